Context: an optimization exercise on an open-source flow, tuned for small area and a short achievable clock period. The choices shown serve that exercise and are no tape-out recipe.
RTL that was checked went through simulation tests only; none was proved equivalent to the original.
Order is by start time. A run may have started before the one above it ended, and the first run may already hold edits.
Some runs may be left out. An edit can pass the tests and still lose a function that they never use.
No functional check of the RTL was part of runs 2 to 5, 10, 15, 16, 23, 24, 27, 28, 32, 34 and 40.
Power figures rest on the tool's default switching activity, not on a simulated workload.

`design/flow/run.sh`:
```
#!/bin/bash
# synth_recipe.tcl (not shown) runs the flow's synth.tcl, then flattens the netlist and writes it again
# the make line also repeats each setting of config.mk as NAME=value (left out here)
make -C /OpenROAD-flow-scripts/flow DESIGN_CONFIG=/design/flow/config.mk WORK_HOME=/design/flow/orfs CLKGATE_MAP_FILE= SYNTH_SCRIPT=/design/flow/synth_recipe.tcl finish
```
`design/flow/config.mk`:
```
export PLATFORM = sky130hd
export DESIGN_NAME = running_average
export DESIGN_NICKNAME = running_average
export VERILOG_FILES = /design/flow/design.v
export SDC_FILE = /design/flow/constraint.sdc
export NUM_CORES = 4
export LEC_CHECK = 0
export CAP_MARGIN = 20
export CORE_MARGIN = 2
export CORE_UTILIZATION = 40
export SLEW_MARGIN = 20
```
`design/flow/constraint.sdc`:
```
create_clock -name core_clock -period 7.0 [get_ports {clk}]
set_input_delay 1.4000 -clock core_clock [delete_from_list [all_inputs] [get_ports {clk}]]
set_output_delay 1.4000 -clock core_clock [all_outputs]
set_load 0.01 [all_outputs]
```
`design/flow/design.v`:
```
module running_average #(
  parameter N = 4,
  parameter DATAWIDTH = 32
)(
  input   wire        clk,
  input   wire        reset,
  input   wire [DATAWIDTH -1 : 0] data_i,
  output  wire [DATAWIDTH -1 : 0] average_o 
);
localparam M = $clog2(N) ;
reg [DATAWIDTH -1 : 0] last_N_inputs [0: N-1];
reg [DATAWIDTH -1 : 0] sum_old;  
wire [DATAWIDTH-1 : 0] sum_new;
int i;
always_ff @(posedge clk or posedge reset) begin
    if (reset) begin
        sum_old <= '0;
        for (i = 0; i< N; i++) begin
            last_N_inputs[i] <= '0;
        end
    end
    else begin 
        for (i = N -1; i> 0; i-- ) begin
            last_N_inputs[i] <= last_N_inputs[i-1];
    end
        last_N_inputs[0] <= data_i;
        sum_old <= sum_new;
    end
end
assign sum_new = (reset) ? '0 : (sum_old - last_N_inputs[N-1] + data_i);
assign average_o = (reset) ? '0 : (sum_new >> M);
endmodule
```
==> key figures, run 1 <==
Status
  • Status: no timing/DRC/antenna violations

STA
  • TNS Setup: 0 ps
  • Clock skew: roughly 10 ps
  • Post-layout min period: ~6400 ps
  • Final setup violation count: 0
  • Relative slew slack: a little under half
  • Slew Viols, Final: 0
  • Final Hold Viols: 0
  • Final critical-path share of the clock period: 91.4%
  • FMAX: roughly 160 MHz
  • RSZ-0062 raised after global routing: no
  • Worst hold margin: roughly 340 ps
  • Measured slew at the worst slew-check pin: ~800 ps

Layout
  • Filler instances: 1632
  • Antenna Cells: 0
  • Multi-input gate area: ~2600 µm²
  • Final core area utilization: between 40% and 50%
  • Register Area: about 4000 µm²
  • Share of cells above drive strength 1: under 10%
  • Final nets: slightly below 800
  • Finished Layout Cells: approximately 940
  • Area Overhead vs Synth: 16.0%

Floorplanning
  • Die area: about 20000 µm²
  • Rows: just under 50
  • Die Y-Extent: 140 µm
  • Starting Density: around 41%
  • Io pins: 66
  • Total core area: 18100 µm²
  • Die width: 140 µm

Worst setup path
  • CP max FO: 5
  • Critical path launch point type: input port
  • Reg-to-Reg End: sum_old[24]
  • Reg2reg start: sum_old[1]
  • Worst R2R Setup Slack: just under 4000 ps
  • Worst setup path end: average_o[24]
  • Crit end category: output port
  • Crit path kind: input port to output port
  • Beginning of the critical path: data_i[3]
  • Required time of the critical path: around 5600 ps
  • Reg2reg path depth: 10
  • Critical Path AT: ~5000 ps

Yosys
  • Post-synthesis async set-or-reset flop share: 100%
  • Syn Area/Cell: ~11 µm²
  • Yosys warns: 2
  • Number of synthesized flops with an enable pin: 0
  • Post-Syn Instances: 660
  • Unique cell type count in the Yosys netlist: between 50 and 60
  • Area leader, netlist: dfrtp_1
  • #FFs+latches synth: 160
  • Post-synthesis sequential area ratio: approximately 54%
  • Area contributors post-synth: dfrtp_1 (54%), fa_1 (8.3%), inv_1 (6.6%), ha_1 (5.4%), buf_4 (3.5%)
  • Yosys top cell area share: roughly 54%
  • Mapped Area: 7440 µm²
  • Synth Flop Type: dfrtp_1

Power
  • Comb power frac: about half
  • Sw Share: between 30% and 40%
  • Cell Pwr Density: approximately 460 nW/µm²
  • Peak supply drop: ~0.21 mV
  • Clock power share: about a quarter
  • Leakage: between 4 and 5 nW
  • Internal power: 2.47 mW
  • Seq pwr share: a little over a quarter
  • P_sw: 1.49 mW

CTS
  • Max Root-Sink Buffers: 2
  • Clock Sinks: 160
  • CTS resizes: 0
  • Skew-Pair Late Insertion Delay: roughly 430 ps
  • TritonCTS buffer count: 17
  • Clock Tree Root: clkbuf_16
  • CTS tree: yes
  • Cts hold-fix bufs: 0
  • CTS H-Tree Depth: 4
  • Setup Buffers After CTS: 0
  • CTS clock-pin slew for the worst setup and hold paths: about 60 ps

Global routing
  • Initial antenna violation count: 0
  • Vias in the first global route: 4717
  • Largest net degree at the start of global routing: between 60 and 70
  • All-Layer GR Usage: about 15%
  • Global-route wire length before repair: approximately 23000 µm
  • GR Overflow Total: 0

Placed design
  • Placer Congestion: 0.854
  • Placed Instances: roughly 900
  • Port bufs: 63
  • Dpl hpwl: roughly 9700 µm

Detailed routing
  • DR iter-0 viols: ~240
  • Remaining antenna violation count: 0
  • Drt drc: 0
  • Post-DR vias/cell: between 4 and 5
  • Routed len/inst: 14.2 µm
  • Drt total wl: between 10000 and 15000 µm
  • Drt first pass iters: 4
  • Vias: 4373

Min path
  • Worst Hold Class: flip-flop to flip-flop

Run
  • Maxcap violations: 0
## synthesized netlist by cell type (all sizes together), types with 2 or more instances
| cell type | instances |
|---|---|
| dfrtp | 160 |
| inv | 130 |
| nor2 | 46 |
| buf | 44 |
| a21oi | 35 |
| ha | 32 |
| fa | 31 |
| nand2 | 25 |
| a21o | 18 |
| o21ai | 18 |
| nand4 | 14 |
| xnor2 | 14 |
| xor2 | 12 |
| a31oi | 9 |
| clkbuf | 7 |
| o211ai | 5 |
| nand3 | 4 |
| nor2b | 4 |
| nor3 | 4 |
| o21bai | 4 |
| o31ai | 4 |
| a211oi | 3 |
| a31o | 3 |
| and2 | 3 |
| mux2 | 3 |
| nand2b | 3 |
| o21a | 3 |
| and3 | 2 |
| and4 | 2 |
| nand3b | 2 |
| or2 | 2 |
| or3 | 2 |
## critical path: stages
cell	delay, ps
clkdlybuf4s50_1	480
inv_1	70
fa_1	520
inv_1	40
ha_1	350
o211ai_1	210
a21oi_1	80
o21ai_0	180
nand3_1	200
a21bo_2	270
a31oi_1	310
mux2_1	390
clkdlybuf4s50_1	490
## placed cells by master (no fill, tap or decap), drive strengths merged, types with 5 or more instances in the layout
master / n
a21o: 18
a21oi: 35
a31oi: 9
clkbuf: 17
clkdlybuf4s50: 63
clkinv: 6
dfrtp: 160
fa: 31
ha: 32
inv: 131
nand2: 25
nand4: 14
nor2: 46
o211ai: 5
o21ai: 18
xnor2: 14
xor2: 12
## metal layers
metal | wire, µm | vias up | global-route usage [%]
met5 | 0 | - | 0
met4 | 228 | 0 | 6.22
met3 | 510 | 15 | 3.83
met2 | 5920 | 94 | 22.7
met1 | 6620 | 2153 | 20.7
li1 | - | 2111 | -
## stage by stage
| stage | area, µm² | setup WS, ps | total power [mW] |
|---|---|---|---|
| final | 8630 | 600 | 3.96 |
| after global routing | 8630 | 365 | 4.26 |
| after CTS | 8630 | 601 | 4.00 |
| after detailed placement | 8020 | 610 | 3.01 |
| after global placement | 8020 | 635 | 2.98 |
| after floorplan | 7450 | 682 | 2.62 |
## final cells by class
class                           instances  share of cell area [%]
Sequential cell                       160                    46.4
Multi-Input combinational cell        318                    29.8
Timing Repair Buffer                   67                    7.65
Inverter                              130                    5.70
Clock buffer                           17                    4.93
Tap cell                              229                    3.32
Clock inverter                         14                    2.20
## worst min path at each step
| stage | startpoint | to | slack [ps] | cells after the start |
|---|---|---|---|---|
| final | last_N_inputs[0][14] | last_N_inputs[1][14] | 340 | 0 |
| after global routing | last_N_inputs[2][28] | last_N_inputs[3][28] | 350 | 0 |
| after detailed placement | last_N_inputs[0][14] | last_N_inputs[1][14] | 330 | 0 |
| after CTS | last_N_inputs[0][14] | last_N_inputs[1][14] | 350 | 0 |
| after floorplan | last_N_inputs[0][0] | last_N_inputs[1][0] | 330 | 0 |
| after global placement | last_N_inputs[0][12] | last_N_inputs[1][12] | 330 | 0 |
## cell families after synthesis
group,synth area share [%]
multiplexers,0.588
flip-flops,53.8
adder cells (fa/ha/maj),13.7
other,0.0504
XOR/XNOR,3.06
AO/OA/AOI/OAI,10.0
AND/OR/NAND/NOR,7.08
buffers and inverters,11.7
## power by group through the flow
stage                     Combinational, mW  Clock, mW  Sequential [mW]
after global routing                   2.16       1.03             1.08
after floorplan                        1.54          0             1.08
after detailed placement               1.92          0             1.09
after global placement                 1.90          0             1.08
final                                  1.93      0.961             1.07
after CTS                              1.94      0.989             1.07
## registers in the layout, summed over array words and instances, names as in the netlist
signal and flops:
last_N_inputs 128, sum_old 32
==> run 2, diff against run 1 <==
==> design/flow/design.v (replaced) <==
module running_average #(
  parameter N = 4,
  parameter DATAWIDTH = 32
)(
  input   wire        clk,
  input   wire        reset,
  input   wire [DATAWIDTH -1 : 0] data_i,
  output  wire [DATAWIDTH -1 : 0] average_o
);
reg  [DATAWIDTH-1:0] s1, s2, s3;
wire [DATAWIDTH-1:0] d = reset ? '0 : data_i;
wire [DATAWIDTH-1:0] sum = d + s3;
always_ff @(posedge clk or posedge reset) begin
  if (reset) begin
    s1 <= '0;
    s2 <= '0;
    s3 <= '0;
  end else begin
    s1 <= data_i;
    s2 <= data_i + s1;
    s3 <= data_i + s2;
  end
end
assign average_o = sum >> 2;
endmodule
==> run 2 against run 1 <==
Still clean on timing, DRC and antenna. Global-route usage increased by 1.8 points. Combinational power decreased by 18%. First-iteration DRC count increased by 7.4%. Hold slack improved by 150 ps. Die area decreased by 2.3%. Final area decreased by 2.4%. Critical path type unchanged. Critical endpoint is now average_o[29].
==> key figures, run 2 <==
Global routing
  • Vias in the first global route: ~5400
  • Initial antenna violation count: 0
  • Global-route wire length before repair: 26700 µm
  • All-Layer GR Usage: 16.8%
  • Largest net degree at the start of global routing: 72
  • GR Overflow Total: 0

Detailed routing
  • Routed len/inst: about 15 µm
  • Drt total wl: 15900 µm
  • Met2 routed WL: slightly above 6000 µm
  • Drt drc: 0
  • Post-DR vias/cell: 5.24
  • Metal1 wirelength: ~9000 µm
  • Remaining antenna violation count: 0
  • Drt first pass iters: 5
  • Wire length on met3: between 500 and 600 µm
  • DR iter-0 viols: 260
  • Highest metal used: met4
  • Vias: ~5600

CTS
  • TritonCTS buffer count: 9
  • CTS resizes: 0
  • CTS H-Tree Depth: 3
  • CTS clock-pin slew for the worst setup and hold paths: approximately 70 ps
  • Clock Tree Root: clkbuf_16
  • Skew-Pair Late Insertion Delay: between 300 and 400 ps
  • CTS tree: yes
  • Setup Buffers After CTS: 0
  • Max Root-Sink Buffers: 2
  • Clock Sinks: 96
  • Cts hold-fix bufs: 0

Yosys
  • Syn Area/Cell: 9.36 µm²
  • Unique cell type count in the Yosys netlist: 62
  • Synth Flop Type: dfrtp_1
  • Yosys warns: 1
  • Area contributors post-synth: dfrtp_1 (33%), ha_1 (16%), xnor2_1 (6.6%), a21oi_1 (5.4%), a21o_1 (5.2%)
  • Post-Syn Instances: 776
  • Post-synth top cells: dfrtp_1 (96), ha_1 (92), a21oi_1 (79), xnor2_1 (55), a21o_1 (50)
  • #FFs+latches synth: 96
  • Number of synthesized flops with an enable pin: 0
  • Post-synthesis async set-or-reset flop share: between 90% and 100%
  • Yosys top cell area share: roughly a third
  • Area leader, netlist: dfrtp_1
  • Post-synthesis sequential area ratio: between 30% and 40%
  • Top-count cell post-synth: dfrtp_1
  • Mapped Area: approximately 7300 µm²

Status
  • Status: no timing/DRC/antenna violations

Floorplanning
  • Io pins: 66
  • Starting Density: approximately two fifths
  • Die width: 139 µm
  • Die area: 19300 µm²
  • Total core area: approximately 18000 µm²
  • Die Y-Extent: between 100 and 150 µm
  • Rows: 49

Run
  • Maxcap violations: 0

STA
  • Slew Viols, Final: 0
  • Final WS setup: slightly above 600 ps
  • Final setup violation count: 0
  • Final critical-path share of the clock period: around 91%
  • Measured slew at the worst slew-check pin: around 860 ps
  • TNS Setup: 0 ps
  • Relative slew slack: 42.5%
  • Post-layout min period: 6390 ps
  • RSZ-0062 raised after global routing: no
  • Final Hold Viols: 0
  • Clock skew: a little over 8 ps
  • FMAX: ~160 MHz

Placed design
  • Placer Congestion: between 0.8 and 0.9
  • Post-place instance area: between 8000 and 9000 µm²
  • Dpl hpwl: between 10000 and 15000 µm
  • Port bufs: between 60 and 70
  • Worst slack, placed: roughly 550 ps

Min path
  • Worst Hold Class: flip-flop to flip-flop
  • Hold path start: s2[0]
  • Hold Path Sink: s3[0]
  • WHS Path Cells: 1

Layout
  • Antenna Cells: 0
  • Post-route cell area: about 8400 µm²
  • Commonest cells after routing, fill and taps aside: dfrtp_1 (96), ha_1 (92), a21oi_1 (79)
  • Leading registers by flop count: s1 x32, s2 x32, s3 x32
  • Most common cell after layout, fill and taps aside: dfrtp_1
  • Share of cells above drive strength 1: ~4.6%
  • Filler instances: approximately 1800
  • Final nets: 964
  • Area Overhead vs Synth: 15.9%

Worst setup path
  • Crit path kind: input port to output port
  • Critical path launch point type: input port
  • Crit-path most repeated cell: clkdlybuf4s50_1
  • Delay-heaviest family, CP: buffers and inverters
  • Crit path largest cell delay: 760 ps
  • Reg2reg start: s1[0]
  • CP max FO: 16
  • Critical Path AT: between 4000 and 5000 ps
  • Required time of the critical path: roughly 5600 ps
  • Crit end category: output port
  • Reg-to-Reg End: s2[30]
  • Buf/Inv on CP: 2
  • Reg2reg path depth: 10
  • Critical path's slowest cell: clkdlybuf4s50_1
  • Critical Path, Cell by Cell: clkdlybuf4s50_1 -> nor2b_1 -> ha_1 -> and4b_1 -> o221ai_2 -> o211ai_2 -> nand4_1 -> a2111oi_2 -> o2111ai_1 -> nand3b_1 -> xnor2_1 -> clkdlybuf4s50_1
  • Worst R2R Setup Slack: 3770 ps

Power
  • Peak supply drop: 0.220 mV
  • Leakage: roughly 3.8 nW
  • Cell Pwr Density: about 330 nW/µm²
run 2: how the worst max path moves through the flow:
stage / to / cells past startpoint / slack (ps) / from
floorplan: average_o[29] / 11 / 1900 / reset
finish: average_o[29] / 12 / 610 / reset
global placement: average_o[29] / 12 / 600 / reset
detailed placement: average_o[29] / 12 / 550 / reset
CTS: average_o[29] / 12 / 550 / reset
global route: average_o[29] / 12 / 240 / reset
run 2: logic make-up (layout without fill, tap and decap cells):
logic type / after synthesis / after routing / synth area share (%)
multiplexers: 2 / 2 / 0.276
buffers and inverters: 34 / 98 / 1.89
AO/OA/AOI/OAI: 253 / 253 / 23.3
flip-flops: 96 / 96 / 33.1
AND/OR/NAND/NOR: 217 / 217 / 15.5
other: 1 / 2 / 0.0516
XOR/XNOR: 79 / 79 / 9.52
adder cells (fa/ha/maj): 94 / 94 / 16.4
run 2: layer usage:
metal  vias up  track usage, %
met4         0            4.15
li1       2962               -
met3        14            2.28
met2       114            23.2
met1      2518            27.4
met5         -               0
run 2: power breakdown:
group          switching (mW)  internal (mW)  total (mW)
Combinational           0.798          0.793        1.59
Clock                   0.229          0.248       0.477
Sequential             0.0489          0.692       0.741
run 2: area by class of cell:
class	count	area, µm²	share of cell area, %
multi-input combinational	647	4730	56.1
sequential	96	2400	28.5
timing repair buffer	66	653	7.76
tap	229	287	3.40
clock buffer	9	225	2.67
clock inverter	7	63.8	0.758
inverter	16	62.6	0.743
run 2: metrics by stage:
stage,hold WS (ps),power (mW),utilization (%),cells
global placement,452,2.33,45.4,1054
detailed placement,472,2.34,45.4,1054
global route,494,3.03,47.0,1070
finish,490,2.81,47.0,1070
CTS,491,2.83,47.0,1070
floorplan,443,1.79,-,777
==> run 3, diff against run 2 <==
--- a/design/flow/config.mk
+++ b/design/flow/config.mk
@@ -10,2 +10,3 @@
 export CORE_UTILIZATION = 40
+export SETUP_SLACK_MARGIN = 3.0
 export SLEW_MARGIN = 20
==> run 3 against run 2 <==
Highest routed layer unchanged. Clock skew decreased by 1.0 ps. Register-to-register slack improved by 300 ps. Core utilization increased by 4.3 points. Final cell count increased by 4.1%. Wire length increased by 11%. Synthesized cell count unchanged. Hold slack got worse by 1.6 ps. Maximum frequency increased by 22%. Flip-flop and latch count unchanged. Sequential power increased by 1%. Die area unchanged.
==> key figures, run 3 <==
Detailed routing
  • Routed len/inst: about 16 µm
  • Drt first pass iters: 4
  • Post-DR vias/cell: ~5.3
  • Drt drc: 0
  • Vias: between 5000 and 6000
  • DR iter-0 viols: 255
  • Drt total wl: between 15000 and 20000 µm
  • Remaining antenna violation count: 0

Yosys
  • Adder-cell share of the synthesized area: 16.4%
  • Yosys top cell area share: between 30% and 40%
  • Post-Syn Instances: 776
  • Mapped Area: around 7300 µm²
  • Xor-xnor portion of the synthesized cell area: 9.52%
  • Syn Area/Cell: around 9.4 µm²
  • Synth Flop Type: dfrtp_1
  • Largest family of logic cells by synthesized area: compound AO/OA/AOI/OAI gates
  • Simple-Gate Fraction of Synth Area: around 16%
  • Number of synthesized flops with an enable pin: 0
  • Post-synthesis sequential area ratio: roughly a third
  • #FFs+latches synth: 96
  • Top-count cell post-synth: dfrtp_1
  • Post-synth top cells: dfrtp_1 (96), ha_1 (92), a21oi_1 (79), xnor2_1 (55), a21o_1 (50)
  • Post-synthesis mux area share: less than 1%
  • Synth Area in Compound Gates: a little under a quarter
  • Unique cell type count in the Yosys netlist: 62
  • Post-synthesis async set-or-reset flop share: 100%
  • Area leader, netlist: dfrtp_1
  • Yosys warns: 1
  • Area contributors post-synth: dfrtp_1 (33%), ha_1 (16%), xnor2_1 (6.6%), a21oi_1 (5.4%), a21o_1 (5.2%)

Placed design
  • Dpl hpwl: ~13000 µm
  • Port bufs: 63
  • Placer Congestion: 0.878

CTS
  • Cts hold-fix bufs: 0
  • CTS tree: yes
  • Max Root-Sink Buffers: 2
  • Clock Sinks: 96
  • CTS clock-pin slew for the worst setup and hold paths: 70 ps
  • TritonCTS buffer count: 9
  • Clock Tree Root: clkbuf_16
  • Skew-Pair Late Insertion Delay: between 300 and 400 ps
  • CTS H-Tree Depth: 3

STA
  • RSZ-0062 raised after global routing: yes
  • Slew Viols, Final: 0
  • Clock skew: a little over 7 ps
  • Measured slew at the worst slew-check pin: just over 900 ps
  • Final critical-path share of the clock period: approximately 75%
  • Post-layout min period: ~5200 ps
  • Relative slew slack: roughly two fifths
  • TNS Setup: 0 ps
  • FMAX: between 150 and 200 MHz
  • Final setup violation count: 0
  • Final Hold Viols: 0

Layout
  • Commonest cells after routing, fill and taps aside: dfrtp_1 (96), ha_1 (86), a21oi_1 (69)
  • Final nets: roughly 1000
  • Antenna Cells: 0
  • Leading registers by flop count: s1 x32, s2 x32, s3 x32
  • Share of cells above drive strength 1: a little over a fifth
  • Most common cell after layout, fill and taps aside: dfrtp_1
  • Area Overhead vs Synth: 26.5%

Worst setup path
  • Reg2reg path depth: 10
  • Crit end category: output port
  • Critical path launch point type: input port
  • CP max FO: 4
  • Required time of the critical path: about 5600 ps
  • Critical Path AT: between 3000 and 4000 ps
  • Crit path kind: input port to output port

Power
  • Peak supply drop: between 0.15 and 0.2 mV
  • Cell Pwr Density: 335 nW/µm²
  • Leakage: around 4.3 nW
  • Tot Pwr: 3.07 mW

Global routing
  • GR Overflow Total: 0
  • Largest net degree at the start of global routing: 75
  • Initial antenna violation count: 0
  • All-Layer GR Usage: 18.3%
  • Vias in the first global route: 5649
  • Global-route wire length before repair: 28800 µm

Floorplanning
  • Die width: 139 µm
  • Die Y-Extent: between 100 and 150 µm
  • Rows: 49
  • Io pins: 66
  • Total core area: 17900 µm²
  • Die area: 19300 µm²
  • Starting Density: around two fifths

Min path
  • Worst Hold Class: flip-flop to flip-flop
  • WHS Path Cells: 1

Run
  • Maxcap violations: 0

Status
  • Status: no timing/DRC/antenna violations
run 3: metal layers:
metal	track usage (%)	share of wire, %
met1	28.5	54
met2	26.8	42
met3	2.38	2.8
met4	5.00	1.4
met5	0	0
run 3: timing repair:
item	CTS	global route
resized for setup	260	51
cloned	2	0
buffers inserted	34	9
pin swaps	47	29
setup endpoints to repair	40	37
run 3: kinds of logic after synthesis:
kind of cell             count (synthesis)
AO/OA/AOI/OAI                          253
XOR/XNOR                                79
adder cells (fa/ha/maj)                 94
buffers and inverters                   34
flip-flops                              96
multiplexers                             2
other                                    1
AND/OR/NAND/NOR                        217
run 3: final timing paths:
check | from | end | slack, ps
hold reg to reg | s1[0] | s2[0] | 490
hold / removal | s1[0] | s2[0] | 490
setup reg to reg | s2[0] | s3[30] | 4070
max in group asynchronous | reset | s1[8] | 4250
setup / recovery | data_i[15] | average_o[25] | 1760
min in group asynchronous | reset | s3[4] | 1480
run 3: cell type report:
| type | count | area, µm² |
|---|---|---|
| clock buffers | 9 | 225 |
| multi-input cells | 647 | 5200 |
| inverters | 16 | 63.8 |
| clock inverters | 7 | 86.3 |
| flip-flops and latches | 96 | 2400 |
| repair buffers | 110 | 917 |
| well taps | 229 | 287 |
| fillers | 1663 | 8720 |
run 3: critical path, cell delays in order:
cell	delay (ps)
clkdlybuf4s15_2	250
nor2b_1	160
ha_1	340
a21o_1	180
a21o_1	170
a21oi_1	270
o21ai_1	150
a21oi_4	240
nor2b_4	90
a211o_1	290
xor2_2	150
buf_2	140
run 3: power by group:
| part | total [mW] | switching [mW] | internal (mW) |
|---|---|---|---|
| logic | 1.81 | 0.946 | 0.862 |
| registers | 0.751 | 0.0586 | 0.693 |
| clock network | 0.516 | 0.231 | 0.284 |
| total | 3.07 | 1.24 | 1.84 |
run 3: stage by stage:
stage / setup slack [ps] / hold WS (ps) / utilization [%] / std cells / instance area (µm²)
2_1_floorplan: 2110 / 443 / - / 777 / 7420
3_3_place_gp: 555 / 446 / 46.0 / 1053 / 8240
3_5_place_dp: 485 / 456 / 46.0 / 1053 / 8240
4_1_cts: 1740 / 478 / 49.8 / 1105 / 8920
5_1_grt: 1660 / 512 / 51.3 / 1114 / 9190
6_report: 1760 / 488 / 51.3 / 1114 / 9190
==> run 4, diff against run 3 <==
==> design/flow/design.v (replaced) <==
module running_average #(
  parameter N = 4,
  parameter DATAWIDTH = 32
)(
  input   wire        clk,
  input   wire        reset,
  input   wire [DATAWIDTH -1 : 0] data_i,
  output  wire [DATAWIDTH -1 : 0] average_o
);
reg  [31:0] s1, s2, s3;
wire [31:0] s2_n, s3_n;
wire [29:0] avg;
ra_add_out u_out (.a(data_i), .b(s3), .r(reset), .y(avg));
ra_add_nxt u_n2  (.a(data_i), .b(s1), .y(s2_n));
ra_add_nxt u_n3  (.a(data_i), .b(s2), .y(s3_n));
always_ff @(posedge clk or posedge reset) begin
  if (reset) begin
    s1 <= '0;
    s2 <= '0;
    s3 <= '0;
  end else begin
    s1 <= data_i;
    s2 <= s2_n;
    s3 <= s3_n;
  end
end
assign average_o = {2'b00, avg};
endmodule
module ra_add_out (input wire [31:0] a, input wire [31:0] b, input wire r, output wire [29:0] y);
  wire n1;
  wire n2;
  wire n3;
  wire n4;
  wire n5;
  wire n6;
  wire n7;
  wire n8;
  wire n9;
  wire n10;
  wire n11;
  wire n12;
  wire n13;
  wire n14;
  wire n15;
  wire n16;
  wire n17;
  wire n18;
  wire n19;
  wire n20;
  wire n21;
  wire n22;
  wire n23;
  wire n24;
  wire n25;
  wire n26;
  wire n27;
  wire n28;
  wire n29;
  wire n30;
  wire n31;
  wire n32;
  wire n33;
  wire n34;
  wire n35;
  wire n36;
  wire n37;
  wire n38;
  wire n39;
  wire n40;
  wire n41;
  wire n42;
  wire n43;
  wire n44;
  wire n45;
  wire n46;
  wire n47;
  wire n48;
  wire n49;
  wire n50;
  wire n51;
  wire n52;
  wire n53;
  wire n54;
  wire n55;
  wire n56;
  wire n57;
  wire n58;
  wire n59;
  wire n60;
  wire n61;
  wire n62;
  wire n63;
  wire n64;
  wire n65;
  wire n66;
  wire n67;
  wire n68;
  wire n69;
  wire n70;
  wire n71;
  wire n72;
  wire n73;
  wire n74;
  wire n75;
  wire n76;
  wire n77;
  wire n78;
  wire n79;
  wire n80;
  wire n81;
  wire n82;
  wire n83;
  wire n84;
  wire n85;
  wire n86;
  wire n87;
  wire n88;
  wire n89;
  wire n90;
  wire n91;
  wire n92;
  wire n93;
  wire n94;
  wire n95;
  wire n96;
  wire n97;
  wire n98;
  wire n99;
  wire n100;
  wire n101;
  wire n102;
  wire n103;
  wire n104;
  wire n105;
  wire n106;
  wire n107;
  wire n108;
  wire n109;
  wire n110;
  wire n111;
  wire n112;
  wire n113;
  wire n114;
  wire n115;
  wire n116;
  wire n117;
  wire n118;
  wire n119;
  wire n120;
  wire n121;
  wire n122;
  wire n123;
  wire n124;
  wire n125;
  wire n126;
  wire n127;
  wire n128;
  wire n129;
  wire n130;
  wire n131;
  wire n132;
  wire n133;
  wire n134;
  wire n135;
  wire n136;
  wire n137;
  wire n138;
  wire n139;
  wire n140;
  wire n141;
  wire n142;
  wire n143;
  wire n144;
  wire n145;
  wire n146;
  wire n147;
  wire n148;
  wire n150;
  wire n151;
  wire n153;
  wire n154;
  wire n156;
  wire n157;
  wire n159;
  wire n160;
  wire n162;
  wire n163;
  wire n165;
  wire n166;
  wire n168;
  wire n169;
  wire n171;
  wire n172;
  wire n174;
  wire n175;
  wire n177;
  wire n178;
  wire n180;
  wire n181;
  wire n183;
  wire n184;
  wire n186;
  wire n187;
  wire n189;
  wire n190;
  wire n192;
  wire n193;
  wire n195;
  wire n196;
  wire n198;
  wire n199;
  wire n201;
  wire n202;
  wire n204;
  wire n205;
  wire n207;
  wire n208;
  wire n210;
  wire n211;
  wire n213;
  wire n214;
  wire n216;
  wire n217;
  wire n219;
  wire n220;
  wire n222;
  wire n223;
  wire n225;
  wire n226;
  wire n228;
  wire n229;
  wire n231;
  wire n232;
  wire n234;
  wire n235;
  ra_nand2 g1 (.a(a[0]), .b(b[0]), .y(n1));
  ra_nor2 g2 (.a(a[0]), .b(b[0]), .y(n2));
  ra_nand2 g3 (.a(a[1]), .b(b[1]), .y(n3));
  ra_nor2 g4 (.a(a[1]), .b(b[1]), .y(n4));
  ra_nand2 g5 (.a(a[2]), .b(b[2]), .y(n5));
  ra_nor2 g6 (.a(a[2]), .b(b[2]), .y(n6));
  ra_nand2 g7 (.a(a[3]), .b(b[3]), .y(n7));
  ra_nor2 g8 (.a(a[3]), .b(b[3]), .y(n8));
  ra_nand2 g9 (.a(a[4]), .b(b[4]), .y(n9));
  ra_nor2 g10 (.a(a[4]), .b(b[4]), .y(n10));
  ra_nand2 g11 (.a(a[5]), .b(b[5]), .y(n11));
  ra_nor2 g12 (.a(a[5]), .b(b[5]), .y(n12));
  ra_nand2 g13 (.a(a[6]), .b(b[6]), .y(n13));
  ra_nor2 g14 (.a(a[6]), .b(b[6]), .y(n14));
  ra_nand2 g15 (.a(a[7]), .b(b[7]), .y(n15));
  ra_nor2 g16 (.a(a[7]), .b(b[7]), .y(n16));
  ra_nand2 g17 (.a(a[8]), .b(b[8]), .y(n17));
  ra_nor2 g18 (.a(a[8]), .b(b[8]), .y(n18));
  ra_nand2 g19 (.a(a[9]), .b(b[9]), .y(n19));
  ra_nor2 g20 (.a(a[9]), .b(b[9]), .y(n20));
  ra_nand2 g21 (.a(a[10]), .b(b[10]), .y(n21));
  ra_nor2 g22 (.a(a[10]), .b(b[10]), .y(n22));
  ra_nand2 g23 (.a(a[11]), .b(b[11]), .y(n23));
  ra_nor2 g24 (.a(a[11]), .b(b[11]), .y(n24));
  ra_nand2 g25 (.a(a[12]), .b(b[12]), .y(n25));
  ra_nor2 g26 (.a(a[12]), .b(b[12]), .y(n26));
  ra_nand2 g27 (.a(a[13]), .b(b[13]), .y(n27));
  ra_nor2 g28 (.a(a[13]), .b(b[13]), .y(n28));
  ra_nand2 g29 (.a(a[14]), .b(b[14]), .y(n29));
  ra_nor2 g30 (.a(a[14]), .b(b[14]), .y(n30));
  ra_nand2 g31 (.a(a[15]), .b(b[15]), .y(n31));
  ra_nor2 g32 (.a(a[15]), .b(b[15]), .y(n32));
  ra_nand2 g33 (.a(a[16]), .b(b[16]), .y(n33));
  ra_nor2 g34 (.a(a[16]), .b(b[16]), .y(n34));
  ra_nand2 g35 (.a(a[17]), .b(b[17]), .y(n35));
  ra_nor2 g36 (.a(a[17]), .b(b[17]), .y(n36));
  ra_nand2 g37 (.a(a[18]), .b(b[18]), .y(n37));
  ra_nor2 g38 (.a(a[18]), .b(b[18]), .y(n38));
  ra_nand2 g39 (.a(a[19]), .b(b[19]), .y(n39));
  ra_nor2 g40 (.a(a[19]), .b(b[19]), .y(n40));
  ra_nand2 g41 (.a(a[20]), .b(b[20]), .y(n41));
  ra_nor2 g42 (.a(a[20]), .b(b[20]), .y(n42));
  ra_nand2 g43 (.a(a[21]), .b(b[21]), .y(n43));
  ra_nor2 g44 (.a(a[21]), .b(b[21]), .y(n44));
  ra_nand2 g45 (.a(a[22]), .b(b[22]), .y(n45));
  ra_nor2 g46 (.a(a[22]), .b(b[22]), .y(n46));
  ra_nand2 g47 (.a(a[23]), .b(b[23]), .y(n47));
  ra_nor2 g48 (.a(a[23]), .b(b[23]), .y(n48));
  ra_nand2 g49 (.a(a[24]), .b(b[24]), .y(n49));
  ra_nor2 g50 (.a(a[24]), .b(b[24]), .y(n50));
  ra_nand2 g51 (.a(a[25]), .b(b[25]), .y(n51));
  ra_nor2 g52 (.a(a[25]), .b(b[25]), .y(n52));
  ra_nand2 g53 (.a(a[26]), .b(b[26]), .y(n53));
  ra_nor2 g54 (.a(a[26]), .b(b[26]), .y(n54));
  ra_nand2 g55 (.a(a[27]), .b(b[27]), .y(n55));
  ra_nor2 g56 (.a(a[27]), .b(b[27]), .y(n56));
  ra_nand2 g57 (.a(a[28]), .b(b[28]), .y(n57));
  ra_nor2 g58 (.a(a[28]), .b(b[28]), .y(n58));
  ra_nand2 g59 (.a(a[29]), .b(b[29]), .y(n59));
  ra_nor2 g60 (.a(a[29]), .b(b[29]), .y(n60));
  ra_nand2 g61 (.a(a[30]), .b(b[30]), .y(n61));
  ra_nor2 g62 (.a(a[30]), .b(b[30]), .y(n62));
  ra_oai21 g63 (.a1(n4), .a2(n1), .b1(n3), .y(n63));
  ra_oai21 g64 (.a1(n8), .a2(n5), .b1(n7), .y(n64));
  ra_nor2 g65 (.a(n8), .b(n6), .y(n65));
  ra_oai21 g66 (.a1(n12), .a2(n9), .b1(n11), .y(n66));
  ra_nor2 g67 (.a(n12), .b(n10), .y(n67));
  ra_oai21 g68 (.a1(n16), .a2(n13), .b1(n15), .y(n68));
  ra_nor2 g69 (.a(n16), .b(n14), .y(n69));
  ra_oai21 g70 (.a1(n20), .a2(n17), .b1(n19), .y(n70));
  ra_nor2 g71 (.a(n20), .b(n18), .y(n71));
  ra_oai21 g72 (.a1(n24), .a2(n21), .b1(n23), .y(n72));
  ra_nor2 g73 (.a(n24), .b(n22), .y(n73));
  ra_oai21 g74 (.a1(n28), .a2(n25), .b1(n27), .y(n74));
  ra_nor2 g75 (.a(n28), .b(n26), .y(n75));
  ra_oai21 g76 (.a1(n32), .a2(n29), .b1(n31), .y(n76));
  ra_nor2 g77 (.a(n32), .b(n30), .y(n77));
  ra_oai21 g78 (.a1(n36), .a2(n33), .b1(n35), .y(n78));
  ra_nor2 g79 (.a(n36), .b(n34), .y(n79));
  ra_oai21 g80 (.a1(n40), .a2(n37), .b1(n39), .y(n80));
  ra_nor2 g81 (.a(n40), .b(n38), .y(n81));
  ra_oai21 g82 (.a1(n44), .a2(n41), .b1(n43), .y(n82));
  ra_nor2 g83 (.a(n44), .b(n42), .y(n83));
  ra_oai21 g84 (.a1(n48), .a2(n45), .b1(n47), .y(n84));
  ra_nor2 g85 (.a(n48), .b(n46), .y(n85));
  ra_oai21 g86 (.a1(n52), .a2(n49), .b1(n51), .y(n86));
  ra_nor2 g87 (.a(n52), .b(n50), .y(n87));
  ra_oai21 g88 (.a1(n56), .a2(n53), .b1(n55), .y(n88));
  ra_nor2 g89 (.a(n56), .b(n54), .y(n89));
  ra_oai21 g90 (.a1(n60), .a2(n57), .b1(n59), .y(n90));
  ra_nor2 g91 (.a(n60), .b(n58), .y(n91));
  ra_aoi21 g92 (.a1(n65), .a2(n63), .b1(n64), .y(n92));
  ra_aoi21 g93 (.a1(n69), .a2(n66), .b1(n68), .y(n93));
  ra_nand2 g94 (.a(n69), .b(n67), .y(n94));
  ra_aoi21 g95 (.a1(n73), .a2(n70), .b1(n72), .y(n95));
  ra_nand2 g96 (.a(n73), .b(n71), .y(n96));
  ra_aoi21 g97 (.a1(n77), .a2(n74), .b1(n76), .y(n97));
  ra_nand2 g98 (.a(n77), .b(n75), .y(n98));
  ra_aoi21 g99 (.a1(n81), .a2(n78), .b1(n80), .y(n99));
  ra_nand2 g100 (.a(n81), .b(n79), .y(n100));
  ra_aoi21 g101 (.a1(n85), .a2(n82), .b1(n84), .y(n101));
  ra_nand2 g102 (.a(n85), .b(n83), .y(n102));
  ra_aoi21 g103 (.a1(n89), .a2(n86), .b1(n88), .y(n103));
  ra_nand2 g104 (.a(n89), .b(n87), .y(n104));
  ra_oai21 g105 (.a1(n94), .a2(n92), .b1(n93), .y(n105));
  ra_oai21 g106 (.a1(n98), .a2(n95), .b1(n97), .y(n106));
  ra_nor2 g107 (.a(n98), .b(n96), .y(n107));
  ra_oai21 g108 (.a1(n102), .a2(n99), .b1(n101), .y(n108));
  ra_nor2 g109 (.a(n102), .b(n100), .y(n109));
  ra_aoi21 g110 (.a1(n107), .a2(n105), .b1(n106), .y(n110));
  ra_inv g111 (.a(n110), .y(n111));
  ra_aoi21 g112 (.a1(n109), .a2(n111), .b1(n108), .y(n112));
  ra_inv g113 (.a(n105), .y(n113));
  ra_oai21 g114 (.a1(n96), .a2(n113), .b1(n95), .y(n114));
  ra_oai21 g115 (.a1(n100), .a2(n110), .b1(n99), .y(n115));
  ra_oai21 g116 (.a1(n104), .a2(n112), .b1(n103), .y(n116));
  ra_inv g117 (.a(n92), .y(n117));
  ra_aoi21 g118 (.a1(n67), .a2(n117), .b1(n66), .y(n118));
  ra_aoi21 g119 (.a1(n71), .a2(n105), .b1(n70), .y(n119));
  ra_aoi21 g120 (.a1(n75), .a2(n114), .b1(n74), .y(n120));
  ra_inv g121 (.a(n110), .y(n121));
  ra_aoi21 g122 (.a1(n79), .a2(n121), .b1(n78), .y(n122));
  ra_aoi21 g123 (.a1(n83), .a2(n115), .b1(n82), .y(n123));
  ra_inv g124 (.a(n112), .y(n124));
  ra_aoi21 g125 (.a1(n87), .a2(n124), .b1(n86), .y(n125));
  ra_aoi21 g126 (.a1(n91), .a2(n116), .b1(n90), .y(n126));
  ra_inv g127 (.a(n63), .y(n127));
  ra_oai21 g128 (.a1(n6), .a2(n127), .b1(n5), .y(n128));
  ra_oai21 g129 (.a1(n10), .a2(n92), .b1(n9), .y(n129));
  ra_oai21 g130 (.a1(n14), .a2(n118), .b1(n13), .y(n130));
  ra_inv g131 (.a(n105), .y(n131));
  ra_oai21 g132 (.a1(n18), .a2(n131), .b1(n17), .y(n132));
  ra_oai21 g133 (.a1(n22), .a2(n119), .b1(n21), .y(n133));
  ra_inv g134 (.a(n114), .y(n134));
  ra_oai21 g135 (.a1(n26), .a2(n134), .b1(n25), .y(n135));
  ra_oai21 g136 (.a1(n30), .a2(n120), .b1(n29), .y(n136));
  ra_oai21 g137 (.a1(n34), .a2(n110), .b1(n33), .y(n137));
  ra_oai21 g138 (.a1(n38), .a2(n122), .b1(n37), .y(n138));
  ra_inv g139 (.a(n115), .y(n139));
  ra_oai21 g140 (.a1(n42), .a2(n139), .b1(n41), .y(n140));
  ra_oai21 g141 (.a1(n46), .a2(n123), .b1(n45), .y(n141));
  ra_oai21 g142 (.a1(n50), .a2(n112), .b1(n49), .y(n142));
  ra_oai21 g143 (.a1(n54), .a2(n125), .b1(n53), .y(n143));
  ra_inv g144 (.a(n116), .y(n144));
  ra_oai21 g145 (.a1(n58), .a2(n144), .b1(n57), .y(n145));
  ra_oai21 g146 (.a1(n62), .a2(n126), .b1(n61), .y(n146));
  ra_xnor2 g147 (.a(a[2]), .b(b[2]), .y(n147));
  ra_nor2 g148 (.a(n147), .b(r), .y(n148));
  ra_xor2 g149 (.a(n148), .b(n63), .y(y[0]));
  ra_xnor2 g150 (.a(a[3]), .b(b[3]), .y(n150));
  ra_nor2 g151 (.a(n150), .b(r), .y(n151));
  ra_xor2 g152 (.a(n151), .b(n128), .y(y[1]));
  ra_xnor2 g153 (.a(a[4]), .b(b[4]), .y(n153));
  ra_nor2 g154 (.a(n153), .b(r), .y(n154));
  ra_xnor2 g155 (.a(n154), .b(n92), .y(y[2]));
  ra_xnor2 g156 (.a(a[5]), .b(b[5]), .y(n156));
  ra_nor2 g157 (.a(n156), .b(r), .y(n157));
  ra_xor2 g158 (.a(n157), .b(n129), .y(y[3]));
  ra_xnor2 g159 (.a(a[6]), .b(b[6]), .y(n159));
  ra_nor2 g160 (.a(n159), .b(r), .y(n160));
  ra_xnor2 g161 (.a(n160), .b(n118), .y(y[4]));
  ra_xnor2 g162 (.a(a[7]), .b(b[7]), .y(n162));
  ra_nor2 g163 (.a(n162), .b(r), .y(n163));
  ra_xor2 g164 (.a(n163), .b(n130), .y(y[5]));
  ra_xnor2 g165 (.a(a[8]), .b(b[8]), .y(n165));
  ra_nor2 g166 (.a(n165), .b(r), .y(n166));
  ra_xor2 g167 (.a(n166), .b(n105), .y(y[6]));
  ra_xnor2 g168 (.a(a[9]), .b(b[9]), .y(n168));
  ra_nor2 g169 (.a(n168), .b(r), .y(n169));
  ra_xor2 g170 (.a(n169), .b(n132), .y(y[7]));
  ra_xnor2 g171 (.a(a[10]), .b(b[10]), .y(n171));
  ra_nor2 g172 (.a(n171), .b(r), .y(n172));
  ra_xnor2 g173 (.a(n172), .b(n119), .y(y[8]));
  ra_xnor2 g174 (.a(a[11]), .b(b[11]), .y(n174));
  ra_nor2 g175 (.a(n174), .b(r), .y(n175));
  ra_xor2 g176 (.a(n175), .b(n133), .y(y[9]));
  ra_xnor2 g177 (.a(a[12]), .b(b[12]), .y(n177));
  ra_nor2 g178 (.a(n177), .b(r), .y(n178));
  ra_xor2 g179 (.a(n178), .b(n114), .y(y[10]));
  ra_xnor2 g180 (.a(a[13]), .b(b[13]), .y(n180));
  ra_nor2 g181 (.a(n180), .b(r), .y(n181));
  ra_xor2 g182 (.a(n181), .b(n135), .y(y[11]));
  ra_xnor2 g183 (.a(a[14]), .b(b[14]), .y(n183));
  ra_nor2 g184 (.a(n183), .b(r), .y(n184));
  ra_xnor2 g185 (.a(n184), .b(n120), .y(y[12]));
  ra_xnor2 g186 (.a(a[15]), .b(b[15]), .y(n186));
  ra_nor2 g187 (.a(n186), .b(r), .y(n187));
  ra_xor2 g188 (.a(n187), .b(n136), .y(y[13]));
  ra_xnor2 g189 (.a(a[16]), .b(b[16]), .y(n189));
  ra_nor2 g190 (.a(n189), .b(r), .y(n190));
  ra_xnor2 g191 (.a(n190), .b(n110), .y(y[14]));
  ra_xnor2 g192 (.a(a[17]), .b(b[17]), .y(n192));
  ra_nor2 g193 (.a(n192), .b(r), .y(n193));
  ra_xor2 g194 (.a(n193), .b(n137), .y(y[15]));
  ra_xnor2 g195 (.a(a[18]), .b(b[18]), .y(n195));
  ra_nor2 g196 (.a(n195), .b(r), .y(n196));
  ra_xnor2 g197 (.a(n196), .b(n122), .y(y[16]));
  ra_xnor2 g198 (.a(a[19]), .b(b[19]), .y(n198));
  ra_nor2 g199 (.a(n198), .b(r), .y(n199));
  ra_xor2 g200 (.a(n199), .b(n138), .y(y[17]));
  ra_xnor2 g201 (.a(a[20]), .b(b[20]), .y(n201));
  ra_nor2 g202 (.a(n201), .b(r), .y(n202));
  ra_xor2 g203 (.a(n202), .b(n115), .y(y[18]));
  ra_xnor2 g204 (.a(a[21]), .b(b[21]), .y(n204));
  ra_nor2 g205 (.a(n204), .b(r), .y(n205));
  ra_xor2 g206 (.a(n205), .b(n140), .y(y[19]));
  ra_xnor2 g207 (.a(a[22]), .b(b[22]), .y(n207));
  ra_nor2 g208 (.a(n207), .b(r), .y(n208));
  ra_xnor2 g209 (.a(n208), .b(n123), .y(y[20]));
  ra_xnor2 g210 (.a(a[23]), .b(b[23]), .y(n210));
  ra_nor2 g211 (.a(n210), .b(r), .y(n211));
  ra_xor2 g212 (.a(n211), .b(n141), .y(y[21]));
  ra_xnor2 g213 (.a(a[24]), .b(b[24]), .y(n213));
  ra_nor2 g214 (.a(n213), .b(r), .y(n214));
  ra_xnor2 g215 (.a(n214), .b(n112), .y(y[22]));
  ra_xnor2 g216 (.a(a[25]), .b(b[25]), .y(n216));
  ra_nor2 g217 (.a(n216), .b(r), .y(n217));
  ra_xor2 g218 (.a(n217), .b(n142), .y(y[23]));
  ra_xnor2 g219 (.a(a[26]), .b(b[26]), .y(n219));
  ra_nor2 g220 (.a(n219), .b(r), .y(n220));
  ra_xnor2 g221 (.a(n220), .b(n125), .y(y[24]));
  ra_xnor2 g222 (.a(a[27]), .b(b[27]), .y(n222));
  ra_nor2 g223 (.a(n222), .b(r), .y(n223));
  ra_xor2 g224 (.a(n223), .b(n143), .y(y[25]));
  ra_xnor2 g225 (.a(a[28]), .b(b[28]), .y(n225));
  ra_nor2 g226 (.a(n225), .b(r), .y(n226));
  ra_xor2 g227 (.a(n226), .b(n116), .y(y[26]));
  ra_xnor2 g228 (.a(a[29]), .b(b[29]), .y(n228));
  ra_nor2 g229 (.a(n228), .b(r), .y(n229));
  ra_xor2 g230 (.a(n229), .b(n145), .y(y[27]));
  ra_xnor2 g231 (.a(a[30]), .b(b[30]), .y(n231));
  ra_nor2 g232 (.a(n231), .b(r), .y(n232));
  ra_xnor2 g233 (.a(n232), .b(n126), .y(y[28]));
  ra_xnor2 g234 (.a(a[31]), .b(b[31]), .y(n234));
  ra_nor2 g235 (.a(n234), .b(r), .y(n235));
  ra_xor2 g236 (.a(n235), .b(n146), .y(y[29]));
endmodule
module ra_add_nxt (input wire [31:0] a, input wire [31:0] b, output wire [31:0] y);
  wire n1;
  wire n2;
  wire n3;
  wire n4;
  wire n5;
  wire n6;
  wire n7;
  wire n8;
  wire n9;
  wire n10;
  wire n11;
  wire n12;
  wire n13;
  wire n14;
  wire n15;
  wire n16;
  wire n17;
  wire n18;
  wire n19;
  wire n20;
  wire n21;
  wire n22;
  wire n23;
  wire n24;
  wire n25;
  wire n26;
  wire n27;
  wire n28;
  wire n29;
  wire n30;
  wire n31;
  wire n32;
  wire n33;
  wire n34;
  wire n35;
  wire n36;
  wire n37;
  wire n38;
  wire n39;
  wire n40;
  wire n41;
  wire n42;
  wire n43;
  wire n44;
  wire n45;
  wire n46;
  wire n47;
  wire n48;
  wire n49;
  wire n50;
  wire n51;
  wire n52;
  wire n53;
  wire n54;
  wire n55;
  wire n56;
  wire n57;
  wire n58;
  wire n59;
  wire n60;
  wire n61;
  wire n62;
  wire n63;
  wire n64;
  wire n65;
  wire n66;
  wire n67;
  wire n68;
  wire n69;
  wire n70;
  wire n71;
  wire n72;
  wire n73;
  wire n74;
  wire n75;
  wire n76;
  wire n77;
  wire n78;
  wire n79;
  wire n80;
  wire n81;
  wire n82;
  wire n83;
  wire n84;
  wire n85;
  wire n86;
  wire n87;
  wire n88;
  wire n89;
  wire n90;
  wire n91;
  wire n92;
  wire n93;
  wire n94;
  wire n95;
  wire n96;
  wire n97;
  wire n98;
  wire n99;
  wire n100;
  wire n101;
  wire n102;
  wire n103;
  wire n104;
  wire n105;
  wire n106;
  wire n107;
  wire n108;
  wire n109;
  wire n110;
  wire n111;
  wire n112;
  wire n113;
  wire n114;
  wire n115;
  wire n116;
  wire n117;
  wire n118;
  wire n119;
  wire n120;
  wire n121;
  wire n122;
  wire n123;
  wire n124;
  wire n125;
  wire n126;
  wire n127;
  wire n128;
  wire n129;
  wire n130;
  wire n131;
  wire n132;
  wire n133;
  wire n134;
  wire n135;
  wire n136;
  wire n137;
  wire n138;
  wire n139;
  wire n140;
  wire n141;
  wire n142;
  wire n143;
  wire n144;
  wire n145;
  wire n146;
  wire n148;
  wire n150;
  wire n152;
  wire n154;
  wire n156;
  wire n158;
  wire n160;
  wire n162;
  wire n164;
  wire n166;
  wire n168;
  wire n170;
  wire n172;
  wire n174;
  wire n176;
  wire n178;
  wire n180;
  wire n182;
  wire n184;
  wire n186;
  wire n188;
  wire n190;
  wire n192;
  wire n194;
  wire n196;
  wire n198;
  wire n200;
  wire n202;
  wire n204;
  wire n206;
  wire n208;
  ra_nand2 g1 (.a(a[0]), .b(b[0]), .y(n1));
  ra_nor2 g2 (.a(a[0]), .b(b[0]), .y(n2));
  ra_nand2 g3 (.a(a[1]), .b(b[1]), .y(n3));
  ra_nor2 g4 (.a(a[1]), .b(b[1]), .y(n4));
  ra_nand2 g5 (.a(a[2]), .b(b[2]), .y(n5));
  ra_nor2 g6 (.a(a[2]), .b(b[2]), .y(n6));
  ra_nand2 g7 (.a(a[3]), .b(b[3]), .y(n7));
  ra_nor2 g8 (.a(a[3]), .b(b[3]), .y(n8));
  ra_nand2 g9 (.a(a[4]), .b(b[4]), .y(n9));
  ra_nor2 g10 (.a(a[4]), .b(b[4]), .y(n10));
  ra_nand2 g11 (.a(a[5]), .b(b[5]), .y(n11));
  ra_nor2 g12 (.a(a[5]), .b(b[5]), .y(n12));
  ra_nand2 g13 (.a(a[6]), .b(b[6]), .y(n13));
  ra_nor2 g14 (.a(a[6]), .b(b[6]), .y(n14));
  ra_nand2 g15 (.a(a[7]), .b(b[7]), .y(n15));
  ra_nor2 g16 (.a(a[7]), .b(b[7]), .y(n16));
  ra_nand2 g17 (.a(a[8]), .b(b[8]), .y(n17));
  ra_nor2 g18 (.a(a[8]), .b(b[8]), .y(n18));
  ra_nand2 g19 (.a(a[9]), .b(b[9]), .y(n19));
  ra_nor2 g20 (.a(a[9]), .b(b[9]), .y(n20));
  ra_nand2 g21 (.a(a[10]), .b(b[10]), .y(n21));
  ra_nor2 g22 (.a(a[10]), .b(b[10]), .y(n22));
  ra_nand2 g23 (.a(a[11]), .b(b[11]), .y(n23));
  ra_nor2 g24 (.a(a[11]), .b(b[11]), .y(n24));
  ra_nand2 g25 (.a(a[12]), .b(b[12]), .y(n25));
  ra_nor2 g26 (.a(a[12]), .b(b[12]), .y(n26));
  ra_nand2 g27 (.a(a[13]), .b(b[13]), .y(n27));
  ra_nor2 g28 (.a(a[13]), .b(b[13]), .y(n28));
  ra_nand2 g29 (.a(a[14]), .b(b[14]), .y(n29));
  ra_nor2 g30 (.a(a[14]), .b(b[14]), .y(n30));
  ra_nand2 g31 (.a(a[15]), .b(b[15]), .y(n31));
  ra_nor2 g32 (.a(a[15]), .b(b[15]), .y(n32));
  ra_nand2 g33 (.a(a[16]), .b(b[16]), .y(n33));
  ra_nor2 g34 (.a(a[16]), .b(b[16]), .y(n34));
  ra_nand2 g35 (.a(a[17]), .b(b[17]), .y(n35));
  ra_nor2 g36 (.a(a[17]), .b(b[17]), .y(n36));
  ra_nand2 g37 (.a(a[18]), .b(b[18]), .y(n37));
  ra_nor2 g38 (.a(a[18]), .b(b[18]), .y(n38));
  ra_nand2 g39 (.a(a[19]), .b(b[19]), .y(n39));
  ra_nor2 g40 (.a(a[19]), .b(b[19]), .y(n40));
  ra_nand2 g41 (.a(a[20]), .b(b[20]), .y(n41));
  ra_nor2 g42 (.a(a[20]), .b(b[20]), .y(n42));
  ra_nand2 g43 (.a(a[21]), .b(b[21]), .y(n43));
  ra_nor2 g44 (.a(a[21]), .b(b[21]), .y(n44));
  ra_nand2 g45 (.a(a[22]), .b(b[22]), .y(n45));
  ra_nor2 g46 (.a(a[22]), .b(b[22]), .y(n46));
  ra_nand2 g47 (.a(a[23]), .b(b[23]), .y(n47));
  ra_nor2 g48 (.a(a[23]), .b(b[23]), .y(n48));
  ra_nand2 g49 (.a(a[24]), .b(b[24]), .y(n49));
  ra_nor2 g50 (.a(a[24]), .b(b[24]), .y(n50));
  ra_nand2 g51 (.a(a[25]), .b(b[25]), .y(n51));
  ra_nor2 g52 (.a(a[25]), .b(b[25]), .y(n52));
  ra_nand2 g53 (.a(a[26]), .b(b[26]), .y(n53));
  ra_nor2 g54 (.a(a[26]), .b(b[26]), .y(n54));
  ra_nand2 g55 (.a(a[27]), .b(b[27]), .y(n55));
  ra_nor2 g56 (.a(a[27]), .b(b[27]), .y(n56));
  ra_nand2 g57 (.a(a[28]), .b(b[28]), .y(n57));
  ra_nor2 g58 (.a(a[28]), .b(b[28]), .y(n58));
  ra_nand2 g59 (.a(a[29]), .b(b[29]), .y(n59));
  ra_nor2 g60 (.a(a[29]), .b(b[29]), .y(n60));
  ra_nand2 g61 (.a(a[30]), .b(b[30]), .y(n61));
  ra_nor2 g62 (.a(a[30]), .b(b[30]), .y(n62));
  ra_oai21 g63 (.a1(n4), .a2(n1), .b1(n3), .y(n63));
  ra_oai21 g64 (.a1(n8), .a2(n5), .b1(n7), .y(n64));
  ra_nor2 g65 (.a(n8), .b(n6), .y(n65));
  ra_oai21 g66 (.a1(n12), .a2(n9), .b1(n11), .y(n66));
  ra_nor2 g67 (.a(n12), .b(n10), .y(n67));
  ra_oai21 g68 (.a1(n16), .a2(n13), .b1(n15), .y(n68));
  ra_nor2 g69 (.a(n16), .b(n14), .y(n69));
  ra_oai21 g70 (.a1(n20), .a2(n17), .b1(n19), .y(n70));
  ra_nor2 g71 (.a(n20), .b(n18), .y(n71));
  ra_oai21 g72 (.a1(n24), .a2(n21), .b1(n23), .y(n72));
  ra_nor2 g73 (.a(n24), .b(n22), .y(n73));
  ra_oai21 g74 (.a1(n28), .a2(n25), .b1(n27), .y(n74));
  ra_nor2 g75 (.a(n28), .b(n26), .y(n75));
  ra_oai21 g76 (.a1(n32), .a2(n29), .b1(n31), .y(n76));
  ra_nor2 g77 (.a(n32), .b(n30), .y(n77));
  ra_oai21 g78 (.a1(n36), .a2(n33), .b1(n35), .y(n78));
  ra_nor2 g79 (.a(n36), .b(n34), .y(n79));
  ra_oai21 g80 (.a1(n40), .a2(n37), .b1(n39), .y(n80));
  ra_nor2 g81 (.a(n40), .b(n38), .y(n81));
  ra_oai21 g82 (.a1(n44), .a2(n41), .b1(n43), .y(n82));
  ra_nor2 g83 (.a(n44), .b(n42), .y(n83));
  ra_oai21 g84 (.a1(n48), .a2(n45), .b1(n47), .y(n84));
  ra_nor2 g85 (.a(n48), .b(n46), .y(n85));
  ra_oai21 g86 (.a1(n52), .a2(n49), .b1(n51), .y(n86));
  ra_nor2 g87 (.a(n52), .b(n50), .y(n87));
  ra_oai21 g88 (.a1(n56), .a2(n53), .b1(n55), .y(n88));
  ra_nor2 g89 (.a(n56), .b(n54), .y(n89));
  ra_oai21 g90 (.a1(n60), .a2(n57), .b1(n59), .y(n90));
  ra_nor2 g91 (.a(n60), .b(n58), .y(n91));
  ra_aoi21 g92 (.a1(n65), .a2(n63), .b1(n64), .y(n92));
  ra_aoi21 g93 (.a1(n69), .a2(n66), .b1(n68), .y(n93));
  ra_nand2 g94 (.a(n69), .b(n67), .y(n94));
  ra_aoi21 g95 (.a1(n73), .a2(n70), .b1(n72), .y(n95));
  ra_nand2 g96 (.a(n73), .b(n71), .y(n96));
  ra_aoi21 g97 (.a1(n77), .a2(n74), .b1(n76), .y(n97));
  ra_nand2 g98 (.a(n77), .b(n75), .y(n98));
  ra_aoi21 g99 (.a1(n81), .a2(n78), .b1(n80), .y(n99));
  ra_nand2 g100 (.a(n81), .b(n79), .y(n100));
  ra_aoi21 g101 (.a1(n85), .a2(n82), .b1(n84), .y(n101));
  ra_nand2 g102 (.a(n85), .b(n83), .y(n102));
  ra_aoi21 g103 (.a1(n89), .a2(n86), .b1(n88), .y(n103));
  ra_nand2 g104 (.a(n89), .b(n87), .y(n104));
  ra_oai21 g105 (.a1(n94), .a2(n92), .b1(n93), .y(n105));
  ra_oai21 g106 (.a1(n98), .a2(n95), .b1(n97), .y(n106));
  ra_nor2 g107 (.a(n98), .b(n96), .y(n107));
  ra_oai21 g108 (.a1(n102), .a2(n99), .b1(n101), .y(n108));
  ra_nor2 g109 (.a(n102), .b(n100), .y(n109));
  ra_aoi21 g110 (.a1(n107), .a2(n105), .b1(n106), .y(n110));
  ra_inv g111 (.a(n110), .y(n111));
  ra_aoi21 g112 (.a1(n109), .a2(n111), .b1(n108), .y(n112));
  ra_inv g113 (.a(n105), .y(n113));
  ra_oai21 g114 (.a1(n96), .a2(n113), .b1(n95), .y(n114));
  ra_oai21 g115 (.a1(n100), .a2(n110), .b1(n99), .y(n115));
  ra_oai21 g116 (.a1(n104), .a2(n112), .b1(n103), .y(n116));
  ra_inv g117 (.a(n92), .y(n117));
  ra_aoi21 g118 (.a1(n67), .a2(n117), .b1(n66), .y(n118));
  ra_aoi21 g119 (.a1(n71), .a2(n105), .b1(n70), .y(n119));
  ra_aoi21 g120 (.a1(n75), .a2(n114), .b1(n74), .y(n120));
  ra_inv g121 (.a(n110), .y(n121));
  ra_aoi21 g122 (.a1(n79), .a2(n121), .b1(n78), .y(n122));
  ra_aoi21 g123 (.a1(n83), .a2(n115), .b1(n82), .y(n123));
  ra_inv g124 (.a(n112), .y(n124));
  ra_aoi21 g125 (.a1(n87), .a2(n124), .b1(n86), .y(n125));
  ra_aoi21 g126 (.a1(n91), .a2(n116), .b1(n90), .y(n126));
  ra_inv g127 (.a(n63), .y(n127));
  ra_oai21 g128 (.a1(n6), .a2(n127), .b1(n5), .y(n128));
  ra_oai21 g129 (.a1(n10), .a2(n92), .b1(n9), .y(n129));
  ra_oai21 g130 (.a1(n14), .a2(n118), .b1(n13), .y(n130));
  ra_inv g131 (.a(n105), .y(n131));
  ra_oai21 g132 (.a1(n18), .a2(n131), .b1(n17), .y(n132));
  ra_oai21 g133 (.a1(n22), .a2(n119), .b1(n21), .y(n133));
  ra_inv g134 (.a(n114), .y(n134));
  ra_oai21 g135 (.a1(n26), .a2(n134), .b1(n25), .y(n135));
  ra_oai21 g136 (.a1(n30), .a2(n120), .b1(n29), .y(n136));
  ra_oai21 g137 (.a1(n34), .a2(n110), .b1(n33), .y(n137));
  ra_oai21 g138 (.a1(n38), .a2(n122), .b1(n37), .y(n138));
  ra_inv g139 (.a(n115), .y(n139));
  ra_oai21 g140 (.a1(n42), .a2(n139), .b1(n41), .y(n140));
  ra_oai21 g141 (.a1(n46), .a2(n123), .b1(n45), .y(n141));
  ra_oai21 g142 (.a1(n50), .a2(n112), .b1(n49), .y(n142));
  ra_oai21 g143 (.a1(n54), .a2(n125), .b1(n53), .y(n143));
  ra_inv g144 (.a(n116), .y(n144));
  ra_oai21 g145 (.a1(n58), .a2(n144), .b1(n57), .y(n145));
  ra_oai21 g146 (.a1(n62), .a2(n126), .b1(n61), .y(n146));
  ra_xor2 g147 (.a(a[0]), .b(b[0]), .y(y[0]));
  ra_xor2 g148 (.a(a[1]), .b(b[1]), .y(n148));
  ra_xnor2 g149 (.a(n148), .b(n1), .y(y[1]));
  ra_xor2 g150 (.a(a[2]), .b(b[2]), .y(n150));
  ra_xor2 g151 (.a(n150), .b(n63), .y(y[2]));
  ra_xor2 g152 (.a(a[3]), .b(b[3]), .y(n152));
  ra_xor2 g153 (.a(n152), .b(n128), .y(y[3]));
  ra_xor2 g154 (.a(a[4]), .b(b[4]), .y(n154));
  ra_xnor2 g155 (.a(n154), .b(n92), .y(y[4]));
  ra_xor2 g156 (.a(a[5]), .b(b[5]), .y(n156));
  ra_xor2 g157 (.a(n156), .b(n129), .y(y[5]));
  ra_xor2 g158 (.a(a[6]), .b(b[6]), .y(n158));
  ra_xnor2 g159 (.a(n158), .b(n118), .y(y[6]));
  ra_xor2 g160 (.a(a[7]), .b(b[7]), .y(n160));
  ra_xor2 g161 (.a(n160), .b(n130), .y(y[7]));
  ra_xor2 g162 (.a(a[8]), .b(b[8]), .y(n162));
  ra_xor2 g163 (.a(n162), .b(n105), .y(y[8]));
  ra_xor2 g164 (.a(a[9]), .b(b[9]), .y(n164));
  ra_xor2 g165 (.a(n164), .b(n132), .y(y[9]));
  ra_xor2 g166 (.a(a[10]), .b(b[10]), .y(n166));
  ra_xnor2 g167 (.a(n166), .b(n119), .y(y[10]));
  ra_xor2 g168 (.a(a[11]), .b(b[11]), .y(n168));
  ra_xor2 g169 (.a(n168), .b(n133), .y(y[11]));
  ra_xor2 g170 (.a(a[12]), .b(b[12]), .y(n170));
  ra_xor2 g171 (.a(n170), .b(n114), .y(y[12]));
  ra_xor2 g172 (.a(a[13]), .b(b[13]), .y(n172));
  ra_xor2 g173 (.a(n172), .b(n135), .y(y[13]));
  ra_xor2 g174 (.a(a[14]), .b(b[14]), .y(n174));
  ra_xnor2 g175 (.a(n174), .b(n120), .y(y[14]));
  ra_xor2 g176 (.a(a[15]), .b(b[15]), .y(n176));
  ra_xor2 g177 (.a(n176), .b(n136), .y(y[15]));
  ra_xor2 g178 (.a(a[16]), .b(b[16]), .y(n178));
  ra_xnor2 g179 (.a(n178), .b(n110), .y(y[16]));
  ra_xor2 g180 (.a(a[17]), .b(b[17]), .y(n180));
  ra_xor2 g181 (.a(n180), .b(n137), .y(y[17]));
  ra_xor2 g182 (.a(a[18]), .b(b[18]), .y(n182));
  ra_xnor2 g183 (.a(n182), .b(n122), .y(y[18]));
  ra_xor2 g184 (.a(a[19]), .b(b[19]), .y(n184));
  ra_xor2 g185 (.a(n184), .b(n138), .y(y[19]));
  ra_xor2 g186 (.a(a[20]), .b(b[20]), .y(n186));
  ra_xor2 g187 (.a(n186), .b(n115), .y(y[20]));
  ra_xor2 g188 (.a(a[21]), .b(b[21]), .y(n188));
  ra_xor2 g189 (.a(n188), .b(n140), .y(y[21]));
  ra_xor2 g190 (.a(a[22]), .b(b[22]), .y(n190));
  ra_xnor2 g191 (.a(n190), .b(n123), .y(y[22]));
  ra_xor2 g192 (.a(a[23]), .b(b[23]), .y(n192));
  ra_xor2 g193 (.a(n192), .b(n141), .y(y[23]));
  ra_xor2 g194 (.a(a[24]), .b(b[24]), .y(n194));
  ra_xnor2 g195 (.a(n194), .b(n112), .y(y[24]));
  ra_xor2 g196 (.a(a[25]), .b(b[25]), .y(n196));
  ra_xor2 g197 (.a(n196), .b(n142), .y(y[25]));
  ra_xor2 g198 (.a(a[26]), .b(b[26]), .y(n198));
  ra_xnor2 g199 (.a(n198), .b(n125), .y(y[26]));
  ra_xor2 g200 (.a(a[27]), .b(b[27]), .y(n200));
  ra_xor2 g201 (.a(n200), .b(n143), .y(y[27]));
  ra_xor2 g202 (.a(a[28]), .b(b[28]), .y(n202));
  ra_xor2 g203 (.a(n202), .b(n116), .y(y[28]));
  ra_xor2 g204 (.a(a[29]), .b(b[29]), .y(n204));
  ra_xor2 g205 (.a(n204), .b(n145), .y(y[29]));
  ra_xor2 g206 (.a(a[30]), .b(b[30]), .y(n206));
  ra_xnor2 g207 (.a(n206), .b(n126), .y(y[30]));
  ra_xor2 g208 (.a(a[31]), .b(b[31]), .y(n208));
  ra_xor2 g209 (.a(n208), .b(n146), .y(y[31]));
endmodule
module ra_aoi21 (input wire a1, input wire a2, input wire b1, output wire y);
  assign y = ~((a1 & a2) | b1);
endmodule
module ra_inv (input wire a, output wire y);
  assign y = ~a;
endmodule
module ra_nand2 (input wire a, input wire b, output wire y);
  assign y = ~(a & b);
endmodule
module ra_nor2 (input wire a, input wire b, output wire y);
  assign y = ~(a | b);
endmodule
module ra_oai21 (input wire a1, input wire a2, input wire b1, output wire y);
  assign y = ~((a1 | a2) & b1);
endmodule
module ra_xnor2 (input wire a, input wire b, output wire y);
  assign y = ~(a ^ b);
endmodule
module ra_xor2 (input wire a, input wire b, output wire y);
  assign y = a ^ b;
endmodule
--- a/design/flow/config.mk
+++ b/design/flow/config.mk
@@ -10,3 +10,3 @@
 export CORE_UTILIZATION = 40
-export SETUP_SLACK_MARGIN = 3.0
 export SLEW_MARGIN = 20
+export SYNTH_HIERARCHICAL = 1
==> run 4 against run 3 <==
Still clean. Clock-buffer cell count grew 4. Final area decreased by 20%. Hold slack got worse by 28 ps. Sequential power grew 8.9%. Combinational power is 22% lower. Global-route usage decreased by 2.7 points. Core utilization decreased by 2.8 points. Non-clock buffer count fell by 44. Die area decreased by 15%. Synthesized cell count shrank 3.2%. Synthesized area shrank 15%. Critical path depth up 2. Critical path type unchanged. Critical endpoint is now average_o[29].
==> key figures, run 4 <==
Detailed routing
  • Remaining antenna violation count: 0
  • Post-DR vias/cell: about 4.8
  • Drt first pass iters: 4
  • Vias: a little under 5000
  • Drt total wl: approximately 12000 µm
  • DR iter-0 viols: 140
  • Drt drc: 0
  • Routed len/inst: approximately 12 µm

Worst setup path
  • CP max FO: 10
  • Required time of the critical path: approximately 5600 ps
  • Crit path kind: input port to output port
  • Crit end category: output port
  • Reg2reg path depth: 11
  • Critical Path AT: roughly 4600 ps
  • Critical path launch point type: input port

Global routing
  • Vias in the first global route: 4723
  • Largest net degree at the start of global routing: 57
  • GR Overflow Total: 0
  • All-Layer GR Usage: 15.6%
  • Global-route wire length before repair: roughly 21000 µm
  • Initial antenna violation count: 0

Layout
  • Final nets: around 860
  • Area Overhead vs Synth: 18.9%
  • Share of cells above drive strength 1: approximately 8.2%
  • Most common cell after layout, fill and taps aside: nor2_1
  • Leading registers by flop count: s1 x32, s2 x32, s3 x32
  • Filler instances: between 1000 and 1500
  • Commonest cells after routing, fill and taps aside: nor2_1 (168), xor2_1 (124), nand2_1 (111)
  • Final core area utilization: roughly 48%
  • Antenna Cells: 0

Placed design
  • Dpl hpwl: 9010 µm
  • Port bufs: 63
  • Placer Congestion: 0.753

Power
  • Leakage: about 3.1 nW
  • Peak supply drop: 0.142 mV
  • Cell Pwr Density: ~370 nW/µm²

Yosys
  • Yosys warns: 7
  • Yosys top cell area share: between 30% and 40%
  • Area leader, netlist: dfrtp_1
  • Unique cell type count in the Yosys netlist: 10
  • Number of synthesized flops with an enable pin: 0
  • Mapped Area: roughly 6200 µm²
  • Post-Syn Instances: ~750
  • Post-synth top cells: nor2_1 (168), xor2_1 (124), nand2_1 (111), o21ai_1 (108), dfrtp_1 (96)
  • Post-synthesis sequential area ratio: 38.9%
  • Syn Area/Cell: 8.22 µm²
  • Synth Flop Type: dfrtp_1
  • Area contributors post-synth: dfrtp_1 (39%), xor2_1 (18%), nor2_1 (10%), xnor2_1 (8.8%), o21ai_1 (8.8%)
  • Post-synthesis async set-or-reset flop share: 100%
  • #FFs+latches synth: between 90 and 100
  • Top-count cell post-synth: nor2_1

Status
  • Status: no timing/DRC/antenna violations

STA
  • Final critical-path share of the clock period: 85.9%
  • TNS Setup: 0 ps
  • RSZ-0062 raised after global routing: no
  • FMAX: ~170 MHz
  • Relative slew slack: between 50% and 60%
  • Clock skew: 8.06 ps
  • Measured slew at the worst slew-check pin: about 730 ps
  • Post-layout min period: between 6000 and 7000 ps
  • Final setup violation count: 0
  • Slew Viols, Final: 0
  • Final Hold Viols: 0

Min path
  • Worst Hold Class: flip-flop to flip-flop
  • WHS Path Cells: 1

Floorplanning
  • Die width: 128 µm
  • Rows: 45
  • Io pins: 66
  • Die Y-Extent: about 130 µm
  • Starting Density: approximately two fifths
  • Die area: ~16000 µm²
  • Total core area: 15100 µm²

Run
  • Maxcap violations: 0

CTS
  • CTS clock-pin slew for the worst setup and hold paths: 70 ps
  • Setup Buffers After CTS: 0
  • Max Root-Sink Buffers: 2
  • Clock Sinks: 96
  • CTS H-Tree Depth: 3
  • Skew-Pair Late Insertion Delay: between 300 and 400 ps
  • Clock Tree Root: clkbuf_16
  • TritonCTS buffer count: 9
  • CTS resizes: 0
  • Cts hold-fix bufs: 0
  • CTS tree: yes
==> run 4: changes by cell type in the layout (fill, tap and decap cells not counted), sizes merged, moves of 13 or more <==
cell	change
a21o	-50
ha	-92
a21oi	-33
o21ai	+68
nand2	+67
inv	+13
buf	-87
nor2	+122
nor2b	-48
o21a	-13
clkdlybuf4s50	+55
nand3	-18
xor2	+100
==> run 4: metal layers <==
layer  track usage [%]  vias to the layer above  wire (µm)
met5                 0                        -          0
met4              6.85                        0        254
met3              2.46                       17        349
met2              26.7                       57       5500
met1              19.5                     2214       5700
li1                  -                     2573          -
==> run 4: report_power, final <==
| group | switching (mW) | internal, mW | total (mW) | leakage, nW |
|---|---|---|---|---|
| registers | 0.120 | 0.698 | 0.818 | 1.12 |
| logic | 0.709 | 0.703 | 1.41 | 1.88 |
| clock network | 0.211 | 0.277 | 0.488 | 0.144 |
==> run 4: final cells by class <==
class,count,area (µm²),share of cell area (%)
Inverter,31,119,1.62
Tap cell,188,235,3.20
Clock inverter,2,12.5,0.170
Clock buffer,13,280,3.82
Timing Repair Buffer,66,648,8.83
Multi-Input combinational cell,623,3640,49.6
Sequential cell,96,2400,32.7
==> run 4: logic make-up (layout without fill, tap and decap cells) <==
| logic type | after synthesis | in the layout | share of synthesized area, % |
|---|---|---|---|
| flops | 96 | 96 | 38.9 |
| other cells | 1 | 2 | 0.0607 |
| buf+inv | 33 | 112 | 2.13 |
| xor+xnor | 186 | 186 | 26.4 |
| compound gates | 156 | 156 | 15.6 |
| simple gates | 279 | 279 | 17.0 |
==> run 4: path summary, 6_finish.rpt <==
path                       startpoint       endpoint  slack, ps
max in group asynchronous       reset         s1[15]       4490
max                         data_i[2]  average_o[29]        990
min in group asynchronous       reset          s3[0]       1380
min reg2reg                     s2[0]          s3[0]        460
max reg2reg                     s1[0]         s2[31]       4270
min                             s2[0]          s3[0]        460
==> run 4: metrics by stage <==
stage / total power [mW] / cell area, µm² / cells / worst slack (ps) / hold WS, ps
after floorplan: 1.71 / 6180 / 752 / 2430 / 441
after global routing: 2.93 / 7340 / 1019 / 685 / 488
after detailed placement: 2.25 / 7050 / 1004 / 986 / 455
after CTS: 2.75 / 7340 / 1019 / 981 / 465
final: 2.72 / 7340 / 1019 / 990 / 460
after global placement: 2.24 / 7050 / 1004 / 1050 / 445
==> run 4: per-module statistics from Yosys (local to each module, per instance), a selection <==
module	times used	cells	flip-flops and latches
running_average	1	100	96
ra_aoi21	48	1	0
ra_xnor2	62	1	0
ra_xor2	124	1	0
ra_oai21	108	1	0
ra_inv	30	1	0
ra_nand2	111	1	0
ra_nor2	168	1	0
==> run 4: worst max-delay path: stages <==
cell             delay, ps
clkdlybuf4s50_1        590
nor2_1                 210
nor2_1                  80
a21oi_2                250
o21ai_1                110
buf_4                  160
a21oi_2                260
inv_1                   90
a21oi_2                240
o21ai_1                200
a21oi_2                220
o21ai_1                100
xor2_1                 140
clkdlybuf4s50_1        540
## Run 5: large edit since run 4, in outline
design/flow/design.v: 881 -> 1143 lines; modules unchanged: 8
  ra_add_out: edited, 444 -> 572 lines, shown in part
  ra_add_nxt: edited, 388 -> 516 lines, not shown
  ra_a21boi: new, 3 lines
  ra_nor2b: new, 3 lines
==> module ra_add_out, changes in run 5, first 127 of 490 lines <==
@@ -149,60 +149,124 @@
   wire n148;
+  wire n149;
   wire n150;
   wire n151;
+  wire n152;
   wire n153;
   wire n154;
+  wire n155;
   wire n156;
   wire n157;
+  wire n158;
   wire n159;
   wire n160;
+  wire n161;
   wire n162;
   wire n163;
+  wire n164;
   wire n165;
   wire n166;
+  wire n167;
   wire n168;
   wire n169;
+  wire n170;
   wire n171;
   wire n172;
+  wire n173;
   wire n174;
   wire n175;
+  wire n176;
   wire n177;
   wire n178;
+  wire n179;
   wire n180;
   wire n181;
+  wire n182;
   wire n183;
   wire n184;
+  wire n185;
   wire n186;
   wire n187;
+  wire n188;
   wire n189;
   wire n190;
+  wire n191;
   wire n192;
   wire n193;
+  wire n194;
   wire n195;
   wire n196;
+  wire n197;
   wire n198;
   wire n199;
+  wire n200;
   wire n201;
   wire n202;
+  wire n203;
   wire n204;
   wire n205;
+  wire n206;
   wire n207;
   wire n208;
+  wire n209;
   wire n210;
   wire n211;
-  wire n213;
+  wire n212;
   wire n214;
-  wire n216;
+  wire n215;
   wire n217;
-  wire n219;
+  wire n218;
   wire n220;
-  wire n222;
+  wire n221;
   wire n223;
-  wire n225;
+  wire n224;
   wire n226;
-  wire n228;
+  wire n227;
   wire n229;
-  wire n231;
+  wire n230;
   wire n232;
-  wire n234;
+  wire n233;
   wire n235;
+  wire n236;
+  wire n238;
+  wire n239;
+  wire n241;
+  wire n242;
+  wire n244;
+  wire n245;
+  wire n247;
+  wire n248;
+  wire n250;
+  wire n251;
+  wire n253;
+  wire n254;
+  wire n256;
+  wire n257;
+  wire n259;
+  wire n260;
+  wire n262;
+  wire n263;
+  wire n265;
+  wire n266;
+  wire n268;
+  wire n269;
+  wire n271;
+  wire n272;
+  wire n274;
+  wire n275;
+  wire n277;
+  wire n278;
+  wire n280;
+  wire n281;
+  wire n283;
+  wire n284;
+  wire n286;
+  wire n287;
+  wire n289;
+  wire n290;
+  wire n292;
==> module ra_a21boi as of run 5 <==
module ra_a21boi (input wire a1, input wire a2, input wire b1n, output wire y);
  assign y = ~((a1 & a2) | ~b1n);
endmodule
==> module ra_nor2b as of run 5 <==
module ra_nor2b (input wire a, input wire bn, output wire y);
  assign y = ~(a | ~bn);
endmodule
==> run 5 against run 4 <==
Maximum frequency increased by 2.7%. Sequential power barely moved. Largest power group unchanged. Still clean. Synthesized cell count increased by 26%. Register-to-register slack better by 170 ps.
==> key figures, run 5 <==
Layout
  • Register Area: between 2000 and 2500 µm²
  • Multi-input gate area: approximately 4900 µm²
  • Area Overhead vs Synth: 17.0%
  • Final nets: roughly 1100
  • Commonest cells after routing, fill and taps aside: nor2_1 (177), nand2_1 (126), o21ai_1 (123)
  • Post-route cell area: 8980 µm²
  • Most common cell after layout, fill and taps aside: nor2_1
  • Antenna Cells: 0
  • Finished Layout Cells: roughly 1300
  • Share of cells above drive strength 1: 16.7%
  • Filler instances: 1848
  • Leading registers by flop count: s1 x32, s2 x32, s3 x32

Global routing
  • GR Overflow Total: 0
  • All-Layer GR Usage: between 10% and 20%
  • Vias in the first global route: 5584
  • Global-route wire length before repair: between 20000 and 30000 µm
  • Initial antenna violation count: 0
  • Largest net degree at the start of global routing: between 60 and 70

Yosys
  • Post-synthesis sequential area ratio: between 30% and 40%
  • Top-count cell post-synth: nor2_1
  • Largest family of logic cells by synthesized area: simple AND/OR/NAND/NOR gates
  • Post-synthesis mux area share: 0%
  • Post-synth top cells: nor2_1 (177), nand2_1 (126), o21ai_1 (123), xor2_1 (103), dfrtp_1 (96)
  • Mapped Area: ~7700 µm²
  • Xor-xnor portion of the synthesized cell area: a little over a fifth
  • Yosys top cell area share: 31.3%
  • Simple-Gate Fraction of Synth Area: between 20% and 30%
  • Synth Area in Compound Gates: between 20 and 25%
  • Adder-cell share of the synthesized area: 0%
  • Post-Syn Instances: 943
  • Area contributors post-synth: dfrtp_1 (31%), xor2_1 (12%), a21oi_2 (9.6%), xnor2_1 (9.5%), nor2_1 (8.7%)
  • #FFs+latches synth: 96
  • Post-synthesis async set-or-reset flop share: 100%
  • Unique cell type count in the Yosys netlist: 12
  • Area leader, netlist: dfrtp_1
  • Number of synthesized flops with an enable pin: 0
  • Yosys warns: 7
  • Syn Area/Cell: just over 8 µm²
  • Synth Flop Type: dfrtp_1

Floorplanning
  • Total core area: around 19000 µm²
  • Io pins: 66
  • Die Y-Extent: ~140 µm
  • Rows: 50
  • Die width: 143 µm
  • Die area: roughly 20000 µm²
  • Starting Density: 40.9%

STA
  • Post-layout min period: between 5000 and 6000 ps
  • Final critical-path share of the clock period: a little over four fifths
  • Final setup violation count: 0
  • RSZ-0062 raised after global routing: no
  • TNS Setup: 0 ps
  • Final Hold Viols: 0
  • Clock skew: around 11 ps
  • FMAX: 171 MHz
  • Measured slew at the worst slew-check pin: roughly 1000 ps
  • Slew Viols, Final: 0
  • Relative slew slack: approximately 30%

Min path
  • Worst Hold Class: flip-flop to flip-flop

Worst setup path
  • Critical path launch point type: input port
  • Crit path kind: input port to output port
  • Delay-heaviest family, CP: simple AND/OR/NAND/NOR gates
  • Required time of the critical path: between 5000 and 6000 ps
  • Critical path's slowest cell: clkdlybuf4s50_1
  • Critical Path AT: about 4500 ps
  • Crit-path most repeated cell: nor2_1
  • Crit end category: output port
  • Buf/Inv on CP: 2
  • Critical Path, Cell by Cell: clkdlybuf4s50_1 -> nor2_1 -> nor2_1 -> nand2_1 -> nor2_1 -> nor2b_4 -> a21oi_2 -> xnor2_1 -> clkdlybuf4s50_1
  • CP max FO: 10
  • Crit path largest cell delay: roughly 690 ps

Detailed routing
  • Vias: 6008
  • DR iter-0 viols: 270
  • Remaining antenna violation count: 0
  • Routed len/inst: 12.3 µm
  • Drt total wl: roughly 16000 µm
  • Drt drc: 0
  • Post-DR vias/cell: around 4.8
  • Drt first pass iters: 4

Power
  • Tot Pwr: 3.27 mW
  • Cell Pwr Density: about 360 nW/µm²
  • Leakage: 3.86 nW
  • Peak supply drop: between 0.1 and 0.15 mV

Placed design
  • Dpl hpwl: ~12000 µm
  • Port bufs: 63
  • Placer Congestion: between 0.7 and 0.8
  • Post-place instance area: 8660 µm²
  • Placed Instances: ~1200

CTS
  • Clock Sinks: between 90 and 100
  • Setup Buffers After CTS: 0
  • CTS resizes: 0
  • Cts hold-fix bufs: 0
  • Skew-Pair Late Insertion Delay: ~350 ps
  • CTS clock-pin slew for the worst setup and hold paths: about 60 ps
  • CTS H-Tree Depth: 3
  • CTS tree: yes
  • TritonCTS buffer count: 9
  • Max Root-Sink Buffers: 2
  • Clock Tree Root: clkbuf_16

Run
  • Maxcap violations: 0

Status
  • Status: no timing/DRC/antenna violations
-- run 5: routing by layer --
layer | routed length [µm] | global-route usage (%)
met1 | 7710 | 22.1
met2 | 7220 | 27.0
met3 | 451 | 2.69
met4 | 177 | 3.75
met5 | 0 | 0
-- run 5: cell type report --
| class | count | share of cell area (%) |
|---|---|---|
| inverter | 85 | 3.58 |
| sequential | 96 | 26.7 |
| clock buffer | 11 | 2.70 |
| timing repair buffer | 72 | 7.77 |
| tap | 234 | 3.26 |
| multi-input combinational | 761 | 55.1 |
| clock inverter | 5 | 0.877 |
-- run 5: report_power, final --
part	total (mW)	internal (mW)	switching (mW)
clock network	0.544	0.323	0.220
registers	0.821	0.699	0.123
logic	1.90	0.938	0.967
total	3.27	1.96	1.31
-- run 5: Yosys stat by module (local to each module, per instance), excerpt --
module	copies in the design	cell area, µm²
ra_oai21	123	5.00
ra_nor2	177	3.75
ra_a21boi	18	11.3
ra_nand2	126	3.75
ra_xor2	103	8.76
ra_xnor2	83	8.76
ra_inv	84	3.75
running_average	1	2420
ra_aoi21	84	8.76
ra_nor2b	45	13.8
-- run 5: per-stage QoR --
step	setup slack [ps]	utilization, %	hold WS, ps
4_1_cts	1090	47.9	467
6_report	1150	47.9	467
3_5_place_dp	1080	46.2	457
2_1_floorplan	2470	-	441
5_1_grt	847	47.9	492
3_3_place_gp	1140	46.2	447
-- run 5: worst paths after layout --
path | start | cells after the start | slack (ps) | endpoint
worst max-delay path | data_i[18] | 9 | 1150 | average_o[23]
worst min-delay path | s2[0] | 1 | 470 | s3[0]
worst max register to register | s2[1] | 8 | 4440 | s3[31]
worst min register to register | s2[0] | 1 | 470 | s3[0]
max in group asynchronous | reset | 3 | 3610 | s3[21]
min in group asynchronous | reset | 2 | 2210 | s3[24]
-- run 5: cell families after synthesis --
| kind of cell | Yosys count |
|---|---|
| compound gates | 225 |
| xor+xnor | 186 |
| buf+inv | 87 |
| flops | 96 |
| other cells | 1 |
| simple gates | 348 |
-- run 5: worst reg2reg max path, stage by stage (launching register included) --
cell	delay, ps
dfrtp_1	400
nor2_1	110
o21ai_1	120
a21oi_2	290
o21ai_1	120
buf_4	200
a21oi_2	740
o21ai_1	250
xor2_1	210
## Run 6: large edit since run 5, in outline
design/flow/design.v: 1143 -> 1045 lines; modules unchanged: 10
  running_average: edited, 28 -> 27 lines
  ra_add_nxt: edited, 516 -> 415 lines, shown in part
  ra_fa: new, 4 lines
==> module running_average as of run 6 <==
module running_average #(
  parameter N = 4,
  parameter DATAWIDTH = 32
)(
  input   wire        clk,
  input   wire        reset,
  input   wire [DATAWIDTH -1 : 0] data_i,
  output  wire [DATAWIDTH -1 : 0] average_o
);
reg  [31:0] s1, s2, s3;
wire [31:0] s3_n;
wire [29:0] avg;
ra_add_out u_out (.a(data_i), .b(s3), .r(reset), .y(avg));
ra_add_nxt u_nxt (.a(s1), .b(s2), .c(data_i), .y(s3_n));
always_ff @(posedge clk or posedge reset) begin
  if (reset) begin
    s1 <= '0;
    s2 <= '0;
    s3 <= '0;
  end else begin
    s1 <= data_i;
    s2 <= s1;
    s3 <= s3_n;
  end
end
assign average_o = {2'b00, avg};
endmodule
==> module ra_add_nxt as of run 6, first 96 of 415 lines <==
module ra_add_nxt (input wire [31:0] a, input wire [31:0] b, input wire [31:0] c, output wire [31:0] y);
  wire [31:0] fs;
  wire [32:0] fc;
  wire n1;
  wire n2;
  wire n3;
  wire n4;
  wire n5;
  wire n6;
  wire n7;
  wire n8;
  wire n9;
  wire n10;
  wire n11;
  wire n12;
  wire n13;
  wire n14;
  wire n15;
  wire n16;
  wire n17;
  wire n18;
  wire n19;
  wire n20;
  wire n21;
  wire n22;
  wire n23;
  wire n24;
  wire n25;
  wire n26;
  wire n27;
  wire n28;
  wire n29;
  wire n30;
  wire n31;
  wire n32;
  wire n33;
  wire n34;
  wire n35;
  wire n36;
  wire n37;
  wire n38;
  wire n39;
  wire n40;
  wire n41;
  wire n42;
  wire n43;
  wire n44;
  wire n45;
  wire n46;
  wire n47;
  wire n48;
  wire n49;
  wire n50;
  wire n51;
  wire n52;
  wire n53;
  wire n54;
  wire n55;
  wire n56;
  wire n57;
  wire n58;
  wire n59;
  wire n60;
  wire n61;
  wire n62;
  wire n63;
  wire n64;
  wire n65;
  wire n66;
  wire n67;
  wire n68;
  wire n69;
  wire n70;
  wire n71;
  wire n72;
  wire n73;
  wire n74;
  wire n75;
  wire n76;
  wire n77;
  wire n78;
  wire n79;
  wire n80;
  wire n81;
  wire n82;
  wire n83;
  wire n84;
  wire n85;
  wire n86;
  wire n87;
  wire n88;
  wire n89;
  wire n90;
  wire n91;
  wire n92;
  wire n93;
==> module ra_fa as of run 6 <==
module ra_fa (input wire a, input wire b, input wire ci, output wire s, output wire co);
  assign s = a ^ b ^ ci;
  assign co = (a & b) | (ci & (a ^ b));
endmodule
--- a/design/flow/config.mk
+++ b/design/flow/config.mk
@@ -10,2 +10,3 @@
 export CORE_UTILIZATION = 40
+export SETUP_SLACK_MARGIN = 5.0
 export SLEW_MARGIN = 20
==> run 6 against run 5 <==
Die area is 19% lower. Clock-buffer cell count is 1 lower. Still clean on timing, DRC and antenna. Wire length is 1.7% higher. Clock power is 7.0% higher. Core utilization is 14 points higher. Combinational power is 15% higher. Critical path type unchanged. Largest power group unchanged. Final area is 4.7% higher. Critical endpoint is now average_o[21]. Synthesized area is 19% lower. Clock skew is 3.7 ps lower. Via count is 18% lower. Non-clock buffer count is 93 higher.
==> key figures, run 6 <==
STA
  • Final critical-path share of the clock period: between 60% and 70%
  • Clock skew: a little over 7 ps
  • RSZ-0062 raised after global routing: yes
  • Final WS setup: roughly 2700 ps
  • TNS Setup: 0 ps
  • Final Hold Viols: 0
  • FMAX: roughly 230 MHz
  • Final setup violation count: 0
  • Worst hold margin: between 400 and 500 ps
  • Slew Viols, Final: 0
  • Post-layout min period: roughly 4300 ps

Yosys
  • Yosys warns: 7
  • Xor-xnor portion of the synthesized cell area: between 10% and 20%
  • Post-synth top cells: nor2_1 (124), dfrtp_1 (96), nand2_1 (78), o21ai_1 (76), xnor2_1 (58)
  • Mapped Area: around 6200 µm²
  • Top-count cell post-synth: nor2_1
  • Simple-Gate Fraction of Synth Area: a little over a fifth
  • Largest family of logic cells by synthesized area: simple AND/OR/NAND/NOR gates
  • Post-Syn Instances: 635
  • Area leader, netlist: dfrtp_1
  • Unique cell type count in the Yosys netlist: 13
  • Post-synthesis sequential area ratio: between 30% and 40%
  • Syn Area/Cell: between 9 and 10 µm²
  • Post-synthesis mux area share: 0%
  • #FFs+latches synth: 96
  • Synth Area in Compound Gates: between 10% and 20%
  • Yosys top cell area share: 38.6%
  • Synth Flop Type: dfrtp_1
  • Number of synthesized flops with an enable pin: 0
  • Area contributors post-synth: dfrtp_1 (39%), fa_1 (10%), nor2b_4 (9.7%), xnor2_1 (8.2%), nor2_1 (7.5%)
  • Post-synthesis async set-or-reset flop share: between 90% and 100%
  • Adder-cell share of the synthesized area: between 10 and 15%

CTS
  • CTS clock-pin slew for the worst setup and hold paths: about 70 ps
  • CTS tree: yes
  • TritonCTS buffer count: 9
  • Max Root-Sink Buffers: 2
  • Cts hold-fix bufs: 0
  • Clock Tree Root: clkbuf_16
  • CTS H-Tree Depth: 3
  • Clock Sinks: between 90 and 100
  • Skew-Pair Late Insertion Delay: roughly 360 ps

Power
  • Clock power share: between 15 and 20%
  • Sw Share: 41.2%
  • P_sw: 1.46 mW
  • Leakage: 4.10 nW
  • Comb power frac: 61.7%
  • Internal power: roughly 2.1 mW
  • Cell Pwr Density: between 300 and 400 nW/µm²
  • Seq pwr share: a little over a fifth
  • Peak supply drop: 0.182 mV

Worst setup path
  • Critical Path, Cell by Cell: buf_8 -> nor2_4 -> o21ai_4 -> a21oi_4 -> o21ai_4 -> a21oi_4 -> buf_12 -> inv_4 -> a21boi_2 -> xnor2_1 -> buf_2
  • CP max FO: 8
  • Reg2reg path depth: 12
  • Crit end category: output port
  • Worst setup path end: average_o[21]
  • Crit path kind: input port to output port
  • Beginning of the critical path: data_i[9]
  • Reg2reg start: s1[10]
  • Required time of the critical path: about 5600 ps
  • Critical Path AT: 2940 ps
  • Crit path largest cell delay: 220 ps
  • Reg-to-Reg End: s3[28]
  • Worst R2R Setup Slack: ~4400 ps
  • Critical path launch point type: input port
  • Critical path's slowest cell: a21oi_4

Placed design
  • Worst slack, placed: 1370 ps
  • Dpl hpwl: a little over 9000 µm
  • Placer Congestion: 0.779
  • Port bufs: 63

Layout
  • Leading registers by flop count: s1 x32, s2 x32, s3 x32
  • Commonest cells after routing, fill and taps aside: dfrtp_1 (96), nor2_1 (61), buf_4 (61)
  • Area Overhead vs Synth: 51.3%
  • Filler instances: between 1000 and 1500
  • Most common cell after layout, fill and taps aside: dfrtp_1
  • Antenna Cells: 0
  • Final nets: slightly below 900
  • Share of cells above drive strength 1: roughly 55%

Floorplanning
  • Die area: approximately 17000 µm²
  • Starting Density: about two fifths
  • Die Y-Extent: 129 µm
  • Rows: 45
  • Die width: between 100 and 150 µm
  • Total core area: between 15000 and 20000 µm²
  • Io pins: between 60 and 70

Global routing
  • GR Overflow Total: 0
  • GR met3 Demand/Resource: around 4.3%
  • M2 GR Usage: around 34%
  • Largest net degree at the start of global routing: 60
  • GR peak layer: met2
  • All-Layer GR Usage: about a fifth
  • Initial antenna violation count: 0
  • Vias in the first global route: roughly 5200
  • Met1 GRT Util: 23.9%
  • Global-route wire length before repair: 24900 µm

Detailed routing
  • Vias: just under 5000
  • Post-DR vias/cell: 4.89
  • Drt first pass iters: 4
  • Remaining antenna violation count: 0
  • DR iter-0 viols: a little over 200
  • Drt total wl: between 15000 and 20000 µm
  • Routed len/inst: between 15 and 20 µm
  • Drt drc: 0

Status
  • Status: no timing/DRC/antenna violations

Min path
  • WHS Path Cells: 0
  • Worst Hold Class: flip-flop to flip-flop

Run
  • Maxcap violations: 0
run 6: repair_timing:
item | 4_1_cts | 5_1_grt
gates cloned | 3 | 0
setup endpoints to repair | 158 | 156
setup buffers | 66 | 30
resized for setup | 485 | 102
pin swaps | 107 | 76
run 6: kinds of logic (layout without fill, tap and decap cells):
family,after synthesis,after routing
fa+ha+maj,32,32
buf+inv,42,220
other cells,1,2
flops,96,96
compound gates,126,126
simple gates,246,246
xor+xnor,92,92
run 6: how the worst min path moves through the flow:
| stage | startpoint | endpoint | slack, ps |
|---|---|---|---|
| global route | s1[27] | s2[27] | 420 |
| CTS | s1[29] | s2[29] | 410 |
| detailed placement | s1[14] | s2[14] | 400 |
| finish | s1[20] | s2[20] | 410 |
| global placement | s1[18] | s2[18] | 390 |
| floorplan | s1[0] | s2[0] | 390 |
run 6: per-module statistics from Yosys, one instance, submodules excluded, a selection:
module / cells inside / cell area, µm²
ra_nor2: 1 / 3.75
ra_xor2: 1 / 8.76
ra_xnor2: 1 / 8.76
running_average: 100 / 2420
ra_oai21: 1 / 5.00
ra_nor2b: 1 / 13.8
ra_a21boi: 1 / 11.3
ra_nand2: 1 / 3.75
ra_fa: 1 / 20.0
ra_add_nxt: 1 / 7.51
ra_aoi21: 1 / 8.76
run 6: power by group through the flow:
stage | clock network, mW | registers, mW | logic [mW]
detailed placement | 0 | 0.751 | 1.57
global placement | 0 | 0.746 | 1.55
CTS | 0.596 | 0.765 | 1.95
global route | 0.616 | 0.789 | 2.35
finish | 0.582 | 0.776 | 2.19
floorplan | 0 | 0.736 | 1.07
run 6: layout make-up:
type	instances	area [µm²]	share of cell area [%]
clock buffer	10	229	2.43
clock inverter	6	108	1.14
inverter	39	168	1.78
multi-input combinational	498	4750	50.5
sequential	96	2400	25.5
tap	188	235	2.50
timing repair buffer	165	1510	16.1
run 6: per-layer routing:
layer	routed length (µm)	part of all wire, %
met1	6790	43
met2	8230	52
met3	586	3.7
met4	213	1.3
met5	0	0
run 6: worst max-delay path, delay by kind of cell:
kind	cells	cell delay, ps
AOI/OAI and AO/OA	5	750
buffers and inverters	4	500
and+or+nand+nor	1	150
xor gates and xnor gates	1	140
run 6: stage by stage:
| step | power, mW | cells | util, % | area [µm²] |
|---|---|---|---|---|
| after global routing | 3.75 | 1002 | 61.9 | 9410 |
| after floorplan | 1.81 | 636 | - | 6410 |
| final | 3.55 | 1002 | 61.9 | 9410 |
| after global placement | 2.30 | 887 | 47.9 | 7280 |
| after CTS | 3.31 | 972 | 58.1 | 8840 |
| after detailed placement | 2.32 | 887 | 47.9 | 7280 |
==> run 7, diff against run 6 <==
--- a/design/flow/config.mk
+++ b/design/flow/config.mk
@@ -10,3 +10,3 @@
 export CORE_UTILIZATION = 40
-export SETUP_SLACK_MARGIN = 5.0
+export SETUP_SLACK_MARGIN = 3.0
 export SLEW_MARGIN = 20
==> run 7 against run 6 <==
Still clean on timing, DRC and antenna. First-iteration DRC count down 26%. Die area is the same. Synthesized cell count unchanged. Critical path type unchanged. Highest routed layer unchanged.
==> key figures, run 7 <==
Yosys
  • Area contributors post-synth: dfrtp_1 (39%), fa_1 (10%), nor2b_4 (9.7%), xnor2_1 (8.2%), nor2_1 (7.5%)
  • Post-synthesis sequential area ratio: between 30% and 40%
  • Yosys warns: 7
  • Top-count cell post-synth: nor2_1
  • #FFs+latches synth: 96
  • Syn Area/Cell: just under 10 µm²
  • Number of synthesized flops with an enable pin: 0
  • Post-synthesis async set-or-reset flop share: 100%
  • Yosys top cell area share: 38.6%
  • Post-synth top cells: nor2_1 (124), dfrtp_1 (96), nand2_1 (78), o21ai_1 (76), xnor2_1 (58)
  • Post-Syn Instances: 635
  • Synth Flop Type: dfrtp_1
  • Mapped Area: 6220 µm²
  • Area leader, netlist: dfrtp_1
  • Unique cell type count in the Yosys netlist: 13

Global routing
  • Largest net degree at the start of global routing: 67
  • Global-route wire length before repair: about 23000 µm
  • Vias in the first global route: between 4000 and 5000
  • Initial antenna violation count: 0
  • All-Layer GR Usage: around 18%
  • GR Overflow Total: 0

STA
  • Measured slew at the worst slew-check pin: 848 ps
  • Clock skew: ~6.7 ps
  • Final Hold Viols: 0
  • Final critical-path share of the clock period: a little over three fifths
  • Slew Viols, Final: 0
  • Post-layout min period: 4390 ps
  • RSZ-0062 raised after global routing: yes
  • TNS Setup: 0 ps
  • FMAX: 228 MHz
  • Relative slew slack: between 40% and 50%
  • Worst hold margin: a little over 400 ps
  • Final setup violation count: 0

Worst setup path
  • Critical path's slowest cell: a21oi_4
  • Required time of the critical path: roughly 5600 ps
  • Crit path largest cell delay: around 170 ps
  • Critical Path AT: between 2000 and 3000 ps
  • Crit end category: output port
  • Crit path kind: input port to output port
  • Crit-path most repeated cell: buf_6
  • Delay-heaviest family, CP: buffers and inverters
  • CP max FO: 8
  • Critical Path, Cell by Cell: buf_6 -> nor2_4 -> nor2_4 -> a21oi_2 -> o21ai_4 -> buf_6 -> a21oi_4 -> buf_6 -> buf_12 -> inv_2 -> a21oi_2 -> xnor2_1 -> buf_2
  • Buf/Inv on CP: 6
  • Critical path launch point type: input port

Placed design
  • Dpl hpwl: 8870 µm
  • Post-place instance area: about 7200 µm²
  • Placer Congestion: ~0.8
  • Placed Instances: around 890
  • Port bufs: 63

Layout
  • Share of cells above drive strength 1: 39.4%
  • Final nets: roughly 810
  • Filler instances: ~1300
  • Leading registers by flop count: s1 x32, s2 x32, s3 x32
  • Antenna Cells: 0
  • Finished Layout Cells: ~940
  • Post-route cell area: 8300 µm²
  • Most common cell after layout, fill and taps aside: dfrtp_1
  • Area Overhead vs Synth: 33.4%
  • Commonest cells after routing, fill and taps aside: dfrtp_1 (96), nor2_1 (84), nand2_1 (65)

CTS
  • CTS clock-pin slew for the worst setup and hold paths: 60 ps
  • TritonCTS buffer count: 9
  • Skew-Pair Late Insertion Delay: between 300 and 400 ps
  • Clock Tree Root: clkbuf_16
  • CTS tree: yes
  • Clock Sinks: 96
  • CTS H-Tree Depth: 3
  • Max Root-Sink Buffers: 2

Floorplanning
  • Die Y-Extent: ~130 µm
  • Io pins: 66
  • Rows: between 40 and 50
  • Die area: about 17000 µm²
  • Starting Density: between 40% and 50%
  • Die width: approximately 130 µm
  • Total core area: approximately 15000 µm²

Power
  • Peak supply drop: ~0.19 mV
  • Cell Pwr Density: roughly 380 nW/µm²
  • Leakage: 3.66 nW

Detailed routing
  • Drt drc: 0
  • DR iter-0 viols: 150
  • Routed len/inst: around 14 µm
  • Drt first pass iters: 4
  • Remaining antenna violation count: 0
  • Drt total wl: between 10000 and 15000 µm
  • Post-DR vias/cell: roughly 4.9
  • Vias: 4611

Status
  • Status: no timing/DRC/antenna violations

Min path
  • Worst Hold Class: flip-flop to flip-flop

Run
  • Maxcap violations: 0
run 7: worst reg2reg max path, stage by stage, from the launching register on:
cell,delay [ps]
dfrtp_1,400
fa_1,490
nor2_1,230
o21ai_1,160
a21oi_2,330
o21ai_4,160
a21oi_4,230
inv_1,80
a21oi_2,250
o21ai_1,200
inv_1,90
o21ai_1,80
xor2_1,170
run 7: final timing paths:
path | startpoint | endpoint | slack (ps) | depth (start not counted)
worst max-delay path | data_i[7] | average_o[26] | 2610 | 13
worst min-delay path | s1[10] | s2[10] | 400 | 0
worst max register to register | s1[2] | s3[30] | 4020 | 12
worst min register to register | s1[10] | s2[10] | 400 | 0
max in group asynchronous | reset | s2[0] | 4290 | 4
min in group asynchronous | reset | s2[17] | 1530 | 3
run 7: Yosys stat by module, one instance, submodules excluded, a selection:
module | cells inside | flops+latches
ra_xor2 | 1 | 0
ra_nand2 | 1 | 0
ra_xnor2 | 1 | 0
ra_aoi21 | 1 | 0
ra_inv | 1 | 0
ra_fa | 1 | 0
ra_oai21 | 1 | 0
run 7: report_power, final:
group,internal (mW),leakage [nW],switching [mW]
Clock,0.395,0.176,0.211
Sequential,0.653,1.12,0.119
Combinational,0.872,2.36,0.942
run 7: through the flow:
stage               total power, mW  worst slack (ps)  util, %
floorplan                      1.77              2950        -
global placement               2.26              1470     47.2
detailed placement             2.28              1410     47.2
CTS                            3.09              2630     53.3
global route                   3.41              2530     54.6
finish                         3.19              2610     54.6
run 7: logic make-up after synthesis:
| group | after synthesis | share of synthesized area, % |
|---|---|---|
| xor+xnor | 92 | 13.0 |
| flops | 96 | 38.6 |
| simple gates | 246 | 21.9 |
| fa+ha+maj | 32 | 10.3 |
| other cells | 1 | 0.0603 |
| compound gates | 126 | 13.4 |
| buf+inv | 42 | 2.72 |
run 7: layout make-up:
cell class,instances,area (µm²),share of cell area (%)
clock buffer,11,243,2.93
clock inverter,5,128,1.54
inverter,39,151,1.83
multi-input combinational,498,4230,51.0
sequential,96,2400,29.0
tap,188,235,2.84
timing repair buffer,104,908,11.0
run 7: repair_timing:
| action | 4_1_cts | 5_1_grt |
|---|---|---|
| cloned | 2 | 0 |
| setup buffers | 28 | 9 |
| endpoints found under the setup margin | 45 | 30 |
| pin swaps | 48 | 31 |
| gates resized for setup | 349 | 39 |
| hold buffers | 0 | 0 |
run 7: per-layer routing:
metal / GRT usage, % / up-vias / routed length, µm
met4: 4.99 / 0 / 176
met5: 0 / - / 0
met3: 4.28 / 13 / 414
li1: - / 2259 / -
met1: 22.3 / 2278 / 6040
met2: 30.0 / 61 / 6960
==> run 8, diff against run 7 <==
==> design/flow/flow/run.sh (new file) <==
#!/bin/bash
# Standard layout, logs kept in this folder.
cp standard.sh flow/standard.sh.copy 2>/dev/null
bash standard.sh > standard.log 2>&1
==> design/flow/flow/standard.sh.copy (new file) <==
#!/bin/bash
# The standard flow's own layout of this design, on the ORFS make targets given (by default finish). After
# finish it leaves the final layout's DEF at /design/flow/out/final.def.
set -euo pipefail
make -C /OpenROAD-flow-scripts/flow DESIGN_CONFIG=/design/flow/config.mk WORK_HOME=/design/flow/orfs CLKGATE_MAP_FILE= SYNTH_SCRIPT=/design/flow/synth_recipe.tcl CAP_MARGIN=20 CORE_MARGIN=2 CORE_UTILIZATION=40 SETUP_SLACK_MARGIN=3.0 SLEW_MARGIN=20 SYNTH_HIERARCHICAL=1 "${@:-finish}"
if [[ -f /design/flow/orfs/results/sky130hd/running_average/base/6_final.odb ]]; then
  : # left out here: write the final layout as DEF
fi
==> design/flow/standard.sh (new file) <==
#!/bin/bash
# synth_recipe.tcl (not shown) runs the flow's synth.tcl, then flattens the netlist and writes it again
# the make line also repeats each setting of config.mk as NAME=value (left out here)
make -C /OpenROAD-flow-scripts/flow DESIGN_CONFIG=/design/flow/config.mk WORK_HOME=/design/flow/orfs CLKGATE_MAP_FILE= SYNTH_SCRIPT=/design/flow/synth_recipe.tcl "${@:-finish}"
removed: design/flow/run.sh
==> run 8 against run 7 <==
Still clean on timing, DRC and antenna. Critical path depth did not move. First-iteration DRC count did not move. Register-to-register slack barely moved. Final area did not move. Non-clock buffer count did not move. Final cell count did not move. Power did not move.
==> key figures, run 8 <==
Yosys
  • Post-synthesis sequential area ratio: 38.6%
  • Synth Flop Type: dfrtp_1
  • Unique cell type count in the Yosys netlist: 13
  • Area leader, netlist: dfrtp_1
  • Post-synthesis async set-or-reset flop share: 100%
  • Yosys warns: 7
  • Top-count cell post-synth: nor2_1
  • Area contributors post-synth: dfrtp_1 (39%), fa_1 (10%), nor2b_4 (9.7%), xnor2_1 (8.2%), nor2_1 (7.5%)
  • Post-Syn Instances: 635
  • #FFs+latches synth: 96
  • Post-synth top cells: nor2_1 (124), dfrtp_1 (96), nand2_1 (78), o21ai_1 (76), xnor2_1 (58)
  • Number of synthesized flops with an enable pin: 0
  • Mapped Area: around 6200 µm²
  • Yosys top cell area share: about 39%
  • Syn Area/Cell: 9.79 µm²

Worst setup path
  • Reg2reg path depth: 12
  • Critical Path AT: roughly 3000 ps
  • Critical path launch point type: input port
  • Crit path kind: input port to output port
  • CP max FO: 8
  • Crit end category: output port
  • Required time of the critical path: around 5600 ps

Detailed routing
  • Routed len/inst: between 10 and 15 µm
  • Drt drc: 0
  • Drt first pass iters: 4
  • DR iter-0 viols: 150
  • Remaining antenna violation count: 0
  • Drt total wl: between 10000 and 15000 µm
  • Vias: roughly 4600
  • Post-DR vias/cell: just under 5

STA
  • Final setup violation count: 0
  • Final critical-path share of the clock period: 62.7%
  • TNS Setup: 0 ps
  • Final WS setup: 2610 ps
  • Clock skew: between 6 and 7 ps
  • Post-layout min period: about 4400 ps
  • Worst hold margin: ~400 ps
  • RSZ-0062 raised after global routing: yes
  • Measured slew at the worst slew-check pin: about 850 ps
  • Slew Viols, Final: 0
  • Final Hold Viols: 0
  • FMAX: approximately 230 MHz
  • Relative slew slack: 43.5%

Layout
  • Commonest cells after routing, fill and taps aside: dfrtp_1 (96), nor2_1 (84), nand2_1 (65)
  • Final nets: between 800 and 900
  • Share of cells above drive strength 1: around 39%
  • Antenna Cells: 0
  • Most common cell after layout, fill and taps aside: dfrtp_1
  • Leading registers by flop count: s1 x32, s2 x32, s3 x32
  • Filler instances: about 1300
  • Final core area utilization: 54.6%
  • Area Overhead vs Synth: 33.4%

Placed design
  • Dpl hpwl: 8870 µm
  • Port bufs: 63
  • Placer Congestion: around 0.79
  • Worst slack, placed: around 1400 ps

CTS
  • Skew-Pair Late Insertion Delay: between 300 and 400 ps
  • TritonCTS buffer count: 9
  • CTS H-Tree Depth: 3
  • CTS tree: yes
  • Cts hold-fix bufs: 0
  • CTS clock-pin slew for the worst setup and hold paths: about 60 ps
  • Clock Tree Root: clkbuf_16
  • Clock Sinks: 96
  • Max Root-Sink Buffers: 2

Min path
  • Worst Hold Class: flip-flop to flip-flop
  • WHS Path Cells: 0

Power
  • Leakage: 3.66 nW
  • Peak supply drop: 0.190 mV
  • Cell Pwr Density: 385 nW/µm²

Status
  • Status: no timing/DRC/antenna violations

Global routing
  • Vias in the first global route: between 4000 and 5000
  • GR Overflow Total: 0
  • Global-route wire length before repair: 22800 µm
  • All-Layer GR Usage: ~18%
  • Initial antenna violation count: 0
  • Largest net degree at the start of global routing: 67

Floorplanning
  • Starting Density: about two fifths
  • Io pins: 66
  • Die width: approximately 130 µm
  • Die Y-Extent: approximately 130 µm
  • Rows: 45
  • Total core area: roughly 15000 µm²
  • Die area: 16600 µm²

Run
  • Maxcap violations: 0
[run 8: cells by family (layout without fill, tap and decap cells)]
| kind of cell | Yosys count | in the layout | share of synthesized area [%] |
|---|---|---|---|
| AOI/OAI and AO/OA | 126 | 126 | 13.4 |
| xor gates and xnor gates | 92 | 92 | 13.0 |
| adders and majority gates | 32 | 32 | 10.3 |
| buffers and inverters | 42 | 159 | 2.72 |
| DFF | 96 | 96 | 38.6 |
| other | 1 | 2 | 0.0603 |
| and+or+nand+nor | 246 | 246 | 21.9 |
[run 8: report_power, final]
| part | leakage [nW] | internal [mW] | switching [mW] |
|---|---|---|---|
| Sequential | 1.12 | 0.653 | 0.119 |
| Clock | 0.176 | 0.395 | 0.211 |
| Combinational | 2.36 | 0.872 | 0.942 |
| Total | 3.66 | 1.92 | 1.27 |
[run 8: repair_timing]
action / 4_1_cts / 5_1_grt
pin swaps: 48 / 31
cloned: 2 / 0
setup buffers: 28 / 9
gates resized for setup: 349 / 39
hold endpoints to repair: 0 / 0
setup endpoints to repair: 45 / 30
[run 8: final cells by class]
cell class              instances  area [µm²]  area share, %
multi-input cells             498        4230           51.0
repair buffers                104         908           11.0
well taps                     188         235           2.84
clock inverters                 5         128           1.54
flip-flops and latches         96        2400           29.0
inverters                      39         151           1.83
clock buffers                  11         243           2.93
[run 8: path summary, 6_finish.rpt]
| check | slack [ps] | start | endpoint |
|---|---|---|---|
| worst max-delay path | 2610 | data_i[7] | average_o[26] |
| worst min-delay path | 400 | s1[10] | s2[10] |
| worst max register to register | 4020 | s1[2] | s3[30] |
| worst min register to register | 400 | s1[10] | s2[10] |
| max in group asynchronous | 4290 | reset | s2[0] |
| min in group asynchronous | 1530 | reset | s2[17] |
[run 8: layer usage]
metal,share of wire [%],GRT usage [%],up-vias,wire [µm]
met5,0,0,-,0
met4,1.3,4.99,0,176
met3,3.0,4.28,13,414
met2,51,30.0,61,6960
met1,44,22.3,2278,6040
li1,-,-,2259,-
[run 8: metrics by stage]
step	power (mW)	cell area (µm²)	cells
2_1_floorplan	1.77	6320	636
6_report	3.19	8300	941
3_3_place_gp	2.26	7180	886
5_1_grt	3.41	8300	941
4_1_cts	3.09	8100	932
3_5_place_dp	2.28	7180	886
[run 8: worst max-delay path, stage by stage]
cell	delay, ps
buf_6	120
nor2_4	150
nor2_4	50
a21oi_2	160
o21ai_4	90
buf_6	130
a21oi_4	170
buf_6	130
buf_12	130
inv_2	40
a21oi_2	140
xnor2_1	130
buf_2	150
[run 8: modules after synthesis, one instance, submodules excluded, a selection]
module,times used,flip-flops and latches
ra_nor2,124,0
ra_inv,38,0
ra_fa,32,0
ra_xnor2,58,0
ra_add_nxt,1,0
ra_a21boi,6,0
ra_nor2b,44,0
ra_aoi21,44,0
ra_xor2,34,0
running_average,1,96
ra_nand2,78,0
ra_oai21,76,0
==> run 9, diff against run 8 <==
==> design/flow/flow/run.sh (replaced) <==
#!/bin/bash
set -euo pipefail
here=$(pwd)
DU_DEFAULT=$(cat flow/default_dont_use.txt)
DU_BIG=$(cat flow/big_cells.txt)
bash standard.sh DONT_USE_CELLS="$DU_DEFAULT $DU_BIG" synth > "$here/synth.log" 2>&1
args=()
if [[ -f flow/pnr_args.txt ]]; then
  while IFS= read -r line; do
    [[ -n "$line" && "$line" != \#* ]] && args+=("$line")
  done < flow/pnr_args.txt
fi
bash standard.sh "${args[@]}" finish > "$here/pnr.log" 2>&1
==> design/flow/flow/big_cells.txt (new file) <==
sky130_fd_sc_hd__a2111o_2 sky130_fd_sc_hd__a2111o_4 sky130_fd_sc_hd__a2111oi_2 sky130_fd_sc_hd__a2111oi_4 sky130_fd_sc_hd__a211o_2 sky130_fd_sc_hd__a211o_4 sky130_fd_sc_hd__a211oi_2 sky130_fd_sc_hd__a211oi_4 sky130_fd_sc_hd__a21bo_2 sky130_fd_sc_hd__a21bo_4 sky130_fd_sc_hd__a21boi_2 sky130_fd_sc_hd__a21boi_4 sky130_fd_sc_hd__a21o_2 sky130_fd_sc_hd__a21o_4 sky130_fd_sc_hd__a21oi_2 sky130_fd_sc_hd__a21oi_4 sky130_fd_sc_hd__a221o_2 sky130_fd_sc_hd__a221o_4 sky130_fd_sc_hd__a221oi_2 sky130_fd_sc_hd__a221oi_4 sky130_fd_sc_hd__a22o_2 sky130_fd_sc_hd__a22o_4 sky130_fd_sc_hd__a22oi_2 sky130_fd_sc_hd__a22oi_4 sky130_fd_sc_hd__a2bb2o_2 sky130_fd_sc_hd__a2bb2o_4 sky130_fd_sc_hd__a2bb2oi_2 sky130_fd_sc_hd__a2bb2oi_4 sky130_fd_sc_hd__a311o_2 sky130_fd_sc_hd__a311o_4 sky130_fd_sc_hd__a311oi_2 sky130_fd_sc_hd__a311oi_4 sky130_fd_sc_hd__a31o_2 sky130_fd_sc_hd__a31o_4 sky130_fd_sc_hd__a31oi_2 sky130_fd_sc_hd__a31oi_4 sky130_fd_sc_hd__a32o_2 sky130_fd_sc_hd__a32o_4 sky130_fd_sc_hd__a32oi_2 sky130_fd_sc_hd__a32oi_4 sky130_fd_sc_hd__a41o_2 sky130_fd_sc_hd__a41o_4 sky130_fd_sc_hd__a41oi_2 sky130_fd_sc_hd__a41oi_4 sky130_fd_sc_hd__and2_2 sky130_fd_sc_hd__and2_4 sky130_fd_sc_hd__and2b_2 sky130_fd_sc_hd__and2b_4 sky130_fd_sc_hd__and3_2 sky130_fd_sc_hd__and3_4 sky130_fd_sc_hd__and3b_2 sky130_fd_sc_hd__and3b_4 sky130_fd_sc_hd__and4_2 sky130_fd_sc_hd__and4_4 sky130_fd_sc_hd__and4b_2 sky130_fd_sc_hd__and4b_4 sky130_fd_sc_hd__and4bb_2 sky130_fd_sc_hd__and4bb_4 sky130_fd_sc_hd__fa_2 sky130_fd_sc_hd__fa_4 sky130_fd_sc_hd__ha_2 sky130_fd_sc_hd__ha_4 sky130_fd_sc_hd__inv_12 sky130_fd_sc_hd__inv_16 sky130_fd_sc_hd__inv_2 sky130_fd_sc_hd__inv_4 sky130_fd_sc_hd__inv_6 sky130_fd_sc_hd__inv_8 sky130_fd_sc_hd__maj3_2 sky130_fd_sc_hd__maj3_4 sky130_fd_sc_hd__mux2_2 sky130_fd_sc_hd__mux2_4 sky130_fd_sc_hd__mux2_8 sky130_fd_sc_hd__mux2i_2 sky130_fd_sc_hd__mux2i_4 sky130_fd_sc_hd__mux4_2 sky130_fd_sc_hd__mux4_4 sky130_fd_sc_hd__nand2_2 sky130_fd_sc_hd__nand2_4 sky130_fd_sc_hd__nand2_8 sky130_fd_sc_hd__nand2b_2 sky130_fd_sc_hd__nand2b_4 sky130_fd_sc_hd__nand3_2 sky130_fd_sc_hd__nand3_4 sky130_fd_sc_hd__nand3b_2 sky130_fd_sc_hd__nand3b_4 sky130_fd_sc_hd__nand4_2 sky130_fd_sc_hd__nand4_4 sky130_fd_sc_hd__nand4b_2 sky130_fd_sc_hd__nand4b_4 sky130_fd_sc_hd__nand4bb_2 sky130_fd_sc_hd__nand4bb_4 sky130_fd_sc_hd__nor2_2 sky130_fd_sc_hd__nor2_4 sky130_fd_sc_hd__nor2_8 sky130_fd_sc_hd__nor2b_2 sky130_fd_sc_hd__nor2b_4 sky130_fd_sc_hd__nor3_2 sky130_fd_sc_hd__nor3_4 sky130_fd_sc_hd__nor3b_2 sky130_fd_sc_hd__nor3b_4 sky130_fd_sc_hd__nor4_2 sky130_fd_sc_hd__nor4_4 sky130_fd_sc_hd__nor4b_2 sky130_fd_sc_hd__nor4b_4 sky130_fd_sc_hd__nor4bb_2 sky130_fd_sc_hd__nor4bb_4 sky130_fd_sc_hd__o2111a_2 sky130_fd_sc_hd__o2111a_4 sky130_fd_sc_hd__o2111ai_2 sky130_fd_sc_hd__o2111ai_4 sky130_fd_sc_hd__o211a_2 sky130_fd_sc_hd__o211a_4 sky130_fd_sc_hd__o211ai_2 sky130_fd_sc_hd__o211ai_4 sky130_fd_sc_hd__o21a_2 sky130_fd_sc_hd__o21a_4 sky130_fd_sc_hd__o21ai_2 sky130_fd_sc_hd__o21ai_4 sky130_fd_sc_hd__o21ba_2 sky130_fd_sc_hd__o21ba_4 sky130_fd_sc_hd__o21bai_2 sky130_fd_sc_hd__o21bai_4 sky130_fd_sc_hd__o221a_2 sky130_fd_sc_hd__o221a_4 sky130_fd_sc_hd__o221ai_2 sky130_fd_sc_hd__o221ai_4 sky130_fd_sc_hd__o22a_2 sky130_fd_sc_hd__o22a_4 sky130_fd_sc_hd__o22ai_2 sky130_fd_sc_hd__o22ai_4 sky130_fd_sc_hd__o2bb2a_2 sky130_fd_sc_hd__o2bb2a_4 sky130_fd_sc_hd__o2bb2ai_2 sky130_fd_sc_hd__o2bb2ai_4 sky130_fd_sc_hd__o311a_2 sky130_fd_sc_hd__o311a_4 sky130_fd_sc_hd__o311ai_2 sky130_fd_sc_hd__o311ai_4 sky130_fd_sc_hd__o31a_2 sky130_fd_sc_hd__o31a_4 sky130_fd_sc_hd__o31ai_2 sky130_fd_sc_hd__o31ai_4 sky130_fd_sc_hd__o32a_2 sky130_fd_sc_hd__o32a_4 sky130_fd_sc_hd__o32ai_2 sky130_fd_sc_hd__o32ai_4 sky130_fd_sc_hd__o41a_2 sky130_fd_sc_hd__o41a_4 sky130_fd_sc_hd__o41ai_2 sky130_fd_sc_hd__o41ai_4 sky130_fd_sc_hd__or2_2 sky130_fd_sc_hd__or2_4 sky130_fd_sc_hd__or2b_2 sky130_fd_sc_hd__or2b_4 sky130_fd_sc_hd__or3_2 sky130_fd_sc_hd__or3_4 sky130_fd_sc_hd__or3b_2 sky130_fd_sc_hd__or3b_4 sky130_fd_sc_hd__or4_2 sky130_fd_sc_hd__or4_4 sky130_fd_sc_hd__or4b_2 sky130_fd_sc_hd__or4b_4 sky130_fd_sc_hd__or4bb_2 sky130_fd_sc_hd__or4bb_4 sky130_fd_sc_hd__xnor2_2 sky130_fd_sc_hd__xnor2_4 sky130_fd_sc_hd__xnor3_2 sky130_fd_sc_hd__xnor3_4 sky130_fd_sc_hd__xor2_2 sky130_fd_sc_hd__xor2_4 sky130_fd_sc_hd__xor3_2 sky130_fd_sc_hd__xor3_4
==> design/flow/flow/default_dont_use.txt (new file) <==
sky130_fd_sc_hd__probe_p_8 sky130_fd_sc_hd__probec_p_8 sky130_fd_sc_hd__lpflow_bleeder_1 sky130_fd_sc_hd__lpflow_clkbufkapwr_1 sky130_fd_sc_hd__lpflow_clkbufkapwr_16 sky130_fd_sc_hd__lpflow_clkbufkapwr_2 sky130_fd_sc_hd__lpflow_clkbufkapwr_4 sky130_fd_sc_hd__lpflow_clkbufkapwr_8 sky130_fd_sc_hd__lpflow_clkinvkapwr_1 sky130_fd_sc_hd__lpflow_clkinvkapwr_16 sky130_fd_sc_hd__lpflow_clkinvkapwr_2 sky130_fd_sc_hd__lpflow_clkinvkapwr_4 sky130_fd_sc_hd__lpflow_clkinvkapwr_8 sky130_fd_sc_hd__lpflow_decapkapwr_12 sky130_fd_sc_hd__lpflow_decapkapwr_3 sky130_fd_sc_hd__lpflow_decapkapwr_4 sky130_fd_sc_hd__lpflow_decapkapwr_6 sky130_fd_sc_hd__lpflow_decapkapwr_8 sky130_fd_sc_hd__lpflow_inputiso0n_1 sky130_fd_sc_hd__lpflow_inputiso0p_1 sky130_fd_sc_hd__lpflow_inputiso1n_1 sky130_fd_sc_hd__lpflow_inputiso1p_1 sky130_fd_sc_hd__lpflow_inputisolatch_1 sky130_fd_sc_hd__lpflow_isobufsrc_1 sky130_fd_sc_hd__lpflow_isobufsrc_16 sky130_fd_sc_hd__lpflow_isobufsrc_2 sky130_fd_sc_hd__lpflow_isobufsrc_4 sky130_fd_sc_hd__lpflow_isobufsrc_8 sky130_fd_sc_hd__lpflow_isobufsrckapwr_16 sky130_fd_sc_hd__lpflow_lsbuf_lh_hl_isowell_tap_1 sky130_fd_sc_hd__lpflow_lsbuf_lh_hl_isowell_tap_2 sky130_fd_sc_hd__lpflow_lsbuf_lh_hl_isowell_tap_4 sky130_fd_sc_hd__lpflow_lsbuf_lh_isowell_4 sky130_fd_sc_hd__lpflow_lsbuf_lh_isowell_tap_1 sky130_fd_sc_hd__lpflow_lsbuf_lh_isowell_tap_2 sky130_fd_sc_hd__lpflow_lsbuf_lh_isowell_tap_4 
==> design/flow/flow/pnr_args.txt (new file) <==
removed: design/flow/flow/standard.sh.copy
==> run 9 against run 8 <==
Critical path depth shrank 1. Synthesized cell count stayed put. First-iteration DRC count is 58% higher. Final area fell by 6.8%. Hold slack improved by 1.8 ps. Core utilization grew 1.1 points. Power is 7.5% lower. Clock power shrank 11%. Critical path type unchanged.
==> key figures, run 9 <==
Status
  • Status: no timing/DRC/antenna violations

STA
  • Post-layout min period: roughly 4400 ps
  • Final critical-path share of the clock period: 62.6%
  • Final Hold Viols: 0
  • RSZ-0062 raised after global routing: yes
  • TNS Setup: 0 ps
  • Measured slew at the worst slew-check pin: around 800 ps
  • Slew Viols, Final: 0
  • FMAX: 228 MHz
  • Clock skew: 4.55 ps
  • Relative slew slack: between 40 and 50%
  • Final setup violation count: 0

Yosys
  • Post-synth top cells: nor2_1 (124), dfrtp_1 (96), nand2_1 (78), o21ai_1 (76), xnor2_1 (58)
  • Top-count cell post-synth: nor2_1
  • Xor-xnor portion of the synthesized cell area: 14.1%
  • Post-synthesis mux area share: 0%
  • Mapped Area: between 5000 and 6000 µm²
  • Synth Flop Type: dfrtp_1
  • Synth Area in Compound Gates: around 11%
  • Yosys warns: 7
  • #FFs+latches synth: 96
  • Area contributors post-synth: dfrtp_1 (42%), fa_1 (11%), xnor2_1 (8.9%), nor2_1 (8.2%), o21ai_1 (6.7%)
  • Area leader, netlist: dfrtp_1
  • Post-Syn Instances: between 600 and 700
  • Simple-Gate Fraction of Synth Area: approximately 18%
  • Syn Area/Cell: between 8 and 9 µm²
  • Yosys top cell area share: a little over two fifths
  • Largest family of logic cells by synthesized area: simple AND/OR/NAND/NOR gates
  • Adder-cell share of the synthesized area: between 10% and 20%
  • Number of synthesized flops with an enable pin: 0
  • Post-synthesis sequential area ratio: 42.1%
  • Unique cell type count in the Yosys netlist: 13
  • Post-synthesis async set-or-reset flop share: 100%

Layout
  • Leading registers by flop count: s1 x32, s2 x32, s3 x32
  • Final core area utilization: 55.7%
  • Most common cell after layout, fill and taps aside: dfrtp_1
  • Final nets: ~820
  • Finished Layout Cells: between 900 and 1000
  • Share of cells above drive strength 1: about 29%
  • Commonest cells after routing, fill and taps aside: dfrtp_1 (96), nor2_1 (90), nand2_1 (66)
  • Area Overhead vs Synth: 35.6%

Worst setup path
  • Buf/Inv on CP: 6
  • Crit end category: output port
  • Critical Path, Cell by Cell: buf_12 -> nor2_4 -> o21ai_4 -> a21oi_2 -> o21ai_4 -> buf_6 -> a21oi_4 -> buf_12 -> buf_16 -> buf_6 -> xnor2_2 -> buf_2
  • Critical Path AT: between 2000 and 3000 ps
  • Critical path's slowest cell: a21oi_4
  • Beginning of the critical path: data_i[5]
  • Delay-heaviest family, CP: buffers and inverters
  • Required time of the critical path: approximately 5600 ps
  • CP max FO: 8
  • Crit path kind: input port to output port
  • Critical path launch point type: input port
  • Reg2reg start: s1[1]
  • Crit path largest cell delay: ~210 ps

Min path
  • Worst Hold Class: flip-flop to flip-flop
  • Hold path start: s1[22]

Global routing
  • Global-route wire length before repair: 21200 µm
  • Met1 GRT Util: about a quarter
  • Vias in the first global route: 4521
  • Initial antenna violation count: 1
  • GR Overflow Total: 0
  • M2 GR Usage: 30.3%
  • All-Layer GR Usage: between 15 and 20%
  • GR peak layer: met2
  • GR met3 Demand/Resource: about 3.4%
  • Largest net degree at the start of global routing: 64

Placed design
  • Placed Instances: 878
  • Placer Congestion: 0.801
  • Dpl hpwl: 8570 µm
  • Port bufs: 63

Detailed routing
  • Drt total wl: approximately 13000 µm
  • Vias: 4570
  • Drt drc: 0
  • Remaining antenna violation count: 0
  • Drt first pass iters: 4
  • DR iter-0 viols: between 200 and 250
  • Post-DR vias/cell: 4.88
  • Routed len/inst: ~14 µm

CTS
  • Clock Sinks: between 90 and 100
  • Clock Tree Root: clkbuf_16
  • TritonCTS buffer count: 9
  • CTS H-Tree Depth: 3
  • Max Root-Sink Buffers: 2
  • CTS tree: yes
  • CTS clock-pin slew for the worst setup and hold paths: about 60 ps
  • Skew-Pair Late Insertion Delay: about 350 ps
  • Cts hold-fix bufs: 0

Floorplanning
  • Die area: approximately 15000 µm²
  • Starting Density: just over 40%
  • Rows: 43
  • Total core area: between 10000 and 15000 µm²
  • Die width: about 120 µm
  • Io pins: between 60 and 70
  • Die Y-Extent: 123 µm

Power
  • Leakage: ~3.3 nW
  • Cell Pwr Density: about 380 nW/µm²
  • Tot Pwr: approximately 3 mW
  • Peak supply drop: roughly 0.17 mV

Run
  • Maxcap violations: 0
[run 9: cell type report]
type / instances / area, µm²
clock buffer: 10 / 239
clock inverter: 6 / 92.6
inverter: 39 / 148
tap: 180 / 225
multi-input combinational: 498 / 3740
fill: 1262 / 6150
sequential: 96 / 2400
timing repair buffer: 107 / 882
antenna: 1 / 2.50
[run 9: Yosys stat by module (local to each module, per instance), excerpt]
module           area [µm²]  copies in the design
ra_a21boi              7.51                     6
ra_add_nxt             7.51                     1
ra_aoi21               5.00                    44
ra_fa                  20.0                    32
ra_inv                 3.75                    38
ra_nand2               3.75                    78
ra_nor2                3.75                   124
ra_nor2b               6.26                    44
ra_oai21               5.00                    76
ra_xnor2               8.76                    58
ra_xor2                8.76                    34
running_average        2420                     1
[run 9: logic make-up after synthesis]
logic type	count (synthesis)
buffers and inverters	42
AOI/OAI and AO/OA	126
other	1
DFF	96
xor gates and xnor gates	92
and+or+nand+nor	246
adders and majority gates	32
[run 9: stage by stage]
| step | setup WS (ps) | hold slack [ps] | cell area, µm² |
|---|---|---|---|
| 2_1_floorplan | 2970 | 386 | 5810 |
| 3_3_place_gp | 1550 | 391 | 6660 |
| 3_5_place_dp | 1480 | 394 | 6660 |
| 4_1_cts | 2670 | 409 | 7600 |
| 5_1_grt | 2540 | 417 | 7730 |
| 6_report | 2620 | 406 | 7730 |
[run 9: per-layer routing]
layer | wire length (µm) | vias to the layer above
met5 | 0 | -
met4 | 297 | 0
met3 | 522 | 19
met2 | 6650 | 71
met1 | 5820 | 2228
li1 | - | 2252
[run 9: path summary, 6_finish.rpt]
check	end	slack, ps	depth (start not counted)
worst max-delay path	average_o[14]	2620	12
worst min-delay path	s2[22]	410	0
worst max register to register	s3[30]	4020	12
worst min register to register	s2[22]	410	0
max in group asynchronous	s2[21]	4220	4
min in group asynchronous	s2[4]	1590	3
[run 9: report_power, final]
part           total [mW]  internal (mW)  switching, mW  leakage, nW
sequential          0.767          0.653          0.114         1.12
clock               0.540          0.324          0.216        0.155
combinational        1.65          0.786          0.862         2.03
[run 9: timing repair]
item                       CTS  global route
setup buffers               35             5
setup endpoints to repair   47            30
gates cloned                 2             0
gates resized for setup    360            33
pin swaps                   68            27
==> run 10, diff against run 9 <==
--- a/design/flow/design.v
+++ b/design/flow/design.v
@@ -239,61 +239,32 @@
   wire n211;
-  wire n212;
-  wire n214;
+  wire n213;
   wire n215;
   wire n217;
-  wire n218;
-  wire n220;
+  wire n219;
   wire n221;
   wire n223;
-  wire n224;
-  wire n226;
+  wire n225;
   wire n227;
   wire n229;
-  wire n230;
-  wire n232;
+  wire n231;
   wire n233;
   wire n235;
-  wire n236;
-  wire n238;
+  wire n237;
   wire n239;
   wire n241;
-  wire n242;
-  wire n244;
+  wire n243;
   wire n245;
   wire n247;
-  wire n248;
-  wire n250;
+  wire n249;
   wire n251;
   wire n253;
-  wire n254;
-  wire n256;
+  wire n255;
   wire n257;
   wire n259;
-  wire n260;
-  wire n262;
+  wire n261;
   wire n263;
   wire n265;
-  wire n266;
-  wire n268;
+  wire n267;
   wire n269;
-  wire n271;
-  wire n272;
-  wire n274;
-  wire n275;
-  wire n277;
-  wire n278;
-  wire n280;
-  wire n281;
-  wire n283;
-  wire n284;
-  wire n286;
-  wire n287;
-  wire n289;
-  wire n290;
-  wire n292;
-  wire n293;
-  wire n295;
-  wire n296;
-  wire n298;
-  wire n299;
+  wire n270;
   ra_nand2 g1 (.a(a[0]), .b(b[0]), .y(n1));
@@ -508,92 +479,63 @@
   ra_oai21 g210 (.a1(n187), .a2(n171), .b1(n186), .y(n210));
-  ra_xnor2 g211 (.a(a[2]), .b(b[2]), .y(n211));
-  ra_nor2 g212 (.a(n211), .b(r), .y(n212));
-  ra_xor2 g213 (.a(n212), .b(n63), .y(y[0]));
-  ra_xnor2 g214 (.a(a[3]), .b(b[3]), .y(n214));
-  ra_nor2 g215 (.a(n214), .b(r), .y(n215));
-  ra_xor2 g216 (.a(n215), .b(n93), .y(y[1]));
-  ra_xnor2 g217 (.a(a[4]), .b(b[4]), .y(n217));
-  ra_nor2 g218 (.a(n217), .b(r), .y(n218));
-  ra_xnor2 g219 (.a(n218), .b(n94), .y(y[2]));
-  ra_xnor2 g220 (.a(a[5]), .b(b[5]), .y(n220));
-  ra_nor2 g221 (.a(n220), .b(r), .y(n221));
-  ra_xor2 g222 (.a(n221), .b(n128), .y(y[3]));
-  ra_xnor2 g223 (.a(a[6]), .b(b[6]), .y(n223));
-  ra_nor2 g224 (.a(n223), .b(r), .y(n224));
-  ra_xnor2 g225 (.a(n224), .b(n130), .y(y[4]));
-  ra_xnor2 g226 (.a(a[7]), .b(b[7]), .y(n226));
-  ra_nor2 g227 (.a(n226), .b(r), .y(n227));
-  ra_xnor2 g228 (.a(n227), .b(n132), .y(y[5]));
-  ra_xnor2 g229 (.a(a[8]), .b(b[8]), .y(n229));
-  ra_nor2 g230 (.a(n229), .b(r), .y(n230));
-  ra_xor2 g231 (.a(n230), .b(n133), .y(y[6]));
-  ra_xnor2 g232 (.a(a[9]), .b(b[9]), .y(n232));
-  ra_nor2 g233 (.a(n232), .b(r), .y(n233));
-  ra_xor2 g234 (.a(n233), .b(n163), .y(y[7]));
-  ra_xnor2 g235 (.a(a[10]), .b(b[10]), .y(n235));
-  ra_nor2 g236 (.a(n235), .b(r), .y(n236));
-  ra_xnor2 g237 (.a(n236), .b(n164), .y(y[8]));
-  ra_xnor2 g238 (.a(a[11]), .b(b[11]), .y(n238));
-  ra_nor2 g239 (.a(n238), .b(r), .y(n239));
-  ra_xnor2 g240 (.a(n239), .b(n165), .y(y[9]));
-  ra_xnor2 g241 (.a(a[12]), .b(b[12]), .y(n241));
-  ra_nor2 g242 (.a(n241), .b(r), .y(n242));
-  ra_xor2 g243 (.a(n242), .b(n167), .y(y[10]));
-  ra_xnor2 g244 (.a(a[13]), .b(b[13]), .y(n244));
-  ra_nor2 g245 (.a(n244), .b(r), .y(n245));
-  ra_xnor2 g246 (.a(n245), .b(n168), .y(y[11]));
-  ra_xnor2 g247 (.a(a[14]), .b(b[14]), .y(n247));
-  ra_nor2 g248 (.a(n247), .b(r), .y(n248));
-  ra_xnor2 g249 (.a(n248), .b(n169), .y(y[12]));
-  ra_xnor2 g250 (.a(a[15]), .b(b[15]), .y(n250));
-  ra_nor2 g251 (.a(n250), .b(r), .y(n251));
-  ra_xnor2 g252 (.a(n251), .b(n170), .y(y[13]));
-  ra_xnor2 g253 (.a(a[16]), .b(b[16]), .y(n253));
-  ra_nor2 g254 (.a(n253), .b(r), .y(n254));
-  ra_xnor2 g255 (.a(n254), .b(n171), .y(y[14]));
-  ra_xnor2 g256 (.a(a[17]), .b(b[17]), .y(n256));
-  ra_nor2 g257 (.a(n256), .b(r), .y(n257));
-  ra_xor2 g258 (.a(n257), .b(n188), .y(y[15]));
-  ra_xnor2 g259 (.a(a[18]), .b(b[18]), .y(n259));
-  ra_nor2 g260 (.a(n259), .b(r), .y(n260));
-  ra_xnor2 g261 (.a(n260), .b(n190), .y(y[16]));
-  ra_xnor2 g262 (.a(a[19]), .b(b[19]), .y(n262));
-  ra_nor2 g263 (.a(n262), .b(r), .y(n263));
-  ra_xnor2 g264 (.a(n263), .b(n192), .y(y[17]));
-  ra_xnor2 g265 (.a(a[20]), .b(b[20]), .y(n265));
-  ra_nor2 g266 (.a(n265), .b(r), .y(n266));
-  ra_xor2 g267 (.a(n266), .b(n193), .y(y[18]));
-  ra_xnor2 g268 (.a(a[21]), .b(b[21]), .y(n268));
-  ra_nor2 g269 (.a(n268), .b(r), .y(n269));
-  ra_xnor2 g270 (.a(n269), .b(n195), .y(y[19]));
-  ra_xnor2 g271 (.a(a[22]), .b(b[22]), .y(n271));
-  ra_nor2 g272 (.a(n271), .b(r), .y(n272));
-  ra_xnor2 g273 (.a(n272), .b(n197), .y(y[20]));
-  ra_xnor2 g274 (.a(a[23]), .b(b[23]), .y(n274));
-  ra_nor2 g275 (.a(n274), .b(r), .y(n275));
-  ra_xnor2 g276 (.a(n275), .b(n199), .y(y[21]));
-  ra_xnor2 g277 (.a(a[24]), .b(b[24]), .y(n277));
-  ra_nor2 g278 (.a(n277), .b(r), .y(n278));
-  ra_xnor2 g279 (.a(n278), .b(n201), .y(y[22]));
-  ra_xnor2 g280 (.a(a[25]), .b(b[25]), .y(n280));
-  ra_nor2 g281 (.a(n280), .b(r), .y(n281));
-  ra_xnor2 g282 (.a(n281), .b(n203), .y(y[23]));
-  ra_xnor2 g283 (.a(a[26]), .b(b[26]), .y(n283));
-  ra_nor2 g284 (.a(n283), .b(r), .y(n284));
-  ra_xor2 g285 (.a(n284), .b(n204), .y(y[24]));
-  ra_xnor2 g286 (.a(a[27]), .b(b[27]), .y(n286));
-  ra_nor2 g287 (.a(n286), .b(r), .y(n287));
-  ra_xor2 g288 (.a(n287), .b(n205), .y(y[25]));
-  ra_xnor2 g289 (.a(a[28]), .b(b[28]), .y(n289));
-  ra_nor2 g290 (.a(n289), .b(r), .y(n290));
-  ra_xnor2 g291 (.a(n290), .b(n207), .y(y[26]));
-  ra_xnor2 g292 (.a(a[29]), .b(b[29]), .y(n292));
-  ra_nor2 g293 (.a(n292), .b(r), .y(n293));
-  ra_xor2 g294 (.a(n293), .b(n208), .y(y[27]));
-  ra_xnor2 g295 (.a(a[30]), .b(b[30]), .y(n295));
-  ra_nor2 g296 (.a(n295), .b(r), .y(n296));
-  ra_xor2 g297 (.a(n296), .b(n209), .y(y[28]));
-  ra_xnor2 g298 (.a(a[31]), .b(b[31]), .y(n298));
-  ra_nor2 g299 (.a(n298), .b(r), .y(n299));
-  ra_xor2 g300 (.a(n299), .b(n210), .y(y[29]));
+  ra_nor3b g211 (.a(n6), .b(r), .cn(n5), .y(n211));
+  ra_xor2 g212 (.a(n211), .b(n63), .y(y[0]));
+  ra_nor3b g213 (.a(n8), .b(r), .cn(n7), .y(n213));
+  ra_xor2 g214 (.a(n213), .b(n93), .y(y[1]));
+  ra_nor3b g215 (.a(n10), .b(r), .cn(n9), .y(n215));
+  ra_xnor2 g216 (.a(n215), .b(n94), .y(y[2]));
+  ra_nor3b g217 (.a(n12), .b(r), .cn(n11), .y(n217));
+  ra_xor2 g218 (.a(n217), .b(n128), .y(y[3]));
+  ra_nor3b g219 (.a(n14), .b(r), .cn(n13), .y(n219));
+  ra_xnor2 g220 (.a(n219), .b(n130), .y(y[4]));
+  ra_nor3b g221 (.a(n16), .b(r), .cn(n15), .y(n221));
+  ra_xnor2 g222 (.a(n221), .b(n132), .y(y[5]));
+  ra_nor3b g223 (.a(n18), .b(r), .cn(n17), .y(n223));
+  ra_xor2 g224 (.a(n223), .b(n133), .y(y[6]));
+  ra_nor3b g225 (.a(n20), .b(r), .cn(n19), .y(n225));
+  ra_xor2 g226 (.a(n225), .b(n163), .y(y[7]));
+  ra_nor3b g227 (.a(n22), .b(r), .cn(n21), .y(n227));
+  ra_xnor2 g228 (.a(n227), .b(n164), .y(y[8]));
+  ra_nor3b g229 (.a(n24), .b(r), .cn(n23), .y(n229));
+  ra_xnor2 g230 (.a(n229), .b(n165), .y(y[9]));
+  ra_nor3b g231 (.a(n26), .b(r), .cn(n25), .y(n231));
+  ra_xor2 g232 (.a(n231), .b(n167), .y(y[10]));
+  ra_nor3b g233 (.a(n28), .b(r), .cn(n27), .y(n233));
+  ra_xnor2 g234 (.a(n233), .b(n168), .y(y[11]));
+  ra_nor3b g235 (.a(n30), .b(r), .cn(n29), .y(n235));
+  ra_xnor2 g236 (.a(n235), .b(n169), .y(y[12]));
+  ra_nor3b g237 (.a(n32), .b(r), .cn(n31), .y(n237));
+  ra_xnor2 g238 (.a(n237), .b(n170), .y(y[13]));
+  ra_nor3b g239 (.a(n34), .b(r), .cn(n33), .y(n239));
+  ra_xnor2 g240 (.a(n239), .b(n171), .y(y[14]));
+  ra_nor3b g241 (.a(n36), .b(r), .cn(n35), .y(n241));
+  ra_xor2 g242 (.a(n241), .b(n188), .y(y[15]));
+  ra_nor3b g243 (.a(n38), .b(r), .cn(n37), .y(n243));
+  ra_xnor2 g244 (.a(n243), .b(n190), .y(y[16]));
+  ra_nor3b g245 (.a(n40), .b(r), .cn(n39), .y(n245));
+  ra_xnor2 g246 (.a(n245), .b(n192), .y(y[17]));
+  ra_nor3b g247 (.a(n42), .b(r), .cn(n41), .y(n247));
+  ra_xor2 g248 (.a(n247), .b(n193), .y(y[18]));
+  ra_nor3b g249 (.a(n44), .b(r), .cn(n43), .y(n249));
+  ra_xnor2 g250 (.a(n249), .b(n195), .y(y[19]));
+  ra_nor3b g251 (.a(n46), .b(r), .cn(n45), .y(n251));
+  ra_xnor2 g252 (.a(n251), .b(n197), .y(y[20]));
+  ra_nor3b g253 (.a(n48), .b(r), .cn(n47), .y(n253));
+  ra_xnor2 g254 (.a(n253), .b(n199), .y(y[21]));
+  ra_nor3b g255 (.a(n50), .b(r), .cn(n49), .y(n255));
+  ra_xnor2 g256 (.a(n255), .b(n201), .y(y[22]));
+  ra_nor3b g257 (.a(n52), .b(r), .cn(n51), .y(n257));
+  ra_xnor2 g258 (.a(n257), .b(n203), .y(y[23]));
+  ra_nor3b g259 (.a(n54), .b(r), .cn(n53), .y(n259));
+  ra_xor2 g260 (.a(n259), .b(n204), .y(y[24]));
+  ra_nor3b g261 (.a(n56), .b(r), .cn(n55), .y(n261));
+  ra_xor2 g262 (.a(n261), .b(n205), .y(y[25]));
+  ra_nor3b g263 (.a(n58), .b(r), .cn(n57), .y(n263));
+  ra_xnor2 g264 (.a(n263), .b(n207), .y(y[26]));
+  ra_nor3b g265 (.a(n60), .b(r), .cn(n59), .y(n265));
+  ra_xor2 g266 (.a(n265), .b(n208), .y(y[27]));
+  ra_nor3b g267 (.a(n62), .b(r), .cn(n61), .y(n267));
+  ra_xor2 g268 (.a(n267), .b(n209), .y(y[28]));
+  ra_xnor2 g269 (.a(a[31]), .b(b[31]), .y(n269));
+  ra_nor2 g270 (.a(n269), .b(r), .y(n270));
+  ra_xor2 g271 (.a(n270), .b(n210), .y(y[29]));
 endmodule
@@ -1036,2 +978,5 @@
 endmodule
+module ra_nor3b (input wire a, input wire b, input wire cn, output wire y);
+  assign y = ~(a | b | ~cn);
+endmodule
 module ra_oai21 (input wire a1, input wire a2, input wire b1, output wire y);
==> run 10 against run 9 <==
Sequential power down 4.0%. Register-to-register slack better by 60 ps. Global-route usage up 0.34 points. Flip-flop and latch count unchanged. Clock-buffer cell count up 2. Wire length up 2.5%. Sequential share of layout area down 1.1 points. Hold slack worse by 1.4 ps. Die area down 2.5%. Worst setup slack worse by 44 ps. Via count up 0.63%. Critical path type unchanged. Highest routed layer unchanged.
==> key figures, run 10 <==
Placed design
  • Dpl hpwl: 8560 µm
  • Placer Congestion: 0.772
  • Port bufs: between 60 and 70

Min path
  • WHS Path Cells: 0
  • Worst Hold Class: flip-flop to flip-flop

Layout
  • Share of cells above drive strength 1: 36.5%
  • Leading registers by flop count: s1 x32, s2 x32, s3 x32
  • Filler instances: 1153
  • Final core area utilization: around three fifths
  • Commonest cells after routing, fill and taps aside: dfrtp_1 (96), nand2_1 (61), nor2_1 (54)
  • Antenna Cells: 0
  • Area Overhead vs Synth: 44.3%
  • Final nets: just over 800
  • Most common cell after layout, fill and taps aside: dfrtp_1

Detailed routing
  • Drt first pass iters: 4
  • Drt total wl: between 10000 and 15000 µm
  • DR iter-0 viols: between 150 and 200
  • Drt drc: 0
  • Routed len/inst: roughly 15 µm
  • Vias: roughly 4600
  • Remaining antenna violation count: 0
  • Post-DR vias/cell: between 4 and 5

Worst setup path
  • Reg2reg path depth: 11
  • Required time of the critical path: 5600 ps
  • Critical Path, Cell by Cell: buf_12 -> nor2_4 -> o21ai_2 -> a21oi_2 -> o21ai_4 -> buf_12 -> a21oi_4 -> buf_12 -> inv_4 -> a21boi_4 -> xnor2_2 -> buf_2
  • Crit path largest cell delay: approximately 200 ps
  • Crit end category: output port
  • Crit path kind: input port to output port
  • Critical Path AT: between 3000 and 4000 ps
  • Buf/Inv on CP: 5
  • Critical path's slowest cell: a21oi_2
  • Critical path depth: 12
  • CP max FO: 8
  • Critical path launch point type: input port
  • Crit-path most repeated cell: buf_12
  • Delay-heaviest family, CP: compound AO/OA/AOI/OAI gates

STA
  • Relative slew slack: ~64%
  • Measured slew at the worst slew-check pin: approximately 540 ps
  • Clock skew: roughly 6.2 ps
  • Slew Viols, Final: 0
  • TNS Setup: 0 ps
  • Final Hold Viols: 0
  • Post-layout min period: approximately 4400 ps
  • Final critical-path share of the clock period: ~63%
  • FMAX: 226 MHz
  • Final setup violation count: 0
  • RSZ-0062 raised after global routing: yes

Yosys
  • Mapped Area: about 5600 µm²
  • Post-synthesis async set-or-reset flop share: 100%
  • Area leader, netlist: dfrtp_1
  • Post-Syn Instances: 606
  • Syn Area/Cell: around 9.2 µm²
  • Unique cell type count in the Yosys netlist: 14
  • Post-synth top cells: dfrtp_1 (96), nor2_1 (95), nand2_1 (78), o21ai_1 (76)
  • Post-synthesis sequential area ratio: between 40 and 50%
  • Yosys top cell area share: between 40% and 50%
  • Synth Flop Type: dfrtp_1
  • #FFs+latches synth: 96
  • Yosys warns: 7
  • Area contributors post-synth: dfrtp_1 (43%), fa_1 (12%), o21ai_1 (6.8%), nor2_1 (6.4%), xor2_1 (5.4%)
  • Number of synthesized flops with an enable pin: 0
  • Top-count cell post-synth: dfrtp_1

Floorplanning
  • Rows: 43
  • Die Y-Extent: around 120 µm
  • Die area: 14800 µm²
  • Io pins: 66
  • Starting Density: between 40 and 50%
  • Total core area: approximately 14000 µm²
  • Die width: 122 µm

CTS
  • Skew-Pair Late Insertion Delay: 350 ps
  • CTS H-Tree Depth: 3
  • Clock Sinks: 96
  • CTS clock-pin slew for the worst setup and hold paths: 60 ps
  • Cts hold-fix bufs: 0
  • Max Root-Sink Buffers: 2
  • TritonCTS buffer count: 9
  • CTS tree: yes
  • Clock Tree Root: clkbuf_16

Status
  • Status: no timing/DRC/antenna violations

Run
  • Maxcap violations: 0

Global routing
  • Largest net degree at the start of global routing: 44
  • All-Layer GR Usage: ~19%
  • Global-route wire length before repair: around 21000 µm
  • Initial antenna violation count: 0
  • GR Overflow Total: 0
  • Vias in the first global route: about 4600

Power
  • Leakage: approximately 3.4 nW
  • Cell Pwr Density: about 380 nW/µm²
  • Peak supply drop: ~0.19 mV
run 10: final cells by class:
| class | instances | area, µm² | share of cell area [%] |
|---|---|---|---|
| clock buffer | 12 | 256 | 3.20 |
| multi-input combinational | 470 | 3800 | 47.4 |
| inverter | 39 | 168 | 2.09 |
| timing repair buffer | 123 | 1100 | 13.8 |
| clock inverter | 3 | 65.1 | 0.811 |
| tap | 180 | 225 | 2.81 |
| sequential | 96 | 2400 | 30.0 |
run 10: what timing repair did:
action	CTS	global route
setup buffers	39	17
resized for setup	376	73
pin swaps	69	48
endpoints found under the setup margin	47	33
cloned	2	0
run 10: worst paths after layout:
kind / slack (ps) / start / to
max: 2580 / data_i[5] / average_o[21]
min: 400 / s1[2] / s2[2]
max reg2reg: 4080 / s1[1] / s3[24]
min reg2reg: 400 / s1[2] / s2[2]
max in group asynchronous: 4610 / reset / s3[19]
min in group asynchronous: 1510 / reset / s3[14]
run 10: cells by family (layout without fill, tap and decap cells):
group / Yosys count / after routing / share of synthesized area (%)
AO/OA/AOI/OAI: 126 / 127 / 11.6
flip-flops: 96 / 96 / 43.2
adder cells (fa/ha/maj): 32 / 32 / 11.5
XOR/XNOR: 63 / 63 / 9.93
buffers and inverters: 42 / 177 / 3.04
other: 1 / 2 / 0.0675
AND/OR/NAND/NOR: 246 / 246 / 20.6
run 10: metrics by stage:
stage	setup WS [ps]	area, µm²	std cells	power (mW)	hold slack (ps)
finish	2580	8020	923	3.04	405
global route	2510	8020	923	3.23	414
CTS	2610	7600	906	2.82	409
detailed placement	1510	6530	850	1.99	395
global placement	1560	6530	850	1.97	390
floorplan	2970	5670	607	1.51	386
run 10: per-layer routing:
layer / track usage, % / wire length [µm]
met1: 23.8 / 5820
met2: 31.4 / 6960
met3: 3.56 / 637
met4: 7.04 / 196
met5: 0 / 0
run 10: modules after synthesis (local to each module, per instance), a selection:
module           cells inside  times used  flip-flops and latches  area [µm²]
ra_xnor2                    1          29                       0        8.76
ra_nor2                     1          95                       0        3.75
ra_oai21                    1          76                       0        5.00
ra_aoi21                    1          44                       0        5.00
ra_fa                       1          32                       0        20.0
running_average           100           1                      96        2420
ra_inv                      1          38                       0        3.75
ra_a21boi                   1           6                       0        7.51
ra_nand2                    1          78                       0        3.75
run 10: report_power, final:
part | total (mW) | switching, mW | internal [mW] | leakage (nW)
Sequential | 0.736 | 0.0822 | 0.654 | 1.12
Clock | 0.532 | 0.202 | 0.330 | 0.159
Combinational | 1.78 | 0.938 | 0.837 | 2.13
==> run 11, diff against run 10 <==
==> design/flow/design.v: back to that of run 6 <==
--- a/design/flow/config.mk
+++ b/design/flow/config.mk
@@ -10,3 +10,3 @@
 export CORE_UTILIZATION = 40
-export SETUP_SLACK_MARGIN = 3.0
+export SETUP_SLACK_MARGIN = 2.5
 export SLEW_MARGIN = 20
==> run 11 against run 10 <==
First-iteration DRC count increased by 18%. Maximum frequency decreased by 0.75%. Die area increased by 2.5%. Largest cell class unchanged.
==> key figures, run 11 <==
Detailed routing
  • Drt total wl: 12500 µm
  • Drt first pass iters: 5
  • Post-DR vias/cell: just under 5
  • Remaining antenna violation count: 0
  • Routed len/inst: between 10 and 15 µm
  • DR iter-0 viols: around 220
  • Vias: 4493
  • Drt drc: 0

Worst setup path
  • Delay-heaviest family, CP: compound AO/OA/AOI/OAI gates
  • Critical path depth: 10
  • Critical path launch point type: input port
  • Required time of the critical path: approximately 5600 ps
  • Reg-to-Reg End: s3[28]
  • Buf/Inv on CP: 3
  • CP max FO: 5
  • Reg2reg start: s1[2]
  • Crit path largest cell delay: between 300 and 400 ps
  • Crit end category: output port
  • Critical path's slowest cell: dlygate4sd2_1
  • Critical Path, Cell by Cell: dlygate4sd2_1 -> nand2_2 -> o21ai_2 -> a21oi_2 -> inv_1 -> a21oi_1 -> a21boi_1 -> o21ai_1 -> xor2_1 -> clkdlybuf4s15_2
  • Worst R2R Setup Slack: about 3700 ps
  • Critical Path AT: 3060 ps
  • Crit path kind: input port to output port
  • Reg2reg path depth: 12

CTS
  • TritonCTS buffer count: 9
  • Clock Tree Root: clkbuf_16
  • CTS tree: yes
  • Clock Sinks: 96
  • CTS clock-pin slew for the worst setup and hold paths: roughly 70 ps
  • Skew-Pair Late Insertion Delay: approximately 340 ps
  • Max Root-Sink Buffers: 2
  • CTS H-Tree Depth: 3

STA
  • Final Hold Viols: 0
  • Final setup violation count: 0
  • TNS Setup: 0 ps
  • RSZ-0062 raised after global routing: yes
  • Post-layout min period: roughly 4500 ps
  • FMAX: roughly 220 MHz
  • Clock skew: between 6 and 7 ps
  • Relative slew slack: 59.5%
  • Measured slew at the worst slew-check pin: approximately 600 ps
  • Final critical-path share of the clock period: between 60% and 70%
  • Slew Viols, Final: 0

Layout
  • Leading registers by flop count: s1 x32, s2 x32, s3 x32
  • Commonest cells after routing, fill and taps aside: nor2_1 (97), dfrtp_1 (96), nand2_1 (70)
  • Antenna Cells: 0
  • Share of cells above drive strength 1: approximately a fifth
  • Post-route cell area: a little over 7000 µm²
  • Area Overhead vs Synth: 24.2%
  • Most common cell after layout, fill and taps aside: nor2_1
  • Final nets: 794

Yosys
  • Area contributors post-synth: dfrtp_1 (42%), fa_1 (11%), xnor2_1 (8.9%), nor2_1 (8.2%), o21ai_1 (6.7%)
  • Yosys top cell area share: between 40% and 50%
  • Synth Flop Type: dfrtp_1
  • #FFs+latches synth: 96
  • Post-synthesis async set-or-reset flop share: 100%
  • Mapped Area: ~5700 µm²
  • Number of synthesized flops with an enable pin: 0
  • Post-synth top cells: nor2_1 (124), dfrtp_1 (96), nand2_1 (78), o21ai_1 (76), xnor2_1 (58)
  • Area leader, netlist: dfrtp_1
  • Post-synthesis sequential area ratio: around 42%
  • Post-Syn Instances: 635
  • Syn Area/Cell: between 8 and 9 µm²
  • Yosys warns: 7
  • Unique cell type count in the Yosys netlist: 13
  • Top-count cell post-synth: nor2_1

Floorplanning
  • Io pins: 66
  • Total core area: between 10000 and 15000 µm²
  • Die area: between 15000 and 20000 µm²
  • Die Y-Extent: around 120 µm
  • Die width: roughly 120 µm
  • Rows: 43
  • Starting Density: ~41%

Min path
  • WHS Path Cells: 0
  • Worst Hold Class: flip-flop to flip-flop
  • Hold path start: s1[26]
  • Hold Path Sink: s2[26]

Power
  • Peak supply drop: roughly 0.19 mV
  • Cell Pwr Density: about 370 nW/µm²
  • Leakage: about 3 nW

Placed design
  • Port bufs: 63
  • Dpl hpwl: ~9000 µm
  • Post-place instance area: around 6600 µm²
  • Placer Congestion: 0.806

Global routing
  • Initial antenna violation count: 0
  • Vias in the first global route: around 4500
  • Global-route wire length before repair: between 20000 and 25000 µm
  • All-Layer GR Usage: between 10% and 20%
  • Largest net degree at the start of global routing: 40
  • GR Overflow Total: 0

Status
  • Status: no timing/DRC/antenna violations

Run
  • Maxcap violations: 0
-- run 11: changes by cell type after synthesis, sizes merged --
cell / delta
xnor2: +29
nor2: +29
nor3b: -29
-- run 11: logic make-up after synthesis --
kind of cell | count (synthesis) | share of synthesized area [%]
fa+ha+maj | 32 | 11.2
compound gates | 126 | 11.3
simple gates | 246 | 18.1
other cells | 1 | 0.0658
buf+inv | 42 | 2.96
xor+xnor | 92 | 14.1
flops | 96 | 42.1
-- run 11: Yosys stat by module, one instance, submodules excluded, a selection --
module	cell area, µm²	cells inside
ra_aoi21	5.00	1
ra_xnor2	8.76	1
ra_oai21	5.00	1
ra_inv	3.75	1
running_average	2420	100
ra_nand2	3.75	1
ra_xor2	8.76	1
ra_nor2b	6.26	1
ra_a21boi	7.51	1
ra_add_nxt	7.51	1
ra_fa	20.0	1
ra_nor2	3.75	1
-- run 11: per-layer routing --
metal	up-vias	track usage [%]	share of wire [%]
li1	2205	-	-
met3	12	3.04	4.3
met5	-	0	0
met2	99	30.0	49
met4	0	6.18	1.3
met1	2177	22.5	45
-- run 11: report_power, final --
part	internal [mW]	leakage [nW]	switching (mW)
combinational	0.632	1.78	0.743
sequential	0.653	1.12	0.106
clock	0.296	0.150	0.208
-- run 11: final cells by class --
class / count / area (µm²)
fillers: 1291 / 6800
multi-input cells: 498 / 3390
flip-flops and latches: 96 / 2400
repair buffers: 84 / 616
clock buffers: 13 / 260
well taps: 180 / 225
inverters: 39 / 148
clock inverters: 3 / 40.0
-- run 11: timing repair --
item,in CTS,in global routing
gates cloned,1,0
setup endpoints to repair,34,28
pin swaps,19,24
hold buffers,0,0
buffers inserted,12,3
gates resized for setup,187,88
-- run 11: how the worst max path moves through the flow --
stage | start | end | slack [ps]
after floorplan | data_i[1] | average_o[22] | 2570
final | data_i[24] | average_o[28] | 2540
after detailed placement | data_i[2] | average_o[23] | 1340
after global routing | data_i[24] | average_o[28] | 2460
after global placement | data_i[2] | average_o[16] | 1400
after CTS | data_i[21] | average_o[26] | 2500
-- run 11: through the flow --
| step | setup slack, ps | instances | util, % | power [mW] | hold slack [ps] |
|---|---|---|---|---|---|
| after floorplan | 2570 | 636 | - | 1.55 | 386 |
| after global placement | 1400 | 881 | 47.4 | 2.05 | 388 |
| after detailed placement | 1340 | 881 | 47.4 | 2.07 | 394 |
| after CTS | 2500 | 910 | 50.5 | 2.60 | 408 |
| after global routing | 2460 | 913 | 51.0 | 2.84 | 413 |
| final | 2540 | 913 | 51.0 | 2.64 | 405 |
==> run 12, diff against run 11 <==
--- a/design/flow/config.mk
+++ b/design/flow/config.mk
@@ -10,4 +10,5 @@
 export CORE_UTILIZATION = 40
-export SETUP_SLACK_MARGIN = 2.5
+export SETUP_SLACK_MARGIN = 3.0
 export SLEW_MARGIN = 20
 export SYNTH_HIERARCHICAL = 1
+export TNS_END_PERCENT = 10
==> run 12 against run 11 <==
Sequential power grew 1%. Core utilization up 2.8 points. Critical path type unchanged. Clock skew is 1.2 ps lower. Still clean. Synthesized area unchanged. Final area grew 5.5%. Global-route usage increased by 0.73 points. Highest routed layer unchanged. Non-clock buffer count grew 13.
==> key figures, run 12 <==
Status
  • Status: no timing/DRC/antenna violations

STA
  • RSZ-0062 raised after global routing: yes
  • Final setup violation count: 0
  • Measured slew at the worst slew-check pin: 803 ps
  • Clock skew: 5.24 ps
  • Final Hold Viols: 0
  • Post-layout min period: 4410 ps
  • Relative slew slack: about 46%
  • FMAX: ~230 MHz
  • Final critical-path share of the clock period: ~63%
  • TNS Setup: 0 ps
  • Slew Viols, Final: 0

Yosys
  • Post-synthesis async set-or-reset flop share: 100%
  • Yosys top cell area share: between 40% and 50%
  • Area leader, netlist: dfrtp_1
  • Post-Syn Instances: roughly 640
  • Number of synthesized flops with an enable pin: 0
  • Unique cell type count in the Yosys netlist: 13
  • Top-count cell post-synth: nor2_1
  • Area contributors post-synth: dfrtp_1 (42%), fa_1 (11%), xnor2_1 (8.9%), nor2_1 (8.2%), o21ai_1 (6.7%)
  • Mapped Area: between 5000 and 6000 µm²
  • Post-synthesis sequential area ratio: 42.1%
  • Synth Flop Type: dfrtp_1
  • #FFs+latches synth: 96
  • Syn Area/Cell: 8.98 µm²
  • Post-synth top cells: nor2_1 (124), dfrtp_1 (96), nand2_1 (78), o21ai_1 (76), xnor2_1 (58)
  • Yosys warns: 7

Detailed routing
  • Remaining antenna violation count: 0
  • DR iter-0 viols: 220
  • Drt total wl: 12900 µm
  • Routed len/inst: between 10 and 15 µm
  • Drt first pass iters: 4
  • Vias: between 4000 and 5000
  • Post-DR vias/cell: around 4.9
  • Drt drc: 0

Placed design
  • Placed Instances: approximately 900
  • Port bufs: between 60 and 70
  • Placer Congestion: roughly 0.8
  • Dpl hpwl: 8610 µm

Power
  • Leakage: roughly 3.2 nW
  • Peak supply drop: between 0.15 and 0.2 mV
  • Cell Pwr Density: roughly 380 nW/µm²

Floorplanning
  • Io pins: 66
  • Die Y-Extent: roughly 120 µm
  • Rows: 43
  • Die width: around 120 µm
  • Total core area: roughly 14000 µm²
  • Die area: roughly 15000 µm²
  • Starting Density: 41.1%

Worst setup path
  • Reg2reg path depth: 12
  • Reg2reg start: s1[3]
  • Beginning of the critical path: data_i[1]
  • Crit path kind: input port to output port
  • CP max FO: 8
  • Critical Path AT: 3010 ps
  • Worst R2R Setup Slack: ~3600 ps
  • Critical path launch point type: input port
  • Required time of the critical path: roughly 5600 ps
  • Crit end category: output port

Min path
  • Hold path start: s1[25]
  • Worst Hold Class: flip-flop to flip-flop
  • WHS Path Cells: 0

CTS
  • Skew-Pair Late Insertion Delay: ~350 ps
  • CTS clock-pin slew for the worst setup and hold paths: 60 ps
  • Clock Tree Root: clkbuf_16
  • Max Root-Sink Buffers: 2
  • CTS tree: yes
  • TritonCTS buffer count: 9
  • CTS H-Tree Depth: 3
  • Clock Sinks: 96

Layout
  • Final core area utilization: between 50 and 60%
  • Most common cell after layout, fill and taps aside: dfrtp_1
  • Commonest cells after routing, fill and taps aside: dfrtp_1 (96), nor2_1 (88), nand2_1 (64)
  • Antenna Cells: 0
  • Filler instances: about 1300
  • Multi-input gate area: between 3000 and 4000 µm²
  • Leading registers by flop count: s1 x32, s2 x32, s3 x32
  • Register Area: 2400 µm²
  • Final nets: between 800 and 900
  • Finished Layout Cells: 926
  • Share of cells above drive strength 1: 25.1%
  • Area Overhead vs Synth: 30.9%

Global routing
  • Vias in the first global route: 4614
  • Largest net degree at the start of global routing: 53
  • Global-route wire length before repair: around 21000 µm
  • GR Overflow Total: 0
  • Initial antenna violation count: 0
  • All-Layer GR Usage: about 18%

Run
  • Maxcap violations: 0
==> run 12: timing repair <==
action	4_1_cts	5_1_grt
buffers inserted	26	5
endpoints found under the setup margin	46	41
pin swaps	39	19
gates cloned	1	0
gates resized for setup	274	43
hold buffers	0	0
==> run 12: final timing paths <==
kind                                  to
max                        average_o[29]
max in group asynchronous          s3[8]
min in group asynchronous         s3[21]
max reg2reg                       s3[28]
min reg2reg                       s2[25]
min                               s2[25]
==> run 12: cell families after synthesis <==
group / synth area share [%]
other cells: 0.0658
buf+inv: 2.96
compound gates: 11.3
simple gates: 18.1
xor+xnor: 14.1
fa+ha+maj: 11.2
flops: 42.1
==> run 12: stage by stage <==
step                instance area [µm²]  hold WS (ps)  setup slack, ps  power [mW]
global placement                   6660           391             1560        2.07
detailed placement                 6660           395             1530        2.10
floorplan                          5810           386             2970        1.60
finish                             7460           409             2590        2.86
CTS                                7360           409             2620        2.81
global route                       7460           415             2490        3.07
==> run 12: routing by layer <==
metal | routed length [µm] | vias to the layer above | part of all wire (%) | global-route usage, %
met1 | 5660 | 2207 | 44 | 22.6
li1 | - | 2237 | - | -
met4 | 209 | 0 | 1.6 | 6.39
met5 | 0 | - | 0 | 0
met2 | 6620 | 79 | 51 | 31.9
met3 | 446 | 16 | 3.4 | 3.69
==> run 12: critical path: stages <==
cell and delay, ps:
buf_8 110, nor2_4 110, o21ai_4 80, a21oi_4 210
o21ai_4 90, buf_6 130, a21oi_4 200, buf_12 140
buf_16 140, o21ai_2 60, xor2_1 180, buf_2 160
==> run 12: Yosys stat by module (local to each module, per instance), excerpt <==
module / times used / cells inside
ra_inv: 38 / 1
ra_aoi21: 44 / 1
ra_add_nxt: 1 / 1
ra_nand2: 78 / 1
ra_xor2: 34 / 1
ra_a21boi: 6 / 1
ra_fa: 32 / 1
ra_nor2b: 44 / 1
ra_xnor2: 58 / 1
running_average: 1 / 100
==> run 12: power by group <==
group	switching, mW	internal (mW)
clock network	0.215	0.322
registers	0.115	0.653
logic	0.815	0.741
total	1.15	1.72
==> run 12: layout make-up <==
type / count / area share, %
sequential: 96 / 32.2
inverter: 39 / 1.98
clock inverter: 5 / 1.07
multi-input combinational: 498 / 48.3
timing repair buffer: 97 / 10.2
tap: 180 / 3.02
clock buffer: 11 / 3.25
==> run 13, diff against run 12 <==
==> design/flow/flow/pnr_args.txt (replaced) <==
BUFFER_PORTS_ARGS=-buffer_cell sky130_fd_sc_hd__buf_2
--- a/design/flow/config.mk
+++ b/design/flow/config.mk
@@ -10,5 +10,5 @@
 export CORE_UTILIZATION = 40
-export SETUP_SLACK_MARGIN = 3.0
+export CTS_BUF_LIST = sky130_fd_sc_hd__clkbuf_4 sky130_fd_sc_hd__clkbuf_8
+export SETUP_SLACK_MARGIN = 2.5
 export SLEW_MARGIN = 20
 export SYNTH_HIERARCHICAL = 1
-export TNS_END_PERCENT = 10
==> run 13 against run 12 <==
Still clean. Via count shrank 3.7%. Final area is 11% lower. Synthesized area stayed put. Hold slack improved by 0.98 ps. Largest power group unchanged. Highest routed layer unchanged.
==> key figures, run 13 <==
CTS
  • CTS H-Tree Depth: 3
  • Skew-Pair Late Insertion Delay: 370 ps
  • Clock Tree Root: clkbuf_8
  • Cts hold-fix bufs: 0
  • Max Root-Sink Buffers: 2
  • TritonCTS buffer count: 9
  • Clock Sinks: 96
  • CTS clock-pin slew for the worst setup and hold paths: ~90 ps
  • CTS tree: yes

Global routing
  • All-Layer GR Usage: roughly 17%
  • Largest net degree at the start of global routing: around 60
  • Vias in the first global route: 4200
  • Global-route wire length before repair: about 20000 µm
  • GR Overflow Total: 0
  • Initial antenna violation count: 0

Floorplanning
  • Rows: 43
  • Starting Density: approximately two fifths
  • Total core area: 13900 µm²
  • Die area: around 15000 µm²
  • Die Y-Extent: 123 µm
  • Die width: 123 µm
  • Io pins: 66

Layout
  • Share of cells above drive strength 1: 15.5%
  • Multi-input gate area: between 3000 and 4000 µm²
  • Leading registers by flop count: s1 x32, s2 x32, s3 x32
  • Commonest cells after routing, fill and taps aside: nor2_1 (117), dfrtp_1 (96), nand2_1 (77)
  • Post-route cell area: around 6700 µm²
  • Filler instances: ~1300
  • Area Overhead vs Synth: 16.8%
  • Finished Layout Cells: roughly 900
  • Most common cell after layout, fill and taps aside: nor2_1
  • Antenna Cells: 0
  • Register Area: between 2000 and 2500 µm²
  • Final nets: just under 800

Detailed routing
  • Drt drc: 0
  • Drt total wl: about 12000 µm
  • Remaining antenna violation count: 0
  • Drt first pass iters: 4
  • Routed len/inst: between 10 and 15 µm
  • DR iter-0 viols: 255
  • Post-DR vias/cell: 4.84
  • Vias: between 4000 and 5000

Worst setup path
  • Crit end category: output port
  • Delay-heaviest family, CP: buffers and inverters
  • Reg2reg start: s1[3]
  • Crit path kind: input port to output port
  • Beginning of the critical path: data_i[6]
  • Critical path's slowest cell: o21ai_4
  • CP max FO: 5
  • Critical path launch point type: input port
  • Critical Path, Cell by Cell: buf_2 -> nor2_2 -> nor2_1 -> nand2_1 -> o21ai_4 -> buf_4 -> inv_1 -> o21ai_1 -> xor2_1 -> buf_2
  • Crit-path most repeated cell: buf_2
  • Crit path largest cell delay: 240 ps
  • Required time of the critical path: around 5600 ps
  • Critical Path AT: approximately 3000 ps
  • Buf/Inv on CP: 4

Yosys
  • #FFs+latches synth: 96
  • Yosys top cell area share: between 40% and 50%
  • Post-synth top cells: nor2_1 (124), dfrtp_1 (96), nand2_1 (78), o21ai_1 (76), xnor2_1 (58)
  • Area contributors post-synth: dfrtp_1 (42%), fa_1 (11%), xnor2_1 (8.9%), nor2_1 (8.2%), o21ai_1 (6.7%)
  • Top-count cell post-synth: nor2_1
  • Unique cell type count in the Yosys netlist: 13
  • Number of synthesized flops with an enable pin: 0
  • Mapped Area: between 5000 and 6000 µm²
  • Synth Flop Type: dfrtp_1
  • Yosys warns: 7
  • Area leader, netlist: dfrtp_1
  • Post-synthesis sequential area ratio: 42.1%
  • Post-Syn Instances: about 640
  • Post-synthesis async set-or-reset flop share: between 90% and 100%
  • Syn Area/Cell: between 8 and 9 µm²

Power
  • Peak supply drop: roughly 0.20 mV
  • Cell Pwr Density: 362 nW/µm²
  • Tot Pwr: approximately 2.4 mW
  • Leakage: around 2.9 nW

STA
  • Final Hold Viols: 0
  • Measured slew at the worst slew-check pin: 756 ps
  • Clock skew: approximately 4.4 ps
  • Final setup violation count: 0
  • Post-layout min period: 4400 ps
  • Worst hold margin: ~410 ps
  • Slew Viols, Final: 0
  • RSZ-0062 raised after global routing: yes
  • FMAX: about 230 MHz
  • Final critical-path share of the clock period: between 60% and 70%
  • Relative slew slack: 49.6%
  • TNS Setup: 0 ps

Placed design
  • Placer Congestion: 0.784
  • Post-place instance area: 6230 µm²
  • Port bufs: 63
  • Dpl hpwl: ~8700 µm
  • Placed Instances: between 800 and 900

Status
  • Status: no timing/DRC/antenna violations

Run
  • Maxcap violations: 0

Min path
  • Hold path start: s1[16]
  • Worst Hold Class: flip-flop to flip-flop
[run 13: cell types whose count changed in the layout (fill, tap and decap cells not counted), sizes merged]
cell           change
clkbuf             -4
dlymetal6s2s       -1
buf                +1
clkinv             +1
dlygate4sd2        -7
clkdlybuf4s50      -8
clkdlybuf4s15      -5
[run 13: worst paths after layout]
path	slack, ps	cells after the start	to
worst max-delay path	2600	10	average_o[10]
max in group asynchronous	4370	3	s3[6]
worst min register to register	410	0	s2[16]
min in group asynchronous	1460	2	s3[23]
worst max register to register	3610	12	s3[28]
worst min-delay path	410	0	s2[16]
[run 13: worst register-to-register path, stage by stage, from the launching register on]
cell	delay (ps)
dfrtp_1	410
fa_1	510
nor2_1	200
nor2_1	80
a21oi_1	350
o21ai_1	320
a21oi_2	380
inv_1	80
a21oi_1	360
inv_1	80
a21oi_1	230
o21ai_1	120
xor2_1	170
[run 13: modules after synthesis, one instance, submodules excluded, a selection]
module / cell area, µm² / cells inside / times used
ra_a21boi: 7.51 / 1 / 6
ra_aoi21: 5.00 / 1 / 44
ra_inv: 3.75 / 1 / 38
ra_nand2: 3.75 / 1 / 78
ra_nor2: 3.75 / 1 / 124
ra_nor2b: 6.26 / 1 / 44
ra_oai21: 5.00 / 1 / 76
ra_xnor2: 8.76 / 1 / 58
ra_xor2: 8.76 / 1 / 34
running_average: 2420 / 100 / 1
[run 13: cells by family after synthesis]
family / share of synthesized area [%]
and+or+nand+nor: 18.1
adders and majority gates: 11.2
AOI/OAI and AO/OA: 11.3
xor gates and xnor gates: 14.1
buffers and inverters: 2.96
DFF: 42.1
other: 0.0658
[run 13: cell type report]
type	instances	area share, %
multi-input combinational	498	48.7
sequential	96	36.1
timing repair buffer	74	6.16
tap	180	3.38
inverter	39	2.22
clock buffer	10	2.07
clock inverter	6	1.39
[run 13: metal layers]
metal  part of all wire, %  GRT usage (%)
met1                    45           21.5
met2                    50           28.0
met3                   4.2           4.01
met4                  0.46           5.04
met5                     0              0
[run 13: metrics by stage]
step,utilization [%],setup WS (ps)
4_1_cts,47.1,2510
3_5_place_dp,44.9,1550
5_1_grt,48.0,2450
2_1_floorplan,-,2570
6_report,48.0,2600
3_3_place_gp,44.9,1610
[run 13: timing repair]
item / in CTS / in global routing
endpoints found under the setup margin: 23 / 19
pin swaps: 2 / 3
setup buffers: 3 / 7
resized for setup: 9 / 17
[run 13: report_power, final]
group          internal, mW  leakage, nW  total, mW  switching (mW)
Combinational         0.550         1.68       1.25           0.700
Clock                 0.212        0.109      0.415           0.203
Sequential            0.652         1.12      0.743          0.0905
==> run 14, diff against run 13 <==
==> design/flow/flow/pnr_args.txt (replaced) <==
--- a/design/flow/config.mk
+++ b/design/flow/config.mk
@@ -10,4 +10,3 @@
 export CORE_UTILIZATION = 40
-export CTS_BUF_LIST = sky130_fd_sc_hd__clkbuf_4 sky130_fd_sc_hd__clkbuf_8
-export SETUP_SLACK_MARGIN = 2.5
+export SETUP_SLACK_MARGIN = 2.0
 export SLEW_MARGIN = 20
==> run 14 against run 13 <==
Combinational power rose by 9%. Largest cell class unchanged. Synthesized area did not move. Sequential power barely moved. Non-clock buffer count did not move. Maximum frequency fell by 11%. Clock power rose by 34%. Clock skew rose by 0.79 ps. Power rose by 10%. First-iteration DRC count fell by 18%. Highest routed layer is now met5. Critical path type unchanged. Still clean on timing, DRC and antenna. Global-route usage rose by 0.15 points.
==> key figures, run 14 <==
Status
  • Status: no timing/DRC/antenna violations

Global routing
  • Largest net degree at the start of global routing: 64
  • GR met3 Demand/Resource: roughly 4.6%
  • Met1 GRT Util: roughly 22%
  • M2 GR Usage: between 20 and 30%
  • Global-route wire length before repair: between 15000 and 20000 µm
  • Vias in the first global route: 4201
  • GR peak layer: met2
  • Initial antenna violation count: 1
  • All-Layer GR Usage: 16.9%
  • GR Overflow Total: 0

STA
  • Relative slew slack: approximately half
  • Worst hold margin: between 400 and 500 ps
  • Final critical-path share of the clock period: between 70 and 80%
  • Slew Viols, Final: 0
  • Clock skew: 5.23 ps
  • Post-layout min period: around 5000 ps
  • Measured slew at the worst slew-check pin: 769 ps
  • Final Hold Viols: 0
  • Final setup violation count: 0
  • RSZ-0062 raised after global routing: yes
  • FMAX: about 200 MHz
  • Final WS setup: a little over 2000 ps
  • TNS Setup: 0 ps

Yosys
  • Synth Flop Type: dfrtp_1
  • Post-synthesis async set-or-reset flop share: between 90% and 100%
  • Post-Syn Instances: between 600 and 700
  • Unique cell type count in the Yosys netlist: 13
  • Top-count cell post-synth: nor2_1
  • Number of synthesized flops with an enable pin: 0
  • Area contributors post-synth: dfrtp_1 (42%), fa_1 (11%), xnor2_1 (8.9%), nor2_1 (8.2%), o21ai_1 (6.7%)
  • Syn Area/Cell: between 8 and 9 µm²
  • Post-synthesis sequential area ratio: between 40 and 50%
  • Mapped Area: 5700 µm²
  • Yosys top cell area share: a little over two fifths
  • #FFs+latches synth: 96
  • Post-synth top cells: nor2_1 (124), dfrtp_1 (96), nand2_1 (78), o21ai_1 (76), xnor2_1 (58)
  • Area leader, netlist: dfrtp_1
  • Yosys warns: 7

Worst setup path
  • CP max FO: 5
  • Buf/Inv on CP: 3
  • Critical path's slowest cell: clkdlybuf4s50_1
  • Crit path largest cell delay: 550 ps
  • Worst R2R Setup Slack: ~3500 ps
  • Reg2reg start: s1[1]
  • Required time of the critical path: between 5000 and 6000 ps
  • Beginning of the critical path: data_i[19]
  • Delay-heaviest family, CP: buffers and inverters
  • Critical path depth: 9
  • Crit path kind: input port to output port
  • Crit end category: output port
  • Reg-to-Reg End: s3[28]
  • Critical Path, Cell by Cell: clkdlybuf4s50_1 -> nor2_1 -> o21ai_1 -> a21oi_4 -> inv_1 -> a21oi_1 -> a21boi_1 -> xnor2_1 -> clkdlybuf4s50_1
  • Critical path launch point type: input port
  • Crit-path most repeated cell: clkdlybuf4s50_1
  • Reg2reg path depth: 12
  • Critical Path AT: 3550 ps

CTS
  • CTS H-Tree Depth: 3
  • TritonCTS buffer count: 9
  • Cts hold-fix bufs: 0
  • Skew-Pair Late Insertion Delay: approximately 350 ps
  • CTS tree: yes
  • Clock Tree Root: clkbuf_16
  • Max Root-Sink Buffers: 2
  • CTS clock-pin slew for the worst setup and hold paths: roughly 60 ps
  • Clock Sinks: between 90 and 100

Layout
  • Final core area utilization: 51.0%
  • Most common cell after layout, fill and taps aside: nor2_1
  • Final nets: about 780
  • Leading registers by flop count: s1 x32, s2 x32, s3 x32
  • Filler instances: approximately 1300
  • Area Overhead vs Synth: 24.1%
  • Commonest cells after routing, fill and taps aside: nor2_1 (108), dfrtp_1 (96), nand2_1 (76)
  • Register Area: around 2400 µm²
  • Multi-input gate area: 3290 µm²
  • Post-route cell area: between 7000 and 8000 µm²
  • Share of cells above drive strength 1: approximately 8.6%

Floorplanning
  • Starting Density: roughly two fifths
  • Die width: 123 µm
  • Rows: 43
  • Die area: between 15000 and 20000 µm²
  • Die Y-Extent: approximately 120 µm
  • Total core area: about 14000 µm²
  • Io pins: between 60 and 70

Detailed routing
  • Routed len/inst: ~13 µm
  • Drt first pass iters: 4
  • DR iter-0 viols: 210
  • Remaining antenna violation count: 0
  • Drt drc: 0
  • Vias: 4363
  • Drt total wl: between 10000 and 15000 µm
  • Post-DR vias/cell: 4.83

Placed design
  • Port bufs: 63
  • Placer Congestion: 0.812
  • Post-place instance area: approximately 6600 µm²
  • Worst slack, placed: 1050 ps
  • Dpl hpwl: between 8000 and 9000 µm

Min path
  • WHS Path Cells: 0
  • Worst Hold Class: flip-flop to flip-flop
  • Hold Path Sink: s2[14]
  • Hold path start: s1[14]

Run
  • Maxcap violations: 0

Power
  • Peak supply drop: 0.220 mV
  • Leakage: about 3.0 nW
  • Cell Pwr Density: 376 nW/µm²
run 14: where the power goes:
part / switching [mW] / internal (mW) / total [mW] / leakage, nW
Sequential: 0.0892 / 0.653 / 0.743 / 1.12
Clock: 0.210 / 0.348 / 0.558 / 0.162
Combinational: 0.716 / 0.641 / 1.36 / 1.76
Total: 1.02 / 1.64 / 2.66 / 3.04
run 14: final cells by class:
| type | instances | share of cell area, % |
|---|---|---|
| sequential | 96 | 34.0 |
| clock buffer | 10 | 3.24 |
| tap | 180 | 3.18 |
| timing repair buffer | 74 | 9.48 |
| clock inverter | 6 | 1.52 |
| inverter | 39 | 2.09 |
| multi-input combinational | 498 | 46.5 |
| antenna | 1 | 0.0354 |
run 14: worst max path at each step:
stage / to / slack (ps)
5_1_grt: average_o[20] / 1930
2_1_floorplan: average_o[15] / 2330
3_5_place_dp: average_o[29] / 1050
3_3_place_gp: average_o[29] / 1150
6_report: average_o[20] / 2050
4_1_cts: average_o[29] / 1880
run 14: routing by layer:
layer | share of wire (%) | vias to the layer above
met5 | 0.11 | -
met4 | 1.0 | 2
met3 | 5.6 | 11
met2 | 48 | 103
met1 | 45 | 2063
li1 | - | 2184
run 14: through the flow:
step	cells	total power, mW
3_5_place_dp	879	2.05
6_report	904	2.66
3_3_place_gp	879	2.03
4_1_cts	901	2.66
2_1_floorplan	636	1.55
5_1_grt	903	2.86
run 14: Yosys stat by module (local to each module, per instance), a selection:
module | flip-flops and latches | copies in the design
ra_xor2 | 0 | 34
ra_fa | 0 | 32
ra_nand2 | 0 | 78
ra_a21boi | 0 | 6
ra_xnor2 | 0 | 58
ra_nor2b | 0 | 44
running_average | 96 | 1
ra_add_nxt | 0 | 1
ra_nor2 | 0 | 124
ra_aoi21 | 0 | 44
run 14: logic make-up after synthesis:
| kind of cell | after synthesis | share of synthesized area (%) |
|---|---|---|
| compound gates | 126 | 11.3 |
| xor+xnor | 92 | 14.1 |
| fa+ha+maj | 32 | 11.2 |
| buf+inv | 42 | 2.96 |
| flops | 96 | 42.1 |
| other cells | 1 | 0.0658 |
| simple gates | 246 | 18.1 |
run 14: timing repair:
action | in CTS | in global routing
cloned | 1 | 0
resized for setup | 68 | 20
pin swaps | 6 | 1
endpoints found under the setup margin | 24 | 17
setup buffers | 5 | 2
run 14: worst register-to-register path, stage by stage (launching register included):
cell and delay [ps]:
dfrtp_1 400, fa_1 510, nand2_1 130, o21ai_1 130, a21oi_1 370, o21ai_1 300, a21oi_1 490, inv_1 80
a21oi_1 360, inv_1 80, a21oi_1 230, o21ai_1 130, xor2_1 170
--- run 15: outline of the changes from run 14 ---
design/flow/design.v: 1045 -> 1147 lines; modules unchanged: 11
  ra_add_out: edited, 572 -> 674 lines, shown in part
  ra_nor3b: new, 3 lines
  removed: ra_a21boi
==> module ra_add_out, changes in run 15, first 115 of 643 lines <==
@@ -213,60 +213,111 @@
   wire n212;
+  wire n213;
   wire n214;
   wire n215;
+  wire n216;
   wire n217;
   wire n218;
+  wire n219;
   wire n220;
   wire n221;
+  wire n222;
   wire n223;
   wire n224;
+  wire n225;
   wire n226;
   wire n227;
+  wire n228;
   wire n229;
   wire n230;
+  wire n231;
   wire n232;
   wire n233;
+  wire n234;
   wire n235;
   wire n236;
+  wire n237;
   wire n238;
   wire n239;
+  wire n240;
   wire n241;
   wire n242;
+  wire n243;
   wire n244;
   wire n245;
+  wire n246;
   wire n247;
   wire n248;
+  wire n249;
   wire n250;
   wire n251;
+  wire n252;
   wire n253;
   wire n254;
+  wire n255;
   wire n256;
   wire n257;
+  wire n258;
   wire n259;
   wire n260;
+  wire n261;
   wire n262;
   wire n263;
+  wire n264;
   wire n265;
   wire n266;
+  wire n267;
   wire n268;
   wire n269;
+  wire n270;
   wire n271;
   wire n272;
+  wire n273;
   wire n274;
   wire n275;
+  wire n276;
   wire n277;
   wire n278;
+  wire n279;
   wire n280;
   wire n281;
+  wire n282;
   wire n283;
   wire n284;
+  wire n285;
   wire n286;
   wire n287;
+  wire n288;
   wire n289;
   wire n290;
-  wire n292;
+  wire n291;
   wire n293;
   wire n295;
-  wire n296;
-  wire n298;
+  wire n297;
   wire n299;
+  wire n301;
+  wire n303;
+  wire n305;
+  wire n307;
+  wire n309;
+  wire n311;
+  wire n313;
+  wire n315;
+  wire n317;
+  wire n319;
+  wire n321;
+  wire n323;
+  wire n325;
+  wire n327;
+  wire n329;
+  wire n331;
+  wire n333;
+  wire n335;
+  wire n337;
+  wire n339;
+  wire n341;
+  wire n343;
+  wire n345;
+  wire n347;
+  wire n349;
+  wire n350;
   ra_nand2 g1 (.a(a[0]), .b(b[0]), .y(n1));
==> module ra_nor3b as of run 15 <==
module ra_nor3b (input wire a, input wire b, input wire cn, output wire y);
  assign y = ~(a | b | ~cn);
endmodule
==> design/flow/flow/pnr_args.txt (replaced) <==
BUFFER_PORTS_ARGS=-buffer_cell sky130_fd_sc_hd__buf_2
--- a/design/flow/config.mk
+++ b/design/flow/config.mk
@@ -10,3 +10,4 @@
 export CORE_UTILIZATION = 40
-export SETUP_SLACK_MARGIN = 2.0
+export CTS_BUF_LIST = sky130_fd_sc_hd__clkbuf_4 sky130_fd_sc_hd__clkbuf_8
+export SETUP_SLACK_MARGIN = 2.5
 export SLEW_MARGIN = 20
==> run 15 against run 14 <==
Still clean. Power fell by 8.3%. Final cell count rose by 5.4%. Die area rose by 2.8%. Register-to-register slack improved by 120 ps. Clock power is 32% lower. Critical path depth stayed put. Synthesized cell count grew 8.0%. Largest cell class unchanged.
==> key figures, run 15 <==
Yosys
  • Post-synthesis sequential area ratio: about two fifths
  • Mapped Area: 5860 µm²
  • Yosys top cell area share: 41.0%
  • Yosys warns: 7
  • Top-count cell post-synth: nor2_1
  • Post-synthesis async set-or-reset flop share: between 90% and 100%
  • #FFs+latches synth: 96
  • Area contributors post-synth: dfrtp_1 (41%), fa_1 (11%), o21ai_1 (9.1%), nor2_1 (8.2%), nand2_1 (7.0%)
  • Area leader, netlist: dfrtp_1
  • Syn Area/Cell: roughly 8.5 µm²
  • Synth Flop Type: dfrtp_1
  • Number of synthesized flops with an enable pin: 0
  • Post-synth top cells: nor2_1 (128), nand2_1 (109), o21ai_1 (107), dfrtp_1 (96), a21oi_1 (68)
  • Unique cell type count in the Yosys netlist: 13
  • Post-Syn Instances: approximately 700

Worst setup path
  • Critical Path AT: approximately 3000 ps
  • Reg2reg path depth: 12
  • Crit path kind: input port to output port
  • Crit end category: output port
  • CP max FO: 4
  • Critical path launch point type: input port
  • Worst R2R Setup Slack: between 3000 and 4000 ps
  • Required time of the critical path: between 5000 and 6000 ps

Layout
  • Final nets: 831
  • Filler instances: roughly 1500
  • Antenna Cells: 0
  • Share of cells above drive strength 1: 15.0%
  • Commonest cells after routing, fill and taps aside: nor2_1 (115), nand2_1 (109), o21ai_1 (102)
  • Post-route cell area: approximately 6800 µm²
  • Most common cell after layout, fill and taps aside: nor2_1
  • Leading registers by flop count: s1 x32, s2 x32, s3 x32
  • Area Overhead vs Synth: 15.1%

Global routing
  • GR Overflow Total: 0
  • Largest net degree at the start of global routing: 56
  • Vias in the first global route: about 4900
  • All-Layer GR Usage: about a fifth
  • Initial antenna violation count: 0
  • Global-route wire length before repair: 24300 µm

Floorplanning
  • Die width: between 100 and 150 µm
  • Io pins: 66
  • Rows: 44
  • Total core area: between 10000 and 15000 µm²
  • Die Y-Extent: about 130 µm
  • Starting Density: about 40%
  • Die area: approximately 16000 µm²

Power
  • Tot Pwr: 2.44 mW
  • Leakage: 2.89 nW
  • P_sw: between 1 and 1.5 mW
  • Sw Share: 45.3%
  • Comb power frac: 55.5%
  • Cell Pwr Density: between 300 and 400 nW/µm²
  • Peak supply drop: about 0.17 mV
  • Clock power share: 15.5%
  • Seq pwr share: about 29%
  • Internal power: 1.33 mW

Detailed routing
  • DR iter-0 viols: about 260
  • Post-DR vias/cell: ~5.1
  • Drt first pass iters: 4
  • Drt drc: 0
  • Drt total wl: 14300 µm
  • Remaining antenna violation count: 0
  • Routed len/inst: roughly 15 µm
  • Vias: a little under 5000

STA
  • TNS Setup: 0 ps
  • Final Hold Viols: 0
  • FMAX: ~230 MHz
  • Measured slew at the worst slew-check pin: ~700 ps
  • Slew Viols, Final: 0
  • Final setup violation count: 0
  • Relative slew slack: a little over half
  • Final critical-path share of the clock period: a little over three fifths
  • Clock skew: roughly 13 ps
  • RSZ-0062 raised after global routing: yes
  • Post-layout min period: about 4400 ps

CTS
  • CTS tree: yes
  • Clock Sinks: 96
  • CTS H-Tree Depth: 3
  • TritonCTS buffer count: 9
  • Skew-Pair Late Insertion Delay: approximately 380 ps
  • Clock Tree Root: clkbuf_8
  • Max Root-Sink Buffers: 2
  • Cts hold-fix bufs: 0
  • CTS clock-pin slew for the worst setup and hold paths: roughly 100 ps

Placed design
  • Post-place instance area: 6400 µm²
  • Dpl hpwl: between 10000 and 15000 µm
  • Placer Congestion: about 0.82
  • Port bufs: 63

Min path
  • WHS Path Cells: 0
  • Worst Hold Class: flip-flop to flip-flop

Run
  • Maxcap violations: 0

Status
  • Status: no timing/DRC/antenna violations
-- run 15: cell count changes after synthesis, sizes merged --
cell	previous run	this run
xor2	34	41
nor2	124	128
nor2b	44	29
a21oi	44	68
nand2	78	109
xnor2	58	22
inv	39	21
o21ai	76	107
a21boi	6	0
nor3b	0	29
-- run 15: layout make-up --
type	instances	area, µm²	share of cell area (%)
Multi-Input combinational cell	567	3460	51.3
Sequential cell	96	2400	35.6
Timing Repair Buffer	70	368	5.45
Tap cell	184	230	3.41
Clock buffer	11	151	2.24
Inverter	21	81.3	1.20
Clock inverter	4	52.6	0.778
-- run 15: worst paths after layout --
kind	to	from
worst max-delay path	average_o[28]	data_i[3]
worst min-delay path	s2[27]	s1[27]
worst max register to register	s3[28]	s1[1]
worst min register to register	s2[27]	s1[27]
max in group asynchronous	s2[9]	reset
min in group asynchronous	s3[17]	reset
-- run 15: power groups by stage --
stage	sequential, mW	combinational (mW)	clock (mW)
after floorplan	0.703	0.876	0
after global placement	0.711	1.29	0
after detailed placement	0.713	1.30	0
after CTS	0.704	1.32	0.394
after global routing	0.721	1.52	0.420
final	0.708	1.35	0.377
-- run 15: metrics by stage --
stage	hold WS, ps	instances	util [%]	setup WS (ps)
after floorplan	386	687	-	2960
after global placement	390	932	44.4	2240
after detailed placement	395	932	44.4	2220
after CTS	411	948	46.1	2470
after global routing	424	953	46.8	2470
final	408	953	46.8	2600
-- run 15: per-module statistics from Yosys (local to each module, per instance), a selection --
module           cell area (µm²)  cells inside
running_average             2420           100
ra_fa                       20.0             1
ra_xnor2                    8.76             1
ra_xor2                     8.76             1
ra_add_nxt                  7.51             1
ra_nor3b                    7.51             1
ra_nor2b                    6.26             1
ra_aoi21                    5.00             1
ra_oai21                    5.00             1
ra_inv                      3.75             1
ra_nand2                    3.75             1
ra_nor2                     3.75             1
-- run 15: repair_timing --
action | CTS | global route
setup endpoints to repair | 9 | 17
setup buffers | 1 | 5
resized for setup | 8 | 22
pin swaps | 1 | 3
hold endpoints to repair | 0 | 0
-- run 15: metal layers --
layer	vias up	share of wire, %	global-route usage (%)
li1	2435	-	-
met5	-	0	0
met2	74	47	31.4
met4	0	1.3	5.23
met1	2347	49	27.4
met3	13	3.1	4.28
-- run 15: cells by family after synthesis --
| kind of cell | count (synthesis) | synth area share, % |
|---|---|---|
| xor gates and xnor gates | 63 | 9.41 |
| AOI/OAI and AO/OA | 175 | 14.9 |
| DFF | 96 | 41.0 |
| adders and majority gates | 32 | 10.9 |
| buffers and inverters | 24 | 1.73 |
| other | 1 | 0.0639 |
| and+or+nand+nor | 295 | 22.0 |
-- run 15: critical path, stage by stage --
cell     delay [ps]
buf_2           130
nor2_1          210
o21ai_1         150
a21oi_1         240
o21ai_2         140
a21oi_2         240
o21ai_1         140
xor2_1          200
buf_2           160
## Run 16: large edit since run 15, in outline
design/flow/design.v: 1147 -> 961 lines; modules unchanged: 12
  ra_add_out: edited, 674 -> 488 lines, shown in part
==> module ra_add_out as of run 16, first 140 of 488 lines <==
module ra_add_out (input wire [31:0] a, input wire [31:0] b, input wire r, output wire [29:0] y);
  wire n1;
  wire n2;
  wire n3;
  wire n4;
  wire n5;
  wire n6;
  wire n7;
  wire n8;
  wire n9;
  wire n10;
  wire n11;
  wire n12;
  wire n13;
  wire n14;
  wire n15;
  wire n16;
  wire n17;
  wire n18;
  wire n19;
  wire n20;
  wire n21;
  wire n22;
  wire n23;
  wire n24;
  wire n25;
  wire n26;
  wire n27;
  wire n28;
  wire n29;
  wire n30;
  wire n31;
  wire n32;
  wire n33;
  wire n34;
  wire n35;
  wire n36;
  wire n37;
  wire n38;
  wire n39;
  wire n40;
  wire n41;
  wire n42;
  wire n43;
  wire n44;
  wire n45;
  wire n46;
  wire n47;
  wire n48;
  wire n49;
  wire n50;
  wire n51;
  wire n52;
  wire n53;
  wire n54;
  wire n55;
  wire n56;
  wire n57;
  wire n58;
  wire n59;
  wire n60;
  wire n61;
  wire n62;
  wire n63;
  wire n64;
  wire n65;
  wire n66;
  wire n67;
  wire n68;
  wire n69;
  wire n70;
  wire n71;
  wire n72;
  wire n73;
  wire n74;
  wire n75;
  wire n76;
  wire n77;
  wire n78;
  wire n79;
  wire n80;
  wire n81;
  wire n82;
  wire n83;
  wire n84;
  wire n85;
  wire n86;
  wire n87;
  wire n88;
  wire n89;
  wire n90;
  wire n91;
  wire n92;
  wire n93;
  wire n94;
  wire n95;
  wire n96;
  wire n97;
  wire n98;
  wire n99;
  wire n100;
  wire n101;
  wire n102;
  wire n103;
  wire n104;
  wire n105;
  wire n106;
  wire n107;
  wire n108;
  wire n109;
  wire n110;
  wire n111;
  wire n112;
  wire n113;
  wire n114;
  wire n115;
  wire n116;
  wire n117;
  wire n118;
  wire n119;
  wire n120;
  wire n121;
  wire n122;
  wire n123;
  wire n124;
  wire n125;
  wire n126;
  wire n127;
  wire n128;
  wire n129;
  wire n130;
  wire n131;
  wire n132;
  wire n133;
  wire n134;
  wire n135;
  wire n136;
  wire n137;
  wire n138;
  wire n139;
==> run 16 against run 15 <==
Still clean on timing, DRC and antenna. First-iteration DRC count down 40%. Hold slack got worse by 0.93 ps. Combinational power down 11%. Synthesized area fell by 7.0%. Via count fell by 12%. Power fell by 4.6%. Wire length fell by 17%. Sequential share of layout area up 1.3 points. Largest power group unchanged.
==> key figures, run 16 <==
Min path
  • WHS Path Cells: 0
  • Hold path start: s1[16]
  • Worst Hold Class: flip-flop to flip-flop
  • Hold Path Sink: s2[16]

STA
  • Worst hold margin: 407 ps
  • Final critical-path share of the clock period: between 60% and 70%
  • Slew Viols, Final: 0
  • Final setup violation count: 0
  • Final Hold Viols: 0
  • Post-layout min period: around 4500 ps
  • Measured slew at the worst slew-check pin: a little over 800 ps
  • TNS Setup: 0 ps
  • Clock skew: 18.8 ps
  • Relative slew slack: roughly 45%
  • RSZ-0062 raised after global routing: yes
  • FMAX: about 220 MHz

Layout
  • Leading registers by flop count: s1 x32, s2 x32, s3 x32
  • Most common cell after layout, fill and taps aside: dfrtp_1
  • Share of cells above drive strength 1: a little over a fifth
  • Final nets: about 740
  • Antenna Cells: 0
  • Commonest cells after routing, fill and taps aside: dfrtp_1 (96), nand2_1 (84), nor2_1 (78)
  • Filler instances: around 1200
  • Area Overhead vs Synth: 19.5%
  • Finished Layout Cells: roughly 850

Placed design
  • Placed Instances: 831
  • Port bufs: 63
  • Dpl hpwl: 8960 µm
  • Placer Congestion: between 0.9 and 1

Worst setup path
  • Reg2reg path depth: 12
  • Critical Path AT: roughly 3100 ps
  • Critical path launch point type: input port
  • Crit path kind: input port to output port
  • Required time of the critical path: approximately 5600 ps
  • Reg2reg start: s1[1]
  • CP max FO: 4
  • Reg-to-Reg End: s3[30]
  • Worst R2R Setup Slack: approximately 3600 ps
  • Crit end category: output port

Yosys
  • #FFs+latches synth: 96
  • Area leader, netlist: dfrtp_1
  • Yosys top cell area share: between 40% and 50%
  • Top-count cell post-synth: nor2_1
  • Syn Area/Cell: 9.20 µm²
  • Post-synthesis sequential area ratio: 44.0%
  • Yosys warns: 7
  • Mapped Area: 5450 µm²
  • Area contributors post-synth: dfrtp_1 (44%), fa_1 (12%), o21ai_1 (7.8%), xor2_1 (7.4%), nor2_1 (7.0%)
  • Post-synth top cells: nor2_1 (101), dfrtp_1 (96), nand2_1 (87), o21ai_1 (85), xor2_1 (46)
  • Synth Flop Type: dfrtp_1
  • Unique cell type count in the Yosys netlist: 13
  • Post-Syn Instances: around 590
  • Post-synthesis async set-or-reset flop share: 100%
  • Number of synthesized flops with an enable pin: 0

Floorplanning
  • Total core area: ~13000 µm²
  • Die area: around 15000 µm²
  • Die width: 121 µm
  • Io pins: 66
  • Rows: 42
  • Starting Density: between 40% and 50%
  • Die Y-Extent: 121 µm

CTS
  • Clock Sinks: 96
  • Cts hold-fix bufs: 0
  • TritonCTS buffer count: 9
  • Max Root-Sink Buffers: 2
  • Clock Tree Root: clkbuf_8
  • CTS tree: yes
  • CTS clock-pin slew for the worst setup and hold paths: roughly 100 ps
  • Skew-Pair Late Insertion Delay: roughly 380 ps
  • CTS H-Tree Depth: 3

Global routing
  • Vias in the first global route: about 4200
  • M2 GR Usage: a little over a quarter
  • GR Overflow Total: 0
  • All-Layer GR Usage: between 10% and 20%
  • GR peak layer: met2
  • Initial antenna violation count: 0
  • GR met3 Demand/Resource: 4.53%
  • Met1 GRT Util: 22.9%
  • Largest net degree at the start of global routing: a little over 50
  • Global-route wire length before repair: about 19000 µm

Detailed routing
  • Drt first pass iters: 4
  • Vias: ~4300
  • Remaining antenna violation count: 0
  • DR iter-0 viols: between 150 and 200
  • Drt total wl: 11800 µm
  • Routed len/inst: about 14 µm
  • Post-DR vias/cell: around 5.0
  • Drt drc: 0

Power
  • Cell Pwr Density: between 300 and 400 nW/µm²
  • Peak supply drop: around 0.19 mV
  • Leakage: about 2.8 nW

Status
  • Status: no timing/DRC/antenna violations

Run
  • Maxcap violations: 0
-- run 16: cell count changes after synthesis --
cell     previous run  this run
nor2_1            128       101
o21ai_1           107        85
a21oi_1            68        41
xnor2_1            22        17
xor2_1             41        46
inv_1              21        26
nand2_1           109        87
-- run 16: critical path, cell delays in order --
cell and delay [ps]:
buf_2 130, nor2_1 80, nor2_1 240, nand2_1 160, nor2_1 210, nand2_1 100
o21ai_2 200, inv_1 70, o21ai_1 180, xor2_1 210, buf_2 160
-- run 16: worst max-delay path by stage --
stage	start	end	slack (ps)	cells after the start
finish	data_i[20]	average_o[27]	2470	11
global route	data_i[21]	average_o[27]	2390	11
CTS	data_i[18]	average_o[19]	2440	11
detailed placement	data_i[0]	average_o[23]	2060	11
global placement	data_i[0]	average_o[23]	2150	11
floorplan	data_i[0]	average_o[23]	2700	9
-- run 16: through the flow --
stage	setup WS (ps)	area (µm²)	utilization (%)	power, mW
after floorplan	2700	5460	-	1.42
after global placement	2150	5980	45.0	1.75
after detailed placement	2060	5980	45.0	1.76
after CTS	2440	6260	47.1	2.21
after global routing	2390	6520	49.0	2.50
final	2470	6520	49.0	2.33
-- run 16: kinds of logic (layout without fill, tap and decap cells) --
family / after synthesis / count (layout) / synth area share, %
AO/OA/AOI/OAI: 126 / 126 / 11.6
XOR/XNOR: 63 / 63 / 10.1
adder cells (fa/ha/maj): 32 / 32 / 11.7
buffers and inverters: 29 / 112 / 2.20
flip-flops: 96 / 96 / 44.0
other: 1 / 2 / 0.0688
AND/OR/NAND/NOR: 246 / 246 / 20.3
-- run 16: layout make-up --
class	instances	area, µm²	area share (%)
clock buffer	12	159	2.44
clock inverter	4	76.3	1.17
inverter	26	98.8	1.52
multi-input combinational	469	3190	48.9
sequential	96	2400	36.9
tap	176	220	3.38
timing repair buffer	70	370	5.68
-- run 16: power breakdown --
| part | total (mW) | switching (mW) | internal (mW) |
|---|---|---|---|
| Sequential | 0.705 | 0.0534 | 0.652 |
| Combinational | 1.20 | 0.736 | 0.463 |
| Clock | 0.421 | 0.196 | 0.225 |
| Total | 2.33 | 0.985 | 1.34 |
-- run 16: per-layer routing --
| metal | share of wire, % | up-vias |
|---|---|---|
| li1 | - | 2098 |
| met1 | 46 | 2049 |
| met2 | 46 | 90 |
| met3 | 4.9 | 25 |
| met4 | 2.5 | 0 |
| met5 | 0 | - |
-- run 16: what timing repair did --
action                     4_1_cts  5_1_grt
setup endpoints to repair       17       16
setup buffers                    0        6
pin swaps                        2       20
gates resized for setup         11       59
-- run 16: Yosys stat by module, one instance, submodules excluded, a selection --
module / copies in the design / flip-flops and latches / area, µm²
ra_add_nxt: 1 / 0 / 7.51
ra_aoi21: 41 / 0 / 5.00
ra_inv: 25 / 0 / 3.75
ra_nor2: 101 / 0 / 3.75
ra_nor2b: 29 / 0 / 6.26
ra_nor3b: 29 / 0 / 7.51
ra_oai21: 85 / 0 / 5.00
ra_xnor2: 17 / 0 / 8.76
ra_xor2: 46 / 0 / 8.76
running_average: 1 / 96 / 2420
==> run 17, diff against run 16 <==
==> design/flow/design.v: back to that of run 6 <==
--- a/design/flow/config.mk
+++ b/design/flow/config.mk
@@ -11,3 +11,3 @@
 export CTS_BUF_LIST = sky130_fd_sc_hd__clkbuf_4 sky130_fd_sc_hd__clkbuf_8
-export SETUP_SLACK_MARGIN = 2.5
+export SETUP_SLACK_MARGIN = 2.7
 export SLEW_MARGIN = 20
==> run 17 against run 16 <==
Still clean on timing, DRC and antenna. Final area grew 11%. Final cell count grew 6.8%. Synthesized area grew 4.5%. Critical path type unchanged. Largest power group unchanged.
==> key figures, run 17 <==
Layout
  • Finished Layout Cells: slightly above 900
  • Commonest cells after routing, fill and taps aside: dfrtp_1 (96), nor2_1 (86), nand2_1 (65)
  • Leading registers by flop count: s1 x32, s2 x32, s3 x32
  • Post-route cell area: between 7000 and 8000 µm²
  • Final nets: ~800
  • Share of cells above drive strength 1: between 20% and 30%
  • Final core area utilization: roughly half
  • Most common cell after layout, fill and taps aside: dfrtp_1
  • Filler instances: 1278
  • Antenna Cells: 0
  • Area Overhead vs Synth: 26.5%

Yosys
  • Largest family of logic cells by synthesized area: simple AND/OR/NAND/NOR gates
  • Post-synthesis async set-or-reset flop share: 100%
  • Post-synthesis mux area share: 0%
  • Mapped Area: between 5000 and 6000 µm²
  • #FFs+latches synth: 96
  • Unique cell type count in the Yosys netlist: 13
  • Simple-Gate Fraction of Synth Area: between 10% and 20%
  • Syn Area/Cell: approximately 9 µm²
  • Yosys top cell area share: a little over two fifths
  • Synth Flop Type: dfrtp_1
  • Area contributors post-synth: dfrtp_1 (42%), fa_1 (11%), xnor2_1 (8.9%), nor2_1 (8.2%), o21ai_1 (6.7%)
  • Synth Area in Compound Gates: 11.3%
  • Post-Syn Instances: ~640
  • Post-synth top cells: nor2_1 (124), dfrtp_1 (96), nand2_1 (78), o21ai_1 (76), xnor2_1 (58)
  • Xor-xnor portion of the synthesized cell area: ~14%
  • Area leader, netlist: dfrtp_1
  • Number of synthesized flops with an enable pin: 0
  • Adder-cell share of the synthesized area: between 10 and 15%
  • Top-count cell post-synth: nor2_1
  • Yosys warns: 7
  • Post-synthesis sequential area ratio: 42.1%

Detailed routing
  • Drt first pass iters: 4
  • Drt total wl: between 10000 and 15000 µm
  • Routed len/inst: roughly 14 µm
  • Vias: 4511
  • Drt drc: 0
  • Remaining antenna violation count: 0
  • DR iter-0 viols: roughly 260
  • Post-DR vias/cell: between 4 and 5

Power
  • Cell Pwr Density: about 360 nW/µm²
  • Peak supply drop: between 0.15 and 0.2 mV
  • Tot Pwr: approximately 2.6 mW
  • Leakage: roughly 3.1 nW

STA
  • TNS Setup: 0 ps
  • Worst hold margin: between 400 and 500 ps
  • Clock skew: ~10 ps
  • Final WS setup: 2720 ps
  • Final Hold Viols: 0
  • RSZ-0062 raised after global routing: yes
  • Measured slew at the worst slew-check pin: about 820 ps
  • Post-layout min period: between 4000 and 5000 ps
  • Slew Viols, Final: 0
  • Relative slew slack: between 40% and 50%
  • FMAX: between 200 and 250 MHz
  • Final critical-path share of the clock period: ~61%
  • Final setup violation count: 0

Floorplanning
  • Total core area: 13900 µm²
  • Io pins: between 60 and 70
  • Starting Density: 41.1%
  • Die Y-Extent: approximately 120 µm
  • Rows: 43
  • Die area: about 15000 µm²
  • Die width: between 100 and 150 µm

Global routing
  • Largest net degree at the start of global routing: 67
  • GR Overflow Total: 0
  • All-Layer GR Usage: 17.1%
  • Initial antenna violation count: 0
  • Vias in the first global route: 4444
  • Global-route wire length before repair: 20200 µm

Status
  • Status: no timing/DRC/antenna violations

CTS
  • CTS H-Tree Depth: 3
  • Skew-Pair Late Insertion Delay: ~380 ps
  • CTS tree: yes
  • Clock Tree Root: clkbuf_8
  • Max Root-Sink Buffers: 2
  • Cts hold-fix bufs: 0
  • Clock Sinks: 96
  • TritonCTS buffer count: 9
  • CTS clock-pin slew for the worst setup and hold paths: 90 ps

Worst setup path
  • Critical path's slowest cell: a21oi_4
  • Critical path launch point type: input port
  • Reg2reg path depth: 12
  • Crit path kind: input port to output port
  • Critical path depth: 11
  • Required time of the critical path: 5600 ps
  • Delay-heaviest family, CP: compound AO/OA/AOI/OAI gates
  • Buf/Inv on CP: 4
  • Crit end category: output port
  • Crit path largest cell delay: roughly 210 ps
  • CP max FO: 8
  • Critical Path, Cell by Cell: buf_2 -> nor2_4 -> nor2_4 -> a21oi_4 -> o21ai_4 -> a21oi_4 -> buf_6 -> inv_1 -> a21oi_2 -> xnor2_1 -> buf_2
  • Critical Path AT: approximately 2900 ps

Placed design
  • Worst slack, placed: a little over 2000 ps
  • Dpl hpwl: approximately 8500 µm
  • Placer Congestion: 0.827
  • Port bufs: between 60 and 70
  • Post-place instance area: 6250 µm²
  • Placed Instances: 877

Min path
  • WHS Path Cells: 0
  • Worst Hold Class: flip-flop to flip-flop

Run
  • Maxcap violations: 0
-- run 17: cell count changes after synthesis, sizes merged, moves of 12 or more --
| cell | before | now |
|---|---|---|
| inv | 26 | 39 |
| nor2 | 101 | 124 |
| nor2b | 29 | 44 |
| nor3b | 29 | 0 |
| xnor2 | 17 | 58 |
| xor2 | 46 | 34 |
-- run 17: power by group --
part | switching, mW | total, mW | internal, mW
clock network | 0.194 | 0.419 | 0.225
registers | 0.109 | 0.761 | 0.652
logic | 0.804 | 1.45 | 0.647
-- run 17: repair_timing --
action | 4_1_cts | 5_1_grt
pin swaps | 8 | 42
setup endpoints to repair | 24 | 23
buffers inserted | 9 | 9
resized for setup | 31 | 138
-- run 17: worst register-to-register path: cells and delay by family, from the launching register on --
kind / cells / cell delay (ps)
AO/OA/AOI/OAI: 7 / 1760
buffers and inverters: 2 / 150
flip-flops: 1 / 410
AND/OR/NAND/NOR: 1 / 160
XOR/XNOR: 1 / 170
adder cells (fa/ha/maj): 1 / 500
-- run 17: area by class of cell --
class | instances | area, µm² | area share [%]
tap | 180 | 225 | 3.12
inverter | 39 | 148 | 2.05
clock buffer | 12 | 159 | 2.20
timing repair buffer | 82 | 569 | 7.90
sequential | 96 | 2400 | 33.3
clock inverter | 4 | 76.3 | 1.06
multi-input combinational | 498 | 3630 | 50.4
-- run 17: metal layers --
layer | vias to the layer above | track usage (%) | wire (µm) | part of all wire (%)
li1 | 2203 | - | - | -
met1 | 2225 | 21.4 | 5490 | 44
met2 | 74 | 29.1 | 6330 | 51
met3 | 9 | 4.15 | 547 | 4.4
met4 | 0 | 5.47 | 128 | 1.0
met5 | - | 0 | 0 | 0
-- run 17: cells by family after synthesis --
group / count (synthesis)
adders and majority gates: 32
xor gates and xnor gates: 92
AOI/OAI and AO/OA: 126
other: 1
buffers and inverters: 42
and+or+nand+nor: 246
DFF: 96
-- run 17: worst paths after layout --
path,from,endpoint,slack (ps)
max,data_i[11],average_o[17],2720
min,s1[11],s2[11],410
max reg2reg,s1[2],s3[28],3730
min reg2reg,s1[11],s2[11],410
max in group asynchronous,reset,s1[11],4400
min in group asynchronous,reset,s2[5],1400
-- run 17: modules after synthesis (local to each module, per instance), a selection --
module / copies in the design / cells inside / flops+latches / area, µm²
ra_nand2: 78 / 1 / 0 / 3.75
ra_xnor2: 58 / 1 / 0 / 8.76
ra_inv: 38 / 1 / 0 / 3.75
ra_aoi21: 44 / 1 / 0 / 5.00
ra_oai21: 76 / 1 / 0 / 5.00
ra_nor2: 124 / 1 / 0 / 3.75
ra_xor2: 34 / 1 / 0 / 8.76
ra_fa: 32 / 1 / 0 / 20.0
ra_a21boi: 6 / 1 / 0 / 7.51
ra_add_nxt: 1 / 1 / 0 / 7.51
running_average: 1 / 100 / 96 / 2420
ra_nor2b: 44 / 1 / 0 / 6.26
==> run 18, diff against run 17 <==
--- a/design/flow/config.mk
+++ b/design/flow/config.mk
@@ -11,3 +11,3 @@
 export CTS_BUF_LIST = sky130_fd_sc_hd__clkbuf_4 sky130_fd_sc_hd__clkbuf_8
-export SETUP_SLACK_MARGIN = 2.7
+export SETUP_SLACK_MARGIN = 2.9
 export SLEW_MARGIN = 20
==> run 18 against run 17 <==
Final cell count is 0.55% higher. Final area is 2.9% higher. Maximum frequency is 1.1% lower. Sequential power hardly changed. Clock power is 4% lower. Critical endpoint is now average_o[20]. Register-to-register slack better by 210 ps.
==> key figures, run 18 <==
Worst setup path
  • Crit path kind: input port to output port
  • Crit end category: output port
  • Worst R2R Setup Slack: 3940 ps
  • Critical path's slowest cell: a21oi_4
  • CP max FO: 8
  • Reg2reg path depth: 11
  • Required time of the critical path: 5600 ps
  • Critical path launch point type: input port
  • Reg-to-Reg End: s3[31]
  • Critical Path, Cell by Cell: buf_4 -> nor2_4 -> o21ai_2 -> a21oi_2 -> o21ai_4 -> a21oi_4 -> buf_12 -> inv_1 -> a21boi_2 -> xnor2_1 -> buf_2
  • Delay-heaviest family, CP: compound AO/OA/AOI/OAI gates
  • Crit path largest cell delay: 190 ps
  • Buf/Inv on CP: 4
  • Critical Path AT: slightly below 3000 ps
  • Reg2reg start: s1[1]

Min path
  • WHS Path Cells: 0
  • Worst Hold Class: flip-flop to flip-flop
  • Hold path start: s1[30]
  • Hold Path Sink: s2[30]

Floorplanning
  • Die width: 123 µm
  • Total core area: between 10000 and 15000 µm²
  • Starting Density: about two fifths
  • Io pins: 66
  • Rows: between 40 and 50
  • Die Y-Extent: between 100 and 150 µm
  • Die area: 15200 µm²

CTS
  • TritonCTS buffer count: 9
  • Skew-Pair Late Insertion Delay: between 300 and 400 ps
  • CTS tree: yes
  • CTS H-Tree Depth: 3
  • Max Root-Sink Buffers: 2
  • Clock Sinks: 96
  • Clock Tree Root: clkbuf_8
  • CTS clock-pin slew for the worst setup and hold paths: 80 ps

Placed design
  • Post-place instance area: ~6300 µm²
  • Placer Congestion: approximately 0.80
  • Port bufs: 63
  • Placed Instances: 877
  • Dpl hpwl: 8450 µm

Layout
  • Leading registers by flop count: s1 x32, s2 x32, s3 x32
  • Most common cell after layout, fill and taps aside: dfrtp_1
  • Filler instances: 1186
  • Share of cells above drive strength 1: between 20 and 30%
  • Final core area utilization: a little over half
  • Finished Layout Cells: approximately 920
  • Area Overhead vs Synth: 30.1%
  • Commonest cells after routing, fill and taps aside: dfrtp_1 (96), nor2_1 (93), nand2_1 (68)
  • Final nets: 797
  • Post-route cell area: 7420 µm²
  • Antenna Cells: 0

Yosys
  • Synth Area in Compound Gates: between 10% and 20%
  • Post-Syn Instances: 635
  • Top-count cell post-synth: nor2_1
  • Yosys warns: 7
  • Simple-Gate Fraction of Synth Area: between 10% and 20%
  • #FFs+latches synth: 96
  • Yosys top cell area share: a little over two fifths
  • Adder-cell share of the synthesized area: 11.2%
  • Unique cell type count in the Yosys netlist: 13
  • Number of synthesized flops with an enable pin: 0
  • Post-synthesis sequential area ratio: 42.1%
  • Post-synth top cells: nor2_1 (124), dfrtp_1 (96), nand2_1 (78), o21ai_1 (76), xnor2_1 (58)
  • Post-synthesis mux area share: 0%
  • Mapped Area: about 5700 µm²
  • Largest family of logic cells by synthesized area: simple AND/OR/NAND/NOR gates
  • Post-synthesis async set-or-reset flop share: 100%
  • Syn Area/Cell: between 8 and 9 µm²
  • Area leader, netlist: dfrtp_1
  • Synth Flop Type: dfrtp_1
  • Xor-xnor portion of the synthesized cell area: between 10% and 20%
  • Area contributors post-synth: dfrtp_1 (42%), fa_1 (11%), xnor2_1 (8.9%), nor2_1 (8.2%), o21ai_1 (6.7%)

Power
  • Clock power share: around 15%
  • Sw Share: around 42%
  • Internal power: 1.58 mW
  • Peak supply drop: 0.191 mV
  • Seq pwr share: approximately 28%
  • Cell Pwr Density: around 370 nW/µm²
  • P_sw: around 1.2 mW
  • Comb power frac: ~58%
  • Leakage: approximately 3.1 nW

Global routing
  • Global-route wire length before repair: 20000 µm
  • All-Layer GR Usage: ~17%
  • Initial antenna violation count: 0
  • Largest net degree at the start of global routing: between 60 and 70
  • GR Overflow Total: 0
  • Vias in the first global route: about 4400

Detailed routing
  • Post-DR vias/cell: 4.88
  • Drt first pass iters: 6
  • Drt drc: 0
  • Vias: between 4000 and 5000
  • Remaining antenna violation count: 0
  • DR iter-0 viols: 181
  • Routed len/inst: approximately 14 µm
  • Drt total wl: about 12000 µm

STA
  • Post-layout min period: approximately 4300 ps
  • FMAX: between 200 and 250 MHz
  • RSZ-0062 raised after global routing: yes
  • Measured slew at the worst slew-check pin: between 700 and 800 ps
  • TNS Setup: 0 ps
  • Clock skew: 9.01 ps
  • Final critical-path share of the clock period: approximately 62%
  • Slew Viols, Final: 0
  • Final setup violation count: 0
  • Worst hold margin: 410 ps
  • Relative slew slack: 48.2%
  • Final Hold Viols: 0

Status
  • Status: no timing/DRC/antenna violations

Run
  • Maxcap violations: 0
-- run 18: changes by cell type in the layout (fill, tap and decap cells not counted), sizes merged --
cell / before / now
buf: 76 / 85
clkbuf: 18 / 12
clkinv: 2 / 4
-- run 18: area by class of cell --
class                      count  area, µm²  area share, %
tap                          180        225           3.04
clock inverter                 6       82.6           1.11
clock buffer                  10        138           1.86
timing repair buffer          87        701           9.45
inverter                      39        155           2.09
multi-input combinational    498       3710           50.1
sequential                    96       2400           32.4
-- run 18: what timing repair did --
| item | 4_1_cts | 5_1_grt |
|---|---|---|
| setup buffers | 15 | 7 |
| gates cloned | 1 | 0 |
| hold buffers | 0 | 0 |
| endpoints found under the setup margin | 26 | 28 |
| pin swaps | 37 | 39 |
| gates resized for setup | 106 | 80 |
-- run 18: Yosys stat by module (local to each module, per instance), excerpt --
| module | flops+latches | cell area [µm²] | times used | cells |
|---|---|---|---|---|
| ra_inv | 0 | 3.75 | 38 | 1 |
| ra_oai21 | 0 | 5.00 | 76 | 1 |
| ra_nand2 | 0 | 3.75 | 78 | 1 |
| ra_nor2 | 0 | 3.75 | 124 | 1 |
| running_average | 96 | 2420 | 1 | 100 |
| ra_add_nxt | 0 | 7.51 | 1 | 1 |
| ra_a21boi | 0 | 7.51 | 6 | 1 |
| ra_xor2 | 0 | 8.76 | 34 | 1 |
| ra_fa | 0 | 20.0 | 32 | 1 |
| ra_aoi21 | 0 | 5.00 | 44 | 1 |
| ra_nor2b | 0 | 6.26 | 44 | 1 |
| ra_xnor2 | 0 | 8.76 | 58 | 1 |
-- run 18: power by group through the flow --
stage,sequential (mW),clock (mW),combinational (mW)
final,0.758,0.403,1.58
after global routing,0.773,0.445,1.72
after CTS,0.747,0.422,1.42
after detailed placement,0.745,0,1.17
after global placement,0.742,0,1.15
after floorplan,0.731,0,0.848
-- run 18: per-layer routing --
| layer | track usage, % | part of all wire [%] | up-vias |
|---|---|---|---|
| met5 | 0 | 0 | - |
| met4 | 4.90 | 2.0 | 0 |
| met3 | 5.17 | 4.6 | 20 |
| met2 | 29.2 | 51 | 83 |
| met1 | 21.2 | 43 | 2162 |
| li1 | - | - | 2207 |
-- run 18: cells by family after synthesis --
| group | count (synthesis) |
|---|---|
| flops | 96 |
| other cells | 1 |
| xor+xnor | 92 |
| buf+inv | 42 |
| fa+ha+maj | 32 |
| simple gates | 246 |
| compound gates | 126 |
-- run 18: stage by stage --
step,worst slack (ps),total power [mW]
after floorplan,2930,1.58
after global routing,2600,2.94
after CTS,2720,2.58
after global placement,2350,1.89
final,2670,2.74
after detailed placement,2310,1.91
-- run 18: worst reg2reg max path, cell delays in order (launching register included) --
cell and delay, ps:
dfrtp_1 410, fa_1 500, nand2_1 130, o21ai_1 130, a21oi_1 360, o21ai_2 230
a21oi_4 270, inv_1 60, a21oi_1 310, o21ai_1 220, a21oi_1 230, xnor2_1 140
-- run 18: how the worst max path moves through the flow --
stage | from | to | cells after the start
floorplan | data_i[16] | average_o[26] | 8
CTS | data_i[5] | average_o[25] | 11
global placement | data_i[17] | average_o[23] | 10
finish | data_i[15] | average_o[20] | 11
global route | data_i[15] | average_o[22] | 11
detailed placement | data_i[16] | average_o[23] | 10
==> run 19, diff against run 18 <==
--- a/design/flow/config.mk
+++ b/design/flow/config.mk
@@ -11,3 +11,3 @@
 export CTS_BUF_LIST = sky130_fd_sc_hd__clkbuf_4 sky130_fd_sc_hd__clkbuf_8
-export SETUP_SLACK_MARGIN = 2.9
+export SETUP_SLACK_MARGIN = 0
 export SLEW_MARGIN = 20
==> run 19 against run 18 <==
Final area shrank 13%. Flip-flop and latch count is the same. Via count shrank 4.5%. Combinational power shrank 28%. Clock power grew 6.5%. Synthesized area is the same. Critical path type unchanged.
==> key figures, run 19 <==
Yosys
  • Yosys top cell area share: 42.1%
  • Post-synth top cells: nor2_1 (124), dfrtp_1 (96), nand2_1 (78), o21ai_1 (76), xnor2_1 (58)
  • Area contributors post-synth: dfrtp_1 (42%), fa_1 (11%), xnor2_1 (8.9%), nor2_1 (8.2%), o21ai_1 (6.7%)
  • Post-Syn Instances: about 640
  • Top-count cell post-synth: nor2_1
  • Unique cell type count in the Yosys netlist: 13
  • Area leader, netlist: dfrtp_1
  • Synth Flop Type: dfrtp_1
  • Post-synthesis async set-or-reset flop share: between 90% and 100%
  • Post-synthesis sequential area ratio: between 40 and 50%
  • Mapped Area: ~5700 µm²
  • Yosys warns: 7
  • Number of synthesized flops with an enable pin: 0
  • Syn Area/Cell: between 8 and 9 µm²
  • #FFs+latches synth: 96

Floorplanning
  • Die width: between 100 and 150 µm
  • Die Y-Extent: 123 µm
  • Io pins: 66
  • Total core area: 13900 µm²
  • Rows: between 40 and 50
  • Die area: between 15000 and 20000 µm²
  • Starting Density: 41.1%

STA
  • Final critical-path share of the clock period: around 80%
  • Measured slew at the worst slew-check pin: just over 800 ps
  • Post-layout min period: between 5000 and 6000 ps
  • Final setup violation count: 0
  • Slew Viols, Final: 0
  • RSZ-0062 raised after global routing: no
  • Relative slew slack: a little under half
  • Clock skew: slightly below 10 ps
  • Final Hold Viols: 0
  • FMAX: roughly 180 MHz
  • TNS Setup: 0 ps

Power
  • Peak supply drop: about 0.21 mV
  • Cell Pwr Density: ~360 nW/µm²
  • Tot Pwr: around 2.3 mW
  • Leakage: between 2 and 3 nW

Min path
  • Worst Hold Class: flip-flop to flip-flop

Worst setup path
  • CP max FO: 9
  • Crit end category: output port
  • Reg2reg start: s1[1]
  • Reg-to-Reg End: s3[28]
  • Beginning of the critical path: data_i[2]
  • Critical Path AT: 4090 ps
  • Reg2reg path depth: 12
  • Crit path kind: input port to output port
  • Worst R2R Setup Slack: 3570 ps
  • Required time of the critical path: roughly 5600 ps
  • Critical path launch point type: input port
  • Worst setup path end: average_o[23]

Placed design
  • Port bufs: 63
  • Dpl hpwl: ~9000 µm
  • Placer Congestion: 0.847

Layout
  • Final nets: slightly below 800
  • Register Area: around 2400 µm²
  • Most common cell after layout, fill and taps aside: nor2_1
  • Filler instances: approximately 1400
  • Share of cells above drive strength 1: 11.5%
  • Multi-input gate area: between 3000 and 4000 µm²
  • Area Overhead vs Synth: 13.6%
  • Leading registers by flop count: s1 x32, s2 x32, s3 x32
  • Commonest cells after routing, fill and taps aside: nor2_1 (124), dfrtp_1 (96), nand2_1 (78)

Global routing
  • All-Layer GR Usage: about 16%
  • Largest net degree at the start of global routing: between 60 and 70
  • GR Overflow Total: 0
  • Initial antenna violation count: 2
  • Global-route wire length before repair: about 19000 µm
  • Vias in the first global route: about 4200

Status
  • Status: no timing/DRC/antenna violations

Run
  • Maxcap violations: 0

CTS
  • CTS tree: yes
  • Clock Sinks: 96
  • Setup Buffers After CTS: 0
  • TritonCTS buffer count: 9
  • Max Root-Sink Buffers: 2
  • Cts hold-fix bufs: 0
  • Skew-Pair Late Insertion Delay: 370 ps
  • CTS clock-pin slew for the worst setup and hold paths: around 90 ps
  • CTS H-Tree Depth: 3
  • Clock Tree Root: clkbuf_8
  • CTS resizes: 0

Detailed routing
  • Drt drc: 0
  • Post-DR vias/cell: ~4.8
  • Drt total wl: around 12000 µm
  • Routed len/inst: between 10 and 15 µm
  • Drt first pass iters: 4
  • DR iter-0 viols: about 280
  • Remaining antenna violation count: 0
  • Vias: roughly 4300
[run 19: cell counts after synthesis]
No cell type changed its count.
[run 19: worst max-delay path, stage by stage]
cell     delay, ps
buf_2          140
nor2_1         140
nor2_1          60
a21oi_1        390
o21ai_1        380
a21oi_1        750
buf_4          300
inv_1           50
a21oi_1        160
xnor2_1        150
buf_2          160
[run 19: final cells by class]
cell class / instances / share of cell area [%]
clock inverters: 7 / 1.70
well taps: 180 / 3.48
inverters: 39 / 2.28
flip-flops and latches: 96 / 37.1
clock buffers: 9 / 1.91
multi-input cells: 498 / 48.4
repair buffers: 65 / 5.10
diodes: 1 / 0.0386
[run 19: logic make-up after synthesis]
| family | synth area share, % |
|---|---|
| AOI/OAI and AO/OA | 11.3 |
| xor gates and xnor gates | 14.1 |
| and+or+nand+nor | 18.1 |
| buffers and inverters | 2.96 |
| DFF | 42.1 |
| adders and majority gates | 11.2 |
| other | 0.0658 |
[run 19: metal layers]
layer	GRT usage (%)	share of wire [%]	up-vias	wire length [µm]
met5	0	0.095	-	11
met4	5.97	1.4	2	157
met3	3.37	4.2	14	484
met2	27.1	47	77	5470
met1	21.5	47	2015	5400
li1	-	-	2161	-
[run 19: through the flow]
stage	hold WS, ps	setup WS (ps)	area, µm²	utilization, %	cells
finish	405	1510	6470	46.6	895
global route	432	1190	6470	46.6	895
CTS	416	1550	6470	46.6	894
detailed placement	394	1530	6240	44.9	878
global placement	390	1680	6240	44.9	878
floorplan	386	2330	5700	-	636
[run 19: where the power goes]
group | total (mW) | switching, mW | internal, mW
Sequential | 0.738 | 0.0852 | 0.652
Combinational | 1.14 | 0.653 | 0.490
Clock | 0.429 | 0.194 | 0.235
[run 19: how the worst min path moves through the flow]
stage / slack, ps / endpoint / from / cells past startpoint
2_1_floorplan: 390 / s2[0] / s1[0] / 0
3_3_place_gp: 390 / s2[28] / s1[28] / 0
3_5_place_dp: 390 / s2[3] / s1[3] / 0
4_1_cts: 420 / s2[3] / s1[3] / 0
5_1_grt: 430 / s2[31] / s1[31] / 0
6_report: 410 / s2[10] / s1[10] / 0
[run 19: Yosys stat by module (local to each module, per instance), excerpt]
module / cells inside / flops+latches / times used
running_average: 100 / 96 / 1
ra_nand2: 1 / 0 / 78
ra_nor2: 1 / 0 / 124
ra_xnor2: 1 / 0 / 58
ra_add_nxt: 1 / 0 / 1
ra_fa: 1 / 0 / 32
ra_oai21: 1 / 0 / 76
ra_xor2: 1 / 0 / 34
ra_a21boi: 1 / 0 / 6
ra_aoi21: 1 / 0 / 44
ra_inv: 1 / 0 / 38
==> run 20, diff against run 19 <==
--- a/design/flow/config.mk
+++ b/design/flow/config.mk
@@ -11,3 +11,3 @@
 export CTS_BUF_LIST = sky130_fd_sc_hd__clkbuf_4 sky130_fd_sc_hd__clkbuf_8
-export SETUP_SLACK_MARGIN = 0
+export SETUP_SLACK_MARGIN = 1.5
 export SLEW_MARGIN = 20
==> run 20 against run 19 <==
Die area unchanged. Sequential power about the same. Clock power about the same. Still clean on timing, DRC and antenna.
==> key figures, run 20 <==
Worst setup path
  • Crit path kind: input port to output port
  • Critical Path AT: between 3000 and 4000 ps
  • CP max FO: 9
  • Critical path launch point type: input port
  • Reg2reg start: s1[1]
  • Worst R2R Setup Slack: between 3000 and 4000 ps
  • Reg2reg path depth: 12
  • Critical path's slowest cell: o21ai_1
  • Beginning of the critical path: data_i[0]
  • Reg-to-Reg End: s3[28]
  • Crit end category: output port
  • Crit path largest cell delay: 730 ps
  • Required time of the critical path: between 5000 and 6000 ps
  • Critical Path, Cell by Cell: buf_2 -> nand2_1 -> o21ai_1 -> a21oi_1 -> o21ai_1 -> a21oi_4 -> buf_4 -> o21ai_1 -> xor2_1 -> buf_2
  • Crit-path most repeated cell: o21ai_1
  • Worst setup path end: average_o[29]

Detailed routing
  • Highest metal used: met5
  • Vias: roughly 4300
  • DR iter-0 viols: between 200 and 300
  • Metal1 wirelength: ~5400 µm
  • Remaining antenna violation count: 0
  • Drt first pass iters: 5
  • Post-DR vias/cell: ~4.8
  • Met2 routed WL: 5480 µm
  • Drt drc: 0
  • Wire length on met3: 484 µm
  • Routed len/inst: between 10 and 15 µm
  • Drt total wl: ~12000 µm

Yosys
  • Syn Area/Cell: approximately 9 µm²
  • Unique cell type count in the Yosys netlist: 13
  • Number of synthesized flops with an enable pin: 0
  • Post-synthesis async set-or-reset flop share: 100%
  • Area leader, netlist: dfrtp_1
  • Yosys top cell area share: a little over two fifths
  • Post-synth top cells: nor2_1 (124), dfrtp_1 (96), nand2_1 (78), o21ai_1 (76), xnor2_1 (58)
  • Area contributors post-synth: dfrtp_1 (42%), fa_1 (11%), xnor2_1 (8.9%), nor2_1 (8.2%), o21ai_1 (6.7%)
  • Mapped Area: around 5700 µm²
  • Post-Syn Instances: 635
  • Top-count cell post-synth: nor2_1
  • Yosys warns: 7
  • #FFs+latches synth: 96
  • Post-synthesis sequential area ratio: between 40% and 50%
  • Synth Flop Type: dfrtp_1

Global routing
  • Global-route wire length before repair: between 15000 and 20000 µm
  • Initial antenna violation count: 2
  • Largest net degree at the start of global routing: 64
  • GR Overflow Total: 0
  • Vias in the first global route: 4244
  • All-Layer GR Usage: between 15 and 20%

Floorplanning
  • Total core area: about 14000 µm²
  • Rows: 43
  • Io pins: 66
  • Starting Density: 41.1%
  • Die area: about 15000 µm²
  • Die width: 123 µm
  • Die Y-Extent: approximately 120 µm

Power
  • Peak supply drop: 0.207 mV
  • Cell Pwr Density: 357 nW/µm²
  • Leakage: approximately 2.9 nW
  • Tot Pwr: between 2 and 2.5 mW

STA
  • Clock skew: between 9 and 10 ps
  • Relative slew slack: 42.1%
  • Final Hold Viols: 0
  • Measured slew at the worst slew-check pin: 863 ps
  • Post-layout min period: between 5000 and 6000 ps
  • FMAX: approximately 190 MHz
  • Final setup violation count: 0
  • Slew Viols, Final: 0
  • Final critical-path share of the clock period: 74.0%
  • TNS Setup: 0 ps
  • RSZ-0062 raised after global routing: no

Min path
  • WHS Path Cells: 0
  • Worst Hold Class: flip-flop to flip-flop

CTS
  • CTS resizes: 0
  • CTS tree: yes
  • CTS H-Tree Depth: 3
  • Skew-Pair Late Insertion Delay: roughly 370 ps
  • TritonCTS buffer count: 9
  • Cts hold-fix bufs: 0
  • Clock Tree Root: clkbuf_8
  • CTS clock-pin slew for the worst setup and hold paths: about 90 ps
  • Max Root-Sink Buffers: 2
  • Clock Sinks: 96
  • Setup Buffers After CTS: 0

Layout
  • Final core area utilization: 46.7%
  • Final nets: about 780
  • Most common cell after layout, fill and taps aside: nor2_1
  • Commonest cells after routing, fill and taps aside: nor2_1 (124), dfrtp_1 (96), nand2_1 (78)
  • Multi-input gate area: 3140 µm²
  • Register Area: around 2400 µm²
  • Share of cells above drive strength 1: between 10% and 20%
  • Filler instances: roughly 1300
  • Leading registers by flop count: s1 x32, s2 x32, s3 x32
  • Area Overhead vs Synth: 13.8%
  • Post-route cell area: about 6500 µm²

Placed design
  • Placer Congestion: 0.847
  • Port bufs: between 60 and 70
  • Post-place instance area: between 6000 and 7000 µm²
  • Dpl hpwl: about 9000 µm

Run
  • Maxcap violations: 0

Status
  • Status: no timing/DRC/antenna violations
run 20: cell counts after synthesis:
Identical to the previous run, type by type.
run 20: worst min-delay path by stage:
| stage | endpoint | from | slack, ps |
|---|---|---|---|
| detailed placement | s2[3] | s1[3] | 390 |
| global placement | s2[28] | s1[28] | 390 |
| finish | s2[10] | s1[10] | 410 |
| floorplan | s2[0] | s1[0] | 390 |
| global route | s2[31] | s1[31] | 430 |
| CTS | s2[3] | s1[3] | 420 |
run 20: area by class of cell:
type | count | share of cell area (%)
antenna | 1 | 0.0386
clock buffer | 9 | 1.91
clock inverter | 7 | 1.70
inverter | 39 | 2.28
multi-input combinational | 498 | 48.5
sequential | 96 | 37.0
tap | 180 | 3.47
timing repair buffer | 65 | 5.09
run 20: modules after synthesis, one instance, submodules excluded, excerpt:
module | cells inside | flip-flops and latches | area [µm²] | times used
ra_inv | 1 | 0 | 3.75 | 38
running_average | 100 | 96 | 2420 | 1
ra_xnor2 | 1 | 0 | 8.76 | 58
ra_nand2 | 1 | 0 | 3.75 | 78
ra_xor2 | 1 | 0 | 8.76 | 34
ra_nor2 | 1 | 0 | 3.75 | 124
run 20: power by group:
part / switching, mW / internal (mW) / leakage, nW
logic: 0.658 / 0.492 / 1.62
clock network: 0.194 / 0.235 / 0.123
registers: 0.0852 / 0.652 / 1.12
total: 0.937 / 1.38 / 2.87
run 20: metrics by stage:
step / hold WS, ps / std cells / worst slack (ps)
final: 405 / 895 / 1820
after global routing: 432 / 895 / 1620
after CTS: 416 / 894 / 1550
after detailed placement: 394 / 878 / 1530
after global placement: 390 / 878 / 1680
after floorplan: 386 / 636 / 2330
run 20: worst max-delay path, delay by kind of cell:
kind	cells	cell delay [ps]
buffers and inverters	3	510
AOI/OAI and AO/OA	5	1630
and+or+nand+nor	1	60
xor gates and xnor gates	1	170
run 20: cell families (layout without fill, tap and decap cells):
logic type | count (synthesis) | after routing | synth area share [%]
buffers and inverters | 42 | 120 | 2.96
xor gates and xnor gates | 92 | 92 | 14.1
other | 1 | 3 | 0.0658
and+or+nand+nor | 246 | 246 | 18.1
AOI/OAI and AO/OA | 126 | 126 | 11.3
adders and majority gates | 32 | 32 | 11.2
DFF | 96 | 96 | 42.1
run 20: routing by layer:
metal	track usage [%]	up-vias
li1	-	2161
met1	21.5	2015
met2	27.1	77
met3	3.37	14
met4	5.97	2
met5	0	-
==> run 21, diff against run 20 <==
--- a/design/flow/config.mk
+++ b/design/flow/config.mk
@@ -9,5 +9,5 @@
 export CORE_MARGIN = 2
-export CORE_UTILIZATION = 40
+export CORE_UTILIZATION = 60
 export CTS_BUF_LIST = sky130_fd_sc_hd__clkbuf_4 sky130_fd_sc_hd__clkbuf_8
-export SETUP_SLACK_MARGIN = 1.5
+export SETUP_SLACK_MARGIN = 2.5
 export SLEW_MARGIN = 20
==> run 21 against run 20 <==
Register-to-register slack better by 110 ps. Hold slack better by 4.0 ps. First-iteration DRC count down 52%. Critical endpoint is now average_o[20].
==> key figures, run 21 <==
Worst setup path
  • Crit path kind: input port to output port
  • Reg2reg path depth: 12
  • Beginning of the critical path: data_i[9]
  • CP max FO: 16
  • Required time of the critical path: between 5000 and 6000 ps
  • Critical Path AT: between 3000 and 4000 ps
  • Reg2reg start: s1[2]
  • Worst R2R Setup Slack: about 3700 ps
  • Worst setup path end: average_o[20]
  • Critical path launch point type: input port
  • Reg-to-Reg End: s3[28]
  • Crit end category: output port

CTS
  • CTS tree: yes
  • Skew-Pair Late Insertion Delay: 360 ps
  • CTS clock-pin slew for the worst setup and hold paths: ~100 ps
  • CTS H-Tree Depth: 3
  • Clock Sinks: 96
  • TritonCTS buffer count: 9
  • Max Root-Sink Buffers: 2
  • Clock Tree Root: clkbuf_8

Layout
  • Multi-input gate area: between 3000 and 4000 µm²
  • Share of cells above drive strength 1: ~14%
  • Leading registers by flop count: s1 x32, s2 x32, s3 x32
  • Area Overhead vs Synth: 15.0%
  • Most common cell after layout, fill and taps aside: nor2_1
  • Final nets: 779
  • Register Area: 2400 µm²
  • Commonest cells after routing, fill and taps aside: nor2_1 (122), dfrtp_1 (96), nand2_1 (77)
  • Filler instances: 726
  • Antenna Cells: 0

STA
  • Slew Viols, Final: 0
  • Post-layout min period: between 4000 and 5000 ps
  • FMAX: between 200 and 250 MHz
  • Final setup violation count: 0
  • Relative slew slack: approximately half
  • RSZ-0062 raised after global routing: no
  • Measured slew at the worst slew-check pin: approximately 730 ps
  • Final critical-path share of the clock period: approximately 63%
  • TNS Setup: 0 ps
  • Final Hold Viols: 0
  • Clock skew: roughly 13 ps

Run
  • Maxcap violations: 0

Detailed routing
  • Drt total wl: 11200 µm
  • DR iter-0 viols: ~130
  • Vias: between 4000 and 5000
  • Post-DR vias/cell: slightly above 5
  • Remaining antenna violation count: 0
  • Drt first pass iters: 4
  • Routed len/inst: 13.2 µm
  • Drt drc: 0

Yosys
  • Number of synthesized flops with an enable pin: 0
  • Post-synth top cells: nor2_1 (124), dfrtp_1 (96), nand2_1 (78), o21ai_1 (76), xnor2_1 (58)
  • Mapped Area: 5700 µm²
  • Yosys warns: 7
  • Yosys top cell area share: 42.1%
  • Post-synthesis sequential area ratio: 42.1%
  • Top-count cell post-synth: nor2_1
  • Post-synthesis async set-or-reset flop share: between 90% and 100%
  • Unique cell type count in the Yosys netlist: 13
  • Post-Syn Instances: around 640
  • Synth Flop Type: dfrtp_1
  • Area contributors post-synth: dfrtp_1 (42%), fa_1 (11%), xnor2_1 (8.9%), nor2_1 (8.2%), o21ai_1 (6.7%)
  • Area leader, netlist: dfrtp_1
  • Syn Area/Cell: 8.98 µm²
  • #FFs+latches synth: between 90 and 100

Placed design
  • Dpl hpwl: around 8300 µm
  • Port bufs: between 60 and 70
  • Placer Congestion: 0.818

Global routing
  • GR peak layer: met2
  • Largest net degree at the start of global routing: 56
  • Global-route wire length before repair: 19100 µm
  • GR met3 Demand/Resource: about 5%
  • All-Layer GR Usage: a little under a quarter
  • M2 GR Usage: about two fifths
  • Vias in the first global route: around 4500
  • Met1 GRT Util: between 20 and 30%
  • Initial antenna violation count: 0
  • GR Overflow Total: 0

Floorplanning
  • Io pins: 66
  • Die Y-Extent: 101 µm
  • Rows: 35
  • Starting Density: 61.7%
  • Die area: between 10000 and 15000 µm²
  • Total core area: roughly 9200 µm²
  • Die width: slightly above 100 µm

Power
  • Tot Pwr: 2.38 mW
  • Cell Pwr Density: approximately 360 nW/µm²
  • Clock power share: about 17%
  • Sw Share: slightly above 40%
  • P_sw: ~970 µW
  • Seq pwr share: ~31%
  • Comb power frac: about 52%
  • Leakage: between 2 and 3 nW
  • Peak supply drop: 0.199 mV
  • Internal power: 1.41 mW

Min path
  • Worst Hold Class: flip-flop to flip-flop

Status
  • Status: no timing/DRC/antenna violations
==> run 21: cells by family after synthesis <==
family	count (synthesis)	share of synthesized area, %
AO/OA/AOI/OAI	126	11.3
XOR/XNOR	92	14.1
adder cells (fa/ha/maj)	32	11.2
buffers and inverters	42	2.96
flip-flops	96	42.1
other	1	0.0658
AND/OR/NAND/NOR	246	18.1
==> run 21: Yosys stat by module (local to each module, per instance), excerpt <==
module,cell area [µm²],cells inside
running_average,2420,100
ra_nor2b,6.26,1
ra_xor2,8.76,1
ra_xnor2,8.76,1
ra_add_nxt,7.51,1
ra_oai21,5.00,1
ra_fa,20.0,1
ra_nor2,3.75,1
ra_a21boi,7.51,1
ra_inv,3.75,1
ra_nand2,3.75,1
ra_aoi21,5.00,1
==> run 21: how the worst min path moves through the flow <==
stage               endpoint  slack, ps  cells past startpoint   start
finish                s2[31]        410                      0  s1[31]
global route           s2[8]        420                      0   s1[8]
CTS                   s2[12]        410                      0  s1[12]
detailed placement    s2[17]        390                      0  s1[17]
global placement      s2[24]        390                      0  s1[24]
floorplan              s2[0]        390                      0   s1[0]
==> run 21: power groups by stage <==
stage	clock, mW	sequential (mW)	combinational [mW]
2_1_floorplan	0	0.731	0.821
3_3_place_gp	0	0.743	1.10
3_5_place_dp	0	0.745	1.13
4_1_cts	0.421	0.735	1.19
5_1_grt	0.447	0.752	1.37
6_report	0.409	0.736	1.23
==> run 21: per-layer routing <==
layer | wire length, µm | up-vias
met4 | 103 | 0
met1 | 5070 | 2101
li1 | - | 2171
met2 | 5660 | 74
met3 | 369 | 11
met5 | 0 | -
==> run 21: critical path, stage by stage <==
cell      delay [ps]
buf_2            130
nor2_1           130
o21ai_1          130
a21oi_2          270
o21ai_2          120
a21oi_4          140
buf_12           170
inv_1             60
a21boi_1         150
xnor2_1          140
buf_2            150
==> run 21: timing repair <==
item | 4_1_cts | 5_1_grt
gates resized for setup | 9 | 12
hold buffers | 0 | 0
setup buffers | 2 | 3
setup endpoints to repair | 24 | 16
pin swaps | 2 | 3
==> run 21: metrics by stage <==
step	hold slack (ps)	cell area, µm²	worst slack (ps)	utilization [%]	std cells
final	409	6550	2590	70.9	847
after global routing	418	6550	2500	70.9	847
after CTS	410	6480	2510	70.2	844
after detailed placement	394	6170	1580	66.8	826
after global placement	388	6170	1730	66.8	826
after floorplan	386	5710	2570	-	636
==> run 21: area by class of cell <==
type,instances,area share [%]
flip-flops and latches,96,36.7
inverters,39,2.25
multi-input cells,498,49.3
clock buffers,10,2.10
repair buffers,69,5.88
well taps,129,2.46
clock inverters,6,1.39
==> run 22, diff against run 21 <==
==> design/flow/flow/pnr_args.txt (replaced) <==
BUFFER_PORTS_ARGS=-buffer_cell sky130_fd_sc_hd__buf_1
--- a/design/flow/config.mk
+++ b/design/flow/config.mk
@@ -7,3 +7,3 @@
 export LEC_CHECK = 0
-export CAP_MARGIN = 20
+export CAP_MARGIN = 0
 export CORE_MARGIN = 2
@@ -12,3 +12,3 @@
 export SETUP_SLACK_MARGIN = 2.5
-export SLEW_MARGIN = 20
+export SLEW_MARGIN = 0
 export SYNTH_HIERARCHICAL = 1
==> run 22 against run 21 <==
Synthesized cell count unchanged. Maximum frequency rose by 0.14%. Non-clock buffer count up 2. Die area is the same. Core utilization down 0.34 points. Clock skew is 2.9 ps higher. Worst setup slack improved by 6.3 ps. Critical endpoint is now average_o[16]. Critical path depth did not move. Final area is 0.48% lower.
==> key figures, run 22 <==
Detailed routing
  • Routed len/inst: 13.6 µm
  • Post-DR vias/cell: just over 5
  • Drt total wl: between 10000 and 15000 µm
  • Remaining antenna violation count: 0
  • Vias: around 4400
  • Drt drc: 0
  • Drt first pass iters: 5
  • DR iter-0 viols: ~240

Yosys
  • Post-Syn Instances: 635
  • Number of synthesized flops with an enable pin: 0
  • Post-synthesis mux area share: 0%
  • Simple-Gate Fraction of Synth Area: 18.1%
  • Yosys top cell area share: between 40% and 50%
  • Yosys warns: 7
  • #FFs+latches synth: 96
  • Post-synthesis async set-or-reset flop share: between 90% and 100%
  • Syn Area/Cell: approximately 9.0 µm²
  • Unique cell type count in the Yosys netlist: 13
  • Adder-cell share of the synthesized area: between 10% and 20%
  • Xor-xnor portion of the synthesized cell area: between 10 and 15%
  • Area contributors post-synth: dfrtp_1 (42%), fa_1 (11%), xnor2_1 (8.9%), nor2_1 (8.2%), o21ai_1 (6.7%)
  • Synth Area in Compound Gates: a little under an eighth
  • Mapped Area: ~5700 µm²
  • Post-synthesis sequential area ratio: between 40% and 50%
  • Top-count cell post-synth: nor2_1
  • Synth Flop Type: dfrtp_1
  • Area leader, netlist: dfrtp_1
  • Largest family of logic cells by synthesized area: simple AND/OR/NAND/NOR gates
  • Post-synth top cells: nor2_1 (124), dfrtp_1 (96), nand2_1 (78), o21ai_1 (76), xnor2_1 (58)

STA
  • RSZ-0062 raised after global routing: yes
  • Post-layout min period: ~4400 ps
  • Worst hold margin: about 400 ps
  • Final critical-path share of the clock period: between 60% and 70%
  • Clock skew: between 15 and 20 ps
  • Measured slew at the worst slew-check pin: around 680 ps
  • Slew Viols, Final: 0
  • Relative slew slack: between 50% and 60%
  • FMAX: 227 MHz
  • Final Hold Viols: 0
  • Final setup violation count: 0
  • TNS Setup: 0 ps

Worst setup path
  • Required time of the critical path: ~5600 ps
  • Critical Path, Cell by Cell: clkbuf_2 -> nor2_1 -> o21ai_1 -> a21oi_4 -> o21ai_2 -> a21oi_4 -> buf_12 -> inv_1 -> a21oi_2 -> xnor2_1 -> clkbuf_2
  • CP max FO: 8
  • Crit end category: output port
  • Critical path's slowest cell: a21oi_4
  • Critical Path AT: roughly 3000 ps
  • Delay-heaviest family, CP: compound AO/OA/AOI/OAI gates
  • Crit path largest cell delay: 200 ps
  • Buf/Inv on CP: 4
  • Crit path kind: input port to output port
  • Critical path launch point type: input port

Floorplanning
  • Rows: 35
  • Total core area: about 9000 µm²
  • Starting Density: between 60% and 70%
  • Die Y-Extent: between 100 and 150 µm
  • Die area: between 10000 and 15000 µm²
  • Die width: 101 µm
  • Io pins: between 60 and 70

Global routing
  • Largest net degree at the start of global routing: between 50 and 60
  • Global-route wire length before repair: approximately 19000 µm
  • All-Layer GR Usage: 24.1%
  • Initial antenna violation count: 0
  • Vias in the first global route: between 4000 and 5000
  • GR Overflow Total: 0

Placed design
  • Placer Congestion: approximately 0.83
  • Dpl hpwl: between 8000 and 9000 µm
  • Port bufs: 63

Layout
  • Commonest cells after routing, fill and taps aside: nor2_1 (113), dfrtp_1 (96), nand2_1 (77)
  • Final nets: a little under 800
  • Antenna Cells: 0
  • Most common cell after layout, fill and taps aside: nor2_1
  • Leading registers by flop count: s1 x32, s2 x32, s3 x32
  • Area Overhead vs Synth: 14.4%
  • Share of cells above drive strength 1: roughly 11%

CTS
  • Clock Tree Root: clkbuf_8
  • Max Root-Sink Buffers: 2
  • TritonCTS buffer count: 9
  • CTS clock-pin slew for the worst setup and hold paths: about 100 ps
  • Clock Sinks: 96
  • Skew-Pair Late Insertion Delay: ~360 ps
  • CTS H-Tree Depth: 3
  • CTS tree: yes

Power
  • Cell Pwr Density: approximately 360 nW/µm²
  • Peak supply drop: ~0.18 mV
  • Sw Share: 42.9%
  • Internal power: roughly 1.3 mW
  • Leakage: ~2.8 nW
  • P_sw: roughly 990 µW
  • Seq pwr share: around a third
  • Comb power frac: between 50 and 60%
  • Clock power share: around 16%

Status
  • Status: no timing/DRC/antenna violations

Min path
  • Worst Hold Class: flip-flop to flip-flop

Run
  • Maxcap violations: 0
==> run 22: cell counts after synthesis <==
No cell type changed its count.
==> run 22: modules after synthesis, one instance, submodules excluded, a selection <==
module / flip-flops and latches / cells inside / cell area [µm²]
ra_oai21: 0 / 1 / 5.00
ra_xnor2: 0 / 1 / 8.76
ra_nor2: 0 / 1 / 3.75
ra_nor2b: 0 / 1 / 6.26
ra_fa: 0 / 1 / 20.0
ra_nand2: 0 / 1 / 3.75
ra_inv: 0 / 1 / 3.75
ra_xor2: 0 / 1 / 8.76
ra_add_nxt: 0 / 1 / 7.51
running_average: 96 / 100 / 2420
ra_a21boi: 0 / 1 / 7.51
==> run 22: kinds of logic (layout without fill, tap and decap cells) <==
| group | after synthesis | in the layout |
|---|---|---|
| compound gates | 126 | 126 |
| other cells | 1 | 2 |
| fa+ha+maj | 32 | 32 |
| xor+xnor | 92 | 92 |
| buf+inv | 42 | 126 |
| flops | 96 | 96 |
| simple gates | 246 | 246 |
==> run 22: worst paths after layout <==
path	startpoint	endpoint	slack, ps	cells after the start
setup / recovery	data_i[11]	average_o[16]	2600	11
hold / removal	s1[8]	s2[8]	410	0
setup reg to reg	s1[3]	s3[28]	3750	12
hold reg to reg	s1[8]	s2[8]	410	0
max in group asynchronous	reset	s1[5]	4550	4
min in group asynchronous	reset	s2[23]	1370	3
==> run 22: final cells by class <==
| class | count | area (µm²) |
|---|---|---|
| Fill cell | 698 | 2720 |
| Sequential cell | 96 | 2400 |
| Timing Repair Buffer | 71 | 345 |
| Tap cell | 129 | 161 |
| Clock buffer | 9 | 124 |
| Multi-Input combinational cell | 498 | 3270 |
| Inverter | 39 | 149 |
| Clock inverter | 7 | 71.3 |
==> run 22: worst register-to-register path, delay by kind of cell (launching register included) <==
kind | cells | cell delay [ps]
compound gates | 6 | 1560
fa+ha+maj | 1 | 510
flops | 1 | 410
simple gates | 2 | 330
xor+xnor | 1 | 180
buf+inv | 2 | 140
==> run 22: metal layers <==
| layer | routed length, µm | GRT usage, % | part of all wire [%] | vias to the layer above |
|---|---|---|---|---|
| met5 | 0 | 0 | 0 | - |
| met4 | 214 | 9.46 | 1.9 | 0 |
| met3 | 377 | 2.90 | 3.3 | 17 |
| met2 | 5950 | 41.4 | 52 | 97 |
| met1 | 5000 | 31.6 | 43 | 2106 |
| li1 | - | - | - | 2174 |
==> run 22: timing repair <==
action | CTS | global route
setup buffers | 4 | 2
gates resized for setup | 13 | 48
hold buffers | 0 | 0
endpoints found under the setup margin | 24 | 24
pin swaps | 4 | 6
==> run 22: power groups by stage <==
stage | Clock [mW] | Sequential [mW] | Combinational [mW]
2_1_floorplan | 0 | 0.731 | 0.821
3_3_place_gp | 0 | 0.743 | 1.06
3_5_place_dp | 0 | 0.748 | 1.09
4_1_cts | 0.374 | 0.739 | 1.16
5_1_grt | 0.394 | 0.755 | 1.35
6_report | 0.364 | 0.741 | 1.21
==> run 22: through the flow <==
step	setup WS, ps	instances	instance area [µm²]	total power [mW]	utilization, %
2_1_floorplan	2570	636	5710	1.55	-
3_3_place_gp	1680	827	6100	1.80	66.0
3_5_place_dp	1510	827	6100	1.84	66.0
4_1_cts	2510	847	6390	2.27	69.2
5_1_grt	2480	849	6520	2.50	70.6
6_report	2600	849	6520	2.32	70.6
--- run 23: outline of the changes from run 22 ---
design/flow/design.v: 1045 -> 886 lines; modules unchanged: 10
  ra_add_out: edited, 572 -> 486 lines, shown in part
  ra_add_nxt: edited, 415 -> 335 lines, not shown
  ra_ha: new, 4 lines
  ra_nor3b: new, 3 lines
  ra_o21bai: new, 3 lines
  removed: ra_nor2b
==> module ra_add_out, changes in run 23, first 94 of 462 lines <==
@@ -198,75 +198,32 @@
   wire n197;
-  wire n198;
   wire n199;
-  wire n200;
   wire n201;
-  wire n202;
   wire n203;
-  wire n204;
   wire n205;
-  wire n206;
   wire n207;
-  wire n208;
   wire n209;
-  wire n210;
   wire n211;
-  wire n212;
-  wire n214;
+  wire n213;
   wire n215;
   wire n217;
-  wire n218;
-  wire n220;
+  wire n219;
   wire n221;
   wire n223;
-  wire n224;
-  wire n226;
+  wire n225;
   wire n227;
   wire n229;
-  wire n230;
-  wire n232;
+  wire n231;
   wire n233;
   wire n235;
-  wire n236;
-  wire n238;
+  wire n237;
   wire n239;
   wire n241;
-  wire n242;
-  wire n244;
+  wire n243;
   wire n245;
   wire n247;
-  wire n248;
-  wire n250;
+  wire n249;
   wire n251;
   wire n253;
-  wire n254;
+  wire n255;
   wire n256;
-  wire n257;
-  wire n259;
-  wire n260;
-  wire n262;
-  wire n263;
-  wire n265;
-  wire n266;
-  wire n268;
-  wire n269;
-  wire n271;
-  wire n272;
-  wire n274;
-  wire n275;
-  wire n277;
-  wire n278;
-  wire n280;
-  wire n281;
-  wire n283;
-  wire n284;
-  wire n286;
-  wire n287;
-  wire n289;
-  wire n290;
-  wire n292;
-  wire n293;
-  wire n295;
-  wire n296;
-  wire n298;
-  wire n299;
   ra_nand2 g1 (.a(a[0]), .b(b[0]), .y(n1));
@@ -362,211 +319,168 @@
   ra_nor2 g91 (.a(n60), .b(n58), .y(n91));
-  ra_inv g92 (.a(n63), .y(n92));
-  ra_oai21 g93 (.a1(n6), .a2(n92), .b1(n5), .y(n93));
-  ra_aoi21 g94 (.a1(n65), .a2(n63), .b1(n64), .y(n94));
-  ra_inv g95 (.a(n66), .y(n95));
-  ra_oai21 g96 (.a1(n14), .a2(n95), .b1(n13), .y(n96));
-  ra_nor2b g97 (.a(n14), .bn(n67), .y(n97));
-  ra_aoi21 g98 (.a1(n69), .a2(n66), .b1(n68), .y(n98));
-  ra_nand2 g99 (.a(n69), .b(n67), .y(n99));
==> module ra_ha as of run 23 <==
module ra_ha (input wire a, input wire b, output wire s, output wire co);
  assign s = a ^ b;
  assign co = a & b;
endmodule
==> module ra_nor3b as of run 23 <==
module ra_nor3b (input wire a, input wire b, input wire cn, output wire y);
  assign y = ~(a | b | ~cn);
endmodule
==> module ra_o21bai as of run 23 <==
module ra_o21bai (input wire a1, input wire a2, input wire b1n, output wire y);
  assign y = ~((a1 | a2) & ~b1n);
endmodule
==> run 23 against run 22 <==
Still clean on timing, DRC and antenna. Register-to-register slack got worse by 230 ps. Sequential power decreased by 2%. Maximum frequency increased by 0.19%. Sequential share of layout area increased by 0.53 points. Clock-buffer cell count increased by 1. Via count decreased by 7.5%. First-iteration DRC count decreased by 58%.
==> key figures, run 23 <==
Global routing
  • GR Overflow Total: 0
  • Initial antenna violation count: 0
  • Global-route wire length before repair: approximately 19000 µm
  • All-Layer GR Usage: 24.0%
  • Largest net degree at the start of global routing: 52
  • Vias in the first global route: 4117

CTS
  • CTS tree: yes
  • Max Root-Sink Buffers: 2
  • Clock Tree Root: clkbuf_8
  • CTS H-Tree Depth: 3
  • Clock Sinks: 96
  • Skew-Pair Late Insertion Delay: roughly 360 ps
  • CTS clock-pin slew for the worst setup and hold paths: between 100 and 150 ps
  • TritonCTS buffer count: 9
  • Cts hold-fix bufs: 0

Yosys
  • Post-synthesis sequential area ratio: between 40% and 50%
  • Top-count cell post-synth: dfrtp_1
  • Number of synthesized flops with an enable pin: 0
  • Area contributors post-synth: dfrtp_1 (44%), fa_1 (12%), ha_1 (6.8%), xor2_1 (5.1%), xnor2_1 (4.9%)
  • Yosys top cell area share: 43.7%
  • Yosys warns: 7
  • Mapped Area: ~5500 µm²
  • Post-synth top cells: dfrtp_1 (96), nand2_1 (67), nor2_1 (62), a21oi_1 (51), o21ai_1 (51)
  • Post-synthesis async set-or-reset flop share: between 90% and 100%
  • Synth Flop Type: dfrtp_1
  • #FFs+latches synth: 96
  • Syn Area/Cell: 10.2 µm²
  • Post-Syn Instances: 538
  • Area leader, netlist: dfrtp_1
  • Unique cell type count in the Yosys netlist: 15

Power
  • Seq pwr share: between 30% and 40%
  • Internal power: ~1.4 mW
  • Cell Pwr Density: 372 nW/µm²
  • P_sw: 1.04 mW
  • Leakage: 2.76 nW
  • Sw Share: a little over two fifths
  • Tot Pwr: about 2.4 mW
  • Comb power frac: 52.7%
  • Clock power share: between 10% and 20%
  • Peak supply drop: around 0.20 mV

Floorplanning
  • Rows: 34
  • Starting Density: between 60% and 70%
  • Die width: roughly 100 µm
  • Total core area: 8810 µm²
  • Die Y-Extent: about 100 µm
  • Die area: slightly below 10000 µm²
  • Io pins: 66

Layout
  • Post-route cell area: between 6000 and 7000 µm²
  • Share of cells above drive strength 1: between 10% and 20%
  • Leading registers by flop count: s1 x32, s2 x32, s3 x32
  • Filler instances: between 600 and 700
  • Commonest cells after routing, fill and taps aside: dfrtp_1 (96), nand2_1 (67), buf_1 (45)
  • Most common cell after layout, fill and taps aside: dfrtp_1
  • Final nets: between 700 and 800
  • Antenna Cells: 0
  • Area Overhead vs Synth: 17.0%

Detailed routing
  • DR iter-0 viols: 100
  • Routed len/inst: roughly 15 µm
  • Drt total wl: roughly 11000 µm
  • Remaining antenna violation count: 0
  • Drt drc: 0
  • Vias: about 4100
  • Post-DR vias/cell: around 5.6
  • Drt first pass iters: 6

STA
  • Relative slew slack: between 50% and 60%
  • Measured slew at the worst slew-check pin: around 640 ps
  • TNS Setup: 0 ps
  • Final critical-path share of the clock period: 62.8%
  • Final Hold Viols: 0
  • Clock skew: roughly 17 ps
  • Post-layout min period: about 4400 ps
  • Final setup violation count: 0
  • Slew Viols, Final: 0
  • RSZ-0062 raised after global routing: no
  • FMAX: 228 MHz
  • Worst hold margin: a little over 400 ps

Worst setup path
  • Reg-to-Reg End: s3[30]
  • Reg2reg path depth: 10
  • Crit end category: output port
  • Critical Path, Cell by Cell: buf_1 -> nand2_1 -> o21ai_4 -> a21oi_2 -> o21ai_2 -> inv_1 -> o21ai_2 -> a21boi_1 -> xnor2_1 -> buf_1
  • Critical path launch point type: input port
  • Crit path largest cell delay: between 200 and 300 ps
  • Worst setup path end: average_o[23]
  • Critical path's slowest cell: o21ai_2
  • Beginning of the critical path: data_i[0]
  • Reg2reg start: s1[1]
  • CP max FO: 5
  • Crit path kind: input port to output port
  • Worst R2R Setup Slack: between 3000 and 4000 ps
  • Critical Path AT: around 3000 ps
  • Required time of the critical path: between 5000 and 6000 ps

Placed design
  • Port bufs: 63
  • Dpl hpwl: between 8000 and 9000 µm
  • Post-place instance area: 5870 µm²
  • Placer Congestion: approximately 0.90

Status
  • Status: no timing/DRC/antenna violations

Run
  • Maxcap violations: 0

Min path
  • Worst Hold Class: flip-flop to flip-flop
## run 23: cell types whose count changed after synthesis, moves of 7 or more
cell,previous run,this run
nor2_1,124,62
nor2b_1,44,0
ha_1,0,30
nor3b_1,0,29
xnor2_1,58,31
o21ai_1,76,51
nand2_1,78,67
inv_1,39,29
a21boi_1,6,15
o21bai_1,0,9
a21oi_1,44,51
## run 23: worst min-delay path by stage
stage / start / cells after the start / to
after floorplan: s1[0] / 0 / s2[0]
after global placement: s1[21] / 0 / s2[21]
after detailed placement: s1[7] / 0 / s2[7]
after CTS: s1[4] / 0 / s2[4]
after global routing: s1[4] / 0 / s2[4]
final: s1[4] / 0 / s2[4]
## run 23: repair_timing
item	4_1_cts	5_1_grt
pin swaps	0	9
endpoints found under the hold margin	0	0
gates resized for setup	16	76
setup endpoints to repair	18	21
buffers inserted	0	7
## run 23: cell families (layout without fill, tap and decap cells)
kind of cell,Yosys count,in the layout,synth area share (%)
xor+xnor,63,63,10.0
compound gates,126,126,12.6
simple gates,158,158,12.8
flops,96,96,43.7
other cells,1,2,0.0682
fa+ha+maj,62,62,18.5
buf+inv,32,117,2.39
## run 23: final cells by class
cell class,instances,area [µm²],share of cell area (%)
sequential,96,2400,37.4
timing repair buffer,72,327,5.08
clock inverter,6,91.3,1.42
clock buffer,10,131,2.04
inverter,29,111,1.73
multi-input combinational,411,3230,50.3
tap,108,135,2.10
## run 23: modules after synthesis, one instance, submodules excluded, excerpt
module | cell area, µm² | flip-flops and latches | times used | cells inside
ra_oai21 | 5.00 | 0 | 51 | 1
ra_add_nxt | 7.51 | 0 | 1 | 1
ra_inv | 3.75 | 0 | 28 | 1
ra_ha | 12.5 | 0 | 30 | 1
ra_nor2 | 3.75 | 0 | 62 | 1
ra_a21boi | 7.51 | 0 | 15 | 1
ra_fa | 20.0 | 0 | 32 | 1
ra_o21bai | 7.51 | 0 | 9 | 1
ra_aoi21 | 5.00 | 0 | 51 | 1
ra_nand2 | 3.75 | 0 | 67 | 1
## run 23: metrics by stage
stage | instances | setup WS [ps] | utilization [%]
global route | 732 | 2480 | 73.0
detailed placement | 709 | 2100 | 66.6
finish | 732 | 2600 | 73.0
global placement | 709 | 2220 | 66.6
CTS | 725 | 2440 | 69.9
floorplan | 539 | 2830 | -
## run 23: power by group through the flow
stage	clock network [mW]	registers, mW	logic [mW]
2_1_floorplan	0	0.714	0.785
3_3_place_gp	0	0.722	1.07
3_5_place_dp	0	0.725	1.09
4_1_cts	0.419	0.715	1.13
5_1_grt	0.446	0.737	1.38
6_report	0.409	0.723	1.26
## run 23: worst max-delay path: cells and delay by family
family                    cells  cell delay, ps
buffers and inverters         3             400
and+or+nand+nor               1             110
AOI/OAI and AO/OA             5             910
xor gates and xnor gates      1             160
## run 23: routing by layer
layer | global-route usage, % | wire length [µm] | share of wire, %
met1 | 32.7 | 5120 | 45
met2 | 40.2 | 5560 | 49
met3 | 4.08 | 377 | 3.3
met4 | 6.85 | 203 | 1.8
met5 | 0 | 0 | 0
==> run 24, diff against run 23 <==
--- a/design/flow/design.v
+++ b/design/flow/design.v
@@ -663,3 +663,48 @@
   wire n87;
+  wire n88;
+  wire n89;
+  wire n90;
+  wire n91;
+  wire n92;
+  wire n93;
+  wire n94;
+  wire n95;
+  wire n96;
+  wire n97;
+  wire n98;
+  wire n99;
+  wire n100;
+  wire n101;
+  wire n102;
+  wire n103;
+  wire n104;
+  wire n105;
+  wire n106;
+  wire n107;
+  wire n108;
+  wire n109;
+  wire n110;
+  wire n111;
+  wire n112;
+  wire n113;
+  wire n114;
+  wire n115;
+  wire n116;
+  wire n117;
   wire n118;
+  wire n119;
+  wire n120;
+  wire n121;
+  wire n122;
+  wire n123;
+  wire n124;
+  wire n125;
+  wire n126;
+  wire n127;
+  wire n128;
+  wire n129;
+  wire n130;
+  wire n131;
+  wire n132;
+  wire n163;
   ra_fa f0 (.a(c[0]), .b(a[0]), .ci(b[0]), .s(fs[0]), .co(fc[1]));
@@ -756,93 +801,138 @@
   ra_oai21 g30 (.a1(n3), .a2(n1), .b1(n2), .y(n30));
-  ra_oai21 g31 (.a1(n7), .a2(n4), .b1(n6), .y(n31));
-  ra_nor2 g32 (.a(n7), .b(n5), .y(n32));
-  ra_oai21 g33 (.a1(n11), .a2(n8), .b1(n10), .y(n33));
-  ra_nor2 g34 (.a(n11), .b(n9), .y(n34));
-  ra_oai21 g35 (.a1(n15), .a2(n12), .b1(n14), .y(n35));
-  ra_nor2 g36 (.a(n15), .b(n13), .y(n36));
-  ra_oai21 g37 (.a1(n19), .a2(n16), .b1(n18), .y(n37));
-  ra_nor2 g38 (.a(n19), .b(n17), .y(n38));
-  ra_oai21 g39 (.a1(n23), .a2(n20), .b1(n22), .y(n39));
-  ra_nor2 g40 (.a(n23), .b(n21), .y(n40));
-  ra_oai21 g41 (.a1(n27), .a2(n24), .b1(n26), .y(n41));
-  ra_nor2 g42 (.a(n27), .b(n25), .y(n42));
-  ra_aoi21 g43 (.a1(n32), .a2(n30), .b1(n31), .y(n43));
-  ra_aoi21 g44 (.a1(n36), .a2(n33), .b1(n35), .y(n44));
-  ra_nand2 g45 (.a(n36), .b(n34), .y(n45));
-  ra_aoi21 g46 (.a1(n40), .a2(n37), .b1(n39), .y(n46));
-  ra_nand2 g47 (.a(n40), .b(n38), .y(n47));
-  ra_oai21 g48 (.a1(n45), .a2(n43), .b1(n44), .y(n48));
-  ra_inv g49 (.a(n47), .y(n49));
-  ra_a21boi g50 (.a1(n49), .a2(n48), .b1n(n46), .y(n50));
-  ra_inv g51 (.a(n34), .y(n51));
-  ra_o21bai g52 (.a1(n51), .a2(n43), .b1n(n33), .y(n52));
-  ra_aoi21 g53 (.a1(n38), .a2(n48), .b1(n37), .y(n53));
-  ra_inv g54 (.a(n42), .y(n54));
-  ra_o21bai g55 (.a1(n54), .a2(n50), .b1n(n41), .y(n55));
-  ra_inv g56 (.a(n5), .y(n56));
-  ra_a21boi g57 (.a1(n56), .a2(n30), .b1n(n4), .y(n57));
-  ra_oai21 g58 (.a1(n9), .a2(n43), .b1(n8), .y(n58));
-  ra_inv g59 (.a(n13), .y(n59));
-  ra_a21boi g60 (.a1(n59), .a2(n52), .b1n(n12), .y(n60));
-  ra_inv g61 (.a(n17), .y(n61));
-  ra_a21boi g62 (.a1(n61), .a2(n48), .b1n(n16), .y(n62));
-  ra_oai21 g63 (.a1(n21), .a2(n53), .b1(n20), .y(n63));
-  ra_oai21 g64 (.a1(n25), .a2(n50), .b1(n24), .y(n64));
-  ra_inv g65 (.a(n29), .y(n65));
-  ra_a21boi g66 (.a1(n65), .a2(n55), .b1n(n28), .y(n66));
-  ra_inv g67 (.a(hs3), .y(n67));
-  ra_o21bai g68 (.a1(n67), .a2(n1), .b1n(hc3), .y(n68));
-  ra_aoi21 g69 (.a1(hs5), .a2(n30), .b1(hc5), .y(n69));
-  ra_inv g70 (.a(hs7), .y(n70));
-  ra_o21bai g71 (.a1(n70), .a2(n57), .b1n(hc7), .y(n71));
-  ra_inv g72 (.a(hs9), .y(n72));
-  ra_o21bai g73 (.a1(n72), .a2(n43), .b1n(hc9), .y(n73));
-  ra_aoi21 g74 (.a1(hs11), .a2(n58), .b1(hc11), .y(n74));
-  ra_aoi21 g75 (.a1(hs13), .a2(n52), .b1(hc13), .y(n75));
-  ra_inv g76 (.a(hs15), .y(n76));
-  ra_o21bai g77 (.a1(n76), .a2(n60), .b1n(hc15), .y(n77));
-  ra_aoi21 g78 (.a1(hs17), .a2(n48), .b1(hc17), .y(n78));
-  ra_inv g79 (.a(hs19), .y(n79));
-  ra_o21bai g80 (.a1(n79), .a2(n62), .b1n(hc19), .y(n80));
-  ra_inv g81 (.a(hs21), .y(n81));
-  ra_o21bai g82 (.a1(n81), .a2(n53), .b1n(hc21), .y(n82));
-  ra_aoi21 g83 (.a1(hs23), .a2(n63), .b1(hc23), .y(n83));
-  ra_inv g84 (.a(hs25), .y(n84));
-  ra_o21bai g85 (.a1(n84), .a2(n50), .b1n(hc25), .y(n85));
-  ra_aoi21 g86 (.a1(hs27), .a2(n64), .b1(hc27), .y(n86));
-  ra_aoi21 g87 (.a1(hs29), .a2(n55), .b1(hc29), .y(n87));
+  ra_oai21 g31 (.a1(n5), .a2(n2), .b1(n4), .y(n31));
+  ra_nor2 g32 (.a(n5), .b(n3), .y(n32));
+  ra_oai21 g33 (.a1(n7), .a2(n4), .b1(n6), .y(n33));
+  ra_nor2 g34 (.a(n7), .b(n5), .y(n34));
+  ra_oai21 g35 (.a1(n9), .a2(n6), .b1(n8), .y(n35));
+  ra_nor2 g36 (.a(n9), .b(n7), .y(n36));
+  ra_oai21 g37 (.a1(n11), .a2(n8), .b1(n10), .y(n37));
+  ra_nor2 g38 (.a(n11), .b(n9), .y(n38));
+  ra_oai21 g39 (.a1(n13), .a2(n10), .b1(n12), .y(n39));
+  ra_nor2 g40 (.a(n13), .b(n11), .y(n40));
+  ra_oai21 g41 (.a1(n15), .a2(n12), .b1(n14), .y(n41));
+  ra_nor2 g42 (.a(n15), .b(n13), .y(n42));
+  ra_oai21 g43 (.a1(n17), .a2(n14), .b1(n16), .y(n43));
+  ra_nor2 g44 (.a(n17), .b(n15), .y(n44));
+  ra_oai21 g45 (.a1(n19), .a2(n16), .b1(n18), .y(n45));
+  ra_nor2 g46 (.a(n19), .b(n17), .y(n46));
+  ra_oai21 g47 (.a1(n21), .a2(n18), .b1(n20), .y(n47));
+  ra_nor2 g48 (.a(n21), .b(n19), .y(n48));
+  ra_oai21 g49 (.a1(n23), .a2(n20), .b1(n22), .y(n49));
+  ra_nor2 g50 (.a(n23), .b(n21), .y(n50));
+  ra_oai21 g51 (.a1(n25), .a2(n22), .b1(n24), .y(n51));
+  ra_nor2 g52 (.a(n25), .b(n23), .y(n52));
+  ra_oai21 g53 (.a1(n27), .a2(n24), .b1(n26), .y(n53));
+  ra_nor2 g54 (.a(n27), .b(n25), .y(n54));
+  ra_oai21 g55 (.a1(n29), .a2(n26), .b1(n28), .y(n55));
+  ra_nor2 g56 (.a(n29), .b(n27), .y(n56));
+  ra_inv g57 (.a(n1), .y(n57));
+  ra_aoi21 g58 (.a1(n32), .a2(n57), .b1(n31), .y(n58));
+  ra_aoi21 g59 (.a1(n34), .a2(n30), .b1(n33), .y(n59));
+  ra_aoi21 g60 (.a1(n36), .a2(n31), .b1(n35), .y(n60));
+  ra_nand2 g61 (.a(n36), .b(n32), .y(n61));
+  ra_aoi21 g62 (.a1(n38), .a2(n33), .b1(n37), .y(n62));
+  ra_nand2 g63 (.a(n38), .b(n34), .y(n63));
+  ra_aoi21 g64 (.a1(n40), .a2(n35), .b1(n39), .y(n64));
+  ra_nand2 g65 (.a(n40), .b(n36), .y(n65));
+  ra_aoi21 g66 (.a1(n42), .a2(n37), .b1(n41), .y(n66));
+  ra_nand2 g67 (.a(n42), .b(n38), .y(n67));
+  ra_aoi21 g68 (.a1(n44), .a2(n39), .b1(n43), .y(n68));
+  ra_nand2 g69 (.a(n44), .b(n40), .y(n69));
+  ra_aoi21 g70 (.a1(n46), .a2(n41), .b1(n45), .y(n70));
+  ra_nand2 g71 (.a(n46), .b(n42), .y(n71));
+  ra_aoi21 g72 (.a1(n48), .a2(n43), .b1(n47), .y(n72));
+  ra_nand2 g73 (.a(n48), .b(n44), .y(n73));
+  ra_aoi21 g74 (.a1(n50), .a2(n45), .b1(n49), .y(n74));
+  ra_nand2 g75 (.a(n50), .b(n46), .y(n75));
+  ra_aoi21 g76 (.a1(n52), .a2(n47), .b1(n51), .y(n76));
+  ra_nand2 g77 (.a(n52), .b(n48), .y(n77));
+  ra_aoi21 g78 (.a1(n54), .a2(n49), .b1(n53), .y(n78));
+  ra_nand2 g79 (.a(n54), .b(n50), .y(n79));
+  ra_aoi21 g80 (.a1(n56), .a2(n51), .b1(n55), .y(n80));
+  ra_nand2 g81 (.a(n56), .b(n52), .y(n81));
+  ra_oai21 g82 (.a1(n61), .a2(n1), .b1(n60), .y(n82));
+  ra_inv g83 (.a(n30), .y(n83));
+  ra_oai21 g84 (.a1(n63), .a2(n83), .b1(n62), .y(n84));
+  ra_oai21 g85 (.a1(n65), .a2(n58), .b1(n64), .y(n85));
+  ra_oai21 g86 (.a1(n67), .a2(n59), .b1(n66), .y(n86));
+  ra_oai21 g87 (.a1(n69), .a2(n60), .b1(n68), .y(n87));
+  ra_nor2 g88 (.a(n69), .b(n61), .y(n88));
+  ra_oai21 g89 (.a1(n71), .a2(n62), .b1(n70), .y(n89));
+  ra_nor2 g90 (.a(n71), .b(n63), .y(n90));
+  ra_oai21 g91 (.a1(n73), .a2(n64), .b1(n72), .y(n91));
+  ra_nor2 g92 (.a(n73), .b(n65), .y(n92));
+  ra_oai21 g93 (.a1(n75), .a2(n66), .b1(n74), .y(n93));
+  ra_nor2 g94 (.a(n75), .b(n67), .y(n94));
+  ra_oai21 g95 (.a1(n77), .a2(n68), .b1(n76), .y(n95));
+  ra_nor2 g96 (.a(n77), .b(n69), .y(n96));
+  ra_oai21 g97 (.a1(n79), .a2(n70), .b1(n78), .y(n97));
+  ra_nor2 g98 (.a(n79), .b(n71), .y(n98));
+  ra_oai21 g99 (.a1(n81), .a2(n72), .b1(n80), .y(n99));
+  ra_nor2 g100 (.a(n81), .b(n73), .y(n100));
+  ra_aoi21 g101 (.a1(n88), .a2(n57), .b1(n87), .y(n101));
+  ra_aoi21 g102 (.a1(n90), .a2(n30), .b1(n89), .y(n102));
+  ra_inv g103 (.a(n58), .y(n103));
+  ra_aoi21 g104 (.a1(n92), .a2(n103), .b1(n91), .y(n104));
+  ra_inv g105 (.a(n59), .y(n105));
+  ra_aoi21 g106 (.a1(n94), .a2(n105), .b1(n93), .y(n106));
+  ra_aoi21 g107 (.a1(n96), .a2(n82), .b1(n95), .y(n107));
+  ra_aoi21 g108 (.a1(n98), .a2(n84), .b1(n97), .y(n108));
+  ra_aoi21 g109 (.a1(n100), .a2(n85), .b1(n99), .y(n109));
+  ra_inv g110 (.a(hs3), .y(n110));
+  ra_o21bai g111 (.a1(n110), .a2(n1), .b1n(hc3), .y(n111));
+  ra_aoi21 g112 (.a1(hs5), .a2(n30), .b1(hc5), .y(n112));
+  ra_inv g113 (.a(hs7), .y(n113));
+  ra_o21bai g114 (.a1(n113), .a2(n58), .b1n(hc7), .y(n114));
+  ra_inv g115 (.a(hs9), .y(n115));
+  ra_o21bai g116 (.a1(n115), .a2(n59), .b1n(hc9), .y(n116));
+  ra_aoi21 g117 (.a1(hs11), .a2(n82), .b1(hc11), .y(n117));
+  ra_aoi21 g118 (.a1(hs13), .a2(n84), .b1(hc13), .y(n118));
+  ra_aoi21 g119 (.a1(hs15), .a2(n85), .b1(hc15), .y(n119));
+  ra_aoi21 g120 (.a1(hs17), .a2(n86), .b1(hc17), .y(n120));
+  ra_inv g121 (.a(hs19), .y(n121));
+  ra_o21bai g122 (.a1(n121), .a2(n101), .b1n(hc19), .y(n122));
+  ra_inv g123 (.a(hs21), .y(n123));
+  ra_o21bai g124 (.a1(n123), .a2(n102), .b1n(hc21), .y(n124));
+  ra_inv g125 (.a(hs23), .y(n125));
+  ra_o21bai g126 (.a1(n125), .a2(n104), .b1n(hc23), .y(n126));
+  ra_inv g127 (.a(hs25), .y(n127));
+  ra_o21bai g128 (.a1(n127), .a2(n106), .b1n(hc25), .y(n128));
+  ra_inv g129 (.a(hs27), .y(n129));
+  ra_o21bai g130 (.a1(n129), .a2(n107), .b1n(hc27), .y(n130));
+  ra_inv g131 (.a(hs29), .y(n131));
+  ra_o21bai g132 (.a1(n131), .a2(n108), .b1n(hc29), .y(n132));
   assign y[0] = fs[0];
   assign fc[0] = 1'b0;
-  ra_xor2 g88 (.a(fs[1]), .b(fc[1]), .y(y[1]));
-  ra_xor2 g89 (.a(hs2), .b(hc1), .y(y[2]));
-  ra_xnor2 g90 (.a(hs3), .b(n1), .y(y[3]));
-  ra_xor2 g91 (.a(hs4), .b(n68), .y(y[4]));
-  ra_xor2 g92 (.a(hs5), .b(n30), .y(y[5]));
-  ra_xnor2 g93 (.a(hs6), .b(n69), .y(y[6]));
-  ra_xnor2 g94 (.a(hs7), .b(n57), .y(y[7]));
-  ra_xor2 g95 (.a(hs8), .b(n71), .y(y[8]));
-  ra_xnor2 g96 (.a(hs9), .b(n43), .y(y[9]));
-  ra_xor2 g97 (.a(hs10), .b(n73), .y(y[10]));
-  ra_xor2 g98 (.a(hs11), .b(n58), .y(y[11]));
-  ra_xnor2 g99 (.a(hs12), .b(n74), .y(y[12]));
-  ra_xor2 g100 (.a(hs13), .b(n52), .y(y[13]));
-  ra_xnor2 g101 (.a(hs14), .b(n75), .y(y[14]));
-  ra_xnor2 g102 (.a(hs15), .b(n60), .y(y[15]));
-  ra_xor2 g103 (.a(hs16), .b(n77), .y(y[16]));
-  ra_xor2 g104 (.a(hs17), .b(n48), .y(y[17]));
-  ra_xnor2 g105 (.a(hs18), .b(n78), .y(y[18]));
-  ra_xnor2 g106 (.a(hs19), .b(n62), .y(y[19]));
-  ra_xor2 g107 (.a(hs20), .b(n80), .y(y[20]));
-  ra_xnor2 g108 (.a(hs21), .b(n53), .y(y[21]));
-  ra_xor2 g109 (.a(hs22), .b(n82), .y(y[22]));
-  ra_xor2 g110 (.a(hs23), .b(n63), .y(y[23]));
-  ra_xnor2 g111 (.a(hs24), .b(n83), .y(y[24]));
-  ra_xnor2 g112 (.a(hs25), .b(n50), .y(y[25]));
-  ra_xor2 g113 (.a(hs26), .b(n85), .y(y[26]));
-  ra_xor2 g114 (.a(hs27), .b(n64), .y(y[27]));
-  ra_xnor2 g115 (.a(hs28), .b(n86), .y(y[28]));
-  ra_xor2 g116 (.a(hs29), .b(n55), .y(y[29]));
-  ra_xnor2 g117 (.a(hs30), .b(n87), .y(y[30]));
-  ra_xor2 g118 (.a(fs[31]), .b(fc[31]), .y(n118));
-  ra_xnor2 g119 (.a(n118), .b(n66), .y(y[31]));
+  ra_xor2 g133 (.a(fs[1]), .b(fc[1]), .y(y[1]));
+  ra_xor2 g134 (.a(hs2), .b(hc1), .y(y[2]));
+  ra_xnor2 g135 (.a(hs3), .b(n1), .y(y[3]));
+  ra_xor2 g136 (.a(hs4), .b(n111), .y(y[4]));
+  ra_xor2 g137 (.a(hs5), .b(n30), .y(y[5]));
+  ra_xnor2 g138 (.a(hs6), .b(n112), .y(y[6]));
+  ra_xnor2 g139 (.a(hs7), .b(n58), .y(y[7]));
+  ra_xor2 g140 (.a(hs8), .b(n114), .y(y[8]));
+  ra_xnor2 g141 (.a(hs9), .b(n59), .y(y[9]));
+  ra_xor2 g142 (.a(hs10), .b(n116), .y(y[10]));
+  ra_xor2 g143 (.a(hs11), .b(n82), .y(y[11]));
+  ra_xnor2 g144 (.a(hs12), .b(n117), .y(y[12]));
+  ra_xor2 g145 (.a(hs13), .b(n84), .y(y[13]));
+  ra_xnor2 g146 (.a(hs14), .b(n118), .y(y[14]));
+  ra_xor2 g147 (.a(hs15), .b(n85), .y(y[15]));
+  ra_xnor2 g148 (.a(hs16), .b(n119), .y(y[16]));
+  ra_xor2 g149 (.a(hs17), .b(n86), .y(y[17]));
+  ra_xnor2 g150 (.a(hs18), .b(n120), .y(y[18]));
+  ra_xnor2 g151 (.a(hs19), .b(n101), .y(y[19]));
+  ra_xor2 g152 (.a(hs20), .b(n122), .y(y[20]));
+  ra_xnor2 g153 (.a(hs21), .b(n102), .y(y[21]));
+  ra_xor2 g154 (.a(hs22), .b(n124), .y(y[22]));
+  ra_xnor2 g155 (.a(hs23), .b(n104), .y(y[23]));
+  ra_xor2 g156 (.a(hs24), .b(n126), .y(y[24]));
+  ra_xnor2 g157 (.a(hs25), .b(n106), .y(y[25]));
+  ra_xor2 g158 (.a(hs26), .b(n128), .y(y[26]));
+  ra_xnor2 g159 (.a(hs27), .b(n107), .y(y[27]));
+  ra_xor2 g160 (.a(hs28), .b(n130), .y(y[28]));
+  ra_xnor2 g161 (.a(hs29), .b(n108), .y(y[29]));
+  ra_xor2 g162 (.a(hs30), .b(n132), .y(y[30]));
+  ra_xor2 g163 (.a(fs[31]), .b(fc[31]), .y(n163));
+  ra_xnor2 g164 (.a(n163), .b(n109), .y(y[31]));
 endmodule
==> run 24 against run 23 <==
Clock skew down 10 ps. Non-clock buffer count decreased by 2. Synthesized cell count increased by 8.4%. Core utilization decreased by 1.8 points. Global-route usage grew 2.6 points. Still clean on timing, DRC and antenna. Clock-buffer cell count is the same. Highest routed layer unchanged. Sequential share of layout area shrank 0.66 points. First-iteration DRC count grew 81%. Final area grew 1.8%. Critical endpoint is now average_o[17].
==> key figures, run 24 <==
Layout
  • Commonest cells after routing, fill and taps aside: dfrtp_1 (96), nand2_1 (76), a21oi_1 (57)
  • Antenna Cells: 0
  • Leading registers by flop count: s1 x32, s2 x32, s3 x32
  • Share of cells above drive strength 1: a little over an eighth
  • Post-route cell area: ~6500 µm²
  • Finished Layout Cells: slightly below 800
  • Final nets: about 760
  • Most common cell after layout, fill and taps aside: dfrtp_1
  • Area Overhead vs Synth: 15.2%
  • Final core area utilization: 71.2%

Global routing
  • GR Overflow Total: 0
  • Largest net degree at the start of global routing: 50
  • All-Layer GR Usage: about a quarter
  • Initial antenna violation count: 0
  • Global-route wire length before repair: roughly 21000 µm
  • Vias in the first global route: between 4000 and 5000

Power
  • Internal power: 1.38 mW
  • Seq pwr share: 29.9%
  • Leakage: around 2.8 nW
  • P_sw: ~1.1 mW
  • Clock power share: roughly 18%
  • Sw Share: about 43%
  • Cell Pwr Density: about 370 nW/µm²
  • Comb power frac: 52.4%
  • Tot Pwr: ~2.4 mW
  • Peak supply drop: between 0.2 and 0.25 mV

STA
  • Final WS setup: around 2600 ps
  • Slew Viols, Final: 0
  • Measured slew at the worst slew-check pin: 601 ps
  • Final critical-path share of the clock period: 63.5%
  • Final setup violation count: 0
  • Worst hold margin: 411 ps
  • Final Hold Viols: 0
  • Post-layout min period: 4440 ps
  • TNS Setup: 0 ps
  • Clock skew: between 6 and 7 ps
  • RSZ-0062 raised after global routing: yes
  • Relative slew slack: between 50% and 60%
  • FMAX: 225 MHz

Detailed routing
  • Routed len/inst: between 15 and 20 µm
  • Wire length on met3: 670 µm
  • Post-DR vias/cell: between 5 and 6
  • Met2 routed WL: just over 6000 µm
  • DR iter-0 viols: roughly 180
  • Drt total wl: about 13000 µm
  • Metal1 wirelength: roughly 5700 µm
  • Drt first pass iters: 5
  • Remaining antenna violation count: 0
  • Drt drc: 0
  • Vias: about 4500
  • Highest metal used: met4

Yosys
  • #FFs+latches synth: 96
  • Top-count cell post-synth: dfrtp_1
  • Yosys warns: 7
  • Post-synthesis async set-or-reset flop share: 100%
  • Mapped Area: around 5700 µm²
  • Post-synthesis sequential area ratio: 42.3%
  • Area contributors post-synth: dfrtp_1 (42%), fa_1 (11%), ha_1 (6.6%), a21oi_1 (5.7%), o21ai_1 (5.7%)
  • Number of synthesized flops with an enable pin: 0
  • Area leader, netlist: dfrtp_1
  • Post-Syn Instances: ~580
  • Syn Area/Cell: 9.75 µm²
  • Unique cell type count in the Yosys netlist: 15
  • Post-synth top cells: dfrtp_1 (96), nand2_1 (76), nor2_1 (76), a21oi_1 (65), o21ai_1 (65)
  • Yosys top cell area share: 42.3%
  • Synth Flop Type: dfrtp_1

Min path
  • Hold Path Sink: s2[6]
  • Worst Hold Class: flip-flop to flip-flop
  • WHS Path Cells: 0
  • Hold path start: s1[6]

CTS
  • CTS H-Tree Depth: 3
  • CTS tree: yes
  • CTS clock-pin slew for the worst setup and hold paths: about 90 ps
  • Skew-Pair Late Insertion Delay: ~370 ps
  • Clock Sinks: 96
  • TritonCTS buffer count: 9
  • Max Root-Sink Buffers: 2
  • Clock Tree Root: clkbuf_8

Worst setup path
  • Crit end category: output port
  • Reg-to-Reg End: s3[26]
  • Worst R2R Setup Slack: around 3700 ps
  • Required time of the critical path: 5600 ps
  • CP max FO: 4
  • Reg2reg path depth: 9
  • Critical path launch point type: input port
  • Reg2reg start: s1[2]
  • Critical Path AT: ~3000 ps
  • Crit path kind: input port to output port

Floorplanning
  • Rows: 35
  • Total core area: around 9200 µm²
  • Io pins: between 60 and 70
  • Starting Density: a little over 60%
  • Die Y-Extent: between 100 and 150 µm
  • Die width: just over 100 µm
  • Die area: approximately 10000 µm²

Placed design
  • Worst slack, placed: 2100 ps
  • Post-place instance area: around 6100 µm²
  • Placed Instances: about 760
  • Placer Congestion: approximately 0.93
  • Port bufs: between 60 and 70
  • Dpl hpwl: 9980 µm

Status
  • Status: no timing/DRC/antenna violations

Run
  • Maxcap violations: 0
[run 24: cell types whose count changed in the layout (fill, tap and decap cells not counted), moves of 3 or more]
cell / delta
a21oi_1: +21
clkbuf_2: -5
nor2_1: +17
nand2_1: +9
a21boi_1: -5
a21oi_2: -6
o21ai_2: -3
buf_1: +5
o21ai_1: +18
[run 24: worst max-delay path by stage]
stage | end | from | slack, ps
after floorplan | average_o[23] | data_i[0] | 2830
after global placement | average_o[23] | data_i[0] | 2190
after detailed placement | average_o[23] | data_i[0] | 2100
after CTS | average_o[29] | data_i[0] | 2440
after global routing | average_o[29] | data_i[0] | 2410
final | average_o[17] | data_i[11] | 2560
[run 24: area by class of cell]
type / count / area (µm²)
fill: 731 / 2650
sequential: 96 / 2400
clock buffer: 10 / 131
multi-input combinational: 457 / 3350
timing repair buffer: 70 / 305
inverter: 28 / 108
clock inverter: 6 / 108
tap: 111 / 139
[run 24: modules after synthesis (local to each module, per instance), excerpt]
module / flops+latches / area, µm² / copies in the design / cells inside
ra_xnor2: 0 / 8.76 / 31 / 1
ra_add_nxt: 0 / 7.51 / 1 / 1
ra_oai21: 0 / 5.00 / 65 / 1
ra_a21boi: 0 / 7.51 / 10 / 1
ra_nor2: 0 / 3.75 / 76 / 1
ra_ha: 0 / 12.5 / 30 / 1
ra_inv: 0 / 3.75 / 27 / 1
ra_nor3b: 0 / 7.51 / 29 / 1
ra_fa: 0 / 20.0 / 32 / 1
ra_aoi21: 0 / 5.00 / 65 / 1
ra_xor2: 0 / 8.76 / 32 / 1
ra_nand2: 0 / 3.75 / 76 / 1
running_average: 96 / 2420 / 1 / 100
ra_o21bai: 0 / 7.51 / 9 / 1
[run 24: power groups by stage]
stage | Clock (mW) | Combinational, mW | Sequential (mW)
6_report | 0.431 | 1.27 | 0.726
5_1_grt | 0.467 | 1.40 | 0.740
4_1_cts | 0.441 | 1.18 | 0.717
3_5_place_dp | 0 | 1.14 | 0.727
3_3_place_gp | 0 | 1.11 | 0.724
2_1_floorplan | 0 | 0.817 | 0.715
[run 24: cell families (layout without fill, tap and decap cells)]
family,Yosys count,count (layout),synth area share (%)
and+or+nand+nor,181,181,13.9
buffers and inverters,31,114,2.25
other,1,2,0.0660
DFF,96,96,42.3
xor gates and xnor gates,63,63,9.71
adders and majority gates,62,62,17.9
AOI/OAI and AO/OA,149,149,14.0
[run 24: metal layers]
layer / global-route usage (%) / vias up
met5: 0 / -
met4: 8.84 / 0
met3: 5.73 / 39
met2: 43.8 / 134
met1: 35.5 / 2184
li1: - / 2106
[run 24: critical path, cell delays in order]
cell,delay [ps]
clkbuf_2,140
nor2_1,180
o21ai_1,110
a21oi_1,200
o21ai_1,150
a21oi_1,190
o21ai_1,150
a21boi_1,180
xnor2_1,170
buf_1,180
[run 24: repair_timing]
action | 4_1_cts | 5_1_grt
hold endpoints to repair | 0 | 0
hold buffers | 0 | 0
setup endpoints to repair | 18 | 18
setup buffers | 1 | 4
gates resized for setup | 12 | 58
pin swaps | 0 | 3
cloned | 0 | 0
==> run 25: too many edits to list; what changed since run 24 <==
design/flow/design.v: 976 -> 973 lines; modules unchanged: 13
  ra_add_nxt: edited, 425 -> 423 lines, shown in part
  ra_nor2b: new, 3 lines
  removed: ra_ha
==> module ra_add_nxt, changes in run 25, first 114 of 518 lines <==
@@ -3,62 +3,2 @@
   wire [32:0] fc;
-  wire hs1;
-  wire hc1;
-  wire hs2;
-  wire hc2;
-  wire hs3;
-  wire hc3;
-  wire hs4;
-  wire hc4;
-  wire hs5;
-  wire hc5;
-  wire hs6;
-  wire hc6;
-  wire hs7;
-  wire hc7;
-  wire hs8;
-  wire hc8;
-  wire hs9;
-  wire hc9;
-  wire hs10;
-  wire hc10;
-  wire hs11;
-  wire hc11;
-  wire hs12;
-  wire hc12;
-  wire hs13;
-  wire hc13;
-  wire hs14;
-  wire hc14;
-  wire hs15;
-  wire hc15;
-  wire hs16;
-  wire hc16;
-  wire hs17;
-  wire hc17;
-  wire hs18;
-  wire hc18;
-  wire hs19;
-  wire hc19;
-  wire hs20;
-  wire hc20;
-  wire hs21;
-  wire hc21;
-  wire hs22;
-  wire hc22;
-  wire hs23;
-  wire hc23;
-  wire hs24;
-  wire hc24;
-  wire hs25;
-  wire hc25;
-  wire hs26;
-  wire hc26;
-  wire hs27;
-  wire hc27;
-  wire hs28;
-  wire hc28;
-  wire hs29;
-  wire hc29;
-  wire hs30;
-  wire hc30;
   wire n1;
@@ -195,3 +135,47 @@
   wire n132;
+  wire n133;
+  wire n134;
+  wire n135;
+  wire n136;
+  wire n137;
+  wire n138;
+  wire n139;
+  wire n140;
+  wire n141;
+  wire n142;
+  wire n143;
+  wire n144;
+  wire n145;
+  wire n146;
+  wire n147;
+  wire n149;
+  wire n151;
+  wire n153;
+  wire n155;
+  wire n157;
+  wire n159;
+  wire n161;
   wire n163;
+  wire n165;
+  wire n167;
+  wire n169;
+  wire n171;
+  wire n173;
+  wire n175;
+  wire n177;
+  wire n179;
+  wire n181;
+  wire n183;
+  wire n185;
+  wire n187;
+  wire n189;
+  wire n191;
+  wire n193;
+  wire n195;
+  wire n197;
+  wire n199;
+  wire n201;
+  wire n203;
+  wire n205;
+  wire n207;
   ra_fa f0 (.a(c[0]), .b(a[0]), .ci(b[0]), .s(fs[0]), .co(fc[1]));
@@ -228,198 +212,212 @@
   ra_fa f31 (.a(c[31]), .b(a[31]), .ci(b[31]), .s(fs[31]), .co(fc[32]));
-  ra_ha h1 (.a(fs[1]), .b(fc[1]), .s(hs1), .co(hc1));
==> module ra_nor2b as of run 25 <==
module ra_nor2b (input wire a, input wire bn, output wire y);
  assign y = ~(a | ~bn);
endmodule
==> run 25 against run 24 <==
Sequential power decreased by 2%. Power decreased by 8.1%. Combinational power decreased by about 10%. Synthesized area decreased by 2.8%. Core utilization decreased by 0.67 points. Non-clock buffer count unchanged. Critical path type unchanged.
==> key figures, run 25 <==
Yosys
  • Post-synthesis sequential area ratio: 43.5%
  • Top-count cell post-synth: nor2_1
  • Unique cell type count in the Yosys netlist: 15
  • Number of synthesized flops with an enable pin: 0
  • Syn Area/Cell: ~9.3 µm²
  • Area leader, netlist: dfrtp_1
  • Yosys top cell area share: 43.5%
  • Post-Syn Instances: approximately 600
  • Post-synth top cells: nor2_1 (101), dfrtp_1 (96), nand2_1 (87), o21ai_1 (66), a21oi_1 (36)
  • Synth Flop Type: dfrtp_1
  • Post-synthesis async set-or-reset flop share: 100%
  • #FFs+latches synth: between 90 and 100
  • Area contributors post-synth: dfrtp_1 (43%), fa_1 (12%), nor2_1 (6.9%), o21ai_1 (6.0%), nand2_1 (5.9%)
  • Mapped Area: between 5000 and 6000 µm²
  • Yosys warns: 7

Worst setup path
  • CP max FO: 4
  • Required time of the critical path: 5600 ps
  • Reg2reg start: s1[1]
  • Worst setup path end: average_o[25]
  • Critical Path AT: between 3000 and 4000 ps
  • Critical path's slowest cell: a21oi_2
  • Crit path largest cell delay: about 270 ps
  • Reg-to-Reg End: s3[31]
  • Reg2reg path depth: 10
  • Crit end category: output port
  • Critical path launch point type: input port
  • Crit path kind: input port to output port
  • Beginning of the critical path: data_i[3]
  • Critical Path, Cell by Cell: clkbuf_2 -> nor2_4 -> o21ai_4 -> a21oi_2 -> o21ai_2 -> a21oi_2 -> o21ai_2 -> a21boi_1 -> xnor2_1 -> buf_1
  • Worst R2R Setup Slack: approximately 3500 ps

Power
  • Leakage: 2.67 nW
  • Tot Pwr: between 2 and 2.5 mW
  • Peak supply drop: 0.181 mV
  • Cell Pwr Density: 349 nW/µm²

Global routing
  • All-Layer GR Usage: between 20% and 30%
  • Initial antenna violation count: 0
  • Global-route wire length before repair: 19100 µm
  • Vias in the first global route: roughly 4300
  • GR Overflow Total: 0
  • Largest net degree at the start of global routing: 62

Placed design
  • Placer Congestion: between 0.8 and 0.9
  • Dpl hpwl: about 8700 µm
  • Port bufs: 63

CTS
  • Clock Tree Root: clkbuf_8
  • Skew-Pair Late Insertion Delay: about 370 ps
  • Clock Sinks: 96
  • CTS H-Tree Depth: 3
  • CTS clock-pin slew for the worst setup and hold paths: ~90 ps
  • Max Root-Sink Buffers: 2
  • CTS tree: yes
  • TritonCTS buffer count: 9

Detailed routing
  • Post-DR vias/cell: between 5 and 6
  • DR iter-0 viols: 130
  • Drt drc: 0
  • Routed len/inst: approximately 15 µm
  • Drt total wl: between 10000 and 15000 µm
  • Drt first pass iters: 7
  • Remaining antenna violation count: 0
  • Vias: ~4300

Floorplanning
  • Io pins: 66
  • Starting Density: 61.0%
  • Die Y-Extent: about 100 µm
  • Rows: 35
  • Total core area: around 9100 µm²
  • Die area: roughly 10000 µm²
  • Die width: ~100 µm

STA
  • Final setup violation count: 0
  • FMAX: about 230 MHz
  • Final Hold Viols: 0
  • RSZ-0062 raised after global routing: yes
  • Relative slew slack: between 40 and 50%
  • Post-layout min period: about 4400 ps
  • Final critical-path share of the clock period: between 60 and 70%
  • Slew Viols, Final: 0
  • TNS Setup: 0 ps
  • Measured slew at the worst slew-check pin: 769 ps
  • Clock skew: between 10 and 15 ps

Layout
  • Final nets: ~740
  • Share of cells above drive strength 1: 15.0%
  • Leading registers by flop count: s1 x32, s2 x32, s3 x32
  • Area Overhead vs Synth: 15.7%
  • Filler instances: slightly below 700
  • Antenna Cells: 0
  • Most common cell after layout, fill and taps aside: dfrtp_1
  • Commonest cells after routing, fill and taps aside: dfrtp_1 (96), nand2_1 (87), nor2_1 (70)

Run
  • Maxcap violations: 0

Min path
  • Worst Hold Class: flip-flop to flip-flop

Status
  • Status: no timing/DRC/antenna violations
-- run 25: cell types whose count changed in the layout (fill, tap and decap cells not counted), sizes merged, moves of 9 or more --
cell    previous run  this run
nor2b              0        29
nor2              76       101
a21boi            10        19
a21oi             65        36
nand2             76        87
ha                30         0
-- run 25: logic make-up after synthesis --
kind of cell / count (synthesis) / synth area share, %
adders and majority gates: 32 / 11.6
other: 1 / 0.0679
and+or+nand+nor: 246 / 20.0
buffers and inverters: 32 / 2.38
xor gates and xnor gates: 63 / 9.99
AOI/OAI and AO/OA: 126 / 12.5
DFF: 96 / 43.5
-- run 25: cell type report --
| class | count | area, µm² | area share, % |
|---|---|---|---|
| multi-input combinational | 469 | 3220 | 50.4 |
| sequential | 96 | 2400 | 37.6 |
| timing repair buffer | 70 | 314 | 4.91 |
| tap | 111 | 139 | 2.17 |
| clock buffer | 10 | 138 | 2.15 |
| inverter | 29 | 111 | 1.74 |
| clock inverter | 6 | 66.3 | 1.04 |
-- run 25: worst max-delay path: cells and delay by family --
| family | cells | cell delay (ps) |
|---|---|---|
| simple gates | 1 | 160 |
| compound gates | 6 | 1000 |
| buf+inv | 2 | 330 |
| xor+xnor | 1 | 150 |
-- run 25: how the worst min path moves through the flow --
stage	start	end	slack, ps	cells past startpoint
6_report	s1[6]	s2[6]	410	0
4_1_cts	s1[16]	s2[16]	420	0
3_3_place_gp	s1[22]	s2[22]	390	0
5_1_grt	s1[17]	s2[17]	420	0
3_5_place_dp	s1[11]	s2[11]	400	0
2_1_floorplan	s1[0]	s2[0]	390	0
-- run 25: what timing repair did --
action / in CTS / in global routing
gates cloned: 0 / 0
hold buffers: 0 / 0
setup buffers: 0 / 5
endpoints found under the setup margin: 17 / 20
pin swaps: 0 / 8
gates resized for setup: 14 / 71
-- run 25: stage by stage --
step / std cells / area (µm²) / setup WS, ps / utilization (%) / hold slack, ps
after floorplan: 597 / 5530 / 2830 / - / 386
after global placement: 770 / 5900 / 2150 / 65.1 / 392
after detailed placement: 770 / 5900 / 2080 / 65.1 / 397
after CTS: 786 / 6160 / 2460 / 67.9 / 418
after global routing: 791 / 6390 / 2470 / 70.5 / 423
final: 791 / 6390 / 2560 / 70.5 / 413
-- run 25: Yosys stat by module, one instance, submodules excluded, a selection --
module,flip-flops and latches,cells inside,area [µm²]
ra_a21boi,0,1,7.51
ra_add_nxt,0,1,7.51
ra_aoi21,0,1,5.00
ra_fa,0,1,20.0
ra_inv,0,1,3.75
ra_nand2,0,1,3.75
ra_nor2,0,1,3.75
ra_nor2b,0,1,6.26
ra_nor3b,0,1,7.51
ra_o21bai,0,1,7.51
ra_oai21,0,1,5.00
ra_xnor2,0,1,8.76
ra_xor2,0,1,8.76
running_average,96,100,2420
-- run 25: power breakdown --
| group | switching (mW) | internal [mW] | leakage (nW) | total [mW] |
|---|---|---|---|---|
| Sequential | 0.0601 | 0.652 | 1.12 | 0.712 |
| Combinational | 0.705 | 0.435 | 1.44 | 1.14 |
| Clock | 0.201 | 0.177 | 0.107 | 0.378 |
| Total | 0.966 | 1.26 | 2.67 | 2.23 |
-- run 25: metal layers --
metal / global-route usage, % / vias up / share of wire, % / wire, µm
met5: 0 / - / 0 / 0
met4: 8.96 / 0 / 2.3 / 264
met3: 4.25 / 24 / 4.3 / 498
met2: 39.8 / 92 / 49 / 5730
met1: 33.0 / 2105 / 44 / 5120
li1: - / 2098 / - / -
==> run 26, diff against run 25 <==
--- a/design/flow/config.mk
+++ b/design/flow/config.mk
@@ -11,2 +11,4 @@
 export CTS_BUF_LIST = sky130_fd_sc_hd__clkbuf_4 sky130_fd_sc_hd__clkbuf_8
+export CTS_CLUSTER_DIAMETER = 100
+export CTS_CLUSTER_SIZE = 32
 export SETUP_SLACK_MARGIN = 2.5
==> run 26 against run 25 <==
Sequential share of layout area stayed put. Via count stayed put. Core utilization stayed put. Combinational power hardly changed. Critical path type unchanged. Largest power group unchanged.
==> key figures, run 26 <==
Status
  • Status: no timing/DRC/antenna violations

Yosys
  • Simple-Gate Fraction of Synth Area: roughly a fifth
  • Area contributors post-synth: dfrtp_1 (43%), fa_1 (12%), nor2_1 (6.9%), o21ai_1 (6.0%), nand2_1 (5.9%)
  • Post-synth top cells: nor2_1 (101), dfrtp_1 (96), nand2_1 (87), o21ai_1 (66), a21oi_1 (36)
  • Largest family of logic cells by synthesized area: simple AND/OR/NAND/NOR gates
  • Unique cell type count in the Yosys netlist: 15
  • Top-count cell post-synth: nor2_1
  • Post-synthesis async set-or-reset flop share: 100%
  • Yosys top cell area share: a little over two fifths
  • #FFs+latches synth: between 90 and 100
  • Syn Area/Cell: 9.27 µm²
  • Synth Flop Type: dfrtp_1
  • Area leader, netlist: dfrtp_1
  • Yosys warns: 7
  • Adder-cell share of the synthesized area: 11.6%
  • Mapped Area: about 5500 µm²
  • Post-synthesis sequential area ratio: a little over two fifths
  • Synth Area in Compound Gates: approximately an eighth
  • Number of synthesized flops with an enable pin: 0
  • Post-Syn Instances: approximately 600
  • Post-synthesis mux area share: 0%
  • Xor-xnor portion of the synthesized cell area: about a tenth

Run
  • Maxcap violations: 0

Layout
  • Finished Layout Cells: between 700 and 800
  • Antenna Cells: 0
  • Register Area: 2400 µm²
  • Commonest cells after routing, fill and taps aside: dfrtp_1 (96), nand2_1 (87), nor2_1 (70)
  • Final nets: roughly 740
  • Multi-input gate area: about 3200 µm²
  • Leading registers by flop count: s1 x32, s2 x32, s3 x32
  • Area Overhead vs Synth: 15.7%
  • Most common cell after layout, fill and taps aside: dfrtp_1
  • Share of cells above drive strength 1: between 10% and 20%
  • Final core area utilization: a little over two thirds
  • Filler instances: between 600 and 700

Placed design
  • Placed Instances: 770
  • Port bufs: between 60 and 70
  • Dpl hpwl: roughly 8700 µm
  • Placer Congestion: 0.881

Floorplanning
  • Starting Density: 61.0%
  • Die area: 9990 µm²
  • Die Y-Extent: between 90 and 100 µm
  • Io pins: 66
  • Total core area: between 9000 and 10000 µm²
  • Rows: 35
  • Die width: around 100 µm

Detailed routing
  • Remaining antenna violation count: 0
  • Drt total wl: ~12000 µm
  • Met2 routed WL: between 5000 and 6000 µm
  • Vias: between 4000 and 5000
  • Highest metal used: met4
  • Routed len/inst: 14.7 µm
  • Drt drc: 0
  • Post-DR vias/cell: roughly 5.5
  • DR iter-0 viols: 130
  • Wire length on met3: approximately 500 µm
  • Drt first pass iters: 7
  • Metal1 wirelength: a little over 5000 µm

Power
  • Peak supply drop: roughly 0.18 mV
  • Leakage: ~2.7 nW
  • Cell Pwr Density: 349 nW/µm²

STA
  • RSZ-0062 raised after global routing: yes
  • Slew Viols, Final: 0
  • Final Hold Viols: 0
  • Post-layout min period: around 4400 ps
  • FMAX: between 200 and 250 MHz
  • Measured slew at the worst slew-check pin: 769 ps
  • Clock skew: about 11 ps
  • Final critical-path share of the clock period: 63.4%
  • Final setup violation count: 0
  • TNS Setup: 0 ps
  • Relative slew slack: around half

CTS
  • Clock Tree Root: clkbuf_8
  • TritonCTS buffer count: 9
  • CTS H-Tree Depth: 3
  • Max Root-Sink Buffers: 2
  • CTS tree: yes
  • CTS clock-pin slew for the worst setup and hold paths: 90 ps
  • Skew-Pair Late Insertion Delay: around 370 ps
  • Clock Sinks: 96

Worst setup path
  • Crit end category: output port
  • Worst R2R Setup Slack: 3510 ps
  • CP max FO: 4
  • Reg2reg path depth: 10
  • Crit path kind: input port to output port
  • Required time of the critical path: 5600 ps
  • Critical Path AT: between 3000 and 4000 ps
  • Critical path launch point type: input port

Global routing
  • Vias in the first global route: about 4300
  • GR Overflow Total: 0
  • Global-route wire length before repair: around 19000 µm
  • Initial antenna violation count: 0
  • All-Layer GR Usage: between 20 and 25%
  • Largest net degree at the start of global routing: 62

Min path
  • WHS Path Cells: 0
  • Worst Hold Class: flip-flop to flip-flop
[run 26: path summary, 6_finish.rpt]
kind / startpoint / to
max: data_i[3] / average_o[25]
min: s1[6] / s2[6]
max reg2reg: s1[1] / s3[31]
min reg2reg: s1[6] / s2[6]
max in group asynchronous: reset / s3[17]
min in group asynchronous: reset / s2[9]
[run 26: layout make-up]
cell class	instances	share of cell area, %
Multi-Input combinational cell	469	50.4
Sequential cell	96	37.6
Timing Repair Buffer	70	4.91
Tap cell	111	2.17
Clock buffer	10	2.15
Inverter	29	1.74
Clock inverter	6	1.04
[run 26: logic make-up after synthesis]
family / count (synthesis)
compound gates: 126
xor+xnor: 63
simple gates: 246
other cells: 1
fa+ha+maj: 32
buf+inv: 32
flops: 96
[run 26: modules after synthesis, one instance, submodules excluded, excerpt]
module,flip-flops and latches,cells inside,cell area [µm²]
ra_add_nxt,0,1,7.51
ra_aoi21,0,1,5.00
ra_fa,0,1,20.0
ra_nand2,0,1,3.75
ra_nor2,0,1,3.75
ra_nor3b,0,1,7.51
running_average,96,100,2420
[run 26: stage by stage]
| step | setup WS [ps] | instance area (µm²) | total power [mW] | hold WS, ps |
|---|---|---|---|---|
| after floorplan | 2830 | 5530 | 1.43 | 386 |
| after global placement | 2150 | 5900 | 1.70 | 392 |
| after detailed placement | 2080 | 5900 | 1.72 | 397 |
| after CTS | 2460 | 6160 | 2.14 | 418 |
| after global routing | 2470 | 6390 | 2.40 | 423 |
| final | 2560 | 6390 | 2.23 | 413 |
[run 26: routing by layer]
layer	global-route usage (%)	up-vias
met3	4.25	24
li1	-	2098
met2	39.8	92
met4	8.96	0
met1	33.0	2105
met5	0	-
[run 26: where the power goes]
| group | internal (mW) | switching, mW |
|---|---|---|
| combinational | 0.435 | 0.705 |
| clock | 0.177 | 0.201 |
| sequential | 0.652 | 0.0601 |
[run 26: critical path: stages]
cell      delay, ps
clkbuf_2        140
nor2_4          160
o21ai_4          90
a21oi_2         270
o21ai_2         120
a21oi_2         230
o21ai_2         120
a21boi_1        170
xnor2_1         150
buf_1           190
[run 26: timing repair]
item,in CTS,in global routing
setup endpoints to repair,17,20
hold endpoints to repair,0,0
hold buffers,0,0
gates resized for setup,14,71
setup buffers,0,5
pin swaps,0,8
==> run 27: too many edits to list; what changed since run 26 <==
design/flow/design.v: 973 -> 1001 lines; modules unchanged: 14
  ra_add_out: edited, 486 -> 514 lines, shown in part
==> module ra_add_out, changes in run 27, first 54 of 377 lines <==
@@ -198,8 +198,15 @@
   wire n197;
+  wire n198;
   wire n199;
+  wire n200;
   wire n201;
+  wire n202;
   wire n203;
+  wire n204;
   wire n205;
+  wire n206;
   wire n207;
+  wire n208;
   wire n209;
+  wire n210;
   wire n211;
@@ -227,3 +234,10 @@
   wire n255;
-  wire n256;
+  wire n257;
+  wire n259;
+  wire n261;
+  wire n263;
+  wire n265;
+  wire n267;
+  wire n269;
+  wire n270;
   ra_nand2 g1 (.a(a[0]), .b(b[0]), .y(n1));
@@ -319,168 +333,182 @@
   ra_nor2 g91 (.a(n60), .b(n58), .y(n91));
-  ra_aoi21 g92 (.a1(n65), .a2(n63), .b1(n64), .y(n92));
-  ra_aoi21 g93 (.a1(n67), .a2(n64), .b1(n66), .y(n93));
-  ra_nand2 g94 (.a(n67), .b(n65), .y(n94));
-  ra_aoi21 g95 (.a1(n69), .a2(n66), .b1(n68), .y(n95));
-  ra_nand2 g96 (.a(n69), .b(n67), .y(n96));
-  ra_aoi21 g97 (.a1(n71), .a2(n68), .b1(n70), .y(n97));
-  ra_nand2 g98 (.a(n71), .b(n69), .y(n98));
-  ra_aoi21 g99 (.a1(n73), .a2(n70), .b1(n72), .y(n99));
-  ra_nand2 g100 (.a(n73), .b(n71), .y(n100));
-  ra_aoi21 g101 (.a1(n75), .a2(n72), .b1(n74), .y(n101));
-  ra_nand2 g102 (.a(n75), .b(n73), .y(n102));
-  ra_aoi21 g103 (.a1(n77), .a2(n74), .b1(n76), .y(n103));
-  ra_nand2 g104 (.a(n77), .b(n75), .y(n104));
-  ra_aoi21 g105 (.a1(n79), .a2(n76), .b1(n78), .y(n105));
-  ra_nand2 g106 (.a(n79), .b(n77), .y(n106));
-  ra_aoi21 g107 (.a1(n81), .a2(n78), .b1(n80), .y(n107));
-  ra_nand2 g108 (.a(n81), .b(n79), .y(n108));
-  ra_aoi21 g109 (.a1(n83), .a2(n80), .b1(n82), .y(n109));
-  ra_nand2 g110 (.a(n83), .b(n81), .y(n110));
-  ra_aoi21 g111 (.a1(n85), .a2(n82), .b1(n84), .y(n111));
-  ra_nand2 g112 (.a(n85), .b(n83), .y(n112));
-  ra_aoi21 g113 (.a1(n87), .a2(n84), .b1(n86), .y(n113));
-  ra_nand2 g114 (.a(n87), .b(n85), .y(n114));
-  ra_aoi21 g115 (.a1(n89), .a2(n86), .b1(n88), .y(n115));
--- a/design/flow/config.mk
+++ b/design/flow/config.mk
@@ -11,4 +11,2 @@
 export CTS_BUF_LIST = sky130_fd_sc_hd__clkbuf_4 sky130_fd_sc_hd__clkbuf_8
-export CTS_CLUSTER_DIAMETER = 100
-export CTS_CLUSTER_SIZE = 32
 export SETUP_SLACK_MARGIN = 2.5
==> run 27 against run 26 <==
Global-route usage down 1.4 points. Power down 0.85%. Wire length down 6.3%. Synthesized area up 2.2%. Non-clock buffer count unchanged. Worst setup slack better by 39 ps. Final cell count up 1.8%. Clock power up 6.1%. Synthesized cell count up 2.3%. Critical endpoint is now average_o[26].
==> key figures, run 27 <==
Detailed routing
  • Drt drc: 0
  • Drt total wl: roughly 11000 µm
  • Routed len/inst: between 10 and 15 µm
  • Drt first pass iters: 7
  • Post-DR vias/cell: 5.25
  • Vias: 4226
  • Remaining antenna violation count: 0
  • DR iter-0 viols: roughly 110

Yosys
  • Yosys top cell area share: between 40% and 50%
  • Number of synthesized flops with an enable pin: 0
  • Area leader, netlist: dfrtp_1
  • #FFs+latches synth: 96
  • Top-count cell post-synth: dfrtp_1
  • Yosys warns: 7
  • Synth Flop Type: dfrtp_1
  • Unique cell type count in the Yosys netlist: 15
  • Post-Syn Instances: 610
  • Area contributors post-synth: dfrtp_1 (43%), fa_1 (11%), nor2_1 (6.3%), xor2_1 (5.7%), o21ai_1 (5.5%)
  • Syn Area/Cell: ~9.3 µm²
  • Mapped Area: 5650 µm²
  • Post-synthesis async set-or-reset flop share: 100%
  • Post-synth top cells: dfrtp_1 (96), nor2_1 (95), nand2_1 (78), o21ai_1 (62), nor2b_1 (44)
  • Post-synthesis sequential area ratio: 42.5%

Worst setup path
  • Crit end category: output port
  • Critical path launch point type: input port
  • Critical path's slowest cell: a21oi_4
  • CP max FO: 8
  • Crit path kind: input port to output port
  • Crit-path most repeated cell: buf_1
  • Worst R2R Setup Slack: ~3700 ps
  • Crit path largest cell delay: approximately 230 ps
  • Critical Path, Cell by Cell: buf_1 -> nor2_1 -> nor2_2 -> buf_4 -> a21oi_4 -> o21ai_4 -> a21boi_1 -> o21ai_1 -> xor2_1 -> buf_1
  • Critical Path AT: 3000 ps
  • Required time of the critical path: between 5000 and 6000 ps

Status
  • Status: no timing/DRC/antenna violations

Power
  • Internal power: 1.31 mW
  • Cell Pwr Density: between 300 and 400 nW/µm²
  • Tot Pwr: approximately 2.2 mW
  • Sw Share: 41.0%
  • P_sw: about 910 µW
  • Seq pwr share: 32.0%
  • Leakage: ~2.7 nW
  • Peak supply drop: just under 0.2 mV
  • Comb power frac: roughly half
  • Clock power share: 18.1%

Layout
  • Share of cells above drive strength 1: under 10%
  • Antenna Cells: 0
  • Leading registers by flop count: s1 x32, s2 x32, s3 x32
  • Most common cell after layout, fill and taps aside: dfrtp_1
  • Finished Layout Cells: 805
  • Commonest cells after routing, fill and taps aside: dfrtp_1 (96), nor2_1 (79), nand2_1 (75)
  • Area Overhead vs Synth: 14.2%
  • Final nets: between 700 and 800
  • Final core area utilization: about 70%

Global routing
  • Initial antenna violation count: 0
  • M2 GR Usage: between 30% and 40%
  • Largest net degree at the start of global routing: 62
  • All-Layer GR Usage: ~23%
  • Global-route wire length before repair: 18300 µm
  • GR Overflow Total: 0
  • Met1 GRT Util: between 20 and 30%
  • GR peak layer: met2
  • Vias in the first global route: 4116
  • GR met3 Demand/Resource: 5.41%

STA
  • Final setup violation count: 0
  • RSZ-0062 raised after global routing: yes
  • Measured slew at the worst slew-check pin: 756 ps
  • Final critical-path share of the clock period: between 60% and 70%
  • Post-layout min period: 4400 ps
  • Clock skew: roughly 8.6 ps
  • Final Hold Viols: 0
  • FMAX: ~230 MHz
  • Relative slew slack: 49.6%
  • TNS Setup: 0 ps
  • Slew Viols, Final: 0

CTS
  • Skew-Pair Late Insertion Delay: roughly 360 ps
  • Clock Sinks: 96
  • CTS clock-pin slew for the worst setup and hold paths: around 90 ps
  • Clock Tree Root: clkbuf_8
  • TritonCTS buffer count: 9
  • Max Root-Sink Buffers: 2
  • CTS tree: yes
  • Cts hold-fix bufs: 0
  • CTS H-Tree Depth: 3

Floorplanning
  • Die Y-Extent: 101 µm
  • Rows: 35
  • Die width: slightly above 100 µm
  • Io pins: 66
  • Total core area: 9200 µm²
  • Starting Density: approximately 61%
  • Die area: 10200 µm²

Placed design
  • Placer Congestion: just over 0.8
  • Dpl hpwl: between 8000 and 9000 µm
  • Port bufs: between 60 and 70
  • Placed Instances: 784

Min path
  • Worst Hold Class: flip-flop to flip-flop

Run
  • Maxcap violations: 0
[run 27: cell types whose count changed in the layout (fill, tap and decap cells not counted), moves of 5 or more]
| cell | delta |
|---|---|
| xor2_1 | +5 |
| nor2_1 | +9 |
| a21oi_2 | -6 |
| inv_1 | +15 |
| nand2_1 | -12 |
| clkbuf_2 | -12 |
| o21ai_2 | -7 |
| xnor2_1 | -5 |
| nor2_2 | -15 |
| buf_1 | +12 |
| o21bai_1 | +9 |
| nor2b_1 | +15 |
[run 27: power by group through the flow]
| stage | combinational (mW) | clock [mW] | sequential (mW) |
|---|---|---|---|
| after floorplan | 0.752 | 0 | 0.703 |
| after global placement | 0.979 | 0 | 0.714 |
| after detailed placement | 1.00 | 0 | 0.715 |
| after CTS | 1.06 | 0.415 | 0.706 |
| after global routing | 1.23 | 0.437 | 0.721 |
| final | 1.10 | 0.401 | 0.707 |
[run 27: logic make-up (layout without fill, tap and decap cells)]
logic type,Yosys count,in the layout,synth area share [%]
AO/OA/AOI/OAI,126,126,12.8
XOR/XNOR,63,63,9.77
adder cells (fa/ha/maj),32,32,11.3
buffers and inverters,46,129,3.26
flip-flops,96,96,42.5
other,1,2,0.0664
AND/OR/NAND/NOR,246,246,20.2
[run 27: final timing paths]
check,from,endpoint,cells after the start
setup / recovery,data_i[19],average_o[26],10
hold / removal,s1[16],s2[16],0
setup reg to reg,s1[3],s3[31],10
hold reg to reg,s1[16],s2[16],0
max in group asynchronous,reset,s2[9],4
min in group asynchronous,reset,s2[16],3
[run 27: per-module statistics from Yosys, one instance, submodules excluded, a selection]
module,flops+latches,cell area [µm²]
ra_o21bai,0,7.51
ra_fa,0,20.0
running_average,96,2420
ra_nand2,0,3.75
ra_xor2,0,8.76
ra_a21boi,0,7.51
ra_oai21,0,5.00
ra_nor3b,0,7.51
ra_aoi21,0,5.00
ra_nor2,0,3.75
ra_inv,0,3.75
ra_add_nxt,0,7.51
ra_nor2b,0,6.26
ra_xnor2,0,8.76
[run 27: routing by layer]
metal  vias to the layer above  part of all wire, %
met5                         -                    0
met2                        69                   49
met3                        12                  3.4
met1                      2016                   46
met4                         0                  1.0
li1                       2129                    -
[run 27: worst max-delay path, delay by kind of cell]
kind	cells	cell delay [ps]
AOI/OAI and AO/OA	4	690
buffers and inverters	3	440
and+or+nand+nor	2	290
xor gates and xnor gates	1	160
[run 27: metrics by stage]
stage                     area [µm²]  setup WS [ps]  hold slack [ps]
final                           6450           2600              404
after CTS                       6330           2510              407
after global routing            6450           2470              424
after global placement          6030           1720              387
after floorplan                 5660           2540              386
after detailed placement        6030           1590              394
[run 27: final cells by class]
cell class | count | area (µm²)
fill | 741 | 2750
inverter | 43 | 164
sequential | 96 | 2400
timing repair buffer | 70 | 312
multi-input combinational | 469 | 3210
clock buffer | 10 | 131
tap | 111 | 139
clock inverter | 6 | 90.1
[run 27: what timing repair did]
item                       4_1_cts  5_1_grt
setup endpoints to repair       24       21
pin swaps                        4        4
resized for setup               10       36
buffers inserted                 3        2
==> run 28: too many edits to list; what changed since run 27 <==
design/flow/design.v: 1001 -> 1157 lines; modules unchanged: 14
  ra_add_out: edited, 514 -> 670 lines, shown in part
==> module ra_add_out, changes in run 28, first 115 of 608 lines <==
@@ -212,32 +212,110 @@
   wire n211;
+  wire n212;
   wire n213;
+  wire n214;
   wire n215;
+  wire n216;
   wire n217;
+  wire n218;
   wire n219;
+  wire n220;
   wire n221;
+  wire n222;
   wire n223;
+  wire n224;
   wire n225;
+  wire n226;
   wire n227;
+  wire n228;
   wire n229;
+  wire n230;
   wire n231;
+  wire n232;
   wire n233;
+  wire n234;
   wire n235;
+  wire n236;
   wire n237;
+  wire n238;
   wire n239;
+  wire n240;
   wire n241;
+  wire n242;
   wire n243;
+  wire n244;
   wire n245;
+  wire n246;
   wire n247;
+  wire n248;
   wire n249;
+  wire n250;
   wire n251;
+  wire n252;
   wire n253;
+  wire n254;
   wire n255;
+  wire n256;
   wire n257;
+  wire n258;
   wire n259;
+  wire n260;
   wire n261;
+  wire n262;
   wire n263;
+  wire n264;
   wire n265;
+  wire n266;
   wire n267;
+  wire n268;
   wire n269;
   wire n270;
+  wire n271;
+  wire n272;
+  wire n273;
+  wire n274;
+  wire n275;
+  wire n276;
+  wire n277;
+  wire n278;
+  wire n279;
+  wire n280;
+  wire n281;
+  wire n282;
+  wire n283;
+  wire n284;
+  wire n285;
+  wire n286;
+  wire n287;
+  wire n288;
+  wire n289;
+  wire n291;
+  wire n293;
+  wire n295;
+  wire n297;
+  wire n299;
+  wire n301;
+  wire n303;
+  wire n305;
+  wire n307;
+  wire n309;
+  wire n311;
+  wire n313;
+  wire n315;
+  wire n317;
+  wire n319;
+  wire n321;
+  wire n323;
+  wire n325;
+  wire n327;
+  wire n329;
+  wire n331;
+  wire n333;
+  wire n335;
+  wire n337;
+  wire n339;
+  wire n341;
+  wire n343;
+  wire n345;
+  wire n347;
+  wire n348;
   ra_nand2 g1 (.a(a[0]), .b(b[0]), .y(n1));
@@ -305,210 +383,288 @@
   ra_oai21 g63 (.a1(n4), .a2(n1), .b1(n3), .y(n63));
-  ra_oai21 g64 (.a1(n8), .a2(n5), .b1(n7), .y(n64));
-  ra_nor2 g65 (.a(n8), .b(n6), .y(n65));
==> run 28 against run 27 <==
Die area increased by 4.4%. Worst setup slack got worse by 99 ps. First-iteration DRC count increased by 91%. Final area increased by 3.7%. Clock power decreased by 6.0%. Core utilization decreased by 1.1 points. Via count increased by 20%. Sequential share of layout area decreased by 1.3 points. Hold slack got worse by 1.6 ps. Still clean. Flip-flop and latch count unchanged. Critical path type unchanged. Synthesized area increased by 4.6%.
==> key figures, run 28 <==
Global routing
  • All-Layer GR Usage: between 20% and 30%
  • GR Overflow Total: 0
  • Initial antenna violation count: 1
  • Largest net degree at the start of global routing: 54
  • Global-route wire length before repair: ~23000 µm
  • Vias in the first global route: around 5000

Yosys
  • Area leader, netlist: dfrtp_1
  • Mapped Area: 5910 µm²
  • Simple-Gate Fraction of Synth Area: 21.8%
  • Yosys warns: 7
  • Post-synthesis sequential area ratio: 40.7%
  • Adder-cell share of the synthesized area: a little over a tenth
  • Post-synthesis async set-or-reset flop share: between 90% and 100%
  • Top-count cell post-synth: nor2_1
  • Xor-xnor portion of the synthesized cell area: under 10%
  • Synth Flop Type: dfrtp_1
  • Yosys top cell area share: between 40 and 50%
  • Largest family of logic cells by synthesized area: simple AND/OR/NAND/NOR gates
  • Synth Area in Compound Gates: 15.4%
  • Syn Area/Cell: roughly 8.6 µm²
  • Unique cell type count in the Yosys netlist: 15
  • #FFs+latches synth: 96
  • Number of synthesized flops with an enable pin: 0
  • Post-synthesis mux area share: 0%
  • Area contributors post-synth: dfrtp_1 (41%), fa_1 (11%), o21ai_1 (8.3%), nor2_1 (8.1%), nand2_1 (6.9%)
  • Post-Syn Instances: around 700
  • Post-synth top cells: nor2_1 (128), nand2_1 (109), o21ai_1 (98), dfrtp_1 (96), a21oi_1 (63)

Layout
  • Share of cells above drive strength 1: between 9 and 10%
  • Leading registers by flop count: s1 x32, s2 x32, s3 x32
  • Antenna Cells: 0
  • Post-route cell area: 6690 µm²
  • Final nets: a little over 800
  • Commonest cells after routing, fill and taps aside: nand2_1 (108), nor2_1 (100), dfrtp_1 (96)
  • Filler instances: roughly 800
  • Area Overhead vs Synth: 13.3%
  • Most common cell after layout, fill and taps aside: nand2_1

Floorplanning
  • Io pins: 66
  • Die area: roughly 11000 µm²
  • Total core area: around 9700 µm²
  • Starting Density: between 60% and 70%
  • Die width: between 100 and 150 µm
  • Rows: 36
  • Die Y-Extent: slightly above 100 µm

Detailed routing
  • Vias: approximately 5100
  • Drt drc: 0
  • Drt total wl: 14900 µm
  • Routed len/inst: ~17 µm
  • DR iter-0 viols: between 200 and 250
  • Remaining antenna violation count: 0
  • Drt first pass iters: 5
  • Post-DR vias/cell: 5.61

Placed design
  • Dpl hpwl: 11900 µm
  • Placer Congestion: just over 0.9
  • Post-place instance area: between 6000 and 7000 µm²
  • Worst slack, placed: roughly 2200 ps
  • Port bufs: 63

STA
  • RSZ-0062 raised after global routing: yes
  • TNS Setup: 0 ps
  • Slew Viols, Final: 0
  • Final critical-path share of the clock period: ~64%
  • Clock skew: 8.79 ps
  • FMAX: approximately 220 MHz
  • Final setup violation count: 0
  • Relative slew slack: a little over half
  • Final WS setup: between 2000 and 3000 ps
  • Worst hold margin: a little over 400 ps
  • Final Hold Viols: 0
  • Measured slew at the worst slew-check pin: 675 ps
  • Post-layout min period: 4500 ps

CTS
  • Cts hold-fix bufs: 0
  • Clock Tree Root: clkbuf_8
  • TritonCTS buffer count: 9
  • Max Root-Sink Buffers: 2
  • Clock Sinks: 96
  • CTS H-Tree Depth: 3
  • CTS clock-pin slew for the worst setup and hold paths: ~90 ps
  • CTS tree: yes
  • Skew-Pair Late Insertion Delay: roughly 390 ps

Status
  • Status: no timing/DRC/antenna violations

Min path
  • Worst Hold Class: flip-flop to flip-flop

Worst setup path
  • Critical Path AT: 3100 ps
  • Crit end category: output port
  • CP max FO: 4
  • Crit path kind: input port to output port
  • Critical path launch point type: input port
  • Required time of the critical path: ~5600 ps

Power
  • Leakage: 2.73 nW
  • Peak supply drop: roughly 0.28 mV
  • Tot Pwr: approximately 2.4 mW
  • Cell Pwr Density: between 300 and 400 nW/µm²

Run
  • Maxcap violations: 0
[run 28: cells by family (layout without fill, tap and decap cells)]
family	after synthesis	count (layout)
AND/OR/NAND/NOR	295	295
AO/OA/AOI/OAI	175	175
flip-flops	96	96
XOR/XNOR	63	63
adder cells (fa/ha/maj)	32	32
buffers and inverters	26	105
other	1	2
[run 28: path summary, 6_finish.rpt]
check | from | end | slack, ps | cells past startpoint
hold reg to reg | s1[10] | s2[10] | 400 | 0
min in group asynchronous | reset | s3[3] | 1320 | 3
setup / recovery | data_i[12] | average_o[29] | 2500 | 9
max in group asynchronous | reset | s3[17] | 4600 | 4
setup reg to reg | s1[1] | s3[24] | 3540 | 10
hold / removal | s1[10] | s2[10] | 400 | 0
[run 28: per-layer routing]
metal,global-route usage (%),share of wire (%),up-vias
met4,9.92,1.3,2
met1,38.5,44,2480
li1,-,-,2431
met5,0,0.047,-
met3,6.79,5.4,19
met2,47.6,49,127
[run 28: cell type report]
type                       count  area [µm²]  area share (%)
clock buffer                  11         151            2.26
timing repair buffer          66         264            3.95
sequential                    96        2400            35.9
clock inverter                 5        55.1           0.823
multi-input combinational    567        3560            53.2
tap                          133         166            2.49
inverter                      23        88.8            1.33
[run 28: per-stage QoR]
step           utilization (%)  instances
3_3_place_gp              65.1        884
3_5_place_dp              65.1        884
6_report                  69.1        901
2_1_floorplan                -        689
4_1_cts                   67.7        900
5_1_grt                   69.1        901
[run 28: repair_timing]
item                       CTS  global route
setup buffers                0             1
setup endpoints to repair    9            20
pin swaps                    0             2
gates resized for setup     11            45
[run 28: report_power, final]
| group | total (mW) | internal, mW | switching [mW] |
|---|---|---|---|
| clock network | 0.377 | 0.183 | 0.194 |
| logic | 1.34 | 0.458 | 0.880 |
| registers | 0.713 | 0.652 | 0.0613 |
| total | 2.43 | 1.29 | 1.14 |
[run 28: per-module statistics from Yosys (local to each module, per instance), a selection]
module,copies in the design,flip-flops and latches,cells,area (µm²)
ra_o21bai,5,0,1,7.51
ra_nand2,109,0,1,3.75
ra_xnor2,26,0,1,8.76
ra_fa,32,0,1,20.0
running_average,1,96,100,2420
ra_nor2b,29,0,1,6.26
ra_aoi21,63,0,1,5.00
ra_nor2,128,0,1,3.75
ra_oai21,98,0,1,5.00
ra_add_nxt,1,0,1,7.51
ra_nor3b,29,0,1,7.51
ra_xor2,37,0,1,8.76
ra_inv,22,0,1,3.75
ra_a21boi,9,0,1,7.51
[run 28: critical path: stages]
cell,delay (ps)
buf_1,130
nor2_1,230
o21ai_1,120
a21oi_1,330
o21ai_2,140
a21oi_2,250
o21ai_2,130
xor2_1,180
buf_1,170
==> run 29, diff against run 28 <==
==> design/flow/design.v: back to that of run 25 <==
--- a/design/flow/config.mk
+++ b/design/flow/config.mk
@@ -11,3 +11,3 @@
 export CTS_BUF_LIST = sky130_fd_sc_hd__clkbuf_4 sky130_fd_sc_hd__clkbuf_8
-export SETUP_SLACK_MARGIN = 2.5
+export SETUP_SLACK_MARGIN = 2.6
 export SLEW_MARGIN = 0
==> run 29 against run 28 <==
Still clean on timing, DRC and antenna. Synthesized cell count down 13%. Global-route usage down 4.5 points. Flip-flop and latch count unchanged. Largest cell class unchanged. Largest power group unchanged. Worst setup slack better by 140 ps. Sequential share of layout area up 0.78 points. Die area down 6.2%.
==> key figures, run 29 <==
Status
  • Status: no timing/DRC/antenna violations

CTS
  • Clock Tree Root: clkbuf_8
  • Skew-Pair Late Insertion Delay: 370 ps
  • Max Root-Sink Buffers: 2
  • TritonCTS buffer count: 9
  • Clock Sinks: 96
  • CTS clock-pin slew for the worst setup and hold paths: about 80 ps
  • Cts hold-fix bufs: 0
  • CTS H-Tree Depth: 3
  • CTS tree: yes

Layout
  • Final nets: roughly 750
  • Post-route cell area: roughly 6500 µm²
  • Area Overhead vs Synth: 18.5%
  • Antenna Cells: 0
  • Leading registers by flop count: s1 x32, s2 x32, s3 x32
  • Commonest cells after routing, fill and taps aside: dfrtp_1 (96), nand2_1 (86), nor2_1 (60)
  • Most common cell after layout, fill and taps aside: dfrtp_1
  • Final core area utilization: roughly 72%
  • Share of cells above drive strength 1: between 20% and 30%
  • Finished Layout Cells: approximately 800

STA
  • Post-layout min period: approximately 4400 ps
  • Final setup violation count: 0
  • Clock skew: approximately 14 ps
  • Worst hold margin: roughly 400 ps
  • Relative slew slack: 48.6%
  • Final WS setup: 2650 ps
  • Slew Viols, Final: 0
  • Final Hold Viols: 0
  • FMAX: 230 MHz
  • RSZ-0062 raised after global routing: yes
  • TNS Setup: 0 ps
  • Final critical-path share of the clock period: 62.2%
  • Measured slew at the worst slew-check pin: approximately 770 ps

Yosys
  • Area leader, netlist: dfrtp_1
  • Area contributors post-synth: dfrtp_1 (43%), fa_1 (12%), nor2_1 (6.9%), o21ai_1 (6.0%), nand2_1 (5.9%)
  • Post-synth top cells: nor2_1 (101), dfrtp_1 (96), nand2_1 (87), o21ai_1 (66), a21oi_1 (36)
  • Yosys warns: 7
  • Top-count cell post-synth: nor2_1
  • Post-synthesis async set-or-reset flop share: 100%
  • Syn Area/Cell: 9.27 µm²
  • Number of synthesized flops with an enable pin: 0
  • Post-Syn Instances: between 500 and 600
  • Unique cell type count in the Yosys netlist: 15
  • #FFs+latches synth: between 90 and 100
  • Post-synthesis sequential area ratio: 43.5%
  • Synth Flop Type: dfrtp_1
  • Mapped Area: around 5500 µm²
  • Yosys top cell area share: between 40 and 50%

Placed design
  • Dpl hpwl: about 8700 µm
  • Placed Instances: 770
  • Post-place instance area: about 5900 µm²
  • Worst slack, placed: 2080 ps
  • Placer Congestion: slightly below 0.9
  • Port bufs: 63

Detailed routing
  • Routed len/inst: 14.8 µm
  • DR iter-0 viols: roughly 110
  • Drt drc: 0
  • Drt total wl: between 10000 and 15000 µm
  • Remaining antenna violation count: 0
  • Post-DR vias/cell: between 5 and 6
  • Drt first pass iters: 4
  • Vias: between 4000 and 5000

Worst setup path
  • Crit path kind: input port to output port
  • Critical Path AT: around 3000 ps
  • Crit end category: output port
  • Crit path largest cell delay: roughly 250 ps
  • Critical Path, Cell by Cell: buf_2 -> nand2_1 -> o21ai_2 -> a21oi_2 -> o21ai_1 -> a21oi_2 -> o21ai_2 -> a21boi_1 -> xnor2_1 -> clkbuf_2
  • Beginning of the critical path: data_i[6]
  • Critical path launch point type: input port
  • Worst R2R Setup Slack: approximately 3600 ps
  • Reg2reg path depth: 10
  • Required time of the critical path: 5600 ps
  • CP max FO: 4
  • Reg2reg start: s1[1]
  • Reg-to-Reg End: s3[31]
  • Critical path's slowest cell: o21ai_2

Floorplanning
  • Starting Density: 61.0%
  • Die Y-Extent: ~100 µm
  • Io pins: 66
  • Die width: roughly 100 µm
  • Total core area: 9060 µm²
  • Die area: ~10000 µm²
  • Rows: 35

Min path
  • Hold path start: s1[16]
  • Hold Path Sink: s2[16]
  • WHS Path Cells: 0
  • Worst Hold Class: flip-flop to flip-flop

Power
  • Peak supply drop: approximately 0.19 mV
  • Leakage: about 2.8 nW
  • Cell Pwr Density: 351 nW/µm²
  • Tot Pwr: ~2.3 mW

Run
  • Maxcap violations: 0

Global routing
  • Largest net degree at the start of global routing: slightly above 60
  • Initial antenna violation count: 0
  • Global-route wire length before repair: slightly below 20000 µm
  • GR Overflow Total: 0
  • Vias in the first global route: 4346
  • All-Layer GR Usage: roughly 25%
## run 29: cell types whose count changed after synthesis, sizes merged
cell	change
a21boi	+10
o21ai	-32
nor2	-27
nand2	-22
xor2	-5
a21oi	-27
xnor2	+5
inv	+6
## run 29: power breakdown
group	switching (mW)	internal (mW)	leakage, nW
Sequential	0.0673	0.652	1.12
Clock	0.201	0.177	0.107
Combinational	0.727	0.471	1.52
Total	0.995	1.30	2.75
## run 29: layout make-up
cell class                 count  area [µm²]
sequential                    96        2400
inverter                      29         111
fill                         665        2520
clock buffer                  10         138
multi-input combinational    469        3320
clock inverter                 6        66.3
timing repair buffer          75         369
tap                          111         139
## run 29: worst max-delay path, delay by kind of cell
| kind | cells | cell delay, ps |
|---|---|---|
| buffers and inverters | 2 | 290 |
| and+or+nand+nor | 1 | 120 |
| AOI/OAI and AO/OA | 6 | 980 |
| xor gates and xnor gates | 1 | 160 |
## run 29: repair_timing
action,4_1_cts,5_1_grt
pin swaps,6,13
hold endpoints to repair,0,0
endpoints found under the setup margin,21,23
gates resized for setup,44,82
buffers inserted,5,5
## run 29: logic make-up (layout without fill, tap and decap cells)
| group | count (synthesis) | in the layout | share of synthesized area [%] |
|---|---|---|---|
| AO/OA/AOI/OAI | 126 | 126 | 12.5 |
| XOR/XNOR | 63 | 63 | 9.99 |
| adder cells (fa/ha/maj) | 32 | 32 | 11.6 |
| buffers and inverters | 32 | 120 | 2.38 |
| flip-flops | 96 | 96 | 43.5 |
| other | 1 | 2 | 0.0679 |
| AND/OR/NAND/NOR | 246 | 246 | 20.0 |
## run 29: per-module statistics from Yosys (local to each module, per instance), excerpt
module	flip-flops and latches	times used	cells	area, µm²
ra_aoi21	0	36	1	5.00
ra_nor2	0	101	1	3.75
ra_nor2b	0	29	1	6.26
ra_o21bai	0	5	1	7.51
ra_oai21	0	66	1	5.00
running_average	96	1	100	2420
## run 29: how the worst max path moves through the flow
stage	slack [ps]	end
CTS	2600	average_o[23]
finish	2650	average_o[29]
global route	2530	average_o[29]
global placement	2150	average_o[23]
detailed placement	2080	average_o[23]
floorplan	2830	average_o[23]
## run 29: per-layer routing
| layer | vias up | part of all wire [%] | track usage (%) | wire [µm] |
|---|---|---|---|---|
| met2 | 70 | 50 | 40.8 | 5900 |
| met3 | 20 | 3.6 | 4.32 | 426 |
| met5 | - | 0 | 0 | 0 |
| met4 | 0 | 1.8 | 9.38 | 212 |
| li1 | 2111 | - | - | - |
| met1 | 2111 | 45 | 32.9 | 5260 |
==> run 30, diff against run 29 <==
--- a/design/flow/config.mk
+++ b/design/flow/config.mk
@@ -9,5 +9,5 @@
 export CORE_MARGIN = 2
-export CORE_UTILIZATION = 60
+export CORE_UTILIZATION = 75
 export CTS_BUF_LIST = sky130_fd_sc_hd__clkbuf_4 sky130_fd_sc_hd__clkbuf_8
-export SETUP_SLACK_MARGIN = 2.6
+export SETUP_SLACK_MARGIN = 2.5
 export SLEW_MARGIN = 0
==> run 30 against run 29 <==
Largest cell class unchanged. Hold slack worse by 5.2 ps. Wire length up 18%. Critical path depth unchanged. Final area down 2.8%. Still clean on timing, DRC and antenna. Worst setup slack worse by 180 ps. Highest routed layer unchanged. Die area down 19%.
==> key figures, run 30 <==
STA
  • Final Hold Viols: 0
  • Measured slew at the worst slew-check pin: between 700 and 800 ps
  • Post-layout min period: ~4500 ps
  • TNS Setup: 0 ps
  • FMAX: approximately 220 MHz
  • Relative slew slack: a little under half
  • Final WS setup: ~2500 ps
  • Final critical-path share of the clock period: 64.7%
  • RSZ-0062 raised after global routing: yes
  • Worst hold margin: just over 400 ps
  • Final setup violation count: 0
  • Slew Viols, Final: 0
  • Clock skew: 12.6 ps

Worst setup path
  • Critical Path, Cell by Cell: clkbuf_2 -> nor2_2 -> nor2_2 -> nand2_1 -> nor2_1 -> a21oi_2 -> buf_4 -> o21ai_1 -> xor2_1 -> buf_1
  • Buf/Inv on CP: 3
  • Critical Path AT: approximately 3100 ps
  • CP max FO: 4
  • Delay-heaviest family, CP: simple AND/OR/NAND/NOR gates
  • Crit path largest cell delay: 250 ps
  • Crit end category: output port
  • Crit-path most repeated cell: nor2_2
  • Required time of the critical path: ~5600 ps
  • Critical path's slowest cell: xor2_1
  • Critical path launch point type: input port
  • Crit path kind: input port to output port

Detailed routing
  • Drt drc: 0
  • Post-DR vias/cell: about 6.1
  • DR iter-0 viols: approximately 470
  • Drt first pass iters: 7
  • Drt total wl: about 14000 µm
  • Remaining antenna violation count: 0
  • Routed len/inst: 17.8 µm
  • Vias: 4771

Yosys
  • Synth Flop Type: dfrtp_1
  • Area contributors post-synth: dfrtp_1 (43%), fa_1 (12%), nor2_1 (6.9%), o21ai_1 (6.0%), nand2_1 (5.9%)
  • Post-synthesis async set-or-reset flop share: 100%
  • Post-synthesis sequential area ratio: between 40% and 50%
  • Unique cell type count in the Yosys netlist: 15
  • Number of synthesized flops with an enable pin: 0
  • Yosys warns: 7
  • Top-count cell post-synth: nor2_1
  • #FFs+latches synth: between 90 and 100
  • Mapped Area: 5530 µm²
  • Area leader, netlist: dfrtp_1
  • Syn Area/Cell: around 9 µm²
  • Post-synth top cells: nor2_1 (101), dfrtp_1 (96), nand2_1 (87), o21ai_1 (66), a21oi_1 (36)
  • Yosys top cell area share: 43.5%
  • Post-Syn Instances: just under 600

Layout
  • Leading registers by flop count: s1 x32, s2 x32, s3 x32
  • Register Area: about 2400 µm²
  • Final core area utilization: ~89%
  • Most common cell after layout, fill and taps aside: dfrtp_1
  • Commonest cells after routing, fill and taps aside: dfrtp_1 (96), nand2_1 (87), nor2_1 (70)
  • Filler instances: around 360
  • Final nets: 743
  • Antenna Cells: 0
  • Area Overhead vs Synth: 15.2%
  • Multi-input gate area: 3210 µm²
  • Share of cells above drive strength 1: between 10 and 15%

Floorplanning
  • Total core area: a little over 7000 µm²
  • Die area: around 8000 µm²
  • Rows: 31
  • Starting Density: between 70% and 80%
  • Io pins: between 60 and 70
  • Die Y-Extent: about 90 µm
  • Die width: 89.8 µm

CTS
  • Clock Tree Root: clkbuf_8
  • Cts hold-fix bufs: 0
  • CTS H-Tree Depth: 3
  • Max Root-Sink Buffers: 2
  • CTS clock-pin slew for the worst setup and hold paths: ~100 ps
  • CTS tree: yes
  • Skew-Pair Late Insertion Delay: 380 ps
  • Clock Sinks: 96
  • TritonCTS buffer count: 9

Min path
  • Worst Hold Class: flip-flop to flip-flop

Placed design
  • Placer Congestion: between 0.9 and 1
  • Port bufs: 63
  • Worst slack, placed: between 2000 and 2500 ps
  • Dpl hpwl: ~9500 µm

Power
  • Peak supply drop: around 0.24 mV
  • Leakage: between 2 and 3 nW
  • Cell Pwr Density: 355 nW/µm²

Global routing
  • Largest net degree at the start of global routing: 52
  • GR Overflow Total: 0
  • All-Layer GR Usage: between 30% and 40%
  • Initial antenna violation count: 0
  • Global-route wire length before repair: 21700 µm
  • Vias in the first global route: approximately 4700

Status
  • Status: no timing/DRC/antenna violations

Run
  • Maxcap violations: 0
run 30: report_power, final:
group / switching, mW / internal, mW
clock: 0.209 / 0.145
sequential: 0.0634 / 0.652
combinational: 0.751 / 0.438
run 30: cells by family (layout without fill, tap and decap cells):
family / Yosys count / count (layout) / share of synthesized area (%)
flops: 96 / 96 / 43.5
simple gates: 246 / 246 / 20.0
fa+ha+maj: 32 / 32 / 11.6
other cells: 1 / 2 / 0.0679
xor+xnor: 63 / 63 / 9.99
compound gates: 126 / 126 / 12.5
buf+inv: 32 / 117 / 2.38
run 30: final timing paths:
kind / from / endpoint / slack (ps) / cells past startpoint
min in group asynchronous: reset / s3[24] / 1430 / 3
hold / removal: s1[24] / s2[24] / 410 / 0
setup reg to reg: s1[2] / s3[31] / 3520 / 10
hold reg to reg: s1[24] / s2[24] / 410 / 0
max in group asynchronous: reset / s3[12] / 4440 / 4
setup / recovery: data_i[2] / average_o[9] / 2470 / 10
run 30: routing by layer:
metal | vias up | wire length (µm) | track usage [%]
li1 | 2101 | - | -
met1 | 2319 | 5350 | 41.3
met2 | 273 | 7140 | 60.7
met3 | 78 | 891 | 7.46
met4 | 0 | 521 | 10.5
met5 | - | 0 | 0
run 30: layout make-up:
cell class	instances	share of cell area, %
clock buffer	10	2.16
inverter	29	1.73
timing repair buffer	72	5.15
clock inverter	6	0.786
sequential	96	37.7
multi-input combinational	469	50.5
tap	99	1.95
run 30: per-module statistics from Yosys (local to each module, per instance), excerpt:
module      flops+latches  cell area [µm²]  copies in the design  cells
ra_fa                   0             20.0                    32      1
ra_xnor2                0             8.76                    31      1
ra_add_nxt              0             7.51                     1      1
ra_nor3b                0             7.51                    29      1
ra_aoi21                0             5.00                    36      1
ra_oai21                0             5.00                    66      1
ra_nor2                 0             3.75                   101      1
ra_inv                  0             3.75                    28      1
ra_nand2                0             3.75                    87      1
run 30: what timing repair did:
item,CTS,global route
setup endpoints to repair,17,16
pin swaps,2,2
buffers inserted,3,4
gates resized for setup,17,65
run 30: stage by stage:
step / cells / area [µm²] / power [mW]
2_1_floorplan: 597 / 5530 / 1.43
3_3_place_gp: 758 / 5880 / 1.68
3_5_place_dp: 758 / 5880 / 1.73
4_1_cts: 777 / 6160 / 2.14
5_1_grt: 781 / 6360 / 2.40
6_report: 781 / 6360 / 2.26
run 30: worst reg2reg max path, stage by stage, from the launching register on:
cell and delay, ps:
dfrtp_1 410, fa_1 490, nor2_1 160, o21ai_1 150, a21oi_1 400, o21ai_1 270
a21oi_1 520, o21bai_1 270, a21boi_1 370, o21bai_1 150, xor2_1 170
==> run 31, diff against run 30 <==
==> design/flow/flow/pnr_args.txt (replaced) <==
BUFFER_PORTS_ARGS=-buffer_cell sky130_fd_sc_hd__buf_1
RECOVER_POWER=100
--- a/design/flow/config.mk
+++ b/design/flow/config.mk
@@ -9,3 +9,3 @@
 export CORE_MARGIN = 2
-export CORE_UTILIZATION = 75
+export CORE_UTILIZATION = 60
 export CTS_BUF_LIST = sky130_fd_sc_hd__clkbuf_4 sky130_fd_sc_hd__clkbuf_8
==> run 31 against run 30 <==
Clock-buffer cell count unchanged. Critical path depth is 1 higher. Core utilization down 19 points. The layout now fails its checks (capacitance limit, slew limit). Critical endpoint is now s3[30]. Highest routed layer unchanged. Worst setup slack got worse by 240 ps. Flip-flop and latch count unchanged. Clock power up 6.5%. Via count fell by 9.8%. Combinational power fell by 5%. Hold slack improved by 6.6 ps.
==> key figures, run 31 <==
Layout
  • Antenna Cells: 0
  • Most common cell after layout, fill and taps aside: dfrtp_1
  • Post-route cell area: 6360 µm²
  • Share of cells above drive strength 1: between 10% and 20%
  • Final nets: around 740
  • Commonest cells after routing, fill and taps aside: dfrtp_1 (96), nand2_1 (87), nor2_1 (70)
  • Leading registers by flop count: s1 x32, s2 x32, s3 x32
  • Area Overhead vs Synth: 15.1%
  • Filler instances: ~700

CTS
  • Clock Tree Root: clkbuf_8
  • CTS tree: yes
  • TritonCTS buffer count: 9
  • Skew-Pair Late Insertion Delay: approximately 370 ps
  • CTS H-Tree Depth: 3
  • CTS clock-pin slew for the worst setup and hold paths: ~90 ps
  • Max Root-Sink Buffers: 2
  • Clock Sinks: between 90 and 100

Power
  • Tot Pwr: 2.22 mW
  • P_sw: 961 µW
  • Leakage: 2.60 nW
  • Sw Share: 43.3%
  • Internal power: 1.26 mW
  • Cell Pwr Density: approximately 350 nW/µm²
  • Clock power share: around 17%
  • Peak supply drop: 0.176 mV
  • Seq pwr share: about a third
  • Comb power frac: between 50% and 60%

Min path
  • Worst Hold Class: flip-flop to flip-flop
  • Hold path start: s1[6]
  • WHS Path Cells: 0
  • Hold Path Sink: s2[6]

STA
  • TNS Setup: 0 ps
  • RSZ-0062 raised after global routing: yes
  • FMAX: roughly 210 MHz
  • Post-layout min period: approximately 4800 ps
  • Relative slew slack: -5.46%
  • Final critical-path share of the clock period: about two thirds
  • Final setup violation count: 0
  • Final Hold Viols: 0
  • Measured slew at the worst slew-check pin: 1570 ps
  • Final WS setup: roughly 2200 ps
  • Slew Viols, Final: 69
  • Clock skew: ~12 ps

Run
  • Maxcap violations: 3

Yosys
  • Post-synthesis sequential area ratio: 43.5%
  • Area contributors post-synth: dfrtp_1 (43%), fa_1 (12%), nor2_1 (6.9%), o21ai_1 (6.0%), nand2_1 (5.9%)
  • Area leader, netlist: dfrtp_1
  • Mapped Area: 5530 µm²
  • Post-synth top cells: nor2_1 (101), dfrtp_1 (96), nand2_1 (87), o21ai_1 (66), a21oi_1 (36)
  • Yosys warns: 7
  • #FFs+latches synth: 96
  • Top-count cell post-synth: nor2_1
  • Post-synthesis async set-or-reset flop share: 100%
  • Syn Area/Cell: around 9 µm²
  • Unique cell type count in the Yosys netlist: 15
  • Number of synthesized flops with an enable pin: 0
  • Yosys top cell area share: approximately 43%
  • Post-Syn Instances: 596
  • Synth Flop Type: dfrtp_1

Worst setup path
  • CP max FO: 5
  • Critical Path AT: about 5100 ps
  • Critical path's slowest cell: o21ai_0
  • Crit path kind: input port to flip-flop
  • Reg2reg start: s1[1]
  • Critical path launch point type: input port
  • Crit path largest cell delay: between 600 and 700 ps
  • Critical Path, Cell by Cell: clkbuf_1 -> fa_1 -> nand2_1 -> o21ai_0 -> a21oi_1 -> o21ai_0 -> a21oi_1 -> o21bai_1 -> a21boi_0 -> o21ai_0 -> xor2_1
  • Worst R2R Setup Slack: between 3000 and 4000 ps
  • Reg-to-Reg End: s3[30]
  • Reg2reg path depth: 10
  • Required time of the critical path: 7290 ps
  • Crit-path most repeated cell: o21ai_0
  • Crit end category: flip-flop

Detailed routing
  • Post-DR vias/cell: ~5.4
  • Vias: between 4000 and 5000
  • Drt drc: 0
  • Routed len/inst: 14.6 µm
  • Drt total wl: between 10000 and 15000 µm
  • DR iter-0 viols: 110
  • Drt first pass iters: 4
  • Remaining antenna violation count: 0

Floorplanning
  • Total core area: a little over 9000 µm²
  • Die area: 9990 µm²
  • Die Y-Extent: about 100 µm
  • Die width: 100 µm
  • Starting Density: about three fifths
  • Io pins: 66
  • Rows: 35

Status
  • Status: complete, but fails checks
  • Blocking Checks: capacitance limit, slew limit

Placed design
  • Port bufs: between 60 and 70
  • Dpl hpwl: 8710 µm
  • Worst slack, placed: roughly 2100 ps
  • Post-place instance area: approximately 5900 µm²
  • Placer Congestion: 0.881

Global routing
  • Initial antenna violation count: 0
  • All-Layer GR Usage: roughly 24%
  • Global-route wire length before repair: between 15000 and 20000 µm
  • Largest net degree at the start of global routing: 62
  • GR Overflow Total: 0
  • Vias in the first global route: ~4300
[run 31: cell counts after synthesis]
Identical to the previous run, type by type.
[run 31: layout make-up]
type | instances | area [µm²] | share of cell area [%]
clock inverter | 6 | 66.3 | 1.04
sequential | 96 | 2400 | 37.8
clock buffer | 10 | 138 | 2.16
inverter | 29 | 110 | 1.73
multi-input combinational | 469 | 3220 | 50.6
timing repair buffer | 70 | 283 | 4.45
tap | 111 | 139 | 2.18
[run 31: how the worst max path moves through the flow]
stage,endpoint,from
after floorplan,average_o[23],data_i[0]
after global placement,average_o[23],data_i[0]
after detailed placement,average_o[23],data_i[1]
after CTS,average_o[27],data_i[3]
after global routing,s1[17],reset
final,s3[30],data_i[1]
[run 31: kinds of logic (layout without fill, tap and decap cells)]
| logic type | Yosys count | in the layout | synth area share, % |
|---|---|---|---|
| compound gates | 126 | 126 | 12.5 |
| xor+xnor | 63 | 63 | 9.99 |
| buf+inv | 32 | 115 | 2.38 |
| fa+ha+maj | 32 | 32 | 11.6 |
| other cells | 1 | 2 | 0.0679 |
| simple gates | 246 | 246 | 20.0 |
| flops | 96 | 96 | 43.5 |
[run 31: modules after synthesis, one instance, submodules excluded, a selection]
module,cell area (µm²),times used
ra_a21boi,7.51,19
ra_add_nxt,7.51,1
ra_aoi21,5.00,36
ra_fa,20.0,32
ra_inv,3.75,28
ra_nand2,3.75,87
ra_nor2,3.75,101
ra_nor2b,6.26,29
ra_nor3b,7.51,29
ra_o21bai,7.51,5
ra_oai21,5.00,66
ra_xnor2,8.76,31
ra_xor2,8.76,32
running_average,2420,1
[run 31: per-layer routing]
layer  track usage [%]  share of wire [%]  wire length (µm)  up-vias
met1              33.0                 44              5110     2088
met3              4.25                4.2               482       24
met5                 0                  0                 0        -
met2              39.8                 50              5730       95
li1                  -                  -                 -     2096
met4              8.96                2.2               253        0
[run 31: timing repair]
action | in CTS | in global routing
setup buffers | 0 | 5
resized for setup | 14 | 71
hold buffers | 0 | 0
pin swaps | 0 | 8
setup endpoints to repair | 17 | 20
[run 31: stage by stage]
stage          utilization [%]  std cells  hold slack [ps]
6_report                  70.1        791              413
5_1_grt                   70.1        791              423
4_1_cts                   67.9        786              418
3_5_place_dp              65.1        770              397
3_3_place_gp              65.1        770              392
2_1_floorplan                -        597              386
[run 31: power by group through the flow]
stage | registers, mW | clock network [mW] | logic, mW
after floorplan | 0.703 | 0 | 0.730
after global routing | 0.725 | 0.411 | 1.25
after global placement | 0.711 | 0 | 0.990
final | 0.713 | 0.377 | 1.13
after CTS | 0.704 | 0.391 | 1.04
after detailed placement | 0.714 | 0 | 1.01
[run 31: worst max-delay path, delay by kind of cell]
| family | cells | cell delay, ps |
|---|---|---|
| and+or+nand+nor | 1 | 90 |
| adders and majority gates | 1 | 600 |
| buffers and inverters | 1 | 130 |
| AOI/OAI and AO/OA | 7 | 2670 |
| xor gates and xnor gates | 1 | 160 |
## Run 32: large edit since run 31, in outline
design/flow/design.v: 973 -> 893 lines; modules unchanged: 13
  ra_add_out: edited, 486 -> 400 lines, not shown
  ra_add_nxt: edited, 423 -> 429 lines, shown in part
==> module ra_add_nxt, changes in run 32, first 81 of 275 lines <==
@@ -150,32 +150,35 @@
   wire n147;
+  wire n148;
   wire n149;
-  wire n151;
-  wire n153;
-  wire n155;
-  wire n157;
-  wire n159;
-  wire n161;
-  wire n163;
-  wire n165;
-  wire n167;
-  wire n169;
-  wire n171;
-  wire n173;
-  wire n175;
-  wire n177;
-  wire n179;
-  wire n181;
-  wire n183;
-  wire n185;
-  wire n187;
-  wire n189;
-  wire n191;
-  wire n193;
-  wire n195;
-  wire n197;
-  wire n199;
-  wire n201;
-  wire n203;
-  wire n205;
-  wire n207;
+  wire n150;
+  wire n152;
+  wire n154;
+  wire n156;
+  wire n158;
+  wire n160;
+  wire n162;
+  wire n164;
+  wire n166;
+  wire n168;
+  wire n170;
+  wire n172;
+  wire n174;
+  wire n176;
+  wire n178;
+  wire n180;
+  wire n182;
+  wire n184;
+  wire n186;
+  wire n188;
+  wire n190;
+  wire n192;
+  wire n194;
+  wire n196;
+  wire n198;
+  wire n200;
+  wire n202;
+  wire n204;
+  wire n206;
+  wire n208;
+  wire n210;
   ra_fa f0 (.a(c[0]), .b(a[0]), .ci(b[0]), .s(fs[0]), .co(fc[1]));
@@ -319,105 +322,108 @@
   ra_nor2 g107 (.a(n100), .b(n98), .y(n107));
-  ra_aoi21 g108 (.a1(n105), .a2(n103), .b1(n104), .y(n108));
-  ra_inv g109 (.a(n107), .y(n109));
-  ra_o21bai g110 (.a1(n109), .a2(n108), .b1n(n106), .y(n110));
-  ra_inv g111 (.a(n94), .y(n111));
-  ra_a21boi g112 (.a1(n111), .a2(n103), .b1n(n93), .y(n112));
-  ra_oai21 g113 (.a1(n98), .a2(n108), .b1(n97), .y(n113));
-  ra_inv g114 (.a(n102), .y(n114));
-  ra_a21boi g115 (.a1(n114), .a2(n110), .b1n(n101), .y(n115));
-  ra_inv g116 (.a(n65), .y(n116));
-  ra_o21bai g117 (.a1(n116), .a2(n90), .b1n(n64), .y(n117));
-  ra_aoi21 g118 (.a1(n69), .a2(n103), .b1(n68), .y(n118));
-  ra_inv g119 (.a(n73), .y(n119));
-  ra_o21bai g120 (.a1(n119), .a2(n112), .b1n(n72), .y(n120));
-  ra_inv g121 (.a(n77), .y(n121));
==> design/flow/flow/pnr_args.txt (replaced) <==
BUFFER_PORTS_ARGS=-buffer_cell sky130_fd_sc_hd__buf_1
==> run 32 against run 31 <==
The run now finishes clean. Synthesized area fell by 2.9%. Combinational power fell by 4%. Maximum frequency rose by 6.9%. Synthesized cell count fell by 6.7%. Critical path type is now input port to output port.
==> key figures, run 32 <==
Floorplanning
  • Die Y-Extent: 98.6 µm
  • Starting Density: between 60% and 70%
  • Die width: 98.6 µm
  • Rows: 34
  • Total core area: slightly below 9000 µm²
  • Io pins: 66
  • Die area: 9710 µm²

Detailed routing
  • Drt first pass iters: 4
  • Drt drc: 0
  • DR iter-0 viols: about 110
  • Drt total wl: about 11000 µm
  • Post-DR vias/cell: 5.27
  • Routed len/inst: ~14 µm
  • Vias: between 3000 and 4000
  • Remaining antenna violation count: 0

Global routing
  • Global-route wire length before repair: roughly 18000 µm
  • All-Layer GR Usage: a little under a quarter
  • Largest net degree at the start of global routing: 64
  • GR Overflow Total: 0
  • Vias in the first global route: between 4000 and 5000
  • Initial antenna violation count: 0

Placed design
  • Post-place instance area: approximately 5700 µm²
  • Placer Congestion: around 0.84
  • Dpl hpwl: approximately 7500 µm
  • Port bufs: 63

Yosys
  • Area leader, netlist: dfrtp_1
  • #FFs+latches synth: between 90 and 100
  • Number of synthesized flops with an enable pin: 0
  • Top-count cell post-synth: dfrtp_1
  • Area contributors post-synth: dfrtp_1 (45%), fa_1 (12%), nor2_1 (6.4%), xnor2_1 (5.2%), nand2_1 (5.1%)
  • Mapped Area: 5360 µm²
  • Post-synthesis async set-or-reset flop share: between 90% and 100%
  • Post-synth top cells: dfrtp_1 (96), nor2_1 (92), nand2_1 (73), o21ai_1 (53)
  • Yosys top cell area share: roughly 45%
  • Yosys warns: 7
  • Post-Syn Instances: 556
  • Synth Flop Type: dfrtp_1
  • Syn Area/Cell: between 9 and 10 µm²
  • Post-synthesis sequential area ratio: approximately 45%
  • Unique cell type count in the Yosys netlist: 15

STA
  • Final setup violation count: 0
  • Relative slew slack: between 40% and 50%
  • Measured slew at the worst slew-check pin: about 760 ps
  • Final critical-path share of the clock period: a little under two thirds
  • Slew Viols, Final: 0
  • Post-layout min period: about 4500 ps
  • FMAX: roughly 220 MHz
  • Final Hold Viols: 0
  • RSZ-0062 raised after global routing: no
  • Clock skew: roughly 15 ps
  • TNS Setup: 0 ps

Min path
  • Worst Hold Class: flip-flop to flip-flop
  • Hold Path Sink: s2[14]
  • WHS Path Cells: 0
  • Hold path start: s1[14]

Status
  • Status: no timing/DRC/antenna violations

Layout
  • Commonest cells after routing, fill and taps aside: dfrtp_1 (96), nand2_1 (68), nor2_1 (68)
  • Leading registers by flop count: s1 x32, s2 x32, s3 x32
  • Register Area: about 2400 µm²
  • Filler instances: just over 600
  • Post-route cell area: between 6000 and 7000 µm²
  • Share of cells above drive strength 1: between 10% and 20%
  • Multi-input gate area: just over 3000 µm²
  • Most common cell after layout, fill and taps aside: dfrtp_1
  • Antenna Cells: 0
  • Area Overhead vs Synth: 19.7%
  • Final nets: just over 700
  • Final core area utilization: approximately 74%

Power
  • Cell Pwr Density: around 340 nW/µm²
  • Clock power share: between 15 and 20%
  • Internal power: roughly 1.3 mW
  • Comb power frac: roughly 50%
  • Sw Share: roughly two fifths
  • Seq pwr share: 32.7%
  • Peak supply drop: roughly 0.21 mV
  • P_sw: about 890 µW
  • Leakage: 2.73 nW

Worst setup path
  • Required time of the critical path: roughly 5600 ps
  • Worst R2R Setup Slack: 3610 ps
  • CP max FO: 4
  • Reg2reg start: s1[2]
  • Crit path kind: input port to output port
  • Critical path launch point type: input port
  • Crit end category: output port
  • Reg-to-Reg End: s3[24]
  • Reg2reg path depth: 10
  • Critical Path AT: 3060 ps

CTS
  • TritonCTS buffer count: 9
  • Clock Sinks: 96
  • Max Root-Sink Buffers: 2
  • CTS tree: yes
  • CTS clock-pin slew for the worst setup and hold paths: approximately 100 ps
  • CTS H-Tree Depth: 3
  • Clock Tree Root: clkbuf_8
  • Skew-Pair Late Insertion Delay: approximately 370 ps

Run
  • Maxcap violations: 0
## run 32: layout make-up
cell class / instances / share of cell area (%)
Timing Repair Buffer: 79 / 7.03
Inverter: 31 / 1.83
Sequential cell: 96 / 37.4
Clock inverter: 7 / 1.31
Multi-Input combinational cell: 427 / 48.4
Tap cell: 108 / 2.10
Clock buffer: 9 / 1.93
## run 32: how the worst max path moves through the flow
stage	startpoint	endpoint	slack [ps]	cells past startpoint
after floorplan	data_i[0]	average_o[25]	2550	9
after global placement	data_i[2]	average_o[25]	1850	11
after detailed placement	data_i[2]	average_o[29]	1760	11
after CTS	data_i[20]	average_o[29]	2500	12
after global routing	data_i[10]	average_o[25]	2440	12
final	data_i[10]	average_o[24]	2540	12
## run 32: critical path, stage by stage
cell and delay [ps]:
clkbuf_2 120, nor2_1 180, nor2_1 90, a21oi_1 220, o21ai_2 100, a21oi_4 150
buf_12 150, o21bai_4 70, a21oi_2 190, buf_4 150, xnor2_2 100, buf_2 140
## run 32: power groups by stage
stage	registers (mW)	clock network (mW)	logic (mW)
after CTS	0.705	0.391	0.977
after floorplan	0.703	0	0.658
after global placement	0.712	0	0.862
after detailed placement	0.713	0	0.886
final	0.717	0.381	1.09
after global routing	0.731	0.417	1.20
## run 32: modules after synthesis, one instance, submodules excluded, excerpt
module      flops+latches  cells
ra_fa                   0      1
ra_xnor2                0      1
ra_xor2                 0      1
ra_o21bai               0      1
ra_add_nxt              0      1
ra_a21boi               0      1
ra_nor3b                0      1
ra_nor2b                0      1
ra_oai21                0      1
ra_aoi21                0      1
ra_nand2                0      1
ra_inv                  0      1
ra_nor2                 0      1
## run 32: per-layer routing
layer | global-route usage (%) | vias to the layer above | wire [µm]
li1 | - | 1974 | -
met1 | 30.3 | 1929 | 4640
met2 | 38.5 | 65 | 5430
met3 | 2.98 | 23 | 314
met4 | 8.32 | 0 | 252
met5 | 0 | - | 0
## run 32: cells by family (layout without fill, tap and decap cells)
kind of cell	Yosys count	in the layout	share of synthesized area, %
AO/OA/AOI/OAI	105	105	11.1
XOR/XNOR	63	63	10.3
adder cells (fa/ha/maj)	32	32	11.9
buffers and inverters	34	126	2.59
flip-flops	96	96	44.8
other	1	2	0.0699
AND/OR/NAND/NOR	225	225	19.2
## run 32: metrics by stage
| step | worst slack, ps | hold slack [ps] | power [mW] | instances |
|---|---|---|---|---|
| after floorplan | 2550 | 386 | 1.36 | 557 |
| after global placement | 1850 | 387 | 1.57 | 727 |
| after detailed placement | 1760 | 396 | 1.60 | 727 |
| after CTS | 2500 | 417 | 2.07 | 750 |
| after global routing | 2440 | 429 | 2.35 | 757 |
| final | 2540 | 413 | 2.19 | 757 |
## run 32: repair_timing
item / in CTS / in global routing
buffers inserted: 7 / 7
pin swaps: 14 / 23
endpoints found under the setup margin: 22 / 13
cloned: 0 / 0
hold buffers: 0 / 0
resized for setup: 40 / 82
==> run 33, diff against run 32 <==
--- a/design/flow/design.v
+++ b/design/flow/design.v
@@ -182,32 +182,47 @@
   wire n154;
+  wire n155;
   wire n156;
+  wire n157;
   wire n158;
+  wire n159;
   wire n160;
+  wire n161;
   wire n162;
+  wire n163;
   wire n164;
+  wire n165;
   wire n166;
+  wire n167;
   wire n168;
-  wire n170;
-  wire n172;
-  wire n174;
-  wire n176;
-  wire n178;
-  wire n180;
-  wire n182;
-  wire n184;
-  wire n186;
-  wire n188;
-  wire n190;
-  wire n192;
-  wire n194;
-  wire n196;
-  wire n198;
-  wire n200;
-  wire n202;
-  wire n204;
-  wire n206;
-  wire n208;
-  wire n210;
-  wire n212;
+  wire n169;
+  wire n171;
+  wire n173;
+  wire n175;
+  wire n177;
+  wire n179;
+  wire n181;
+  wire n183;
+  wire n185;
+  wire n187;
+  wire n189;
+  wire n191;
+  wire n193;
+  wire n195;
+  wire n197;
+  wire n199;
+  wire n201;
+  wire n203;
+  wire n205;
+  wire n207;
+  wire n209;
+  wire n211;
   wire n213;
+  wire n215;
+  wire n217;
+  wire n219;
+  wire n221;
+  wire n223;
+  wire n225;
+  wire n227;
+  wire n228;
   ra_nand2 g1 (.a(a[0]), .b(b[0]), .y(n1));
@@ -316,112 +331,127 @@
   ra_nand2 g104 (.a(n89), .b(n87), .y(n104));
-  ra_oai21 g105 (.a1(n94), .a2(n92), .b1(n93), .y(n105));
-  ra_oai21 g106 (.a1(n98), .a2(n95), .b1(n97), .y(n106));
-  ra_nor2 g107 (.a(n98), .b(n96), .y(n107));
-  ra_oai21 g108 (.a1(n102), .a2(n99), .b1(n101), .y(n108));
-  ra_nor2 g109 (.a(n102), .b(n100), .y(n109));
-  ra_inv g110 (.a(n96), .y(n110));
-  ra_a21boi g111 (.a1(n110), .a2(n105), .b1n(n95), .y(n111));
-  ra_aoi21 g112 (.a1(n107), .a2(n105), .b1(n106), .y(n112));
-  ra_inv g113 (.a(n104), .y(n113));
-  ra_a21boi g114 (.a1(n113), .a2(n108), .b1n(n103), .y(n114));
-  ra_nor2b g115 (.a(n104), .bn(n109), .y(n115));
-  ra_oai21 g116 (.a1(n100), .a2(n112), .b1(n99), .y(n116));
-  ra_inv g117 (.a(n109), .y(n117));
-  ra_o21bai g118 (.a1(n117), .a2(n112), .b1n(n108), .y(n118));
-  ra_inv g119 (.a(n115), .y(n119));
-  ra_oai21 g120 (.a1(n119), .a2(n112), .b1(n114), .y(n120));
-  ra_inv g121 (.a(n67), .y(n121));
-  ra_o21bai g122 (.a1(n121), .a2(n92), .b1n(n66), .y(n122));
-  ra_aoi21 g123 (.a1(n71), .a2(n105), .b1(n70), .y(n123));
-  ra_inv g124 (.a(n75), .y(n124));
-  ra_o21bai g125 (.a1(n124), .a2(n111), .b1n(n74), .y(n125));
-  ra_inv g126 (.a(n79), .y(n126));
-  ra_o21bai g127 (.a1(n126), .a2(n112), .b1n(n78), .y(n127));
-  ra_aoi21 g128 (.a1(n83), .a2(n116), .b1(n82), .y(n128));
-  ra_aoi21 g129 (.a1(n87), .a2(n118), .b1(n86), .y(n129));
-  ra_aoi21 g130 (.a1(n91), .a2(n120), .b1(n90), .y(n130));
-  ra_inv g131 (.a(n6), .y(n131));
-  ra_a21boi g132 (.a1(n131), .a2(n63), .b1n(n5), .y(n132));
-  ra_oai21 g133 (.a1(n10), .a2(n92), .b1(n9), .y(n133));
-  ra_inv g134 (.a(n14), .y(n134));
-  ra_a21boi g135 (.a1(n134), .a2(n122), .b1n(n13), .y(n135));
-  ra_inv g136 (.a(n18), .y(n136));
-  ra_a21boi g137 (.a1(n136), .a2(n105), .b1n(n17), .y(n137));
-  ra_oai21 g138 (.a1(n22), .a2(n123), .b1(n21), .y(n138));
-  ra_oai21 g139 (.a1(n26), .a2(n111), .b1(n25), .y(n139));
-  ra_inv g140 (.a(n30), .y(n140));
-  ra_a21boi g141 (.a1(n140), .a2(n125), .b1n(n29), .y(n141));
-  ra_oai21 g142 (.a1(n34), .a2(n112), .b1(n33), .y(n142));
-  ra_inv g143 (.a(n38), .y(n143));
-  ra_a21boi g144 (.a1(n143), .a2(n127), .b1n(n37), .y(n144));
-  ra_inv g145 (.a(n42), .y(n145));
-  ra_a21boi g146 (.a1(n145), .a2(n116), .b1n(n41), .y(n146));
-  ra_oai21 g147 (.a1(n46), .a2(n128), .b1(n45), .y(n147));
-  ra_inv g148 (.a(n50), .y(n148));
-  ra_a21boi g149 (.a1(n148), .a2(n118), .b1n(n49), .y(n149));
-  ra_oai21 g150 (.a1(n54), .a2(n129), .b1(n53), .y(n150));
-  ra_inv g151 (.a(n58), .y(n151));
-  ra_a21boi g152 (.a1(n151), .a2(n120), .b1n(n57), .y(n152));
-  ra_oai21 g153 (.a1(n62), .a2(n130), .b1(n61), .y(n153));
-  ra_nor3b g154 (.a(n6), .b(r), .cn(n5), .y(n154));
-  ra_xor2 g155 (.a(n154), .b(n63), .y(y[0]));
-  ra_nor3b g156 (.a(n8), .b(r), .cn(n7), .y(n156));
-  ra_xnor2 g157 (.a(n156), .b(n132), .y(y[1]));
-  ra_nor3b g158 (.a(n10), .b(r), .cn(n9), .y(n158));
-  ra_xnor2 g159 (.a(n158), .b(n92), .y(y[2]));
-  ra_nor3b g160 (.a(n12), .b(r), .cn(n11), .y(n160));
-  ra_xor2 g161 (.a(n160), .b(n133), .y(y[3]));
-  ra_nor3b g162 (.a(n14), .b(r), .cn(n13), .y(n162));
-  ra_xor2 g163 (.a(n162), .b(n122), .y(y[4]));
-  ra_nor3b g164 (.a(n16), .b(r), .cn(n15), .y(n164));
-  ra_xnor2 g165 (.a(n164), .b(n135), .y(y[5]));
-  ra_nor3b g166 (.a(n18), .b(r), .cn(n17), .y(n166));
-  ra_xor2 g167 (.a(n166), .b(n105), .y(y[6]));
-  ra_nor3b g168 (.a(n20), .b(r), .cn(n19), .y(n168));
-  ra_xnor2 g169 (.a(n168), .b(n137), .y(y[7]));
-  ra_nor3b g170 (.a(n22), .b(r), .cn(n21), .y(n170));
-  ra_xnor2 g171 (.a(n170), .b(n123), .y(y[8]));
-  ra_nor3b g172 (.a(n24), .b(r), .cn(n23), .y(n172));
-  ra_xor2 g173 (.a(n172), .b(n138), .y(y[9]));
-  ra_nor3b g174 (.a(n26), .b(r), .cn(n25), .y(n174));
-  ra_xnor2 g175 (.a(n174), .b(n111), .y(y[10]));
-  ra_nor3b g176 (.a(n28), .b(r), .cn(n27), .y(n176));
-  ra_xor2 g177 (.a(n176), .b(n139), .y(y[11]));
-  ra_nor3b g178 (.a(n30), .b(r), .cn(n29), .y(n178));
-  ra_xor2 g179 (.a(n178), .b(n125), .y(y[12]));
-  ra_nor3b g180 (.a(n32), .b(r), .cn(n31), .y(n180));
-  ra_xnor2 g181 (.a(n180), .b(n141), .y(y[13]));
-  ra_nor3b g182 (.a(n34), .b(r), .cn(n33), .y(n182));
-  ra_xnor2 g183 (.a(n182), .b(n112), .y(y[14]));
-  ra_nor3b g184 (.a(n36), .b(r), .cn(n35), .y(n184));
-  ra_xor2 g185 (.a(n184), .b(n142), .y(y[15]));
-  ra_nor3b g186 (.a(n38), .b(r), .cn(n37), .y(n186));
-  ra_xor2 g187 (.a(n186), .b(n127), .y(y[16]));
-  ra_nor3b g188 (.a(n40), .b(r), .cn(n39), .y(n188));
-  ra_xnor2 g189 (.a(n188), .b(n144), .y(y[17]));
-  ra_nor3b g190 (.a(n42), .b(r), .cn(n41), .y(n190));
-  ra_xor2 g191 (.a(n190), .b(n116), .y(y[18]));
-  ra_nor3b g192 (.a(n44), .b(r), .cn(n43), .y(n192));
-  ra_xnor2 g193 (.a(n192), .b(n146), .y(y[19]));
-  ra_nor3b g194 (.a(n46), .b(r), .cn(n45), .y(n194));
-  ra_xnor2 g195 (.a(n194), .b(n128), .y(y[20]));
-  ra_nor3b g196 (.a(n48), .b(r), .cn(n47), .y(n196));
-  ra_xor2 g197 (.a(n196), .b(n147), .y(y[21]));
-  ra_nor3b g198 (.a(n50), .b(r), .cn(n49), .y(n198));
-  ra_xor2 g199 (.a(n198), .b(n118), .y(y[22]));
-  ra_nor3b g200 (.a(n52), .b(r), .cn(n51), .y(n200));
-  ra_xnor2 g201 (.a(n200), .b(n149), .y(y[23]));
-  ra_nor3b g202 (.a(n54), .b(r), .cn(n53), .y(n202));
-  ra_xnor2 g203 (.a(n202), .b(n129), .y(y[24]));
-  ra_nor3b g204 (.a(n56), .b(r), .cn(n55), .y(n204));
-  ra_xor2 g205 (.a(n204), .b(n150), .y(y[25]));
-  ra_nor3b g206 (.a(n58), .b(r), .cn(n57), .y(n206));
-  ra_xor2 g207 (.a(n206), .b(n120), .y(y[26]));
-  ra_nor3b g208 (.a(n60), .b(r), .cn(n59), .y(n208));
-  ra_xnor2 g209 (.a(n208), .b(n152), .y(y[27]));
-  ra_nor3b g210 (.a(n62), .b(r), .cn(n61), .y(n210));
-  ra_xnor2 g211 (.a(n210), .b(n130), .y(y[28]));
-  ra_xnor2 g212 (.a(a[31]), .b(b[31]), .y(n212));
-  ra_nor2 g213 (.a(n212), .b(r), .y(n213));
-  ra_xor2 g214 (.a(n213), .b(n153), .y(y[29]));
+  ra_inv g105 (.a(n67), .y(n105));
+  ra_o21bai g106 (.a1(n105), .a2(n92), .b1n(n66), .y(n106));
+  ra_oai21 g107 (.a1(n94), .a2(n92), .b1(n93), .y(n107));
+  ra_inv g108 (.a(n75), .y(n108));
+  ra_o21bai g109 (.a1(n108), .a2(n95), .b1n(n74), .y(n109));
+  ra_nor2b g110 (.a(n96), .bn(n75), .y(n110));
+  ra_oai21 g111 (.a1(n98), .a2(n95), .b1(n97), .y(n111));
+  ra_nor2 g112 (.a(n98), .b(n96), .y(n112));
+  ra_inv g113 (.a(n83), .y(n113));
+  ra_o21bai g114 (.a1(n113), .a2(n99), .b1n(n82), .y(n114));
+  ra_nor2b g115 (.a(n100), .bn(n83), .y(n115));
+  ra_oai21 g116 (.a1(n102), .a2(n99), .b1(n101), .y(n116));
+  ra_nor2 g117 (.a(n102), .b(n100), .y(n117));
+  ra_inv g118 (.a(n91), .y(n118));
+  ra_o21bai g119 (.a1(n118), .a2(n103), .b1n(n90), .y(n119));
+  ra_nor2b g120 (.a(n104), .bn(n91), .y(n120));
+  ra_aoi21 g121 (.a1(n71), .a2(n107), .b1(n70), .y(n121));
+  ra_inv g122 (.a(n96), .y(n122));
+  ra_a21boi g123 (.a1(n122), .a2(n107), .b1n(n95), .y(n123));
+  ra_aoi21 g124 (.a1(n110), .a2(n107), .b1(n109), .y(n124));
+  ra_aoi21 g125 (.a1(n112), .a2(n107), .b1(n111), .y(n125));
+  ra_aoi21 g126 (.a1(n87), .a2(n116), .b1(n86), .y(n126));
+  ra_nand2 g127 (.a(n87), .b(n117), .y(n127));
+  ra_inv g128 (.a(n104), .y(n128));
+  ra_a21boi g129 (.a1(n128), .a2(n116), .b1n(n103), .y(n129));
+  ra_nor2b g130 (.a(n104), .bn(n117), .y(n130));
+  ra_aoi21 g131 (.a1(n120), .a2(n116), .b1(n119), .y(n131));
+  ra_nand2 g132 (.a(n120), .b(n117), .y(n132));
+  ra_inv g133 (.a(n79), .y(n133));
+  ra_o21bai g134 (.a1(n133), .a2(n125), .b1n(n78), .y(n134));
+  ra_oai21 g135 (.a1(n100), .a2(n125), .b1(n99), .y(n135));
+  ra_inv g136 (.a(n115), .y(n136));
+  ra_o21bai g137 (.a1(n136), .a2(n125), .b1n(n114), .y(n137));
+  ra_inv g138 (.a(n117), .y(n138));
+  ra_o21bai g139 (.a1(n138), .a2(n125), .b1n(n116), .y(n139));
+  ra_oai21 g140 (.a1(n127), .a2(n125), .b1(n126), .y(n140));
+  ra_inv g141 (.a(n130), .y(n141));
+  ra_oai21 g142 (.a1(n141), .a2(n125), .b1(n129), .y(n142));
+  ra_oai21 g143 (.a1(n132), .a2(n125), .b1(n131), .y(n143));
+  ra_inv g144 (.a(n6), .y(n144));
+  ra_a21boi g145 (.a1(n144), .a2(n63), .b1n(n5), .y(n145));
+  ra_oai21 g146 (.a1(n10), .a2(n92), .b1(n9), .y(n146));
+  ra_inv g147 (.a(n14), .y(n147));
+  ra_a21boi g148 (.a1(n147), .a2(n106), .b1n(n13), .y(n148));
+  ra_inv g149 (.a(n18), .y(n149));
+  ra_a21boi g150 (.a1(n149), .a2(n107), .b1n(n17), .y(n150));
+  ra_oai21 g151 (.a1(n22), .a2(n121), .b1(n21), .y(n151));
+  ra_oai21 g152 (.a1(n26), .a2(n123), .b1(n25), .y(n152));
+  ra_oai21 g153 (.a1(n30), .a2(n124), .b1(n29), .y(n153));
+  ra_oai21 g154 (.a1(n34), .a2(n125), .b1(n33), .y(n154));
+  ra_inv g155 (.a(n38), .y(n155));
+  ra_a21boi g156 (.a1(n155), .a2(n134), .b1n(n37), .y(n156));
+  ra_inv g157 (.a(n42), .y(n157));
+  ra_a21boi g158 (.a1(n157), .a2(n135), .b1n(n41), .y(n158));
+  ra_inv g159 (.a(n46), .y(n159));
+  ra_a21boi g160 (.a1(n159), .a2(n137), .b1n(n45), .y(n160));
+  ra_inv g161 (.a(n50), .y(n161));
+  ra_a21boi g162 (.a1(n161), .a2(n139), .b1n(n49), .y(n162));
+  ra_inv g163 (.a(n54), .y(n163));
+  ra_a21boi g164 (.a1(n163), .a2(n140), .b1n(n53), .y(n164));
+  ra_inv g165 (.a(n58), .y(n165));
+  ra_a21boi g166 (.a1(n165), .a2(n142), .b1n(n57), .y(n166));
+  ra_inv g167 (.a(n62), .y(n167));
+  ra_a21boi g168 (.a1(n167), .a2(n143), .b1n(n61), .y(n168));
+  ra_nor3b g169 (.a(n6), .b(r), .cn(n5), .y(n169));
+  ra_xor2 g170 (.a(n169), .b(n63), .y(y[0]));
+  ra_nor3b g171 (.a(n8), .b(r), .cn(n7), .y(n171));
+  ra_xnor2 g172 (.a(n171), .b(n145), .y(y[1]));
+  ra_nor3b g173 (.a(n10), .b(r), .cn(n9), .y(n173));
+  ra_xnor2 g174 (.a(n173), .b(n92), .y(y[2]));
+  ra_nor3b g175 (.a(n12), .b(r), .cn(n11), .y(n175));
+  ra_xor2 g176 (.a(n175), .b(n146), .y(y[3]));
+  ra_nor3b g177 (.a(n14), .b(r), .cn(n13), .y(n177));
+  ra_xor2 g178 (.a(n177), .b(n106), .y(y[4]));
+  ra_nor3b g179 (.a(n16), .b(r), .cn(n15), .y(n179));
+  ra_xnor2 g180 (.a(n179), .b(n148), .y(y[5]));
+  ra_nor3b g181 (.a(n18), .b(r), .cn(n17), .y(n181));
+  ra_xor2 g182 (.a(n181), .b(n107), .y(y[6]));
+  ra_nor3b g183 (.a(n20), .b(r), .cn(n19), .y(n183));
+  ra_xnor2 g184 (.a(n183), .b(n150), .y(y[7]));
+  ra_nor3b g185 (.a(n22), .b(r), .cn(n21), .y(n185));
+  ra_xnor2 g186 (.a(n185), .b(n121), .y(y[8]));
+  ra_nor3b g187 (.a(n24), .b(r), .cn(n23), .y(n187));
+  ra_xor2 g188 (.a(n187), .b(n151), .y(y[9]));
+  ra_nor3b g189 (.a(n26), .b(r), .cn(n25), .y(n189));
+  ra_xnor2 g190 (.a(n189), .b(n123), .y(y[10]));
+  ra_nor3b g191 (.a(n28), .b(r), .cn(n27), .y(n191));
+  ra_xor2 g192 (.a(n191), .b(n152), .y(y[11]));
+  ra_nor3b g193 (.a(n30), .b(r), .cn(n29), .y(n193));
+  ra_xnor2 g194 (.a(n193), .b(n124), .y(y[12]));
+  ra_nor3b g195 (.a(n32), .b(r), .cn(n31), .y(n195));
+  ra_xor2 g196 (.a(n195), .b(n153), .y(y[13]));
+  ra_nor3b g197 (.a(n34), .b(r), .cn(n33), .y(n197));
+  ra_xnor2 g198 (.a(n197), .b(n125), .y(y[14]));
+  ra_nor3b g199 (.a(n36), .b(r), .cn(n35), .y(n199));
+  ra_xor2 g200 (.a(n199), .b(n154), .y(y[15]));
+  ra_nor3b g201 (.a(n38), .b(r), .cn(n37), .y(n201));
+  ra_xor2 g202 (.a(n201), .b(n134), .y(y[16]));
+  ra_nor3b g203 (.a(n40), .b(r), .cn(n39), .y(n203));
+  ra_xnor2 g204 (.a(n203), .b(n156), .y(y[17]));
+  ra_nor3b g205 (.a(n42), .b(r), .cn(n41), .y(n205));
+  ra_xor2 g206 (.a(n205), .b(n135), .y(y[18]));
+  ra_nor3b g207 (.a(n44), .b(r), .cn(n43), .y(n207));
+  ra_xnor2 g208 (.a(n207), .b(n158), .y(y[19]));
+  ra_nor3b g209 (.a(n46), .b(r), .cn(n45), .y(n209));
+  ra_xor2 g210 (.a(n209), .b(n137), .y(y[20]));
+  ra_nor3b g211 (.a(n48), .b(r), .cn(n47), .y(n211));
+  ra_xnor2 g212 (.a(n211), .b(n160), .y(y[21]));
+  ra_nor3b g213 (.a(n50), .b(r), .cn(n49), .y(n213));
+  ra_xor2 g214 (.a(n213), .b(n139), .y(y[22]));
+  ra_nor3b g215 (.a(n52), .b(r), .cn(n51), .y(n215));
+  ra_xnor2 g216 (.a(n215), .b(n162), .y(y[23]));
+  ra_nor3b g217 (.a(n54), .b(r), .cn(n53), .y(n217));
+  ra_xor2 g218 (.a(n217), .b(n140), .y(y[24]));
+  ra_nor3b g219 (.a(n56), .b(r), .cn(n55), .y(n219));
+  ra_xnor2 g220 (.a(n219), .b(n164), .y(y[25]));
+  ra_nor3b g221 (.a(n58), .b(r), .cn(n57), .y(n221));
+  ra_xor2 g222 (.a(n221), .b(n142), .y(y[26]));
+  ra_nor3b g223 (.a(n60), .b(r), .cn(n59), .y(n223));
+  ra_xnor2 g224 (.a(n223), .b(n166), .y(y[27]));
+  ra_nor3b g225 (.a(n62), .b(r), .cn(n61), .y(n225));
+  ra_xor2 g226 (.a(n225), .b(n143), .y(y[28]));
+  ra_xnor2 g227 (.a(a[31]), .b(b[31]), .y(n227));
+  ra_nor2 g228 (.a(n227), .b(r), .y(n228));
+  ra_xnor2 g229 (.a(n228), .b(n168), .y(y[29]));
 endmodule
==> run 33 against run 32 <==
Critical path depth is 1 lower. Hold slack worse by 3.4 ps. Clock-buffer cell count increased by 2. Global-route usage up 0.83 points. Sequential power hardly changed. Synthesized area up 1.5%. Final cell count rose by 1.3%. Final area down 1.3%. First-iteration DRC count is 30% higher. Power down 1.5%. Maximum frequency rose by 0.73%. Die area grew 1.5%. Largest power group unchanged. Highest routed layer unchanged.
==> key figures, run 33 <==
STA
  • Final WS setup: ~2600 ps
  • Post-layout min period: ~4400 ps
  • FMAX: 226 MHz
  • RSZ-0062 raised after global routing: yes
  • Measured slew at the worst slew-check pin: 728 ps
  • TNS Setup: 0 ps
  • Final Hold Viols: 0
  • Relative slew slack: ~51%
  • Clock skew: 10.5 ps
  • Final critical-path share of the clock period: between 60% and 70%
  • Slew Viols, Final: 0
  • Final setup violation count: 0
  • Worst hold margin: slightly above 400 ps

CTS
  • CTS H-Tree Depth: 3
  • Clock Tree Root: clkbuf_8
  • Max Root-Sink Buffers: 2
  • CTS clock-pin slew for the worst setup and hold paths: 90 ps
  • Clock Sinks: between 90 and 100
  • CTS tree: yes
  • TritonCTS buffer count: 9
  • Cts hold-fix bufs: 0
  • Skew-Pair Late Insertion Delay: roughly 350 ps

Floorplanning
  • Total core area: approximately 9000 µm²
  • Starting Density: between 60% and 70%
  • Die area: between 9000 and 10000 µm²
  • Die width: between 90 and 100 µm
  • Die Y-Extent: just under 100 µm
  • Io pins: 66
  • Rows: 34

Yosys
  • Yosys top cell area share: 44.1%
  • Mapped Area: around 5400 µm²
  • Number of synthesized flops with an enable pin: 0
  • Top-count cell post-synth: dfrtp_1
  • Post-synthesis sequential area ratio: 44.1%
  • Synth Flop Type: dfrtp_1
  • Syn Area/Cell: 9.54 µm²
  • Yosys warns: 7
  • Post-synthesis async set-or-reset flop share: 100%
  • Area leader, netlist: dfrtp_1
  • #FFs+latches synth: 96
  • Post-synth top cells: dfrtp_1 (96), nor2_1 (92), nand2_1 (75), o21ai_1 (53), inv_1 (36)
  • Unique cell type count in the Yosys netlist: 15
  • Area contributors post-synth: dfrtp_1 (44%), fa_1 (12%), nor2_1 (6.3%), nand2_1 (5.2%), xnor2_1 (5.1%)
  • Post-Syn Instances: between 500 and 600

Detailed routing
  • Drt drc: 0
  • DR iter-0 viols: about 150
  • Post-DR vias/cell: 5.38
  • Routed len/inst: approximately 14 µm
  • Remaining antenna violation count: 0
  • Drt total wl: 11100 µm
  • Vias: approximately 4100
  • Drt first pass iters: 5

Layout
  • Leading registers by flop count: s1 x32, s2 x32, s3 x32
  • Share of cells above drive strength 1: between 15 and 20%
  • Final core area utilization: ~72%
  • Antenna Cells: 0
  • Filler instances: 646
  • Area Overhead vs Synth: 16.4%
  • Commonest cells after routing, fill and taps aside: dfrtp_1 (96), nor2_1 (74), nand2_1 (73)
  • Final nets: slightly above 700
  • Most common cell after layout, fill and taps aside: dfrtp_1

Placed design
  • Placer Congestion: about 0.77
  • Worst slack, placed: slightly below 2000 ps
  • Port bufs: 63
  • Dpl hpwl: between 8000 and 9000 µm

Power
  • Tot Pwr: 2.16 mW
  • Leakage: 2.70 nW
  • Cell Pwr Density: around 340 nW/µm²
  • Peak supply drop: 0.188 mV

Status
  • Status: no timing/DRC/antenna violations

Min path
  • Worst Hold Class: flip-flop to flip-flop

Global routing
  • Vias in the first global route: between 4000 and 5000
  • All-Layer GR Usage: between 20% and 30%
  • Initial antenna violation count: 0
  • GR Overflow Total: 0
  • Largest net degree at the start of global routing: 59
  • Global-route wire length before repair: between 15000 and 20000 µm

Worst setup path
  • Crit path kind: input port to output port
  • Crit end category: output port
  • Critical path launch point type: input port
  • Critical Path AT: around 3000 ps
  • Required time of the critical path: ~5600 ps
  • CP max FO: 8

Run
  • Maxcap violations: 0
## run 33: changes by cell type after synthesis
cell      before  now
inv_1         31   36
nor2b_1       31   34
o21bai_1       8   11
a21boi_1      20   22
nand2_1       73   75
## run 33: layer usage
layer	vias up	wire, µm	track usage [%]
li1	2012	-	-
met1	2020	4680	30.3
met2	82	5760	40.3
met3	9	472	5.55
met4	0	156	6.32
met5	-	0	0
## run 33: critical path: stages
cell	delay, ps
clkbuf_2	120
nor2_2	190
nor2_1	80
a21oi_1	180
o21ai_2	110
a21oi_2	170
buf_6	210
o21ai_4	80
a21boi_2	200
xnor2_2	130
buf_2	150
## run 33: cell families after synthesis
group           count (synthesis)  synth area share (%)
other cells                     1                0.0689
compound gates                110                  11.6
flops                          96                  44.1
simple gates                  230                  19.4
buf+inv                        39                  2.89
xor+xnor                       63                  10.1
fa+ha+maj                      32                  11.8
## run 33: worst paths after layout
| check | start | to | slack [ps] | cells past startpoint |
|---|---|---|---|---|
| worst max-delay path | data_i[7] | average_o[29] | 2570 | 11 |
| worst min-delay path | s1[18] | s2[18] | 410 | 0 |
| worst max register to register | s1[2] | s3[28] | 3610 | 10 |
| worst min register to register | s1[18] | s2[18] | 410 | 0 |
| max in group asynchronous | reset | s1[19] | 4550 | 4 |
| min in group asynchronous | reset | s1[14] | 1350 | 3 |
## run 33: stage by stage
| step | instance area [µm²] | std cells |
|---|---|---|
| finish | 6340 | 767 |
| global route | 6340 | 767 |
| CTS | 6110 | 762 |
| detailed placement | 5820 | 743 |
| global placement | 5820 | 743 |
| floorplan | 5450 | 572 |
## run 33: cell type report
type                            count  area [µm²]  share of cell area (%)
Multi-Input combinational cell    437        3090                    48.8
Inverter                           36         138                    2.17
Clock buffer                       11         145                    2.29
Clock inverter                      5        63.8                    1.01
Timing Repair Buffer               74         363                    5.72
Sequential cell                    96        2400                    37.9
Tap cell                          108         135                    2.13
## run 33: modules after synthesis, one instance, submodules excluded, a selection
module | times used | flip-flops and latches
ra_fa | 32 | 0
ra_nor2b | 34 | 0
ra_xor2 | 31 | 0
ra_add_nxt | 1 | 0
ra_nor2 | 92 | 0
running_average | 1 | 96
ra_nand2 | 75 | 0
ra_o21bai | 11 | 0
ra_oai21 | 53 | 0
ra_nor3b | 29 | 0
ra_inv | 35 | 0
ra_xnor2 | 32 | 0
## run 33: where the power goes
group	total (mW)	switching [mW]	internal [mW]
sequential	0.718	0.0656	0.652
combinational	1.07	0.624	0.449
clock	0.369	0.187	0.182
total	2.16	0.877	1.28
## run 33: what timing repair did
action | in CTS | in global routing
pin swaps | 3 | 11
gates resized for setup | 19 | 69
endpoints found under the hold margin | 0 | 0
endpoints found under the setup margin | 22 | 14
buffers inserted | 3 | 5
==> run 34, diff against run 33 <==
--- a/design/flow/design.v
+++ b/design/flow/design.v
@@ -607,35 +607,32 @@
   wire n147;
-  wire n148;
   wire n149;
-  wire n150;
-  wire n152;
-  wire n154;
-  wire n156;
-  wire n158;
-  wire n160;
-  wire n162;
-  wire n164;
-  wire n166;
-  wire n168;
-  wire n170;
-  wire n172;
-  wire n174;
-  wire n176;
-  wire n178;
-  wire n180;
-  wire n182;
-  wire n184;
-  wire n186;
-  wire n188;
-  wire n190;
-  wire n192;
-  wire n194;
-  wire n196;
-  wire n198;
-  wire n200;
-  wire n202;
-  wire n204;
-  wire n206;
-  wire n208;
-  wire n210;
+  wire n151;
+  wire n153;
+  wire n155;
+  wire n157;
+  wire n159;
+  wire n161;
+  wire n163;
+  wire n165;
+  wire n167;
+  wire n169;
+  wire n171;
+  wire n173;
+  wire n175;
+  wire n177;
+  wire n179;
+  wire n181;
+  wire n183;
+  wire n185;
+  wire n187;
+  wire n189;
+  wire n191;
+  wire n193;
+  wire n195;
+  wire n197;
+  wire n199;
+  wire n201;
+  wire n203;
+  wire n205;
+  wire n207;
   ra_fa f0 (.a(c[0]), .b(a[0]), .ci(b[0]), .s(fs[0]), .co(fc[1]));
@@ -779,108 +776,105 @@
   ra_nor2 g107 (.a(n100), .b(n98), .y(n107));
-  ra_inv g108 (.a(n94), .y(n108));
-  ra_a21boi g109 (.a1(n108), .a2(n103), .b1n(n93), .y(n109));
-  ra_aoi21 g110 (.a1(n105), .a2(n103), .b1(n104), .y(n110));
-  ra_inv g111 (.a(n102), .y(n111));
-  ra_a21boi g112 (.a1(n111), .a2(n106), .b1n(n101), .y(n112));
-  ra_nor2b g113 (.a(n102), .bn(n107), .y(n113));
-  ra_oai21 g114 (.a1(n98), .a2(n110), .b1(n97), .y(n114));
-  ra_inv g115 (.a(n107), .y(n115));
-  ra_o21bai g116 (.a1(n115), .a2(n110), .b1n(n106), .y(n116));
-  ra_inv g117 (.a(n113), .y(n117));
-  ra_oai21 g118 (.a1(n117), .a2(n110), .b1(n112), .y(n118));
-  ra_inv g119 (.a(n65), .y(n119));
-  ra_o21bai g120 (.a1(n119), .a2(n90), .b1n(n64), .y(n120));
-  ra_aoi21 g121 (.a1(n69), .a2(n103), .b1(n68), .y(n121));
-  ra_inv g122 (.a(n73), .y(n122));
-  ra_o21bai g123 (.a1(n122), .a2(n109), .b1n(n72), .y(n123));
-  ra_inv g124 (.a(n77), .y(n124));
-  ra_o21bai g125 (.a1(n124), .a2(n110), .b1n(n76), .y(n125));
-  ra_aoi21 g126 (.a1(n81), .a2(n114), .b1(n80), .y(n126));
-  ra_aoi21 g127 (.a1(n85), .a2(n116), .b1(n84), .y(n127));
-  ra_aoi21 g128 (.a1(n89), .a2(n118), .b1(n88), .y(n128));
-  ra_inv g129 (.a(n6), .y(n129));
-  ra_a21boi g130 (.a1(n129), .a2(n61), .b1n(n5), .y(n130));
-  ra_oai21 g131 (.a1(n10), .a2(n90), .b1(n9), .y(n131));
-  ra_inv g132 (.a(n14), .y(n132));
-  ra_a21boi g133 (.a1(n132), .a2(n120), .b1n(n13), .y(n133));
-  ra_inv g134 (.a(n18), .y(n134));
-  ra_a21boi g135 (.a1(n134), .a2(n103), .b1n(n17), .y(n135));
-  ra_oai21 g136 (.a1(n22), .a2(n121), .b1(n21), .y(n136));
-  ra_oai21 g137 (.a1(n26), .a2(n109), .b1(n25), .y(n137));
-  ra_inv g138 (.a(n30), .y(n138));
-  ra_a21boi g139 (.a1(n138), .a2(n123), .b1n(n29), .y(n139));
-  ra_oai21 g140 (.a1(n34), .a2(n110), .b1(n33), .y(n140));
-  ra_inv g141 (.a(n38), .y(n141));
-  ra_a21boi g142 (.a1(n141), .a2(n125), .b1n(n37), .y(n142));
-  ra_inv g143 (.a(n42), .y(n143));
-  ra_a21boi g144 (.a1(n143), .a2(n114), .b1n(n41), .y(n144));
-  ra_oai21 g145 (.a1(n46), .a2(n126), .b1(n45), .y(n145));
-  ra_inv g146 (.a(n50), .y(n146));
-  ra_a21boi g147 (.a1(n146), .a2(n116), .b1n(n49), .y(n147));
-  ra_oai21 g148 (.a1(n54), .a2(n127), .b1(n53), .y(n148));
-  ra_inv g149 (.a(n58), .y(n149));
-  ra_a21boi g150 (.a1(n149), .a2(n118), .b1n(n57), .y(n150));
+  ra_aoi21 g108 (.a1(n105), .a2(n103), .b1(n104), .y(n108));
+  ra_inv g109 (.a(n107), .y(n109));
+  ra_o21bai g110 (.a1(n109), .a2(n108), .b1n(n106), .y(n110));
+  ra_inv g111 (.a(n94), .y(n111));
+  ra_a21boi g112 (.a1(n111), .a2(n103), .b1n(n93), .y(n112));
+  ra_oai21 g113 (.a1(n98), .a2(n108), .b1(n97), .y(n113));
+  ra_inv g114 (.a(n102), .y(n114));
+  ra_a21boi g115 (.a1(n114), .a2(n110), .b1n(n101), .y(n115));
+  ra_inv g116 (.a(n65), .y(n116));
+  ra_o21bai g117 (.a1(n116), .a2(n90), .b1n(n64), .y(n117));
+  ra_aoi21 g118 (.a1(n69), .a2(n103), .b1(n68), .y(n118));
+  ra_inv g119 (.a(n73), .y(n119));
+  ra_o21bai g120 (.a1(n119), .a2(n112), .b1n(n72), .y(n120));
+  ra_inv g121 (.a(n77), .y(n121));
+  ra_o21bai g122 (.a1(n121), .a2(n108), .b1n(n76), .y(n122));
+  ra_aoi21 g123 (.a1(n81), .a2(n113), .b1(n80), .y(n123));
+  ra_aoi21 g124 (.a1(n85), .a2(n110), .b1(n84), .y(n124));
+  ra_inv g125 (.a(n89), .y(n125));
+  ra_o21bai g126 (.a1(n125), .a2(n115), .b1n(n88), .y(n126));
+  ra_inv g127 (.a(n6), .y(n127));
+  ra_a21boi g128 (.a1(n127), .a2(n61), .b1n(n5), .y(n128));
+  ra_oai21 g129 (.a1(n10), .a2(n90), .b1(n9), .y(n129));
+  ra_inv g130 (.a(n14), .y(n130));
+  ra_a21boi g131 (.a1(n130), .a2(n117), .b1n(n13), .y(n131));
+  ra_inv g132 (.a(n18), .y(n132));
+  ra_a21boi g133 (.a1(n132), .a2(n103), .b1n(n17), .y(n133));
+  ra_oai21 g134 (.a1(n22), .a2(n118), .b1(n21), .y(n134));
+  ra_oai21 g135 (.a1(n26), .a2(n112), .b1(n25), .y(n135));
+  ra_inv g136 (.a(n30), .y(n136));
+  ra_a21boi g137 (.a1(n136), .a2(n120), .b1n(n29), .y(n137));
+  ra_oai21 g138 (.a1(n34), .a2(n108), .b1(n33), .y(n138));
+  ra_inv g139 (.a(n38), .y(n139));
+  ra_a21boi g140 (.a1(n139), .a2(n122), .b1n(n37), .y(n140));
+  ra_inv g141 (.a(n42), .y(n141));
+  ra_a21boi g142 (.a1(n141), .a2(n113), .b1n(n41), .y(n142));
+  ra_oai21 g143 (.a1(n46), .a2(n123), .b1(n45), .y(n143));
+  ra_inv g144 (.a(n50), .y(n144));
+  ra_a21boi g145 (.a1(n144), .a2(n110), .b1n(n49), .y(n145));
+  ra_oai21 g146 (.a1(n54), .a2(n124), .b1(n53), .y(n146));
+  ra_oai21 g147 (.a1(n58), .a2(n115), .b1(n57), .y(n147));
   assign y[0] = fs[0];
   assign fc[0] = 1'b0;
-  ra_xor2 g151 (.a(fs[1]), .b(fc[1]), .y(y[1]));
-  ra_nor2b g152 (.a(n4), .bn(n3), .y(n152));
-  ra_xnor2 g153 (.a(n152), .b(n1), .y(y[2]));
-  ra_nor2b g154 (.a(n6), .bn(n5), .y(n154));
-  ra_xor2 g155 (.a(n154), .b(n61), .y(y[3]));
-  ra_nor2b g156 (.a(n8), .bn(n7), .y(n156));
-  ra_xnor2 g157 (.a(n156), .b(n130), .y(y[4]));
-  ra_nor2b g158 (.a(n10), .bn(n9), .y(n158));
-  ra_xnor2 g159 (.a(n158), .b(n90), .y(y[5]));
-  ra_nor2b g160 (.a(n12), .bn(n11), .y(n160));
-  ra_xor2 g161 (.a(n160), .b(n131), .y(y[6]));
-  ra_nor2b g162 (.a(n14), .bn(n13), .y(n162));
-  ra_xor2 g163 (.a(n162), .b(n120), .y(y[7]));
-  ra_nor2b g164 (.a(n16), .bn(n15), .y(n164));
-  ra_xnor2 g165 (.a(n164), .b(n133), .y(y[8]));
-  ra_nor2b g166 (.a(n18), .bn(n17), .y(n166));
-  ra_xor2 g167 (.a(n166), .b(n103), .y(y[9]));
-  ra_nor2b g168 (.a(n20), .bn(n19), .y(n168));
-  ra_xnor2 g169 (.a(n168), .b(n135), .y(y[10]));
-  ra_nor2b g170 (.a(n22), .bn(n21), .y(n170));
-  ra_xnor2 g171 (.a(n170), .b(n121), .y(y[11]));
-  ra_nor2b g172 (.a(n24), .bn(n23), .y(n172));
-  ra_xor2 g173 (.a(n172), .b(n136), .y(y[12]));
-  ra_nor2b g174 (.a(n26), .bn(n25), .y(n174));
-  ra_xnor2 g175 (.a(n174), .b(n109), .y(y[13]));
-  ra_nor2b g176 (.a(n28), .bn(n27), .y(n176));
-  ra_xor2 g177 (.a(n176), .b(n137), .y(y[14]));
-  ra_nor2b g178 (.a(n30), .bn(n29), .y(n178));
-  ra_xor2 g179 (.a(n178), .b(n123), .y(y[15]));
-  ra_nor2b g180 (.a(n32), .bn(n31), .y(n180));
-  ra_xnor2 g181 (.a(n180), .b(n139), .y(y[16]));
-  ra_nor2b g182 (.a(n34), .bn(n33), .y(n182));
-  ra_xnor2 g183 (.a(n182), .b(n110), .y(y[17]));
-  ra_nor2b g184 (.a(n36), .bn(n35), .y(n184));
-  ra_xor2 g185 (.a(n184), .b(n140), .y(y[18]));
-  ra_nor2b g186 (.a(n38), .bn(n37), .y(n186));
-  ra_xor2 g187 (.a(n186), .b(n125), .y(y[19]));
-  ra_nor2b g188 (.a(n40), .bn(n39), .y(n188));
-  ra_xnor2 g189 (.a(n188), .b(n142), .y(y[20]));
-  ra_nor2b g190 (.a(n42), .bn(n41), .y(n190));
-  ra_xor2 g191 (.a(n190), .b(n114), .y(y[21]));
-  ra_nor2b g192 (.a(n44), .bn(n43), .y(n192));
-  ra_xnor2 g193 (.a(n192), .b(n144), .y(y[22]));
-  ra_nor2b g194 (.a(n46), .bn(n45), .y(n194));
-  ra_xnor2 g195 (.a(n194), .b(n126), .y(y[23]));
-  ra_nor2b g196 (.a(n48), .bn(n47), .y(n196));
-  ra_xor2 g197 (.a(n196), .b(n145), .y(y[24]));
-  ra_nor2b g198 (.a(n50), .bn(n49), .y(n198));
-  ra_xor2 g199 (.a(n198), .b(n116), .y(y[25]));
-  ra_nor2b g200 (.a(n52), .bn(n51), .y(n200));
-  ra_xnor2 g201 (.a(n200), .b(n147), .y(y[26]));
-  ra_nor2b g202 (.a(n54), .bn(n53), .y(n202));
-  ra_xnor2 g203 (.a(n202), .b(n127), .y(y[27]));
-  ra_nor2b g204 (.a(n56), .bn(n55), .y(n204));
-  ra_xor2 g205 (.a(n204), .b(n148), .y(y[28]));
-  ra_nor2b g206 (.a(n58), .bn(n57), .y(n206));
-  ra_xor2 g207 (.a(n206), .b(n118), .y(y[29]));
-  ra_nor2b g208 (.a(n60), .bn(n59), .y(n208));
-  ra_xnor2 g209 (.a(n208), .b(n150), .y(y[30]));
-  ra_xor2 g210 (.a(fs[31]), .b(fc[31]), .y(n210));
-  ra_xnor2 g211 (.a(n210), .b(n128), .y(y[31]));
+  ra_xor2 g148 (.a(fs[1]), .b(fc[1]), .y(y[1]));
+  ra_nor2b g149 (.a(n4), .bn(n3), .y(n149));
+  ra_xnor2 g150 (.a(n149), .b(n1), .y(y[2]));
+  ra_nor2b g151 (.a(n6), .bn(n5), .y(n151));
+  ra_xor2 g152 (.a(n151), .b(n61), .y(y[3]));
+  ra_nor2b g153 (.a(n8), .bn(n7), .y(n153));
+  ra_xnor2 g154 (.a(n153), .b(n128), .y(y[4]));
+  ra_nor2b g155 (.a(n10), .bn(n9), .y(n155));
+  ra_xnor2 g156 (.a(n155), .b(n90), .y(y[5]));
+  ra_nor2b g157 (.a(n12), .bn(n11), .y(n157));
+  ra_xor2 g158 (.a(n157), .b(n129), .y(y[6]));
+  ra_nor2b g159 (.a(n14), .bn(n13), .y(n159));
+  ra_xor2 g160 (.a(n159), .b(n117), .y(y[7]));
+  ra_nor2b g161 (.a(n16), .bn(n15), .y(n161));
+  ra_xnor2 g162 (.a(n161), .b(n131), .y(y[8]));
+  ra_nor2b g163 (.a(n18), .bn(n17), .y(n163));
+  ra_xor2 g164 (.a(n163), .b(n103), .y(y[9]));
+  ra_nor2b g165 (.a(n20), .bn(n19), .y(n165));
+  ra_xnor2 g166 (.a(n165), .b(n133), .y(y[10]));
+  ra_nor2b g167 (.a(n22), .bn(n21), .y(n167));
+  ra_xnor2 g168 (.a(n167), .b(n118), .y(y[11]));
+  ra_nor2b g169 (.a(n24), .bn(n23), .y(n169));
+  ra_xor2 g170 (.a(n169), .b(n134), .y(y[12]));
+  ra_nor2b g171 (.a(n26), .bn(n25), .y(n171));
+  ra_xnor2 g172 (.a(n171), .b(n112), .y(y[13]));
+  ra_nor2b g173 (.a(n28), .bn(n27), .y(n173));
+  ra_xor2 g174 (.a(n173), .b(n135), .y(y[14]));
+  ra_nor2b g175 (.a(n30), .bn(n29), .y(n175));
+  ra_xor2 g176 (.a(n175), .b(n120), .y(y[15]));
+  ra_nor2b g177 (.a(n32), .bn(n31), .y(n177));
+  ra_xnor2 g178 (.a(n177), .b(n137), .y(y[16]));
+  ra_nor2b g179 (.a(n34), .bn(n33), .y(n179));
+  ra_xnor2 g180 (.a(n179), .b(n108), .y(y[17]));
+  ra_nor2b g181 (.a(n36), .bn(n35), .y(n181));
+  ra_xor2 g182 (.a(n181), .b(n138), .y(y[18]));
+  ra_nor2b g183 (.a(n38), .bn(n37), .y(n183));
+  ra_xor2 g184 (.a(n183), .b(n122), .y(y[19]));
+  ra_nor2b g185 (.a(n40), .bn(n39), .y(n185));
+  ra_xnor2 g186 (.a(n185), .b(n140), .y(y[20]));
+  ra_nor2b g187 (.a(n42), .bn(n41), .y(n187));
+  ra_xor2 g188 (.a(n187), .b(n113), .y(y[21]));
+  ra_nor2b g189 (.a(n44), .bn(n43), .y(n189));
+  ra_xnor2 g190 (.a(n189), .b(n142), .y(y[22]));
+  ra_nor2b g191 (.a(n46), .bn(n45), .y(n191));
+  ra_xnor2 g192 (.a(n191), .b(n123), .y(y[23]));
+  ra_nor2b g193 (.a(n48), .bn(n47), .y(n193));
+  ra_xor2 g194 (.a(n193), .b(n143), .y(y[24]));
+  ra_nor2b g195 (.a(n50), .bn(n49), .y(n195));
+  ra_xor2 g196 (.a(n195), .b(n110), .y(y[25]));
+  ra_nor2b g197 (.a(n52), .bn(n51), .y(n197));
+  ra_xnor2 g198 (.a(n197), .b(n145), .y(y[26]));
+  ra_nor2b g199 (.a(n54), .bn(n53), .y(n199));
+  ra_xnor2 g200 (.a(n199), .b(n124), .y(y[27]));
+  ra_nor2b g201 (.a(n56), .bn(n55), .y(n201));
+  ra_xor2 g202 (.a(n201), .b(n146), .y(y[28]));
+  ra_nor2b g203 (.a(n58), .bn(n57), .y(n203));
+  ra_xnor2 g204 (.a(n203), .b(n115), .y(y[29]));
+  ra_nor2b g205 (.a(n60), .bn(n59), .y(n205));
+  ra_xor2 g206 (.a(n205), .b(n147), .y(y[30]));
+  ra_xor2 g207 (.a(fs[31]), .b(fc[31]), .y(n207));
+  ra_xor2 g208 (.a(n207), .b(n126), .y(y[31]));
 endmodule
==> run 34 against run 33 <==
Die area decreased by 0.26%. Critical endpoint unchanged. Synthesized area decreased by 0.28%. Combinational power about the same. Flip-flop and latch count unchanged. Power increased by 0.32%. First-iteration DRC count decreased by 13%. Highest routed layer unchanged. Critical path type unchanged. Critical path depth unchanged. Still clean. Core utilization about the same. Maximum frequency about the same.
==> key figures, run 34 <==
Status
  • Status: no timing/DRC/antenna violations

Yosys
  • Yosys top cell area share: between 40% and 50%
  • Number of synthesized flops with an enable pin: 0
  • Area contributors post-synth: dfrtp_1 (44%), fa_1 (12%), nor2_1 (6.4%), nand2_1 (5.2%), xor2_1 (5.2%)
  • Mapped Area: 5430 µm²
  • #FFs+latches synth: between 90 and 100
  • Post-Syn Instances: between 500 and 600
  • Syn Area/Cell: 9.56 µm²
  • Yosys warns: 7
  • Synth Flop Type: dfrtp_1
  • Area leader, netlist: dfrtp_1
  • Unique cell type count in the Yosys netlist: 15
  • Top-count cell post-synth: dfrtp_1
  • Post-synthesis async set-or-reset flop share: between 90% and 100%
  • Post-synth top cells: dfrtp_1 (96), nor2_1 (92), nand2_1 (75), o21ai_1 (53), inv_1 (35)
  • Post-synthesis sequential area ratio: 44.2%

Power
  • Leakage: ~2.7 nW
  • Tot Pwr: around 2.2 mW
  • Peak supply drop: ~0.18 mV
  • Cell Pwr Density: about 340 nW/µm²

Layout
  • Commonest cells after routing, fill and taps aside: dfrtp_1 (96), nor2_1 (75), nand2_1 (74)
  • Area Overhead vs Synth: 16.7%
  • Final nets: between 700 and 800
  • Antenna Cells: 0
  • Share of cells above drive strength 1: between 10% and 20%
  • Most common cell after layout, fill and taps aside: dfrtp_1
  • Leading registers by flop count: s1 x32, s2 x32, s3 x32

Worst setup path
  • CP max FO: 5
  • Critical path launch point type: input port
  • Required time of the critical path: 5600 ps
  • Crit end category: output port
  • Critical Path AT: slightly above 3000 ps
  • Crit-path most repeated cell: o21ai_2
  • Crit path kind: input port to output port
  • Crit path largest cell delay: around 230 ps
  • Critical path's slowest cell: a21oi_2
  • Critical Path, Cell by Cell: buf_4 -> nor2_4 -> o21ai_2 -> a21oi_2 -> o21ai_2 -> a21oi_2 -> buf_6 -> o21ai_2 -> a21boi_1 -> xnor2_1 -> clkbuf_2
  • Delay-heaviest family, CP: compound AO/OA/AOI/OAI gates
  • Buf/Inv on CP: 3

STA
  • Relative slew slack: between 50% and 60%
  • Clock skew: between 9 and 10 ps
  • Final Hold Viols: 0
  • Final setup violation count: 0
  • FMAX: 226 MHz
  • RSZ-0062 raised after global routing: yes
  • Slew Viols, Final: 0
  • TNS Setup: 0 ps
  • Final critical-path share of the clock period: between 60% and 70%
  • Measured slew at the worst slew-check pin: around 670 ps
  • Post-layout min period: 4430 ps

Min path
  • Worst Hold Class: flip-flop to flip-flop

Detailed routing
  • Post-DR vias/cell: approximately 5.3
  • Metal1 wirelength: between 4000 and 5000 µm
  • DR iter-0 viols: 129
  • Drt drc: 0
  • Routed len/inst: roughly 14 µm
  • Vias: just over 4000
  • Wire length on met3: between 400 and 500 µm
  • Drt total wl: around 11000 µm
  • Drt first pass iters: 4
  • Highest metal used: met4
  • Remaining antenna violation count: 0
  • Met2 routed WL: 5430 µm

Global routing
  • Vias in the first global route: 4051
  • All-Layer GR Usage: 23.0%
  • Global-route wire length before repair: approximately 18000 µm
  • GR Overflow Total: 0
  • Initial antenna violation count: 0
  • Largest net degree at the start of global routing: 56

Floorplanning
  • Rows: 34
  • Die width: 99.1 µm
  • Die Y-Extent: between 90 and 100 µm
  • Die area: roughly 9800 µm²
  • Io pins: 66
  • Starting Density: between 60% and 70%
  • Total core area: slightly below 9000 µm²

CTS
  • CTS H-Tree Depth: 3
  • CTS clock-pin slew for the worst setup and hold paths: 100 ps
  • TritonCTS buffer count: 9
  • Clock Tree Root: clkbuf_8
  • Cts hold-fix bufs: 0
  • Skew-Pair Late Insertion Delay: between 300 and 400 ps
  • Max Root-Sink Buffers: 2
  • Clock Sinks: 96
  • CTS tree: yes

Placed design
  • Port bufs: 63
  • Dpl hpwl: roughly 7800 µm
  • Placer Congestion: 0.794

Run
  • Maxcap violations: 0
## run 34: cell types whose count changed after synthesis
cell,before,now
inv_1,36,35
xor2_1,31,32
a21oi_1,24,23
a21boi_1,22,21
xnor2_1,32,31
nor2b_1,34,33
o21bai_1,11,12
## run 34: timing repair
| action | in CTS | in global routing |
|---|---|---|
| endpoints found under the setup margin | 23 | 17 |
| gates resized for setup | 9 | 87 |
| setup buffers | 2 | 7 |
| pin swaps | 2 | 25 |
| hold endpoints to repair | 0 | 0 |
| cloned | 0 | 1 |
## run 34: final timing paths
kind                           start             to  slack [ps]  cells past startpoint
setup / recovery           data_i[1]  average_o[29]        2570                     11
setup reg to reg               s1[1]         s3[31]        3600                     10
hold / removal                 s1[4]          s2[4]         400                      0
min in group asynchronous      reset         s1[25]        1350                      3
hold reg to reg                s1[4]          s2[4]         400                      0
max in group asynchronous      reset         s1[15]        4600                      4
## run 34: cells by family (layout without fill, tap and decap cells)
group,count (synthesis),count (layout),synth area share (%)
other,1,2,0.0690
xor gates and xnor gates,63,63,10.2
AOI/OAI and AO/OA,109,109,11.6
buffers and inverters,38,127,2.83
DFF,96,96,44.2
adders and majority gates,32,32,11.8
and+or+nand+nor,229,229,19.4
## run 34: stage by stage
stage / setup slack (ps) / instance area (µm²) / cells / utilization, % / hold WS [ps]
2_1_floorplan: 2550 / 5440 / 569 / - / 386
3_3_place_gp: 2090 / 5810 / 740 / 66.3 / 389
3_5_place_dp: 2020 / 5810 / 740 / 66.3 / 394
4_1_cts: 2480 / 6070 / 758 / 69.2 / 410
5_1_grt: 2450 / 6340 / 766 / 72.4 / 423
6_report: 2570 / 6340 / 766 / 72.4 / 402
## run 34: report_power, final
part / leakage, nW / switching, mW / internal, mW
clock: 0.104 / 0.197 / 0.182
sequential: 1.12 / 0.0632 / 0.652
combinational: 1.48 / 0.619 / 0.453
total: 2.71 / 0.880 / 1.29
## run 34: routing by layer
layer | GRT usage [%] | up-vias
li1 | - | 2006
met1 | 29.2 | 1975
met2 | 38.7 | 74
met3 | 5.90 | 13
met4 | 7.69 | 0
met5 | 0 | -
## run 34: layout make-up
class	count	area (µm²)
Clock buffer	11	145
Clock inverter	5	63.8
Fill cell	664	2420
Inverter	35	134
Multi-Input combinational cell	435	3080
Sequential cell	96	2400
Tap cell	108	135
Timing Repair Buffer	76	382
## run 34: modules after synthesis, one instance, submodules excluded, a selection
module           flip-flops and latches  times used
ra_o21bai                             0          12
ra_xnor2                              0          31
ra_add_nxt                            0           1
ra_aoi21                              0          23
running_average                      96           1
ra_a21boi                             0          21
ra_nand2                              0          75
ra_nor2                               0          92
ra_xor2                               0          32
ra_nor2b                              0          33
ra_nor3b                              0          29
ra_fa                                 0          32
ra_oai21                              0          53
ra_inv                                0          34
==> run 35, diff against run 34 <==
==> design/flow/design.v: back to that of run 33 <==
--- a/design/flow/config.mk
+++ b/design/flow/config.mk
@@ -14 +14,2 @@
 export SYNTH_HIERARCHICAL = 1
+export TNS_END_PERCENT = 20
==> run 35 against run 34 <==
Hold slack better by 7.9 ps. Non-clock buffer count down 2. Clock power is 3% lower. Final cell count increased by 0.13%. Power is 0.62% lower. Combinational power is essentially flat. Die area is 0.26% higher. Worst setup slack worse by 4.0 ps. Highest routed layer unchanged.
==> key figures, run 35 <==
Status
  • Status: no timing/DRC/antenna violations

Yosys
  • Mapped Area: 5450 µm²
  • Post-synthesis async set-or-reset flop share: 100%
  • Post-synthesis mux area share: 0%
  • Unique cell type count in the Yosys netlist: 15
  • Top-count cell post-synth: dfrtp_1
  • Post-Syn Instances: 571
  • Number of synthesized flops with an enable pin: 0
  • Synth Flop Type: dfrtp_1
  • Area leader, netlist: dfrtp_1
  • Synth Area in Compound Gates: between 10% and 20%
  • Yosys warns: 7
  • Post-synth top cells: dfrtp_1 (96), nor2_1 (92), nand2_1 (75), o21ai_1 (53), inv_1 (36)
  • Xor-xnor portion of the synthesized cell area: about a tenth
  • Area contributors post-synth: dfrtp_1 (44%), fa_1 (12%), nor2_1 (6.3%), nand2_1 (5.2%), xnor2_1 (5.1%)
  • Adder-cell share of the synthesized area: a little under an eighth
  • Yosys top cell area share: 44.1%
  • Simple-Gate Fraction of Synth Area: between 10% and 20%
  • #FFs+latches synth: 96
  • Post-synthesis sequential area ratio: between 40% and 50%
  • Largest family of logic cells by synthesized area: simple AND/OR/NAND/NOR gates
  • Syn Area/Cell: 9.54 µm²

Power
  • Cell Pwr Density: ~340 nW/µm²
  • Peak supply drop: about 0.18 mV
  • Leakage: around 2.7 nW
  • Tot Pwr: 2.15 mW

Global routing
  • Global-route wire length before repair: about 18000 µm
  • GR Overflow Total: 0
  • Largest net degree at the start of global routing: 59
  • All-Layer GR Usage: 23.5%
  • Initial antenna violation count: 0
  • Vias in the first global route: 4102

STA
  • FMAX: around 230 MHz
  • Slew Viols, Final: 0
  • Worst hold margin: between 400 and 500 ps
  • Measured slew at the worst slew-check pin: a little over 700 ps
  • Clock skew: between 10 and 15 ps
  • Post-layout min period: between 4000 and 5000 ps
  • Relative slew slack: just over 50%
  • RSZ-0062 raised after global routing: yes
  • Final Hold Viols: 0
  • Final critical-path share of the clock period: 63.3%
  • TNS Setup: 0 ps
  • Final WS setup: about 2600 ps
  • Final setup violation count: 0

Detailed routing
  • Routed len/inst: between 10 and 15 µm
  • DR iter-0 viols: 155
  • Drt first pass iters: 5
  • Post-DR vias/cell: ~5.4
  • Vias: 4114
  • Drt total wl: 11100 µm
  • Remaining antenna violation count: 0
  • Drt drc: 0

CTS
  • CTS H-Tree Depth: 3
  • Cts hold-fix bufs: 0
  • Clock Sinks: 96
  • Clock Tree Root: clkbuf_8
  • Max Root-Sink Buffers: 2
  • CTS tree: yes
  • CTS clock-pin slew for the worst setup and hold paths: about 90 ps
  • TritonCTS buffer count: 9
  • Skew-Pair Late Insertion Delay: 350 ps

Worst setup path
  • Reg2reg path depth: 10
  • CP max FO: 8
  • Crit end category: output port
  • Critical path launch point type: input port
  • Required time of the critical path: about 5600 ps
  • Critical Path AT: a little over 3000 ps
  • Crit path kind: input port to output port

Placed design
  • Port bufs: 63
  • Worst slack, placed: between 1500 and 2000 ps
  • Post-place instance area: 5820 µm²
  • Placed Instances: approximately 740
  • Dpl hpwl: between 8000 and 9000 µm
  • Placer Congestion: between 0.7 and 0.8

Layout
  • Leading registers by flop count: s1 x32, s2 x32, s3 x32
  • Filler instances: 646
  • Antenna Cells: 0
  • Final core area utilization: between 70% and 80%
  • Commonest cells after routing, fill and taps aside: dfrtp_1 (96), nor2_1 (75), nand2_1 (73)
  • Most common cell after layout, fill and taps aside: dfrtp_1
  • Finished Layout Cells: 767
  • Area Overhead vs Synth: 16.1%
  • Share of cells above drive strength 1: 14.9%
  • Final nets: 720
  • Post-route cell area: about 6300 µm²

Floorplanning
  • Starting Density: 62.2%
  • Die Y-Extent: approximately 99 µm
  • Die area: approximately 10000 µm²
  • Rows: 34
  • Total core area: roughly 8800 µm²
  • Die width: 99.3 µm
  • Io pins: 66

Run
  • Maxcap violations: 0

Min path
  • WHS Path Cells: 0
  • Worst Hold Class: flip-flop to flip-flop
-- run 35: changes by cell type after synthesis --
cell      delta
a21boi_1     +1
a21oi_1      +1
inv_1        +1
nor2b_1      +1
o21bai_1     -1
xnor2_1      +1
xor2_1       -1
-- run 35: cell type report --
class                           instances  area, µm²  share of cell area [%]
Clock inverter                          5       63.8                    1.01
Clock buffer                           11        145                    2.29
Timing Repair Buffer                   74        358                    5.66
Sequential cell                        96       2400                    38.0
Tap cell                              108        135                    2.14
Multi-Input combinational cell        437       3080                    48.7
Inverter                               36        138                    2.18
-- run 35: logic make-up after synthesis --
group           Yosys count
buf+inv                  39
flops                    96
fa+ha+maj                32
other cells               1
simple gates            230
xor+xnor                 63
compound gates          110
-- run 35: routing by layer --
| metal | wire, µm | track usage, % | vias to the layer above | share of wire [%] |
|---|---|---|---|---|
| li1 | - | - | 2014 | - |
| met1 | 4650 | 30.3 | 2007 | 42 |
| met2 | 5750 | 40.3 | 84 | 52 |
| met3 | 495 | 5.55 | 9 | 4.5 |
| met4 | 159 | 6.32 | 0 | 1.4 |
| met5 | 0 | 0 | - | 0 |
-- run 35: per-module statistics from Yosys (local to each module, per instance), a selection --
module      cells  flops+latches  cell area (µm²)
ra_xnor2        1              0             8.76
ra_nor3b        1              0             7.51
ra_add_nxt      1              0             7.51
ra_o21bai       1              0             7.51
ra_oai21        1              0             5.00
ra_aoi21        1              0             5.00
ra_nor2         1              0             3.75
-- run 35: power by group --
| group | switching, mW | internal (mW) | total (mW) |
|---|---|---|---|
| Clock | 0.187 | 0.182 | 0.368 |
| Combinational | 0.623 | 0.445 | 1.07 |
| Sequential | 0.0649 | 0.652 | 0.717 |
| Total | 0.874 | 1.28 | 2.15 |
-- run 35: worst paths after layout --
| check | startpoint | to | slack, ps |
|---|---|---|---|
| worst max register to register | s1[2] | s3[28] | 3580 |
| worst max-delay path | data_i[7] | average_o[29] | 2570 |
| min in group asynchronous | reset | s1[14] | 1350 |
| worst min-delay path | s1[18] | s2[18] | 410 |
| max in group asynchronous | reset | s1[19] | 4550 |
| worst min register to register | s1[18] | s2[18] | 410 |
-- run 35: repair_timing --
item                       CTS  global route
pin swaps                    3            10
setup buffers                3             5
gates resized for setup     19            64
hold endpoints to repair     0             0
setup endpoints to repair   22            14
-- run 35: worst max-delay path, stage by stage --
cell	delay (ps)
clkbuf_2	120
nor2_2	190
nor2_1	80
a21oi_1	180
o21ai_2	110
a21oi_2	170
buf_6	210
o21ai_4	80
a21boi_2	200
xnor2_2	130
buf_2	150
==> run 36: too many edits to list; what changed since run 35 <==
design/flow/design.v: 923 -> 837 lines; modules unchanged: 14
  ra_add_nxt: edited, 429 -> 339 lines, shown in part
  ra_ha: new, 4 lines
==> module ra_add_nxt, changes in run 36, first 124 of 524 lines <==
@@ -3,2 +3,62 @@
   wire [32:0] fc;
+  wire hs1;
+  wire hc1;
+  wire hs2;
+  wire hc2;
+  wire hs3;
+  wire hc3;
+  wire hs4;
+  wire hc4;
+  wire hs5;
+  wire hc5;
+  wire hs6;
+  wire hc6;
+  wire hs7;
+  wire hc7;
+  wire hs8;
+  wire hc8;
+  wire hs9;
+  wire hc9;
+  wire hs10;
+  wire hc10;
+  wire hs11;
+  wire hc11;
+  wire hs12;
+  wire hc12;
+  wire hs13;
+  wire hc13;
+  wire hs14;
+  wire hc14;
+  wire hs15;
+  wire hc15;
+  wire hs16;
+  wire hc16;
+  wire hs17;
+  wire hc17;
+  wire hs18;
+  wire hc18;
+  wire hs19;
+  wire hc19;
+  wire hs20;
+  wire hc20;
+  wire hs21;
+  wire hc21;
+  wire hs22;
+  wire hc22;
+  wire hs23;
+  wire hc23;
+  wire hs24;
+  wire hc24;
+  wire hs25;
+  wire hc25;
+  wire hs26;
+  wire hc26;
+  wire hs27;
+  wire hc27;
+  wire hs28;
+  wire hc28;
+  wire hs29;
+  wire hc29;
+  wire hs30;
+  wire hc30;
   wire n1;
@@ -92,93 +152,3 @@
   wire n89;
-  wire n90;
-  wire n91;
-  wire n92;
-  wire n93;
-  wire n94;
-  wire n95;
-  wire n96;
-  wire n97;
-  wire n98;
-  wire n99;
-  wire n100;
-  wire n101;
-  wire n102;
-  wire n103;
-  wire n104;
-  wire n105;
-  wire n106;
-  wire n107;
-  wire n108;
-  wire n109;
-  wire n110;
-  wire n111;
-  wire n112;
-  wire n113;
-  wire n114;
-  wire n115;
-  wire n116;
-  wire n117;
-  wire n118;
-  wire n119;
   wire n120;
-  wire n121;
-  wire n122;
-  wire n123;
-  wire n124;
-  wire n125;
-  wire n126;
-  wire n127;
-  wire n128;
-  wire n129;
-  wire n130;
-  wire n131;
-  wire n132;
-  wire n133;
-  wire n134;
-  wire n135;
-  wire n136;
-  wire n137;
-  wire n138;
-  wire n139;
-  wire n140;
-  wire n141;
-  wire n142;
-  wire n143;
-  wire n144;
-  wire n145;
-  wire n146;
-  wire n147;
-  wire n148;
==> module ra_ha as of run 36 <==
module ra_ha (input wire a, input wire b, output wire s, output wire co);
  assign s = a ^ b;
  assign co = a & b;
endmodule
--- a/design/flow/config.mk
+++ b/design/flow/config.mk
@@ -11,5 +11,4 @@
 export CTS_BUF_LIST = sky130_fd_sc_hd__clkbuf_4 sky130_fd_sc_hd__clkbuf_8
-export SETUP_SLACK_MARGIN = 2.5
+export SETUP_SLACK_MARGIN = 2.6
 export SLEW_MARGIN = 0
 export SYNTH_HIERARCHICAL = 1
-export TNS_END_PERCENT = 20
==> run 36 against run 35 <==
Still clean. Synthesized cell count decreased by 10%. Clock skew shrank 0.89 ps. Via count fell by 8.4%. Register-to-register slack improved by 20 ps.
==> key figures, run 36 <==
Worst setup path
  • Crit path largest cell delay: approximately 200 ps
  • Crit path kind: input port to output port
  • Delay-heaviest family, CP: compound AO/OA/AOI/OAI gates
  • Buf/Inv on CP: 3
  • Critical path depth: 11
  • Worst R2R Setup Slack: between 3000 and 4000 ps
  • Critical path's slowest cell: a21oi_2
  • CP max FO: 8
  • Critical Path AT: 2960 ps
  • Required time of the critical path: around 5600 ps
  • Crit end category: output port
  • Critical Path, Cell by Cell: clkbuf_2 -> nor2_2 -> o21ai_1 -> a21oi_2 -> o21ai_4 -> a21oi_4 -> buf_12 -> o21ai_2 -> a21boi_1 -> xnor2_1 -> buf_1
  • Critical path launch point type: input port
  • Reg2reg path depth: 10

Layout
  • Share of cells above drive strength 1: 20.0%
  • Area Overhead vs Synth: 18.8%
  • Post-route cell area: between 6000 and 7000 µm²
  • Commonest cells after routing, fill and taps aside: dfrtp_1 (96), nand2_1 (51), inv_1 (34)
  • Final nets: approximately 690
  • Most common cell after layout, fill and taps aside: dfrtp_1
  • Antenna Cells: 0
  • Leading registers by flop count: s1 x32, s2 x32, s3 x32

Global routing
  • Largest net degree at the start of global routing: 51
  • All-Layer GR Usage: ~22%
  • Global-route wire length before repair: ~18000 µm
  • GR Overflow Total: 0
  • Vias in the first global route: between 3000 and 4000
  • Initial antenna violation count: 0

Run
  • Maxcap violations: 0

Detailed routing
  • Drt total wl: roughly 10000 µm
  • Routed len/inst: around 15 µm
  • Vias: 3770
  • Drt first pass iters: 5
  • Remaining antenna violation count: 0
  • Post-DR vias/cell: ~5.3
  • DR iter-0 viols: roughly 130
  • Drt drc: 0

Placed design
  • Placer Congestion: between 0.8 and 0.9
  • Dpl hpwl: about 7600 µm
  • Port bufs: 63
  • Post-place instance area: between 5000 and 6000 µm²

CTS
  • TritonCTS buffer count: 9
  • Clock Sinks: 96
  • CTS tree: yes
  • CTS H-Tree Depth: 3
  • Skew-Pair Late Insertion Delay: approximately 360 ps
  • Cts hold-fix bufs: 0
  • CTS clock-pin slew for the worst setup and hold paths: around 100 ps
  • Max Root-Sink Buffers: 2
  • Clock Tree Root: clkbuf_8

STA
  • Post-layout min period: about 4400 ps
  • TNS Setup: 0 ps
  • Clock skew: around 10 ps
  • Final critical-path share of the clock period: 62.3%
  • RSZ-0062 raised after global routing: yes
  • Final setup violation count: 0
  • Relative slew slack: 59.2%
  • Slew Viols, Final: 0
  • Measured slew at the worst slew-check pin: just over 600 ps
  • FMAX: roughly 230 MHz
  • Final Hold Viols: 0

Yosys
  • Area contributors post-synth: dfrtp_1 (44%), fa_1 (12%), ha_1 (6.9%), xor2_1 (5.3%), xnor2_1 (4.9%)
  • Number of synthesized flops with an enable pin: 0
  • Post-synthesis async set-or-reset flop share: 100%
  • Top-count cell post-synth: dfrtp_1
  • #FFs+latches synth: 96
  • Yosys warns: 7
  • Post-Syn Instances: 512
  • Mapped Area: ~5400 µm²
  • Syn Area/Cell: roughly 11 µm²
  • Synth Flop Type: dfrtp_1
  • Unique cell type count in the Yosys netlist: 16
  • Post-synthesis sequential area ratio: roughly 44%
  • Post-synth top cells: dfrtp_1 (96), nand2_1 (55), nor2_1 (53), o21ai_1 (39), a21oi_1 (38)
  • Area leader, netlist: dfrtp_1
  • Yosys top cell area share: 44.4%

Min path
  • WHS Path Cells: 0
  • Worst Hold Class: flip-flop to flip-flop

Power
  • Cell Pwr Density: around 360 nW/µm²
  • Leakage: 2.82 nW
  • Peak supply drop: between 0.2 and 0.25 mV
  • Tot Pwr: about 2.3 mW

Floorplanning
  • Starting Density: ~62%
  • Die area: roughly 9800 µm²
  • Rows: 34
  • Die width: between 90 and 100 µm
  • Total core area: between 8000 and 9000 µm²
  • Io pins: 66
  • Die Y-Extent: 99 µm

Status
  • Status: no timing/DRC/antenna violations
run 36: cell types whose count changed after synthesis, moves of 6 or more:
cell	change
nand2_1	-20
o21ai_1	-14
nor2_1	-39
a21oi_1	+14
ha_1	+30
a21boi_1	-6
o21bai_1	+6
nor2b_1	-29
run 36: layout make-up:
class / instances / area, µm²
well taps: 108 / 135
inverters: 35 / 134
clock inverters: 6 / 90.1
fillers: 623 / 2290
flip-flops and latches: 96 / 2400
multi-input cells: 379 / 3140
repair buffers: 74 / 400
clock buffers: 10 / 131
run 36: per-module statistics from Yosys, one instance, submodules excluded, a selection:
module	cell area [µm²]	flops+latches
ra_fa	20.0	0
ra_ha	12.5	0
ra_xnor2	8.76	0
ra_xor2	8.76	0
ra_nor3b	7.51	0
ra_o21bai	7.51	0
ra_add_nxt	7.51	0
ra_nor2b	6.26	0
ra_aoi21	5.00	0
ra_oai21	5.00	0
ra_nor2	3.75	0
ra_nand2	3.75	0
run 36: stage by stage:
step | hold slack, ps | cells | worst slack [ps] | util (%)
floorplan | 386 | 513 | 2690 | -
global placement | 388 | 683 | 1890 | 66.4
detailed placement | 395 | 683 | 1830 | 66.4
CTS | 408 | 705 | 2600 | 71.0
finish | 405 | 708 | 2640 | 73.8
global route | 419 | 708 | 2500 | 73.8
run 36: what timing repair did:
action	in CTS	in global routing
gates resized for setup	44	73
hold endpoints to repair	0	0
setup buffers	6	3
gates cloned	0	0
endpoints found under the setup margin	23	24
pin swaps	9	12
run 36: worst paths after layout:
check | from | endpoint
worst min-delay path | s1[10] | s2[10]
worst max register to register | s1[2] | s3[28]
worst max-delay path | data_i[5] | average_o[19]
worst min register to register | s1[10] | s2[10]
max in group asynchronous | reset | s2[4]
min in group asynchronous | reset | s2[25]
run 36: worst register-to-register path, stage by stage (launching register included):
cell and delay [ps]:
dfrtp_1 410, fa_1 480, ha_1 330, a21oi_1 310, o21ai_1 240, a21oi_2 360, o21ai_1 300, a21boi_1 400
o21ai_1 180, a21oi_1 190, xnor2_1 130
run 36: cells by family (layout without fill, tap and decap cells):
group                      count (synthesis)  count (layout)  share of synthesized area (%)
and+or+nand+nor                          142             142                           12.1
AOI/OAI and AO/OA                        110             110                           11.7
DFF                                       96              96                           44.4
xor gates and xnor gates                  63              63                           10.2
adders and majority gates                 62              62                           18.8
buffers and inverters                     38             125                           2.84
other                                      1               2                         0.0692
run 36: metal layers:
metal / part of all wire [%] / vias to the layer above / wire length (µm) / GRT usage, %
met5: 0 / - / 0 / 0
met4: 1.5 / 0 / 154 / 7.06
met3: 3.8 / 16 / 398 / 4.11
met2: 51 / 83 / 5300 / 38.2
met1: 44 / 1818 / 4640 / 29.5
li1: - / 1853 / - / -
run 36: where the power goes:
part	switching, mW	leakage (nW)	total [mW]	internal, mW
Sequential	0.0676	1.12	0.728	0.660
Clock	0.195	0.111	0.402	0.207
Combinational	0.688	1.59	1.20	0.515
Total	0.950	2.82	2.33	1.38
==> run 37, diff against run 36 <==
--- a/design/flow/config.mk
+++ b/design/flow/config.mk
@@ -11,4 +11,5 @@
 export CTS_BUF_LIST = sky130_fd_sc_hd__clkbuf_4 sky130_fd_sc_hd__clkbuf_8
-export SETUP_SLACK_MARGIN = 2.6
+export SETUP_SLACK_MARGIN = 2.5
 export SLEW_MARGIN = 0
 export SYNTH_HIERARCHICAL = 1
+export TNS_END_PERCENT = 20
==> run 37 against run 36 <==
Via count is 1.4% higher. Clock skew rose by 0.79 ps. Combinational power fell by 7%. Sequential share of layout area rose by 1.4 points. Wire length down 0.95%. Largest cell class unchanged. Largest power group unchanged.
==> key figures, run 37 <==
CTS
  • TritonCTS buffer count: 9
  • Clock Tree Root: clkbuf_8
  • Max Root-Sink Buffers: 2
  • CTS H-Tree Depth: 3
  • Cts hold-fix bufs: 0
  • Clock Sinks: 96
  • CTS clock-pin slew for the worst setup and hold paths: around 90 ps
  • Skew-Pair Late Insertion Delay: between 300 and 400 ps
  • CTS tree: yes

Worst setup path
  • Crit path kind: input port to output port
  • Critical Path AT: 3100 ps
  • CP max FO: 5
  • Crit path largest cell delay: between 200 and 300 ps
  • Crit end category: output port
  • Reg2reg start: s1[2]
  • Crit-path most repeated cell: a21oi_2
  • Critical Path, Cell by Cell: clkbuf_2 -> nor2_2 -> nor2_1 -> a21oi_2 -> o21ai_2 -> a21oi_2 -> buf_6 -> o21ai_1 -> a21boi_1 -> xnor2_1 -> buf_2
  • Critical path's slowest cell: a21oi_2
  • Critical path launch point type: input port
  • Beginning of the critical path: data_i[2]
  • Required time of the critical path: 5600 ps

Floorplanning
  • Die width: about 100 µm
  • Io pins: 66
  • Starting Density: between 60 and 70%
  • Total core area: a little under 9000 µm²
  • Die Y-Extent: about 100 µm
  • Die area: between 9000 and 10000 µm²
  • Rows: 34

Placed design
  • Dpl hpwl: slightly below 8000 µm
  • Placer Congestion: about 0.81
  • Port bufs: 63
  • Worst slack, placed: 2010 ps

STA
  • FMAX: around 220 MHz
  • Final critical-path share of the clock period: 64.2%
  • Post-layout min period: ~4500 ps
  • Final setup violation count: 0
  • Clock skew: between 10 and 15 ps
  • Relative slew slack: between 50% and 60%
  • Final Hold Viols: 0
  • RSZ-0062 raised after global routing: yes
  • TNS Setup: 0 ps
  • Slew Viols, Final: 0
  • Measured slew at the worst slew-check pin: ~640 ps
  • Final WS setup: 2500 ps

Power
  • P_sw: approximately 920 µW
  • Comb power frac: just over 50%
  • Cell Pwr Density: 354 nW/µm²
  • Leakage: between 2 and 3 nW
  • Internal power: 1.27 mW
  • Sw Share: between 40% and 50%
  • Peak supply drop: between 0.2 and 0.25 mV
  • Clock power share: 16.0%
  • Seq pwr share: 33.2%

Yosys
  • Post-synthesis async set-or-reset flop share: 100%
  • Number of synthesized flops with an enable pin: 0
  • Area contributors post-synth: dfrtp_1 (44%), fa_1 (12%), ha_1 (6.9%), xor2_1 (5.3%), xnor2_1 (4.9%)
  • Yosys top cell area share: between 40 and 50%
  • #FFs+latches synth: 96
  • Syn Area/Cell: 10.6 µm²
  • Synth Flop Type: dfrtp_1
  • Unique cell type count in the Yosys netlist: 16
  • Post-synth top cells: dfrtp_1 (96), nand2_1 (55), nor2_1 (53), o21ai_1 (39), a21oi_1 (38)
  • Yosys warns: 7
  • Area leader, netlist: dfrtp_1
  • Post-synthesis sequential area ratio: approximately 44%
  • Mapped Area: 5420 µm²
  • Post-Syn Instances: between 500 and 600
  • Top-count cell post-synth: dfrtp_1

Global routing
  • GR met3 Demand/Resource: between 4 and 5%
  • GR peak layer: met2
  • Vias in the first global route: ~3900
  • GR Overflow Total: 0
  • Largest net degree at the start of global routing: 53
  • All-Layer GR Usage: 22.5%
  • Global-route wire length before repair: about 17000 µm
  • M2 GR Usage: 36.9%
  • Initial antenna violation count: 0
  • Met1 GRT Util: slightly below 30%

Status
  • Status: no timing/DRC/antenna violations

Layout
  • Area Overhead vs Synth: 14.4%
  • Leading registers by flop count: s1 x32, s2 x32, s3 x32
  • Commonest cells after routing, fill and taps aside: dfrtp_1 (96), nand2_1 (54), nor2_1 (41)
  • Share of cells above drive strength 1: a little over an eighth
  • Antenna Cells: 0
  • Final nets: 688
  • Most common cell after layout, fill and taps aside: dfrtp_1

Detailed routing
  • DR iter-0 viols: around 110
  • Routed len/inst: about 15 µm
  • Drt first pass iters: 4
  • Remaining antenna violation count: 0
  • Vias: between 3000 and 4000
  • Drt total wl: between 10000 and 15000 µm
  • Post-DR vias/cell: 5.42
  • Drt drc: 0

Run
  • Maxcap violations: 0

Min path
  • Worst Hold Class: flip-flop to flip-flop
  • Hold path start: s1[19]
run 37: cell counts after synthesis:
Identical to the previous run, type by type.
run 37: critical path: cells and delay by family:
| family | cells | cell delay [ps] |
|---|---|---|
| simple gates | 2 | 230 |
| compound gates | 5 | 850 |
| buf+inv | 3 | 470 |
| xor+xnor | 1 | 130 |
run 37: repair_timing:
item	4_1_cts	5_1_grt
endpoints found under the setup margin	22	19
endpoints found under the hold margin	0	0
gates cloned	0	1
buffers inserted	2	2
pin swaps	2	9
resized for setup	13	54
run 37: path summary, 6_finish.rpt:
path,slack (ps),depth (start not counted),end
worst max-delay path,2500,11,average_o[19]
worst min-delay path,410,0,s2[19]
worst max register to register,3620,10,s3[28]
worst min register to register,410,0,s2[19]
max in group asynchronous,4620,4,s2[4]
min in group asynchronous,1360,3,s2[14]
run 37: logic make-up after synthesis:
kind of cell | after synthesis | synth area share (%)
compound gates | 110 | 11.7
xor+xnor | 63 | 10.2
fa+ha+maj | 62 | 18.8
buf+inv | 38 | 2.84
flops | 96 | 44.4
other cells | 1 | 0.0692
simple gates | 142 | 12.1
run 37: final cells by class:
class | instances | area, µm²
Fill cell | 675 | 2520
Timing Repair Buffer | 71 | 348
Clock inverter | 7 | 65.1
Multi-Input combinational cell | 379 | 2990
Tap cell | 108 | 135
Inverter | 35 | 134
Clock buffer | 9 | 124
Sequential cell | 96 | 2400
run 37: through the flow:
stage          cell area (µm²)  hold WS [ps]  utilization [%]  power (mW)  std cells
4_1_cts                   6040           415             69.3        2.12        702
2_1_floorplan             5420           386                -        1.44        513
3_3_place_gp              5790           388             66.4        1.69        684
3_5_place_dp              5790           395             66.4        1.72        684
6_report                  6200           414             71.0        2.19        705
5_1_grt                   6200           425             71.0        2.35        705
run 37: power by group through the flow:
stage / Combinational, mW / Sequential (mW) / Clock [mW]
3_5_place_dp: 0.994 / 0.727 / 0
4_1_cts: 1.04 / 0.717 / 0.366
5_1_grt: 1.23 / 0.739 / 0.387
3_3_place_gp: 0.965 / 0.724 / 0
6_report: 1.11 / 0.726 / 0.350
2_1_floorplan: 0.730 / 0.714 / 0
run 37: Yosys stat by module (local to each module, per instance), excerpt:
| module | area (µm²) | cells inside |
|---|---|---|
| ra_add_nxt | 7.51 | 1 |
| ra_inv | 3.75 | 1 |
| ra_nand2 | 3.75 | 1 |
| ra_aoi21 | 5.00 | 1 |
| ra_a21boi | 7.51 | 1 |
| ra_nor3b | 7.51 | 1 |
| ra_xnor2 | 8.76 | 1 |
run 37: routing by layer:
metal  vias up  wire length (µm)
met5         -                 0
met4         0               166
met3        12               328
met2        64              5190
met1      1894              4710
li1       1851                 -
==> run 38, diff against run 37 <==
--- a/design/flow/config.mk
+++ b/design/flow/config.mk
@@ -9,3 +9,3 @@
 export CORE_MARGIN = 2
-export CORE_UTILIZATION = 60
+export CORE_UTILIZATION = 50
 export CTS_BUF_LIST = sky130_fd_sc_hd__clkbuf_4 sky130_fd_sc_hd__clkbuf_8
@@ -14,2 +14 @@
 export SYNTH_HIERARCHICAL = 1
-export TNS_END_PERCENT = 20
==> run 38 against run 37 <==
Non-clock buffer count grew 1. Still clean on timing, DRC and antenna. Global-route usage shrank 2.8 points. Core utilization shrank 11 points. Synthesized cell count unchanged. Maximum frequency increased by 1.2%.
==> key figures, run 38 <==
Worst setup path
  • CP max FO: 4
  • Critical Path AT: just over 3000 ps
  • Crit end category: output port
  • Buf/Inv on CP: 2
  • Reg-to-Reg End: s3[24]
  • Critical path launch point type: input port
  • Worst R2R Setup Slack: ~3700 ps
  • Reg2reg path depth: 10
  • Critical Path, Cell by Cell: clkbuf_2 -> nor2_2 -> o21ai_1 -> a21oi_2 -> o21ai_2 -> a21boi_1 -> o21ai_4 -> a21boi_2 -> xnor2_1 -> buf_2
  • Delay-heaviest family, CP: compound AO/OA/AOI/OAI gates
  • Critical path's slowest cell: a21oi_2
  • Crit path kind: input port to output port
  • Reg2reg start: s1[2]
  • Beginning of the critical path: data_i[17]
  • Crit path largest cell delay: approximately 280 ps
  • Required time of the critical path: about 5600 ps

STA
  • Clock skew: between 8 and 9 ps
  • Measured slew at the worst slew-check pin: approximately 630 ps
  • Final setup violation count: 0
  • Final critical-path share of the clock period: a little under two thirds
  • Relative slew slack: about 58%
  • TNS Setup: 0 ps
  • Post-layout min period: between 4000 and 5000 ps
  • Worst hold margin: just over 400 ps
  • Slew Viols, Final: 0
  • Final Hold Viols: 0
  • Final WS setup: about 2600 ps
  • RSZ-0062 raised after global routing: yes
  • FMAX: 225 MHz

Detailed routing
  • Drt drc: 0
  • DR iter-0 viols: between 150 and 200
  • Drt total wl: 10600 µm
  • Vias: approximately 3800
  • Post-DR vias/cell: 5.14
  • Remaining antenna violation count: 0
  • Drt first pass iters: 4
  • Routed len/inst: roughly 14 µm

Global routing
  • GR Overflow Total: 0
  • Global-route wire length before repair: approximately 18000 µm
  • Largest net degree at the start of global routing: 50
  • All-Layer GR Usage: around a fifth
  • Initial antenna violation count: 0
  • Vias in the first global route: 3938

CTS
  • CTS tree: yes
  • Cts hold-fix bufs: 0
  • Skew-Pair Late Insertion Delay: approximately 360 ps
  • TritonCTS buffer count: 9
  • Max Root-Sink Buffers: 2
  • CTS H-Tree Depth: 3
  • Clock Sinks: 96
  • Clock Tree Root: clkbuf_8
  • CTS clock-pin slew for the worst setup and hold paths: 90 ps

Layout
  • Share of cells above drive strength 1: roughly 16%
  • Antenna Cells: 0
  • Final nets: around 690
  • Filler instances: around 890
  • Most common cell after layout, fill and taps aside: dfrtp_1
  • Area Overhead vs Synth: 16.3%
  • Commonest cells after routing, fill and taps aside: dfrtp_1 (96), nand2_1 (54), nor2_1 (36)
  • Post-route cell area: 6300 µm²
  • Multi-input gate area: about 3000 µm²
  • Register Area: about 2400 µm²
  • Leading registers by flop count: s1 x32, s2 x32, s3 x32

Yosys
  • Post-synth top cells: dfrtp_1 (96), nand2_1 (55), nor2_1 (53), o21ai_1 (39), a21oi_1 (38)
  • Post-Syn Instances: slightly above 500
  • Synth Flop Type: dfrtp_1
  • Yosys warns: 7
  • Mapped Area: ~5400 µm²
  • Area contributors post-synth: dfrtp_1 (44%), fa_1 (12%), ha_1 (6.9%), xor2_1 (5.3%), xnor2_1 (4.9%)
  • #FFs+latches synth: 96
  • Post-synthesis sequential area ratio: between 40 and 50%
  • Yosys top cell area share: between 40 and 50%
  • Number of synthesized flops with an enable pin: 0
  • Top-count cell post-synth: dfrtp_1
  • Area leader, netlist: dfrtp_1
  • Post-synthesis async set-or-reset flop share: 100%
  • Syn Area/Cell: 10.6 µm²
  • Unique cell type count in the Yosys netlist: 16

Floorplanning
  • Die Y-Extent: about 110 µm
  • Total core area: roughly 10000 µm²
  • Io pins: between 60 and 70
  • Rows: 37
  • Die area: 11700 µm²
  • Starting Density: between 50% and 60%
  • Die width: between 100 and 150 µm

Run
  • Maxcap violations: 0

Placed design
  • Worst slack, placed: ~2000 ps
  • Port bufs: 63
  • Dpl hpwl: 7750 µm
  • Placer Congestion: between 0.7 and 0.8
  • Post-place instance area: slightly below 6000 µm²

Min path
  • Hold Path Sink: s2[28]
  • WHS Path Cells: 0
  • Hold path start: s1[28]
  • Worst Hold Class: flip-flop to flip-flop

Status
  • Status: no timing/DRC/antenna violations

Power
  • Cell Pwr Density: 358 nW/µm²
  • Tot Pwr: 2.26 mW
  • Leakage: ~2.8 nW
  • Peak supply drop: 0.181 mV
## run 38: cell count changes in the layout (fill, tap and decap cells not counted), moves of 2 or more
| cell | delta |
|---|---|
| nor2_2 | +7 |
| nor2_1 | -5 |
| clkbuf_2 | +4 |
| buf_1 | -3 |
| buf_4 | +3 |
| inv_8 | -3 |
| bufinv_16 | +2 |
| nor2_4 | -2 |
| o21ai_2 | -2 |
| o21ai_4 | +2 |
## run 38: worst reg2reg max path, stage by stage, from the launching register on
cell and delay (ps):
dfrtp_1 410, fa_1 480, ha_1 320, a21oi_1 120
o21ai_1 370, a21oi_2 190, o21ai_1 520, a21oi_1 240
o21ai_1 260, a21oi_1 110, xnor2_1 190
## run 38: final cells by class
type	count	share of cell area [%]
clock buffer	11	2.30
clock inverter	5	1.27
inverter	35	2.13
multi-input combinational	379	48.0
sequential	96	38.1
tap	136	2.70
timing repair buffer	72	5.44
## run 38: through the flow
stage | util, % | instances
finish | 60.5 | 734
floorplan | - | 513
global route | 60.5 | 734
CTS | 58.9 | 730
global placement | 56.0 | 712
detailed placement | 56.0 | 712
## run 38: Yosys stat by module, one instance, submodules excluded, excerpt
module / flops+latches / area (µm²) / copies in the design
ra_ha: 0 / 12.5 / 30
ra_inv: 0 / 3.75 / 34
ra_nand2: 0 / 3.75 / 55
ra_nor2: 0 / 3.75 / 53
ra_nor2b: 0 / 6.26 / 5
ra_nor3b: 0 / 7.51 / 29
ra_o21bai: 0 / 7.51 / 17
## run 38: report_power, final
| group | leakage (nW) | internal [mW] | switching (mW) |
|---|---|---|---|
| Combinational | 1.53 | 0.468 | 0.655 |
| Sequential | 1.12 | 0.660 | 0.0666 |
| Clock | 0.109 | 0.215 | 0.192 |
## run 38: metal layers
metal  share of wire [%]  wire, µm  track usage (%)
met1                  47      4960             26.5
met2                  49      5160             32.9
met3                 3.2       338             2.89
met4                 1.2       124             6.32
met5                   0         0                0
## run 38: cell families after synthesis
kind of cell	after synthesis	synth area share, %
AO/OA/AOI/OAI	110	11.7
adder cells (fa/ha/maj)	62	18.8
XOR/XNOR	63	10.2
flip-flops	96	44.4
buffers and inverters	38	2.84
AND/OR/NAND/NOR	142	12.1
other	1	0.0692
## run 38: worst max path at each step
stage,end,depth (start not counted),slack [ps]
3_3_place_gp,average_o[27],11,2000
5_1_grt,average_o[17],11,2450
4_1_cts,average_o[19],11,2510
2_1_floorplan,average_o[17],8,2550
6_report,average_o[27],10,2550
3_5_place_dp,average_o[27],11,1960
## run 38: repair_timing
item                       CTS  global route
setup buffers                2             4
setup endpoints to repair   22            20
pin swaps                    3             7
hold endpoints to repair     0             0
gates resized for setup     18            56
==> run 39, diff against run 38 <==
--- a/design/flow/config.mk
+++ b/design/flow/config.mk
@@ -9,3 +9,3 @@
 export CORE_MARGIN = 2
-export CORE_UTILIZATION = 50
+export CORE_UTILIZATION = 60
 export CTS_BUF_LIST = sky130_fd_sc_hd__clkbuf_4 sky130_fd_sc_hd__clkbuf_8
==> run 39 against run 38 <==
Flip-flop and latch count unchanged. Synthesized area unchanged. Sequential power about the same. Synthesized cell count unchanged.
==> key figures, run 39 <==
Status
  • Status: no timing/DRC/antenna violations

Floorplanning
  • Starting Density: around 62%
  • Total core area: 8720 µm²
  • Die Y-Extent: between 90 and 100 µm
  • Die area: 9800 µm²
  • Rows: 34
  • Die width: 99 µm
  • Io pins: 66

Worst setup path
  • Crit path kind: input port to output port
  • Reg2reg start: s1[2]
  • Critical Path AT: approximately 3100 ps
  • Critical path launch point type: input port
  • Reg2reg path depth: 10
  • CP max FO: 5
  • Reg-to-Reg End: s3[28]
  • Worst R2R Setup Slack: roughly 3700 ps
  • Required time of the critical path: approximately 5600 ps
  • Crit end category: output port
  • Beginning of the critical path: data_i[3]

STA
  • Clock skew: 11.1 ps
  • Final Hold Viols: 0
  • Worst hold margin: just over 400 ps
  • Final critical-path share of the clock period: 63.8%
  • Post-layout min period: around 4500 ps
  • RSZ-0062 raised after global routing: yes
  • Relative slew slack: a little under three fifths
  • TNS Setup: 0 ps
  • FMAX: around 220 MHz
  • Final setup violation count: 0
  • Slew Viols, Final: 0
  • Measured slew at the worst slew-check pin: between 600 and 700 ps

Detailed routing
  • Remaining antenna violation count: 0
  • Vias: around 3800
  • Drt total wl: 10400 µm
  • Drt drc: 0
  • Routed len/inst: about 15 µm
  • DR iter-0 viols: ~130
  • Post-DR vias/cell: between 5 and 6
  • Drt first pass iters: 4

Power
  • Cell Pwr Density: approximately 350 nW/µm²
  • Leakage: between 2 and 3 nW
  • Peak supply drop: between 0.2 and 0.25 mV

Layout
  • Area Overhead vs Synth: 14.9%
  • Leading registers by flop count: s1 x32, s2 x32, s3 x32
  • Post-route cell area: between 6000 and 7000 µm²
  • Filler instances: 671
  • Commonest cells after routing, fill and taps aside: dfrtp_1 (96), nand2_1 (53), nor2_1 (40)
  • Final nets: roughly 690
  • Most common cell after layout, fill and taps aside: dfrtp_1
  • Antenna Cells: 0
  • Register Area: between 2000 and 2500 µm²
  • Share of cells above drive strength 1: ~15%
  • Multi-input gate area: 3010 µm²

Yosys
  • Yosys warns: 7
  • Post-synthesis mux area share: 0%
  • Synth Area in Compound Gates: between 10% and 20%
  • Post-synthesis async set-or-reset flop share: between 90% and 100%
  • Post-synth top cells: dfrtp_1 (96), nand2_1 (55), nor2_1 (53), o21ai_1 (39), a21oi_1 (38)
  • Area leader, netlist: dfrtp_1
  • Number of synthesized flops with an enable pin: 0
  • Top-count cell post-synth: dfrtp_1
  • Mapped Area: approximately 5400 µm²
  • Post-Syn Instances: about 500
  • #FFs+latches synth: 96
  • Yosys top cell area share: about 44%
  • Largest family of logic cells by synthesized area: adder cells
  • Unique cell type count in the Yosys netlist: 16
  • Syn Area/Cell: between 10 and 15 µm²
  • Xor-xnor portion of the synthesized cell area: about a tenth
  • Adder-cell share of the synthesized area: 18.8%
  • Area contributors post-synth: dfrtp_1 (44%), fa_1 (12%), ha_1 (6.9%), xor2_1 (5.3%), xnor2_1 (4.9%)
  • Simple-Gate Fraction of Synth Area: 12.1%
  • Synth Flop Type: dfrtp_1
  • Post-synthesis sequential area ratio: 44.4%

CTS
  • Clock Tree Root: clkbuf_8
  • CTS tree: yes
  • CTS H-Tree Depth: 3
  • Max Root-Sink Buffers: 2
  • CTS clock-pin slew for the worst setup and hold paths: ~100 ps
  • TritonCTS buffer count: 9
  • Clock Sinks: 96
  • Skew-Pair Late Insertion Delay: approximately 370 ps

Placed design
  • Port bufs: 63
  • Placer Congestion: a little over 0.8
  • Post-place instance area: just under 6000 µm²
  • Dpl hpwl: ~7700 µm

Run
  • Maxcap violations: 0

Global routing
  • All-Layer GR Usage: 22.5%
  • GR Overflow Total: 0
  • Initial antenna violation count: 0
  • Largest net degree at the start of global routing: 53
  • Global-route wire length before repair: between 15000 and 20000 µm
  • Vias in the first global route: 3866

Min path
  • Worst Hold Class: flip-flop to flip-flop
  • Hold Path Sink: s2[20]
  • WHS Path Cells: 0
  • Hold path start: s1[20]
[run 39: cell count changes in the layout (fill, tap and decap cells not counted), moves of 2 or more]
cell	change
nor2_2	-7
nor2_1	+4
buf_2	+3
clkbuf_2	-3
inv_8	+3
nor2_4	+3
o21ai_2	+3
buf_4	-2
bufinv_16	-2
o21ai_4	-2
[run 39: kinds of logic after synthesis]
kind of cell | Yosys count
simple gates | 142
compound gates | 110
buf+inv | 38
flops | 96
fa+ha+maj | 62
xor+xnor | 63
other cells | 1
[run 39: report_power, final]
group | switching [mW] | total [mW] | internal, mW
clock | 0.213 | 0.350 | 0.137
sequential | 0.0668 | 0.727 | 0.660
combinational | 0.649 | 1.13 | 0.477
[run 39: how the worst max path moves through the flow]
stage	depth (start not counted)	end
global placement	11	average_o[21]
CTS	11	average_o[23]
global route	11	average_o[19]
detailed placement	11	average_o[17]
floorplan	8	average_o[17]
finish	11	average_o[19]
[run 39: what timing repair did]
item                                    CTS  global route
buffers inserted                          2             2
gates resized for setup                  13            67
hold buffers                              0             0
pin swaps                                 2            11
endpoints found under the setup margin   22            19
cloned                                    0             1
[run 39: stage by stage]
stage / worst slack (ps) / util, % / cells / power [mW]
after global placement: 2060 / 66.4 / 684 / 1.69
after floorplan: 2550 / - / 513 / 1.44
final: 2530 / 71.4 / 705 / 2.20
after CTS: 2510 / 69.3 / 702 / 2.12
after detailed placement: 2010 / 66.4 / 684 / 1.72
after global routing: 2450 / 71.4 / 705 / 2.37
[run 39: worst max-delay path, cell delays in order]
cell,delay (ps)
buf_2,140
nor2_4,130
o21ai_1,90
a21oi_2,170
o21ai_2,110
a21oi_2,250
buf_6,190
o21ai_1,110
a21boi_1,190
xnor2_1,140
buf_2,150
[run 39: cell type report]
| cell class | count | share of cell area, % |
|---|---|---|
| Clock buffer | 9 | 1.99 |
| Clock inverter | 7 | 1.05 |
| Inverter | 35 | 2.15 |
| Multi-Input combinational cell | 379 | 48.3 |
| Sequential cell | 96 | 38.6 |
| Tap cell | 108 | 2.17 |
| Timing Repair Buffer | 71 | 5.71 |
[run 39: layer usage]
metal,routed length [µm],vias up,GRT usage [%]
met5,0,-,0
met1,4700,1876,29.8
met3,348,12,4.33
li1,-,1854,-
met2,5180,70,36.9
met4,166,0,8.96
[run 39: modules after synthesis, one instance, submodules excluded, a selection]
module | flip-flops and latches | cell area [µm²]
ra_nand2 | 0 | 3.75
ra_o21bai | 0 | 7.51
ra_xor2 | 0 | 8.76
ra_oai21 | 0 | 5.00
running_average | 96 | 2420
ra_a21boi | 0 | 7.51
ra_add_nxt | 0 | 7.51
ra_xnor2 | 0 | 8.76
ra_ha | 0 | 12.5
ra_nor3b | 0 | 7.51
ra_inv | 0 | 3.75
==> run 40, diff against run 39 <==
--- a/design/flow/design.v
+++ b/design/flow/design.v
@@ -227,2 +227,6 @@
   wire n228;
+  wire n107_d1;
+  wire n116_d1;
+  wire n125_d1;
+  wire n125_d2;
   ra_nand2 g1 (.a(a[0]), .b(b[0]), .y(n1));
@@ -349,5 +353,5 @@
   ra_inv g122 (.a(n96), .y(n122));
-  ra_a21boi g123 (.a1(n122), .a2(n107), .b1n(n95), .y(n123));
+  ra_a21boi g123 (.a1(n122), .a2(n107_d1), .b1n(n95), .y(n123));
   ra_aoi21 g124 (.a1(n110), .a2(n107), .b1(n109), .y(n124));
-  ra_aoi21 g125 (.a1(n112), .a2(n107), .b1(n111), .y(n125));
+  ra_aoi21 g125 (.a1(n112), .a2(n107_d1), .b1(n111), .y(n125));
   ra_aoi21 g126 (.a1(n87), .a2(n116), .b1(n86), .y(n126));
@@ -355,3 +359,3 @@
   ra_inv g128 (.a(n104), .y(n128));
-  ra_a21boi g129 (.a1(n128), .a2(n116), .b1n(n103), .y(n129));
+  ra_a21boi g129 (.a1(n128), .a2(n116_d1), .b1n(n103), .y(n129));
   ra_nor2b g130 (.a(n104), .bn(n117), .y(n130));
@@ -361,10 +365,10 @@
   ra_o21bai g134 (.a1(n133), .a2(n125), .b1n(n78), .y(n134));
-  ra_oai21 g135 (.a1(n100), .a2(n125), .b1(n99), .y(n135));
+  ra_oai21 g135 (.a1(n100), .a2(n125_d1), .b1(n99), .y(n135));
   ra_inv g136 (.a(n115), .y(n136));
-  ra_o21bai g137 (.a1(n136), .a2(n125), .b1n(n114), .y(n137));
+  ra_o21bai g137 (.a1(n136), .a2(n125_d2), .b1n(n114), .y(n137));
   ra_inv g138 (.a(n117), .y(n138));
-  ra_o21bai g139 (.a1(n138), .a2(n125), .b1n(n116), .y(n139));
-  ra_oai21 g140 (.a1(n127), .a2(n125), .b1(n126), .y(n140));
+  ra_o21bai g139 (.a1(n138), .a2(n125), .b1n(n116_d1), .y(n139));
+  ra_oai21 g140 (.a1(n127), .a2(n125_d1), .b1(n126), .y(n140));
   ra_inv g141 (.a(n130), .y(n141));
-  ra_oai21 g142 (.a1(n141), .a2(n125), .b1(n129), .y(n142));
+  ra_oai21 g142 (.a1(n141), .a2(n125_d2), .b1(n129), .y(n142));
   ra_oai21 g143 (.a1(n132), .a2(n125), .b1(n131), .y(n143));
@@ -380,3 +384,3 @@
   ra_oai21 g153 (.a1(n30), .a2(n124), .b1(n29), .y(n153));
-  ra_oai21 g154 (.a1(n34), .a2(n125), .b1(n33), .y(n154));
+  ra_oai21 g154 (.a1(n34), .a2(n125_d1), .b1(n33), .y(n154));
   ra_inv g155 (.a(n38), .y(n155));
@@ -456,2 +460,6 @@
   ra_xnor2 g229 (.a(n228), .b(n168), .y(y[29]));
+  ra_oai21 g230 (.a1(n94), .a2(n92), .b1(n93), .y(n107_d1));
+  ra_oai21 g231 (.a1(n102), .a2(n99), .b1(n101), .y(n116_d1));
+  ra_aoi21 g232 (.a1(n112), .a2(n107), .b1(n111), .y(n125_d1));
+  ra_aoi21 g233 (.a1(n112), .a2(n107), .b1(n111), .y(n125_d2));
 endmodule
==> run 40 against run 39 <==
Core utilization increased by 0.25 points. First-iteration DRC count is 6.9% lower. Maximum frequency up 0.24%. Hold slack lost 0.94 ps. Global-route usage up 0.35 points. Via count rose by 0.18%. Critical path type unchanged. Final area increased by 0.84%. Critical endpoint is now average_o[21]. Synthesized area grew 0.37%. Register-to-register slack got worse by 20 ps. Clock-buffer cell count stayed put.
==> key figures, run 40 <==
Status
  • Status: no timing/DRC/antenna violations

Floorplanning
  • Die width: between 90 and 100 µm
  • Die Y-Extent: 99.2 µm
  • Total core area: between 8000 and 9000 µm²
  • Die area: about 9800 µm²
  • Io pins: 66
  • Rows: 34
  • Starting Density: about 62%

Worst setup path
  • Crit-path most repeated cell: buf_1
  • Critical Path, Cell by Cell: buf_1 -> nor2_1 -> o21ai_1 -> a21oi_4 -> o21ai_4 -> a21oi_2 -> o21bai_1 -> a21boi_1 -> xnor2_1 -> buf_1
  • Required time of the critical path: about 5600 ps
  • Crit path largest cell delay: about 270 ps
  • Critical path launch point type: input port
  • CP max FO: 5
  • Critical path's slowest cell: o21ai_4
  • Critical Path AT: slightly above 3000 ps
  • Crit path kind: input port to output port
  • Delay-heaviest family, CP: compound AO/OA/AOI/OAI gates
  • Crit end category: output port
  • Buf/Inv on CP: 2

Power
  • P_sw: around 940 µW
  • Internal power: 1.33 mW
  • Seq pwr share: between 30% and 40%
  • Peak supply drop: around 0.18 mV
  • Sw Share: between 40% and 50%
  • Cell Pwr Density: between 300 and 400 nW/µm²
  • Leakage: ~2.7 nW
  • Comb power frac: 50.8%
  • Clock power share: 17.5%

STA
  • TNS Setup: 0 ps
  • RSZ-0062 raised after global routing: yes
  • Post-layout min period: 4460 ps
  • Final setup violation count: 0
  • Measured slew at the worst slew-check pin: between 700 and 800 ps
  • Worst hold margin: slightly above 400 ps
  • FMAX: ~220 MHz
  • Final Hold Viols: 0
  • Final critical-path share of the clock period: about 64%
  • Clock skew: 9.86 ps
  • Relative slew slack: around 53%
  • Slew Viols, Final: 0

Global routing
  • Vias in the first global route: approximately 4000
  • Global-route wire length before repair: ~18000 µm
  • GR Overflow Total: 0
  • Largest net degree at the start of global routing: 57
  • All-Layer GR Usage: 22.8%
  • Initial antenna violation count: 0

CTS
  • Clock Tree Root: clkbuf_8
  • CTS H-Tree Depth: 3
  • TritonCTS buffer count: 9
  • Cts hold-fix bufs: 0
  • Skew-Pair Late Insertion Delay: between 300 and 400 ps
  • CTS tree: yes
  • CTS clock-pin slew for the worst setup and hold paths: around 90 ps
  • Clock Sinks: between 90 and 100
  • Max Root-Sink Buffers: 2

Yosys
  • Yosys top cell area share: about 44%
  • Area contributors post-synth: dfrtp_1 (44%), fa_1 (12%), ha_1 (6.9%), xor2_1 (5.3%), xnor2_1 (4.8%)
  • Synth Flop Type: dfrtp_1
  • Adder-cell share of the synthesized area: between 10% and 20%
  • Unique cell type count in the Yosys netlist: 16
  • Yosys warns: 7
  • Synth Area in Compound Gates: about an eighth
  • Syn Area/Cell: between 10 and 15 µm²
  • Xor-xnor portion of the synthesized cell area: between 10% and 20%
  • Post-synthesis mux area share: 0%
  • Post-Syn Instances: slightly above 500
  • #FFs+latches synth: 96
  • Top-count cell post-synth: dfrtp_1
  • Number of synthesized flops with an enable pin: 0
  • Largest family of logic cells by synthesized area: adder cells
  • Post-synthesis sequential area ratio: between 40% and 50%
  • Simple-Gate Fraction of Synth Area: between 10% and 20%
  • Post-synthesis async set-or-reset flop share: 100%
  • Area leader, netlist: dfrtp_1
  • Mapped Area: about 5400 µm²
  • Post-synth top cells: dfrtp_1 (96), nand2_1 (55), nor2_1 (53), o21ai_1 (41), a21oi_1 (40)

Layout
  • Commonest cells after routing, fill and taps aside: dfrtp_1 (96), nand2_1 (55), buf_1 (39)
  • Filler instances: between 600 and 700
  • Area Overhead vs Synth: 15.5%
  • Finished Layout Cells: just over 700
  • Most common cell after layout, fill and taps aside: dfrtp_1
  • Share of cells above drive strength 1: between 10% and 20%
  • Final nets: 691
  • Final core area utilization: between 70 and 80%
  • Antenna Cells: 0
  • Leading registers by flop count: s1 x32, s2 x32, s3 x32

Detailed routing
  • Remaining antenna violation count: 0
  • Post-DR vias/cell: roughly 5.4
  • Vias: ~3800
  • Drt drc: 0
  • Drt total wl: 10400 µm
  • Drt first pass iters: 5
  • DR iter-0 viols: around 120
  • Routed len/inst: 14.7 µm

Run
  • Maxcap violations: 0

Min path
  • Worst Hold Class: flip-flop to flip-flop

Placed design
  • Port bufs: 63
  • Dpl hpwl: between 7000 and 8000 µm
  • Placer Congestion: roughly 0.85
  • Placed Instances: 687
-- run 40: cell types whose count changed after synthesis, sizes merged --
cell | previous run | this run
a21oi | 38 | 40
o21ai | 39 | 41
-- run 40: per-layer routing --
layer	GRT usage [%]	routed length (µm)
met1	27.4	4360
met2	41.7	5480
met3	4.57	355
met4	6.64	197
met5	0	0
-- run 40: power groups by stage --
| stage | Clock (mW) | Combinational (mW) | Sequential (mW) |
|---|---|---|---|
| 2_1_floorplan | 0 | 0.741 | 0.714 |
| 3_3_place_gp | 0 | 0.992 | 0.721 |
| 3_5_place_dp | 0 | 1.02 | 0.725 |
| 4_1_cts | 0.410 | 1.10 | 0.715 |
| 5_1_grt | 0.428 | 1.27 | 0.732 |
| 6_report | 0.397 | 1.15 | 0.718 |
-- run 40: worst paths after layout --
path                           start  slack [ps]  depth (start not counted)            end
max                        data_i[3]        2540                         10  average_o[21]
min                            s1[9]         410                          0          s2[9]
max reg2reg                    s1[2]        3630                         10         s3[24]
min reg2reg                    s1[9]         410                          0          s2[9]
max in group asynchronous      reset        4580                          4          s3[8]
min in group asynchronous      reset        1340                          3         s3[16]
-- run 40: cell type report --
cell class | count | area [µm²] | area share [%]
Inverter | 35 | 134 | 2.13
Timing Repair Buffer | 70 | 319 | 5.08
Multi-Input combinational cell | 383 | 3070 | 48.9
Clock inverter | 6 | 91.3 | 1.46
Clock buffer | 9 | 124 | 1.97
Sequential cell | 96 | 2400 | 38.3
Tap cell | 108 | 135 | 2.15
-- run 40: timing repair --
| item | in CTS | in global routing |
|---|---|---|
| resized for setup | 28 | 43 |
| setup endpoints to repair | 22 | 21 |
| setup buffers | 2 | 3 |
| pin swaps | 6 | 6 |
-- run 40: logic make-up (layout without fill, tap and decap cells) --
family	Yosys count	count (layout)
adder cells (fa/ha/maj)	62	62
XOR/XNOR	63	63
buffers and inverters	38	120
AND/OR/NAND/NOR	142	142
flip-flops	96	96
other	1	2
AO/OA/AOI/OAI	114	114
-- run 40: worst reg2reg max path: cells and delay by family (launching register included) --
kind / cells / cell delay, ps
xor gates and xnor gates: 1 / 130
AOI/OAI and AO/OA: 7 / 1930
DFF: 1 / 410
adders and majority gates: 2 / 840
-- run 40: per-stage QoR --
step / setup slack (ps) / area, µm² / total power [mW]
3_5_place_dp: 2020 / 5810 / 1.74
4_1_cts: 2490 / 6150 / 2.22
5_1_grt: 2470 / 6280 / 2.43
3_3_place_gp: 2110 / 5810 / 1.71
2_1_floorplan: 2750 / 5440 / 1.46
6_report: 2540 / 6280 / 2.27
-- run 40: Yosys stat by module (local to each module, per instance), excerpt --
module	flip-flops and latches	copies in the design	cells inside
ra_xnor2	0	30	1
ra_xor2	0	33	1
ra_nor3b	0	29	1
ra_o21bai	0	17	1
ra_nor2b	0	5	1
ra_inv	0	34	1
ra_nor2	0	53	1
ra_nand2	0	55	1

[static timing again, ports no longer ideal]
No port has a modelled driver above. Below, the same layouts with a new extraction and two added sets of constraints.
Step 1 assumes that a clkbuf_16 drives the clock port and a buf_2 every other input.
Step 2 moves the port delays by t, midway between the first and last clock arrival at a register: inputs arrive t later, outputs are due t later. That takes back most of the time a late clock gives input paths.
a / b / c = ideal / step 1 / step 2; a / b = the first two.
run	t (ns)	setup WS [ns]	worst register clock-pin slew, ns	worst slew at a driven data input, ns
run 1	0.468	0.600 / 0.574 / 0.574	0.06 / 0.06	0.05
run 2	0.381	0.607 / 0.584 / 0.584	0.07 / 0.07	0.04
run 3	0.390	1.763 / 1.666 / 1.666	0.07 / 0.07	0.18
run 4	0.381	0.990 / 0.970 / 0.970	0.07 / 0.07	0.06
run 5	0.385	1.146 / 1.121 / 1.121	0.07 / 0.07	0.06
run 6	0.397	2.655 / 2.614 / 2.614	0.07 / 0.07	0.07
run 7	0.385	2.610 / 2.576 / 2.576	0.07 / 0.07	0.06
run 8	0.385	2.610 / 2.576 / 2.576	0.07 / 0.07	0.06
run 9	0.383	2.621 / 2.573 / 2.573	0.07 / 0.07	0.06
run 10	0.382	2.577 / 2.527 / 2.527	0.07 / 0.07	0.06
run 11	0.379	2.544 / 2.527 / 2.517	0.07 / 0.07	0.04
run 12	0.387	2.591 / 2.544 / 2.481	0.07 / 0.07	0.06
run 13	0.408	2.600 / 2.577 / 2.438	0.09 / 0.09	0.04
run 14	0.385	2.048 / 2.023 / 2.023	0.07 / 0.07	0.05
run 15	0.412	2.605 / 2.586 / 2.453	0.10 / 0.10	0.03
run 16	0.407	2.473 / 2.450 / 2.450	0.10 / 0.10	0.03
run 17	0.403	2.720 / 2.686 / 2.573	0.09 / 0.09	0.06
run 18	0.411	2.671 / 2.627 / 2.627	0.09 / 0.09	0.07
run 19	0.399	1.505 / 1.485 / 1.485	0.10 / 0.10	0.05
run 20	0.399	1.818 / 1.798 / 1.798	0.10 / 0.10	0.05
run 21	0.385	2.590 / 2.571 / 2.510	0.10 / 0.10	0.05
run 22	0.389	2.596 / 2.574 / 2.533	0.10 / 0.10	0.05
run 23	0.388	2.604 / 2.580 / 2.349	0.11 / 0.11	0.04
run 24	0.398	2.555 / 2.534 / 2.534	0.09 / 0.09	0.04
run 25	0.394	2.564 / 2.538 / 2.343	0.10 / 0.10	0.05
run 26	0.394	2.564 / 2.538 / 2.343	0.10 / 0.10	0.05
run 27	0.394	2.603 / 2.577 / 2.479	0.09 / 0.09	0.04
run 28	0.418	2.504 / 2.485 / 2.335	0.09 / 0.09	0.03
run 29	0.392	2.648 / 2.624 / 2.438	0.10 / 0.10	0.04
run 30	0.402	2.470 / 2.439 / 2.350	0.10 / 0.10	0.04
run 31	0.391	2.234 / 2.245 / 1.854	0.10 / 0.10	0.04
run 32	0.394	2.541 / 2.517 / 2.442	0.10 / 0.10	0.05
run 33	0.380	2.573 / 2.553 / 2.433	0.09 / 0.09	0.05
run 34	0.392	2.575 / 2.551 / 2.424	0.10 / 0.10	0.05
run 35	0.380	2.571 / 2.550 / 2.402	0.09 / 0.09	0.05
run 36	0.382	2.637 / 2.601 / 2.457	0.10 / 0.10	0.05
run 37	0.397	2.503 / 2.481 / 2.468	0.10 / 0.10	0.05
run 38	0.386	2.554 / 2.533 / 2.533	0.09 / 0.09	0.05
run 39	0.397	2.534 / 2.510 / 2.470	0.10 / 0.10	0.05
run 40	0.385	2.544 / 2.517 / 2.478	0.09 / 0.09	0.05
For run 31, which loses most, drivers alone change the setup slack by +0.011 ns; drivers and shift together by -0.380 ns.
